Background: an optimization exercise with open tools, aiming at small area, a short achievable clock period and few clock cycles. Do not read the settings as production practice.
At most, simulation tests tie the RTL to the original design; equivalence was not proved.
The runs stand in the order in which they began. Some may have run side by side, so a run need not build on the results above it, and the first need not be the original design.
Not every run is shown, and edits may drop behaviour that the tests do not exercise.
Function not checked in runs 2 to 7, 10 to 17 and 21: the RTL went through the layout flow alone.

==> design.v <==
module CmpAdd(A, B, Dout);
    input [31:0] A, B;
    output [31:0] Dout;
    wire signed [15:0] Ar, Ai, Br, Bi, Dr, Di;
    assign {Ar, Ai} = A;
    assign {Br, Bi} = B;
    assign Dr = Ar + Br;
    assign Di = Ai + Bi;
    assign Dout = {Dr, Di};
endmodule
module CmpSub(A, B, Dout);
    input [31:0] A, B;
    output [31:0] Dout;
    wire signed [15:0] Ar, Ai, Br, Bi, Dr, Di;
    assign {Ar, Ai} = A;
    assign {Br, Bi} = B;
    assign Dr = Ar - Br;
    assign Di = Ai - Bi;
    assign Dout = {Dr, Di};
endmodule
module CmpMul_SR10(A, B, Dout);
    input [31:0] A, B;
    output [31:0] Dout;
    wire signed [15:0] Ar, Ai, Br, Bi;
    wire signed [31:0] Tr, Ti, Tr1, Ti1, Tr2, Ti2;
    assign {Ar, Ai} = A;
    assign {Br, Bi} = B;
    assign Tr1 = Ar * Br;
    assign Ti1 = Ai * Bi;
    assign Tr2 = Ar * Bi;
    assign Ti2 = Ai * Br;
    assign Tr = Tr1 - Ti1;
    assign Ti = Tr2 + Ti2;
    assign Dout = {Tr[25:10], Ti[25:10]};
endmodule
module SandeTukey(A, B, W, Aout, Bout);
    input [31:0] A, B, W;
    output [31:0] Aout, Bout;
    wire [31:0] X;
    CmpAdd U0(A, B, Aout);
    CmpSub U1(A, B, X);
    CmpMul_SR10 U2(X, W, Bout);
endmodule
module Stag1(reset, clk, en, Bus_in, W_in, Bus_out);
    input reset, clk, en;
    input [16*32-1:0] Bus_in;
    input [8*32-1:0] W_in;
    output [16*32-1:0] Bus_out;
    wire [31:0] Din[0:15], nDout[0:15], W[0:7];
    reg [31:0] Dout[0:15];
    integer i;
    always @(posedge clk) begin
        if(reset) begin
            for(i = 0; i <= 15; i = i + 1) begin
                Dout[i] <= 32'd0;
            end
        end
        else begin
            if(en) begin
                for(i = 0; i <= 15; i = i + 1) begin
                    Dout[i] <= nDout[i];
                end
            end
        end
    end
    assign Bus_out = {Dout[15], Dout[14], Dout[13], Dout[12],
                      Dout[11], Dout[10], Dout[9],  Dout[8],
                      Dout[7],  Dout[6],  Dout[5],  Dout[4],
                      Dout[3],  Dout[2],  Dout[1],  Dout[0]};
    assign {Din[15], Din[14], Din[13], Din[12],
            Din[11], Din[10], Din[9],  Din[8],
            Din[7],  Din[6],  Din[5],  Din[4],
            Din[3],  Din[2],  Din[1],  Din[0]} = Bus_in;
    assign {W[7], W[6], W[5], W[4],
            W[3], W[2], W[1], W[0]} = W_in;
    genvar gi;
    generate
        for(gi = 0; gi <= 7; gi = gi + 1) begin : TK_Loop1
            SandeTukey UTK(
                Din[gi],
                Din[gi + 8],
                W[gi],
                nDout[gi],
                nDout[gi + 8]
            );
        end
    endgenerate
endmodule
module Stag2(reset, clk, en, Bus_in, W_in, Bus_out);
    input reset, clk, en;
    input [16*32-1:0] Bus_in;
    input [8*32-1:0] W_in;
    output [16*32-1:0] Bus_out;
    wire [31:0] Din[0:15], nDout[0:15], W[0:7];
    reg [31:0] Dout[0:15];
    integer i;
    always @(posedge clk) begin
        if(reset) begin
            for(i = 0; i <= 15; i = i + 1) begin
                Dout[i] <= 32'd0;
            end
        end
        else begin
            if(en) begin
                for(i = 0; i <= 15; i = i + 1) begin
                    Dout[i] <= nDout[i];
                end
            end
        end
    end
    assign Bus_out = {Dout[15], Dout[14], Dout[13], Dout[12],
                      Dout[11], Dout[10], Dout[9],  Dout[8],
                      Dout[7],  Dout[6],  Dout[5],  Dout[4],
                      Dout[3],  Dout[2],  Dout[1],  Dout[0]};
    assign {Din[15], Din[14], Din[13], Din[12],
            Din[11], Din[10], Din[9],  Din[8],
            Din[7],  Din[6],  Din[5],  Din[4],
            Din[3],  Din[2],  Din[1],  Din[0]} = Bus_in;
    assign {W[7], W[6], W[5], W[4],
            W[3], W[2], W[1], W[0]} = W_in;
    genvar gii;
    generate
        for(gii = 0; gii <= 3; gii = gii + 1) begin : TK_Loop2
            SandeTukey UTK_A(
                Din[gii],
                Din[gii + 4],
                W[gii],
                nDout[gii],
                nDout[gii + 4]
            );
            SandeTukey UTK_B(
                Din[gii + 8],
                Din[gii + 12],
                W[gii + 4],
                nDout[gii + 8],
                nDout[gii + 12]
            );
        end
    endgenerate
endmodule
module Stag3(reset, clk, en, Bus_in, W_in, Bus_out);
    input reset, clk, en;
    input [16*32-1:0] Bus_in;
    input [8*32-1:0] W_in;
    output [16*32-1:0] Bus_out;
    wire [31:0] Din[0:15], nDout[0:15], W[0:7];
    reg [31:0] Dout[0:15];
    integer i;
    always @(posedge clk) begin
        if(reset) begin
            for(i = 0; i <= 15; i = i + 1) begin
                Dout[i] <= 32'd0;
            end
        end
        else begin
            if(en) begin
                for(i = 0; i <= 15; i = i + 1) begin
                    Dout[i] <= nDout[i];
                end
            end
        end
    end
    assign Bus_out = {Dout[15], Dout[14], Dout[13], Dout[12],
                      Dout[11], Dout[10], Dout[9],  Dout[8],
                      Dout[7],  Dout[6],  Dout[5],  Dout[4],
                      Dout[3],  Dout[2],  Dout[1],  Dout[0]};
    assign {Din[15], Din[14], Din[13], Din[12],
            Din[11], Din[10], Din[9],  Din[8],
            Din[7],  Din[6],  Din[5],  Din[4],
            Din[3],  Din[2],  Din[1],  Din[0]} = Bus_in;
    assign {W[7], W[6], W[5], W[4],
            W[3], W[2], W[1], W[0]} = W_in;
    genvar giii;
    generate
        for(giii = 0; giii <= 1; giii = giii + 1) begin : TK_Loop3
			  SandeTukey U0(Din[giii],Din[giii+2],W[giii],nDout[giii],nDout[giii+2]);
			  SandeTukey U1(Din[giii+4],Din[giii+6],W[giii+2],nDout[giii+4],nDout[giii+6]);
			  SandeTukey U2(Din[giii+8],Din[giii+10],W[giii+4],nDout[giii+8],nDout[giii+10]);
			  SandeTukey U3(Din[giii+12],Din[giii+14],W[giii+6],nDout[giii+12],nDout[giii+14]);
        end
    endgenerate
endmodule
module Stag4(reset, clk, en, Bus_in, W_in, Bus_out);
    input reset, clk, en;
    input [16*32-1:0] Bus_in;
    input [8*32-1:0] W_in;
    output [16*32-1:0] Bus_out;
    wire [31:0] Din[0:15], nDout[0:15], W[0:7];
    reg [31:0] Dout[0:15];
    integer i;
    always @(posedge clk) begin
        if(reset) begin
            for(i = 0; i <= 15; i = i + 1) begin
                Dout[i] <= 32'd0;
            end
        end
        else begin
            if(en) begin
                for(i = 0; i <= 15; i = i + 1) begin
                    Dout[i]<= nDout[i];
                end
            end
        end
    end
    assign Bus_out = {Dout[15], Dout[14], Dout[13], Dout[12],
                      Dout[11], Dout[10], Dout[9],  Dout[8],
                      Dout[7],  Dout[6],  Dout[5],  Dout[4],
                      Dout[3],  Dout[2],  Dout[1],  Dout[0]};
    assign {Din[15], Din[14], Din[13], Din[12],
            Din[11], Din[10], Din[9],  Din[8],
            Din[7],  Din[6],  Din[5],  Din[4],
            Din[3],  Din[2],  Din[1],  Din[0]} = Bus_in;
    assign {W[7], W[6], W[5], W[4],
            W[3], W[2], W[1], W[0]} = W_in;
    SandeTukey UTK0(Din[0],  Din[1],  W[0], nDout[0],  nDout[8]);    
    SandeTukey UTK1(Din[2],  Din[3],  W[1], nDout[4],  nDout[12]);   
    SandeTukey UTK2(Din[4],  Din[5],  W[2], nDout[2],  nDout[10]);   
    SandeTukey UTK3(Din[6],  Din[7],  W[3], nDout[6],  nDout[14]);   
    SandeTukey UTK4(Din[8],  Din[9],  W[4], nDout[1],  nDout[9]);    
    SandeTukey UTK5(Din[10], Din[11], W[5], nDout[5],  nDout[13]);   
    SandeTukey UTK6(Din[12], Din[13], W[6], nDout[3],  nDout[11]);   
    SandeTukey UTK7(Din[14], Din[15], W[7], nDout[7],  nDout[15]);   
endmodule
module FFT16(reset, clk, en, Bus_in, Bus_out);
    input reset, clk, en;
    input [16*32-1:0] Bus_in;
    output [16*32-1:0] Bus_out;
    wire [8*32-1:0] W1, W2, W3, W4;
    wire [16*32-1:0] BS1_out, BS2_out, BS3_out, BS4_out;
    assign W1 = {
        32'hFC4EFE78,   
        32'hFD2CFD2C,   
        32'hFE78FC4E,   
        32'h0000FC00,   
        32'h0188FC4E,   
        32'h02D4FD2C,   
        32'h03B2FE78,   
        32'h04000000    
    };
    assign W2 = {
        32'hFD2CFD2C,   
        32'h0000FC00,   
        32'h02D4FD2C,   
        32'h04000000,   
        32'hFD2CFD2C,   
        32'h0000FC00,   
        32'h02D4FD2C,   
        32'h04000000    
    };
    assign W3 = {
		 32'h0000FC00,   
		 32'h04000000,   
		 32'h0000FC00,   
		 32'h04000000,   
		 32'h0000FC00,   
		 32'h04000000,   
		 32'h0000FC00,   
		 32'h04000000    
	};
    assign W4 = {
        32'h04000000, 32'h04000000,
        32'h04000000, 32'h04000000,
        32'h04000000, 32'h04000000,
        32'h04000000, 32'h04000000
    };
    Stag1 SU0(reset, clk, en, Bus_in,   W1, BS1_out);
    Stag2 SU1(reset, clk, en, BS1_out,  W2, BS2_out);
    Stag3 SU2(reset, clk, en, BS2_out,  W3, BS3_out);
    Stag4 SU3(reset, clk, en, BS3_out,  W4, BS4_out);
    assign Bus_out = BS4_out;
endmodule
module FFT16_RTL (
    input clk,
    input reset,
    input             load_en,         
    input [31:0]      serial_data_in,  
    output reg [31:0] serial_data_out,  
    output reg        data_out_valid,   
    output reg        fft_done,         
    output reg        fft_core_en         
);
    wire [16*32-1:0] internal_bus_in;   
    wire [16*32-1:0] internal_bus_out;  
    reg [31:0] buffer_ram [0:15];       
    reg [3:0] load_counter;             
    integer   i;                        
    reg       trigger_fft_next_cycle;   
    reg       fft_start;              
    reg start_pipe_s0, start_pipe_s1, start_pipe_s2, start_pipe_s3;
    reg [16*32-1:0] internal_result_reg; 
    reg [3:0]       unload_counter;      
    reg             unloading_active;    
    FFT16 uut_fft_core (
        .reset(reset),
        .clk(clk),
        .en(fft_core_en),  
        .Bus_in(internal_bus_in),
        .Bus_out(internal_bus_out)
    );
    genvar gi;
    generate
        for (gi = 0; gi < 16; gi = gi + 1) begin : RAM_PACK_LOOP
            assign internal_bus_in[gi*32 +: 32] = buffer_ram[gi];
        end
    endgenerate
    always @(posedge clk) begin
        if (reset) begin
            load_counter           <= 4'd0;
            fft_start              <= 1'b0;
            fft_done               <= 1'b0;
            data_out_valid         <= 1'b0;
            serial_data_out        <= 32'd0;
            unloading_active       <= 1'b0;
            unload_counter         <= 4'd0;
            trigger_fft_next_cycle <= 1'b0;
            start_pipe_s0          <= 1'b0;
            start_pipe_s1          <= 1'b0;
            start_pipe_s2          <= 1'b0;
            start_pipe_s3          <= 1'b0;
            fft_core_en            <= 1'b0;  
        end
        else begin
            fft_start              <= trigger_fft_next_cycle;
            trigger_fft_next_cycle <= 1'b0;  
            fft_done               <= 1'b0;
            data_out_valid         <= 1'b0;
            if (trigger_fft_next_cycle) begin
                fft_core_en <= 1'b1;
            end
            if (unloading_active) begin
                data_out_valid  <= 1'b1; 
                serial_data_out <= internal_result_reg[unload_counter*32 +: 32];
                if (unload_counter == 4'd15) begin
                    unloading_active <= 1'b0;  
                    fft_done         <= 1'b1;  
                    fft_core_en      <= 1'b0;  
                end
                else begin
                    unload_counter <= unload_counter + 1;
                end
            end
            else if (load_en && !fft_core_en) begin
                buffer_ram[load_counter] <= serial_data_in;
                if (load_counter == 4'd15) begin
                    load_counter <= 4'd0;     
                    trigger_fft_next_cycle <= 1'b1;  
                end
                else begin
                    load_counter <= load_counter + 1;
                end
            end
            start_pipe_s0 <= fft_start;  
            start_pipe_s1 <= start_pipe_s0;
            start_pipe_s2 <= start_pipe_s1;
            start_pipe_s3 <= start_pipe_s2;
            if (start_pipe_s3) begin
                internal_result_reg <= internal_bus_out;
                unloading_active    <= 1'b1;
                unload_counter      <= 4'd0;
            end
        end
    end
endmodule
==> run.sh <==
#!/bin/bash
# synth_recipe.tcl (not shown) runs the flow's synth.tcl, then flattens the netlist and writes it again
# the make line also repeats each setting of config.mk as NAME=value (left out here)
make -C /OpenROAD-flow-scripts/flow DESIGN_CONFIG=/design/flow/config.mk WORK_HOME=/design/flow/orfs CLKGATE_MAP_FILE= SYNTH_SCRIPT=/design/flow/synth_recipe.tcl finish
==> config.mk <==
export PLATFORM = sky130hd
export DESIGN_NAME = FFT16_RTL
export DESIGN_NICKNAME = FFT16_RTL
export VERILOG_FILES = /design/flow/design.v
export SDC_FILE = /design/flow/constraint.sdc
export NUM_CORES = 8
export LEC_CHECK = 0
export CAP_MARGIN = 20
export CORE_MARGIN = 2
export CORE_UTILIZATION = 40
export SLEW_MARGIN = 30
==> constraint.sdc <==
create_clock -name core_clock -period 10.0 [get_ports {clk}]
set_input_delay 2.0000 -clock core_clock [delete_from_list [all_inputs] [get_ports {clk}]]
set_output_delay 2.0000 -clock core_clock [all_outputs]
set_load 0.01 [all_outputs]
==> impl_metrics.py, run 1 <==
metrics = {
    "outcome": {
        "status": "complete, no violations",
    },
    "layout": {
        "top_register": "buffer_ram",
        "fin_area_mm2": 0.318,
        "final_layout_size_suffix_gt1_frac": 0.0512,
        "layout_commonest_cell": "inv_1",
        "top_regs": "buffer_ram x512, uut_fft_core.SU0.Dout x508, uut_fft_core.SU1.Dout x504",
        "mostFrequentLayoutCells": "inv_1, ha_1, nor2_1",
        "syn_to_final_growth_pct": 9.24,
        "largest_reg_flops": 512,
        "final_cells": 42346,
        "nets": 38806,
    },
    "cts": {
        "cts.sinks": 3062,
        "cts_tree": "done",
        "clkLatencyLatePin_ns": 1.06,
        "cts_hold_buf": 0,
        "path_clk_slew_ns": 0.07,
        "cts_resized": 0,
        "cts_setup_buffers": 0,
        "clk_path_buf_depth": 4,
        "cts_buffers": 353,
        "cts-root-buf": "clkbuf_16",
        "ctsHtreeMaxLevel": 5,
    },
    "yosys": {
        "postSynthNetCount": 38860,
        "ys_ff_latch": 3062,
        "avgSynthCellArea_um2": 8.98,
        "synth_edf_count": 1008,
        "synth_area_mm2": 0.291,
        "synthArstFlopShare": 0,
        "synth_cell_types": 97,
        "synthCells": 32434,
        "yosysWarnings": 13,
        "synth_ff_type": "dfxtp_1",
        "synth_seq_area_share": 0.245,
    },
    "placed_design": {
        "dp.cells": 41632,
        "routabilityCongestion": 0.971,
        "portBuffers": 69,
        "hpwl_um": 821000,
        "dpl_cell_area_mm2": 0.306,
    },
    "floorplanning": {
        "die_width_um": 857,
        "fp.coreArea_mm2": 0.726,
        "die_area_mm2": 0.735,
        "num_io_pins": 70,
        "initial_core_util": 0.401,
        "num_rows": 313,
        "die_h_um": 857,
    },
    "min_path": {
        "whs_path_depth": 0,
        "hold_path_class": "flop to flop",
        "min_from": "uut_fft_core.SU3.Dout[10][31]",
        "worstHoldEndpoint": "internal_result_reg[351]",
    },
    "critical_path": {
        "cpMaxStageDelayCell": "a2111oi_0",
        "worst-setup-path-type": "flop to flop",
        "worstPathArrival_ns": 10.30,
        "reg2reg_depth": 35,
        "endpoint_kind": "flop",
        "crit_path_max_incr_delay_ns": 0.69,
        "critPathLaunchType": "flop",
        "crit-reg2reg-capture": "uut_fft_core.SU0.Dout[11][14]",
        "cp.required_ns": 10.90,
        "cp.buffers_inverters": 5,
        "crit_fanout": 5,
        "r2r_slack_ns": 0.59,
        "crit_family": "adder cells",
        "timing.rr.start": "buffer_ram[3][16]",
    },
    "run": {
        "drv_cap": 0,
    },
    "sta": {
        "finalHoldViolations": 0,
        "rsz0062_at_grt": "false",
        "fin_worst_skew_ns": 0.0870,
        "fin_crit_ns": 9.41,
        "tightest_slew_ns": 1.12,
        "timing.fmax_mhz": 106,
        "setup_violations": 0,
        "drv_slew": 0,
        "slew_headroom": 0.248,
        "min_period_over_period": 0.941,
    },
    "route": {
        "wl_um": 999000,
        "drtIter0Drc": 18410,
        "vias": 229045,
        "drt_pass1_iterations": 8,
        "ant_nets": 0,
        "drc": 0,
        "vias_per_cell": 5.41,
        "post_drt_wl_per_cell_um": 23.6,
    },
    "global_route": {
        "antenna_found_initial": 105,
        "grt_pass1_vias": 218572,
        "grt_pass1_wl_um": 1450000,
        "grt_start_max_net_pins": 205,
        "overflow": 0,
        "track_usage": 0.263,
    },
}
==> cell type report <==
class	instances	area, um^2
Clock buffer	464	9780
Timing Repair Buffer	547	4730
Multi-Input combinational cell	23234	198000
Sequential cell	3062	71400
Fill cell	70804	408000
Inverter	5182	19500
Tap cell	9607	12000
Clock inverter	198	2700
Antenna cell	52	130
==> through the flow <==
step                hold slack, ns  utilization  setup TNS, ns  setup slack [ns]
finish                       0.380        0.438              0             0.594
global route                 0.397        0.438              0            0.0324
CTS                          0.371        0.438              0             0.441
detailed placement           0.413        0.421              0             0.430
global placement             0.413        0.420              0             0.325
floorplan                    0.408            -         -87.71            -0.177
==> cell usage after synthesis, types with 37 or more instances <==
master,instances,area (um^2)
a2111oi_0,40,350
a211o_1,37,324
a211oi_1,852,6400
a21boi_0,155,1160
a21o_1,376,2820
a21oi_1,2113,10600
a311oi_1,339,2970
a31o_2,68,596
a31oi_1,190,1190
and2_1,46,288
and3_1,188,1180
buf_1,103,387
clkbuf_1,841,3160
dfxtp_1,2054,41100
edfxtp_1,1008,30300
fa_1,1462,29300
ha_1,4929,61700
inv_1,5171,19400
mux2_2,47,529
mux2i_1,538,5390
mux4_2,154,3470
nand2_1,1040,3900
nand2b_1,429,2680
nand3_1,358,1790
nand3b_1,111,833
nand4_1,52,325
nor2_1,3053,11500
nor2b_1,320,2000
nor3_1,549,2750
nor3b_1,92,691
nor4_1,60,375
o211ai_1,75,563
o21a_1,182,1370
o21ai_0,1524,7630
o21ba_2,78,781
o21bai_1,327,2450
o221ai_1,51,447
o31a_1,42,368
o31ai_1,84,631
o41ai_1,83,727
or2_2,84,526
or3_1,444,2780
or4_1,56,420
xnor2_1,1723,15100
xor2_1,533,4670
==> worst reg2reg max path, delay by kind of cell (launching register included) <==
kind | cells | cell delay (ns)
buffers and inverters | 5 | 0.54
DFF | 1 | 0.40
muxes | 1 | 0.13
xor gates and xnor gates | 3 | 0.94
AOI/OAI and AO/OA | 9 | 2.44
adders and majority gates | 9 | 3.12
and+or+nand+nor | 8 | 1.73
==> layer usage <==
layer / vias up / routed length, um / GRT usage
met3: 1195 / 57700 / 0.0333
met1: 111682 / 448000 / 0.361
li1: 110273 / - / -
met5: - / 285 / 0
met2: 5853 / 443000 / 0.419
met4: 42 / 49100 / 0.107
==> worst max-delay path by stage <==
stage / startpoint / to / slack (ns) / depth (start not counted)
final: buffer_ram[3][16] / uut_fft_core.SU0.Dout[11][14] / 0.59 / 35
after global routing: buffer_ram[3][16] / uut_fft_core.SU0.Dout[11][14] / 0.03 / 35
after CTS: buffer_ram[1][0] / uut_fft_core.SU0.Dout[9][15] / 0.44 / 40
after detailed placement: buffer_ram[1][0] / uut_fft_core.SU0.Dout[9][15] / 0.43 / 40
after global placement: buffer_ram[1][0] / uut_fft_core.SU0.Dout[9][15] / 0.32 / 38
after floorplan: reset / internal_result_reg[100] / -0.18 / 4
==> logic make-up (layout without fill, tap and decap cells) <==
kind of cell    after synthesis  count (layout)  share of synthesized area
simple gates               6943            6943                      0.112
compound gates             6888            6888                      0.151
fa+ha+maj                  6391            6391                      0.312
buf+inv                    6138            6391                     0.0791
flops                      3062            3062                      0.245
xor+xnor                   2273            2273                     0.0691
mux                         739             739                     0.0322
other cells                   0              52                          0
Testbench counts, summed over its fixed seeds: cycles 19,464.
Power of run 1 is not shown: the default activity estimate is doubtful for this run.
==> inputs of run 2 (changes only) <==
==> design.v (replaced) <==
module fft_csa26 (input [25:0] a, input [25:0] b, input [25:0] c,
                  output [25:0] s, output [25:0] y);
    wire [25:0] m = (a & b) | (a & c) | (b & c);
    assign s = a ^ b ^ c;
    assign y = {m[24:0], 1'b0};
endmodule
module fft_odd_tree (input [15:0] xu, input nu, input [15:0] xv, input nv,
                     output [25:0] s, output [25:0] c);
    wire [15:0] yu = xu ^ {16{nu}};
    wire [15:0] yv = xv ^ {16{nv}};
    wire [15:0] fp = {~yu[15], yu[14:0]};
    wire [15:0] fn = { yu[15], ~yu[14:0]};
    wire [15:0] gp = {~yv[15], yv[14:0]};
    wire [15:0] gn = { yv[15], ~yv[14:0]};
    wire [25:0] t0 = {fp, 10'b0};           
    wire [25:0] t1 = {4'b0, fn, 6'b0};      
    wire [25:0] t2 = {6'b0, fn, 4'b0};      
    wire [25:0] t3 = {9'b0, fp, 1'b0};      
    wire [25:0] t4 = {1'b0, gp, 9'b0};      
    wire [25:0] t5 = {3'b0, gn, 7'b0};      
    wire [25:0] t6 = {7'b0, gp, 3'b0};      
    wire [25:0] k  = nu ? (nv ? 26'h093060a : 26'h0930482)
                        : (nv ? 26'h0930258 : 26'h09300d0);
    wire [25:0] s1, y1, s2, y2, s3, y3, s4, y4, s5, y5;
    fft_csa26 c1 (t0, t1, t2, s1, y1);
    fft_csa26 c2 (t3, t4, t5, s2, y2);
    fft_csa26 c3 (s1, y1, s2, s3, y3);
    fft_csa26 c4 (y2, t6, k,  s4, y4);
    fft_csa26 c5 (s3, y3, s4, s5, y5);
    fft_csa26 c6 (s5, y5, y4, s, c);
endmodule
module fft_t724_tree (input [15:0] x1, input n1, input [15:0] x2, input n2,
                      output [25:0] s, output [25:0] c);
    wire [15:0] y1 = x1 ^ {16{n1}};
    wire [15:0] y2 = x2 ^ {16{n2}};
    wire [15:0] f1 = {~y1[15], y1[14:0]};
    wire [15:0] f2 = {~y2[15], y2[14:0]};
    wire [25:0] a0 = {1'b0, f1, 9'b0};
    wire [25:0] a1 = {3'b0, f1, 7'b0};
    wire [25:0] a2 = {4'b0, f1, 6'b0};
    wire [25:0] a3 = {6'b0, f1, 4'b0};
    wire [25:0] a4 = {8'b0, f1, 2'b0};
    wire [25:0] b0 = {1'b0, f2, 9'b0};
    wire [25:0] b1 = {3'b0, f2, 7'b0};
    wire [25:0] b2 = {4'b0, f2, 6'b0};
    wire [25:0] b3 = {6'b0, f2, 4'b0};
    wire [25:0] b4 = {8'b0, f2, 2'b0};
    wire [25:0] k  = (n1 & n2) ? 26'h12c05a8 : (n1 | n2) ? 26'h12c02d4 : 26'h12c0000;
    wire [25:0] s1, y1_, s2, y2_, s3, y3_, s4, y4_, s5, y5_, s6, y6_, s7, y7_, s8, y8_;
    fft_csa26 c1 (a0, a1, a2, s1, y1_);
    fft_csa26 c2 (a3, a4, b0, s2, y2_);
    fft_csa26 c3 (b1, b2, b3, s3, y3_);
    fft_csa26 c4 (s1, y1_, s2, s4, y4_);
    fft_csa26 c5 (y2_, s3, y3_, s5, y5_);
    fft_csa26 c6 (s4, y4_, s5, s6, y6_);
    fft_csa26 c7 (y5_, b4, k, s7, y7_);
    fft_csa26 c8 (s6, y6_, s7, s8, y8_);
    fft_csa26 c9 (s8, y8_, y7_, s, c);
endmodule
module FFT16_RTL (
    input             clk,
    input             reset,
    input             load_en,
    input      [31:0] serial_data_in,
    output reg [31:0] serial_data_out,
    output reg        data_out_valid,
    output reg        fft_done,
    output reg        fft_core_en
);
    reg [31:0] xr;
    reg        xv;
    reg [3:0]  xi;
    reg [3:0]  idx;
    always @(posedge clk) begin
        xr <= serial_data_in;
        xi <= idx;
        if (reset) begin
            xv  <= 1'b0;
            idx <= 4'd0;
        end else begin
            xv <= load_en;
            if (load_en) idx <= idx + 4'd1;
        end
    end
    reg [31:0] Alo0, Alo1, Alo2, Alo3;    
    reg [31:0] Ahi0, Ahi1, Ahi2, Ahi3;    
    reg [31:0] B0, B1, B2, B3;            
    reg [31:0] Bd0, Bd1, Bd2, Bd3;        
    reg [31:0] Bt;                        
    wire g8  = xi[3];
    wire g12 = xi[3] & xi[2];
    wire nj1 = (xi == 4'd12);             
    wire nj2 = (xi == 4'd14);             
    wire [15:0] xre = xr[31:16], xim = xr[15:0];
    wire [15:0] lre = Alo0[31:16], lim = Alo0[15:0];
    wire [15:0] hre = Ahi0[31:16], him = Ahi0[15:0];
    wire [15:0] s3r = xre + (g8 ? lre : 16'd0) + (g12 ? hre : 16'd0);
    wire [15:0] s3i = xim + (g8 ? lim : 16'd0) + (g12 ? him : 16'd0);
    wire [31:0] sum3 = {s3r, s3i};
    wire [15:0] d1r = nj1 ? (lim - xim) : (lre - xre);
    wire [15:0] d1i = nj1 ? (xre - lre) : (lim - xim);
    wire [31:0] d1 = {d1r, d1i};
    wire [15:0] dar = nj2 ? (him - lim - xim) : (hre - lre - xre);
    wire [15:0] dai = nj2 ? (lre + xre - hre) : (him - lim - xim);
    wire [31:0] d2a = {dar, dai};
    reg       run;
    reg [4:0] pc;
    always @(posedge clk) begin
        if (reset) begin
            run <= 1'b0;
            pc  <= 5'd0;
        end else if (xv && xi == 4'd15) begin
            run <= 1'b1;
            pc  <= 5'd1;
        end else if (run) begin
            pc <= pc + 5'd1;
            if (pc == 5'd20) run <= 1'b0;
        end
    end
    reg        e2v;
    reg [1:0]  e2j;
    reg [31:0] Bsel;
    always @(*) begin
        case (e2j)
            2'd0: Bsel = B0;
            2'd1: Bsel = B1;
            2'd2: Bsel = B2;
            default: Bsel = B3;
        endcase
    end
    wire [15:0] bre = Bsel[31:16], bim = Bsel[15:0];
    wire [15:0] tre = Bt[31:16],   tim = Bt[15:0];
    wire [31:0] e2sum = {bre + tre, bim + tim};
    wire        e2nj  = (e2j == 2'd2);
    wire [15:0] e2dr  = e2nj ? (bim - tim) : (bre - tre);
    wire [15:0] e2di  = e2nj ? (tre - bre) : (bim - tim);
    wire [31:0] e2dif = {e2dr, e2di};
    reg [31:0] Min;
    reg [2:0]  Mmode;
    reg [3:0]  Mtag;
    reg        Mv;
    always @(posedge clk) begin
        if (reset) Mv <= 1'b0;
        else Mv <= (xv & xi[3]) | (run & (pc == 5'd1 | pc == 5'd2 | pc == 5'd4)) |
                   (e2v & e2j == 2'd3);
        if (xv & xi[3]) begin
            Min   <= d1;
            Mtag  <= {1'b0, xi[2:0]};
            Mmode <= (xi[1:0] == 2'd0) ? 3'd0 : xi[2:0];
        end else if (pc == 5'd1) begin
            Min   <= Alo3;
            Mtag  <= 4'd8;
            Mmode <= 3'd6;
        end else if (pc == 5'd2) begin
            Min   <= Alo1;
            Mtag  <= 4'd9;
            Mmode <= 3'd2;
        end else if (e2v & e2j == 2'd3) begin
            Min   <= {e2dr, e2di};
            Mtag  <= 4'd10;
            Mmode <= 3'd6;
        end else begin
            Min   <= Bd1;
            Mtag  <= 4'd11;
            Mmode <= 3'd2;
        end
    end
    wire [15:0] mr = Min[31:16], mi = Min[15:0];
    wire m1 = (Mmode == 3'd1), m3 = (Mmode == 3'd3), m5 = (Mmode == 3'd5), m7 = (Mmode == 3'd7);
    wire m6 = (Mmode == 3'd6);
    wire modd = Mmode[0];
    wire m724 = (Mmode == 3'd2) | m6;
    wire m17 = m1 | m7;
    wire [25:0] osr, ocr, osi, oci;
    fft_odd_tree otr (.xu(m17 ? mr : mi), .nu(m7), .xv(m17 ? mi : mr), .nv(m5),
                      .s(osr), .c(ocr));
    fft_odd_tree oti (.xu(m17 ? mi : mr), .nu(~m1), .xv(m17 ? mr : mi), .nv(~m3),
                      .s(osi), .c(oci));
    wire [25:0] wsr, wcr, wsi, wci;
    fft_t724_tree wtr (.x1(mr), .n1(m6),   .x2(mi), .n2(1'b0), .s(wsr), .c(wcr));
    fft_t724_tree wti (.x1(mr), .n1(1'b1), .x2(mi), .n2(m6),   .s(wsi), .c(wci));
    wire [25:0] csr = modd ? osr : m724 ? wsr : {mr, 10'b0};
    wire [25:0] ccr = modd ? ocr : m724 ? wcr : 26'd0;
    wire [25:0] csi = modd ? osi : m724 ? wsi : {mi, 10'b0};
    wire [25:0] cci = modd ? oci : m724 ? wci : 26'd0;
    wire [10:0] lor = {1'b0, csr[9:0]} + {1'b0, ccr[9:0]};
    wire [10:0] loi = {1'b0, csi[9:0]} + {1'b0, cci[9:0]};
    reg [15:0] Sr, Cr, Si, Ci;
    reg        cr10, ci10;
    reg [3:0]  Ttag;
    reg        Tv;
    always @(posedge clk) begin
        Sr <= csr[25:10]; Cr <= ccr[25:10]; cr10 <= lor[10];
        Si <= csi[25:10]; Ci <= cci[25:10]; ci10 <= loi[10];
        Ttag <= Mtag;
        Tv <= reset ? 1'b0 : Mv;
    end
    wire [15:0] rr = Sr + Cr + {15'd0, cr10};
    wire [15:0] ri = Si + Ci + {15'd0, ci10};
    wire [31:0] mres = {rr, ri};
    wire we_b   = Tv & (Ttag[3:2] == 2'b00);
    wire we_bt  = Tv & (Ttag[3:2] == 2'b01);
    wire we_a3  = Tv & (Ttag == 4'd8);
    wire we_a1  = Tv & (Ttag == 4'd9);
    wire we_b3  = Tv & (Ttag == 4'd10);
    wire we_b1  = Tv & (Ttag == 4'd11);
    always @(posedge clk) begin
        if (reset) e2v <= 1'b0;
        else e2v <= we_bt;
        e2j <= Ttag[1:0];
    end
    always @(posedge clk) begin
        if (xv) begin
            Ahi0 <= Ahi1; Ahi1 <= Ahi2; Ahi2 <= Ahi3; Ahi3 <= sum3;
            Alo0 <= Alo1; Alo1 <= Alo2; Alo2 <= Alo3; Alo3 <= g12 ? d2a : Ahi0;
        end else begin
            if (we_a1) Alo1 <= mres;
            if (we_a3) Alo3 <= mres;
        end
        if (we_bt) Bt <= mres;
        if ((we_b & Ttag[1:0] == 2'd0) | (e2v & e2j == 2'd0)) B0 <= we_b ? mres : e2sum;
        if ((we_b & Ttag[1:0] == 2'd1) | (e2v & e2j == 2'd1)) B1 <= we_b ? mres : e2sum;
        if ((we_b & Ttag[1:0] == 2'd2) | (e2v & e2j == 2'd2)) B2 <= we_b ? mres : e2sum;
        if ((we_b & Ttag[1:0] == 2'd3) | (e2v & e2j == 2'd3)) B3 <= we_b ? mres : e2sum;
        if (e2v & e2j == 2'd0) Bd0 <= e2dif;
        if (we_b1 | (e2v & e2j == 2'd1)) Bd1 <= we_b1 ? mres : e2dif;
        if (e2v & e2j == 2'd2) Bd2 <= e2dif;
        if (we_b3) Bd3 <= mres;
    end
    wire [3:0]  ok = pc[3:0] - 4'd4;      
    wire        o1v = run & (pc >= 5'd4) & (pc <= 5'd19);
    reg [31:0] P, Q, R, S;
    always @(*) begin
        case (ok[1:0])
            2'd0: begin P = Ahi0; Q = Ahi1; R = Ahi2; S = Ahi3; end
            2'd1: begin P = B0;   Q = B1;   R = B2;   S = B3;   end
            2'd2: begin P = Alo0; Q = Alo1; R = Alo2; S = Alo3; end
            default: begin P = Bd0; Q = Bd1; R = Bd2; S = Bd3; end
        endcase
    end
    wire [1:0] md = ok[3:2];              
    wire xsel = md[0];
    wire ngr   = md[0];
    wire ngq_r = md[1];
    wire ngs_r = md[0] ^ md[1];
    wire ngq_i = md[0] ^ md[1];
    wire ngs_i = md[1];
    wire k2    = md[0] | md[1];
    wire [15:0] ar_ = P[31:16];
    wire [15:0] br_ = R[31:16] ^ {16{ngr}};
    wire [15:0] cr_ = (xsel ? Q[15:0] : Q[31:16]) ^ {16{ngq_r}};
    wire [15:0] dr_ = (xsel ? S[15:0] : S[31:16]) ^ {16{ngs_r}};
    wire [15:0] ai_ = P[15:0];
    wire [15:0] bi_ = R[15:0] ^ {16{ngr}};
    wire [15:0] ci_ = (xsel ? Q[31:16] : Q[15:0]) ^ {16{ngq_i}};
    wire [15:0] di_ = (xsel ? S[31:16] : S[15:0]) ^ {16{ngs_i}};
    wire [15:0] s1r = ar_ ^ br_ ^ cr_;
    wire [15:0] m1r = (ar_ & br_) | (ar_ & cr_) | (br_ & cr_);
    wire [15:0] c1r = {m1r[14:0], k2};
    wire [15:0] s1i = ai_ ^ bi_ ^ ci_;
    wire [15:0] m1i = (ai_ & bi_) | (ai_ & ci_) | (bi_ & ci_);
    wire [15:0] c1i = {m1i[14:0], k2};
    wire [15:0] m2r = (s1r & c1r) | (s1r & dr_) | (c1r & dr_);
    wire [15:0] m2i = (s1i & c1i) | (s1i & di_) | (c1i & di_);
    reg [15:0] OSr, OCr, OSi, OCi;
    reg        ov1, olast;
    always @(posedge clk) begin
        OSr <= s1r ^ c1r ^ dr_;
        OCr <= {m2r[14:0], k2};
        OSi <= s1i ^ c1i ^ di_;
        OCi <= {m2i[14:0], k2};
        olast <= (ok == 4'd15);
        ov1 <= reset ? 1'b0 : o1v;
    end
    always @(posedge clk) begin
        if (ov1) serial_data_out <= {OSr + OCr, OSi + OCi};
        if (reset) begin
            data_out_valid <= 1'b0;
            fft_done       <= 1'b0;
            fft_core_en    <= 1'b0;
        end else begin
            data_out_valid <= ov1;
            fft_done       <= ov1 & olast;
            if (load_en && idx == 4'd15) fft_core_en <= 1'b1;
            else if (ov1 & olast)        fft_core_en <= 1'b0;
        end
    end
endmodule
==> impl_metrics.py, run 2 <==
metrics = {
    "outcome": {
        "status": "complete, no violations",
    },
    "critical_path": {
        "crit_top_cell": "inv_1",
        "crit_path_max_incr_delay_ns": 0.91,
        "endpoint_kind": "flop",
        "path_cells": "nor3b_2 -> inv_1 -> nand2_2 -> buf_4 -> a21o_1 -> o21ai_0 -> inv_1 -> ha_1 -> inv_1 -> fa_1 -> fa_1 -> inv_1 -> fa_1 -> a22o_1 -> ha_1 -> a21oi_1 -> nand2_1",
        "cp.buffers_inverters": 5,
        "cpMaxStageDelayCell": "dfxtp_2",
        "r2r_slack_ns": 3.51,
        "crit_fanout": 34,
        "reg2reg_depth": 17,
        "critPathLaunchType": "flop",
        "timing.rr.start": "Mmode[1]",
        "crit-reg2reg-capture": "ci10",
        "worstPathArrival_ns": 7.10,
        "cp.required_ns": 10.61,
        "crit_family": "adder cells",
        "worst-setup-path-type": "flop to flop",
    },
    "cts": {
        "cts_setup_buffers": 0,
        "clkLatencyLatePin_ns": 0.73,
        "path_clk_slew_ns": 0.07,
        "cts_tree": "done",
        "clk_path_buf_depth": 3,
        "cts_resized": 0,
        "cts.sinks": 805,
        "cts-root-buf": "clkbuf_16",
        "cts_buffers": 93,
        "cts_hold_buf": 0,
        "ctsHtreeMaxLevel": 3,
    },
    "layout": {
        "mostFrequentLayoutCells": "inv_1, edfxtp_1, fa_1",
        "num-fill-cells": 14513,
        "syn_to_final_growth_pct": 10.7,
        "final_layout_size_suffix_gt1_frac": 0.0674,
        "nets": 6942,
        "layout_commonest_cell": "inv_1",
        "final_cells": 8074,
    },
    "yosys": {
        "synthArstFlopShare": 0,
        "synthCells": 5955,
        "synth_area_leader_cell": "edfxtp_1",
        "synth_area_mm2": 0.0616,
        "muxShareOfSynthArea": 0.0278,
        "synth_area_leaders": "edfxtp_1, fa_1, ha_1",
        "synth_top_family_by_area": "adder cells",
        "synth_most_common_cell": "inv_1",
        "postSynthNetCount": 6952,
        "synth-compound-area-share": 0.146,
        "synthXorXnorAreaFrac": 0.0646,
        "yosysWarnings": 1,
        "synth_edf_count": 576,
        "synth_seq_area_share": 0.355,
        "synth_fa_ha_area_frac": 0.255,
        "ys_ff_latch": 805,
        "synth_top_area_frac": 0.281,
        "yosys-top-cells-count": "inv_1, edfxtp_1, fa_1, ha_1, nand2_1",
        "synth_cell_types": 88,
        "synth-simple-area-share": 0.0878,
        "avgSynthCellArea_um2": 10.3,
        "synth_ff_type": "edfxtp_1",
    },
    "placed_design": {
        "dp.cells": 7894,
        "portBuffers": 69,
        "routabilityCongestion": 1.03,
        "hpwl_um": 168000,
    },
    "sta": {
        "tns_ns": 0,
        "finalHoldViolations": 0,
        "fin_worst_skew_ns": 0.0563,
        "timing.fmax_mhz": 154,
        "min_period_over_period": 0.649,
        "fin_crit_ns": 6.49,
        "setup_violations": 0,
        "slew_headroom": 0.259,
        "rsz0062_at_grt": "false",
        "tightest_slew_ns": 1.10,
        "drv_slew": 0,
    },
    "route": {
        "drtIter0Drc": 5675,
        "drt_pass1_iterations": 10,
        "ant_nets": 0,
        "wl_um": 220000,
        "vias_per_cell": 5.78,
        "drc": 0,
        "post_drt_wl_per_cell_um": 27.3,
        "vias": 46684,
    },
    "global_route": {
        "grt_pass1_wl_um": 317000,
        "overflow": 0,
        "grt_start_max_net_pins": 120,
        "grt_pass1_vias": 46334,
        "track_usage": 0.277,
        "antenna_found_initial": 9,
    },
    "min_path": {
        "hold_path_class": "flop to flop",
        "worstHoldEndpoint": "Ttag[3]",
        "whs_path_depth": 0,
        "min_from": "Mtag[3]",
    },
    "floorplanning": {
        "die_h_um": 397,
        "initial_core_util": 0.401,
        "num_rows": 144,
        "die_area_mm2": 0.157,
        "die_width_um": 397,
        "fp.coreArea_mm2": 0.154,
        "num_io_pins": 70,
    },
    "run": {
        "drv_cap": 0,
    },
}
## run 2: cell count changes after synthesis, sizes merged, moves of 1200 or more
cell,previous run,this run
nor2,3053,370
xnor2,1724,376
ha,4929,479
o21ai,1529,329
inv,5176,738
dfxtp,2054,229
a21oi,2114,413
## run 2: worst reg2reg max path, cell delays in order, from the launching register on
cell,delay (ns)
dfxtp_2,0.91
nor3b_2,0.13
inv_1,0.72
nand2_2,0.60
buf_4,0.42
a21o_1,0.28
o21ai_0,0.69
inv_1,0.12
ha_1,0.31
inv_1,0.04
fa_1,0.39
fa_1,0.51
inv_1,0.05
fa_1,0.43
a22o_1,0.25
ha_1,0.29
a21oi_1,0.15
nand2_1,0.08
## run 2: final cells by class
type | count | area [um^2] | area share
Multi-Input combinational cell | 4120 | 36000 | 0.528
Sequential cell | 805 | 21900 | 0.321
Inverter | 741 | 2790 | 0.0408
Clock buffer | 130 | 2680 | 0.0392
Tap cell | 2044 | 2560 | 0.0375
Timing Repair Buffer | 184 | 1600 | 0.0234
Clock inverter | 46 | 649 | 0.00952
Antenna cell | 4 | 10.0 | 0.000147
## run 2: how the worst max path moves through the flow
stage	slack [ns]	end	startpoint	cells past startpoint
after floorplan	2.78	Alo1[0]	xv	3
after global placement	3.57	ci10	Mmode[1]	17
after detailed placement	3.56	ci10	Mmode[1]	17
after CTS	3.52	ci10	Mmode[1]	17
after global routing	3.16	ci10	Mmode[1]	17
final	3.51	ci10	Mmode[1]	17
## run 2: cells by family (layout without fill, tap and decap cells)
family / Yosys count / count (layout)
compound gates: 1369 / 1369
other cells: 0 / 4
flops: 805 / 805
fa+ha+maj: 970 / 970
simple gates: 1200 / 1200
buf+inv: 1030 / 1101
mux: 128 / 128
xor+xnor: 453 / 453
## run 2: per-layer routing
layer | routed length [um] | vias up | global-route usage | part of all wire
met5 | 13 | - | 0 | 0.000059
met4 | 11100 | 2 | 0.123 | 0.050
met3 | 20700 | 441 | 0.0501 | 0.094
met2 | 102000 | 2464 | 0.451 | 0.47
met1 | 85900 | 23158 | 0.359 | 0.39
li1 | - | 20619 | - | -
## run 2: stage by stage
step | setup slack [ns] | area [um^2] | hold WS (ns) | utilization
6_report | 3.51 | 68200 | 0.327 | 0.444
5_1_grt | 3.16 | 68200 | 0.331 | 0.444
4_1_cts | 3.52 | 68200 | 0.327 | 0.444
3_5_place_dp | 3.56 | 64900 | 0.312 | 0.423
3_3_place_gp | 3.57 | 64800 | 0.311 | 0.422
2_1_floorplan | 2.78 | 61600 | 0.310 | -
Power of run 2 is not shown: the default activity estimate is doubtful for this run.
==> inputs of run 3 (changes only) <==
==> design.v (replaced) <==
module fft_csa26 (input [25:0] a, input [25:0] b, input [25:0] c,
                  output [25:0] s, output [25:0] y);
    wire [25:0] m = (a & b) | (a & c) | (b & c);
    assign s = a ^ b ^ c;
    assign y = {m[24:0], 1'b0};
endmodule
module fft_odd_tree (input [15:0] xu, input nu, input [15:0] xv, input nv,
                     output [25:0] s, output [25:0] c);
    wire [15:0] yu = xu ^ {16{nu}};
    wire [15:0] yv = xv ^ {16{nv}};
    wire [15:0] fp = {~yu[15], yu[14:0]};
    wire [15:0] fn = { yu[15], ~yu[14:0]};
    wire [15:0] gp = {~yv[15], yv[14:0]};
    wire [15:0] gn = { yv[15], ~yv[14:0]};
    wire [25:0] t0 = {fp, 10'b0};           
    wire [25:0] t1 = {4'b0, fn, 6'b0};      
    wire [25:0] t2 = {6'b0, fn, 4'b0};      
    wire [25:0] t3 = {9'b0, fp, 1'b0};      
    wire [25:0] t4 = {1'b0, gp, 9'b0};      
    wire [25:0] t5 = {3'b0, gn, 7'b0};      
    wire [25:0] t6 = {7'b0, gp, 3'b0};      
    wire [25:0] k  = nu ? (nv ? 26'h093060a : 26'h0930482)
                        : (nv ? 26'h0930258 : 26'h09300d0);
    wire [25:0] s1, y1, s2, y2, s3, y3, s4, y4, s5, y5;
    fft_csa26 c1 (t0, t1, t2, s1, y1);
    fft_csa26 c2 (t3, t4, t5, s2, y2);
    fft_csa26 c3 (s1, y1, s2, s3, y3);
    fft_csa26 c4 (y2, t6, k,  s4, y4);
    fft_csa26 c5 (s3, y3, s4, s5, y5);
    fft_csa26 c6 (s5, y5, y4, s, c);
endmodule
module fft_p724 #(parameter [25:0] K = 26'h0) (input [15:0] x, output [25:0] s, output [25:0] c);
    wire [15:0] f = {~x[15], x[14:0]};
    wire [25:0] t0 = {1'b0, f, 9'b0};
    wire [25:0] t1 = {3'b0, f, 7'b0};
    wire [25:0] t2 = {4'b0, f, 6'b0};
    wire [25:0] t3 = {6'b0, f, 4'b0};
    wire [25:0] t4 = {8'b0, f, 2'b0};
    wire [25:0] s1, y1, s2, y2, s3, y3;
    fft_csa26 c1 (t0, t1, t2, s1, y1);
    fft_csa26 c2 (t3, t4, K,  s2, y2);
    fft_csa26 c3 (s1, y1, s2, s3, y3);
    fft_csa26 c4 (s3, y3, y2, s, c);
endmodule
module fft_t724 (input [15:0] xr, input [15:0] xi, input w6,
                 output [25:0] sr, output [25:0] cr, output [25:0] si, output [25:0] ci);
    wire [25:0] pas, pac, pbs, pbc;
    fft_p724 #(26'h295fffe) pa (xr, pas, pac);
    fft_p724 #(26'h2960000) pb (xi, pbs, pbc);
    wire [25:0] ar_s = pas ^ {26{w6}}, ar_c = pac ^ {26{w6}};
    wire [25:0] u1, v1;
    fft_csa26 c1 (pbs, pbc, ar_s, u1, v1);
    wire [25:0] u2, v2;
    fft_csa26 c2 (u1, {v1[25:1], ~w6}, ar_c, u2, v2);
    assign sr = u2;
    assign cr = {v2[25:1], ~w6};
    wire [25:0] bi_s = pbs ^ {26{w6}}, bi_c = pbc ^ {26{w6}};
    wire [25:0] u3, v3;
    fft_csa26 c3 (~pas, ~pac, bi_s, u3, v3);
    wire [25:0] u4, v4;
    fft_csa26 c4 (u3, {v3[25:1], w6}, bi_c, u4, v4);
    assign si = u4;
    assign ci = {v4[25:1], w6};
endmodule
module FFT16_RTL (
    input             clk,
    input             reset,
    input             load_en,
    input      [31:0] serial_data_in,
    output reg [31:0] serial_data_out,
    output reg        data_out_valid,
    output reg        fft_done,
    output reg        fft_core_en
);
    reg [31:0] xr;
    reg        xv;                        
    reg [3:0]  idx;                       
    reg        g8, g12, nj1, nj2, xlast;  
    reg [2:0]  xj;
    always @(posedge clk) begin
        xr    <= serial_data_in;
        g8    <= idx[3];
        g12   <= idx[3] & idx[2];
        nj1   <= (idx == 4'd12);
        nj2   <= (idx == 4'd14);
        xlast <= (idx == 4'd15);
        xj    <= idx[2:0];
        if (reset) begin
            xv  <= 1'b0;
            idx <= 4'd0;
        end else begin
            xv <= load_en;
            if (load_en) idx <= idx + 4'd1;
        end
    end
    reg [31:0] Alo0, Alo1, Alo2, Alo3;    
    reg [31:0] Ahi0, Ahi1, Ahi2, Ahi3;    
    reg [31:0] B0, B1, B2, B3;            
    reg [31:0] Bd0, Bd1, Bd2, Bd3;        
    reg [31:0] Bt;                        
    wire [15:0] xre = xr[31:16], xim = xr[15:0];
    wire [15:0] lre = Alo0[31:16], lim = Alo0[15:0];
    wire [15:0] hre = Ahi0[31:16], him = Ahi0[15:0];
    wire [15:0] s3r = xre + (g8 ? lre : 16'd0) + (g12 ? hre : 16'd0);
    wire [15:0] s3i = xim + (g8 ? lim : 16'd0) + (g12 ? him : 16'd0);
    wire [31:0] sum3 = {s3r, s3i};
    wire [15:0] d1r = (nj1 ? lim : lre) - (nj1 ? xim : xre);
    wire [15:0] d1i = (nj1 ? xre : lim) - (nj1 ? lre : xim);
    wire [31:0] d1 = {d1r, d1i};
    wire [15:0] ha = nj2 ? him : hre, la = nj2 ? lim : lre, xa = nj2 ? xim : xre;
    wire [15:0] hb = nj2 ? hre : him, lb = nj2 ? lre : lim, xb = nj2 ? xre : xim;
    wire [15:0] pa1 = ha, pa2 = ~la, pa3 = ~xa;
    wire [15:0] pb1 = hb ^ {16{nj2}}, pb2 = lb ^ {16{~nj2}}, pb3 = xb ^ {16{~nj2}};
    wire [15:0] sa = pa1 ^ pa2 ^ pa3;
    wire [15:0] ma = (pa1 & pa2) | (pa1 & pa3) | (pa2 & pa3);
    wire [15:0] sb = pb1 ^ pb2 ^ pb3;
    wire [15:0] mb = (pb1 & pb2) | (pb1 & pb3) | (pb2 & pb3);
    wire [15:0] dar = sa - ~{ma[14:0], 1'b1};
    wire [15:0] dai = sb - ~{mb[14:0], ~nj2};
    wire [31:0] d2a = {dar, dai};
    reg       run;
    reg [4:0] pc;
    always @(posedge clk) begin
        if (reset) begin
            run <= 1'b0;
            pc  <= 5'd0;
        end else if (xv & xlast) begin
            run <= 1'b1;
            pc  <= 5'd1;
        end else if (run) begin
            pc <= pc + 5'd1;
            if (pc == 5'd20) run <= 1'b0;
        end
    end
    reg        e2v;
    reg [3:0]  e2s;                       
    wire [31:0] Bsel = ({32{e2s[0]}} & B0) | ({32{e2s[1]}} & B1) |
                       ({32{e2s[2]}} & B2) | ({32{e2s[3]}} & B3);
    wire [15:0] bre = Bsel[31:16], bim = Bsel[15:0];
    wire [15:0] tre = Bt[31:16],   tim = Bt[15:0];
    wire [31:0] e2sum = {bre + tre, bim + tim};
    wire        e2nj  = e2s[2];
    wire [15:0] e2dr  = (e2nj ? bim : bre) - (e2nj ? tim : tre);
    wire [15:0] e2di  = (e2nj ? tre : bim) - (e2nj ? bre : tim);
    wire [31:0] e2dif = {e2dr, e2di};
    reg [31:0] Min;
    reg        Mv;
    reg        f_odd, f_724, f_17, f_nut, f_nvt, f_nui, f_nvi, f_w6;
    reg [7:0]  Mdst;    
    reg        Mb1;
    reg [2:0]  k;
    reg [31:0] msrc;
    reg [7:0]  mdst;
    reg        mb1;
    wire ld_s1 = xv & g8;
    wire ld_a3 = run & (pc == 5'd1);
    wire ld_a1 = run & (pc == 5'd2);
    wire ld_b3 = e2v & e2s[3];
    wire ld_b1 = run & (pc == 5'd4);
    always @(*) begin
        mb1 = 1'b0;
        if (ld_s1) begin
            msrc = d1; k = (xj[1:0] == 2'd0) ? 3'd0 : xj;
            mdst = xj[2] ? 8'b0001_0000 : (8'b0000_0001 << xj[1:0]);
        end else if (ld_a3) begin
            msrc = Alo3; k = 3'd6; mdst = 8'b0010_0000;
        end else if (ld_a1) begin
            msrc = Alo1; k = 3'd2; mdst = 8'b0100_0000;
        end else if (ld_b3) begin
            msrc = e2dif; k = 3'd6; mdst = 8'b1000_0000;
        end else begin
            msrc = Bd1; k = 3'd2; mdst = 8'b1000_0000; mb1 = 1'b1;
        end
    end
    always @(posedge clk) begin
        if (reset) Mv <= 1'b0;
        else Mv <= ld_s1 | ld_a3 | ld_a1 | ld_b3 | ld_b1;
        Min   <= msrc;
        Mdst  <= mdst;
        Mb1   <= mb1;
        f_odd <= k[0];
        f_724 <= (k == 3'd2) | (k == 3'd6);
        f_17  <= (k == 3'd1) | (k == 3'd7);
        f_nut <= (k == 3'd7);
        f_nvt <= (k == 3'd5);
        f_nui <= (k != 3'd1);
        f_nvi <= (k != 3'd3);
        f_w6  <= (k == 3'd6);
    end
    wire [15:0] mr = Min[31:16], mi = Min[15:0];
    wire [25:0] osr, ocr, osi, oci;
    fft_odd_tree otr (.xu(f_17 ? mr : mi), .nu(f_nut), .xv(f_17 ? mi : mr), .nv(f_nvt),
                      .s(osr), .c(ocr));
    fft_odd_tree oti (.xu(f_17 ? mi : mr), .nu(f_nui), .xv(f_17 ? mr : mi), .nv(f_nvi),
                      .s(osi), .c(oci));
    wire [25:0] wsr, wcr, wsi, wci;
    fft_t724 wt (.xr(mr), .xi(mi), .w6(f_w6), .sr(wsr), .cr(wcr), .si(wsi), .ci(wci));
    wire f_pass = ~f_odd & ~f_724;
    wire [25:0] csr = ({26{f_odd}} & osr) | ({26{f_724}} & wsr) | ({26{f_pass}} & {mr, 10'b0});
    wire [25:0] ccr = ({26{f_odd}} & ocr) | ({26{f_724}} & wcr);
    wire [25:0] csi = ({26{f_odd}} & osi) | ({26{f_724}} & wsi) | ({26{f_pass}} & {mi, 10'b0});
    wire [25:0] cci = ({26{f_odd}} & oci) | ({26{f_724}} & wci);
    wire [10:0] lor = {1'b0, csr[9:0]} + {1'b0, ccr[9:0]};
    wire [10:0] loi = {1'b0, csi[9:0]} + {1'b0, cci[9:0]};
    reg [15:0] Sr, Cr, Si, Ci;
    reg        cr10, ci10;
    reg [7:0]  Tdst;
    reg        Tb1;
    always @(posedge clk) begin
        Sr <= csr[25:10]; Cr <= ccr[25:10]; cr10 <= lor[10];
        Si <= csi[25:10]; Ci <= cci[25:10]; ci10 <= loi[10];
        Tdst <= (reset | ~Mv) ? 8'd0 : Mdst;
        Tb1  <= Mb1;
    end
    wire [15:0] rr = Sr + Cr + {15'd0, cr10};
    wire [15:0] ri = Si + Ci + {15'd0, ci10};
    wire [31:0] mres = {rr, ri};
    always @(posedge clk) begin
        if (reset) e2v <= 1'b0;
        else e2v <= Tdst[4];
        e2s <= (4'b0001 << Tb1_j);
    end
    reg [1:0] Mj, Tj, Tb1_j;
    always @(posedge clk) begin
        Mj <= xj[1:0];
        Tj <= Mj;
    end
    always @(*) Tb1_j = Tj;
    always @(posedge clk) begin
        if (xv) begin
            Ahi0 <= Ahi1; Ahi1 <= Ahi2; Ahi2 <= Ahi3; Ahi3 <= sum3;
            Alo0 <= Alo1; Alo1 <= Alo2; Alo2 <= Alo3; Alo3 <= g12 ? d2a : Ahi0;
        end else begin
            if (Tdst[6]) Alo1 <= mres;
            if (Tdst[5]) Alo3 <= mres;
        end
        if (Tdst[4]) Bt <= mres;
        if (Tdst[0] | (e2v & e2s[0])) B0 <= Tdst[0] ? mres : e2sum;
        if (Tdst[1] | (e2v & e2s[1])) B1 <= Tdst[1] ? mres : e2sum;
        if (Tdst[2] | (e2v & e2s[2])) B2 <= Tdst[2] ? mres : e2sum;
        if (Tdst[3] | (e2v & e2s[3])) B3 <= Tdst[3] ? mres : e2sum;
        if (e2v & e2s[0]) Bd0 <= e2dif;
        if ((Tdst[7] & Tb1) | (e2v & e2s[1])) Bd1 <= (Tdst[7] & Tb1) ? mres : e2dif;
        if (e2v & e2s[2]) Bd2 <= e2dif;
        if (Tdst[7] & ~Tb1) Bd3 <= mres;
    end
    reg        oact;                      
    reg [3:0]  ok;                        
    reg [3:0]  orow;                      
    reg        xsel, ngr, ngq_r, ngs_r, ngq_i, ngs_i, k2, olast_n;
    wire [3:0] okn = oact ? ok + 4'd1 : 4'd0;
    wire [1:0] mdn = okn[3:2];            
    always @(posedge clk) begin
        if (reset) oact <= 1'b0;
        else if (run & pc == 5'd3) oact <= 1'b1;
        else if (ok == 4'd15) oact <= 1'b0;
        ok      <= okn;
        orow    <= 4'b0001 << okn[1:0];
        xsel    <= mdn[0];
        ngr     <= mdn[0];
        ngq_r   <= mdn[1];
        ngs_r   <= mdn[0] ^ mdn[1];
        ngq_i   <= mdn[0] ^ mdn[1];
        ngs_i   <= mdn[1];
        k2      <= mdn[0] | mdn[1];
        olast_n <= (okn == 4'd15);
    end
    wire [31:0] P = ({32{orow[0]}} & Ahi0) | ({32{orow[1]}} & B0) |
                    ({32{orow[2]}} & Alo0) | ({32{orow[3]}} & Bd0);
    wire [31:0] Q = ({32{orow[0]}} & Ahi1) | ({32{orow[1]}} & B1) |
                    ({32{orow[2]}} & Alo1) | ({32{orow[3]}} & Bd1);
    wire [31:0] R = ({32{orow[0]}} & Ahi2) | ({32{orow[1]}} & B2) |
                    ({32{orow[2]}} & Alo2) | ({32{orow[3]}} & Bd2);
    wire [31:0] S = ({32{orow[0]}} & Ahi3) | ({32{orow[1]}} & B3) |
                    ({32{orow[2]}} & Alo3) | ({32{orow[3]}} & Bd3);
    wire [15:0] ar_ = P[31:16];
    wire [15:0] br_ = R[31:16] ^ {16{ngr}};
    wire [15:0] cr_ = (xsel ? Q[15:0] : Q[31:16]) ^ {16{ngq_r}};
    wire [15:0] dr_ = (xsel ? S[15:0] : S[31:16]) ^ {16{ngs_r}};
    wire [15:0] ai_ = P[15:0];
    wire [15:0] bi_ = R[15:0] ^ {16{ngr}};
    wire [15:0] ci_ = (xsel ? Q[31:16] : Q[15:0]) ^ {16{ngq_i}};
    wire [15:0] di_ = (xsel ? S[31:16] : S[15:0]) ^ {16{ngs_i}};
    wire [15:0] s1r = ar_ ^ br_ ^ cr_;
    wire [15:0] m1r = (ar_ & br_) | (ar_ & cr_) | (br_ & cr_);
    wire [15:0] c1r = {m1r[14:0], k2};
    wire [15:0] s1i = ai_ ^ bi_ ^ ci_;
    wire [15:0] m1i = (ai_ & bi_) | (ai_ & ci_) | (bi_ & ci_);
    wire [15:0] c1i = {m1i[14:0], k2};
    wire [15:0] m2r = (s1r & c1r) | (s1r & dr_) | (c1r & dr_);
    wire [15:0] m2i = (s1i & c1i) | (s1i & di_) | (c1i & di_);
    reg [15:0] OSr, OCr, OSi, OCi;
    reg        ov1, olast;
    always @(posedge clk) begin
        OSr <= s1r ^ c1r ^ dr_;
        OCr <= {m2r[14:0], k2};
        OSi <= s1i ^ c1i ^ di_;
        OCi <= {m2i[14:0], k2};
        olast <= olast_n & oact;
        ov1 <= reset ? 1'b0 : oact;
    end
    always @(posedge clk) begin
        if (ov1) serial_data_out <= {OSr + OCr, OSi + OCi};
        if (reset) begin
            data_out_valid <= 1'b0;
            fft_done       <= 1'b0;
            fft_core_en    <= 1'b0;
        end else begin
            data_out_valid <= ov1;
            fft_done       <= ov1 & olast;
            if (load_en && idx == 4'd15) fft_core_en <= 1'b1;
            else if (ov1 & olast)        fft_core_en <= 1'b0;
        end
    end
endmodule
--- a/config.mk
+++ b/config.mk
@@ -5,7 +5,9 @@
 export SDC_FILE = /design/flow/constraint.sdc
 export NUM_CORES = 8
 export LEC_CHECK = 0
+export ABC_CLOCK_PERIOD_IN_PS = 3000
 export CAP_MARGIN = 20
 export CORE_MARGIN = 2
-export CORE_UTILIZATION = 40
+export CORE_UTILIZATION = 60
+export SETUP_SLACK_MARGIN = 5
 export SLEW_MARGIN = 30
==> impl_metrics.py, run 3 <==
metrics = {
    "outcome": {
        "status": "complete, no violations",
    },
    "layout": {
        "mostFrequentLayoutCells": "inv_1, edfxtp_1, nand2_1",
        "syn_to_final_growth_pct": 9.11,
        "nets": 6271,
        "final_layout_size_suffix_gt1_frac": 0.0772,
        "num-fill-cells": 7829,
        "multi_input_area_mm2": 0.0334,
        "layout_commonest_cell": "inv_1",
        "regArea_mm2": 0.0227,
    },
    "sta": {
        "min_period_over_period": 0.482,
        "tns_ns": 0,
        "timing.fmax_mhz": 208,
        "finalHoldViolations": 0,
        "fin_crit_ns": 4.82,
        "fin_worst_skew_ns": 0.0569,
        "tightest_slew_ns": 1.16,
        "setup_violations": 0,
        "rsz0062_at_grt": "false",
        "slew_headroom": 0.229,
        "drv_slew": 0,
    },
    "yosys": {
        "ys_ff_latch": 841,
        "synth_area_leaders": "edfxtp_1, fa_1, dfxtp_1",
        "synth_top_area_frac": 0.293,
        "synth_most_common_cell": "inv_1",
        "synth_area_leader_cell": "edfxtp_1",
        "yosys-top-cells-count": "inv_1, edfxtp_1, nand2_1, fa_1, ha_1",
        "postSynthNetCount": 6279,
        "synth_cell_types": 81,
        "synth_seq_area_share": 0.383,
        "synth-compound-area-share": 0.132,
        "muxShareOfSynthArea": 0.0566,
        "synthCells": 5442,
        "synth-simple-area-share": 0.0789,
        "synth_fa_ha_area_frac": 0.225,
        "synthXorXnorAreaFrac": 0.0708,
        "synthArstFlopShare": 0,
        "synth_area_mm2": 0.0590,
        "yosysWarnings": 1,
        "synth_ff_type": "edfxtp_1",
        "synth_top_family_by_area": "adder cells",
        "avgSynthCellArea_um2": 10.8,
        "synth_edf_count": 576,
    },
    "global_route": {
        "grt_start_max_net_pins": 154,
        "grt_pass1_vias": 42857,
        "antenna_found_initial": 15,
        "grt_pass1_wl_um": 287000,
        "overflow": 0,
        "track_usage": 0.391,
    },
    "min_path": {
        "min_from": "Mj[0]",
        "hold_path_class": "flop to flop",
        "worstHoldEndpoint": "Tj[0]",
        "whs_path_depth": 0,
    },
    "route": {
        "post_drt_wl_per_cell_um": 29.1,
        "vias": 43744,
        "vias_per_cell": 6.42,
        "drtIter0Drc": 6064,
        "drt_pass1_iterations": 8,
        "wl_um": 198000,
        "ant_nets": 0,
        "drc": 0,
    },
    "placed_design": {
        "routabilityCongestion": 0.956,
        "portBuffers": 69,
        "hpwl_um": 150000,
    },
    "cts": {
        "path_clk_slew_ns": 0.07,
        "cts.sinks": 841,
        "cts_buffers": 94,
        "cts-root-buf": "clkbuf_16",
        "clk_path_buf_depth": 3,
        "cts_resized": 0,
        "ctsHtreeMaxLevel": 3,
        "cts_setup_buffers": 0,
        "cts_hold_buf": 0,
        "cts_tree": "done",
        "clkLatencyLatePin_ns": 0.75,
    },
    "critical_path": {
        "cp-startpoint": "nj2",
        "path_cells": "buf_6 -> mux2i_1 -> fa_1 -> ha_1 -> inv_1 -> fa_1 -> a21oi_1 -> o21ai_0 -> a211oi_1 -> o21ai_0 -> a31oi_1 -> o31ai_1 -> mux2i_1 -> a2bb2oi_1",
        "cpMaxStageDelayCell": "dfxtp_4",
        "worstSetupPathDepth": 14,
        "endpoint_kind": "flop",
        "worst-setup-path-type": "flop to flop",
        "reg2reg_depth": 14,
        "crit-reg2reg-capture": "Alo3[14]",
        "r2r_slack_ns": 5.18,
        "cp.required_ns": 10.43,
        "timing.rr.start": "nj2",
        "worstPathArrival_ns": 5.25,
        "crit_family": "compound AO/OA/AOI/OAI gates",
        "critPathLaunchType": "flop",
        "crit_path_max_incr_delay_ns": 0.57,
        "crit_fanout": 41,
        "cp.buffers_inverters": 2,
    },
    "floorplanning": {
        "die_h_um": 318,
        "num_rows": 115,
        "initial_core_util": 0.602,
        "die_width_um": 318,
        "num_io_pins": 70,
        "die_area_mm2": 0.101,
        "fp.coreArea_mm2": 0.0980,
    },
    "run": {
        "drv_cap": 0,
    },
}
## run 3: kinds of logic (layout without fill, tap and decap cells)
| logic type | Yosys count | in the layout |
|---|---|---|
| AO/OA/AOI/OAI | 1144 | 1144 |
| AND/OR/NAND/NOR | 1020 | 1020 |
| flip-flops | 841 | 841 |
| buffers and inverters | 839 | 913 |
| adder cells (fa/ha/maj) | 805 | 805 |
| XOR/XNOR | 475 | 475 |
| multiplexers | 318 | 318 |
| other | 0 | 12 |
## run 3: layer usage
| layer | GRT usage | part of all wire | vias to the layer above |
|---|---|---|---|
| met5 | 0.00757 | 0.00053 | - |
| met4 | 0.167 | 0.048 | 2 |
| met3 | 0.0972 | 0.12 | 408 |
| met2 | 0.591 | 0.44 | 2556 |
| met1 | 0.537 | 0.39 | 21656 |
| li1 | - | - | 19122 |
## run 3: worst max path at each step
stage	slack, ns	end
6_report	5.18	Alo3[14]
5_1_grt	5.03	ci10
4_1_cts	5.11	Alo3[14]
3_5_place_dp	5.09	Alo3[14]
3_3_place_gp	5.11	Bd1[14]
2_1_floorplan	5.41	cr10
## run 3: through the flow
step | std cells | instance area (um^2) | hold slack [ns] | worst slack (ns) | util
global placement | 6625 | 61000 | 0.311 | 5.11 | 0.623
detailed placement | 6625 | 61100 | 0.313 | 5.09 | 0.623
floorplan | 5442 | 59000 | 0.310 | 5.41 | -
CTS | 6803 | 64300 | 0.327 | 5.11 | 0.656
global route | 6809 | 64400 | 0.329 | 5.03 | 0.657
finish | 6815 | 64400 | 0.323 | 5.18 | 0.657
## run 3: cell type report
type	instances	share of cell area
multi-input combinational	3762	0.518
sequential	841	0.352
clock buffer	128	0.0406
inverter	592	0.0345
tap	1287	0.0250
timing repair buffer	143	0.0197
clock inverter	50	0.00954
antenna	12	0.000466
Power of run 3 is not shown: the default activity estimate is doubtful for this run.
==> inputs of run 4 (changes only) <==
==> config.mk (replaced) <==
export PLATFORM = sky130hd
export DESIGN_NAME = FFT16_RTL
export DESIGN_NICKNAME = FFT16_RTL
export VERILOG_FILES = /design/flow/design.v
export SDC_FILE = /design/flow/constraint.sdc
export NUM_CORES = 8
export LEC_CHECK = 0
export CAP_MARGIN = 20
export CORE_MARGIN = 2
export CORE_UTILIZATION = 40
export SLEW_MARGIN = 30
==> impl_metrics.py, run 4 <==
metrics = {
    "outcome": {
        "status": "complete, no violations",
    },
    "route": {
        "drc": 0,
        "vias_per_cell": 5.86,
        "vias": 43569,
        "post_drt_wl_per_cell_um": 27.8,
        "drtIter0Drc": 5498,
        "wl_um": 206000,
        "drt_pass1_iterations": 10,
        "ant_nets": 0,
    },
    "cts": {
        "cts.sinks": 841,
        "cts_setup_buffers": 0,
        "path_clk_slew_ns": 0.06,
        "clk_path_buf_depth": 3,
        "cts_hold_buf": 0,
        "ctsHtreeMaxLevel": 3,
        "cts_tree": "done",
        "cts_buffers": 95,
        "cts_resized": 0,
        "cts-root-buf": "clkbuf_16",
        "clkLatencyLatePin_ns": 0.74,
    },
    "floorplanning": {
        "die_width_um": 388,
        "num_rows": 140,
        "die_h_um": 388,
        "initial_core_util": 0.404,
        "die_area_mm2": 0.151,
        "fp.coreArea_mm2": 0.146,
        "num_io_pins": 70,
    },
    "critical_path": {
        "worst-setup-path-type": "flop to flop",
        "critPathLaunchType": "flop",
        "reg2reg_depth": 12,
        "crit-reg2reg-capture": "Alo3[15]",
        "r2r_slack_ns": 4.61,
        "worstPathArrival_ns": 5.84,
        "crit_fanout": 64,
        "crit_path_max_incr_delay_ns": 1.02,
        "crit_family": "compound AO/OA/AOI/OAI gates",
        "cpMaxStageDelayCell": "o41ai_1",
        "cp-startpoint": "nj2",
        "cp.buffers_inverters": 1,
        "path_cells": "mux2i_1 -> fa_1 -> inv_1 -> ha_1 -> o21a_1 -> o31ai_1 -> a211oi_1 -> nor3_1 -> o41ai_1 -> xnor2_1 -> a21oi_1 -> a21o_1",
        "cp.required_ns": 10.44,
        "endpoint_kind": "flop",
        "timing.rr.start": "nj2",
    },
    "global_route": {
        "use_met1": 0.375,
        "grt_start_max_net_pins": 81,
        "grt_util_met2": 0.418,
        "grt_pass1_wl_um": 298000,
        "grt_pass1_vias": 42453,
        "grt_busiest_layer": "met2",
        "antenna_found_initial": 13,
        "met3_usage": 0.0546,
        "track_usage": 0.270,
        "overflow": 0,
    },
    "placed_design": {
        "portBuffers": 69,
        "routabilityCongestion": 0.975,
        "hpwl_um": 155000,
    },
    "yosys": {
        "synth_area_leader_cell": "edfxtp_1",
        "ys_ff_latch": 841,
        "synth_area_mm2": 0.0590,
        "synth_ff_type": "edfxtp_1",
        "synth_top_area_frac": 0.293,
        "synth_edf_count": 576,
        "synthArstFlopShare": 0,
        "yosys-top-cells-count": "inv_1, edfxtp_1, nand2_1, fa_1, ha_1",
        "postSynthNetCount": 6279,
        "yosysWarnings": 1,
        "synth_area_leaders": "edfxtp_1, fa_1, dfxtp_1",
        "synth_seq_area_share": 0.383,
        "synthCells": 5442,
        "synth_most_common_cell": "inv_1",
        "avgSynthCellArea_um2": 10.8,
        "synth_cell_types": 81,
    },
    "layout": {
        "mostFrequentLayoutCells": "inv_1, edfxtp_1, nand2_1",
        "layout_commonest_cell": "inv_1",
        "post-route-util": 0.446,
        "final_layout_size_suffix_gt1_frac": 0.0782,
        "nets": 6270,
        "syn_to_final_growth_pct": 10.4,
    },
    "sta": {
        "fin_worst_skew_ns": 0.0590,
        "finalHoldViolations": 0,
        "fin_crit_ns": 5.39,
        "tightest_slew_ns": 1.13,
        "timing.fmax_mhz": 185,
        "slew_headroom": 0.245,
        "tns_ns": 0,
        "drv_slew": 0,
        "rsz0062_at_grt": "false",
        "min_period_over_period": 0.539,
        "setup_violations": 0,
        "hold_ws_ns": 0.327,
    },
    "run": {
        "drv_cap": 0,
    },
    "min_path": {
        "hold_path_class": "flop to flop",
        "whs_path_depth": 0,
        "worstHoldEndpoint": "Tj[0]",
        "min_from": "Mj[0]",
    },
}
[run 4: layout make-up]
class | instances | area [um^2]
timing repair buffer | 141 | 1230
tap | 1917 | 2400
clock buffer | 140 | 2830
clock inverter | 39 | 405
inverter | 592 | 2220
antenna | 3 | 7.51
fill | 13653 | 81000
sequential | 841 | 22700
multi-input combinational | 3762 | 33400
[run 4: cell families (layout without fill, tap and decap cells)]
family | after synthesis | after routing | synth area share
compound gates | 1144 | 1144 | 0.132
flops | 841 | 841 | 0.383
xor+xnor | 475 | 475 | 0.0708
other cells | 0 | 3 | 0
buf+inv | 839 | 912 | 0.0534
mux | 318 | 318 | 0.0566
simple gates | 1020 | 1020 | 0.0789
fa+ha+maj | 805 | 805 | 0.225
[run 4: metrics by stage]
step | instances | cell area [um^2] | setup WS (ns)
2_1_floorplan | 5442 | 59000 | 3.50
3_3_place_gp | 7253 | 61800 | 4.86
3_5_place_dp | 7253 | 61900 | 4.84
4_1_cts | 7432 | 65100 | 4.81
5_1_grt | 7432 | 65100 | 4.55
6_report | 7435 | 65100 | 4.61
[run 4: routing by layer]
metal  vias to the layer above  wire, um  part of all wire
li1                      19081         -                 -
met1                     21731     84700              0.41
met2                      2351     91600              0.44
met3                       396     21800              0.11
met4                        10      8300             0.040
met5                         -        67           0.00032
[run 4: worst max path at each step]
stage | endpoint | slack [ns] | depth (start not counted)
CTS | Alo3[15] | 4.81 | 12
floorplan | Min[25] | 3.50 | 7
global placement | Alo3[15] | 4.86 | 12
global route | Alo3[15] | 4.55 | 12
detailed placement | Alo3[15] | 4.84 | 12
finish | Alo3[15] | 4.61 | 12
Power of run 4 is not shown: the default activity estimate is doubtful for this run.
==> inputs of run 5 (changes only) <==
==> flow/run.sh (new file) <==
#!/bin/bash
set -euo pipefail
bash standard.sh SETUP_SLACK_MARGIN=6.8 finish > standard.log 2>&1
==> standard.sh (new file) <==
#!/bin/bash
# synth_recipe.tcl (not shown) runs the flow's synth.tcl, then flattens the netlist and writes it again
# the make line also repeats each setting of config.mk as NAME=value (left out here)
make -C /OpenROAD-flow-scripts/flow DESIGN_CONFIG=/design/flow/config.mk WORK_HOME=/design/flow/orfs CLKGATE_MAP_FILE= SYNTH_SCRIPT=/design/flow/synth_recipe.tcl "${@:-finish}"
--- a/config.mk
+++ b/config.mk
@@ -5,7 +5,9 @@
 export SDC_FILE = /design/flow/constraint.sdc
 export NUM_CORES = 8
 export LEC_CHECK = 0
+export ABC_CLOCK_PERIOD_IN_PS = 3000
 export CAP_MARGIN = 20
 export CORE_MARGIN = 2
-export CORE_UTILIZATION = 40
+export CORE_UTILIZATION = 60
+export SETUP_SLACK_MARGIN = 5
 export SLEW_MARGIN = 30
removed: run.sh
==> impl_metrics.py, run 5 <==
metrics = {
    "yosys": {
        "synth_edf_count": 576,
        "synth_area_leader_cell": "edfxtp_1",
        "synth_area_mm2": 0.0590,
        "postSynthNetCount": 6279,
        "synthCells": 5442,
        "synthArstFlopShare": 0,
        "yosys-top-cells-count": "inv_1, edfxtp_1, nand2_1, fa_1, ha_1",
        "avgSynthCellArea_um2": 10.8,
        "ys_ff_latch": 841,
        "synth_top_area_frac": 0.293,
        "synth_most_common_cell": "inv_1",
        "synth_ff_type": "edfxtp_1",
        "synth_seq_area_share": 0.383,
        "yosysWarnings": 1,
        "synth_cell_types": 81,
        "synth_area_leaders": "edfxtp_1, fa_1, dfxtp_1",
    },
    "sta": {
        "tightest_slew_ns": 1.04,
        "fin_crit_ns": 4.05,
        "tns_ns": 0,
        "fin_worst_skew_ns": 0.0252,
        "rsz0062_at_grt": "true",
        "setup_violations": 0,
        "timing.final.ws_setup_ns": 5.95,
        "finalHoldViolations": 0,
        "min_period_over_period": 0.405,
        "drv_slew": 0,
        "timing.fmax_mhz": 247,
        "slew_headroom": 0.309,
    },
    "global_route": {
        "antenna_found_initial": 18,
        "grt_pass1_wl_um": 314000,
        "overflow": 0,
        "grt_pass1_vias": 46431,
        "grt_start_max_net_pins": 128,
        "track_usage": 0.430,
    },
    "route": {
        "vias_per_cell": 6.58,
        "wl_um": 225000,
        "drtIter0Drc": 5985,
        "ant_nets": 0,
        "drt_pass1_iterations": 10,
        "vias": 47325,
        "drc": 0,
        "post_drt_wl_per_cell_um": 31.3,
    },
    "layout": {
        "post-route-util": 0.749,
        "layout_commonest_cell": "edfxtp_1",
        "final_layout_size_suffix_gt1_frac": 0.253,
        "syn_to_final_growth_pct": 24.4,
        "mostFrequentLayoutCells": "edfxtp_1, inv_1, nand2_1",
        "nets": 6655,
        "num-fill-cells": 6491,
    },
    "critical_path": {
        "cp.buffers_inverters": 6,
        "worst-setup-path-type": "flop to flop",
        "path_cells": "buf_6 -> buf_12 -> buf_16 -> buf_4 -> mux2i_4 -> xnor2_1 -> inv_1 -> ha_1 -> inv_1 -> fa_2 -> fa_2 -> fa_2 -> o221ai_1",
        "crit_path_max_incr_delay_ns": 0.58,
        "crit_family": "adder cells",
        "cp.required_ns": 10.52,
        "timing.rr.start": "f_17",
        "cpMaxStageDelayCell": "fa_2",
        "worstPathArrival_ns": 4.57,
        "crit_top_cell": "fa_2",
        "cp-startpoint": "f_17",
        "crit_fanout": 7,
        "critPathLaunchType": "flop",
        "endpoint_kind": "flop",
    },
    "cts": {
        "clkLatencyLatePin_ns": 0.72,
        "cts-root-buf": "clkbuf_16",
        "cts_hold_buf": 0,
        "cts_buffers": 93,
        "cts_tree": "done",
        "clk_path_buf_depth": 3,
        "path_clk_slew_ns": 0.06,
        "ctsHtreeMaxLevel": 3,
        "cts.sinks": 841,
    },
    "floorplanning": {
        "num_io_pins": 70,
        "num_rows": 115,
        "die_area_mm2": 0.101,
        "fp.coreArea_mm2": 0.0980,
        "initial_core_util": 0.602,
        "die_width_um": 318,
        "die_h_um": 318,
    },
    "min_path": {
        "hold_path_class": "flop to flop",
        "min_from": "Mj[1]",
    },
    "placed_design": {
        "hpwl_um": 152000,
        "routabilityCongestion": 1.00,
        "pre_cts_ws_ns": 5.09,
        "portBuffers": 69,
    },
    "run": {
        "drv_cap": 0,
    },
    "outcome": {
        "status": "complete, no violations",
    },
}
==> run 5: per-layer routing <==
metal | wire, um | global-route usage
met1 | 77700 | 0.524
met2 | 101000 | 0.681
met3 | 26200 | 0.110
met4 | 20000 | 0.281
met5 | 153 | 0.00709
==> run 5: stage by stage <==
| stage | instances | hold WS, ns | instance area [um^2] |
|---|---|---|---|
| finish | 7188 | 0.333 | 73400 |
| CTS | 7064 | 0.325 | 70700 |
| global placement | 6615 | 0.313 | 61400 |
| detailed placement | 6615 | 0.312 | 61400 |
| global route | 7185 | 0.344 | 73400 |
| floorplan | 5442 | 0.310 | 59700 |
==> run 5: cells by family (layout without fill, tap and decap cells) <==
kind of cell	count (synthesis)	count (layout)	share of synthesized area
adders and majority gates	805	805	0.225
and+or+nand+nor	1020	1020	0.0789
AOI/OAI and AO/OA	1144	1144	0.132
muxes	318	318	0.0566
other	0	3	0
buffers and inverters	839	1295	0.0534
xor gates and xnor gates	475	475	0.0708
DFF	841	841	0.383
==> run 5: worst paths after layout <==
| path | to | slack [ns] | cells past startpoint |
|---|---|---|---|
| worst max-delay path | Si[7] | 5.95 | 13 |
| worst min-delay path | Tj[1] | 0.33 | 0 |
| worst max register to register | Si[7] | 5.95 | 13 |
| worst min register to register | Tj[1] | 0.33 | 0 |
==> run 5: area by class of cell <==
| class | count | area [um^2] | area share |
|---|---|---|---|
| flip-flops and latches | 841 | 22800 | 0.310 |
| diodes | 3 | 7.51 | 0.000102 |
| well taps | 1287 | 1610 | 0.0219 |
| clock buffers | 116 | 2600 | 0.0355 |
| clock inverters | 59 | 554 | 0.00755 |
| repair inverters | 1 | 16.3 | 0.000222 |
| multi-input cells | 3762 | 38100 | 0.519 |
| repair buffers | 527 | 5470 | 0.0745 |
| inverters | 592 | 2270 | 0.0309 |
==> run 5: repair_timing <==
item / CTS / global route
resized for setup: 897 / 341
pin swaps: 233 / 221
setup buffers: 257 / 119
endpoints found under the setup margin: 403 / 322
cloned: 17 / 0
Power of run 5 is not shown: the default activity estimate is doubtful for this run.
==> inputs of run 6 (changes only) <==
==> design.v (replaced) <==
module fft_csa26 (input [25:0] a, input [25:0] b, input [25:0] c,
                  output [25:0] s, output [25:0] y);
    wire [25:0] m = (a & b) | (a & c) | (b & c);
    assign s = a ^ b ^ c;
    assign y = {m[24:0], 1'b0};
endmodule
module fft_odd_tree (input [15:0] xu, input nu, input [15:0] xv, input nv,
                     output [25:0] s, output [25:0] c);
    wire [15:0] yu = xu ^ {16{nu}};
    wire [15:0] yv = xv ^ {16{nv}};
    wire [15:0] fp = {~yu[15], yu[14:0]};
    wire [15:0] fn = { yu[15], ~yu[14:0]};
    wire [15:0] gp = {~yv[15], yv[14:0]};
    wire [15:0] gn = { yv[15], ~yv[14:0]};
    wire [25:0] t0 = {fp, 10'b0};           
    wire [25:0] t1 = {4'b0, fn, 6'b0};      
    wire [25:0] t2 = {6'b0, fn, 4'b0};      
    wire [25:0] t3 = {9'b0, fp, 1'b0};      
    wire [25:0] t4 = {1'b0, gp, 9'b0};      
    wire [25:0] t5 = {3'b0, gn, 7'b0};      
    wire [25:0] t6 = {7'b0, gp, 3'b0};      
    wire [25:0] k  = nu ? (nv ? 26'h093060a : 26'h0930482)
                        : (nv ? 26'h0930258 : 26'h09300d0);
    wire [25:0] s1, y1, s2, y2, s3, y3, s4, y4, s5, y5;
    fft_csa26 c1 (t0, t1, t2, s1, y1);
    fft_csa26 c2 (t3, t4, t5, s2, y2);
    fft_csa26 c3 (s1, y1, s2, s3, y3);
    fft_csa26 c4 (y2, t6, k,  s4, y4);
    fft_csa26 c5 (s3, y3, s4, s5, y5);
    fft_csa26 c6 (s5, y5, y4, s, c);
endmodule
module fft_p724 #(parameter [25:0] K = 26'h0) (input [15:0] x, output [25:0] s, output [25:0] c);
    wire [15:0] f = {~x[15], x[14:0]};
    wire [25:0] t0 = {1'b0, f, 9'b0};
    wire [25:0] t1 = {3'b0, f, 7'b0};
    wire [25:0] t2 = {4'b0, f, 6'b0};
    wire [25:0] t3 = {6'b0, f, 4'b0};
    wire [25:0] t4 = {8'b0, f, 2'b0};
    wire [25:0] s1, y1, s2, y2, s3, y3;
    fft_csa26 c1 (t0, t1, t2, s1, y1);
    fft_csa26 c2 (t3, t4, K,  s2, y2);
    fft_csa26 c3 (s1, y1, s2, s3, y3);
    fft_csa26 c4 (s3, y3, y2, s, c);
endmodule
module fft_t724 (input [15:0] xr, input [15:0] xi, input w6,
                 output [25:0] sr, output [25:0] cr, output [25:0] si, output [25:0] ci);
    wire [25:0] pas, pac, pbs, pbc;
    fft_p724 #(26'h295fffe) pa (xr, pas, pac);
    fft_p724 #(26'h2960000) pb (xi, pbs, pbc);
    wire [25:0] ar_s = pas ^ {26{w6}}, ar_c = pac ^ {26{w6}};
    wire [25:0] u1, v1;
    fft_csa26 c1 (pbs, pbc, ar_s, u1, v1);
    wire [25:0] u2, v2;
    fft_csa26 c2 (u1, {v1[25:1], ~w6}, ar_c, u2, v2);
    assign sr = u2;
    assign cr = {v2[25:1], ~w6};
    wire [25:0] bi_s = pbs ^ {26{w6}}, bi_c = pbc ^ {26{w6}};
    wire [25:0] u3, v3;
    fft_csa26 c3 (~pas, ~pac, bi_s, u3, v3);
    wire [25:0] u4, v4;
    fft_csa26 c4 (u3, {v3[25:1], w6}, bi_c, u4, v4);
    assign si = u4;
    assign ci = {v4[25:1], w6};
endmodule
module FFT16_RTL (
    input             clk,
    input             reset,
    input             load_en,
    input      [31:0] serial_data_in,
    output reg [31:0] serial_data_out,
    output reg        data_out_valid,
    output reg        fft_done,
    output reg        fft_core_en
);
    reg [31:0] xr;
    reg        xv;                        
    reg [3:0]  idx;                       
    reg        g8, g12, xlast;            
    reg [2:0]  xj;
    always @(posedge clk) begin
        xr    <= serial_data_in;
        g8    <= idx[3];
        g12   <= idx[3] & idx[2];
        xlast <= (idx == 4'd15);
        xj    <= idx[2:0];
        if (reset) begin
            xv  <= 1'b0;
            idx <= 4'd0;
        end else begin
            xv <= load_en;
            if (load_en) idx <= idx + 4'd1;
        end
    end
    reg [31:0] Alo0, Alo1, Alo2, Alo3;    
    reg [31:0] Ahi0, Ahi1, Ahi2, Ahi3;    
    reg [31:0] B0, B1, B2, B3;            
    reg [31:0] Bd0, Bd1, Bd2, Bd3;        
    reg [31:0] Bt;                        
    wire [15:0] xre = xr[31:16], xim = xr[15:0];
    wire [15:0] lre = Alo0[31:16], lim = Alo0[15:0];
    wire [15:0] hre = Ahi0[31:16], him = Ahi0[15:0];
    wire [15:0] s3r = xre + (g8 ? lre : 16'd0) + (g12 ? hre : 16'd0);
    wire [15:0] s3i = xim + (g8 ? lim : 16'd0) + (g12 ? him : 16'd0);
    wire [31:0] sum3 = {s3r, s3i};
    wire [31:0] d1 = {lre - xre, lim - xim};
    wire [15:0] sa = hre ^ ~lre ^ ~xre;
    wire [15:0] ma = (hre & ~lre) | (hre & ~xre) | (~lre & ~xre);
    wire [15:0] sb = him ^ ~lim ^ ~xim;
    wire [15:0] mb = (him & ~lim) | (him & ~xim) | (~lim & ~xim);
    wire [31:0] d2a = {sa - ~{ma[14:0], 1'b1}, sb - ~{mb[14:0], 1'b1}};
    reg       run;
    reg [4:0] pc;
    always @(posedge clk) begin
        if (reset) begin
            run <= 1'b0;
            pc  <= 5'd0;
        end else if (xv & xlast) begin
            run <= 1'b1;
            pc  <= 5'd1;
        end else if (run) begin
            pc <= pc + 5'd1;
            if (pc == 5'd20) run <= 1'b0;
        end
    end
    reg        e2v;
    reg        e2last;                    
    wire [15:0] bre = B0[31:16], bim = B0[15:0];
    wire [15:0] tre = Bt[31:16], tim = Bt[15:0];
    wire [31:0] e2sum = {bre + tre, bim + tim};
    wire [31:0] e2dif = {bre - tre, bim - tim};
    reg [31:0] Min;
    reg        Mv;
    reg        f_a, f_b, f_w, f_p, f_pj;   
    reg        f_sw;                       
    reg        f_na1, f_na2, f_nb1, f_nb2, f_w6;
    reg [6:0]  Mdst;    
    reg [2:0]  k;
    reg [31:0] msrc;
    reg [6:0]  mdst;
    wire ld_s1 = xv & g8;
    wire ld_a3 = run & (pc == 5'd1);
    wire ld_a1 = run & (pc == 5'd2);
    wire ld_b3 = e2v & e2last;
    wire ld_b1 = run & (pc == 5'd4);
    always @(*) begin
        if (ld_s1) begin
            msrc = d1; k = xj;
            mdst = xj[2] ? 7'b000_0010 : 7'b000_0001;
        end else if (ld_a3) begin
            msrc = Alo3; k = 3'd6; mdst = 7'b000_0100;
        end else if (ld_a1) begin
            msrc = Alo1; k = 3'd2; mdst = 7'b000_1000;
        end else if (ld_b3) begin
            msrc = e2dif; k = 3'd6; mdst = 7'b001_0000;
        end else begin
            msrc = Bd1; k = 3'd2; mdst = 7'b010_0000;
        end
    end
    always @(posedge clk) begin
        if (reset) Mv <= 1'b0;
        else Mv <= ld_s1 | ld_a3 | ld_a1 | ld_b3 | ld_b1;
        Min   <= msrc;
        Mdst  <= mdst;
        f_a   <= k[0];
        f_w   <= (k == 3'd2) | (k == 3'd6);
        f_p   <= (k == 3'd0);
        f_pj  <= (k == 3'd4);
        f_sw  <= (k == 3'd3) | (k == 3'd5);
        f_na1 <= (k != 3'd1);
        f_na2 <= (k == 3'd5);
        f_nb1 <= (k == 3'd7);
        f_nb2 <= (k != 3'd3);
        f_w6  <= (k == 3'd6);
    end
    wire [15:0] mr = Min[31:16], mi = Min[15:0];
    wire [25:0] oas, oac, obs, obc;
    fft_odd_tree ota (.xu(mr), .nu(f_na1), .xv(mi), .nv(f_na2), .s(oas), .c(oac));
    fft_odd_tree otb (.xu(mi), .nu(f_nb1), .xv(mr), .nv(f_nb2), .s(obs), .c(obc));
    wire [25:0] wsr, wcr, wsi, wci;
    fft_t724 wt (.xr(mr), .xi(mi), .w6(f_w6), .sr(wsr), .cr(wcr), .si(wsi), .ci(wci));
    wire sa_r = f_a & ~f_sw, sb_r = f_a & f_sw;
    wire [25:0] csr = ({26{sa_r}} & oas) | ({26{sb_r}} & obs) | ({26{f_w}} & wsr) |
                      ({26{f_p}} & {mr, 10'b0}) | ({26{f_pj}} & {mi, 10'b0});
    wire [25:0] ccr = ({26{sa_r}} & oac) | ({26{sb_r}} & obc) | ({26{f_w}} & wcr);
    wire [25:0] csi = ({26{sb_r}} & oas) | ({26{sa_r}} & obs) | ({26{f_w}} & wsi) |
                      ({26{f_p}} & {mi, 10'b0}) | ({26{f_pj}} & {~mr, 10'b0});
    wire [25:0] cci = ({26{sb_r}} & oac) | ({26{sa_r}} & obc) | ({26{f_w}} & wci) |
                      ({26{f_pj}} & 26'h400);
    reg [25:0] Sr, Cr, Si, Ci;
    reg [6:0]  Tdst;
    always @(posedge clk) begin
        Sr <= csr; Cr <= ccr;
        Si <= csi; Ci <= cci;
        Tdst <= (reset | ~Mv) ? 7'd0 : Mdst;
    end
    wire [25:0] rr = Sr + Cr;
    wire [25:0] ri = Si + Ci;
    wire [31:0] mres = {rr[25:10], ri[25:10]};
    reg [1:0] e2c;
    always @(posedge clk) begin
        if (reset) begin
            e2v <= 1'b0;
            e2c <= 2'd0;
        end else begin
            e2v <= Tdst[1];
            if (e2v) e2c <= e2c + 2'd1;
        end
        e2last <= Tdst[1] & (e2c == 2'd3 - {1'b0, e2v});
    end
    always @(posedge clk) begin
        if (xv) begin
            Ahi0 <= Ahi1; Ahi1 <= Ahi2; Ahi2 <= Ahi3; Ahi3 <= sum3;
            Alo0 <= Alo1; Alo1 <= Alo2; Alo2 <= Alo3; Alo3 <= g12 ? d2a : Ahi0;
        end else begin
            if (Tdst[3]) Alo1 <= mres;
            if (Tdst[2]) Alo3 <= mres;
        end
        if (Tdst[1]) Bt <= mres;
        if (Tdst[0] | e2v) begin
            B0 <= B1; B1 <= B2; B2 <= B3; B3 <= Tdst[0] ? mres : e2sum;
        end
        if (e2v & e2c == 2'd0) Bd0 <= e2dif;
        if (Tdst[5] | (e2v & e2c == 2'd1)) Bd1 <= Tdst[5] ? mres : e2dif;
        if (e2v & e2c == 2'd2) Bd2 <= e2dif;
        if (Tdst[4]) Bd3 <= mres;
    end
    reg        oact;                      
    reg [3:0]  ok;                        
    reg [3:0]  orow;                      
    reg        rj;                        
    reg        xsel, ngr, ngq_r, ngs_r, ngq_i, ngs_i, ngr_i, k2r, kia, kib, kic, olast_n;
    wire [3:0] okn = oact ? ok + 4'd1 : 4'd0;
    wire [1:0] mdn = okn[3:2];            
    wire       rjn = okn[1];
    wire [1:0] nim = {1'b0, mdn[0] ^ rjn} + {1'b0, mdn[0] ^ mdn[1]} + {1'b0, mdn[1]};
    always @(posedge clk) begin
        if (reset) oact <= 1'b0;
        else if (run & pc == 5'd3) oact <= 1'b1;
        else if (ok == 4'd15) oact <= 1'b0;
        ok      <= okn;
        orow    <= 4'b0001 << okn[1:0];
        rj      <= rjn;
        xsel    <= mdn[0];
        ngr     <= mdn[0];
        ngr_i   <= mdn[0] ^ rjn;
        ngq_r   <= mdn[1];
        ngs_r   <= mdn[0] ^ mdn[1];
        ngq_i   <= mdn[0] ^ mdn[1];
        ngs_i   <= mdn[1];
        k2r     <= mdn[0] | mdn[1];
        kia     <= nim != 2'd0;
        kib     <= nim[1];
        kic     <= nim == 2'd3;
        olast_n <= (okn == 4'd15);
    end
    wire [31:0] P = ({32{orow[0]}} & Ahi0) | ({32{orow[1]}} & B0) |
                    ({32{orow[2]}} & Alo0) | ({32{orow[3]}} & Bd0);
    wire [31:0] Q = ({32{orow[0]}} & Ahi1) | ({32{orow[1]}} & B1) |
                    ({32{orow[2]}} & Alo1) | ({32{orow[3]}} & Bd1);
    wire [31:0] R = ({32{orow[0]}} & Ahi2) | ({32{orow[1]}} & B2) |
                    ({32{orow[2]}} & Alo2) | ({32{orow[3]}} & Bd2);
    wire [31:0] S = ({32{orow[0]}} & Ahi3) | ({32{orow[1]}} & B3) |
                    ({32{orow[2]}} & Alo3) | ({32{orow[3]}} & Bd3);
    wire [15:0] ar_ = P[31:16];
    wire [15:0] br_ = (rj ? R[15:0] : R[31:16]) ^ {16{ngr}};
    wire [15:0] cr_ = (xsel ? Q[15:0] : Q[31:16]) ^ {16{ngq_r}};
    wire [15:0] dr_ = (xsel ? S[15:0] : S[31:16]) ^ {16{ngs_r}};
    wire [15:0] ai_ = P[15:0];
    wire [15:0] bi_ = (rj ? R[31:16] : R[15:0]) ^ {16{ngr_i}};
    wire [15:0] ci_ = (xsel ? Q[31:16] : Q[15:0]) ^ {16{ngq_i}};
    wire [15:0] di_ = (xsel ? S[31:16] : S[15:0]) ^ {16{ngs_i}};
    wire [15:0] s1r = ar_ ^ br_ ^ cr_;
    wire [15:0] m1r = (ar_ & br_) | (ar_ & cr_) | (br_ & cr_);
    wire [15:0] c1r = {m1r[14:0], k2r};
    wire [15:0] s1i = ai_ ^ bi_ ^ ci_;
    wire [15:0] m1i = (ai_ & bi_) | (ai_ & ci_) | (bi_ & ci_);
    wire [15:0] c1i = {m1i[14:0], kia};
    wire [15:0] m2r = (s1r & c1r) | (s1r & dr_) | (c1r & dr_);
    wire [15:0] m2i = (s1i & c1i) | (s1i & di_) | (c1i & di_);
    reg [15:0] OSr, OCr, OSi, OCi;
    reg        ov1, olast, ocin;
    always @(posedge clk) begin
        OSr <= s1r ^ c1r ^ dr_;
        OCr <= {m2r[14:0], k2r};
        OSi <= s1i ^ c1i ^ di_;
        OCi <= {m2i[14:0], kib};
        ocin <= kic;
        olast <= olast_n & oact;
        ov1 <= reset ? 1'b0 : oact;
    end
    always @(posedge clk) begin
        if (ov1) serial_data_out <= {OSr + OCr, OSi + OCi + {15'd0, ocin}};
        if (reset) begin
            data_out_valid <= 1'b0;
            fft_done       <= 1'b0;
            fft_core_en    <= 1'b0;
        end else begin
            data_out_valid <= ov1;
            fft_done       <= ov1 & olast;
            if (load_en && idx == 4'd15) fft_core_en <= 1'b1;
            else if (ov1 & olast)        fft_core_en <= 1'b0;
        end
    end
endmodule
==> run.sh (new file) <==
#!/bin/bash
# synth_recipe.tcl (not shown) runs the flow's synth.tcl, then flattens the netlist and writes it again
# the make line also repeats each setting of config.mk as NAME=value (left out here)
make -C /OpenROAD-flow-scripts/flow DESIGN_CONFIG=/design/flow/config.mk WORK_HOME=/design/flow/orfs CLKGATE_MAP_FILE= SYNTH_SCRIPT=/design/flow/synth_recipe.tcl finish
removed: flow/run.sh
removed: standard.sh
==> impl_metrics.py, run 6 <==
metrics = {
    "outcome": {
        "status": "complete, no violations",
    },
    "yosys": {
        "synth_most_common_cell": "inv_1",
        "synth_area_leader_cell": "edfxtp_1",
        "synth_area_mm2": 0.0583,
        "ys_ff_latch": 869,
        "avgSynthCellArea_um2": 10.8,
        "yosys-top-cells-count": "inv_1, edfxtp_1, ha_1, fa_1, xnor2_1",
        "synth_cell_types": 78,
        "yosysWarnings": 1,
        "synth_area_leaders": "edfxtp_1, fa_1, dfxtp_1",
        "postSynthNetCount": 6229,
        "synthCells": 5387,
        "synth_top_area_frac": 0.297,
        "synth_seq_area_share": 0.397,
        "synth_ff_type": "edfxtp_1",
        "synthArstFlopShare": 0,
        "synth_edf_count": 576,
    },
    "cts": {
        "cts_buffers": 96,
        "path_clk_slew_ns": 0.06,
        "cts_resized": 0,
        "cts.sinks": 869,
        "cts_hold_buf": 0,
        "clk_path_buf_depth": 3,
        "cts-root-buf": "clkbuf_16",
        "ctsHtreeMaxLevel": 3,
        "clkLatencyLatePin_ns": 0.69,
        "cts_setup_buffers": 0,
        "cts_tree": "done",
    },
    "route": {
        "post_drt_wl_per_cell_um": 25.9,
        "vias": 41688,
        "vias_per_cell": 6.21,
        "wl_um": 174000,
        "ant_nets": 0,
        "drc": 0,
        "drtIter0Drc": 4640,
        "drt_pass1_iterations": 9,
    },
    "sta": {
        "min_period_over_period": 0.469,
        "fin_worst_skew_ns": 0.0436,
        "finalHoldViolations": 0,
        "timing.fmax_mhz": 213,
        "fin_crit_ns": 4.69,
        "slew_headroom": 0.315,
        "drv_slew": 0,
        "tightest_slew_ns": 1.03,
        "hold_ws_ns": 0.338,
        "tns_ns": 0,
        "setup_violations": 0,
        "rsz0062_at_grt": "false",
    },
    "layout": {
        "final_layout_size_suffix_gt1_frac": 0.0581,
        "nets": 6199,
        "syn_to_final_growth_pct": 8.67,
        "mostFrequentLayoutCells": "inv_1, edfxtp_1, ha_1",
        "layout_commonest_cell": "inv_1",
    },
    "global_route": {
        "grt_pass1_wl_um": 258000,
        "use_met1": 0.485,
        "antenna_found_initial": 4,
        "overflow": 0,
        "met3_usage": 0.0587,
        "track_usage": 0.350,
        "grt_pass1_vias": 41278,
        "grt_util_met2": 0.559,
        "grt_start_max_net_pins": 153,
        "grt_busiest_layer": "met2",
    },
    "critical_path": {
        "endpoint_kind": "flop",
        "reg2reg_depth": 13,
        "worstPathArrival_ns": 5.06,
        "critPathLaunchType": "flop",
        "worst-setup-path-type": "flop to flop",
        "timing.rr.start": "Alo0[1]",
        "setup.worst_path.end": "Alo3[15]",
        "cp.required_ns": 10.37,
        "cp-startpoint": "Alo0[1]",
        "crit_fanout": 4,
        "crit-reg2reg-capture": "Alo3[15]",
        "r2r_slack_ns": 5.31,
    },
    "floorplanning": {
        "die_area_mm2": 0.0996,
        "fp.coreArea_mm2": 0.0964,
        "initial_core_util": 0.604,
        "num_rows": 114,
        "die_h_um": 316,
        "die_width_um": 316,
        "num_io_pins": 70,
    },
    "min_path": {
        "hold_path_class": "flop to flop",
    },
    "placed_design": {
        "portBuffers": 69,
        "hpwl_um": 127000,
        "routabilityCongestion": 0.960,
    },
    "run": {
        "drv_cap": 0,
    },
}
run 6: cell types whose count changed in the layout (fill, tap and decap cells not counted), sizes merged, moves of 25 or more:
cell and change:
fa -25, dfxtp +28, xor2 +49, o22ai +42, clkdlybuf4s50 +35, inv +48, a22oi +33, o21ai -32
buf -427, ha +30, mux2 -67, mux2i -100, a22o -35, nand2 -104
run 6: stage by stage:
step / area (um^2) / setup slack, ns / instances / util
after floorplan: 58300 / 5.65 / 5387 / -
after global placement: 60100 / 5.46 / 6535 / 0.624
after detailed placement: 60100 / 5.42 / 6535 / 0.624
after CTS: 63300 / 5.35 / 6716 / 0.657
after global routing: 63300 / 5.05 / 6716 / 0.657
final: 63300 / 5.31 / 6717 / 0.657
run 6: final cells by class:
type,count,area [um^2]
clock inverter,50,526
antenna,1,2.50
multi-input combinational,3623,31800
timing repair buffer,130,1160
fill,7743,33100
tap,1276,1600
sequential,869,23200
clock buffer,131,2660
inverter,637,2390
run 6: cells by family (layout without fill, tap and decap cells):
| logic type | count (synthesis) | count (layout) | share of synthesized area |
|---|---|---|---|
| mux | 151 | 151 | 0.0271 |
| buf+inv | 895 | 948 | 0.0578 |
| simple gates | 965 | 965 | 0.0776 |
| xor+xnor | 524 | 524 | 0.0787 |
| fa+ha+maj | 817 | 817 | 0.227 |
| compound gates | 1166 | 1166 | 0.134 |
| other cells | 0 | 1 | 0 |
| flops | 869 | 869 | 0.397 |
run 6: worst min-delay path by stage:
| stage | from | end | slack, ns | cells after the start |
|---|---|---|---|---|
| 2_1_floorplan | kib | OCi[0] | 0.31 | 0 |
| 3_3_place_gp | kic | ocin | 0.31 | 0 |
| 3_5_place_dp | kib | OCi[0] | 0.32 | 0 |
| 4_1_cts | kib | OCi[0] | 0.34 | 0 |
| 5_1_grt | kib | OCi[0] | 0.35 | 0 |
| 6_report | kic | ocin | 0.34 | 0 |
run 6: layer usage:
| metal | wire length, um | vias to the layer above |
|---|---|---|
| met5 | 0 | - |
| met4 | 6610 | 0 |
| met3 | 15300 | 346 |
| met2 | 80400 | 1981 |
| met1 | 71600 | 20653 |
| li1 | - | 18708 |
run 6: worst max-delay path: stages, from the launching register on:
cell and delay [ns]:
edfxtp_1 0.46, inv_1 0.19, fa_1 0.42, inv_1 0.07, ha_1 0.17, inv_1 0.07, fa_1 0.48, a211oi_1 0.49
o21ai_0 0.35, a2111oi_0 0.75, o41ai_1 0.30, a311oi_1 0.37, xor2_1 0.17, mux2i_1 0.08
Power of run 6 is not shown: the default activity estimate is doubtful for this run.
==> inputs of run 7 (changes only) <==
--- a/design.v
+++ b/design.v
@@ -277,28 +277,21 @@
     wire [15:0] c1i = {m1i[14:0], kia};
     wire [15:0] m2r = (s1r & c1r) | (s1r & dr_) | (c1r & dr_);
     wire [15:0] m2i = (s1i & c1i) | (s1i & di_) | (c1i & di_);
-    reg [15:0] OSr, OCr, OSi, OCi;
-    reg        ov1, olast, ocin;
+    wire [15:0] s2r = s1r ^ c1r ^ dr_;
+    wire [15:0] c2r = {m2r[14:0], k2r};
+    wire [15:0] s2i = s1i ^ c1i ^ di_;
+    wire [15:0] c2i = {m2i[14:0], kib};
     always @(posedge clk) begin
-        OSr <= s1r ^ c1r ^ dr_;
-        OCr <= {m2r[14:0], k2r};
-        OSi <= s1i ^ c1i ^ di_;
-        OCi <= {m2i[14:0], kib};
-        ocin <= kic;
-        olast <= olast_n & oact;
-        ov1 <= reset ? 1'b0 : oact;
-    end
-    always @(posedge clk) begin
-        if (ov1) serial_data_out <= {OSr + OCr, OSi + OCi + {15'd0, ocin}};
+        if (oact) serial_data_out <= {s2r + c2r, s2i + c2i + {15'd0, kic}};
         if (reset) begin
             data_out_valid <= 1'b0;
             fft_done       <= 1'b0;
             fft_core_en    <= 1'b0;
         end else begin
-            data_out_valid <= ov1;
-            fft_done       <= ov1 & olast;
+            data_out_valid <= oact;
+            fft_done       <= oact & olast_n;
             if (load_en && idx == 4'd15) fft_core_en <= 1'b1;
-            else if (ov1 & olast)        fft_core_en <= 1'b0;
+            else if (oact & olast_n)     fft_core_en <= 1'b0;
         end
     end
 endmodule
==> impl_metrics.py, run 7 <==
metrics = {
    "cts": {
        "cts_buffers": 92,
        "cts_tree": "done",
        "clkLatencyLatePin_ns": 0.68,
        "cts-root-buf": "clkbuf_16",
        "clk_path_buf_depth": 3,
        "path_clk_slew_ns": 0.06,
        "cts.sinks": 802,
        "ctsHtreeMaxLevel": 3,
    },
    "yosys": {
        "synthCells": 5150,
        "synthXorXnorAreaFrac": 0.0747,
        "yosysWarnings": 1,
        "synth_area_leaders": "edfxtp_1, fa_1, ha_1",
        "synth-compound-area-share": 0.131,
        "synth-simple-area-share": 0.0821,
        "yosys-top-cells-count": "inv_1, edfxtp_1, fa_1, ha_1, xnor2_1",
        "synth_top_family_by_area": "adder cells",
        "synth_cell_types": 87,
        "ys_ff_latch": 802,
        "synthArstFlopShare": 0,
        "postSynthNetCount": 6014,
        "synth_most_common_cell": "inv_1",
        "synth_seq_area_share": 0.388,
        "synth_area_mm2": 0.0563,
        "avgSynthCellArea_um2": 10.9,
        "synth_area_leader_cell": "edfxtp_1",
        "synth_edf_count": 576,
        "muxShareOfSynthArea": 0.0280,
        "synth_ff_type": "edfxtp_1",
        "synth_fa_ha_area_frac": 0.242,
        "synth_top_area_frac": 0.307,
    },
    "floorplanning": {
        "num_rows": 112,
        "initial_core_util": 0.604,
        "fp.coreArea_mm2": 0.0932,
        "die_width_um": 310,
        "num_io_pins": 70,
        "die_area_mm2": 0.0963,
        "die_h_um": 310,
    },
    "min_path": {
        "hold_path_class": "flop to flop",
    },
    "sta": {
        "tightest_slew_ns": 1.06,
        "tns_ns": 0,
        "fin_worst_skew_ns": 0.0229,
        "setup_violations": 0,
        "finalHoldViolations": 0,
        "fin_crit_ns": 4.78,
        "slew_headroom": 0.291,
        "min_period_over_period": 0.478,
        "rsz0062_at_grt": "false",
        "drv_slew": 0,
        "hold_ws_ns": 0.383,
        "timing.fmax_mhz": 209,
    },
    "layout": {
        "layout_commonest_cell": "edfxtp_1",
        "final_layout_size_suffix_gt1_frac": 0.0657,
        "mostFrequentLayoutCells": "edfxtp_1, inv_1, fa_1",
        "syn_to_final_growth_pct": 9.69,
        "nets": 6007,
        "num-fill-cells": 7276,
        "final_cells": 6476,
    },
    "critical_path": {
        "worstPathArrival_ns": 5.19,
        "crit_family": "compound AO/OA/AOI/OAI gates",
        "critPathLaunchType": "flop",
        "path_cells": "buf_4 -> buf_4 -> a22oi_1 -> nand3_1 -> o21ai_0 -> xnor2_1 -> fa_1 -> fa_1 -> ha_1 -> inv_1 -> o21bai_1 -> a21oi_1 -> o21ai_0 -> a31oi_2 -> a21oi_1 -> mux2i_1 -> nand3_1",
        "r2r_slack_ns": 5.22,
        "endpoint_kind": "flop",
        "worst-setup-path-type": "flop to flop",
        "cp.required_ns": 10.41,
        "cp.buffers_inverters": 3,
        "cpMaxStageDelayCell": "fa_1",
        "crit_path_max_incr_delay_ns": 0.59,
        "crit_fanout": 11,
    },
    "route": {
        "drc": 0,
        "drtIter0Drc": 4671,
        "wl_um": 169000,
        "vias_per_cell": 6.17,
        "ant_nets": 0,
        "vias": 39960,
        "post_drt_wl_per_cell_um": 26.0,
        "drt_pass1_iterations": 6,
    },
    "outcome": {
        "status": "complete, no violations",
    },
    "run": {
        "drv_cap": 0,
    },
    "placed_design": {
        "dp.cells": 6290,
        "portBuffers": 69,
        "hpwl_um": 122000,
        "routabilityCongestion": 0.934,
    },
    "global_route": {
        "grt_start_max_net_pins": 126,
        "overflow": 0,
        "grt_pass1_vias": 39602,
        "track_usage": 0.351,
        "grt_pass1_wl_um": 248000,
        "antenna_found_initial": 2,
    },
}
-- run 7: changes by cell type after synthesis, moves of 11 or more --
cell      previous run  this run
or2_2                5        18
nand2_1            334       316
dfxtp_1            293       226
nor2b_1             31        49
clkbuf_1           209       186
a21oi_1            209       176
inv_1              630       577
nor2_1             191       174
a221oi_1            22        11
nand3_1            127       147
xnor2_1            361       321
o21bai_1            31        20
fa_1               403       425
-- run 7: per-layer routing --
layer,part of all wire,vias up,track usage
li1,-,17981,-
met1,0.41,19820,0.479
met2,0.47,1879,0.571
met3,0.092,280,0.0628
met4,0.033,0,0.112
met5,0,-,0
-- run 7: cell type report --
class / count / area (um^2) / share of cell area
Clock buffer: 112 / 2470 / 0.0400
Timing Repair Buffer: 136 / 1480 / 0.0239
Inverter: 582 / 2180 / 0.0354
Multi-Input combinational cell: 3529 / 31500 / 0.510
Sequential cell: 802 / 21900 / 0.354
Tap cell: 1254 / 1570 / 0.0254
Antenna cell: 1 / 2.50 / 0.0000405
Clock inverter: 60 / 701 / 0.0113
-- run 7: worst paths after layout --
check                             start                   to  depth (start not counted)
worst max-delay path            orow[0]  serial_data_out[30]                         17
worst max register to register  orow[0]  serial_data_out[30]                         17
worst min-delay path             idx[3]                   g8                          0
worst min register to register   idx[3]                   g8                          0
-- run 7: cells by family (layout without fill, tap and decap cells) --
family | count (synthesis) | count (layout)
muxes | 151 | 151
xor gates and xnor gates | 480 | 480
DFF | 802 | 802
AOI/OAI and AO/OA | 1094 | 1094
buffers and inverters | 819 | 890
adders and majority gates | 835 | 835
and+or+nand+nor | 969 | 969
other | 0 | 1
-- run 7: timing repair --
action | in CTS | in global routing
hold endpoints to repair | 0 | 0
gates resized for setup | 21 | 19
cloned | 2 | 1
setup buffers | 8 | 2
pin swaps | 0 | 2
hold buffers | 0 | 0
setup endpoints to repair | 24 | 9
-- run 7: metrics by stage --
| step | cell area (um^2) | utilization | setup WS (ns) |
|---|---|---|---|
| 3_3_place_gp | 58100 | 0.624 | 3.91 |
| 2_1_floorplan | 56300 | - | 5.05 |
| 6_report | 61800 | 0.663 | 5.22 |
| 5_1_grt | 61800 | 0.663 | 5.01 |
| 4_1_cts | 61600 | 0.661 | 5.02 |
| 3_5_place_dp | 58200 | 0.624 | 3.79 |
Power of run 7 is not shown: the default activity estimate is doubtful for this run.
==> inputs of run 8 (changes only) <==
--- a/design.v
+++ b/design.v
@@ -76,13 +76,11 @@
     reg        xv;                        
     reg [3:0]  idx;                       
     reg        g8, g12, xlast;            
-    reg [2:0]  xj;
     always @(posedge clk) begin
         xr    <= serial_data_in;
         g8    <= idx[3];
         g12   <= idx[3] & idx[2];
         xlast <= (idx == 4'd15);
-        xj    <= idx[2:0];
         if (reset) begin
             xv  <= 1'b0;
             idx <= 4'd0;
@@ -102,7 +100,8 @@
     wire [15:0] s3r = xre + (g8 ? lre : 16'd0) + (g12 ? hre : 16'd0);
     wire [15:0] s3i = xim + (g8 ? lim : 16'd0) + (g12 ? him : 16'd0);
     wire [31:0] sum3 = {s3r, s3i};
-    wire [31:0] d1 = {lre - xre, lim - xim};
+    wire [31:0] lsel = xv ? Alo1 : Alo0;
+    wire [31:0] d1 = {lsel[31:16] - serial_data_in[31:16], lsel[15:0] - serial_data_in[15:0]};
     wire [15:0] sa = hre ^ ~lre ^ ~xre;
     wire [15:0] ma = (hre & ~lre) | (hre & ~xre) | (~lre & ~xre);
     wire [15:0] sb = him ^ ~lim ^ ~xim;
@@ -137,17 +136,17 @@
     reg [2:0]  k;
     reg [31:0] msrc;
     reg [6:0]  mdst;
-    wire ld_s1 = xv & g8;
-    wire ld_a3 = run & (pc == 5'd1);
-    wire ld_a1 = run & (pc == 5'd2);
+    wire ld_s1 = load_en & idx[3];
+    wire ld_a3 = xv & xlast;
+    wire ld_a1 = run & (pc == 5'd1);
     wire ld_b3 = e2v & e2last;
-    wire ld_b1 = run & (pc == 5'd4);
+    wire ld_b1 = run & (pc == 5'd3);
     always @(*) begin
         if (ld_s1) begin
-            msrc = d1; k = xj;
-            mdst = xj[2] ? 7'b000_0010 : 7'b000_0001;
+            msrc = d1; k = idx[2:0];
+            mdst = idx[2] ? 7'b000_0010 : 7'b000_0001;
         end else if (ld_a3) begin
-            msrc = Alo3; k = 3'd6; mdst = 7'b000_0100;
+            msrc = d2a; k = 3'd6; mdst = 7'b000_0100;
         end else if (ld_a1) begin
             msrc = Alo1; k = 3'd2; mdst = 7'b000_1000;
         end else if (ld_b3) begin
@@ -235,7 +234,7 @@
     wire [1:0] nim = {1'b0, mdn[0] ^ rjn} + {1'b0, mdn[0] ^ mdn[1]} + {1'b0, mdn[1]};
     always @(posedge clk) begin
         if (reset) oact <= 1'b0;
-        else if (run & pc == 5'd3) oact <= 1'b1;
+        else if (run & pc == 5'd2) oact <= 1'b1;
         else if (ok == 4'd15) oact <= 1'b0;
         ok      <= okn;
         orow    <= 4'b0001 << okn[1:0];
==> impl_metrics.py, run 8 <==
metrics = {
    "outcome": {
        "status": "complete, no violations",
    },
    "sta": {
        "fin_worst_skew_ns": 0.0245,
        "tns_ns": 0,
        "slew_headroom": 0.242,
        "fin_crit_ns": 4.87,
        "setup_violations": 0,
        "drv_slew": 0,
        "min_period_over_period": 0.487,
        "tightest_slew_ns": 1.14,
        "rsz0062_at_grt": "true",
        "finalHoldViolations": 0,
        "timing.final.ws_setup_ns": 5.13,
        "timing.fmax_mhz": 205,
    },
    "layout": {
        "nets": 6050,
        "num-fill-cells": 7404,
        "fin_area_mm2": 0.0611,
        "mostFrequentLayoutCells": "inv_1, edfxtp_1, fa_1",
        "final_layout_size_suffix_gt1_frac": 0.0649,
        "layout_commonest_cell": "inv_1",
        "syn_to_final_growth_pct": 9.58,
    },
    "cts": {
        "cts_tree": "done",
        "cts-root-buf": "clkbuf_16",
        "clk_path_buf_depth": 3,
        "path_clk_slew_ns": 0.07,
        "clkLatencyLatePin_ns": 0.67,
        "ctsHtreeMaxLevel": 3,
        "cts.sinks": 799,
        "cts_hold_buf": 0,
        "cts_buffers": 89,
    },
    "yosys": {
        "synth_ff_type": "edfxtp_1",
        "synth_cell_types": 86,
        "avgSynthCellArea_um2": 10.7,
        "synth_seq_area_share": 0.384,
        "postSynthNetCount": 6058,
        "synth_area_mm2": 0.0558,
        "ys_ff_latch": 799,
        "synth_area_leader_cell": "edfxtp_1",
        "yosysWarnings": 1,
        "yosys-top-cells-count": "inv_1, edfxtp_1, fa_1, ha_1, nand2_1",
        "synthArstFlopShare": 0,
        "synthCells": 5224,
        "synth_edf_count": 544,
        "synth_area_leaders": "edfxtp_1, fa_1, dfxtp_1",
        "synth_top_area_frac": 0.293,
        "synth_most_common_cell": "inv_1",
    },
    "placed_design": {
        "pre_cts_ws_ns": 4.12,
        "dpl_cell_area_mm2": 0.0577,
        "hpwl_um": 128000,
        "routabilityCongestion": 0.968,
        "portBuffers": 69,
    },
    "floorplanning": {
        "num_io_pins": 70,
        "initial_core_util": 0.607,
        "fp.coreArea_mm2": 0.0919,
        "die_h_um": 309,
        "die_area_mm2": 0.0954,
        "num_rows": 111,
        "die_width_um": 309,
    },
    "route": {
        "drtIter0Drc": 4634,
        "drt_pass1_iterations": 6,
        "vias": 40415,
        "vias_per_cell": 6.19,
        "wl_um": 173000,
        "ant_nets": 0,
        "post_drt_wl_per_cell_um": 26.5,
        "drc": 0,
    },
    "critical_path": {
        "cp.required_ns": 10.41,
        "worst-setup-path-type": "flop to flop",
        "cpMaxStageDelayCell": "fa_1",
        "crit_top_cell": "fa_1",
        "critPathLaunchType": "flop",
        "crit_fanout": 28,
        "worstPathArrival_ns": 5.28,
        "endpoint_kind": "flop",
        "path_cells": "buf_16 -> a22oi_1 -> nand3_1 -> o21ai_0 -> xnor2_1 -> fa_1 -> fa_1 -> fa_1 -> a21o_1 -> a21oi_2 -> o21ai_1 -> a211o_1 -> nand3_1 -> nand4_1 -> a31o_2 -> a21oi_1 -> xnor2_1",
        "crit_path_max_incr_delay_ns": 0.58,
    },
    "global_route": {
        "overflow": 0,
        "grt_start_max_net_pins": 132,
        "antenna_found_initial": 4,
        "track_usage": 0.366,
        "grt_pass1_wl_um": 255000,
        "grt_pass1_vias": 40443,
    },
    "min_path": {
        "hold_path_class": "flop to flop",
    },
    "run": {
        "drv_cap": 0,
    },
}
run 8: cell types whose count changed in the layout (fill, tap and decap cells not counted), sizes merged, moves of 28 or more:
cell,before,now
o21ai,260,313
nand2,316,360
a21oi,176,204
edfxtp,576,544
dfxtp,226,255
ha,404,374
inv,586,622
run 8: layout make-up:
class / instances / area, um^2 / area share
Inverter: 622 / 2330 / 0.0382
Multi-Input combinational cell: 3555 / 31200 / 0.511
Clock inverter: 39 / 444 / 0.00727
Timing Repair Buffer: 149 / 1570 / 0.0257
Clock buffer: 123 / 2490 / 0.0408
Antenna cell: 1 / 2.50 / 0.0000409
Sequential cell: 799 / 21500 / 0.351
Tap cell: 1243 / 1560 / 0.0254
run 8: cell families after synthesis:
family / count (synthesis) / synth area share
buffers and inverters: 870 / 0.0587
XOR/XNOR: 491 / 0.0774
flip-flops: 799 / 0.384
multiplexers: 151 / 0.0281
AO/OA/AOI/OAI: 1118 / 0.131
adder cells (fa/ha/maj): 805 / 0.237
AND/OR/NAND/NOR: 990 / 0.0830
run 8: routing by layer:
metal | routed length, um | vias to the layer above | GRT usage | part of all wire
li1 | - | 18079 | - | -
met1 | 69500 | 19961 | 0.492 | 0.40
met2 | 79700 | 2017 | 0.589 | 0.46
met3 | 17300 | 352 | 0.0764 | 0.10
met4 | 6830 | 6 | 0.131 | 0.039
met5 | 42 | - | 0 | 0.00024
run 8: worst max-delay path: cells and delay by family (launching register included):
kind            cells  cell delay, ns
xor+xnor            2            0.25
fa+ha+maj           3            1.49
buf+inv             1            0.24
simple gates        3            0.52
compound gates      8            1.58
flops               1            0.52
run 8: stage by stage:
step / hold slack [ns] / cells / util
final: 0.428 / 6531 / 0.665
after CTS: 0.432 / 6523 / 0.662
after global routing: 0.442 / 6530 / 0.665
after global placement: 0.409 / 6350 / 0.627
after floorplan: 0.329 / 5224 / -
after detailed placement: 0.416 / 6350 / 0.627
run 8: repair_timing:
action | CTS | global route
gates resized for setup | 19 | 38
buffers inserted | 10 | 6
endpoints found under the setup margin | 16 | 9
gates cloned | 1 | 1
pin swaps | 2 | 3
run 8: final timing paths:
| path | start | end | slack (ns) | cells past startpoint |
|---|---|---|---|---|
| max | orow[2] | serial_data_out[30] | 5.13 | 17 |
| min | Mdst[4] | Tdst[4] | 0.43 | 1 |
| max reg2reg | orow[2] | serial_data_out[30] | 5.13 | 17 |
| min reg2reg | Mdst[4] | Tdst[4] | 0.43 | 1 |
Testbench counts for the RTL of run 8, summed over its fixed seeds: cycles 17,928.
Power of run 8 is not shown: the default activity estimate is doubtful for this run.
==> inputs of run 9 (changes only) <==
--- a/config.mk
+++ b/config.mk
@@ -5,9 +5,11 @@
 export SDC_FILE = /design/flow/constraint.sdc
 export NUM_CORES = 8
 export LEC_CHECK = 0
-export ABC_CLOCK_PERIOD_IN_PS = 3000
 export CAP_MARGIN = 20
 export CORE_MARGIN = 2
 export CORE_UTILIZATION = 60
+export CTS_BUF_LIST = sky130_fd_sc_hd__clkbuf_8
+export CTS_CLUSTER_DIAMETER = 50
+export CTS_CLUSTER_SIZE = 20
 export SETUP_SLACK_MARGIN = 5
 export SLEW_MARGIN = 30
==> impl_metrics.py, run 9 <==
metrics = {
    "yosys": {
        "synth_area_leaders": "edfxtp_1, fa_1, dfxtp_1",
        "synthArstFlopShare": 0,
        "synth_area_leader_cell": "edfxtp_1",
        "yosys-top-cells-count": "inv_1, edfxtp_1, fa_1, ha_1, nand2_1",
        "synth_top_area_frac": 0.293,
        "ys_ff_latch": 799,
        "synth_seq_area_share": 0.384,
        "yosysWarnings": 1,
        "synth_cell_types": 86,
        "synth_ff_type": "edfxtp_1",
        "postSynthNetCount": 6058,
        "synth_edf_count": 544,
        "synth_most_common_cell": "inv_1",
        "avgSynthCellArea_um2": 10.7,
        "synthCells": 5224,
        "synth_area_mm2": 0.0558,
    },
    "critical_path": {
        "cp-startpoint": "orow[1]",
        "r2r_slack_ns": 5.12,
        "worst-setup-path-type": "flop to flop",
        "cp.required_ns": 10.56,
        "crit_fanout": 25,
        "timing.rr.start": "orow[1]",
        "worstPathArrival_ns": 5.44,
        "crit-reg2reg-capture": "serial_data_out[30]",
        "endpoint_kind": "flop",
        "critPathLaunchType": "flop",
        "reg2reg_depth": 18,
    },
    "floorplanning": {
        "die_area_mm2": 0.0954,
        "die_h_um": 309,
        "die_width_um": 309,
        "initial_core_util": 0.607,
        "fp.coreArea_mm2": 0.0919,
        "num_rows": 111,
        "num_io_pins": 70,
    },
    "sta": {
        "fin_worst_skew_ns": 0.0619,
        "min_period_over_period": 0.488,
        "finalHoldViolations": 0,
        "tightest_slew_ns": 1.15,
        "rsz0062_at_grt": "true",
        "fin_crit_ns": 4.88,
        "timing.final.ws_setup_ns": 5.12,
        "drv_slew": 0,
        "timing.fmax_mhz": 205,
        "hold_ws_ns": 0.411,
        "tns_ns": 0,
        "setup_violations": 0,
        "slew_headroom": 0.236,
    },
    "route": {
        "met3_length_um": 16800,
        "top_layer": "met5",
        "ant_nets": 0,
        "drt_pass1_iterations": 7,
        "vias_per_cell": 6.18,
        "route.met2.wl_um": 79100,
        "vias": 40491,
        "wl_um": 173000,
        "post_drt_wl_per_cell_um": 26.3,
        "drtIter0Drc": 4415,
        "m1WireLength_um": 69400,
        "drc": 0,
    },
    "cts": {
        "ctsHtreeMaxLevel": 3,
        "clk_path_buf_depth": 3,
        "cts-root-buf": "clkbuf_8",
        "cts_tree": "done",
        "cts_hold_buf": 0,
        "cts_buffers": 98,
        "path_clk_slew_ns": 0.09,
        "clkLatencyLatePin_ns": 0.80,
        "cts.sinks": 799,
    },
    "min_path": {
        "whs_path_depth": 0,
        "hold_path_class": "flop to flop",
        "worstHoldEndpoint": "B2[17]",
        "min_from": "B3[17]",
    },
    "placed_design": {
        "routabilityCongestion": 0.968,
        "pre_cts_ws_ns": 4.12,
        "portBuffers": 69,
        "dp.cells": 6350,
        "hpwl_um": 128000,
    },
    "global_route": {
        "grt_pass1_wl_um": 253000,
        "grt_pass1_vias": 40291,
        "antenna_found_initial": 5,
        "track_usage": 0.363,
        "grt_start_max_net_pins": 132,
        "overflow": 0,
    },
    "layout": {
        "final_cells": 6557,
        "layout_commonest_cell": "inv_1",
        "num-fill-cells": 7491,
        "nets": 6060,
        "syn_to_final_growth_pct": 8.28,
        "final_layout_size_suffix_gt1_frac": 0.0710,
        "mostFrequentLayoutCells": "inv_1, edfxtp_1, fa_1",
    },
    "run": {
        "drv_cap": 0,
    },
    "outcome": {
        "status": "complete, no violations",
    },
}
==> run 9: cells by family (layout without fill, tap and decap cells) <==
kind of cell / count (synthesis) / in the layout / synth area share
and+or+nand+nor: 990 / 990 / 0.0830
AOI/OAI and AO/OA: 1118 / 1118 / 0.131
DFF: 799 / 799 / 0.384
other: 0 / 3 / 0
adders and majority gates: 805 / 805 / 0.237
buffers and inverters: 870 / 957 / 0.0587
muxes: 151 / 151 / 0.0281
xor gates and xnor gates: 491 / 491 / 0.0774
==> run 9: metal layers <==
metal  vias to the layer above  GRT usage
li1                      18112          -
met1                     20003      0.488
met2                      1988      0.584
met3                       386     0.0800
met4                         2      0.128
met5                         -          0
==> run 9: worst max path at each step <==
| stage | end | slack, ns | cells past startpoint |
|---|---|---|---|
| after floorplan | serial_data_out[14] | 5.04 | 20 |
| after global placement | serial_data_out[15] | 4.18 | 14 |
| after detailed placement | serial_data_out[15] | 4.12 | 15 |
| after CTS | serial_data_out[31] | 4.98 | 17 |
| after global routing | serial_data_out[14] | 4.99 | 19 |
| final | serial_data_out[30] | 5.12 | 18 |
==> run 9: stage by stage <==
| stage | instance area, um^2 | util |
|---|---|---|
| floorplan | 55800 | - |
| global placement | 57600 | 0.627 |
| detailed placement | 57700 | 0.627 |
| CTS | 60200 | 0.654 |
| global route | 60400 | 0.657 |
| finish | 60400 | 0.657 |
==> run 9: cell type report <==
cell class / instances / area, um^2 / area share
clock inverters: 83 / 866 / 0.0143
clock buffers: 102 / 1400 / 0.0232
inverters: 622 / 2330 / 0.0387
diodes: 3 / 7.51 / 0.000124
well taps: 1243 / 1560 / 0.0257
repair buffers: 150 / 1530 / 0.0253
flip-flops and latches: 799 / 21500 / 0.356
multi-input cells: 3555 / 31200 / 0.517
==> run 9: critical path, cell delays in order (launching register included) <==
cell      delay (ns)
dfxtp_4         0.41
clkbuf_4        0.20
buf_4           0.15
buf_12          0.16
a22oi_1         0.16
nand2_1         0.14
fa_1            0.53
fa_1            0.42
ha_1            0.23
fa_1            0.46
a21o_1          0.20
a21oi_2         0.16
o21ai_1         0.14
a211o_1         0.35
nand3_1         0.14
nand4_1         0.27
a31o_2          0.30
a21oi_2         0.14
xnor2_1         0.07
==> run 9: timing repair <==
action / in CTS / in global routing
pin swaps: 1 / 4
setup endpoints to repair: 16 / 8
setup buffers: 10 / 8
gates resized for setup: 19 / 30
gates cloned: 0 / 1
Power of run 9 is not shown: the default activity estimate is doubtful for this run.
==> inputs of run 10 (changes only) <==
--- a/design.v
+++ b/design.v
@@ -72,36 +72,26 @@
     output reg        fft_done,
     output reg        fft_core_en
 );
-    reg [31:0] xr;
-    reg        xv;                        
     reg [3:0]  idx;                       
-    reg        g8, g12, xlast;            
-    always @(posedge clk) begin
-        xr    <= serial_data_in;
-        g8    <= idx[3];
-        g12   <= idx[3] & idx[2];
-        xlast <= (idx == 4'd15);
-        if (reset) begin
-            xv  <= 1'b0;
-            idx <= 4'd0;
-        end else begin
-            xv <= load_en;
-            if (load_en) idx <= idx + 4'd1;
-        end
+    wire       g8    = idx[3];
+    wire       g12   = idx[3] & idx[2];
+    wire       xlast = load_en & (idx == 4'd15);
+    always @(posedge clk) begin
+        if (reset) idx <= 4'd0;
+        else if (load_en) idx <= idx + 4'd1;
     end
     reg [31:0] Alo0, Alo1, Alo2, Alo3;    
     reg [31:0] Ahi0, Ahi1, Ahi2, Ahi3;    
     reg [31:0] B0, B1, B2, B3;            
     reg [31:0] Bd0, Bd1, Bd2, Bd3;        
     reg [31:0] Bt;                        
-    wire [15:0] xre = xr[31:16], xim = xr[15:0];
+    wire [15:0] xre = serial_data_in[31:16], xim = serial_data_in[15:0];
     wire [15:0] lre = Alo0[31:16], lim = Alo0[15:0];
     wire [15:0] hre = Ahi0[31:16], him = Ahi0[15:0];
     wire [15:0] s3r = xre + (g8 ? lre : 16'd0) + (g12 ? hre : 16'd0);
     wire [15:0] s3i = xim + (g8 ? lim : 16'd0) + (g12 ? him : 16'd0);
     wire [31:0] sum3 = {s3r, s3i};
-    wire [31:0] lsel = xv ? Alo1 : Alo0;
-    wire [31:0] d1 = {lsel[31:16] - serial_data_in[31:16], lsel[15:0] - serial_data_in[15:0]};
+    wire [31:0] d1 = {lre - xre, lim - xim};
     wire [15:0] sa = hre ^ ~lre ^ ~xre;
     wire [15:0] ma = (hre & ~lre) | (hre & ~xre) | (~lre & ~xre);
     wire [15:0] sb = him ^ ~lim ^ ~xim;
@@ -113,9 +103,9 @@
         if (reset) begin
             run <= 1'b0;
             pc  <= 5'd0;
-        end else if (xv & xlast) begin
+        end else if (xlast) begin
             run <= 1'b1;
-            pc  <= 5'd1;
+            pc  <= 5'd0;
         end else if (run) begin
             pc <= pc + 5'd1;
             if (pc == 5'd20) run <= 1'b0;
@@ -137,7 +127,7 @@
     reg [31:0] msrc;
     reg [6:0]  mdst;
     wire ld_s1 = load_en & idx[3];
-    wire ld_a3 = xv & xlast;
+    wire ld_a3 = run & (pc == 5'd0);
     wire ld_a1 = run & (pc == 5'd1);
     wire ld_b3 = e2v & e2last;
     wire ld_b1 = run & (pc == 5'd3);
@@ -146,7 +136,7 @@
             msrc = d1; k = idx[2:0];
             mdst = idx[2] ? 7'b000_0010 : 7'b000_0001;
         end else if (ld_a3) begin
-            msrc = d2a; k = 3'd6; mdst = 7'b000_0100;
+            msrc = Alo3; k = 3'd6; mdst = 7'b000_0100;
         end else if (ld_a1) begin
             msrc = Alo1; k = 3'd2; mdst = 7'b000_1000;
         end else if (ld_b3) begin
@@ -207,7 +197,7 @@
         e2last <= Tdst[1] & (e2c == 2'd3 - {1'b0, e2v});
     end
     always @(posedge clk) begin
-        if (xv) begin
+        if (load_en) begin
             Ahi0 <= Ahi1; Ahi1 <= Ahi2; Ahi2 <= Ahi3; Ahi3 <= sum3;
             Alo0 <= Alo1; Alo1 <= Alo2; Alo2 <= Alo3; Alo3 <= g12 ? d2a : Ahi0;
         end else begin
==> impl_metrics.py, run 10 <==
metrics = {
    "global_route": {
        "grt_start_max_net_pins": 94,
        "grt_pass1_vias": 39449,
        "antenna_found_initial": 4,
        "track_usage": 0.357,
        "grt_pass1_wl_um": 248000,
        "overflow": 0,
    },
    "placed_design": {
        "routabilityCongestion": 0.955,
        "portBuffers": 69,
        "dp.cells": 6121,
        "hpwl_um": 123000,
        "pre_cts_ws_ns": 3.83,
    },
    "yosys": {
        "synth_area_leaders": "edfxtp_1, fa_1, ha_1",
        "yosysWarnings": 1,
        "synth_ff_type": "edfxtp_1",
        "synth_seq_area_share": 0.383,
        "ys_ff_latch": 763,
        "synth_area_mm2": 0.0550,
        "avgSynthCellArea_um2": 10.9,
        "synth_cell_types": 81,
        "postSynthNetCount": 5912,
        "synth_top_area_frac": 0.314,
        "synth_most_common_cell": "inv_1",
        "synthCells": 5048,
        "synth_area_leader_cell": "edfxtp_1",
        "synthArstFlopShare": 0,
        "yosys-top-cells-count": "inv_1, edfxtp_1, fa_1, ha_1, nand2_1",
        "synth_edf_count": 576,
    },
    "route": {
        "post_drt_wl_per_cell_um": 26.5,
        "drtIter0Drc": 4486,
        "ant_nets": 0,
        "met3_length_um": 14800,
        "wl_um": 168000,
        "vias_per_cell": 6.21,
        "m1WireLength_um": 68300,
        "drc": 0,
        "route.met2.wl_um": 78900,
        "drt_pass1_iterations": 7,
        "vias": 39323,
        "top_layer": "met4",
    },
    "cts": {
        "path_clk_slew_ns": 0.09,
        "cts_hold_buf": 0,
        "cts.sinks": 763,
        "cts-root-buf": "clkbuf_8",
        "clkLatencyLatePin_ns": 0.77,
        "ctsHtreeMaxLevel": 3,
        "clk_path_buf_depth": 3,
        "cts_buffers": 92,
        "cts_tree": "done",
    },
    "floorplanning": {
        "die_h_um": 307,
        "num_io_pins": 70,
        "die_width_um": 307,
        "die_area_mm2": 0.0941,
        "num_rows": 111,
        "fp.coreArea_mm2": 0.0912,
        "initial_core_util": 0.603,
    },
    "sta": {
        "tns_ns": 0,
        "timing.final.ws_setup_ns": 5.08,
        "drv_slew": 0,
        "rsz0062_at_grt": "false",
        "slew_headroom": 0.286,
        "min_period_over_period": 0.492,
        "tightest_slew_ns": 1.06,
        "fin_crit_ns": 4.92,
        "setup_violations": 0,
        "finalHoldViolations": 0,
        "timing.fmax_mhz": 203,
        "fin_worst_skew_ns": 0.0480,
    },
    "critical_path": {
        "crit_fanout": 4,
        "reg2reg_depth": 15,
        "critPathLaunchType": "input port",
        "worstPathArrival_ns": 5.45,
        "worst-setup-path-type": "input port to flop",
        "endpoint_kind": "flop",
        "cp.required_ns": 10.53,
    },
    "layout": {
        "layout_commonest_cell": "inv_1",
        "final_layout_size_suffix_gt1_frac": 0.0772,
        "final_cells": 6331,
        "mostFrequentLayoutCells": "inv_1, edfxtp_1, fa_1",
        "nets": 5926,
        "syn_to_final_growth_pct": 8.75,
    },
    "min_path": {
        "hold_path_class": "flop to flop",
        "whs_path_depth": 1,
    },
    "run": {
        "drv_cap": 0,
    },
    "outcome": {
        "status": "complete, no violations",
    },
}
run 10: kinds of logic after synthesis:
logic type,after synthesis,share of synthesized area
AO/OA/AOI/OAI,1083,0.131
XOR/XNOR,488,0.0777
adder cells (fa/ha/maj),837,0.248
buffers and inverters,836,0.0572
flip-flops,763,0.383
multiplexers,134,0.0253
AND/OR/NAND/NOR,907,0.0778
run 10: layout make-up:
class	instances	area [um^2]
clock buffer	94	1290
antenna	3	7.51
timing repair buffer	162	1690
inverter	594	2230
multi-input combinational	3449	31100
clock inverter	80	960
sequential	763	21100
fill	7359	31400
tap	1186	1480
run 10: through the flow:
| stage | hold slack (ns) | util | area [um^2] |
|---|---|---|---|
| 6_report | 0.435 | 0.656 | 59800 |
| 5_1_grt | 0.444 | 0.656 | 59800 |
| 4_1_cts | 0.424 | 0.652 | 59500 |
| 3_5_place_dp | 0.420 | 0.623 | 56800 |
| 3_3_place_gp | 0.412 | 0.622 | 56800 |
| 2_1_floorplan | 0.329 | - | 55000 |
run 10: layer usage:
metal,vias up,GRT usage
li1,17601,-
met1,19511,0.484
met4,0,0.122
met5,-,0
met3,307,0.0637
met2,1904,0.582
run 10: worst max-delay path: stages:
cell and delay, ns:
clkdlybuf4s50_1 0.65, inv_1 0.17, fa_1 0.56, ha_1 0.26, nor3_1 0.09, and3_1 0.25, o31a_1 0.37, a211oi_1 0.47
a31oi_1 0.17, xor2_1 0.20, o211ai_1 0.10, o21a_1 0.14
run 10: path summary, 6_finish.rpt:
| path | from | end | slack, ns |
|---|---|---|---|
| setup / recovery | serial_data_in[22] | Alo3[30] | 5.08 |
| hold / removal | Mdst[3] | Tdst[3] | 0.43 |
| setup reg to reg | orow[2] | serial_data_out[15] | 5.12 |
| hold reg to reg | Mdst[3] | Tdst[3] | 0.43 |
run 10: repair_timing:
action,in CTS,in global routing
buffers inserted,20,8
setup endpoints to repair,27,19
cloned,4,1
pin swaps,3,17
gates resized for setup,37,39
Power of run 10 is not shown: the default activity estimate is doubtful for this run.
==> inputs of run 11 (changes only) <==
--- a/design.v
+++ b/design.v
@@ -115,7 +115,6 @@
     reg        e2last;                    
     wire [15:0] bre = B0[31:16], bim = B0[15:0];
     wire [15:0] tre = Bt[31:16], tim = Bt[15:0];
-    wire [31:0] e2sum = {bre + tre, bim + tim};
     wire [31:0] e2dif = {bre - tre, bim - tim};
     reg [31:0] Min;
     reg        Mv;
@@ -195,23 +194,6 @@
             if (e2v) e2c <= e2c + 2'd1;
         end
         e2last <= Tdst[1] & (e2c == 2'd3 - {1'b0, e2v});
-    end
-    always @(posedge clk) begin
-        if (load_en) begin
-            Ahi0 <= Ahi1; Ahi1 <= Ahi2; Ahi2 <= Ahi3; Ahi3 <= sum3;
-            Alo0 <= Alo1; Alo1 <= Alo2; Alo2 <= Alo3; Alo3 <= g12 ? d2a : Ahi0;
-        end else begin
-            if (Tdst[3]) Alo1 <= mres;
-            if (Tdst[2]) Alo3 <= mres;
-        end
-        if (Tdst[1]) Bt <= mres;
-        if (Tdst[0] | e2v) begin
-            B0 <= B1; B1 <= B2; B2 <= B3; B3 <= Tdst[0] ? mres : e2sum;
-        end
-        if (e2v & e2c == 2'd0) Bd0 <= e2dif;
-        if (Tdst[5] | (e2v & e2c == 2'd1)) Bd1 <= Tdst[5] ? mres : e2dif;
-        if (e2v & e2c == 2'd2) Bd2 <= e2dif;
-        if (Tdst[4]) Bd3 <= mres;
     end
     reg        oact;                      
     reg [3:0]  ok;                        
@@ -270,8 +252,11 @@
     wire [15:0] c2r = {m2r[14:0], k2r};
     wire [15:0] s2i = s1i ^ c1i ^ di_;
     wire [15:0] c2i = {m2i[14:0], kib};
-    always @(posedge clk) begin
-        if (oact) serial_data_out <= {s2r + c2r, s2i + c2i + {15'd0, kic}};
+    wire [15:0] sum_r = (oact ? s2r : bre) + (oact ? c2r : tre);
+    wire [15:0] sum_i = (oact ? s2i : bim) + (oact ? c2i : tim) + {15'd0, oact & kic};
+    wire [31:0] e2sum = {sum_r, sum_i};
+    always @(posedge clk) begin
+        serial_data_out <= {sum_r, sum_i};
         if (reset) begin
             data_out_valid <= 1'b0;
             fft_done       <= 1'b0;
@@ -283,4 +268,21 @@
             else if (oact & olast_n)     fft_core_en <= 1'b0;
         end
     end
-endmodule
+    always @(posedge clk) begin
+        if (load_en) begin
+            Ahi0 <= Ahi1; Ahi1 <= Ahi2; Ahi2 <= Ahi3; Ahi3 <= sum3;
+            Alo0 <= Alo1; Alo1 <= Alo2; Alo2 <= Alo3; Alo3 <= g12 ? d2a : Ahi0;
+        end else begin
+            if (Tdst[3]) Alo1 <= mres;
+            if (Tdst[2]) Alo3 <= mres;
+        end
+        Bt <= mres;
+        if (Tdst[0] | e2v) begin
+            B0 <= B1; B1 <= B2; B2 <= B3; B3 <= Tdst[0] ? mres : e2sum;
+        end
+        if (e2v & e2c == 2'd0) Bd0 <= e2dif;
+        if (Tdst[5] | (e2v & e2c == 2'd1)) Bd1 <= Tdst[5] ? mres : e2dif;
+        if (e2v & e2c == 2'd2) Bd2 <= e2dif;
+        if (Tdst[4]) Bd3 <= mres;
+    end
+endmodule
==> impl_metrics.py, run 11 <==
metrics = {
    "critical_path": {
        "cp.required_ns": 10.53,
        "r2r_slack_ns": 4.76,
        "reg2reg_depth": 19,
        "critPathLaunchType": "flop",
        "worst-setup-path-type": "flop to flop",
        "crit_fanout": 8,
        "timing.rr.start": "orow[0]",
        "worstPathArrival_ns": 5.77,
        "endpoint_kind": "flop",
        "crit-reg2reg-capture": "B3[15]",
    },
    "yosys": {
        "ys_ff_latch": 763,
        "synth_area_mm2": 0.0539,
        "synthCells": 4953,
        "synth_top_area_frac": 0.285,
        "synth_edf_count": 512,
        "synth_ff_type": "edfxtp_1",
        "synth_area_leaders": "edfxtp_1, fa_1, dfxtp_1",
        "synth_area_leader_cell": "edfxtp_1",
        "synth_seq_area_share": 0.378,
        "synth_most_common_cell": "inv_1",
        "synth_cell_types": 77,
        "postSynthNetCount": 5785,
        "synthArstFlopShare": 0,
        "avgSynthCellArea_um2": 10.9,
        "yosysWarnings": 1,
        "yosys-top-cells-count": "inv_1, edfxtp_1, fa_1, ha_1, nand2_1",
    },
    "placed_design": {
        "routabilityCongestion": 0.926,
        "hpwl_um": 117000,
        "portBuffers": 69,
    },
    "route": {
        "vias_per_cell": 6.24,
        "drt_pass1_iterations": 6,
        "drtIter0Drc": 3938,
        "post_drt_wl_per_cell_um": 26.5,
        "wl_um": 166000,
        "vias": 39041,
        "drc": 0,
        "ant_nets": 0,
    },
    "layout": {
        "nets": 5840,
        "layout_commonest_cell": "inv_1",
        "mostFrequentLayoutCells": "inv_1, edfxtp_1, fa_1",
        "final_layout_size_suffix_gt1_frac": 0.107,
        "syn_to_final_growth_pct": 10.9,
        "num-fill-cells": 6939,
    },
    "cts": {
        "cts-root-buf": "clkbuf_8",
        "clkLatencyLatePin_ns": 0.79,
        "clk_path_buf_depth": 3,
        "cts_hold_buf": 0,
        "cts.sinks": 763,
        "ctsHtreeMaxLevel": 3,
        "cts_tree": "done",
        "path_clk_slew_ns": 0.10,
        "cts_buffers": 98,
    },
    "floorplanning": {
        "initial_core_util": 0.607,
        "fp.coreArea_mm2": 0.0888,
        "die_width_um": 304,
        "num_rows": 109,
        "die_area_mm2": 0.0923,
        "die_h_um": 304,
        "num_io_pins": 70,
    },
    "sta": {
        "min_period_over_period": 0.524,
        "setup_violations": 0,
        "fin_crit_ns": 5.24,
        "tns_ns": 0,
        "drv_slew": 0,
        "timing.fmax_mhz": 191,
        "slew_headroom": 0.307,
        "fin_worst_skew_ns": 0.0527,
        "tightest_slew_ns": 1.03,
        "rsz0062_at_grt": "true",
        "finalHoldViolations": 0,
    },
    "min_path": {
        "hold_path_class": "flop to flop",
        "min_from": "Mdst[0]",
        "worstHoldEndpoint": "Tdst[0]",
        "whs_path_depth": 1,
    },
    "global_route": {
        "antenna_found_initial": 4,
        "grt_pass1_wl_um": 245000,
        "grt_start_max_net_pins": 123,
        "grt_pass1_vias": 38786,
        "overflow": 0,
        "track_usage": 0.356,
    },
    "outcome": {
        "status": "complete, no violations",
    },
    "run": {
        "drv_cap": 0,
    },
}
[run 11: cell families after synthesis]
family                   synth area share
adder cells (fa/ha/maj)             0.245
flip-flops                          0.378
XOR/XNOR                           0.0736
buffers and inverters              0.0566
multiplexers                       0.0404
AO/OA/AOI/OAI                       0.129
AND/OR/NAND/NOR                    0.0772
[run 11: repair_timing]
| item | 4_1_cts | 5_1_grt |
|---|---|---|
| buffers inserted | 27 | 28 |
| gates cloned | 6 | 2 |
| pin swaps | 37 | 64 |
| gates resized for setup | 83 | 104 |
| setup endpoints to repair | 58 | 28 |
[run 11: worst max-delay path by stage]
stage | from | to | slack, ns | depth (start not counted)
2_1_floorplan | serial_data_in[17] | Alo3[31] | 5.01 | 15
3_3_place_gp | orow[0] | B3[14] | 3.57 | 20
3_5_place_dp | orow[0] | B3[15] | 3.50 | 18
4_1_cts | orow[0] | B3[14] | 4.95 | 20
5_1_grt | orow[0] | B3[14] | 4.71 | 20
6_report | orow[0] | B3[15] | 4.76 | 19
[run 11: per-stage QoR]
| step | instance area (um^2) | hold WS, ns | setup WS [ns] | utilization | cells |
|---|---|---|---|---|---|
| after global routing | 59800 | 0.443 | 4.71 | 0.673 | 6259 |
| after floorplan | 54000 | 0.329 | 5.01 | - | 4953 |
| after CTS | 59000 | 0.433 | 4.95 | 0.665 | 6228 |
| after global placement | 55700 | 0.412 | 3.57 | 0.628 | 6010 |
| after detailed placement | 55800 | 0.413 | 3.50 | 0.628 | 6010 |
| final | 59800 | 0.429 | 4.76 | 0.673 | 6261 |
[run 11: metal layers]
layer  vias to the layer above  GRT usage  share of wire
met5                         -          0       0.000072
met4                         2      0.114          0.035
met3                       328     0.0708          0.096
met2                      1910      0.571           0.46
met1                     19374      0.489           0.40
li1                      17427          -              -
[run 11: worst max-delay path, cell delays in order, from the launching register on]
cell and delay, ns:
dfxtp_4 0.38, buf_12 0.14, a22oi_2 0.32, nand2_1 0.15, o21ai_2 0.22, xnor2_2 0.09
fa_1 0.57, fa_1 0.41, nand2_1 0.10, o21ai_2 0.08, fa_2 0.42, a211oi_2 0.23
nor2_2 0.09, o41a_1 0.43, a41o_1 0.28, o41ai_4 0.32, o21ai_2 0.12, a31oi_1 0.24
xnor2_1 0.12, mux2_2 0.26
[run 11: area by class of cell]
type	instances	area (um^2)	area share
Timing Repair Buffer	188	2130	0.0357
Inverter	580	2180	0.0364
Antenna cell	3	7.51	0.000126
Clock buffer	101	1390	0.0233
Tap cell	1165	1460	0.0244
Multi-Input combinational cell	3377	31100	0.521
Sequential cell	763	20400	0.342
Clock inverter	84	1030	0.0172
Power of run 11 is not shown: the default activity estimate is doubtful for this run.
==> inputs of run 12 (changes only) <==
==> flow/run.sh (new file) <==
#!/bin/bash
set -euo pipefail
bash standard.sh SETUP_SLACK_MARGIN=5.8 finish > standard.log 2>&1
==> standard.sh (new file) <==
#!/bin/bash
# synth_recipe.tcl (not shown) runs the flow's synth.tcl, then flattens the netlist and writes it again
# the make line also repeats each setting of config.mk as NAME=value (left out here)
make -C /OpenROAD-flow-scripts/flow DESIGN_CONFIG=/design/flow/config.mk WORK_HOME=/design/flow/orfs CLKGATE_MAP_FILE= SYNTH_SCRIPT=/design/flow/synth_recipe.tcl "${@:-finish}"
removed: run.sh
==> impl_metrics.py, run 12 <==
metrics = {
    "sta": {
        "rsz0062_at_grt": "true",
        "fin_crit_ns": 5.05,
        "fin_worst_skew_ns": 0.0425,
        "drv_slew": 0,
        "tightest_slew_ns": 1.06,
        "timing.fmax_mhz": 198,
        "min_period_over_period": 0.505,
        "finalHoldViolations": 0,
        "slew_headroom": 0.290,
        "hold_ws_ns": 0.433,
        "setup_violations": 0,
        "tns_ns": 0,
    },
    "critical_path": {
        "worstPathArrival_ns": 5.59,
        "critPathLaunchType": "flop",
        "crit_top_cell": "fa_1",
        "crit_path_max_incr_delay_ns": 0.46,
        "path_cells": "buf_12 -> buf_6 -> a22oi_2 -> nand3_1 -> o21ai_1 -> xor2_1 -> fa_1 -> fa_1 -> a21oi_2 -> ha_1 -> a211oi_2 -> nor2_2 -> o41a_1 -> a41o_1 -> o41ai_4 -> o21ai_2 -> a31oi_1 -> xnor2_1 -> mux2_2",
        "cp.buffers_inverters": 2,
        "cp.required_ns": 10.54,
        "crit_family": "compound AO/OA/AOI/OAI gates",
        "r2r_slack_ns": 4.95,
        "endpoint_kind": "flop",
        "crit_fanout": 5,
        "cpMaxStageDelayCell": "fa_1",
        "worst-setup-path-type": "flop to flop",
    },
    "yosys": {
        "yosysWarnings": 1,
        "synth_cell_types": 77,
        "synth_top_area_frac": 0.285,
        "synth_area_mm2": 0.0539,
        "synth_area_leaders": "edfxtp_1, fa_1, dfxtp_1",
        "synth_edf_count": 512,
        "synth_most_common_cell": "inv_1",
        "postSynthNetCount": 5785,
        "synth_area_leader_cell": "edfxtp_1",
        "yosys-top-cells-count": "inv_1, edfxtp_1, fa_1, ha_1, nand2_1",
        "synth_ff_type": "edfxtp_1",
        "avgSynthCellArea_um2": 10.9,
        "ys_ff_latch": 763,
        "synthArstFlopShare": 0,
        "synth_seq_area_share": 0.378,
        "synthCells": 4953,
    },
    "cts": {
        "path_clk_slew_ns": 0.09,
        "clkLatencyLatePin_ns": 0.80,
        "cts_tree": "done",
        "cts_hold_buf": 0,
        "clk_path_buf_depth": 3,
        "cts.sinks": 763,
        "cts_buffers": 103,
        "cts-root-buf": "clkbuf_8",
        "ctsHtreeMaxLevel": 3,
    },
    "route": {
        "ant_nets": 0,
        "post_drt_wl_per_cell_um": 26.7,
        "drt_pass1_iterations": 7,
        "vias": 39534,
        "vias_per_cell": 6.24,
        "wl_um": 169000,
        "drc": 0,
        "drtIter0Drc": 3997,
    },
    "global_route": {
        "antenna_found_initial": 6,
        "grt_start_max_net_pins": 120,
        "overflow": 0,
        "grt_pass1_vias": 39578,
        "grt_pass1_wl_um": 248000,
        "track_usage": 0.361,
    },
    "min_path": {
        "hold_path_class": "flop to flop",
    },
    "floorplanning": {
        "num_io_pins": 70,
        "initial_core_util": 0.607,
        "fp.coreArea_mm2": 0.0888,
        "die_area_mm2": 0.0923,
        "die_width_um": 304,
        "die_h_um": 304,
        "num_rows": 109,
    },
    "layout": {
        "post-route-util": 0.691,
        "final_layout_size_suffix_gt1_frac": 0.152,
        "regArea_mm2": 0.0205,
        "syn_to_final_growth_pct": 13.8,
        "layout_commonest_cell": "inv_1",
        "num-fill-cells": 6667,
        "nets": 5909,
        "multi_input_area_mm2": 0.0320,
        "mostFrequentLayoutCells": "inv_1, edfxtp_1, fa_1",
    },
    "placed_design": {
        "hpwl_um": 119000,
        "routabilityCongestion": 0.943,
        "portBuffers": 69,
    },
    "outcome": {
        "status": "complete, no violations",
    },
    "run": {
        "drv_cap": 0,
    },
}
## run 12: kinds of logic after synthesis
logic type	count (synthesis)	share of synthesized area
compound gates	1025	0.129
xor+xnor	453	0.0736
fa+ha+maj	802	0.245
buf+inv	813	0.0566
flops	763	0.378
mux	207	0.0404
simple gates	890	0.0772
## run 12: path summary, 6_finish.rpt
check / from / to / cells past startpoint
max reg2reg: orow[2] / B3[15] / 19
min: Mdst[4] / Tdst[4] / 1
max: orow[2] / B3[15] / 19
min reg2reg: Mdst[4] / Tdst[4] / 1
## run 12: area by class of cell
| cell class | count | share of cell area |
|---|---|---|
| multi-input cells | 3377 | 0.522 |
| flip-flops and latches | 763 | 0.334 |
| repair buffers | 252 | 0.0432 |
| inverters | 580 | 0.0362 |
| clock buffers | 108 | 0.0242 |
| well taps | 1165 | 0.0238 |
| clock inverters | 86 | 0.0166 |
| diodes | 4 | 0.000163 |
## run 12: per-stage QoR
stage	setup WS (ns)	std cells	cell area [um^2]
after floorplan	5.08	4953	54500
after global placement	3.84	6006	56000
after detailed placement	3.85	6006	56000
after CTS	5.06	6287	60400
after global routing	4.82	6335	61300
final	4.95	6335	61300
## run 12: layer usage
metal	vias to the layer above	global-route usage	part of all wire
li1	17575	-	-
met1	19615	0.488	0.40
met2	1978	0.577	0.46
met3	364	0.0795	0.10
met4	2	0.125	0.040
met5	-	0.0124	0.00092
## run 12: what timing repair did
item	in CTS	in global routing
pin swaps	99	100
gates cloned	4	2
resized for setup	240	141
buffers inserted	83	42
setup endpoints to repair	146	92
Power of run 12 is not shown: the default activity estimate is doubtful for this run.
==> inputs of run 13 (changes only) <==
--- a/design.v
+++ b/design.v
@@ -115,6 +115,7 @@
     reg        e2last;                    
     wire [15:0] bre = B0[31:16], bim = B0[15:0];
     wire [15:0] tre = Bt[31:16], tim = Bt[15:0];
+    wire [31:0] e2sum = {bre + tre, bim + tim};
     wire [31:0] e2dif = {bre - tre, bim - tim};
     reg [31:0] Min;
     reg        Mv;
@@ -194,6 +195,23 @@
             if (e2v) e2c <= e2c + 2'd1;
         end
         e2last <= Tdst[1] & (e2c == 2'd3 - {1'b0, e2v});
+    end
+    always @(posedge clk) begin
+        if (load_en) begin
+            Ahi0 <= Ahi1; Ahi1 <= Ahi2; Ahi2 <= Ahi3; Ahi3 <= sum3;
+            Alo0 <= Alo1; Alo1 <= Alo2; Alo2 <= Alo3; Alo3 <= g12 ? d2a : Ahi0;
+        end else begin
+            if (Tdst[3]) Alo1 <= mres;
+            if (Tdst[2]) Alo3 <= mres;
+        end
+        Bt <= mres;
+        if (Tdst[0] | e2v) begin
+            B0 <= B1; B1 <= B2; B2 <= B3; B3 <= Tdst[0] ? mres : e2sum;
+        end
+        if (e2v & e2c == 2'd0) Bd0 <= e2dif;
+        if (Tdst[5] | (e2v & e2c == 2'd1)) Bd1 <= Tdst[5] ? mres : e2dif;
+        if (e2v & e2c == 2'd2) Bd2 <= e2dif;
+        if (Tdst[4]) Bd3 <= mres;
     end
     reg        oact;                      
     reg [3:0]  ok;                        
@@ -252,11 +270,8 @@
     wire [15:0] c2r = {m2r[14:0], k2r};
     wire [15:0] s2i = s1i ^ c1i ^ di_;
     wire [15:0] c2i = {m2i[14:0], kib};
-    wire [15:0] sum_r = (oact ? s2r : bre) + (oact ? c2r : tre);
-    wire [15:0] sum_i = (oact ? s2i : bim) + (oact ? c2i : tim) + {15'd0, oact & kic};
-    wire [31:0] e2sum = {sum_r, sum_i};
-    always @(posedge clk) begin
-        serial_data_out <= {sum_r, sum_i};
+    always @(posedge clk) begin
+        serial_data_out <= {s2r + c2r, s2i + c2i + {15'd0, kic}};
         if (reset) begin
             data_out_valid <= 1'b0;
             fft_done       <= 1'b0;
@@ -268,21 +283,4 @@
             else if (oact & olast_n)     fft_core_en <= 1'b0;
         end
     end
-    always @(posedge clk) begin
-        if (load_en) begin
-            Ahi0 <= Ahi1; Ahi1 <= Ahi2; Ahi2 <= Ahi3; Ahi3 <= sum3;
-            Alo0 <= Alo1; Alo1 <= Alo2; Alo2 <= Alo3; Alo3 <= g12 ? d2a : Ahi0;
-        end else begin
-            if (Tdst[3]) Alo1 <= mres;
-            if (Tdst[2]) Alo3 <= mres;
-        end
-        Bt <= mres;
-        if (Tdst[0] | e2v) begin
-            B0 <= B1; B1 <= B2; B2 <= B3; B3 <= Tdst[0] ? mres : e2sum;
-        end
-        if (e2v & e2c == 2'd0) Bd0 <= e2dif;
-        if (Tdst[5] | (e2v & e2c == 2'd1)) Bd1 <= Tdst[5] ? mres : e2dif;
-        if (e2v & e2c == 2'd2) Bd2 <= e2dif;
-        if (Tdst[4]) Bd3 <= mres;
-    end
-endmodule
+endmodule
==> flow/run.sh (replaced) <==
#!/bin/bash
set -euo pipefail
bash standard.sh SETUP_SLACK_MARGIN=6.0 finish > standard.log 2>&1
==> impl_metrics.py, run 13 <==
metrics = {
    "sta": {
        "drv_slew": 0,
        "setup_violations": 0,
        "min_period_over_period": 0.446,
        "tightest_slew_ns": 1.01,
        "slew_headroom": 0.323,
        "fin_worst_skew_ns": 0.0841,
        "timing.fmax_mhz": 224,
        "rsz0062_at_grt": "true",
        "finalHoldViolations": 0,
        "fin_crit_ns": 4.46,
        "tns_ns": 0,
    },
    "cts": {
        "cts_buffers": 102,
        "clkLatencyLatePin_ns": 0.82,
        "cts.sinks": 763,
        "ctsHtreeMaxLevel": 3,
        "cts-root-buf": "clkbuf_8",
        "cts_hold_buf": 0,
        "clk_path_buf_depth": 3,
        "cts_tree": "done",
        "path_clk_slew_ns": 0.09,
    },
    "yosys": {
        "yosys-top-cells-count": "inv_1, edfxtp_1, fa_1, ha_1, nand2_1",
        "synth_area_leaders": "edfxtp_1, fa_1, ha_1",
        "synthCells": 5077,
        "synth_most_common_cell": "inv_1",
        "avgSynthCellArea_um2": 10.7,
        "synth_ff_type": "edfxtp_1",
        "ys_ff_latch": 763,
        "yosysWarnings": 1,
        "postSynthNetCount": 5941,
        "synthArstFlopShare": 0,
        "synth_edf_count": 512,
        "synth_seq_area_share": 0.374,
        "synth_top_area_frac": 0.282,
        "synth_area_leader_cell": "edfxtp_1",
        "synth_area_mm2": 0.0545,
        "synth_cell_types": 90,
    },
    "critical_path": {
        "critPathLaunchType": "flop",
        "worstPathArrival_ns": 5.21,
        "crit_fanout": 7,
        "endpoint_kind": "flop",
        "cp.required_ns": 10.75,
        "worst-setup-path-type": "flop to flop",
    },
    "floorplanning": {
        "initial_core_util": 0.605,
        "num_io_pins": 70,
        "fp.coreArea_mm2": 0.0900,
        "die_width_um": 305,
        "die_h_um": 305,
        "num_rows": 110,
        "die_area_mm2": 0.0933,
    },
    "route": {
        "ant_nets": 0,
        "vias": 39939,
        "drtIter0Drc": 4774,
        "drt_pass1_iterations": 8,
        "drc": 0,
        "vias_per_cell": 6.18,
        "wl_um": 170000,
        "post_drt_wl_per_cell_um": 26.4,
    },
    "outcome": {
        "status": "complete, no violations",
    },
    "global_route": {
        "grt_start_max_net_pins": 103,
        "overflow": 0,
        "antenna_found_initial": 3,
        "grt_pass1_wl_um": 252000,
        "track_usage": 0.365,
        "grt_pass1_vias": 39990,
    },
    "layout": {
        "num-fill-cells": 6888,
        "mostFrequentLayoutCells": "inv_1, edfxtp_1, fa_1",
        "final_layout_size_suffix_gt1_frac": 0.148,
        "layout_commonest_cell": "inv_1",
        "regArea_mm2": 0.0205,
        "syn_to_final_growth_pct": 14.0,
        "nets": 6059,
        "multi_input_area_mm2": 0.0326,
    },
    "placed_design": {
        "routabilityCongestion": 0.925,
        "portBuffers": 69,
        "hpwl_um": 123000,
    },
    "min_path": {
        "hold_path_class": "flop to flop",
    },
    "run": {
        "drv_cap": 0,
    },
}
## run 13: cell types whose count changed after synthesis, sizes merged, moves of 22 or more
cell / change
xnor2: +79
a22oi: +46
mux2: -43
xor2: -42
o21ai: +38
ha: +30
mux2i: -27
a22o: -23
inv: +22
## run 13: through the flow
stage               instances  hold slack [ns]   util  setup WS, ns  instance area, um^2
floorplan                5077            0.329      -          5.38                55100
global placement         6138            0.409  0.629          4.20                56600
detailed placement       6140            0.415  0.630          4.16                56700
CTS                      6405            0.402  0.677          5.44                61000
global route             6460            0.435  0.690          5.38                62100
finish                   6461            0.413  0.690          5.54                62100
## run 13: worst paths after layout
path	from	end	slack [ns]	depth (start not counted)
max	orow[3]	serial_data_out[30]	5.54	19
min	B3[18]	B2[18]	0.41	0
max reg2reg	orow[3]	serial_data_out[30]	5.54	19
min reg2reg	B3[18]	B2[18]	0.41	0
## run 13: kinds of logic after synthesis
kind of cell / Yosys count / share of synthesized area
compound gates: 1077 / 0.132
xor+xnor: 490 / 0.0790
fa+ha+maj: 837 / 0.250
buf+inv: 844 / 0.0583
flops: 763 / 0.374
mux: 137 / 0.0262
simple gates: 929 / 0.0799
## run 13: layout make-up
class / instances / share of cell area
clock buffer: 106 / 0.0235
clock inverter: 86 / 0.0161
sequential: 763 / 0.330
tap: 1176 / 0.0237
antenna: 2 / 0.0000806
timing repair buffer: 257 / 0.0452
multi-input combinational: 3470 / 0.524
inverter: 601 / 0.0371
## run 13: worst max-delay path, cell delays in order, from the launching register on
cell	delay, ns
dfxtp_4	0.39
buf_16	0.15
buf_8	0.12
buf_6	0.11
a22oi_2	0.28
nand2_1	0.09
o21ai_1	0.15
xnor2_1	0.15
fa_1	0.47
fa_1	0.51
fa_2	0.39
a21o_1	0.21
a21oi_2	0.19
o21bai_2	0.10
a211oi_2	0.25
or3_4	0.20
a31oi_4	0.13
a21o_1	0.24
a21oi_2	0.15
xnor2_1	0.12
## run 13: layer usage
layer  global-route usage  routed length, um  up-vias  share of wire
li1                     -                  -    17866              -
met1                0.490              67800    19878           0.40
met2                0.596              80200     1869           0.47
met3               0.0686              15800      324          0.093
met4                0.130               6520        2          0.038
met5                    0                  9        -       0.000053
## run 13: repair_timing
action / CTS / global route
endpoints found under the setup margin: 145 / 67
pin swaps: 98 / 82
gates cloned: 11 / 0
buffers inserted: 62 / 54
gates resized for setup: 287 / 143
Power of run 13 is not shown: the default activity estimate is doubtful for this run.
==> inputs of run 14 (changes only) <==
==> run.sh (new file) <==
#!/bin/bash
# synth_recipe.tcl (not shown) runs the flow's synth.tcl, then flattens the netlist and writes it again
# the make line also repeats each setting of config.mk as NAME=value (left out here)
make -C /OpenROAD-flow-scripts/flow DESIGN_CONFIG=/design/flow/config.mk WORK_HOME=/design/flow/orfs CLKGATE_MAP_FILE= SYNTH_SCRIPT=/design/flow/synth_recipe.tcl finish
removed: flow/run.sh
removed: standard.sh
==> impl_metrics.py, run 14 <==
metrics = {
    "placed_design": {
        "routabilityCongestion": 0.948,
        "dp.cells": 6129,
        "portBuffers": 69,
        "pre_cts_ws_ns": 3.85,
        "hpwl_um": 122000,
    },
    "outcome": {
        "status": "complete, no violations",
    },
    "sta": {
        "tightest_slew_ns": 1.07,
        "min_period_over_period": 0.490,
        "finalHoldViolations": 0,
        "tns_ns": 0,
        "slew_headroom": 0.288,
        "fin_worst_skew_ns": 0.0609,
        "timing.fmax_mhz": 204,
        "timing.final.ws_setup_ns": 5.10,
        "setup_violations": 0,
        "drv_slew": 0,
        "rsz0062_at_grt": "true",
        "hold_ws_ns": 0.425,
        "fin_crit_ns": 4.90,
    },
    "cts": {
        "path_clk_slew_ns": 0.10,
        "ctsHtreeMaxLevel": 3,
        "cts_tree": "done",
        "clk_path_buf_depth": 3,
        "cts_buffers": 98,
        "cts-root-buf": "clkbuf_8",
        "clkLatencyLatePin_ns": 0.82,
        "cts.sinks": 763,
        "cts_hold_buf": 0,
    },
    "yosys": {
        "synthXorXnorAreaFrac": 0.0790,
        "muxShareOfSynthArea": 0.0262,
        "avgSynthCellArea_um2": 10.7,
        "synth_seq_area_share": 0.374,
        "synth_top_area_frac": 0.282,
        "synth_area_mm2": 0.0545,
        "synth_cell_types": 90,
        "synthArstFlopShare": 0,
        "ys_ff_latch": 763,
        "synth_area_leaders": "edfxtp_1, fa_1, ha_1",
        "yosys-top-cells-count": "inv_1, edfxtp_1, fa_1, ha_1, nand2_1",
        "synth_ff_type": "edfxtp_1",
        "synth_area_leader_cell": "edfxtp_1",
        "yosysWarnings": 1,
        "synth-compound-area-share": 0.132,
        "synthCells": 5077,
        "synth-simple-area-share": 0.0799,
        "postSynthNetCount": 5941,
        "synth_fa_ha_area_frac": 0.250,
        "synth_top_family_by_area": "adder cells",
        "synth_edf_count": 512,
        "synth_most_common_cell": "inv_1",
    },
    "layout": {
        "layout_commonest_cell": "inv_1",
        "final_cells": 6337,
        "syn_to_final_growth_pct": 8.30,
        "nets": 5939,
        "final_layout_size_suffix_gt1_frac": 0.0736,
        "num-fill-cells": 7280,
        "mostFrequentLayoutCells": "inv_1, edfxtp_1, fa_1",
    },
    "critical_path": {
        "endpoint_kind": "flop",
        "cp.required_ns": 10.68,
        "critPathLaunchType": "flop",
        "worst-setup-path-type": "flop to flop",
        "crit_fanout": 14,
        "worstPathArrival_ns": 5.58,
    },
    "route": {
        "vias_per_cell": 6.23,
        "vias": 39486,
        "post_drt_wl_per_cell_um": 26.5,
        "drc": 0,
        "drt_pass1_iterations": 9,
        "drtIter0Drc": 4291,
        "ant_nets": 0,
        "wl_um": 168000,
    },
    "floorplanning": {
        "initial_core_util": 0.605,
        "num_io_pins": 70,
        "fp.coreArea_mm2": 0.0900,
        "num_rows": 110,
        "die_width_um": 305,
        "die_h_um": 305,
        "die_area_mm2": 0.0933,
    },
    "global_route": {
        "track_usage": 0.360,
        "antenna_found_initial": 5,
        "grt_start_max_net_pins": 105,
        "grt_pass1_wl_um": 249000,
        "grt_pass1_vias": 39774,
        "overflow": 0,
    },
    "min_path": {
        "hold_path_class": "flop to flop",
    },
    "run": {
        "drv_cap": 0,
    },
}
run 14: per-stage QoR:
| stage | cell area [um^2] | utilization |
|---|---|---|
| detailed placement | 56200 | 0.624 |
| floorplan | 54500 | - |
| finish | 59000 | 0.656 |
| global placement | 56200 | 0.624 |
| CTS | 58700 | 0.653 |
| global route | 59000 | 0.656 |
run 14: layer usage:
| metal | vias to the layer above | GRT usage | wire (um) |
|---|---|---|---|
| li1 | 17629 | - | - |
| met1 | 19558 | 0.486 | 67900 |
| met2 | 1966 | 0.566 | 76300 |
| met3 | 327 | 0.0788 | 16600 |
| met4 | 6 | 0.149 | 7010 |
| met5 | - | 0 | 39 |
run 14: kinds of logic after synthesis:
family	count (synthesis)
AO/OA/AOI/OAI	1077
XOR/XNOR	490
adder cells (fa/ha/maj)	837
buffers and inverters	844
flip-flops	763
multiplexers	137
AND/OR/NAND/NOR	929
run 14: path summary, 6_finish.rpt:
path	start	to	slack (ns)	depth (start not counted)
worst max-delay path	orow[2]	serial_data_out[14]	5.10	18
worst min register to register	Mdst[2]	Tdst[2]	0.42	1
worst max register to register	orow[2]	serial_data_out[14]	5.10	18
worst min-delay path	Mdst[2]	Tdst[2]	0.42	1
run 14: area by class of cell:
class | count | area (um^2) | share of cell area
flip-flops and latches | 763 | 20400 | 0.346
repair buffers | 141 | 1480 | 0.0251
clock buffers | 103 | 1420 | 0.0240
well taps | 1176 | 1470 | 0.0249
diodes | 1 | 2.50 | 0.0000424
inverters | 601 | 2260 | 0.0382
multi-input cells | 3470 | 31100 | 0.526
clock inverters | 82 | 885 | 0.0150
run 14: what timing repair did:
item | CTS | global route
cloned | 0 | 0
setup buffers | 8 | 12
endpoints found under the setup margin | 27 | 24
resized for setup | 25 | 36
pin swaps | 4 | 15
run 14: worst max-delay path, stage by stage (launching register included):
cell and delay, ns:
dfxtp_4 0.45, a22oi_2 0.24, nand2_1 0.08, o21ai_0 0.21, xnor2_1 0.13, fa_1 0.52
inv_1 0.05, fa_1 0.45, fa_1 0.43, fa_1 0.48, nor2b_1 0.12, o21ai_0 0.12
a21boi_1 0.21, o21ai_1 0.17, a211oi_2 0.34, nor3_1 0.13, o41ai_1 0.38, a21oi_1 0.14
xnor2_1 0.13
Power of run 14 is not shown: the default activity estimate is doubtful for this run.
==> inputs of run 15 (changes only) <==
--- a/design.v
+++ b/design.v
@@ -29,38 +29,26 @@
     fft_csa26 c5 (s3, y3, s4, s5, y5);
     fft_csa26 c6 (s5, y5, y4, s, c);
 endmodule
-module fft_p724 #(parameter [25:0] K = 26'h0) (input [15:0] x, output [25:0] s, output [25:0] c);
-    wire [15:0] f = {~x[15], x[14:0]};
-    wire [25:0] t0 = {1'b0, f, 9'b0};
-    wire [25:0] t1 = {3'b0, f, 7'b0};
-    wire [25:0] t2 = {4'b0, f, 6'b0};
-    wire [25:0] t3 = {6'b0, f, 4'b0};
-    wire [25:0] t4 = {8'b0, f, 2'b0};
+module fft_m724 (input [17:0] v, output [25:0] s, output [25:0] c);
+    wire [17:0] f = {~v[17], v[16:0]};
+    wire [25:0] t0 = {f[16:0], 9'b0};
+    wire [25:0] t1 = {1'b0, f, 7'b0};
+    wire [25:0] t2 = {2'b0, f, 6'b0};
+    wire [25:0] t3 = {4'b0, f, 4'b0};
+    wire [25:0] t4 = {6'b0, f, 2'b0};
     wire [25:0] s1, y1, s2, y2, s3, y3;
     fft_csa26 c1 (t0, t1, t2, s1, y1);
-    fft_csa26 c2 (t3, t4, K,  s2, y2);
+    fft_csa26 c2 (t3, t4, 26'h2580000, s2, y2);
     fft_csa26 c3 (s1, y1, s2, s3, y3);
     fft_csa26 c4 (s3, y3, y2, s, c);
 endmodule
 module fft_t724 (input [15:0] xr, input [15:0] xi, input w6,
                  output [25:0] sr, output [25:0] cr, output [25:0] si, output [25:0] ci);
-    wire [25:0] pas, pac, pbs, pbc;
-    fft_p724 #(26'h295fffe) pa (xr, pas, pac);
-    fft_p724 #(26'h2960000) pb (xi, pbs, pbc);
-    wire [25:0] ar_s = pas ^ {26{w6}}, ar_c = pac ^ {26{w6}};
-    wire [25:0] u1, v1;
-    fft_csa26 c1 (pbs, pbc, ar_s, u1, v1);
-    wire [25:0] u2, v2;
-    fft_csa26 c2 (u1, {v1[25:1], ~w6}, ar_c, u2, v2);
-    assign sr = u2;
-    assign cr = {v2[25:1], ~w6};
-    wire [25:0] bi_s = pbs ^ {26{w6}}, bi_c = pbc ^ {26{w6}};
-    wire [25:0] u3, v3;
-    fft_csa26 c3 (~pas, ~pac, bi_s, u3, v3);
-    wire [25:0] u4, v4;
-    fft_csa26 c4 (u3, {v3[25:1], w6}, bi_c, u4, v4);
-    assign si = u4;
-    assign ci = {v4[25:1], w6};
+    wire [17:0] r = {{2{xr[15]}}, xr}, i = {{2{xi[15]}}, xi};
+    wire [17:0] vr = (r ^ {18{w6}}) + i + {17'd0, w6};       
+    wire [17:0] vi = (i ^ {18{w6}}) - r + {17'd0, w6};       
+    fft_m724 mr_ (vr, sr, cr);
+    fft_m724 mi_ (vi, si, ci);
 endmodule
 module FFT16_RTL (
     input             clk,
==> flow/run.sh (new file) <==
#!/bin/bash
set -euo pipefail
bash standard.sh SETUP_SLACK_MARGIN=6.5 finish > standard.log 2>&1
==> standard.sh (new file) <==
#!/bin/bash
# synth_recipe.tcl (not shown) runs the flow's synth.tcl, then flattens the netlist and writes it again
# the make line also repeats each setting of config.mk as NAME=value (left out here)
make -C /OpenROAD-flow-scripts/flow DESIGN_CONFIG=/design/flow/config.mk WORK_HOME=/design/flow/orfs CLKGATE_MAP_FILE= SYNTH_SCRIPT=/design/flow/synth_recipe.tcl "${@:-finish}"
removed: run.sh
==> impl_metrics.py, run 15 <==
metrics = {
    "outcome": {
        "status": "complete, no violations",
    },
    "floorplanning": {
        "die_h_um": 303,
        "die_area_mm2": 0.0918,
        "num_rows": 109,
        "fp.coreArea_mm2": 0.0885,
        "num_io_pins": 70,
        "die_width_um": 303,
        "initial_core_util": 0.606,
    },
    "critical_path": {
        "crit-reg2reg-capture": "Si[19]",
        "endpoint_kind": "flop",
        "worstPathArrival_ns": 5.86,
        "worst-setup-path-type": "flop to flop",
        "crit_fanout": 8,
        "critPathLaunchType": "flop",
        "reg2reg_depth": 22,
        "timing.rr.start": "f_w6",
        "cp-startpoint": "f_w6",
        "setup.worst_path.end": "Si[19]",
        "r2r_slack_ns": 4.81,
        "cp.required_ns": 10.67,
    },
    "layout": {
        "nets": 6116,
        "mostFrequentLayoutCells": "edfxtp_1, inv_1, nand2_1",
        "layout_commonest_cell": "edfxtp_1",
        "final_layout_size_suffix_gt1_frac": 0.220,
        "num-fill-cells": 6270,
        "syn_to_final_growth_pct": 20.1,
    },
    "route": {
        "drtIter0Drc": 4461,
        "ant_nets": 0,
        "vias": 42006,
        "wl_um": 182000,
        "drc": 0,
        "drt_pass1_iterations": 18,
        "post_drt_wl_per_cell_um": 27.5,
        "vias_per_cell": 6.37,
    },
    "yosys": {
        "avgSynthCellArea_um2": 10.5,
        "postSynthNetCount": 5879,
        "synth_top_area_frac": 0.287,
        "yosys-top-cells-count": "edfxtp_1, inv_1, ha_1, nand2_1, xnor2_1",
        "synth_ff_type": "edfxtp_1",
        "synth_area_leaders": "edfxtp_1, fa_1, ha_1",
        "synthCells": 5110,
        "ys_ff_latch": 754,
        "synthArstFlopShare": 0,
        "synth_area_mm2": 0.0536,
        "synth_area_leader_cell": "edfxtp_1",
        "synth_cell_types": 93,
        "synth_edf_count": 512,
        "yosysWarnings": 1,
        "synth_most_common_cell": "edfxtp_1",
        "synth_seq_area_share": 0.377,
    },
    "cts": {
        "cts.sinks": 754,
        "cts-root-buf": "clkbuf_8",
        "cts_tree": "done",
        "path_clk_slew_ns": 0.08,
        "clk_path_buf_depth": 3,
        "clkLatencyLatePin_ns": 0.80,
        "cts_buffers": 96,
        "ctsHtreeMaxLevel": 3,
    },
    "sta": {
        "tns_ns": 0,
        "drv_slew": 0,
        "timing.fmax_mhz": 193,
        "fin_crit_ns": 5.19,
        "slew_headroom": 0.228,
        "rsz0062_at_grt": "true",
        "min_period_over_period": 0.519,
        "finalHoldViolations": 0,
        "fin_worst_skew_ns": 0.0432,
        "setup_violations": 0,
        "tightest_slew_ns": 1.15,
    },
    "run": {
        "drv_cap": 0,
    },
    "placed_design": {
        "portBuffers": 69,
        "routabilityCongestion": 0.993,
        "hpwl_um": 122000,
    },
    "global_route": {
        "grt_pass1_vias": 42297,
        "overflow": 0,
        "track_usage": 0.392,
        "grt_start_max_net_pins": 70,
        "grt_pass1_wl_um": 263000,
        "antenna_found_initial": 10,
    },
    "min_path": {
        "hold_path_class": "flop to flop",
    },
}
## run 15: cell types whose count changed after synthesis, moves of 28 or more
cell | previous run | this run
xnor2_1 | 318 | 353
o21ai_0 | 251 | 286
inv_1 | 591 | 481
o22ai_1 | 64 | 36
nand2_1 | 333 | 382
nor2_1 | 177 | 218
fa_1 | 425 | 332
## run 15: cells by family after synthesis
family,Yosys count,share of synthesized area
xor+xnor,531,0.0881
fa+ha+maj,752,0.221
compound gates,1135,0.143
flops,754,0.377
buf+inv,738,0.0518
simple gates,1060,0.0921
mux,140,0.0271
## run 15: area by class of cell
type	instances	area (um^2)	share of cell area
clock inverters	85	970	0.0151
clock buffers	97	1340	0.0207
repair buffers	391	3990	0.0620
multi-input cells	3618	34500	0.535
diodes	3	7.51	0.000117
well taps	1165	1460	0.0226
flip-flops and latches	754	20300	0.315
inverters	486	1900	0.0296
## run 15: through the flow
step	hold slack [ns]	instance area (um^2)	util	worst slack, ns	instances
2_1_floorplan	0.406	54700	-	5.10	5110
3_3_place_gp	0.408	56200	0.635	4.07	6161
3_5_place_dp	0.410	56200	0.635	4.09	6161
4_1_cts	0.420	62900	0.710	4.87	6532
5_1_grt	0.448	64400	0.727	4.70	6599
6_report	0.426	64400	0.727	4.81	6599
## run 15: repair_timing
item / CTS / global route
resized for setup: 636 / 208
endpoints found under the setup margin: 229 / 219
pin swaps: 264 / 187
buffers inserted: 179 / 63
gates cloned: 10 / 1
hold buffers: 0 / 0
## run 15: worst min-delay path by stage
| stage | startpoint | endpoint | slack (ns) | cells past startpoint |
|---|---|---|---|---|
| after floorplan | Mdst[0] | Tdst[0] | 0.41 | 1 |
| after global routing | B3[11] | B2[11] | 0.45 | 0 |
| final | B3[11] | B2[11] | 0.43 | 0 |
| after global placement | Mdst[5] | Tdst[5] | 0.41 | 1 |
| after CTS | B3[11] | B2[11] | 0.42 | 0 |
| after detailed placement | Mdst[3] | Tdst[3] | 0.41 | 1 |
## run 15: per-layer routing
metal,global-route usage,share of wire,up-vias
li1,-,-,18476
met1,0.505,0.38,20712
met2,0.637,0.46,2287
met3,0.0704,0.098,531
met4,0.198,0.058,0
met5,0,0,-
## run 15: worst max-delay path: stages (launching register included)
cell and delay (ns):
dfxtp_4 0.37, buf_12 0.15, inv_2 0.05, ha_4 0.26
inv_1 0.05, ha_2 0.19, fa_2 0.35, a21oi_2 0.14
nor2b_1 0.08, a311o_1 0.41, o31a_1 0.34, buf_4 0.17
buf_6 0.11, a21o_1 0.17, a21oi_4 0.18, xnor2_4 0.23
xnor2_2 0.17, xnor2_2 0.17, fa_1 0.52, inv_1 0.06
fa_2 0.52, o22ai_1 0.08, a221o_1 0.30
Power of run 15 is not shown: the default activity estimate is doubtful for this run.
==> inputs of run 16 (changes only) <==
==> flow/run.sh (replaced) <==
#!/bin/bash
set -euo pipefail
bash standard.sh SETUP_SLACK_MARGIN=6.0 finish > standard.log 2>&1
==> impl_metrics.py, run 16 <==
metrics = {
    "global_route": {
        "grt_pass1_wl_um": 257000,
        "overflow": 0,
        "antenna_found_initial": 4,
        "grt_start_max_net_pins": 80,
        "track_usage": 0.382,
        "grt_pass1_vias": 41311,
    },
    "sta": {
        "fin_crit_ns": 5.10,
        "tns_ns": 0,
        "rsz0062_at_grt": "true",
        "tightest_slew_ns": 1.11,
        "fin_worst_skew_ns": 0.0759,
        "drv_slew": 0,
        "min_period_over_period": 0.510,
        "setup_violations": 0,
        "timing.fmax_mhz": 196,
        "slew_headroom": 0.255,
        "finalHoldViolations": 0,
    },
    "yosys": {
        "synth_area_mm2": 0.0536,
        "ys_ff_latch": 754,
        "postSynthNetCount": 5879,
        "synth_area_leaders": "edfxtp_1, fa_1, ha_1",
        "synth_cell_types": 93,
        "avgSynthCellArea_um2": 10.5,
        "synth_ff_type": "edfxtp_1",
        "synth_most_common_cell": "edfxtp_1",
        "synth_top_area_frac": 0.287,
        "yosysWarnings": 1,
        "synthArstFlopShare": 0,
        "synth_seq_area_share": 0.377,
        "synth_edf_count": 512,
        "synth_area_leader_cell": "edfxtp_1",
        "yosys-top-cells-count": "edfxtp_1, inv_1, ha_1, nand2_1, xnor2_1",
        "synthCells": 5110,
    },
    "cts": {
        "cts.sinks": 754,
        "cts_buffers": 100,
        "clk_path_buf_depth": 3,
        "path_clk_slew_ns": 0.09,
        "clkLatencyLatePin_ns": 0.81,
        "cts-root-buf": "clkbuf_8",
        "cts_tree": "done",
        "ctsHtreeMaxLevel": 3,
    },
    "critical_path": {
        "timing.rr.start": "f_w6",
        "setup.worst_path.end": "Si[21]",
        "worstSetupPathDepth": 21,
        "cpMaxStageDelayCell": "fa_2",
        "path_cells": "buf_12 -> buf_12 -> xor2_1 -> ha_2 -> fa_2 -> a21oi_2 -> nor2b_2 -> a311o_1 -> o31a_1 -> a311o_1 -> a21o_1 -> xnor2_2 -> inv_2 -> ha_4 -> inv_2 -> xnor2_2 -> fa_2 -> inv_1 -> fa_1 -> o22ai_1 -> a221o_1",
        "crit-reg2reg-capture": "Si[21]",
        "cp-startpoint": "f_w6",
        "worst-setup-path-type": "flop to flop",
        "r2r_slack_ns": 4.90,
        "crit_path_max_incr_delay_ns": 0.52,
        "endpoint_kind": "flop",
        "crit_fanout": 10,
        "critPathLaunchType": "flop",
        "cp.required_ns": 10.64,
        "worstPathArrival_ns": 5.74,
        "reg2reg_depth": 21,
        "cp.buffers_inverters": 5,
        "crit_family": "adder cells",
    },
    "floorplanning": {
        "initial_core_util": 0.606,
        "die_width_um": 303,
        "fp.coreArea_mm2": 0.0885,
        "num_rows": 109,
        "die_h_um": 303,
        "num_io_pins": 70,
        "die_area_mm2": 0.0918,
    },
    "placed_design": {
        "portBuffers": 69,
        "routabilityCongestion": 0.957,
        "hpwl_um": 121000,
    },
    "layout": {
        "regArea_mm2": 0.0203,
        "mostFrequentLayoutCells": "edfxtp_1, inv_1, nand2_1",
        "layout_commonest_cell": "edfxtp_1",
        "syn_to_final_growth_pct": 16.6,
        "num-fill-cells": 6522,
        "nets": 6066,
        "final_layout_size_suffix_gt1_frac": 0.176,
        "post-route-util": 0.706,
        "multi_input_area_mm2": 0.0330,
    },
    "route": {
        "drc": 0,
        "vias": 41489,
        "ant_nets": 0,
        "drtIter0Drc": 4859,
        "vias_per_cell": 6.33,
        "wl_um": 177000,
        "drt_pass1_iterations": 26,
        "post_drt_wl_per_cell_um": 27.0,
    },
    "outcome": {
        "status": "complete, no violations",
    },
    "min_path": {
        "hold_path_class": "flop to flop",
    },
    "run": {
        "drv_cap": 0,
    },
}
[run 16: cell types whose count changed in the layout (fill, tap and decap cells not counted), sizes merged]
cell | before | now
clkdlybuf4s50 | 7 | 44
dlymetal6s2s | 1 | 5
bufbuf | 10 | 9
inv | 520 | 534
clkdlybuf4s15 | 0 | 3
bufinv | 8 | 4
buf | 327 | 269
dlygate4sd2 | 43 | 4
clkinv | 31 | 23
diode | 3 | 1
clkinvlp | 12 | 10
clkbuf | 100 | 108
[run 16: worst reg2reg max path, delay by kind of cell, from the launching register on]
kind	cells	cell delay [ns]
flops	1	0.36
simple gates	1	0.06
buf+inv	5	0.50
xor+xnor	3	0.56
fa+ha+maj	5	1.89
compound gates	7	1.63
[run 16: how the worst min path moves through the flow]
stage,slack (ns),endpoint,from,cells after the start
floorplan,0.41,Tdst[0],Mdst[0],1
global placement,0.41,Tdst[5],Mdst[5],1
detailed placement,0.41,Tdst[2],Mdst[2],1
CTS,0.40,B2[15],B3[15],0
global route,0.41,B2[15],B3[15],0
finish,0.40,B2[11],B3[11],0
[run 16: cells by family after synthesis]
family,Yosys count,synth area share
AO/OA/AOI/OAI,1135,0.143
XOR/XNOR,531,0.0881
adder cells (fa/ha/maj),752,0.221
buffers and inverters,738,0.0518
flip-flops,754,0.377
multiplexers,140,0.0271
AND/OR/NAND/NOR,1060,0.0921
[run 16: cell type report]
class	count	area share
antenna	1	0.0000400
sequential	754	0.324
clock inverter	85	0.0143
timing repair buffer	337	0.0571
multi-input combinational	3618	0.528
inverter	486	0.0300
clock buffer	105	0.0231
tap	1165	0.0233
[run 16: per-stage QoR]
stage	std cells	instance area, um^2	setup WS [ns]	hold WS [ns]
CTS	6499	61400	4.90	0.402
floorplan	5110	54400	5.10	0.406
detailed placement	6163	56000	4.13	0.415
global route	6551	62500	4.72	0.405
global placement	6163	55900	4.15	0.409
finish	6551	62500	4.90	0.405
[run 16: what timing repair did]
action                                  4_1_cts  5_1_grt
gates cloned                                  9        1
endpoints found under the setup margin      211      127
hold buffers                                  0        0
setup buffers                               137       50
pin swaps                                   162      126
gates resized for setup                     381      170
[run 16: layer usage]
layer  global-route usage  wire length (um)  vias up
met5                    0                 6        -
met4                0.179              9560        2
met3               0.0810             17300      537
met2                0.627             83300     2219
met1                0.485             66500    20361
li1                     -                 -    18370
Power of run 16 is not shown: the default activity estimate is doubtful for this run.
==> inputs of run 17 (changes only) <==
--- a/design.v
+++ b/design.v
@@ -29,26 +29,38 @@
     fft_csa26 c5 (s3, y3, s4, s5, y5);
     fft_csa26 c6 (s5, y5, y4, s, c);
 endmodule
-module fft_m724 (input [17:0] v, output [25:0] s, output [25:0] c);
-    wire [17:0] f = {~v[17], v[16:0]};
-    wire [25:0] t0 = {f[16:0], 9'b0};
-    wire [25:0] t1 = {1'b0, f, 7'b0};
-    wire [25:0] t2 = {2'b0, f, 6'b0};
-    wire [25:0] t3 = {4'b0, f, 4'b0};
-    wire [25:0] t4 = {6'b0, f, 2'b0};
+module fft_p724 #(parameter [25:0] K = 26'h0) (input [15:0] x, output [25:0] s, output [25:0] c);
+    wire [15:0] f = {~x[15], x[14:0]};
+    wire [25:0] t0 = {1'b0, f, 9'b0};
+    wire [25:0] t1 = {3'b0, f, 7'b0};
+    wire [25:0] t2 = {4'b0, f, 6'b0};
+    wire [25:0] t3 = {6'b0, f, 4'b0};
+    wire [25:0] t4 = {8'b0, f, 2'b0};
     wire [25:0] s1, y1, s2, y2, s3, y3;
     fft_csa26 c1 (t0, t1, t2, s1, y1);
-    fft_csa26 c2 (t3, t4, 26'h2580000, s2, y2);
+    fft_csa26 c2 (t3, t4, K,  s2, y2);
     fft_csa26 c3 (s1, y1, s2, s3, y3);
     fft_csa26 c4 (s3, y3, y2, s, c);
 endmodule
 module fft_t724 (input [15:0] xr, input [15:0] xi, input w6,
                  output [25:0] sr, output [25:0] cr, output [25:0] si, output [25:0] ci);
-    wire [17:0] r = {{2{xr[15]}}, xr}, i = {{2{xi[15]}}, xi};
-    wire [17:0] vr = (r ^ {18{w6}}) + i + {17'd0, w6};       
-    wire [17:0] vi = (i ^ {18{w6}}) - r + {17'd0, w6};       
-    fft_m724 mr_ (vr, sr, cr);
-    fft_m724 mi_ (vi, si, ci);
+    wire [25:0] pas, pac, pbs, pbc;
+    fft_p724 #(26'h295fffe) pa (xr, pas, pac);
+    fft_p724 #(26'h2960000) pb (xi, pbs, pbc);
+    wire [25:0] ar_s = pas ^ {26{w6}}, ar_c = pac ^ {26{w6}};
+    wire [25:0] u1, v1;
+    fft_csa26 c1 (pbs, pbc, ar_s, u1, v1);
+    wire [25:0] u2, v2;
+    fft_csa26 c2 (u1, {v1[25:1], ~w6}, ar_c, u2, v2);
+    assign sr = u2;
+    assign cr = {v2[25:1], ~w6};
+    wire [25:0] bi_s = pbs ^ {26{w6}}, bi_c = pbc ^ {26{w6}};
+    wire [25:0] u3, v3;
+    fft_csa26 c3 (~pas, ~pac, bi_s, u3, v3);
+    wire [25:0] u4, v4;
+    fft_csa26 c4 (u3, {v3[25:1], w6}, bi_c, u4, v4);
+    assign si = u4;
+    assign ci = {v4[25:1], w6};
 endmodule
 module FFT16_RTL (
     input             clk,
@@ -60,26 +72,36 @@
     output reg        fft_done,
     output reg        fft_core_en
 );
+    reg [31:0] xr;
+    reg        xv;                        
     reg [3:0]  idx;                       
-    wire       g8    = idx[3];
-    wire       g12   = idx[3] & idx[2];
-    wire       xlast = load_en & (idx == 4'd15);
-    always @(posedge clk) begin
-        if (reset) idx <= 4'd0;
-        else if (load_en) idx <= idx + 4'd1;
+    reg        g8, g12, xlast;            
+    always @(posedge clk) begin
+        xr    <= serial_data_in;
+        g8    <= idx[3];
+        g12   <= idx[3] & idx[2];
+        xlast <= (idx == 4'd15);
+        if (reset) begin
+            xv  <= 1'b0;
+            idx <= 4'd0;
+        end else begin
+            xv <= load_en;
+            if (load_en) idx <= idx + 4'd1;
+        end
     end
     reg [31:0] Alo0, Alo1, Alo2, Alo3;    
     reg [31:0] Ahi0, Ahi1, Ahi2, Ahi3;    
     reg [31:0] B0, B1, B2, B3;            
     reg [31:0] Bd0, Bd1, Bd2, Bd3;        
     reg [31:0] Bt;                        
-    wire [15:0] xre = serial_data_in[31:16], xim = serial_data_in[15:0];
+    wire [15:0] xre = xr[31:16], xim = xr[15:0];
     wire [15:0] lre = Alo0[31:16], lim = Alo0[15:0];
     wire [15:0] hre = Ahi0[31:16], him = Ahi0[15:0];
     wire [15:0] s3r = xre + (g8 ? lre : 16'd0) + (g12 ? hre : 16'd0);
     wire [15:0] s3i = xim + (g8 ? lim : 16'd0) + (g12 ? him : 16'd0);
     wire [31:0] sum3 = {s3r, s3i};
-    wire [31:0] d1 = {lre - xre, lim - xim};
+    wire [31:0] lsel = xv ? Alo1 : Alo0;
+    wire [31:0] d1 = {lsel[31:16] - serial_data_in[31:16], lsel[15:0] - serial_data_in[15:0]};
     wire [15:0] sa = hre ^ ~lre ^ ~xre;
     wire [15:0] ma = (hre & ~lre) | (hre & ~xre) | (~lre & ~xre);
     wire [15:0] sb = him ^ ~lim ^ ~xim;
@@ -91,9 +113,9 @@
         if (reset) begin
             run <= 1'b0;
             pc  <= 5'd0;
-        end else if (xlast) begin
+        end else if (xv & xlast) begin
             run <= 1'b1;
-            pc  <= 5'd0;
+            pc  <= 5'd1;
         end else if (run) begin
             pc <= pc + 5'd1;
             if (pc == 5'd20) run <= 1'b0;
@@ -115,7 +137,7 @@
     reg [31:0] msrc;
     reg [6:0]  mdst;
     wire ld_s1 = load_en & idx[3];
-    wire ld_a3 = run & (pc == 5'd0);
+    wire ld_a3 = xv & xlast;
     wire ld_a1 = run & (pc == 5'd1);
     wire ld_b3 = e2v & e2last;
     wire ld_b1 = run & (pc == 5'd3);
@@ -124,7 +146,7 @@
             msrc = d1; k = idx[2:0];
             mdst = idx[2] ? 7'b000_0010 : 7'b000_0001;
         end else if (ld_a3) begin
-            msrc = Alo3; k = 3'd6; mdst = 7'b000_0100;
+            msrc = d2a; k = 3'd6; mdst = 7'b000_0100;
         end else if (ld_a1) begin
             msrc = Alo1; k = 3'd2; mdst = 7'b000_1000;
         end else if (ld_b3) begin
@@ -185,7 +207,7 @@
         e2last <= Tdst[1] & (e2c == 2'd3 - {1'b0, e2v});
     end
     always @(posedge clk) begin
-        if (load_en) begin
+        if (xv) begin
             Ahi0 <= Ahi1; Ahi1 <= Ahi2; Ahi2 <= Ahi3; Ahi3 <= sum3;
             Alo0 <= Alo1; Alo1 <= Alo2; Alo2 <= Alo3; Alo3 <= g12 ? d2a : Ahi0;
         end else begin
==> impl_metrics.py, run 17 <==
metrics = {
    "yosys": {
        "synthCells": 5173,
        "postSynthNetCount": 6007,
        "synth_area_leader_cell": "edfxtp_1",
        "synthArstFlopShare": 0,
        "yosysWarnings": 1,
        "yosys-top-cells-count": "inv_1, edfxtp_1, fa_1, ha_1, nand2_1",
        "synth_edf_count": 480,
        "synth_top_area_frac": 0.262,
        "synth_cell_types": 93,
        "synth_area_mm2": 0.0551,
        "ys_ff_latch": 799,
        "synth_area_leaders": "edfxtp_1, fa_1, dfxtp_1",
        "synth_seq_area_share": 0.378,
        "synth_ff_type": "edfxtp_1",
        "avgSynthCellArea_um2": 10.6,
        "synth_most_common_cell": "inv_1",
    },
    "critical_path": {
        "critPathLaunchType": "flop",
        "cpMaxStageDelayCell": "fa_1",
        "crit_fanout": 5,
        "path_cells": "buf_12 -> clkbuf_16 -> buf_6 -> a22oi_2 -> nand2_1 -> o21ai_2 -> xnor2_2 -> fa_1 -> fa_1 -> ha_4 -> a21o_1 -> a21o_1 -> a21oi_2 -> o31ai_4 -> a41oi_2 -> a21oi_2 -> a21o_1 -> a21oi_2 -> xnor2_1",
        "worstPathArrival_ns": 5.03,
        "cp.required_ns": 10.70,
        "endpoint_kind": "flop",
        "worst-setup-path-type": "flop to flop",
        "crit_path_max_incr_delay_ns": 0.57,
    },
    "sta": {
        "tightest_slew_ns": 1.06,
        "slew_headroom": 0.289,
        "fin_worst_skew_ns": 0.0669,
        "min_period_over_period": 0.433,
        "drv_slew": 0,
        "setup_violations": 0,
        "timing.fmax_mhz": 231,
        "rsz0062_at_grt": "true",
        "tns_ns": 0,
        "finalHoldViolations": 0,
        "fin_crit_ns": 4.33,
    },
    "cts": {
        "cts.sinks": 799,
        "cts-root-buf": "clkbuf_8",
        "path_clk_slew_ns": 0.09,
        "cts_hold_buf": 0,
        "clk_path_buf_depth": 3,
        "ctsHtreeMaxLevel": 3,
        "cts_tree": "done",
        "cts_buffers": 98,
        "clkLatencyLatePin_ns": 0.80,
    },
    "placed_design": {
        "routabilityCongestion": 0.938,
        "hpwl_um": 125000,
        "dp.cells": 6235,
        "portBuffers": 69,
    },
    "route": {
        "post_drt_wl_per_cell_um": 27.2,
        "drc": 0,
        "vias": 40738,
        "ant_nets": 0,
        "drt_pass1_iterations": 5,
        "vias_per_cell": 6.25,
        "wl_um": 177000,
        "drtIter0Drc": 4456,
    },
    "outcome": {
        "status": "complete, no violations",
    },
    "floorplanning": {
        "num_io_pins": 70,
        "initial_core_util": 0.603,
        "die_width_um": 307,
        "die_area_mm2": 0.0942,
        "die_h_um": 307,
        "fp.coreArea_mm2": 0.0912,
        "num_rows": 111,
    },
    "global_route": {
        "use_met1": 0.512,
        "grt_util_met2": 0.595,
        "antenna_found_initial": 7,
        "met3_usage": 0.0726,
        "grt_pass1_wl_um": 259000,
        "grt_start_max_net_pins": 122,
        "overflow": 0,
        "track_usage": 0.374,
        "grt_busiest_layer": "met2",
        "grt_pass1_vias": 40179,
    },
    "layout": {
        "nets": 6072,
        "final_cells": 6514,
        "layout_commonest_cell": "inv_1",
        "regArea_mm2": 0.0209,
        "mostFrequentLayoutCells": "inv_1, edfxtp_1, fa_1",
        "num-fill-cells": 7164,
        "multi_input_area_mm2": 0.0323,
        "final_layout_size_suffix_gt1_frac": 0.124,
        "syn_to_final_growth_pct": 12.3,
    },
    "min_path": {
        "hold_path_class": "flop to flop",
    },
    "run": {
        "drv_cap": 0,
    },
}
run 17: cell types whose count changed in the layout (fill, tap and decap cells not counted), moves of 32 or more:
cell | previous run | this run
a21oi_1 | 150 | 215
a22oi_1 | 245 | 206
and3_1 | 53 | 19
buf_4 | 189 | 93
dfxtp_1 | 217 | 274
edfxtp_1 | 512 | 480
fa_1 | 289 | 418
fa_2 | 43 | 7
inv_1 | 442 | 600
inv_2 | 44 | 7
nor2_1 | 201 | 163
o22ai_1 | 31 | 64
run 17: what timing repair did:
item,in CTS,in global routing
setup endpoints to repair,107,72
gates cloned,6,2
gates resized for setup,190,142
setup buffers,41,40
pin swaps,31,38
run 17: metrics by stage:
step	hold WS, ns	area (um^2)	setup WS, ns	util
6_report	0.436	61800	5.67	0.678
4_1_cts	0.430	60800	5.75	0.666
5_1_grt	0.441	61800	5.54	0.678
3_3_place_gp	0.410	56900	4.73	0.624
3_5_place_dp	0.413	56900	4.64	0.624
2_1_floorplan	0.329	55400	5.65	-
run 17: logic make-up after synthesis:
logic type / after synthesis / share of synthesized area
xor+xnor: 488 / 0.0783
mux: 163 / 0.0309
simple gates: 904 / 0.0764
compound gates: 1160 / 0.138
buf+inv: 855 / 0.0585
fa+ha+maj: 804 / 0.240
flops: 799 / 0.378
run 17: area by class of cell:
| class | instances | share of cell area |
|---|---|---|
| Clock inverter | 85 | 0.0171 |
| Antenna cell | 4 | 0.000162 |
| Inverter | 608 | 0.0369 |
| Multi-Input combinational cell | 3519 | 0.522 |
| Tap cell | 1186 | 0.0240 |
| Sequential cell | 799 | 0.339 |
| Clock buffer | 101 | 0.0225 |
| Timing Repair Buffer | 212 | 0.0388 |
run 17: worst max-delay path: cells and delay by family (launching register included):
family	cells	cell delay (ns)
AO/OA/AOI/OAI	10	1.85
AND/OR/NAND/NOR	1	0.10
XOR/XNOR	2	0.22
adder cells (fa/ha/maj)	3	1.27
flip-flops	1	0.39
buffers and inverters	3	0.40
run 17: final timing paths:
path	to	cells after the start	slack, ns	from
worst max-delay path	serial_data_out[30]	19	5.67	orow[3]
worst max register to register	serial_data_out[30]	19	5.67	orow[3]
worst min register to register	Tdst[5]	1	0.44	Mdst[5]
worst min-delay path	Tdst[5]	1	0.44	Mdst[5]
run 17: layer usage:
| metal | share of wire | wire length, um | vias up |
|---|---|---|---|
| li1 | - | - | 18018 |
| met1 | 0.40 | 70400 | 20177 |
| met2 | 0.46 | 81600 | 2181 |
| met3 | 0.10 | 17900 | 360 |
| met4 | 0.040 | 7100 | 2 |
| met5 | 0.000068 | 12 | - |
Power of run 17 is not shown: the default activity estimate is doubtful for this run.
==> inputs of run 18 (changes only) <==
--- a/design.v
+++ b/design.v
@@ -280,17 +280,25 @@
     wire [15:0] c2r = {m2r[14:0], k2r};
     wire [15:0] s2i = s1i ^ c1i ^ di_;
     wire [15:0] c2i = {m2i[14:0], kib};
+    reg [15:0] OSr, OCr, OSi, OCi;
+    reg        ov1, olast, ocin;
     always @(posedge clk) begin
-        serial_data_out <= {s2r + c2r, s2i + c2i + {15'd0, kic}};
+        OSr <= s2r; OCr <= c2r; OSi <= s2i; OCi <= c2i;
+        ocin  <= kic;
+        olast <= oact & olast_n;
+        ov1   <= reset ? 1'b0 : oact;
+    end
+    always @(posedge clk) begin
+        serial_data_out <= {OSr + OCr, OSi + OCi + {15'd0, ocin}};
         if (reset) begin
             data_out_valid <= 1'b0;
             fft_done       <= 1'b0;
             fft_core_en    <= 1'b0;
         end else begin
-            data_out_valid <= oact;
-            fft_done       <= oact & olast_n;
+            data_out_valid <= ov1;
+            fft_done       <= ov1 & olast;
             if (load_en && idx == 4'd15) fft_core_en <= 1'b1;
-            else if (oact & olast_n)     fft_core_en <= 1'b0;
+            else if (ov1 & olast)        fft_core_en <= 1'b0;
         end
     end
 endmodule
==> flow/run.sh (replaced) <==
#!/bin/bash
set -euo pipefail
bash standard.sh SETUP_SLACK_MARGIN=7.0 finish > standard.log 2>&1
==> impl_metrics.py, run 18 <==
metrics = {
    "outcome": {
        "status": "complete, no violations",
    },
    "yosys": {
        "yosys-top-cells-count": "inv_1, edfxtp_1, fa_1, dfxtp_1, nand2_1",
        "synth_area_leader_cell": "edfxtp_1",
        "synth_area_mm2": 0.0580,
        "synthArstFlopShare": 0,
        "synth_cell_types": 103,
        "synth_area_leaders": "edfxtp_1, fa_1, dfxtp_1",
        "yosysWarnings": 1,
        "synth_edf_count": 480,
        "synthCells": 5529,
        "synth_ff_type": "edfxtp_1",
        "synth_seq_area_share": 0.382,
        "postSynthNetCount": 6341,
        "avgSynthCellArea_um2": 10.5,
        "synth_top_area_frac": 0.249,
        "ys_ff_latch": 866,
        "synth_most_common_cell": "inv_1",
    },
    "global_route": {
        "track_usage": 0.419,
        "grt_pass1_vias": 44857,
        "overflow": 0,
        "grt_pass1_wl_um": 299000,
        "antenna_found_initial": 8,
        "grt_start_max_net_pins": 88,
    },
    "critical_path": {
        "crit_family": "adder cells",
        "worst-setup-path-type": "flop to flop",
        "path_cells": "buf_12 -> clkinvlp_4 -> fa_1 -> fa_1 -> fa_2 -> xor2_2 -> fa_2 -> fa_1 -> o22ai_1 -> a221o_1",
        "endpoint_kind": "flop",
        "crit_fanout": 4,
        "cpMaxStageDelayCell": "fa_2",
        "crit_path_max_incr_delay_ns": 0.60,
        "cp.buffers_inverters": 2,
        "worstSetupPathDepth": 10,
        "worstPathArrival_ns": 4.43,
        "critPathLaunchType": "flop",
        "reg2reg_depth": 10,
        "cp.required_ns": 10.64,
        "crit_top_cell": "fa_1",
    },
    "sta": {
        "timing.fmax_mhz": 264,
        "tns_ns": 0,
        "finalHoldViolations": 0,
        "drv_slew": 0,
        "min_period_over_period": 0.379,
        "fin_crit_ns": 3.79,
        "setup_violations": 0,
        "tightest_slew_ns": 0.999,
        "slew_headroom": 0.329,
        "fin_worst_skew_ns": 0.0524,
        "rsz0062_at_grt": "true",
    },
    "floorplanning": {
        "num_io_pins": 70,
        "die_width_um": 315,
        "die_h_um": 315,
        "die_area_mm2": 0.0992,
        "num_rows": 114,
        "initial_core_util": 0.602,
        "fp.coreArea_mm2": 0.0963,
    },
    "layout": {
        "num-fill-cells": 6782,
        "regArea_mm2": 0.0223,
        "final_layout_size_suffix_gt1_frac": 0.247,
        "mostFrequentLayoutCells": "inv_1, edfxtp_1, nand2_1",
        "multi_input_area_mm2": 0.0367,
        "layout_commonest_cell": "inv_1",
        "post-route-util": 0.733,
        "nets": 6643,
        "syn_to_final_growth_pct": 21.6,
        "fin_area_mm2": 0.0706,
    },
    "cts": {
        "clk_path_buf_depth": 3,
        "ctsHtreeMaxLevel": 3,
        "cts_buffers": 100,
        "cts_tree": "done",
        "clkLatencyLatePin_ns": 0.79,
        "path_clk_slew_ns": 0.09,
        "cts.sinks": 866,
        "cts_hold_buf": 0,
        "cts-root-buf": "clkbuf_8",
    },
    "route": {
        "post_drt_wl_per_cell_um": 29.2,
        "drtIter0Drc": 5436,
        "vias": 46017,
        "drt_pass1_iterations": 6,
        "ant_nets": 0,
        "drc": 0,
        "wl_um": 210000,
        "vias_per_cell": 6.39,
    },
    "placed_design": {
        "routabilityCongestion": 0.972,
        "hpwl_um": 145000,
        "portBuffers": 69,
        "dpl_cell_area_mm2": 0.0604,
    },
    "min_path": {
        "hold_path_class": "flop to flop",
        "whs_path_depth": 0,
    },
    "run": {
        "drv_cap": 0,
    },
}
run 18: cell count changes after synthesis, sizes merged, moves of 22 or more:
cell	before	now
fa	425	403
nand2	343	385
nor3	47	69
buf	47	76
xnor2	311	340
a21oi	238	204
inv	605	639
dfxtp	319	386
run 18: metrics by stage:
stage / instances / setup WS (ns) / hold WS (ns)
after floorplan: 5529 / 5.72 / 0.310
after global placement: 6645 / 5.14 / 0.314
after detailed placement: 6645 / 5.09 / 0.319
after CTS: 7107 / 6.24 / 0.339
after global routing: 7197 / 6.14 / 0.351
final: 7202 / 6.21 / 0.340
run 18: layout make-up:
type / count / area share
diodes: 7 / 0.000248
clock buffers: 103 / 0.0201
clock inverters: 87 / 0.0133
inverters: 642 / 0.0351
multi-input cells: 3739 / 0.521
flip-flops and latches: 866 / 0.317
well taps: 1276 / 0.0226
repair buffers: 482 / 0.0713
run 18: path summary, 6_finish.rpt:
check             slack, ns  startpoint  endpoint
setup / recovery       6.21     Min[12]    Si[19]
hold / removal         0.34         kic      ocin
setup reg to reg       6.21     Min[12]    Si[19]
hold reg to reg        0.34         kic      ocin
run 18: cell families after synthesis:
kind of cell | share of synthesized area
AOI/OAI and AO/OA | 0.144
and+or+nand+nor | 0.0852
buffers and inverters | 0.0607
DFF | 0.382
adders and majority gates | 0.222
xor gates and xnor gates | 0.0788
muxes | 0.0282
run 18: metal layers:
metal | up-vias | share of wire | wire length [um] | GRT usage
li1 | 19781 | - | - | -
met1 | 22715 | 0.36 | 76100 | 0.534
met2 | 2842 | 0.45 | 94400 | 0.654
met3 | 673 | 0.11 | 22600 | 0.0836
met4 | 6 | 0.081 | 17000 | 0.269
met5 | - | 0.00075 | 157 | 0.00967
run 18: what timing repair did:
action / in CTS / in global routing
buffers inserted: 262 / 86
gates resized for setup: 751 / 364
pin swaps: 161 / 181
endpoints found under the setup margin: 368 / 275
cloned: 10 / 2
Testbench counts for the RTL of run 18, summed over its fixed seeds: cycles 18,440.
Power of run 18 is not shown: the default activity estimate is doubtful for this run.
==> inputs of run 19 (changes only) <==
==> flow/run.sh (replaced) <==
#!/bin/bash
set -euo pipefail
bash standard.sh SETUP_SLACK_MARGIN=6.5 finish > standard.log 2>&1
--- a/config.mk
+++ b/config.mk
@@ -7,7 +7,7 @@
 export LEC_CHECK = 0
 export CAP_MARGIN = 20
 export CORE_MARGIN = 2
-export CORE_UTILIZATION = 60
+export CORE_UTILIZATION = 70
 export CTS_BUF_LIST = sky130_fd_sc_hd__clkbuf_8
 export CTS_CLUSTER_DIAMETER = 50
 export CTS_CLUSTER_SIZE = 20
==> impl_metrics.py, run 19 <==
metrics = {
    "layout": {
        "syn_to_final_growth_pct": 13.7,
        "regArea_mm2": 0.0223,
        "nets": 6523,
        "mostFrequentLayoutCells": "inv_1, edfxtp_1, nand2_1",
        "multi_input_area_mm2": 0.0340,
        "final_layout_size_suffix_gt1_frac": 0.154,
        "layout_commonest_cell": "inv_1",
        "num-fill-cells": 4900,
    },
    "cts": {
        "cts.sinks": 866,
        "cts_buffers": 92,
        "clkLatencyLatePin_ns": 0.80,
        "path_clk_slew_ns": 0.10,
        "cts_tree": "done",
        "cts-root-buf": "clkbuf_8",
        "clk_path_buf_depth": 3,
        "cts_hold_buf": 0,
        "ctsHtreeMaxLevel": 3,
    },
    "yosys": {
        "synth_area_leader_cell": "edfxtp_1",
        "synth_area_leaders": "edfxtp_1, fa_1, dfxtp_1",
        "postSynthNetCount": 6341,
        "yosys-top-cells-count": "inv_1, edfxtp_1, fa_1, dfxtp_1, nand2_1",
        "yosysWarnings": 1,
        "synth_edf_count": 480,
        "ys_ff_latch": 866,
        "synth_most_common_cell": "inv_1",
        "synth_seq_area_share": 0.382,
        "synthArstFlopShare": 0,
        "synth_cell_types": 103,
        "avgSynthCellArea_um2": 10.5,
        "synth_ff_type": "edfxtp_1",
        "synth_area_mm2": 0.0580,
        "synth_top_area_frac": 0.249,
        "synthCells": 5529,
    },
    "global_route": {
        "track_usage": 0.471,
        "grt_util_met2": 0.709,
        "grt_pass1_wl_um": 291000,
        "met3_usage": 0.133,
        "use_met1": 0.589,
        "overflow": 0,
        "grt_busiest_layer": "met2",
        "grt_pass1_vias": 45421,
        "grt_start_max_net_pins": 85,
        "antenna_found_initial": 8,
    },
    "sta": {
        "min_period_over_period": 0.406,
        "finalHoldViolations": 0,
        "drv_slew": 0,
        "setup_violations": 0,
        "slew_headroom": 0.264,
        "fin_crit_ns": 4.06,
        "tns_ns": 0,
        "timing.fmax_mhz": 246,
        "rsz0062_at_grt": "true",
        "tightest_slew_ns": 1.10,
        "fin_worst_skew_ns": 0.0411,
    },
    "floorplanning": {
        "num_io_pins": 70,
        "num_rows": 105,
        "die_width_um": 292,
        "die_area_mm2": 0.0852,
        "initial_core_util": 0.706,
        "fp.coreArea_mm2": 0.0821,
        "die_h_um": 292,
    },
    "critical_path": {
        "crit_fanout": 5,
        "cp.required_ns": 10.67,
        "reg2reg_depth": 10,
        "worstPathArrival_ns": 4.73,
        "worst-setup-path-type": "flop to flop",
        "critPathLaunchType": "flop",
        "crit-reg2reg-capture": "Sr[16]",
        "timing.rr.start": "Min[27]",
        "r2r_slack_ns": 5.94,
        "endpoint_kind": "flop",
    },
    "route": {
        "drtIter0Drc": 7654,
        "drt_pass1_iterations": 7,
        "vias_per_cell": 6.92,
        "drc": 0,
        "ant_nets": 0,
        "post_drt_wl_per_cell_um": 30.5,
        "vias": 47487,
        "wl_um": 210000,
    },
    "min_path": {
        "hold_path_class": "flop to flop",
        "worstHoldEndpoint": "OCi[0]",
        "min_from": "kib",
        "whs_path_depth": 0,
    },
    "placed_design": {
        "routabilityCongestion": 1.01,
        "portBuffers": 69,
        "hpwl_um": 140000,
    },
    "outcome": {
        "status": "complete, no violations",
    },
    "run": {
        "drv_cap": 0,
    },
}
## run 19: per-layer routing
layer  vias to the layer above  share of wire
li1                      19518              -
met1                     22756           0.33
met2                      4140           0.42
met3                      1071           0.15
met4                         2          0.097
met5                         -        0.00033
## run 19: final cells by class
| cell class | count | area share |
|---|---|---|
| multi-input cells | 3741 | 0.516 |
| flip-flops and latches | 866 | 0.338 |
| repair buffers | 368 | 0.0550 |
| inverters | 642 | 0.0371 |
| well taps | 1070 | 0.0203 |
| clock buffers | 96 | 0.0200 |
| clock inverters | 78 | 0.0132 |
| diodes | 5 | 0.000190 |
## run 19: logic make-up (layout without fill, tap and decap cells)
kind of cell	count (synthesis)	in the layout	synth area share
mux	155	155	0.0282
compound gates	1239	1239	0.144
simple gates	1037	1039	0.0852
other cells	0	5	0
fa+ha+maj	789	789	0.222
xor+xnor	519	519	0.0788
buf+inv	924	1184	0.0607
flops	866	866	0.382
## run 19: worst max-delay path by stage
stage / startpoint / endpoint / slack, ns
floorplan: xv / Min[12] / 5.72
global placement: load_en / Min[28] / 5.07
detailed placement: load_en / Min[13] / 4.94
CTS: Min[25] / Sr[18] / 6.22
global route: Min[27] / Sr[16] / 5.93
finish: Min[27] / Sr[16] / 5.94
## run 19: worst max-delay path, stage by stage, from the launching register on
cell	delay [ns]
dfxtp_4	0.43
buf_4	0.18
buf_4	0.19
maj3_1	0.37
xnor2_1	0.67
fa_1	0.55
inv_1	0.09
fa_1	0.46
fa_2	0.58
mux2i_1	0.08
a221o_1	0.33
## run 19: metrics by stage
stage / std cells / area [um^2] / utilization / hold WS [ns] / setup WS [ns]
2_1_floorplan: 5529 / 58500 / - / 0.310 / 5.72
3_3_place_gp: 6442 / 59600 / 0.726 / 0.314 / 5.07
3_5_place_dp: 6442 / 59600 / 0.726 / 0.313 / 4.94
4_1_cts: 6803 / 64700 / 0.788 / 0.337 / 6.22
5_1_grt: 6862 / 65900 / 0.803 / 0.346 / 5.93
6_report: 6866 / 65900 / 0.803 / 0.337 / 5.94
## run 19: timing repair
item | in CTS | in global routing
pin swaps | 112 | 74
cloned | 9 | 0
gates resized for setup | 312 | 174
setup buffers | 178 | 58
endpoints found under the setup margin | 204 | 108
Power of run 19 is not shown: the default activity estimate is doubtful for this run.
==> inputs of run 20 (changes only) <==
--- a/config.mk
+++ b/config.mk
@@ -7,7 +7,7 @@
 export LEC_CHECK = 0
 export CAP_MARGIN = 20
 export CORE_MARGIN = 2
-export CORE_UTILIZATION = 70
+export CORE_UTILIZATION = 60
 export CTS_BUF_LIST = sky130_fd_sc_hd__clkbuf_8
 export CTS_CLUSTER_DIAMETER = 50
 export CTS_CLUSTER_SIZE = 20
==> impl_metrics.py, run 20 <==
metrics = {
    "yosys": {
        "muxShareOfSynthArea": 0.0282,
        "synth_most_common_cell": "inv_1",
        "synthArstFlopShare": 0,
        "synth-simple-area-share": 0.0852,
        "avgSynthCellArea_um2": 10.5,
        "postSynthNetCount": 6341,
        "synth_edf_count": 480,
        "synth_cell_types": 103,
        "synth_area_leader_cell": "edfxtp_1",
        "synth_top_family_by_area": "adder cells",
        "yosysWarnings": 1,
        "synth-compound-area-share": 0.144,
        "synthCells": 5529,
        "yosys-top-cells-count": "inv_1, edfxtp_1, fa_1, dfxtp_1, nand2_1",
        "ys_ff_latch": 866,
        "synth_top_area_frac": 0.249,
        "synth_ff_type": "edfxtp_1",
        "synth_area_leaders": "edfxtp_1, fa_1, dfxtp_1",
        "synth_fa_ha_area_frac": 0.222,
        "synth_area_mm2": 0.0580,
        "synthXorXnorAreaFrac": 0.0788,
        "synth_seq_area_share": 0.382,
    },
    "route": {
        "vias_per_cell": 6.28,
        "drtIter0Drc": 5942,
        "drc": 0,
        "post_drt_wl_per_cell_um": 28.5,
        "vias": 44434,
        "ant_nets": 0,
        "drt_pass1_iterations": 6,
        "wl_um": 201000,
    },
    "critical_path": {
        "crit-reg2reg-capture": "Si[16]",
        "worst-setup-path-type": "flop to flop",
        "reg2reg_depth": 10,
        "worstPathArrival_ns": 4.46,
        "critPathLaunchType": "flop",
        "r2r_slack_ns": 6.19,
        "timing.rr.start": "Min[10]",
        "endpoint_kind": "flop",
        "cp.required_ns": 10.65,
        "crit_fanout": 5,
    },
    "sta": {
        "drv_slew": 0,
        "timing.fmax_mhz": 263,
        "tns_ns": 0,
        "setup_violations": 0,
        "rsz0062_at_grt": "true",
        "finalHoldViolations": 0,
        "fin_worst_skew_ns": 0.0648,
        "slew_headroom": 0.322,
        "tightest_slew_ns": 1.01,
        "min_period_over_period": 0.381,
        "fin_crit_ns": 3.81,
    },
    "layout": {
        "syn_to_final_growth_pct": 14.7,
        "regArea_mm2": 0.0223,
        "num-fill-cells": 7390,
        "final_layout_size_suffix_gt1_frac": 0.158,
        "mostFrequentLayoutCells": "inv_1, edfxtp_1, nand2_1",
        "multi_input_area_mm2": 0.0342,
        "nets": 6511,
        "layout_commonest_cell": "inv_1",
    },
    "min_path": {
        "hold_path_class": "flop to flop",
        "worstHoldEndpoint": "ocin",
        "min_from": "kic",
        "whs_path_depth": 0,
    },
    "floorplanning": {
        "die_area_mm2": 0.0992,
        "fp.coreArea_mm2": 0.0963,
        "die_width_um": 315,
        "num_rows": 114,
        "die_h_um": 315,
        "num_io_pins": 70,
        "initial_core_util": 0.602,
    },
    "global_route": {
        "grt_pass1_wl_um": 283000,
        "track_usage": 0.398,
        "grt_pass1_vias": 42460,
        "grt_start_max_net_pins": 103,
        "antenna_found_initial": 4,
        "overflow": 0,
    },
    "cts": {
        "clk_path_buf_depth": 3,
        "path_clk_slew_ns": 0.10,
        "cts.sinks": 866,
        "cts_hold_buf": 0,
        "ctsHtreeMaxLevel": 3,
        "cts_buffers": 104,
        "cts-root-buf": "clkbuf_8",
        "clkLatencyLatePin_ns": 0.82,
        "cts_tree": "done",
    },
    "run": {
        "drv_cap": 0,
    },
    "placed_design": {
        "hpwl_um": 143000,
        "portBuffers": 69,
        "routabilityCongestion": 0.971,
    },
    "outcome": {
        "status": "complete, no violations",
    },
}
run 20: changes by cell type in the layout (fill, tap and decap cells not counted), moves of 6 or more:
cell      before  now
xnor2_2       13   23
clkbuf_8      96  109
fa_1         370  357
xnor2_1      324  315
fa_2          33   46
inv_1        599  613
buf_4        225  196
buf_8         14    8
buf_6         28   35
inv_8         10   16
inv_2         34   26
clkinv_4       5   11
run 20: logic make-up after synthesis:
logic type,Yosys count
AO/OA/AOI/OAI,1239
AND/OR/NAND/NOR,1037
buffers and inverters,924
flip-flops,866
adder cells (fa/ha/maj),789
XOR/XNOR,519
multiplexers,155
run 20: area by class of cell:
cell class	instances	share of cell area
well taps	1276	0.0240
flip-flops and latches	866	0.335
multi-input cells	3739	0.514
clock buffers	109	0.0225
repair buffers	346	0.0532
inverters	642	0.0367
diodes	4	0.000150
clock inverters	89	0.0142
run 20: worst max-delay path, stage by stage (launching register included):
cell,delay [ns]
dfxtp_4,0.38
buf_6,0.16
fa_2,0.52
inv_1,0.05
fa_2,0.54
fa_1,0.47
xor2_1,0.22
fa_2,0.47
fa_1,0.50
o22ai_1,0.07
a221o_1,0.30
run 20: worst max-delay path by stage:
stage                 start       to  slack, ns  cells after the start
CTS                 Min[10]   Si[19]       6.22                      9
detailed placement  load_en  Min[31]       4.98                      8
global route        Min[21]   Sr[14]       6.12                     11
floorplan                xv  Min[12]       5.72                     14
global placement    load_en  Min[28]       4.80                      8
finish              Min[10]   Si[16]       6.19                     10
run 20: what timing repair did:
| action | 4_1_cts | 5_1_grt |
|---|---|---|
| pin swaps | 74 | 112 |
| buffers inserted | 151 | 62 |
| gates cloned | 4 | 4 |
| gates resized for setup | 286 | 234 |
| endpoints found under the setup margin | 206 | 117 |
run 20: stage by stage:
| stage | std cells | setup WS (ns) | util | hold WS [ns] | cell area (um^2) |
|---|---|---|---|---|---|
| after floorplan | 5529 | 5.72 | - | 0.310 | 58500 |
| after global placement | 6648 | 4.80 | 0.622 | 0.315 | 59900 |
| after detailed placement | 6648 | 4.98 | 0.623 | 0.314 | 60000 |
| after CTS | 7001 | 6.22 | 0.673 | 0.338 | 64800 |
| after global routing | 7069 | 6.12 | 0.691 | 0.341 | 66500 |
| final | 7071 | 6.19 | 0.691 | 0.337 | 66500 |
run 20: per-layer routing:
metal | global-route usage | wire length (um) | part of all wire | vias up
met4 | 0.213 | 13300 | 0.066 | 4
met5 | 0 | 25 | 0.00012 | -
li1 | - | - | - | 19504
met1 | 0.530 | 76300 | 0.38 | 21801
met2 | 0.614 | 89700 | 0.45 | 2589
met3 | 0.0797 | 21900 | 0.11 | 536
Power of run 20 is not shown: the default activity estimate is doubtful for this run.
==> inputs of run 21 (changes only) <==
--- a/design.v
+++ b/design.v
@@ -4,10 +4,8 @@
     assign s = a ^ b ^ c;
     assign y = {m[24:0], 1'b0};
 endmodule
-module fft_odd_tree (input [15:0] xu, input nu, input [15:0] xv, input nv,
+module fft_odd_tree (input [15:0] yu, input nu, input [15:0] yv, input nv,
                      output [25:0] s, output [25:0] c);
-    wire [15:0] yu = xu ^ {16{nu}};
-    wire [15:0] yv = xv ^ {16{nv}};
     wire [15:0] fp = {~yu[15], yu[14:0]};
     wire [15:0] fn = { yu[15], ~yu[14:0]};
     wire [15:0] gp = {~yv[15], yv[14:0]};
@@ -42,25 +40,25 @@
     fft_csa26 c3 (s1, y1, s2, s3, y3);
     fft_csa26 c4 (s3, y3, y2, s, c);
 endmodule
-module fft_t724 (input [15:0] xr, input [15:0] xi, input w6,
-                 output [25:0] sr, output [25:0] cr, output [25:0] si, output [25:0] ci);
+module fft_t724 (input [15:0] xr, input [15:0] xi,
+                 output [25:0] xs, output [25:0] xc, output [25:0] ys, output [25:0] yc,
+                 output [25:0] zs, output [25:0] zc);
     wire [25:0] pas, pac, pbs, pbc;
     fft_p724 #(26'h295fffe) pa (xr, pas, pac);
     fft_p724 #(26'h2960000) pb (xi, pbs, pbc);
-    wire [25:0] ar_s = pas ^ {26{w6}}, ar_c = pac ^ {26{w6}};
-    wire [25:0] u1, v1;
-    fft_csa26 c1 (pbs, pbc, ar_s, u1, v1);
-    wire [25:0] u2, v2;
-    fft_csa26 c2 (u1, {v1[25:1], ~w6}, ar_c, u2, v2);
-    assign sr = u2;
-    assign cr = {v2[25:1], ~w6};
-    wire [25:0] bi_s = pbs ^ {26{w6}}, bi_c = pbc ^ {26{w6}};
-    wire [25:0] u3, v3;
-    fft_csa26 c3 (~pas, ~pac, bi_s, u3, v3);
-    wire [25:0] u4, v4;
-    fft_csa26 c4 (u3, {v3[25:1], w6}, bi_c, u4, v4);
-    assign si = u4;
-    assign ci = {v4[25:1], w6};
+    wire [25:0] u1, v1, u2, v2, u3, v3, u4, v4, u5, v5, u6, v6;
+    fft_csa26 c1 (pbs, pbc, pas, u1, v1);
+    fft_csa26 c2 (u1, {v1[25:1], 1'b1}, pac, u2, v2);
+    assign xs = u2;
+    assign xc = {v2[25:1], 1'b1};
+    fft_csa26 c3 (pbs, pbc, ~pas, u3, v3);
+    fft_csa26 c4 (u3, v3, ~pac, u4, v4);
+    assign ys = u4;
+    assign yc = v4;
+    fft_csa26 c5 (~pbs, ~pbc, ~pas, u5, v5);
+    fft_csa26 c6 (u5, {v5[25:1], 1'b1}, ~pac, u6, v6);
+    assign zs = u6;
+    assign zc = {v6[25:1], 1'b1};
 endmodule
 module FFT16_RTL (
     input             clk,
@@ -127,11 +125,12 @@
     wire [15:0] tre = Bt[31:16], tim = Bt[15:0];
     wire [31:0] e2sum = {bre + tre, bim + tim};
     wire [31:0] e2dif = {bre - tre, bim - tim};
-    reg [31:0] Min;
+    reg [31:0] Min;                      
+    reg [31:0] MinB;                     
     reg        Mv;
     reg        f_a, f_b, f_w, f_p, f_pj;   
     reg        f_sw;                       
-    reg        f_na1, f_na2, f_nb1, f_nb2, f_w6;
+    reg        f_na1, f_na2, f_nb1, f_nb2, f_w2, f_w6;
     reg [6:0]  Mdst;    
     reg [2:0]  k;
     reg [31:0] msrc;
@@ -158,7 +157,8 @@
     always @(posedge clk) begin
         if (reset) Mv <= 1'b0;
         else Mv <= ld_s1 | ld_a3 | ld_a1 | ld_b3 | ld_b1;
-        Min   <= msrc;
+        Min   <= {msrc[31:16] ^ {16{k[0] & (k != 3'd1)}}, msrc[15:0] ^ {16{k == 3'd5}}};
+        MinB  <= {msrc[15:0] ^ {16{k == 3'd7}}, msrc[31:16] ^ {16{k[0] & (k != 3'd3)}}};
         Mdst  <= mdst;
         f_a   <= k[0];
         f_w   <= (k == 3'd2) | (k == 3'd6);
@@ -170,20 +170,21 @@
         f_nb1 <= (k == 3'd7);
         f_nb2 <= (k != 3'd3);
         f_w6  <= (k == 3'd6);
+        f_w2  <= (k == 3'd2);
     end
     wire [15:0] mr = Min[31:16], mi = Min[15:0];
     wire [25:0] oas, oac, obs, obc;
-    fft_odd_tree ota (.xu(mr), .nu(f_na1), .xv(mi), .nv(f_na2), .s(oas), .c(oac));
-    fft_odd_tree otb (.xu(mi), .nu(f_nb1), .xv(mr), .nv(f_nb2), .s(obs), .c(obc));
-    wire [25:0] wsr, wcr, wsi, wci;
-    fft_t724 wt (.xr(mr), .xi(mi), .w6(f_w6), .sr(wsr), .cr(wcr), .si(wsi), .ci(wci));
+    fft_odd_tree ota (.yu(mr), .nu(f_na1), .yv(mi), .nv(f_na2), .s(oas), .c(oac));
+    fft_odd_tree otb (.yu(MinB[31:16]), .nu(f_nb1), .yv(MinB[15:0]), .nv(f_nb2), .s(obs), .c(obc));
+    wire [25:0] wxs, wxc, wys, wyc, wzs, wzc;
+    fft_t724 wt (.xr(mr), .xi(mi), .xs(wxs), .xc(wxc), .ys(wys), .yc(wyc), .zs(wzs), .zc(wzc));
     wire sa_r = f_a & ~f_sw, sb_r = f_a & f_sw;
-    wire [25:0] csr = ({26{sa_r}} & oas) | ({26{sb_r}} & obs) | ({26{f_w}} & wsr) |
+    wire [25:0] csr = ({26{sa_r}} & oas) | ({26{sb_r}} & obs) | ({26{f_w2}} & wxs) | ({26{f_w6}} & wys) |
                       ({26{f_p}} & {mr, 10'b0}) | ({26{f_pj}} & {mi, 10'b0});
-    wire [25:0] ccr = ({26{sa_r}} & oac) | ({26{sb_r}} & obc) | ({26{f_w}} & wcr);
-    wire [25:0] csi = ({26{sb_r}} & oas) | ({26{sa_r}} & obs) | ({26{f_w}} & wsi) |
+    wire [25:0] ccr = ({26{sa_r}} & oac) | ({26{sb_r}} & obc) | ({26{f_w2}} & wxc) | ({26{f_w6}} & wyc);
+    wire [25:0] csi = ({26{sb_r}} & oas) | ({26{sa_r}} & obs) | ({26{f_w2}} & wys) | ({26{f_w6}} & wzs) |
                       ({26{f_p}} & {mi, 10'b0}) | ({26{f_pj}} & {~mr, 10'b0});
-    wire [25:0] cci = ({26{sb_r}} & oac) | ({26{sa_r}} & obc) | ({26{f_w}} & wci) |
+    wire [25:0] cci = ({26{sb_r}} & oac) | ({26{sa_r}} & obc) | ({26{f_w2}} & wyc) | ({26{f_w6}} & wzc) |
                       ({26{f_pj}} & 26'h400);
     reg [25:0] Sr, Cr, Si, Ci;
     reg [6:0]  Tdst;
==> impl_metrics.py, run 21 <==
metrics = {
    "global_route": {
        "overflow": 0,
        "grt_start_max_net_pins": 91,
        "track_usage": 0.370,
        "antenna_found_initial": 4,
        "grt_pass1_wl_um": 268000,
        "grt_pass1_vias": 42014,
    },
    "sta": {
        "rsz0062_at_grt": "true",
        "setup_violations": 0,
        "slew_headroom": 0.306,
        "fin_crit_ns": 4.08,
        "finalHoldViolations": 0,
        "hold_ws_ns": 0.335,
        "min_period_over_period": 0.408,
        "fin_worst_skew_ns": 0.0606,
        "timing.final.ws_setup_ns": 5.92,
        "tightest_slew_ns": 1.03,
        "drv_slew": 0,
        "timing.fmax_mhz": 245,
        "tns_ns": 0,
    },
    "placed_design": {
        "pre_cts_ws_ns": 4.33,
        "portBuffers": 69,
        "hpwl_um": 133000,
        "routabilityCongestion": 0.946,
    },
    "cts": {
        "cts_hold_buf": 0,
        "cts_tree": "done",
        "path_clk_slew_ns": 0.09,
        "cts-root-buf": "clkbuf_8",
        "ctsHtreeMaxLevel": 3,
        "cts_buffers": 104,
        "clkLatencyLatePin_ns": 0.79,
        "cts.sinks": 898,
        "clk_path_buf_depth": 3,
    },
    "layout": {
        "syn_to_final_growth_pct": 15.3,
        "mostFrequentLayoutCells": "inv_1, edfxtp_1, nand2_1",
        "nets": 6527,
        "post-route-util": 0.699,
        "layout_commonest_cell": "inv_1",
        "num-fill-cells": 7120,
        "final_layout_size_suffix_gt1_frac": 0.178,
    },
    "floorplanning": {
        "die_area_mm2": 0.0987,
        "fp.coreArea_mm2": 0.0952,
        "num_io_pins": 70,
        "die_width_um": 314,
        "num_rows": 113,
        "die_h_um": 314,
        "initial_core_util": 0.606,
    },
    "critical_path": {
        "critPathLaunchType": "input port",
        "crit_path_max_incr_delay_ns": 0.35,
        "worstPathArrival_ns": 4.76,
        "crit_top_cell": "a21o_1",
        "cp.buffers_inverters": 3,
        "crit_family": "compound AO/OA/AOI/OAI gates",
        "path_cells": "buf_8 -> ha_4 -> inv_2 -> fa_2 -> a21o_1 -> a21o_1 -> a21oi_4 -> o21ai_4 -> a311oi_2 -> nor3b_2 -> o41ai_2 -> xnor2_1 -> a222oi_1 -> buf_4 -> mux2i_1",
        "worst-setup-path-type": "input port to flop",
        "crit_fanout": 3,
        "cp.required_ns": 10.69,
        "cpMaxStageDelayCell": "o41ai_2",
        "endpoint_kind": "flop",
    },
    "run": {
        "drv_cap": 0,
    },
    "yosys": {
        "synth-simple-area-share": 0.0843,
        "synth_most_common_cell": "inv_1",
        "postSynthNetCount": 6301,
        "ys_ff_latch": 898,
        "synth_ff_type": "edfxtp_1",
        "muxShareOfSynthArea": 0.0324,
        "synth_top_area_frac": 0.250,
        "synthCells": 5425,
        "synth_top_family_by_area": "adder cells",
        "yosysWarnings": 1,
        "synth-compound-area-share": 0.133,
        "avgSynthCellArea_um2": 10.6,
        "synth_seq_area_share": 0.395,
        "synth_edf_count": 480,
        "synth_cell_types": 80,
        "synthArstFlopShare": 0,
        "yosys-top-cells-count": "inv_1, edfxtp_1, fa_1, nand2_1, dfxtp_1",
        "synth_area_leader_cell": "edfxtp_1",
        "synthXorXnorAreaFrac": 0.0566,
        "synth_area_mm2": 0.0577,
        "synth_area_leaders": "edfxtp_1, fa_1, dfxtp_1",
        "synth_fa_ha_area_frac": 0.240,
    },
    "route": {
        "wl_um": 185000,
        "drt_pass1_iterations": 18,
        "ant_nets": 0,
        "post_drt_wl_per_cell_um": 26.5,
        "vias": 43050,
        "vias_per_cell": 6.14,
        "drc": 0,
        "drtIter0Drc": 5416,
    },
    "min_path": {
        "hold_path_class": "flop to flop",
    },
    "outcome": {
        "status": "complete, no violations",
    },
}
-- run 21: cell count changes after synthesis, sizes merged, moves of 24 or more --
cell and delta:
nand2 +59, o31ai -25, nor2 +45, xor2 -89
clkbuf -28, o221ai +54, o21a -24, o22ai -49
inv +28, buf -24, xnor2 -57, a221o -29
fa +41, dfxtp +32
-- run 21: worst paths after layout --
check	start	end	slack (ns)	cells past startpoint
worst min register to register	kib	OCi[0]	0.33	0
worst max-delay path	serial_data_in[0]	MinB[30]	5.92	15
worst max register to register	Ahi0[1]	Alo3[15]	6.10	18
worst min-delay path	kib	OCi[0]	0.33	0
-- run 21: metal layers --
metal | vias up | routed length (um) | track usage
met3 | 374 | 20600 | 0.0914
met2 | 2319 | 83500 | 0.569
met1 | 21226 | 74300 | 0.515
met4 | 0 | 7090 | 0.125
met5 | - | 0 | 0
li1 | 19131 | - | -
-- run 21: repair_timing --
action                     CTS  global route
pin swaps                  140           202
setup endpoints to repair  324           160
setup buffers              140            79
cloned                       4             2
gates resized for setup    435           231
-- run 21: cell families after synthesis --
| kind of cell | after synthesis |
|---|---|
| compound gates | 1162 |
| simple gates | 1073 |
| buf+inv | 900 |
| flops | 898 |
| fa+ha+maj | 842 |
| xor+xnor | 373 |
| mux | 177 |
-- run 21: through the flow --
stage                     instance area (um^2)  cells
after global placement                   59700   6585
after global routing                     66600   7007
final                                    66600   7009
after detailed placement                 59700   6585
after CTS                                64800   6925
after floorplan                          57800   5425
-- run 21: cell type report --
| type | instances | area [um^2] | share of cell area |
|---|---|---|---|
| multi-input cells | 3627 | 33900 | 0.509 |
| well taps | 1265 | 1580 | 0.0238 |
| flip-flops and latches | 898 | 22900 | 0.345 |
| inverters | 670 | 2550 | 0.0383 |
| diodes | 3 | 7.51 | 0.000113 |
| repair buffers | 350 | 3250 | 0.0488 |
| clock buffers | 110 | 1510 | 0.0227 |
| clock inverters | 86 | 837 | 0.0126 |
Power of run 21 is not shown: the default activity estimate is doubtful for this run.
==> inputs of run 22 (changes only) <==
==> design.v: back to that of run 18 <==
==> flow/run.sh (replaced) <==
#!/bin/bash
set -euo pipefail
bash standard.sh SETUP_SLACK_MARGIN=6.1 finish > standard.log 2>&1
==> impl_metrics.py, run 22 <==
metrics = {
    "critical_path": {
        "crit_fanout": 14,
        "endpoint_kind": "flop",
        "worstPathArrival_ns": 4.55,
        "setup.worst_path.end": "Si[16]",
        "cp-startpoint": "Min[7]",
        "timing.rr.start": "Min[7]",
        "crit-reg2reg-capture": "Si[16]",
        "critPathLaunchType": "flop",
        "r2r_slack_ns": 6.14,
        "cp.required_ns": 10.68,
        "reg2reg_depth": 10,
        "worst-setup-path-type": "flop to flop",
    },
    "floorplanning": {
        "die_area_mm2": 0.0992,
        "fp.coreArea_mm2": 0.0963,
        "die_width_um": 315,
        "num_io_pins": 70,
        "num_rows": 114,
        "initial_core_util": 0.602,
        "die_h_um": 315,
    },
    "placed_design": {
        "portBuffers": 69,
        "routabilityCongestion": 1.00,
        "dpl_cell_area_mm2": 0.0599,
        "hpwl_um": 144000,
    },
    "sta": {
        "fin_crit_ns": 3.86,
        "timing.fmax_mhz": 259,
        "slew_headroom": 0.300,
        "fin_worst_skew_ns": 0.0378,
        "finalHoldViolations": 0,
        "setup_violations": 0,
        "drv_slew": 0,
        "min_period_over_period": 0.386,
        "tightest_slew_ns": 1.05,
        "rsz0062_at_grt": "true",
        "tns_ns": 0,
    },
    "layout": {
        "fin_area_mm2": 0.0635,
        "mostFrequentLayoutCells": "inv_1, edfxtp_1, nand2_1",
        "regArea_mm2": 0.0222,
        "layout_commonest_cell": "inv_1",
        "syn_to_final_growth_pct": 9.53,
        "multi_input_area_mm2": 0.0328,
        "final_layout_size_suffix_gt1_frac": 0.0995,
        "num-fill-cells": 7720,
        "nets": 6369,
    },
    "yosys": {
        "avgSynthCellArea_um2": 10.5,
        "synth_most_common_cell": "inv_1",
        "ys_ff_latch": 866,
        "synthCells": 5529,
        "synth_ff_type": "edfxtp_1",
        "synth_area_leaders": "edfxtp_1, fa_1, dfxtp_1",
        "synth_top_family_by_area": "adder cells",
        "yosysWarnings": 1,
        "synth_cell_types": 103,
        "muxShareOfSynthArea": 0.0282,
        "synth_area_leader_cell": "edfxtp_1",
        "synth_edf_count": 480,
        "yosys-top-cells-count": "inv_1, edfxtp_1, fa_1, dfxtp_1, nand2_1",
        "synth_area_mm2": 0.0580,
        "synth-simple-area-share": 0.0852,
        "synth_seq_area_share": 0.382,
        "postSynthNetCount": 6341,
        "synthXorXnorAreaFrac": 0.0788,
        "synthArstFlopShare": 0,
        "synth-compound-area-share": 0.144,
        "synth_top_area_frac": 0.249,
        "synth_fa_ha_area_frac": 0.222,
    },
    "cts": {
        "clk_path_buf_depth": 3,
        "cts-root-buf": "clkbuf_8",
        "cts_tree": "done",
        "ctsHtreeMaxLevel": 3,
        "path_clk_slew_ns": 0.10,
        "cts_buffers": 105,
        "clkLatencyLatePin_ns": 0.82,
        "cts.sinks": 866,
    },
    "min_path": {
        "whs_path_depth": 0,
        "hold_path_class": "flop to flop",
        "min_from": "kib",
    },
    "route": {
        "drc": 0,
        "drtIter0Drc": 5436,
        "vias_per_cell": 6.26,
        "drt_pass1_iterations": 6,
        "wl_um": 194000,
        "ant_nets": 0,
        "post_drt_wl_per_cell_um": 28.0,
        "vias": 43364,
    },
    "global_route": {
        "overflow": 0,
        "grt_start_max_net_pins": 88,
        "antenna_found_initial": 5,
        "grt_pass1_vias": 41844,
        "track_usage": 0.388,
        "grt_pass1_wl_um": 278000,
    },
    "run": {
        "drv_cap": 0,
    },
    "outcome": {
        "status": "complete, no violations",
    },
}
==> run 22: final cells by class <==
type | instances | share of cell area
multi-input combinational | 3740 | 0.516
sequential | 866 | 0.350
inverter | 642 | 0.0382
timing repair buffer | 202 | 0.0323
tap | 1276 | 0.0251
clock buffer | 111 | 0.0240
clock inverter | 89 | 0.0140
antenna | 2 | 0.0000788
==> run 22: metrics by stage <==
stage               setup WS (ns)  hold WS (ns)  instances  utilization
CTS                          5.99         0.336       6876        0.651
finish                       6.14         0.335       6928        0.660
global placement             5.01         0.316       6666        0.622
detailed placement           4.85         0.318       6666        0.622
floorplan                    5.72         0.310       5529            -
global route                 6.03         0.358       6927        0.660
==> run 22: logic make-up after synthesis <==
group | Yosys count
AOI/OAI and AO/OA | 1239
xor gates and xnor gates | 519
adders and majority gates | 789
buffers and inverters | 924
muxes | 155
DFF | 866
and+or+nand+nor | 1037
==> run 22: worst max-delay path, stage by stage, from the launching register on <==
cell and delay, ns:
dfxtp_1 0.34, buf_12 0.16, fa_2 0.57, inv_1 0.06
fa_2 0.54, fa_1 0.45, xor2_1 0.27, fa_2 0.48
fa_1 0.48, o22ai_1 0.07, a221o_1 0.29
==> run 22: routing by layer <==
| layer | global-route usage | part of all wire |
|---|---|---|
| met1 | 0.514 | 0.38 |
| met2 | 0.605 | 0.45 |
| met3 | 0.0851 | 0.11 |
| met4 | 0.195 | 0.056 |
| met5 | 0 | 0.00039 |
==> run 22: what timing repair did <==
| item | CTS | global route |
|---|---|---|
| endpoints found under the setup margin | 103 | 45 |
| hold buffers | 0 | 0 |
| setup buffers | 8 | 50 |
| pin swaps | 4 | 26 |
| gates cloned | 2 | 0 |
| resized for setup | 76 | 106 |
==> run 22: how the worst min path moves through the flow <==
stage                         to
after floorplan           OCi[0]
after CTS                 OCi[0]
after global routing      OCi[0]
after detailed placement  OCi[0]
final                     OCi[0]
after global placement    OCi[0]
Testbench counts for the RTL of run 22, summed over its fixed seeds: cycles 18,440.
Power of run 22 is not shown: the default activity estimate is doubtful for this run.
==> inputs of run 23 (changes only) <==
--- a/design.v
+++ b/design.v
@@ -125,7 +125,6 @@
     reg        e2last;                    
     wire [15:0] bre = B0[31:16], bim = B0[15:0];
     wire [15:0] tre = Bt[31:16], tim = Bt[15:0];
-    wire [31:0] e2sum = {bre + tre, bim + tim};
     wire [31:0] e2dif = {bre - tre, bim - tim};
     reg [31:0] Min;
     reg        Mv;
@@ -206,23 +205,6 @@
         end
         e2last <= Tdst[1] & (e2c == 2'd3 - {1'b0, e2v});
     end
-    always @(posedge clk) begin
-        if (xv) begin
-            Ahi0 <= Ahi1; Ahi1 <= Ahi2; Ahi2 <= Ahi3; Ahi3 <= sum3;
-            Alo0 <= Alo1; Alo1 <= Alo2; Alo2 <= Alo3; Alo3 <= g12 ? d2a : Ahi0;
-        end else begin
-            if (Tdst[3]) Alo1 <= mres;
-            if (Tdst[2]) Alo3 <= mres;
-        end
-        Bt <= mres;
-        if (Tdst[0] | e2v) begin
-            B0 <= B1; B1 <= B2; B2 <= B3; B3 <= Tdst[0] ? mres : e2sum;
-        end
-        if (e2v & e2c == 2'd0) Bd0 <= e2dif;
-        if (Tdst[5] | (e2v & e2c == 2'd1)) Bd1 <= Tdst[5] ? mres : e2dif;
-        if (e2v & e2c == 2'd2) Bd2 <= e2dif;
-        if (Tdst[4]) Bd3 <= mres;
-    end
     reg        oact;                      
     reg [3:0]  ok;                        
     reg [3:0]  orow;                      
@@ -280,6 +262,9 @@
     wire [15:0] c2r = {m2r[14:0], k2r};
     wire [15:0] s2i = s1i ^ c1i ^ di_;
     wire [15:0] c2i = {m2i[14:0], kib};
+    wire [15:0] sum_r = (ov1 ? OSr : bre) + (ov1 ? OCr : tre);
+    wire [15:0] sum_i = (ov1 ? OSi : bim) + (ov1 ? OCi : tim) + {15'd0, ov1 & ocin};
+    wire [31:0] e2sum = {sum_r, sum_i};
     reg [15:0] OSr, OCr, OSi, OCi;
     reg        ov1, olast, ocin;
     always @(posedge clk) begin
@@ -289,7 +274,7 @@
         ov1   <= reset ? 1'b0 : oact;
     end
     always @(posedge clk) begin
-        serial_data_out <= {OSr + OCr, OSi + OCi + {15'd0, ocin}};
+        serial_data_out <= {sum_r, sum_i};
         if (reset) begin
             data_out_valid <= 1'b0;
             fft_done       <= 1'b0;
@@ -301,4 +286,21 @@
             else if (ov1 & olast)        fft_core_en <= 1'b0;
         end
     end
+    always @(posedge clk) begin
+        if (xv) begin
+            Ahi0 <= Ahi1; Ahi1 <= Ahi2; Ahi2 <= Ahi3; Ahi3 <= sum3;
+            Alo0 <= Alo1; Alo1 <= Alo2; Alo2 <= Alo3; Alo3 <= g12 ? d2a : Ahi0;
+        end else begin
+            if (Tdst[3]) Alo1 <= mres;
+            if (Tdst[2]) Alo3 <= mres;
+        end
+        Bt <= mres;
+        if (Tdst[0] | e2v) begin
+            B0 <= B1; B1 <= B2; B2 <= B3; B3 <= Tdst[0] ? mres : e2sum;
+        end
+        if (e2v & e2c == 2'd0) Bd0 <= e2dif;
+        if (Tdst[5] | (e2v & e2c == 2'd1)) Bd1 <= Tdst[5] ? mres : e2dif;
+        if (e2v & e2c == 2'd2) Bd2 <= e2dif;
+        if (Tdst[4]) Bd3 <= mres;
+    end
 endmodule
--- a/config.mk
+++ b/config.mk
@@ -9,7 +9,7 @@
 export CORE_MARGIN = 2
 export CORE_UTILIZATION = 60
 export CTS_BUF_LIST = sky130_fd_sc_hd__clkbuf_8
-export CTS_CLUSTER_DIAMETER = 50
-export CTS_CLUSTER_SIZE = 20
+export CTS_CLUSTER_DIAMETER = 40
+export CTS_CLUSTER_SIZE = 16
 export SETUP_SLACK_MARGIN = 5
 export SLEW_MARGIN = 30
==> impl_metrics.py, run 23 <==
metrics = {
    "global_route": {
        "track_usage": 0.370,
        "grt_pass1_vias": 40276,
        "grt_start_max_net_pins": 101,
        "antenna_found_initial": 5,
        "overflow": 0,
        "grt_pass1_wl_um": 258000,
    },
    "route": {
        "drc": 0,
        "drtIter0Drc": 4976,
        "vias_per_cell": 6.12,
        "wl_um": 177000,
        "vias": 41225,
        "route.met2.wl_um": 78200,
        "top_layer": "met5",
        "met3_length_um": 19800,
        "drt_pass1_iterations": 8,
        "post_drt_wl_per_cell_um": 26.3,
        "ant_nets": 0,
        "m1WireLength_um": 72900,
    },
    "yosys": {
        "synth_most_common_cell": "inv_1",
        "avgSynthCellArea_um2": 10.6,
        "postSynthNetCount": 6062,
        "synth_ff_type": "edfxtp_1",
        "synth_edf_count": 480,
        "synth_area_mm2": 0.0562,
        "ys_ff_latch": 866,
        "synth_area_leaders": "edfxtp_1, fa_1, dfxtp_1",
        "synth_cell_types": 80,
        "synth_area_leader_cell": "edfxtp_1",
        "synthCells": 5282,
        "synth_top_area_frac": 0.256,
        "synthArstFlopShare": 0,
        "synth_seq_area_share": 0.394,
        "yosys-top-cells-count": "inv_1, edfxtp_1, nand2_1, fa_1, dfxtp_1",
        "yosysWarnings": 1,
    },
    "min_path": {
        "min_from": "kib",
        "hold_path_class": "flop to flop",
    },
    "sta": {
        "rsz0062_at_grt": "true",
        "fin_worst_skew_ns": 0.0509,
        "slew_headroom": 0.268,
        "tns_ns": 0,
        "finalHoldViolations": 0,
        "min_period_over_period": 0.387,
        "timing.fmax_mhz": 258,
        "fin_crit_ns": 3.87,
        "tightest_slew_ns": 1.09,
        "drv_slew": 0,
        "setup_violations": 0,
    },
    "placed_design": {
        "hpwl_um": 131000,
        "routabilityCongestion": 0.941,
        "portBuffers": 69,
    },
    "cts": {
        "cts.sinks": 866,
        "ctsHtreeMaxLevel": 4,
        "clk_path_buf_depth": 3,
        "clkLatencyLatePin_ns": 0.83,
        "path_clk_slew_ns": 0.08,
        "cts_tree": "done",
        "cts-root-buf": "clkbuf_8",
        "cts_buffers": 131,
    },
    "critical_path": {
        "endpoint_kind": "flop",
        "worst-setup-path-type": "input port to flop",
        "crit_path_max_incr_delay_ns": 0.65,
        "crit_fanout": 6,
        "r2r_slack_ns": 6.13,
        "cp-startpoint": "serial_data_in[24]",
        "timing.rr.start": "Min[26]",
        "cp.required_ns": 10.67,
        "cpMaxStageDelayCell": "clkdlybuf4s50_1",
        "worstPathArrival_ns": 4.54,
        "path_cells": "clkdlybuf4s50_1 -> inv_1 -> ha_1 -> nand3_1 -> a211oi_2 -> nor2_2 -> a2111oi_4 -> mux2i_1 -> a221o_1",
        "critPathLaunchType": "input port",
    },
    "floorplanning": {
        "fp.coreArea_mm2": 0.0930,
        "die_width_um": 310,
        "die_h_um": 310,
        "die_area_mm2": 0.0961,
        "initial_core_util": 0.604,
        "num_io_pins": 70,
        "num_rows": 112,
    },
    "layout": {
        "layout_commonest_cell": "inv_1",
        "syn_to_final_growth_pct": 11.6,
        "mostFrequentLayoutCells": "inv_1, edfxtp_1, nand2_1",
        "num-fill-cells": 7338,
        "nets": 6153,
        "final_layout_size_suffix_gt1_frac": 0.121,
    },
    "outcome": {
        "status": "complete, no violations",
    },
    "run": {
        "drv_cap": 0,
    },
}
run 23: cell type report:
type | instances | area, um^2 | area share
Tap cell | 1254 | 1570 | 0.0250
Sequential cell | 866 | 22300 | 0.355
Clock inverter | 98 | 1120 | 0.0179
Inverter | 603 | 2280 | 0.0363
Antenna cell | 2 | 5.00 | 0.0000798
Multi-Input combinational cell | 3559 | 31600 | 0.503
Timing Repair Buffer | 212 | 1970 | 0.0314
Clock buffer | 143 | 1970 | 0.0314
run 23: per-layer routing:
| layer | vias to the layer above | track usage |
|---|---|---|
| li1 | 18384 | - |
| met1 | 20369 | 0.520 |
| met2 | 2165 | 0.558 |
| met3 | 305 | 0.0975 |
| met4 | 2 | 0.123 |
| met5 | - | 0 |
run 23: final timing paths:
check | cells past startpoint | to
hold / removal | 0 | OCi[0]
hold reg to reg | 0 | OCi[0]
setup reg to reg | 10 | Si[19]
setup / recovery | 9 | Min[29]
run 23: per-stage QoR:
stage	setup WS [ns]	util	instance area [um^2]	hold slack [ns]	instances
6_report	6.13	0.674	62700	0.341	6737
5_1_grt	5.97	0.674	62700	0.356	6737
4_1_cts	6.08	0.663	61700	0.346	6676
3_5_place_dp	5.06	0.625	58200	0.319	6424
3_3_place_gp	5.07	0.625	58200	0.320	6424
2_1_floorplan	5.89	-	56400	0.310	5282
run 23: cells by family after synthesis:
family / after synthesis / synth area share
simple gates: 970 / 0.0781
fa+ha+maj: 753 / 0.221
flops: 866 / 0.394
xor+xnor: 513 / 0.0801
compound gates: 1113 / 0.130
mux: 210 / 0.0398
buf+inv: 857 / 0.0572
run 23: worst max-delay path: cells and delay by family:
family,cells,cell delay (ns)
mux,1,0.13
buf+inv,2,0.73
fa+ha+maj,1,0.41
simple gates,2,0.25
compound gates,3,1.01
run 23: timing repair:
action,in CTS,in global routing
resized for setup,103,101
setup buffers,11,59
hold buffers,0,0
pin swaps,13,31
endpoints found under the setup margin,95,57
Testbench counts for the RTL of run 23, summed over its fixed seeds: cycles 18,440.
Power of run 23 is not shown: the default activity estimate is doubtful for this run.
==> inputs of run 24 (changes only) <==
--- a/config.mk
+++ b/config.mk
@@ -9,7 +9,7 @@
 export CORE_MARGIN = 2
 export CORE_UTILIZATION = 60
 export CTS_BUF_LIST = sky130_fd_sc_hd__clkbuf_8
-export CTS_CLUSTER_DIAMETER = 40
-export CTS_CLUSTER_SIZE = 16
+export CTS_CLUSTER_DIAMETER = 50
+export CTS_CLUSTER_SIZE = 20
 export SETUP_SLACK_MARGIN = 5
 export SLEW_MARGIN = 30
==> impl_metrics.py, run 24 <==
metrics = {
    "sta": {
        "timing.fmax_mhz": 258,
        "fin_crit_ns": 3.87,
        "min_period_over_period": 0.387,
        "tightest_slew_ns": 1.19,
        "drv_slew": 0,
        "setup_violations": 0,
        "fin_worst_skew_ns": 0.0653,
        "slew_headroom": 0.200,
        "finalHoldViolations": 0,
        "rsz0062_at_grt": "true",
        "tns_ns": 0,
        "hold_ws_ns": 0.344,
    },
    "layout": {
        "num-fill-cells": 7451,
        "post-route-util": 0.667,
        "regArea_mm2": 0.0223,
        "nets": 6127,
        "syn_to_final_growth_pct": 10.4,
        "final_layout_size_suffix_gt1_frac": 0.116,
        "mostFrequentLayoutCells": "inv_1, edfxtp_1, nand2_1",
        "layout_commonest_cell": "inv_1",
        "multi_input_area_mm2": 0.0317,
    },
    "critical_path": {
        "crit_fanout": 4,
        "worstPathArrival_ns": 4.54,
        "r2r_slack_ns": 6.14,
        "cp.required_ns": 10.67,
        "cpMaxStageDelayCell": "clkdlybuf4s50_1",
        "endpoint_kind": "flop",
        "crit_path_max_incr_delay_ns": 0.62,
        "critPathLaunchType": "input port",
        "crit-reg2reg-capture": "Bd1[31]",
        "worst-setup-path-type": "input port to flop",
        "timing.rr.start": "B0[17]",
        "reg2reg_depth": 10,
        "path_cells": "clkdlybuf4s50_1 -> inv_1 -> ha_1 -> o21ai_0 -> a211oi_4 -> nor2_1 -> a211o_1 -> o21a_1 -> xnor2_1 -> o22a_1",
    },
    "floorplanning": {
        "die_area_mm2": 0.0961,
        "die_h_um": 310,
        "num_io_pins": 70,
        "die_width_um": 310,
        "fp.coreArea_mm2": 0.0930,
        "initial_core_util": 0.604,
        "num_rows": 112,
    },
    "cts": {
        "cts_buffers": 97,
        "clk_path_buf_depth": 3,
        "clkLatencyLatePin_ns": 0.80,
        "path_clk_slew_ns": 0.10,
        "cts_tree": "done",
        "ctsHtreeMaxLevel": 3,
        "cts-root-buf": "clkbuf_8",
        "cts.sinks": 866,
    },
    "yosys": {
        "avgSynthCellArea_um2": 10.6,
        "synthCells": 5282,
        "synthArstFlopShare": 0,
        "synth_most_common_cell": "inv_1",
        "synth_area_leaders": "edfxtp_1, fa_1, dfxtp_1",
        "ys_ff_latch": 866,
        "synth_ff_type": "edfxtp_1",
        "yosysWarnings": 1,
        "synth_seq_area_share": 0.394,
        "synth_area_leader_cell": "edfxtp_1",
        "synth_top_area_frac": 0.256,
        "synth_cell_types": 80,
        "postSynthNetCount": 6062,
        "yosys-top-cells-count": "inv_1, edfxtp_1, nand2_1, fa_1, dfxtp_1",
        "synth_area_mm2": 0.0562,
        "synth_edf_count": 480,
    },
    "min_path": {
        "whs_path_depth": 0,
        "worstHoldEndpoint": "OCi[0]",
        "min_from": "kib",
        "hold_path_class": "flop to flop",
    },
    "global_route": {
        "antenna_found_initial": 6,
        "grt_pass1_wl_um": 256000,
        "grt_pass1_vias": 39871,
        "overflow": 0,
        "track_usage": 0.367,
        "grt_start_max_net_pins": 101,
    },
    "route": {
        "drtIter0Drc": 4503,
        "drt_pass1_iterations": 8,
        "post_drt_wl_per_cell_um": 26.3,
        "vias": 40665,
        "drc": 0,
        "wl_um": 176000,
        "vias_per_cell": 6.08,
        "ant_nets": 0,
    },
    "outcome": {
        "status": "complete, no violations",
    },
    "placed_design": {
        "portBuffers": 69,
        "hpwl_um": 131000,
        "routabilityCongestion": 0.941,
    },
    "run": {
        "drv_cap": 0,
    },
}
## run 24: worst max-delay path: cells and delay by family
| family | cells | cell delay [ns] |
|---|---|---|
| buffers and inverters | 2 | 0.70 |
| adder cells (fa/ha/maj) | 1 | 0.34 |
| AND/OR/NAND/NOR | 1 | 0.09 |
| XOR/XNOR | 1 | 0.12 |
| AO/OA/AOI/OAI | 5 | 1.28 |
## run 24: kinds of logic (layout without fill, tap and decap cells)
kind of cell             count (synthesis)  after routing  synth area share
AO/OA/AOI/OAI                         1113           1113             0.130
multiplexers                           210            210            0.0398
flip-flops                             866            866             0.394
buffers and inverters                  857           1007            0.0572
adder cells (fa/ha/maj)                753            753             0.221
XOR/XNOR                               513            513            0.0801
other                                    0              2                 0
AND/OR/NAND/NOR                        970            970            0.0781
## run 24: repair_timing
item                                    in CTS  in global routing
gates resized for setup                    118                114
buffers inserted                            13                 65
pin swaps                                   16                 42
hold buffers                                 0                  0
endpoints found under the setup margin     100                 61
## run 24: area by class of cell
cell class	count	area share
tap	1254	0.0253
timing repair buffer	220	0.0332
inverter	603	0.0366
clock inverter	83	0.0133
clock buffer	101	0.0224
antenna	2	0.0000806
multi-input combinational	3559	0.510
sequential	866	0.359
## run 24: per-layer routing
metal | part of all wire | vias to the layer above | track usage
li1 | - | 18326 | -
met1 | 0.41 | 20004 | 0.508
met2 | 0.44 | 2034 | 0.553
met3 | 0.12 | 299 | 0.107
met4 | 0.036 | 2 | 0.131
met5 | 0.000074 | - | 0
## run 24: how the worst max path moves through the flow
stage | startpoint | endpoint | slack, ns | cells after the start
after global routing | Ahi0[1] | Ahi3[15] | 5.96 | 14
after CTS | Ahi0[1] | Ahi3[15] | 6.04 | 14
after floorplan | xv | Min[15] | 5.89 | 15
after global placement | serial_data_in[17] | Min[29] | 5.07 | 11
after detailed placement | serial_data_in[17] | Min[29] | 5.06 | 11
final | serial_data_in[22] | Min[30] | 6.13 | 10
## run 24: per-stage QoR
step / instances / cell area, um^2 / setup slack [ns]
floorplan: 5282 / 56400 / 5.89
global placement: 6424 / 58200 / 5.07
detailed placement: 6424 / 58200 / 5.06
CTS: 6621 / 60900 / 6.04
global route: 6687 / 62100 / 5.96
finish: 6688 / 62100 / 6.13
Power of run 24 is not shown: the default activity estimate is doubtful for this run.
==> inputs of run 25 (changes only) <==
--- a/config.mk
+++ b/config.mk
@@ -11,5 +11,6 @@
 export CTS_BUF_LIST = sky130_fd_sc_hd__clkbuf_8
 export CTS_CLUSTER_DIAMETER = 50
 export CTS_CLUSTER_SIZE = 20
+export PLACE_DENSITY = 0.72
 export SETUP_SLACK_MARGIN = 5
 export SLEW_MARGIN = 30
==> impl_metrics.py, run 25 <==
metrics = {
    "outcome": {
        "status": "complete, no violations",
    },
    "floorplanning": {
        "die_h_um": 310,
        "die_width_um": 310,
        "fp.coreArea_mm2": 0.0930,
        "num_io_pins": 70,
        "initial_core_util": 0.604,
        "num_rows": 112,
        "die_area_mm2": 0.0961,
    },
    "yosys": {
        "synth_top_family_by_area": "adder cells",
        "synth_area_leaders": "edfxtp_1, fa_1, dfxtp_1",
        "synth_edf_count": 480,
        "synthXorXnorAreaFrac": 0.0801,
        "synth_most_common_cell": "inv_1",
        "synth_top_area_frac": 0.256,
        "synthCells": 5282,
        "synth_area_leader_cell": "edfxtp_1",
        "yosysWarnings": 1,
        "synth_cell_types": 80,
        "synth-simple-area-share": 0.0781,
        "synth_seq_area_share": 0.394,
        "synthArstFlopShare": 0,
        "postSynthNetCount": 6062,
        "yosys-top-cells-count": "inv_1, edfxtp_1, nand2_1, fa_1, dfxtp_1",
        "synth_area_mm2": 0.0562,
        "synth-compound-area-share": 0.130,
        "synth_fa_ha_area_frac": 0.221,
        "muxShareOfSynthArea": 0.0398,
        "avgSynthCellArea_um2": 10.6,
        "ys_ff_latch": 866,
        "synth_ff_type": "edfxtp_1",
    },
    "layout": {
        "layout_commonest_cell": "inv_1",
        "syn_to_final_growth_pct": 10.5,
        "post-route-util": 0.668,
        "final_layout_size_suffix_gt1_frac": 0.112,
        "final_cells": 6669,
        "nets": 6114,
        "mostFrequentLayoutCells": "inv_1, edfxtp_1, nand2_1",
    },
    "global_route": {
        "overflow": 0,
        "grt_pass1_wl_um": 251000,
        "track_usage": 0.356,
        "antenna_found_initial": 2,
        "grt_start_max_net_pins": 90,
        "grt_pass1_vias": 39972,
    },
    "critical_path": {
        "worstPathArrival_ns": 4.54,
        "critPathLaunchType": "input port",
        "crit_fanout": 5,
        "worst-setup-path-type": "input port to flop",
        "r2r_slack_ns": 6.15,
        "endpoint_kind": "flop",
        "timing.rr.start": "g8",
        "reg2reg_depth": 15,
        "crit-reg2reg-capture": "Ahi3[15]",
        "cp.required_ns": 10.66,
    },
    "min_path": {
        "worstHoldEndpoint": "OCi[0]",
        "whs_path_depth": 0,
        "min_from": "kib",
        "hold_path_class": "flop to flop",
    },
    "sta": {
        "fin_worst_skew_ns": 0.0616,
        "hold_ws_ns": 0.337,
        "drv_slew": 0,
        "rsz0062_at_grt": "true",
        "timing.fmax_mhz": 258,
        "setup_violations": 0,
        "slew_headroom": 0.306,
        "min_period_over_period": 0.387,
        "tightest_slew_ns": 1.04,
        "fin_crit_ns": 3.87,
        "tns_ns": 0,
        "finalHoldViolations": 0,
    },
    "route": {
        "drt_pass1_iterations": 6,
        "post_drt_wl_per_cell_um": 25.8,
        "vias_per_cell": 6.19,
        "vias": 41273,
        "drtIter0Drc": 5102,
        "wl_um": 172000,
        "drc": 0,
        "ant_nets": 0,
    },
    "placed_design": {
        "routabilityCongestion": 0.954,
        "portBuffers": 69,
        "dp.cells": 6415,
        "hpwl_um": 127000,
    },
    "cts": {
        "cts_buffers": 91,
        "ctsHtreeMaxLevel": 3,
        "clkLatencyLatePin_ns": 0.78,
        "cts_hold_buf": 0,
        "cts_tree": "done",
        "cts-root-buf": "clkbuf_8",
        "clk_path_buf_depth": 3,
        "path_clk_slew_ns": 0.10,
        "cts.sinks": 866,
    },
    "run": {
        "drv_cap": 0,
    },
}
-- run 25: cell counts after synthesis --
Identical to the previous run, type by type.
-- run 25: metrics by stage --
stage	instance area [um^2]	setup WS, ns
5_1_grt	62100	6.02
6_report	62100	6.13
2_1_floorplan	56400	5.89
3_3_place_gp	58100	5.06
4_1_cts	60900	6.05
3_5_place_dp	58200	4.98
-- run 25: logic make-up after synthesis --
kind of cell    Yosys count
compound gates         1113
simple gates            970
flops                   866
buf+inv                 857
fa+ha+maj               753
xor+xnor                513
mux                     210
-- run 25: cell type report --
type	instances	area [um^2]
well taps	1254	1570
fillers	7222	30900
multi-input cells	3559	31600
inverters	603	2270
clock inverters	77	971
clock buffers	95	1310
diodes	2	5.00
repair buffers	213	2090
flip-flops and latches	866	22300
-- run 25: per-layer routing --
metal  wire length, um  global-route usage  up-vias  share of wire
met1             68600               0.500    20199           0.40
li1                  -                   -    18283              -
met4              5200               0.105        0          0.030
met3             22100              0.0958      301           0.13
met2             76300               0.542     2490           0.44
met5                 0                   0        -              0
-- run 25: worst max path at each step --
stage	slack, ns	from	endpoint
after floorplan	5.89	xv	Min[15]
after global placement	5.06	serial_data_in[16]	Min[30]
after detailed placement	4.98	load_en	Min[12]
after CTS	6.05	Ahi0[1]	Ahi3[15]
after global routing	6.02	Min[26]	Sr[12]
final	6.13	serial_data_in[25]	Min[30]
-- run 25: critical path, cell delays in order --
cell and delay [ns]:
clkdlybuf4s50_1 0.60, inv_1 0.07, ha_1 0.42, nand3_1 0.17
a211oi_4 0.33, nor2_1 0.08, a211o_1 0.32, o21a_1 0.21
xnor2_1 0.12, o22a_1 0.20
-- run 25: repair_timing --
| action | in CTS | in global routing |
|---|---|---|
| gates cloned | 1 | 1 |
| gates resized for setup | 110 | 110 |
| pin swaps | 12 | 40 |
| endpoints found under the setup margin | 101 | 65 |
| setup buffers | 12 | 65 |
Power of run 25 is not shown: the default activity estimate is doubtful for this run.
==> inputs of run 26 (changes only) <==
==> flow/run.sh (replaced) <==
#!/bin/bash
set -euo pipefail
bash standard.sh SETUP_SLACK_MARGIN=6.2 finish > standard.log 2>&1
--- a/config.mk
+++ b/config.mk
@@ -11,6 +11,5 @@
 export CTS_BUF_LIST = sky130_fd_sc_hd__clkbuf_8
 export CTS_CLUSTER_DIAMETER = 50
 export CTS_CLUSTER_SIZE = 20
-export PLACE_DENSITY = 0.72
 export SETUP_SLACK_MARGIN = 5
 export SLEW_MARGIN = 30
==> impl_metrics.py, run 26 <==
metrics = {
    "floorplanning": {
        "num_io_pins": 70,
        "die_area_mm2": 0.0961,
        "num_rows": 112,
        "initial_core_util": 0.604,
        "fp.coreArea_mm2": 0.0930,
        "die_width_um": 310,
        "die_h_um": 310,
    },
    "global_route": {
        "track_usage": 0.370,
        "grt_pass1_wl_um": 258000,
        "grt_start_max_net_pins": 86,
        "overflow": 0,
        "antenna_found_initial": 4,
        "grt_pass1_vias": 39848,
    },
    "sta": {
        "min_period_over_period": 0.382,
        "timing.fmax_mhz": 262,
        "tightest_slew_ns": 1.08,
        "timing.final.ws_setup_ns": 6.18,
        "fin_worst_skew_ns": 0.0493,
        "fin_crit_ns": 3.82,
        "setup_violations": 0,
        "drv_slew": 0,
        "rsz0062_at_grt": "true",
        "finalHoldViolations": 0,
        "tns_ns": 0,
        "slew_headroom": 0.275,
    },
    "route": {
        "vias": 41528,
        "post_drt_wl_per_cell_um": 26.5,
        "drc": 0,
        "ant_nets": 0,
        "vias_per_cell": 6.15,
        "wl_um": 179000,
        "drt_pass1_iterations": 7,
        "drtIter0Drc": 5193,
    },
    "yosys": {
        "synth_seq_area_share": 0.394,
        "synth_area_leaders": "edfxtp_1, fa_1, dfxtp_1",
        "ys_ff_latch": 866,
        "synthArstFlopShare": 0,
        "synth_cell_types": 80,
        "synth_edf_count": 480,
        "avgSynthCellArea_um2": 10.6,
        "synth_ff_type": "edfxtp_1",
        "synth_top_area_frac": 0.256,
        "synth_most_common_cell": "inv_1",
        "yosysWarnings": 1,
        "postSynthNetCount": 6062,
        "synth_area_mm2": 0.0562,
        "synthCells": 5282,
        "synth_area_leader_cell": "edfxtp_1",
        "yosys-top-cells-count": "inv_1, edfxtp_1, nand2_1, fa_1, dfxtp_1",
    },
    "cts": {
        "cts.sinks": 866,
        "cts_hold_buf": 0,
        "path_clk_slew_ns": 0.11,
        "cts_tree": "done",
        "ctsHtreeMaxLevel": 3,
        "cts_buffers": 97,
        "cts-root-buf": "clkbuf_8",
        "clk_path_buf_depth": 3,
        "clkLatencyLatePin_ns": 0.78,
    },
    "layout": {
        "layout_commonest_cell": "inv_1",
        "post-route-util": 0.680,
        "nets": 6192,
        "syn_to_final_growth_pct": 12.6,
        "mostFrequentLayoutCells": "inv_1, edfxtp_1, nand2_1",
        "final_layout_size_suffix_gt1_frac": 0.138,
        "num-fill-cells": 7221,
    },
    "critical_path": {
        "cpMaxStageDelayCell": "fa_2",
        "worstPathArrival_ns": 4.45,
        "path_cells": "buf_12 -> clkinvlp_4 -> buf_12 -> fa_1 -> fa_1 -> inv_1 -> fa_2 -> fa_1 -> fa_1 -> o22ai_1 -> a221o_1",
        "cp.required_ns": 10.63,
        "crit_fanout": 5,
        "endpoint_kind": "flop",
        "cp.buffers_inverters": 4,
        "crit_top_cell": "fa_1",
        "worst-setup-path-type": "flop to flop",
        "crit_family": "adder cells",
        "critPathLaunchType": "flop",
        "crit_path_max_incr_delay_ns": 0.59,
    },
    "placed_design": {
        "pre_cts_ws_ns": 5.06,
        "routabilityCongestion": 0.916,
        "hpwl_um": 131000,
        "portBuffers": 69,
    },
    "min_path": {
        "hold_path_class": "flop to flop",
    },
    "outcome": {
        "status": "complete, no violations",
    },
    "run": {
        "drv_cap": 0,
    },
}
[run 26: timing repair]
item                       in CTS  in global routing
gates cloned                    1                  1
gates resized for setup       185                151
pin swaps                      34                 84
setup endpoints to repair     124                 70
buffers inserted               61                 84
[run 26: path summary, 6_finish.rpt]
kind / depth (start not counted) / endpoint / startpoint / slack (ns)
hold reg to reg: 0 / OCi[0] / kib / 0.34
setup / recovery: 11 / Si[19] / Min[26] / 6.18
setup reg to reg: 11 / Si[19] / Min[26] / 6.18
hold / removal: 0 / OCi[0] / kib / 0.34
[run 26: cell type report]
class                   count  area, um^2  area share
multi-input cells        3559       32000       0.506
inverters                 603        2290      0.0363
flip-flops and latches    866       22300       0.352
clock inverters            85         971      0.0153
clock buffers              99        1360      0.0215
repair buffers            285        2790      0.0440
diodes                      1        2.50   0.0000395
well taps                1254        1570      0.0248
[run 26: metal layers]
metal | routed length (um) | GRT usage
met2 | 77200 | 0.546
met5 | 0 | 0
met3 | 21500 | 0.0967
met4 | 7300 | 0.138
met1 | 72800 | 0.524
[run 26: cells by family (layout without fill, tap and decap cells)]
group | after synthesis | after routing | synth area share
AOI/OAI and AO/OA | 1113 | 1113 | 0.130
and+or+nand+nor | 970 | 970 | 0.0781
DFF | 866 | 866 | 0.394
buffers and inverters | 857 | 1072 | 0.0572
adders and majority gates | 753 | 753 | 0.221
xor gates and xnor gates | 513 | 513 | 0.0801
muxes | 210 | 210 | 0.0398
other | 0 | 1 | 0
[run 26: worst register-to-register path: cells and delay by family, from the launching register on]
family                     cells  cell delay, ns
adders and majority gates      5            2.45
buffers and inverters          4            0.53
DFF                            1            0.36
AOI/OAI and AO/OA              2            0.35
[run 26: through the flow]
stage               std cells  hold WS [ns]  area, um^2
floorplan                5282         0.310       56400
global placement         6417         0.311       58100
detailed placement       6419         0.321       58200
CTS                      6665         0.343       61800
global route             6752         0.354       63300
finish                   6752         0.341       63300
Power of run 26 is not shown: the default activity estimate is doubtful for this run.
==> inputs of run 27 (changes only) <==
==> flow/run.sh (replaced) <==
#!/bin/bash
set -euo pipefail
bash standard.sh SETUP_SLACK_MARGIN=6.0 finish > standard.log 2>&1
==> impl_metrics.py, run 27 <==
metrics = {
    "outcome": {
        "status": "complete, no violations",
    },
    "critical_path": {
        "timing.rr.start": "B0[17]",
        "cp.required_ns": 10.65,
        "crit-reg2reg-capture": "Bd1[29]",
        "reg2reg_depth": 10,
        "critPathLaunchType": "input port",
        "cp-startpoint": "serial_data_in[20]",
        "endpoint_kind": "flop",
        "crit_fanout": 4,
        "worst-setup-path-type": "input port to flop",
        "setup.worst_path.end": "Min[29]",
        "r2r_slack_ns": 6.06,
        "worstPathArrival_ns": 4.60,
    },
    "yosys": {
        "synth_area_mm2": 0.0562,
        "synth_edf_count": 480,
        "postSynthNetCount": 6062,
        "synth_most_common_cell": "inv_1",
        "synth_ff_type": "edfxtp_1",
        "yosysWarnings": 1,
        "synth_seq_area_share": 0.394,
        "synth_area_leaders": "edfxtp_1, fa_1, dfxtp_1",
        "ys_ff_latch": 866,
        "yosys-top-cells-count": "inv_1, edfxtp_1, nand2_1, fa_1, dfxtp_1",
        "synth_cell_types": 80,
        "synth_top_area_frac": 0.256,
        "avgSynthCellArea_um2": 10.6,
        "synthCells": 5282,
        "synth_area_leader_cell": "edfxtp_1",
        "synthArstFlopShare": 0,
    },
    "placed_design": {
        "routabilityCongestion": 0.922,
        "portBuffers": 69,
        "hpwl_um": 131000,
    },
    "sta": {
        "setup_violations": 0,
        "drv_slew": 0,
        "timing.fmax_mhz": 253,
        "min_period_over_period": 0.395,
        "rsz0062_at_grt": "true",
        "fin_crit_ns": 3.95,
        "tightest_slew_ns": 1.17,
        "slew_headroom": 0.217,
        "finalHoldViolations": 0,
        "tns_ns": 0,
        "fin_worst_skew_ns": 0.0675,
    },
    "layout": {
        "layout_commonest_cell": "inv_1",
        "final_layout_size_suffix_gt1_frac": 0.0966,
        "syn_to_final_growth_pct": 8.94,
        "nets": 6068,
        "mostFrequentLayoutCells": "inv_1, edfxtp_1, nand2_1",
    },
    "route": {
        "drt_pass1_iterations": 8,
        "wl_um": 175000,
        "drc": 0,
        "vias": 40715,
        "vias_per_cell": 6.14,
        "post_drt_wl_per_cell_um": 26.5,
        "ant_nets": 0,
        "drtIter0Drc": 4599,
    },
    "cts": {
        "clkLatencyLatePin_ns": 0.79,
        "cts.sinks": 866,
        "path_clk_slew_ns": 0.11,
        "cts-root-buf": "clkbuf_8",
        "ctsHtreeMaxLevel": 3,
        "cts_tree": "done",
        "clk_path_buf_depth": 3,
        "cts_buffers": 94,
    },
    "global_route": {
        "track_usage": 0.366,
        "antenna_found_initial": 4,
        "grt_start_max_net_pins": 85,
        "grt_pass1_vias": 39885,
        "overflow": 0,
        "grt_pass1_wl_um": 256000,
    },
    "floorplanning": {
        "num_rows": 112,
        "initial_core_util": 0.604,
        "num_io_pins": 70,
        "die_h_um": 310,
        "die_area_mm2": 0.0961,
        "fp.coreArea_mm2": 0.0930,
        "die_width_um": 310,
    },
    "min_path": {
        "hold_path_class": "flop to flop",
    },
    "run": {
        "drv_cap": 0,
    },
}
==> run 27: stage by stage <==
step | std cells | setup slack, ns | area (um^2) | util | hold WS, ns
global placement | 6423 | 4.98 | 58200 | 0.625 | 0.311
finish | 6629 | 6.05 | 61200 | 0.658 | 0.341
floorplan | 5282 | 5.89 | 56300 | - | 0.310
detailed placement | 6423 | 5.04 | 58200 | 0.626 | 0.315
CTS | 6610 | 5.90 | 60800 | 0.653 | 0.347
global route | 6627 | 5.94 | 61200 | 0.658 | 0.354
==> run 27: final cells by class <==
type,count,area [um^2]
Antenna cell,5,12.5
Inverter,603,2270
Multi-Input combinational cell,3559,31300
Clock inverter,81,896
Tap cell,1254,1570
Sequential cell,866,22200
Fill cell,7539,31800
Timing Repair Buffer,164,1610
Clock buffer,97,1340
==> run 27: repair_timing <==
action / CTS / global route
endpoints found under the setup margin: 75 / 48
setup buffers: 8 / 14
resized for setup: 59 / 82
pin swaps: 8 / 14
cloned: 1 / 0
hold buffers: 0 / 0
==> run 27: cell families (layout without fill, tap and decap cells) <==
logic type                 Yosys count  count (layout)  share of synthesized area
other                                0               5                          0
AOI/OAI and AO/OA                 1113            1113                      0.130
buffers and inverters              857             945                     0.0572
DFF                                866             866                      0.394
xor gates and xnor gates           513             513                     0.0801
muxes                              210             210                     0.0398
and+or+nand+nor                    970             970                     0.0781
adders and majority gates          753             753                      0.221
==> run 27: metal layers <==
layer / up-vias / wire length (um) / global-route usage
li1: 18224 / - / -
met1: 20118 / 71400 / 0.509
met2: 2093 / 78000 / 0.560
met3: 280 / 20600 / 0.101
met4: 0 / 5440 / 0.116
met5: - / 0 / 0
==> run 27: how the worst min path moves through the flow <==
stage               cells past startpoint  slack (ns)  startpoint     end
CTS                                     0        0.35         kic    ocin
detailed placement                      0        0.31         kic    ocin
floorplan                               0        0.31         kib  OCi[0]
global placement                        0        0.31         kic    ocin
finish                                  0        0.34         kic    ocin
global route                            0        0.35         kic    ocin
==> run 27: critical path, cell delays in order <==
cell and delay [ns]:
clkdlybuf4s50_1 0.56, inv_1 0.07, ha_1 0.37, o21a_1 0.15, nor2_1 0.05, a211oi_2 0.34
nor2_2 0.15, a2111oi_4 0.40, mux2i_1 0.13, a221o_1 0.37
Power of run 27 is not shown: the default activity estimate is doubtful for this run.
==> inputs of run 28 (changes only) <==
==> flow/run.sh (replaced) <==
#!/bin/bash
set -euo pipefail
bash standard.sh SETUP_SLACK_MARGIN=6.1 finish > standard.log 2>&1
==> config.mk (replaced) <==
export PLATFORM = sky130hd
export DESIGN_NAME = FFT16_RTL
export DESIGN_NICKNAME = FFT16_RTL
export VERILOG_FILES = /design/flow/design.v
export SDC_FILE = /design/flow/constraint.sdc
export NUM_CORES = 8
export LEC_CHECK = 0
export CAP_MARGIN = 10
export CORE_MARGIN = 2
export CORE_UTILIZATION = 55
export CTS_BUF_LIST = sky130_fd_sc_hd__clkbuf_8
export CTS_CLUSTER_DIAMETER = 40
export CTS_CLUSTER_SIZE = 16
export SETUP_SLACK_MARGIN = 5
export SLEW_MARGIN = 10
==> impl_metrics.py, run 28 <==
metrics = {
    "outcome": {
        "status": "complete, no violations",
    },
    "layout": {
        "post-route-util": 0.623,
        "final_layout_size_suffix_gt1_frac": 0.130,
        "layout_commonest_cell": "inv_1",
        "nets": 6184,
        "num-fill-cells": 8531,
        "syn_to_final_growth_pct": 12.6,
        "final_cells": 6887,
        "mostFrequentLayoutCells": "inv_1, edfxtp_1, nand2_1",
    },
    "critical_path": {
        "worstPathArrival_ns": 4.63,
        "crit_fanout": 12,
        "r2r_slack_ns": 6.09,
        "path_cells": "buf_4 -> fa_1 -> inv_1 -> fa_1 -> fa_1 -> xor2_1 -> fa_2 -> fa_1 -> o22ai_1 -> a221o_1",
        "crit_top_cell": "fa_1",
        "cpMaxStageDelayCell": "fa_1",
        "cp.required_ns": 10.72,
        "crit_path_max_incr_delay_ns": 0.59,
        "endpoint_kind": "flop",
        "worst-setup-path-type": "flop to flop",
        "critPathLaunchType": "flop",
    },
    "yosys": {
        "synth_cell_types": 80,
        "synth_area_mm2": 0.0562,
        "avgSynthCellArea_um2": 10.6,
        "synth_area_leader_cell": "edfxtp_1",
        "synth_edf_count": 480,
        "postSynthNetCount": 6062,
        "synth_top_area_frac": 0.256,
        "synth_seq_area_share": 0.394,
        "synth_area_leaders": "edfxtp_1, fa_1, dfxtp_1",
        "synthCells": 5282,
        "ys_ff_latch": 866,
        "synthArstFlopShare": 0,
        "synth_ff_type": "edfxtp_1",
        "synth_most_common_cell": "inv_1",
        "yosysWarnings": 1,
        "yosys-top-cells-count": "inv_1, edfxtp_1, nand2_1, fa_1, dfxtp_1",
    },
    "sta": {
        "hold_ws_ns": 0.334,
        "fin_crit_ns": 3.91,
        "rsz0062_at_grt": "true",
        "tightest_slew_ns": 1.36,
        "tns_ns": 0,
        "setup_violations": 0,
        "fin_worst_skew_ns": 0.0502,
        "min_period_over_period": 0.391,
        "finalHoldViolations": 0,
        "timing.fmax_mhz": 256,
        "drv_slew": 0,
        "slew_headroom": 0.0927,
    },
    "global_route": {
        "grt_pass1_wl_um": 263000,
        "antenna_found_initial": 7,
        "grt_pass1_vias": 40277,
        "grt_start_max_net_pins": 84,
        "track_usage": 0.346,
        "overflow": 0,
    },
    "route": {
        "drt_pass1_iterations": 6,
        "wl_um": 180000,
        "post_drt_wl_per_cell_um": 26.2,
        "vias": 41012,
        "drtIter0Drc": 4667,
        "ant_nets": 0,
        "vias_per_cell": 5.95,
        "drc": 0,
    },
    "floorplanning": {
        "die_width_um": 324,
        "num_rows": 117,
        "die_area_mm2": 0.105,
        "die_h_um": 324,
        "fp.coreArea_mm2": 0.102,
        "num_io_pins": 70,
        "initial_core_util": 0.553,
    },
    "placed_design": {
        "routabilityCongestion": 0.933,
        "hpwl_um": 134000,
        "portBuffers": 69,
        "dp.cells": 6532,
    },
    "cts": {
        "path_clk_slew_ns": 0.08,
        "cts_buffers": 133,
        "cts-root-buf": "clkbuf_8",
        "cts_tree": "done",
        "clkLatencyLatePin_ns": 0.85,
        "cts.sinks": 866,
        "ctsHtreeMaxLevel": 4,
        "cts_hold_buf": 0,
        "clk_path_buf_depth": 3,
    },
    "min_path": {
        "hold_path_class": "flop to flop",
    },
    "run": {
        "drv_cap": 0,
    },
}
## run 28: kinds of logic (layout without fill, tap and decap cells)
| logic type | Yosys count | count (layout) | share of synthesized area |
|---|---|---|---|
| compound gates | 1113 | 1113 | 0.130 |
| buf+inv | 857 | 1091 | 0.0572 |
| mux | 210 | 210 | 0.0398 |
| simple gates | 970 | 970 | 0.0781 |
| xor+xnor | 513 | 513 | 0.0801 |
| other cells | 0 | 3 | 0 |
| flops | 866 | 866 | 0.394 |
| fa+ha+maj | 753 | 753 | 0.221 |
## run 28: stage by stage
step           cell area, um^2  worst slack, ns
6_report                 63300             6.09
5_1_grt                  63300             5.98
4_1_cts                  62200             6.05
3_5_place_dp             58300             5.05
3_3_place_gp             58300             5.08
2_1_floorplan            56400             5.89
## run 28: final timing paths
kind	cells past startpoint	start	end
worst max-delay path	10	Min[1]	Si[10]
worst min-delay path	0	kib	OCi[0]
worst max register to register	10	Min[1]	Si[10]
worst min register to register	0	kib	OCi[0]
## run 28: area by class of cell
type	count	area, um^2	share of cell area
Clock inverter	98	1050	0.0166
Clock buffer	149	2050	0.0324
Tap cell	1368	1710	0.0270
Inverter	603	2280	0.0360
Multi-Input combinational cell	3559	31600	0.500
Antenna cell	3	7.51	0.000119
Sequential cell	866	22300	0.352
Timing Repair Buffer	241	2310	0.0365
## run 28: worst max-delay path, delay by kind of cell, from the launching register on
kind	cells	cell delay [ns]
XOR/XNOR	1	0.24
adder cells (fa/ha/maj)	5	2.56
AO/OA/AOI/OAI	2	0.38
buffers and inverters	2	0.27
flip-flops	1	0.31
## run 28: timing repair
action | CTS | global route
gates cloned | 0 | 1
gates resized for setup | 140 | 122
endpoints found under the setup margin | 109 | 76
setup buffers | 27 | 77
pin swaps | 20 | 61
endpoints found under the hold margin | 0 | 0
## run 28: routing by layer
| layer | wire (um) | global-route usage | share of wire | up-vias |
|---|---|---|---|---|
| met5 | 0 | 0 | 0 | - |
| met4 | 5210 | 0.107 | 0.029 | 0 |
| met3 | 17900 | 0.0836 | 0.099 | 250 |
| met2 | 78900 | 0.517 | 0.44 | 1884 |
| met1 | 78200 | 0.498 | 0.43 | 20412 |
| li1 | - | - | - | 18466 |
Power of run 28 is not shown: the default activity estimate is doubtful for this run.
==> inputs of run 29 (changes only) <==
--- a/config.mk
+++ b/config.mk
@@ -7,9 +7,9 @@
 export LEC_CHECK = 0
 export CAP_MARGIN = 10
 export CORE_MARGIN = 2
-export CORE_UTILIZATION = 55
+export CORE_UTILIZATION = 60
 export CTS_BUF_LIST = sky130_fd_sc_hd__clkbuf_8
-export CTS_CLUSTER_DIAMETER = 40
-export CTS_CLUSTER_SIZE = 16
+export CTS_CLUSTER_DIAMETER = 50
+export CTS_CLUSTER_SIZE = 20
 export SETUP_SLACK_MARGIN = 5
 export SLEW_MARGIN = 10
==> impl_metrics.py, run 29 <==
metrics = {
    "outcome": {
        "status": "complete, no violations",
    },
    "cts": {
        "cts_buffers": 98,
        "clk_path_buf_depth": 3,
        "cts_tree": "done",
        "clkLatencyLatePin_ns": 0.80,
        "cts.sinks": 866,
        "cts-root-buf": "clkbuf_8",
        "path_clk_slew_ns": 0.09,
        "cts_hold_buf": 0,
        "ctsHtreeMaxLevel": 3,
    },
    "yosys": {
        "yosysWarnings": 1,
        "yosys-top-cells-count": "inv_1, edfxtp_1, nand2_1, fa_1, dfxtp_1",
        "avgSynthCellArea_um2": 10.6,
        "synth_ff_type": "edfxtp_1",
        "synth_top_area_frac": 0.256,
        "synth_most_common_cell": "inv_1",
        "synth_cell_types": 80,
        "synth_area_leaders": "edfxtp_1, fa_1, dfxtp_1",
        "synthCells": 5282,
        "synth_area_leader_cell": "edfxtp_1",
        "synth_edf_count": 480,
        "synth_area_mm2": 0.0562,
        "synthArstFlopShare": 0,
        "synth_seq_area_share": 0.394,
        "ys_ff_latch": 866,
        "postSynthNetCount": 6062,
    },
    "min_path": {
        "whs_path_depth": 0,
        "min_from": "kib",
        "worstHoldEndpoint": "OCi[0]",
        "hold_path_class": "flop to flop",
    },
    "floorplanning": {
        "fp.coreArea_mm2": 0.0930,
        "die_h_um": 310,
        "num_io_pins": 70,
        "die_area_mm2": 0.0961,
        "initial_core_util": 0.604,
        "num_rows": 112,
        "die_width_um": 310,
    },
    "sta": {
        "drv_slew": 0,
        "timing.fmax_mhz": 258,
        "tightest_slew_ns": 1.16,
        "slew_headroom": 0.223,
        "setup_violations": 0,
        "rsz0062_at_grt": "true",
        "tns_ns": 0,
        "min_period_over_period": 0.388,
        "fin_worst_skew_ns": 0.0694,
        "fin_crit_ns": 3.88,
        "finalHoldViolations": 0,
    },
    "route": {
        "vias_per_cell": 6.15,
        "ant_nets": 0,
        "drtIter0Drc": 4877,
        "drc": 0,
        "drt_pass1_iterations": 6,
        "post_drt_wl_per_cell_um": 26.3,
        "wl_um": 176000,
        "vias": 41194,
    },
    "global_route": {
        "grt_pass1_vias": 40030,
        "overflow": 0,
        "grt_pass1_wl_um": 257000,
        "grt_start_max_net_pins": 101,
        "antenna_found_initial": 3,
        "track_usage": 0.367,
    },
    "critical_path": {
        "cp.required_ns": 10.66,
        "critPathLaunchType": "input port",
        "r2r_slack_ns": 6.15,
        "crit_path_max_incr_delay_ns": 0.62,
        "worst-setup-path-type": "input port to flop",
        "path_cells": "clkdlybuf4s50_1 -> inv_1 -> ha_1 -> o21ai_0 -> a211oi_4 -> nor2_1 -> a211o_1 -> o21a_1 -> xnor2_1 -> o22a_1",
        "endpoint_kind": "flop",
        "worstPathArrival_ns": 4.54,
        "cpMaxStageDelayCell": "clkdlybuf4s50_1",
        "crit_fanout": 4,
        "crit-reg2reg-capture": "Si[19]",
        "timing.rr.start": "Min[10]",
        "reg2reg_depth": 9,
    },
    "layout": {
        "nets": 6133,
        "layout_commonest_cell": "inv_1",
        "final_cells": 6699,
        "mostFrequentLayoutCells": "inv_1, edfxtp_1, nand2_1",
        "final_layout_size_suffix_gt1_frac": 0.117,
        "syn_to_final_growth_pct": 10.6,
    },
    "run": {
        "drv_cap": 0,
    },
    "placed_design": {
        "dp.cells": 6424,
        "hpwl_um": 131000,
        "portBuffers": 69,
        "routabilityCongestion": 0.941,
    },
}
## run 29: cell types whose count changed in the layout (fill, tap and decap cells not counted), moves of 4 or more
cell	change
inv_8	+6
ha_4	+5
bufinv_16	-7
a21oi_2	-5
clkbuf_8	-49
clkinv_8	+11
buf_6	-4
a21oi_1	+5
clkinv_2	-6
clkinv_4	+8
inv_1	-6
clkinvlp_4	-18
buf_4	-9
## run 29: worst max path at each step
| stage | slack (ns) | from | cells after the start | to |
|---|---|---|---|---|
| floorplan | 5.89 | xv | 15 | Min[15] |
| global placement | 5.07 | serial_data_in[17] | 11 | Min[29] |
| detailed placement | 5.06 | serial_data_in[17] | 11 | Min[29] |
| CTS | 5.94 | g12 | 13 | Ahi3[15] |
| global route | 5.98 | Ahi0[17] | 16 | Alo3[31] |
| finish | 6.12 | serial_data_in[22] | 10 | Min[30] |
## run 29: repair_timing
action | 4_1_cts | 5_1_grt
setup buffers | 16 | 67
gates resized for setup | 110 | 125
pin swaps | 16 | 41
gates cloned | 0 | 0
endpoints found under the setup margin | 103 | 71
## run 29: stage by stage
stage | area (um^2) | utilization | hold WS, ns | setup slack (ns)
floorplan | 56400 | - | 0.310 | 5.89
global placement | 58200 | 0.625 | 0.320 | 5.07
detailed placement | 58200 | 0.625 | 0.319 | 5.06
CTS | 61100 | 0.656 | 0.349 | 5.94
global route | 62200 | 0.668 | 0.351 | 5.98
finish | 62200 | 0.668 | 0.345 | 6.12
## run 29: kinds of logic (layout without fill, tap and decap cells)
group | count (synthesis) | after routing | share of synthesized area
AO/OA/AOI/OAI | 1113 | 1113 | 0.130
AND/OR/NAND/NOR | 970 | 970 | 0.0781
flip-flops | 866 | 866 | 0.394
buffers and inverters | 857 | 1014 | 0.0572
adder cells (fa/ha/maj) | 753 | 753 | 0.221
XOR/XNOR | 513 | 513 | 0.0801
multiplexers | 210 | 210 | 0.0398
other | 0 | 6 | 0
## run 29: layout make-up
class                           count  area, um^2
Clock inverter                     86         983
Sequential cell                   866       22300
Timing Repair Buffer              225        2110
Tap cell                         1254        1570
Fill cell                        7356       30900
Antenna cell                        6        15.0
Clock buffer                      100        1380
Inverter                          603        2280
Multi-Input combinational cell   3559       31600
## run 29: per-layer routing
| layer | GRT usage | routed length, um | vias up |
|---|---|---|---|
| li1 | - | - | 18341 |
| met1 | 0.521 | 73000 | 20458 |
| met2 | 0.559 | 77800 | 2099 |
| met3 | 0.0906 | 19800 | 296 |
| met4 | 0.113 | 5830 | 0 |
| met5 | 0 | 0 | - |
## run 29: worst max-delay path: cells and delay by family
kind,cells,cell delay (ns)
fa+ha+maj,1,0.34
compound gates,5,1.29
xor+xnor,1,0.12
buf+inv,2,0.70
simple gates,1,0.09
Power of run 29 is not shown: the default activity estimate is doubtful for this run.
==> inputs of run 30 (changes only) <==
--- a/config.mk
+++ b/config.mk
@@ -11,5 +11,6 @@
 export CTS_BUF_LIST = sky130_fd_sc_hd__clkbuf_8
 export CTS_CLUSTER_DIAMETER = 50
 export CTS_CLUSTER_SIZE = 20
+export GPL_ROUTABILITY_DRIVEN = 0
 export SETUP_SLACK_MARGIN = 5
 export SLEW_MARGIN = 10
==> impl_metrics.py, run 30 <==
metrics = {
    "outcome": {
        "status": "complete, no violations",
    },
    "sta": {
        "fin_worst_skew_ns": 0.0626,
        "drv_slew": 0,
        "finalHoldViolations": 0,
        "min_period_over_period": 0.387,
        "tns_ns": 0,
        "timing.fmax_mhz": 258,
        "setup_violations": 0,
        "timing.final.ws_setup_ns": 6.13,
        "slew_headroom": 0.151,
        "rsz0062_at_grt": "true",
        "tightest_slew_ns": 1.26,
        "fin_crit_ns": 3.87,
    },
    "cts": {
        "cts.sinks": 866,
        "clk_path_buf_depth": 3,
        "path_clk_slew_ns": 0.10,
        "cts_hold_buf": 0,
        "clkLatencyLatePin_ns": 0.79,
        "cts-root-buf": "clkbuf_8",
        "cts_buffers": 98,
        "ctsHtreeMaxLevel": 3,
        "cts_tree": "done",
    },
    "route": {
        "drc": 0,
        "route.met2.wl_um": 76700,
        "ant_nets": 0,
        "vias": 41340,
        "met3_length_um": 19500,
        "m1WireLength_um": 73200,
        "top_layer": "met5",
        "wl_um": 176000,
        "vias_per_cell": 6.15,
        "post_drt_wl_per_cell_um": 26.2,
        "drtIter0Drc": 5011,
        "drt_pass1_iterations": 7,
    },
    "critical_path": {
        "crit-reg2reg-capture": "Ahi3[15]",
        "reg2reg_depth": 15,
        "timing.rr.start": "Ahi0[1]",
        "cp.required_ns": 10.64,
        "crit_fanout": 5,
        "worstPathArrival_ns": 4.51,
        "endpoint_kind": "flop",
        "worst-setup-path-type": "input port to flop",
        "critPathLaunchType": "input port",
        "path_cells": "clkdlybuf4s50_1 -> inv_1 -> ha_1 -> nand3_1 -> a211oi_4 -> nor2_1 -> a211o_1 -> o21a_1 -> xnor2_1 -> o22a_1",
        "cpMaxStageDelayCell": "clkdlybuf4s50_1",
        "r2r_slack_ns": 6.14,
        "crit_path_max_incr_delay_ns": 0.64,
    },
    "global_route": {
        "antenna_found_initial": 6,
        "grt_start_max_net_pins": 94,
        "track_usage": 0.367,
        "grt_pass1_wl_um": 256000,
        "grt_pass1_vias": 39882,
        "overflow": 0,
    },
    "yosys": {
        "synth_ff_type": "edfxtp_1",
        "ys_ff_latch": 866,
        "synth_top_area_frac": 0.256,
        "synth_area_leaders": "edfxtp_1, fa_1, dfxtp_1",
        "postSynthNetCount": 6062,
        "synthCells": 5282,
        "yosys-top-cells-count": "inv_1, edfxtp_1, nand2_1, fa_1, dfxtp_1",
        "synth_most_common_cell": "inv_1",
        "avgSynthCellArea_um2": 10.6,
        "synth_edf_count": 480,
        "synth_seq_area_share": 0.394,
        "synthArstFlopShare": 0,
        "synth_area_mm2": 0.0562,
        "synth_area_leader_cell": "edfxtp_1",
        "synth_cell_types": 80,
        "yosysWarnings": 1,
    },
    "placed_design": {
        "hpwl_um": 131000,
        "portBuffers": 69,
        "pre_cts_ws_ns": 5.09,
        "dpl_cell_area_mm2": 0.0582,
    },
    "min_path": {
        "worstHoldEndpoint": "OCi[0]",
        "min_from": "kib",
        "whs_path_depth": 0,
        "hold_path_class": "flop to flop",
    },
    "layout": {
        "fin_area_mm2": 0.0623,
        "nets": 6151,
        "layout_commonest_cell": "inv_1",
        "syn_to_final_growth_pct": 10.9,
        "final_layout_size_suffix_gt1_frac": 0.118,
        "mostFrequentLayoutCells": "inv_1, edfxtp_1, nand2_1",
    },
    "floorplanning": {
        "fp.coreArea_mm2": 0.0930,
        "die_width_um": 310,
        "die_area_mm2": 0.0961,
        "num_rows": 112,
        "initial_core_util": 0.604,
        "num_io_pins": 70,
        "die_h_um": 310,
    },
    "run": {
        "drv_cap": 0,
    },
}
run 30: worst max-delay path by stage:
stage	startpoint	to	slack, ns	cells past startpoint
after global placement	serial_data_in[17]	Min[29]	5.11	11
after floorplan	xv	Min[15]	5.89	15
final	serial_data_in[23]	Min[30]	6.13	10
after CTS	Ahi0[1]	Ahi3[15]	6.07	15
after global routing	Ahi0[1]	Ahi3[15]	5.98	15
after detailed placement	serial_data_in[17]	Min[29]	5.09	11
run 30: cell families (layout without fill, tap and decap cells):
group,after synthesis,count (layout),share of synthesized area
AO/OA/AOI/OAI,1113,1113,0.130
buffers and inverters,857,1032,0.0572
XOR/XNOR,513,513,0.0801
multiplexers,210,210,0.0398
other,0,6,0
adder cells (fa/ha/maj),753,753,0.221
flip-flops,866,866,0.394
AND/OR/NAND/NOR,970,970,0.0781
run 30: routing by layer:
metal | vias to the layer above | GRT usage
met3 | 319 | 0.0808
met4 | 2 | 0.129
li1 | 18379 | -
met5 | - | 0
met1 | 20482 | 0.528
met2 | 2158 | 0.548
run 30: cell type report:
class / count / area [um^2]
fill: 7432 / 30700
inverter: 603 / 2290
antenna: 6 / 15.0
timing repair buffer: 243 / 2290
tap: 1254 / 1570
clock inverter: 84 / 965
sequential: 866 / 22300
multi-input combinational: 3559 / 31500
clock buffer: 102 / 1400
run 30: what timing repair did:
item,in CTS,in global routing
pin swaps,15,48
cloned,0,0
buffers inserted,14,90
setup endpoints to repair,96,97
resized for setup,113,118
run 30: per-stage QoR:
| step | utilization | instances | hold WS [ns] |
|---|---|---|---|
| global placement | 0.625 | 6421 | 0.313 |
| finish | 0.670 | 6717 | 0.337 |
| detailed placement | 0.625 | 6421 | 0.318 |
| CTS | 0.656 | 6621 | 0.340 |
| global route | 0.670 | 6713 | 0.345 |
| floorplan | - | 5282 | 0.310 |
run 30: worst max-delay path: cells and delay by family:
kind | cells | cell delay [ns]
xor gates and xnor gates | 1 | 0.12
and+or+nand+nor | 2 | 0.25
buffers and inverters | 2 | 0.73
AOI/OAI and AO/OA | 4 | 1.03
adders and majority gates | 1 | 0.37
Power of run 30 is not shown: the default activity estimate is doubtful for this run.

[separate check: timing with driven ports]
No port has a modelled driver above. Below, the same layouts with a new extraction and two added sets of constraints. Step 1, drivers: a clkbuf_16 drives clk and a buf_2 each remaining input, both assumed. Step 2 also shifts input and output timing later by t, the mid clock arrival at the registers, as if the neighbouring blocks saw the same clock. Three values: ideal ports, drivers, drivers and shift; two values: the first two.
| run | t (ns) | slack for setup (ns) | hold WS [ns] |
|---|---|---|---|
| run 1 | 1.185 | 0.594 / 0.594 / 0.594 | 0.380 / 0.380 / 0.380 |
| run 2 | 0.789 | 3.505 / 3.505 / 3.505 | 0.327 / 0.327 / 0.327 |
| run 3 | 0.795 | 5.181 / 5.181 / 5.181 | 0.323 / 0.323 / 0.323 |
| run 4 | 0.792 | 4.605 / 4.605 / 4.605 | 0.327 / 0.327 / 0.327 |
| run 5 | 0.784 | 5.955 / 5.955 / 5.955 | 0.333 / 0.333 / 0.333 |
| run 6 | 0.746 | 5.314 / 5.314 / 5.314 | 0.338 / 0.338 / 0.338 |
| run 7 | 0.731 | 5.216 / 5.216 / 5.216 | 0.383 / 0.383 / 0.383 |
| run 8 | 0.727 | 5.131 / 5.131 / 4.553 | 0.428 / 0.428 / 0.428 |
| run 9 | 0.835 | 5.124 / 5.124 / 4.428 | 0.411 / 0.411 / 0.411 |
| run 10 | 0.820 | 5.082 / 5.123 / 4.308 | 0.435 / 0.435 / 0.435 |
| run 11 | 0.828 | 4.761 / 4.761 / 4.346 | 0.429 / 0.429 / 0.429 |
| run 12 | 0.835 | 4.952 / 4.952 / 4.759 | 0.433 / 0.433 / 0.433 |
| run 13 | 0.847 | 5.535 / 5.535 / 4.985 | 0.413 / 0.413 / 0.413 |
| run 14 | 0.843 | 5.096 / 5.096 / 4.313 | 0.425 / 0.425 / 0.425 |
| run 15 | 0.847 | 4.809 / 4.809 / 4.809 | 0.426 / 0.426 / 0.426 |
| run 16 | 0.835 | 4.896 / 4.896 / 4.769 | 0.405 / 0.405 / 0.405 |
| run 17 | 0.843 | 5.667 / 5.667 / 5.219 | 0.436 / 0.436 / 0.436 |
| run 18 | 0.843 | 6.208 / 6.208 / 5.718 | 0.340 / 0.340 / 0.340 |
| run 19 | 0.851 | 5.940 / 5.940 / 5.663 | 0.337 / 0.337 / 0.337 |
| run 20 | 0.857 | 6.192 / 6.192 / 5.656 | 0.337 / 0.337 / 0.337 |
| run 21 | 0.829 | 5.924 / 5.944 / 5.115 | 0.335 / 0.335 / 0.335 |
| run 22 | 0.876 | 6.139 / 6.139 / 5.326 | 0.335 / 0.335 / 0.335 |
| run 23 | 0.879 | 6.131 / 6.131 / 5.302 | 0.341 / 0.341 / 0.341 |
| run 24 | 0.838 | 6.131 / 6.138 / 5.340 | 0.344 / 0.344 / 0.344 |
| run 25 | 0.815 | 6.129 / 6.151 / 5.352 | 0.337 / 0.337 / 0.337 |
| run 26 | 0.829 | 6.176 / 6.176 / 5.400 | 0.341 / 0.341 / 0.341 |
| run 27 | 0.830 | 6.050 / 6.065 / 5.275 | 0.341 / 0.341 / 0.341 |
| run 28 | 0.900 | 6.094 / 6.094 / 5.303 | 0.334 / 0.334 / 0.334 |
| run 29 | 0.838 | 6.125 / 6.148 / 5.331 | 0.345 / 0.345 / 0.345 |
| run 30 | 0.830 | 6.126 / 6.141 / 5.335 | 0.337 / 0.337 / 0.337 |
After both steps every run listed still meets setup and hold. For run 23, which loses most, drivers alone change the setup slack by 0.000 ns; drivers and shift together by -0.829 ns.
